What follows belongs to an exercise in optimizing a design on an open flow for small area, a short achievable clock period and few clock cycles per item; a production flow would make more cautious choices. Function was checked by simulation only, so behaviour that the tests miss may differ from the original. The runs stand in the order in which they began. Some may have run side by side, so a run need not build on the results above it, and the first need not be the original design. Not every run is shown, and edits may drop behaviour that the tests do not exercise. Power and IR drop assume default switching activity.

--- flow/config.mk ---
export PLATFORM = sky130hd
export DESIGN_NAME = DIVIDER_wrapper
export DESIGN_NICKNAME = DIVIDER_wrapper
export VERILOG_FILES = /design/flow/design.v
export SDC_FILE = /design/flow/constraint.sdc
export NUM_CORES = 4
export LEC_CHECK = 0
export CAP_MARGIN = 20
export CORE_MARGIN = 2
export CORE_UTILIZATION = 40
export SLEW_MARGIN = 20
--- flow/constraint.sdc ---
create_clock -name core_clock -period 10.0 [get_ports {clk}]
set_input_delay 2.0000 -clock core_clock [delete_from_list [all_inputs] [get_ports {clk}]]
set_output_delay 2.0000 -clock core_clock [all_outputs]
set_load 0.01 [all_outputs]
--- flow/design.v ---
module DIVIDER (
    input logic [31:0] nume, den, 
    input en, clk, clr,
    output logic [31:0] quotient, remainder,
    output reg done, busy
);
logic [63:0] DEN, NEXT_DEN, NEXT_NUME, NUME;  
logic [31:0] NEXT_q, current_q ; 
logic [5:0]  NEXT_counter, counter; 
logic NEXT_done, current_done, check, running; 
assign busy = ~current_done; 
assign done = current_done; 
assign quotient = current_q; 
assign remainder = NUME[31:0]; 
always_ff @(posedge clk)begin 
    if(clr)begin 
        counter <= 0; 
        current_done <= 1; 
    end 
    else if(en && current_done)begin 
        current_done <= 0; 
        counter <= 0;  
        current_q <= NEXT_q; 
        NUME <= {32'b0, nume}; 
        DEN <= {den, 32'b0}; 
    end 
    else if(~current_done)begin 
        DEN <= NEXT_DEN; 
        NUME <= NEXT_NUME; 
        current_done <= NEXT_done; 
        current_q <= NEXT_q; 
        counter <= NEXT_counter; 
    end 
end 
always_comb begin 
    NEXT_done = 1; 
    NEXT_counter = 0; 
    NEXT_NUME = 0;  
    NEXT_DEN = 0; 
    NEXT_q = 0; 
    if(~current_done)begin 
        if(counter == 0)begin 
            case (den)
                0: begin 
                    NEXT_DEN = {32'b0,32'hffffffff};
                    NEXT_NUME ={32'b0, nume};
                    NEXT_q = 32'hffffffff;
                    NEXT_done = 1; 
                end
                1: begin 
                    NEXT_NUME =  64'b0;
                    NEXT_q = nume;
                    NEXT_done = 1;
                end
                2: begin 
                    NEXT_NUME = {63'b0,nume[0]};
                    NEXT_q = nume >> 1;
                    NEXT_done = 1;
                end
                4: begin 
                    NEXT_NUME = {62'b0,nume[1:0]};
                    NEXT_q = nume >> 2;
                    NEXT_done = 1;
                end
                8: begin 
                    NEXT_NUME = {61'b0,nume[2:0]};
                    NEXT_q = nume >> 3;
                    NEXT_done = 1;
                end
                default: begin 
                    NEXT_DEN = DEN >> 1;
                    NEXT_q = current_q << 1; 
                    if(NUME >= DEN)begin 
                        NEXT_NUME = NUME - DEN; 
                        NEXT_q[0] = 1; 
                    end 
                    else begin 
                        NEXT_NUME = NUME; 
                    end 
                    NEXT_counter = counter +1; 
                    NEXT_done = 0; 
                end 
            endcase
        end
        else begin 
            NEXT_DEN = DEN >> 1;
            NEXT_q = current_q << 1; 
            if(NUME >= DEN)begin 
                NEXT_NUME = NUME - DEN; 
                NEXT_q[0] = 1; 
            end 
            else begin 
                NEXT_NUME = NUME; 
            end 
            NEXT_counter = counter +1; 
            if(counter != 32)begin 
                NEXT_done = 0; 
            end 
        end 
    end 
end 
endmodule
module DIVIDER_wrapper(
    input clk, go, clr,
    input [1:0] func3,  
    input [31:0] rs1, rs2, 
    output done, 
    output logic [31:0] rd); 
    logic error, en, r_done, busy; 
    wire w_done; 
    wire [31:0] quotient, remainder; 
    logic [31:0] nume, den;
    DIVIDER divider(.nume(nume), 
                    .den(den),  
                    .en(en), 
                    .clk(clk), 
                    .clr(clr), 
                    .quotient(quotient), 
                    .remainder(remainder), 
                    .done(w_done),
                    .busy(busy)); 
    assign done = r_done; 
    logic neg_q, neg_r, is_rem; 
    always_ff@(posedge clk) begin 
        if(clr)begin 
            en <= 0; 
            r_done <= 1; 
        end 
        else begin 
            en <= 0; 
            if(go && r_done)begin 
                if(~func3[0])begin 
                    nume <= rs1[31] ? ~rs1 + 1: rs1; 
                    den <= rs2[31] ? ~rs2 + 1: rs2; 
                end 
                else begin 
                    nume <= rs1; 
                    den <= rs2; 
                end 
                neg_q <= ~func3[0] && (rs1[31]^rs2[31]) && (rs2 != 0); 
                neg_r <= ~func3[0] && rs1[31]; 
                is_rem <= func3[1]; 
                en <= 1; 
                r_done <= 0; 
            end 
            else if(~r_done && ~en && w_done)begin 
                if(is_rem)begin   
                    rd <= neg_r ? ~remainder + 1 : remainder; 
                end 
                else begin 
                    rd <= neg_q ? ~quotient + 1 : quotient; 
                end 
                r_done <= 1; 
            end 
        end 
    end 
endmodule 
--- flow/run.sh ---
#!/bin/bash
# synth_recipe.tcl (not shown) runs the flow's synth.tcl, then flattens the netlist and writes it again
# the make line also repeats each setting of config.mk as NAME=value (left out here)
make -C /OpenROAD-flow-scripts/flow DESIGN_CONFIG=/design/flow/config.mk WORK_HOME=/design/flow/orfs CLKGATE_MAP_FILE= SYNTH_SCRIPT=/design/flow/synth_recipe.tcl finish
==> flow_summary.rst, run 1 <==
.. list-table::
   :header-rows: 1

   * - Metric
     - Value
   * - Result of the run
     - no timing/DRC/antenna violations
   * - Cell Int Power
     - 2.402 mW
   * - Share of the synthesized area in the top cell type
     - 42.62%
   * - # DRC
     - 0
   * - Kind of path behind the tightest hold check
     - register to register
   * - Worst setup startpoint
     - divider.NUME[0]$_DFFE_PP_
   * - Number of library cell types mapped by synthesis
     - 88
   * - Hold slack final
     - 0.5064 ns
   * - Cell class contributing the biggest share of worst-path delay
     - simple AND/OR/NAND/NOR gates
   * - Worst Hold End
     - r_done$_SDFFE_PP1P_
   * - Cell with the biggest individual delay on the critical path
     - sky130_fd_sc_hd__or2_2
   * - Post-synthesis net count
     - 2075
   * - Sequential share of the synthesized area
     - 43.61%
   * - Number of optimization iterations in the first detailed-route pass
     - 10
   * - Tightest Pin Transition
     - 1.090 ns
   * - Initial cell density of the core
     - 40.38%
   * - Instance count after placement with tap cells included
     - 2544
   * - Mean post-synth cell area
     - 9.430 um2
   * - Final weighted congestion in routability-driven placement
     - 0.9263
   * - Total grt overflow
     - 0
   * - Top_reg_cell synth
     - sky130_fd_sc_hd__edfxtp_1
   * - Startpoint of the worst register-to-register path
     - divider.NUME[0]$_DFFE_PP_
   * - Combinational Power Share
     - 19.8%
   * - Area of the die
     - 0.04734 mm2
   * - Buffers plus inverters on the worst setup path
     - 2
   * - Relative slew slack
     - 27.30%
   * - Highest clock frequency the design can meet
     - 0.2111 GHz
   * - Post-synth EDFFs
     - 259
   * - RSZ-0062 raised after global routing
     - no
   * - Routed wirelength normalized by instance count
     - 19.62 um
   * - Clock tree root driver cell
     - sky130_fd_sc_hd__clkbuf_16
   * - Filler cells
     - 4255
   * - Number of input and output port buffers inserted
     - 101
   * - Number of global-route vias before repair
     - 14.26k
   * - Final instance count without filler cells
     - 2600
   * - Clk pin slew, worst setup/hold paths
     - 0.06 ns
   * - Synth-to-Final Area Change
     - 14.46%
   * - H-Tree Depth
     - 1
   * - MaxCap Viol Count
     - 0
   * - Net count reported at finish
     - 2116
   * - Flop2flop setup slack
     - 5.26 ns
   * - Via count
     - 15.36k
   * - Share of the clock period used by the worst path after layout
     - 47.37%
   * - Worst-path maximum fanout
     - 44
   * - Part of the total power dissipated in the clock network
     - 38.6%
   * - Clock period minus worst slack
     - 4.737 ns
   * - Core Rows
     - 78
   * - Switching power total
     - 930.9 uW
   * - Post-cts resize count
     - 0
   * - Peak supply drop
     - 0.1250 mV
   * - Type of the worst setup path
     - register to register
   * - Count of antenna diodes in the layout
     - 0
   * - Iter 0 DRT Violations
     - 1706
   * - Areal power density over the cells
     - 159.6 mW/mm2
   * - Sort of element at the end of the critical path
     - register
   * - Post CTS Setup Buffer Count
     - 0
   * - Storage element area
     - 0.007958 mm2
   * - Final Slew Violations
     - 0
   * - Aggregate negative setup slack
     - 0 ns
   * - Antenna violations before repair
     - 0
   * - Number of warning messages in the yosys log
     - 4
   * - Area used by multi-input combinational logic
     - 0.009464 mm2
   * - Clock tree sinks
     - 268
   * - Critical Path Max Stage Delay
     - 0.76 ns
   * - Clock Skews
     - 0.01327 ns
   * - Type of origin of the critical path
     - register
   * - Yosys reg bits
     - 268
   * - Total CTS buffers
     - 30
   * - Share of layout cells above drive strength 1
     - 5.350%
   * - Sequential power share
     - 41.5%
   * - Instance count along the most critical hold path
     - 2
   * - Cells after synthesis
     - 1935
   * - Worst path cell trace
     - inv_1, ha_1, fa_1, and2b_1, o2111ai_2, and4b_1, o31ai_4, a211oi_4, a31oi_4, or2_2, buf_4, mux2i_1, o21ai_1
   * - Pleak
     - 7.599 nW
   * - Proportion of synthesized flip-flops having asynchronous set or reset
     - 0%
   * - I/O Pins
     - 102
   * - Core region area
     - 0.04519 mm2
   * - Half-perimeter wire length of the detailed placement result
     - 37290 um
   * - Startpoint of the worst hold path
     - r_done$_SDFFE_PP1P_
   * - Maximum clock path buffer count
     - 3
   * - Total track usage
     - 21.21%
   * - Yosys top cell by area
     - sky130_fd_sc_hd__edfxtp_1
   * - Instance area after placement
     - 0.01974 mm2
   * - Chip width
     - 217.6 um
   * - Clock tree from TritonCTS
     - built
   * - Core Util, Final
     - 46.22%
   * - Worst flop-to-flop path endpoint
     - divider.NUME[18]$_DFFE_PP_
   * - Switching part of the total power
     - 27.93%
   * - FF-to-FF path depth
     - 13
   * - Number of buffers inserted by hold repair at cts
     - 0
   * - Post-route antenna net violation count
     - 0
   * - Setup violation total in the final timing report
     - 0
   * - Final routed wirelength across all metal layers
     - 51020 um
   * - Endpoints failing hold
     - 0
   * - Area of the mapped netlist
     - 0.01825 mm2
   * - Worst Path Required
     - 10.29 ns
   * - Global-route wire length before repair
     - 80250 um
   * - Later-pin clock latency in the skew report
     - 0.58 ns
   * - Synth top area cells
     - sky130_fd_sc_hd__edfxtp_1 43%, sky130_fd_sc_hd__ha_1 4.8%, sky130_fd_sc_hd__a21oi_1 4.6%
   * - Final standard cell area without fillers
     - 0.02089 mm2
   * - Number of vias per cell
     - 5.906
   * - Critical path arrival
     - 5.03 ns
   * - Vertical extent of the die
     - 217.6 um
   * - Largest net degree at the start of global routing
     - 88
==> flip-flops by register name (all words and copies together), names as in the netlist <==
signal	cells
is_rem	1
neg_q	1
divider.current_done	1
en	1
divider.current_q	32
divider.DEN	64
den	32
divider.counter	6
neg_r	1
divider.NUME	64
nume	32
rd	32
r_done	1
==> cells by family (layout without fill, tap and decap cells) <==
family | after synthesis | after routing | synth area share, %
AO/OA/AOI/OAI | 602 | 602 | 21.45
buffers and inverters | 221 | 286 | 4.854
adder cells (fa/ha/maj) | 71 | 71 | 4.909
flip-flops | 268 | 268 | 43.61
multiplexers | 35 | 35 | 1.920
AND/OR/NAND/NOR | 567 | 567 | 15.05
XOR/XNOR | 171 | 171 | 8.208
==> layout by cell type, fill, tap and decap left out, types with 29 or more instances in the layout <==
cell,count
sky130_fd_sc_hd__xnor2_1,85
sky130_fd_sc_hd__a222oi_1,29
sky130_fd_sc_hd__nand3_1,38
sky130_fd_sc_hd__nor2_1,126
sky130_fd_sc_hd__inv_1,111
sky130_fd_sc_hd__a21oi_1,165
sky130_fd_sc_hd__xor2_1,86
sky130_fd_sc_hd__edfxtp_1,259
sky130_fd_sc_hd__clkdlybuf4s50_1,101
sky130_fd_sc_hd__o21ai_0,116
sky130_fd_sc_hd__mux2i_1,35
sky130_fd_sc_hd__a211oi_1,32
sky130_fd_sc_hd__a21o_1,36
sky130_fd_sc_hd__o31ai_1,55
sky130_fd_sc_hd__nand2_1,203
sky130_fd_sc_hd__nor3_1,32
sky130_fd_sc_hd__ha_1,70
sky130_fd_sc_hd__clkbuf_16,31
sky130_fd_sc_hd__o21ai_1,49
==> final cells by class <==
cell class / count / area share [%]
Clock buffer: 33 / 3.750
Sequential cell: 268 / 38.10
Clock inverter: 23 / 1.761
Timing Repair Buffer: 119 / 5.487
Tap cell: 600 / 3.594
Multi-Input combinational cell: 1446 / 45.31
Inverter: 111 / 1.995
==> cells in the mapped netlist, types with 36 or more instances <==
cell type and count:
sky130_fd_sc_hd__o21ai_0 116, sky130_fd_sc_hd__o21ai_1 49, sky130_fd_sc_hd__nand3_1 38, sky130_fd_sc_hd__clkbuf_1 90, sky130_fd_sc_hd__nor2_1 128, sky130_fd_sc_hd__nand2_1 204
sky130_fd_sc_hd__a21o_1 36, sky130_fd_sc_hd__edfxtp_1 259, sky130_fd_sc_hd__inv_1 111, sky130_fd_sc_hd__a21oi_1 166, sky130_fd_sc_hd__o31ai_1 55, sky130_fd_sc_hd__xor2_1 86
sky130_fd_sc_hd__ha_1 70, sky130_fd_sc_hd__xnor2_1 85
==> power groups by stage <==
stage               Combinational, mW  Clock (mW)  Sequential, mW
floorplan                       0.465           0            1.39
global placement                0.643           0            1.40
detailed placement              0.649           0            1.41
CTS                             0.653        1.31            1.38
global route                    0.729        1.36            1.39
finish                          0.661        1.29            1.38
==> routing by layer <==
layer	up-vias	global-route usage, %	wire length (um)
met1	7325	32.59	24450
met4	0	7.055	1599
met5	-	0	0
li1	7307	-	-
met3	86	2.789	3738
met2	637	30.45	21230
==> tightest hold or removal path, cell delays in order, from the launching register on <==
cell,delay (ns)
sky130_fd_sc_hd__dfxtp_1,0.34
sky130_fd_sc_hd__inv_1,0.06
sky130_fd_sc_hd__a21oi_1,0.06
==> worst max-delay path by stage <==
stage	endpoint	depth (start not counted)	slack, ns
2_1_floorplan	divider.current_done$_SDFF_PP1_	2	3.13
3_3_place_gp	neg_q$_DFFE_PP_	10	4.96
3_5_place_dp	neg_q$_DFFE_PP_	10	4.90
4_1_cts	divider.NUME[4]$_DFFE_PP_	13	5.26
5_1_grt	divider.NUME[4]$_DFFE_PP_	13	5.03
6_report	divider.NUME[18]$_DFFE_PP_	13	5.26
==> metrics by stage <==
stage	power, mW	setup slack (ns)
2_1_floorplan	1.858	3.125
3_3_place_gp	2.047	4.962
3_5_place_dp	2.055	4.905
4_1_cts	3.344	5.258
5_1_grt	3.475	5.029
6_report	3.333	5.263
Testbench counts, summed over its fixed seeds: cycles 105,984, items 3,200.
==> inputs of run 2 (changes only) <==
==> flow/design.v (replaced) <==
module DIVIDER (
    input  logic        clk, clr, go,
    input  logic [1:0]  func3,
    input  logic [31:0] rs1, rs2,
    output logic        done,
    output logic [31:0] rd
);
localparam logic [1:0] S_PREP = 2'd0, S_ITER = 2'd1, S_FIN = 2'd2;
logic [1:0]  state;
logic        done_r;
logic [31:0] R, B, Q;
logic [4:0]  cnt;
logic        neg_q, neg_r, is_rem;
assign done = done_r;
assign rd   = is_rem ? R : Q;
function automatic [5:0] clz32(input [31:0] x);
    integer i;
    clz32 = 6'd32;
    for (i = 0; i < 32; i = i + 1)
        if (x[i]) clz32 = 6'd31 - i[5:0];
endfunction
logic        sgn;
logic [31:0] abs_a, abs_b;
assign sgn   = ~func3[0];
assign abs_a = (sgn & rs1[31]) ? -rs1 : rs1;
assign abs_b = (sgn & rs2[31]) ? -rs2 : rs2;
logic [5:0]  za, zb;
logic [5:0]  dd;
logic        b_zero, short_op;
assign za      = clz32(R);
assign zb      = clz32(B);
assign dd      = zb - za;
assign b_zero  = zb[5];
assign short_op = b_zero | (zb < za);
logic [32:0] diff;
logic        qbit;
assign diff = {1'b0, R} - {1'b0, B};
assign qbit = ~diff[32];
logic [31:0] negx;
assign negx = -(is_rem ? R : Q);
logic need_neg;
assign need_neg = is_rem ? neg_r : neg_q;
always_ff @(posedge clk) begin
    if (clr) begin
        done_r <= 1'b1;
        state  <= S_PREP;
    end else if (done_r) begin
        if (go) begin
            R      <= abs_a;
            B      <= abs_b;
            is_rem <= func3[1];
            neg_r  <= sgn & rs1[31];
            neg_q  <= sgn & (rs1[31] ^ rs2[31]) & (rs2 != 32'b0);
            state  <= S_PREP;
            done_r <= 1'b0;
        end
    end else begin
        case (state)
        S_PREP: begin
            if (short_op) begin
                Q <= {32{b_zero}};
                if (is_rem & neg_r) state <= S_FIN;
                else done_r <= 1'b1;
            end else begin
                B     <= B << dd[4:0];
                cnt   <= dd[4:0];
                Q     <= 32'b0;
                state <= S_ITER;
            end
        end
        S_ITER: begin
            if (qbit) R <= diff[31:0];
            Q   <= {Q[30:0], qbit};
            B   <= B >> 1;
            cnt <= cnt - 5'd1;
            if (cnt == 5'd0) begin
                if (need_neg) state <= S_FIN;
                else done_r <= 1'b1;
            end
        end
        default: begin
            if (is_rem) R <= negx;
            else        Q <= negx;
            done_r <= 1'b1;
        end
        endcase
    end
end
endmodule
module DIVIDER_wrapper(
    input clk, go, clr,
    input [1:0] func3,
    input [31:0] rs1, rs2,
    output done,
    output logic [31:0] rd);
    DIVIDER divider(.clk(clk), .clr(clr), .go(go), .func3(func3),
                    .rs1(rs1), .rs2(rs2), .done(done), .rd(rd));
endmodule
--- a/flow/config.mk
+++ b/flow/config.mk
@@ -7,2 +7,3 @@
 export LEC_CHECK = 0
+export ABC_CLOCK_PERIOD_IN_PS = 3000
 export CAP_MARGIN = 20
@@ -10,2 +11,3 @@
 export CORE_UTILIZATION = 40
+export SETUP_SLACK_MARGIN = 5
 export SLEW_MARGIN = 20
==> flow_summary.rst, run 2 <==
.. list-table::
   :header-rows: 1

   * - Metric
     - Value
   * - Most frequent standard cell in the layout excluding fill and tap cells
     - sky130_fd_sc_hd__a21oi_1
   * - FF-to-FF path depth
     - 15 (+2)
   * - Worst path setup slack after routing
     - 5.234 ns (-0.02984 ns)
   * - Total CTS buffers
     - 9 (-70%)
   * - Antenna violations before repair
     - 0 (unchanged)
   * - Net count reported at finish
     - 1537 (-27%)
   * - Core region area
     - 0.02855 mm2 (-37%)
   * - Highest clock frequency the design can meet
     - 0.2098 GHz (-0.63%)
   * - Iter 0 DRT Violations
     - 982 (-42%)
   * - Total grt overflow
     - 0 (unchanged)
   * - Synth top area cells
     - sky130_fd_sc_hd__edfxtp_1 27%, sky130_fd_sc_hd__a21oi_1 6.3%, sky130_fd_sc_hd__xor2_1 4.9%
   * - Clock tree sinks
     - 107 (-60%)
   * - I/O Pins
     - 102 (unchanged)
   * - Top cells by count, synth
     - 145 x sky130_fd_sc_hd__a21oi_1, 128 x sky130_fd_sc_hd__nor2_1, 117 x sky130_fd_sc_hd__nand2_1
   * - Kind of path behind the tightest hold check
     - register to register
   * - Sort of element at the end of the critical path
     - register
   * - Post-route antenna net violation count
     - 0 (unchanged)
   * - Yosys top cell by area
     - sky130_fd_sc_hd__edfxtp_1
   * - Area of the mapped netlist
     - 0.01150 mm2 (-37%)
   * - XOR/XNOR share of the synthesized area
     - 8.897% (+0.69 points)
   * - Clock tree root driver cell
     - sky130_fd_sc_hd__clkbuf_16
   * - Via count
     - 10.80k (-30%)
   * - MaxCap Viol Count
     - 0 (unchanged)
   * - Number of warning messages in the yosys log
     - 1 (-3)
   * - Routed wirelength normalized by instance count
     - 20.35 um (+3.7%)
   * - Setup violation total in the final timing report
     - 0 (unchanged)
   * - Endpoints failing hold
     - 0 (unchanged)
   * - Post-synthesis net count
     - 1477 (-29%)
   * - Type of the worst setup path
     - input pin to register
   * - Area of the die
     - 0.03013 mm2 (-36%)
   * - Share of the clock period used by the worst path after layout
     - 47.66% (+0.30 points)
   * - Result of the run
     - no timing/DRC/antenna violations
   * - Post-placement setup slack
     - 4.700 ns (-0.2047 ns)
   * - Mux contribution to synthesized area
     - 12.51% (+11 points)
   * - Clock tree from TritonCTS
     - built
   * - Global-route wire length before repair
     - 58510 um (-27%)
   * - Final routed wirelength across all metal layers
     - 36880 um (-28%)
   * - Critical Path Max Stage Delay
     - 0.70 ns (-0.06 ns)
   * - Critical path arrival
     - 4.90 ns (-0.13 ns)
   * - Number of global-route vias before repair
     - 10.45k (-27%)
   * - Later-pin clock latency in the skew report
     - 0.37 ns (-0.21 ns)
   * - Pleak
     - 4.854 nW (-36%)
   * - Vertical extent of the die
     - 173.6 um (-20%)
   * - Largest family of logic cells by synthesized area
     - compound AO/OA/AOI/OAI gates
   * - Peak supply drop
     - 0.09536 mV (-24%)
   * - Number of buffers inserted by hold repair at cts
     - 0 (unchanged)
   * - Clock period minus worst slack
     - 4.766 ns (+0.02984 ns)
   * - Tightest Pin Transition
     - 0.9600 ns (-0.1305 ns)
   * - Worst-path maximum fanout
     - 4 (-91%)
   * - Arithmetic-cell share of the synthesized area counting full adders, half adders and majority gates
     - 5.025% (+0.12 points)
   * - Total track usage
     - 24.17% (+3.0 points)
   * - Share of layout cells above drive strength 1
     - 9.734% (+4.4 points)
   * - Instance count along the most critical hold path
     - 2 (unchanged)
   * - Number of input and output port buffers inserted
     - 101 (unchanged)
   * - Maximum clock path buffer count
     - 2 (-1)
   * - Hold slack final
     - 0.5945 ns (+0.08808 ns)
   * - Number of optimization iterations in the first detailed-route pass
     - 5 (-5)
   * - Count of antenna diodes in the layout
     - 0 (unchanged)
   * - Initial cell density of the core
     - 40.30% (-0.087 points)
   * - Proportion of synthesized flip-flops having asynchronous set or reset
     - 0% (unchanged)
   * - Top-count cell post-synth
     - sky130_fd_sc_hd__a21oi_1
   * - Type of origin of the critical path
     - input pin
   * - Number of vias per cell
     - 5.962 (+0.95%)
   * - Commonest cells after routing, fill and taps aside
     - 141 x sky130_fd_sc_hd__a21oi_1, 125 x sky130_fd_sc_hd__nor2_1, 117 x sky130_fd_sc_hd__nand2_1
   * - Chip width
     - 173.6 um (-20%)
   * - Top_reg_cell synth
     - sky130_fd_sc_hd__edfxtp_1
   * - Worst path cell trace
     - clkdlybuf4s50_1, nor4_1, or4b_2, nor3_1, nand2_1, nor2_1, a21oi_1, xor2_1, mux2_2
   * - Share of the synthesized area in the top cell type
     - 27.15% (-15 points)
   * - Number of library cell types mapped by synthesis
     - 82 (-6.8%)
   * - RSZ-0062 raised after global routing
     - no
   * - Sequential share of the synthesized area
     - 27.67% (-16 points)
   * - Instance area after placement
     - 0.01284 mm2 (-35%)
   * - Mean post-synth cell area
     - 8.440 um2 (-11%)
   * - Synth Area in Compound Gates
     - 23.20% (+1.8 points)
   * - Largest net degree at the start of global routing
     - 65 (-26%)
   * - H-Tree Depth
     - 3 (+2)
   * - Yosys reg bits
     - 107 (-60%)
   * - Top flop regs
     - divider.B x32, divider.Q x32, divider.R x32
   * - Final instance count without filler cells
     - 1812 (-30%)
   * - Final standard cell area without fillers
     - 0.01330 mm2 (-36%)
   * - Instance count after placement with tap cells included
     - 1786 (-30%)
   * - Final weighted congestion in routability-driven placement
     - 0.9447 (+2.0%)
   * - Simple-Gate Fraction of Synth Area
     - 17.42% (+2.4 points)
   * - Worst Path Required
     - 10.13 ns (-0.16 ns)
   * - Clk pin slew, worst setup/hold paths
     - 0.09 ns (+0.03 ns)
   * - # DRC
     - 0 (unchanged)
   * - Cells after synthesis
     - 1363 (-30%)
   * - Cell with the biggest individual delay on the critical path
     - sky130_fd_sc_hd__or4b_2
   * - Synth-to-Final Area Change
     - 15.65%
   * - Half-perimeter wire length of the detailed placement result
     - 27330 um (-27%)
   * - Core Rows
     - 62 (-21%)
   * - Post-synth EDFFs
     - 104 (-60%)
   * - Relative slew slack
     - 35.86% (+8.6 points)
   * - Aggregate negative setup slack
     - 0 ns (unchanged)
   * - Clock Skews
     - 0.01492 ns (+0.001656 ns)
   * - Areal power density over the cells
     - 172.8 mW/mm2 (+8.3%)
   * - Final Slew Violations
     - 0 (unchanged)
-- run 2: changes by cell type after synthesis, sizes merged, moves of 27 or more --
cell    delta
inv       -40
a222oi    -27
o31ai     -37
xnor2     -34
clkbuf    -30
o21ai     -67
mux2      +30
ha        -27
edfxtp   -155
nand2     -86
-- run 2: cell type report --
cell class / instances / area [um2]
Multi-Input combinational cell: 1108 / 7838
Tap cell: 384 / 480.5
Fill cell: 2865 / 15240
Sequential cell: 107 / 3188
Clock inverter: 7 / 70.07
Timing Repair Buffer: 126 / 1236
Inverter: 71 / 266.5
Clock buffer: 9 / 225.2
-- run 2: final timing paths --
path                                 startpoint                         to  slack [ns]
hold / removal    divider.state[1]$_SDFFE_PP0P_  divider.done_r$_SDFF_PP1_        0.59
setup / recovery                         rs2[8]    divider.B[30]$_DFFE_PP_        5.23
setup reg to reg         divider.B[3]$_DFFE_PP_    divider.B[27]$_DFFE_PP_        5.26
hold reg to reg   divider.state[1]$_SDFFE_PP0P_  divider.done_r$_SDFF_PP1_        0.59
-- run 2: critical path, delay by kind of cell --
kind | cells | cell delay (ns)
xor+xnor | 1 | 0.19
buf+inv | 1 | 0.46
mux | 1 | 0.27
compound gates | 1 | 0.10
simple gates | 5 | 1.88
-- run 2: repair_timing --
action	CTS	global route
cloned	0	1
gates resized for setup	2	18
pin swaps	0	2
setup endpoints to repair	20	65
buffers inserted	0	9
-- run 2: kinds of logic after synthesis --
| logic type | Yosys count |
|---|---|
| xor+xnor | 116 |
| simple gates | 413 |
| mux | 110 |
| flops | 107 |
| buf+inv | 148 |
| fa+ha+maj | 45 |
| compound gates | 424 |
-- run 2: stage by stage --
stage	utilization, %	total power, mW
final	46.60	2.299
after detailed placement	44.98	1.870
after floorplan	-	1.521
after global placement	44.98	1.866
after CTS	46.03	2.252
after global routing	46.60	2.434
-- run 2: layer usage --
metal	wire [um]	global-route usage (%)
met4	535	5.147
met1	15830	32.12
met2	18300	42.00
met3	2206	3.355
met5	0	0
-- run 2: power breakdown --
group          total [mW]  internal, mW  switching, mW
sequential          0.654         0.570         0.0840
clock               0.378         0.177          0.201
combinational        1.27         0.551          0.717
Testbench counts for the RTL of run 2, summed over its fixed seeds: cycles 36,209, items 3,200.
==> inputs of run 3 (changes only) <==
--- a/flow/config.mk
+++ b/flow/config.mk
@@ -7,3 +7,2 @@
 export LEC_CHECK = 0
-export ABC_CLOCK_PERIOD_IN_PS = 3000
 export CAP_MARGIN = 20
@@ -11,3 +10,2 @@
 export CORE_UTILIZATION = 40
-export SETUP_SLACK_MARGIN = 5
 export SLEW_MARGIN = 20
==> flow_summary.rst, run 3 <==
.. list-table::
   :header-rows: 1

   * - Metric
     - Value
   * - Number of input and output port buffers inserted
     - 101 (unchanged)
   * - Number of buffers inserted by hold repair at cts
     - 0 (unchanged)
   * - Tightest Pin Transition
     - 1.115 ns (+0.1552 ns)
   * - Chip width
     - 173.6 um (unchanged)
   * - Aggregate negative setup slack
     - 0 ns (unchanged)
   * - Cell class contributing the biggest share of worst-path delay
     - compound AO/OA/AOI/OAI gates
   * - Relative slew slack
     - 25.38% (-10 points)
   * - Total grt overflow
     - 0 (unchanged)
   * - I/O Pins
     - 102 (unchanged)
   * - Type of origin of the critical path
     - register
   * - Share of the clock period used by the worst path after layout
     - 52.50% (+4.8 points)
   * - Clock tree from TritonCTS
     - built
   * - Buffers plus inverters on the worst setup path
     - 1 (unchanged)
   * - RSZ-0062 raised after global routing
     - no
   * - Mean post-synth cell area
     - 8.440 um2 (unchanged)
   * - MaxCap Viol Count
     - 0 (unchanged)
   * - Share of layout cells above drive strength 1
     - 8.316% (-1.4 points)
   * - Clock period minus worst slack
     - 5.250 ns (+0.4832 ns)
   * - Pleak
     - 4.799 nW (-1.1%)
   * - Core region area
     - 0.02855 mm2 (unchanged)
   * - Hold slack final
     - 0.5989 ns (+0.004344 ns)
   * - Commonest cells after routing, fill and taps aside
     - 144 x sky130_fd_sc_hd__a21oi_1, 127 x sky130_fd_sc_hd__nor2_1, 117 x sky130_fd_sc_hd__nand2_1
   * - Area of the mapped netlist
     - 0.01150 mm2 (unchanged)
   * - Critical path arrival
     - 5.37 ns (+0.47 ns)
   * - Maximum clock path buffer count
     - 2 (unchanged)
   * - Yosys top cell by area
     - sky130_fd_sc_hd__edfxtp_1
   * - Vertical extent of the die
     - 173.6 um (unchanged)
   * - Kind of path behind the tightest hold check
     - register to register
   * - Worst-path maximum fanout
     - 14 (+10)
   * - Global-route wire length before repair
     - 58120 um (-0.67%)
   * - Number of warning messages in the yosys log
     - 1 (unchanged)
   * - Half-perimeter wire length of the detailed placement result
     - 27480 um (+0.55%)
   * - Top cells by count, synth
     - 145 x sky130_fd_sc_hd__a21oi_1, 128 x sky130_fd_sc_hd__nor2_1, 117 x sky130_fd_sc_hd__nand2_1
   * - Via count
     - 10.83k (+0.28%)
   * - Area of the die
     - 0.03013 mm2 (unchanged)
   * - Worst flop-to-flop path endpoint
     - divider.B[31]$_DFFE_PP_
   * - Cell with the biggest individual delay on the critical path
     - sky130_fd_sc_hd__nor2_1
   * - Worst Path Required
     - 10.12 ns (about the same)
   * - Worst path cell trace
     - nor2_1, o311ai_0, a311oi_1, o31ai_1, a211oi_1, o311ai_0, a311o_1, a21oi_1, fa_1, nor2b_1, o21ai_0, nand3_1, nor2b_1, buf_4, nor2_1, nand2_1, o21a_1
   * - Synth top area cells
     - sky130_fd_sc_hd__edfxtp_1 27%, sky130_fd_sc_hd__a21oi_1 6.3%, sky130_fd_sc_hd__xor2_1 4.9%
   * - Post-synthesis net count
     - 1477 (unchanged)
   * - Number of library cell types mapped by synthesis
     - 82 (unchanged)
   * - Initial cell density of the core
     - 40.30% (unchanged)
   * - Number of vias per cell
     - 6.008 (+0.78%)
   * - Filler cells
     - 2838 (-0.94%)
   * - Routed wirelength normalized by instance count
     - 20.48 um (+0.63%)
   * - Post-route antenna net violation count
     - 0 (unchanged)
   * - Clock Skews
     - 0.01496 ns (+0.00003800 ns)
   * - Iter 0 DRT Violations
     - 973 (-0.92%)
   * - Critical Path Max Stage Delay
     - 0.72 ns (+0.02 ns)
   * - Antenna violations before repair
     - 0 (unchanged)
   * - Top_reg_cell synth
     - sky130_fd_sc_hd__edfxtp_1
   * - Clock tree root driver cell
     - sky130_fd_sc_hd__clkbuf_16
   * - Final Slew Violations
     - 0 (unchanged)
   * - Areal power density over the cells
     - 174.4 mW/mm2 (+0.93%)
   * - Count of antenna diodes in the layout
     - 0 (unchanged)
   * - Number of global-route vias before repair
     - 10.53k (+0.76%)
   * - Largest net degree at the start of global routing
     - 67 (+3.1%)
   * - Final routed wirelength across all metal layers
     - 36930 um (+0.13%)
   * - Post-cts resize count
     - 0 (-2)
   * - Clk pin slew, worst setup/hold paths
     - 0.08 ns (about the same)
   * - Post-synth EDFFs
     - 104 (unchanged)
   * - Top-count cell post-synth
     - sky130_fd_sc_hd__a21oi_1
   * - Total CTS buffers
     - 9 (unchanged)
   * - Endpoints failing hold
     - 0 (unchanged)
   * - H-Tree Depth
     - 3 (unchanged)
   * - Type of the worst setup path
     - register to register
   * - Highest clock frequency the design can meet
     - 0.1905 GHz (-9.2%)
   * - Later-pin clock latency in the skew report
     - 0.37 ns (about the same)
   * - Instance count on the critical path
     - 17 (+8)
   * - CP Capture Point
     - divider.B[31]$_DFFE_PP_
   * - Peak supply drop
     - 0.1222 mV (+28%)
   * - Top flop regs
     - divider.B x32, divider.Q x32, divider.R x32
   * - FF-to-FF path depth
     - 17 (+2)
   * - Result of the run
     - no timing/DRC/antenna violations
   * - Total track usage
     - 24.10% (-0.075 points)
   * - Synth-to-Final Area Change
     - 14.54%
   * - Final weighted congestion in routability-driven placement
     - 0.9171 (-2.9%)
   * - Worst setup startpoint
     - divider.B[1]$_DFFE_PP_
   * - # DRC
     - 0 (unchanged)
   * - Share of the synthesized area in the top cell type
     - 27.15% (unchanged)
   * - Most frequent standard cell in the layout excluding fill and tap cells
     - sky130_fd_sc_hd__a21oi_1
   * - Net count reported at finish
     - 1528 (-0.59%)
   * - Cells after synthesis
     - 1363 (unchanged)
   * - Flop2flop setup slack
     - 4.75 ns (-0.51 ns)
   * - Post CTS Setup Buffer Count
     - 0 (unchanged)
   * - Sequential share of the synthesized area
     - 27.67% (unchanged)
   * - Setup violation total in the final timing report
     - 0 (unchanged)
   * - Yosys reg bits
     - 107 (unchanged)
   * - Proportion of synthesized flip-flops having asynchronous set or reset
     - 0% (unchanged)
   * - Startpoint of the worst register-to-register path
     - divider.B[1]$_DFFE_PP_
   * - Core Rows
     - 62 (unchanged)
   * - Sort of element at the end of the critical path
     - register
   * - Number of optimization iterations in the first detailed-route pass
     - 5 (unchanged)
   * - Clock tree sinks
     - 107 (unchanged)
run 3: cell types whose count changed in the layout (fill, tap and decap cells not counted), sizes merged:
cell,delta
buf,-8
bufinv,+2
clkinv,-2
clkbuf,-1
clkinvlp,+1
inv,-1
run 3: power by group:
| part | total [mW] | internal, mW | switching (mW) |
|---|---|---|---|
| sequential | 0.655 | 0.570 | 0.0856 |
| combinational | 1.23 | 0.524 | 0.701 |
| clock | 0.418 | 0.225 | 0.193 |
| total | 2.30 | 1.32 | 0.980 |
run 3: stage by stage:
stage / cell area (um2) / instances / util (%) / power, mW / worst slack, ns
6_report: 13180 / 1803 / 46.16 / 2.299 / 4.750
5_1_grt: 13180 / 1803 / 46.16 / 2.436 / 4.350
4_1_cts: 13180 / 1803 / 46.16 / 2.289 / 4.936
3_5_place_dp: 12840 / 1787 / 44.99 / 1.869 / 4.757
3_3_place_gp: 12840 / 1787 / 44.99 / 1.865 / 4.839
2_1_floorplan: 11500 / 1363 / - / 1.521 / 4.791
run 3: layer usage:
layer | wire [um] | vias up | part of all wire, % | GRT usage [%]
li1 | - | 5207 | - | -
met1 | 16230 | 5213 | 44 | 31.90
met2 | 18050 | 362 | 49 | 41.52
met3 | 1991 | 51 | 5.4 | 3.443
met4 | 654 | 0 | 1.8 | 6.057
met5 | 0 | - | 0 | 0
run 3: final cells by class:
type	count	area, um2	area share [%]
Multi-Input combinational cell	1108	7779	59.04
Sequential cell	107	3188	24.20
Timing Repair Buffer	117	1131	8.584
Tap cell	384	480.5	3.646
Inverter	71	266.5	2.023
Clock buffer	9	225.2	1.709
Clock inverter	7	106.4	0.8071
run 3: worst min-delay path, cell delays in order (launching register included):
cell,delay (ns)
sky130_fd_sc_hd__dfxtp_2,0.39
sky130_fd_sc_hd__a22oi_1,0.10
sky130_fd_sc_hd__nor2_1,0.07
run 3: kinds of logic after synthesis:
group,Yosys count,share of synthesized area [%]
AOI/OAI and AO/OA,424,23.20
and+or+nand+nor,413,17.42
buffers and inverters,148,5.275
xor gates and xnor gates,116,8.897
muxes,110,12.51
DFF,107,27.67
adders and majority gates,45,5.025
run 3: worst min-delay path by stage:
stage,from,cells past startpoint,end
after floorplan,divider.cnt[0]$_DFFE_PP_,1,divider.cnt[0]$_DFFE_PP_
after global placement,divider.state[1]$_SDFFE_PP0P_,2,divider.state[1]$_SDFFE_PP0P_
after detailed placement,divider.state[1]$_SDFFE_PP0P_,2,divider.state[1]$_SDFFE_PP0P_
after CTS,divider.state[1]$_SDFFE_PP0P_,2,divider.state[1]$_SDFFE_PP0P_
after global routing,divider.cnt[0]$_DFFE_PP_,1,divider.cnt[0]$_DFFE_PP_
final,divider.state[1]$_SDFFE_PP0P_,2,divider.state[1]$_SDFFE_PP0P_
==> inputs of run 4 (changes only) <==
--- a/flow/design.v
+++ b/flow/design.v
@@ -11,3 +11,3 @@
 logic [31:0] R, B, Q;
-logic [4:0]  cnt;
+logic [3:0]  cnt;
 logic        neg_q, neg_r, is_rem;
@@ -15,8 +15,2 @@
 assign rd   = is_rem ? R : Q;
-function automatic [5:0] clz32(input [31:0] x);
-    integer i;
-    clz32 = 6'd32;
-    for (i = 0; i < 32; i = i + 1)
-        if (x[i]) clz32 = 6'd31 - i[5:0];
-endfunction
 logic        sgn;
@@ -27,13 +21,33 @@
 logic [5:0]  za, zb;
-logic [5:0]  dd;
+logic [6:0]  dd;
 logic        b_zero, short_op;
-assign za      = clz32(R);
-assign zb      = clz32(B);
-assign dd      = zb - za;
-assign b_zero  = zb[5];
-assign short_op = b_zero | (zb < za);
-logic [32:0] diff;
-logic        qbit;
-assign diff = {1'b0, R} - {1'b0, B};
-assign qbit = ~diff[32];
+lzc32 lz_a (.x(R), .n(za));
+lzc32 lz_b (.x(B), .n(zb));
+assign dd       = {1'b0, zb} - {1'b0, za};
+assign b_zero   = zb[5];
+assign short_op = b_zero | dd[6];
+logic [32:0] d1;
+logic [33:0] d2;
+logic [34:0] d3, csa_s, csa_c, x3, y3, z3;
+logic        ge1, ge2, ge3;
+assign d1 = {1'b0, R} - {1'b0, B};
+assign d2 = {2'b0, R} - {1'b0, B, 1'b0};
+assign x3 = {3'b0, R};
+assign y3 = {3'b0, B};
+assign z3 = ~{1'b0, B, 2'b0};
+assign csa_s = x3 ^ y3 ^ z3;
+assign csa_c = (x3 & y3) | (x3 & z3) | (y3 & z3);
+assign d3 = csa_s + {csa_c[33:0], 1'b1};
+assign ge1 = ~d1[32];
+assign ge2 = ~d2[33];
+assign ge3 = ~d3[34];
+logic [31:0] r_next;
+logic [1:0]  qd;
+always_comb begin
+    if (ge3)      r_next = d3[31:0];
+    else if (ge2) r_next = d2[31:0];
+    else if (ge1) r_next = d1[31:0];
+    else          r_next = R;
+end
+assign qd = {ge2, ge3 | (ge1 & ~ge2)};
 logic [31:0] negx;
@@ -64,4 +78,4 @@
             end else begin
-                B     <= B << dd[4:0];
-                cnt   <= dd[4:0];
+                B     <= B << {dd[4:1], 1'b0};
+                cnt   <= dd[4:1];
                 Q     <= 32'b0;
@@ -71,7 +85,7 @@
         S_ITER: begin
-            if (qbit) R <= diff[31:0];
-            Q   <= {Q[30:0], qbit};
-            B   <= B >> 1;
-            cnt <= cnt - 5'd1;
-            if (cnt == 5'd0) begin
+            R   <= r_next;
+            Q   <= {Q[29:0], qd};
+            B   <= {2'b0, B[31:2]};
+            cnt <= cnt - 4'd1;
+            if (cnt == 4'd0) begin
                 if (need_neg) state <= S_FIN;
@@ -89,2 +103,32 @@
 endmodule
+module lzc32 (
+    input  logic [31:0] x,
+    output logic [5:0]  n
+);
+    logic [15:0] z1; logic [15:0] c1;
+    logic [7:0]  z2; logic [1:0] c2 [8];
+    logic [3:0]  z3; logic [2:0] c3 [4];
+    logic [1:0]  z4; logic [3:0] c4 [2];
+    logic [4:0]  c5;
+    always_comb begin
+        for (int i = 0; i < 16; i++) begin
+            z1[i] = ~(x[2*i+1] | x[2*i]);
+            c1[i] = ~x[2*i+1];
+        end
+        for (int i = 0; i < 8; i++) begin
+            z2[i] = z1[2*i+1] & z1[2*i];
+            c2[i] = z1[2*i+1] ? {1'b1, c1[2*i]} : {1'b0, c1[2*i+1]};
+        end
+        for (int i = 0; i < 4; i++) begin
+            z3[i] = z2[2*i+1] & z2[2*i];
+            c3[i] = z2[2*i+1] ? {1'b1, c2[2*i]} : {1'b0, c2[2*i+1]};
+        end
+        for (int i = 0; i < 2; i++) begin
+            z4[i] = z3[2*i+1] & z3[2*i];
+            c4[i] = z3[2*i+1] ? {1'b1, c3[2*i]} : {1'b0, c3[2*i+1]};
+        end
+        c5 = z4[1] ? {1'b1, c4[0]} : {1'b0, c4[1]};
+        n  = (z4[1] & z4[0]) ? 6'd32 : {1'b0, c5};
+    end
+endmodule
 module DIVIDER_wrapper(
--- a/flow/config.mk
+++ b/flow/config.mk
@@ -7,2 +7,3 @@
 export LEC_CHECK = 0
+export ABC_CLOCK_PERIOD_IN_PS = 3000
 export CAP_MARGIN = 20
@@ -10,2 +11,3 @@
 export CORE_UTILIZATION = 40
+export SETUP_SLACK_MARGIN = 5
 export SLEW_MARGIN = 20
==> flow_summary.rst, run 4 <==
.. list-table::
   :header-rows: 1

   * - Metric
     - Value
   * - Result of the run
     - no timing/DRC/antenna violations
   * - Clock tree from TritonCTS
     - built
   * - Power consumption
     - 2.820 mW (+23%)
   * - Net count reported at finish
     - 2228 (+46%)
   * - Clock tree root driver cell
     - sky130_fd_sc_hd__clkbuf_16
   * - Total CTS buffers
     - 9 (unchanged)
   * - Number of global-route vias before repair
     - 15.26k (+45%)
   * - Later-pin clock latency in the skew report
     - 0.37 ns (about the same)
   * - Yosys top cell by area
     - sky130_fd_sc_hd__edfxtp_1
   * - # DRC
     - 0 (unchanged)
   * - Synth-to-Final Area Change
     - 14.39%
   * - Clock period minus worst slack
     - 4.911 ns (-0.3382 ns)
   * - Number of vias per cell
     - 6.216 (+3.5%)
   * - Clk pin slew, worst setup/hold paths
     - 0.07 ns (about the same)
   * - Share of the synthesized area in the top cell type
     - 20.19% (-7.0 points)
   * - Highest clock frequency the design can meet
     - 0.2036 GHz (+6.9%)
   * - Top_reg_cell synth
     - sky130_fd_sc_hd__edfxtp_1
   * - Sequential share of the synthesized area
     - 20.58% (-7.1 points)
   * - Type of the worst setup path
     - input pin to register
   * - Post-synthesis net count
     - 2155 (+46%)
   * - Most frequent standard cell in the layout excluding fill and tap cells
     - sky130_fd_sc_hd__a21oi_1
   * - Vertical extent of the die
     - 199.7 um (+15%)
   * - Via count
     - 15.76k (+45%)
   * - Worst Path Required
     - 10.12 ns (about the same)
   * - Total grt overflow
     - 0 (unchanged)
   * - Number of warning messages in the yosys log
     - 5 (+4)
   * - Cells after synthesis
     - 1946 (+43%)
   * - Clock tree sinks
     - 106 (-0.93%)
   * - Global-route wire length before repair
     - 88730 um (+53%)
   * - Mean post-synth cell area
     - 7.874 um2 (-6.7%)
   * - I/O Pins
     - 102 (unchanged)
   * - Share of layout cells above drive strength 1
     - 6.621% (-1.7 points)
   * - Antenna violations before repair
     - 0 (unchanged)
   * - H-Tree Depth
     - 3 (unchanged)
   * - Area of the die
     - 0.03989 mm2 (+32%)
   * - Peak supply drop
     - 0.08538 mV (-30%)
   * - Top cells by count, synth
     - 199 x sky130_fd_sc_hd__a21oi_1, 179 x sky130_fd_sc_hd__inv_1, 158 x sky130_fd_sc_hd__nand2_1
   * - Kind of path behind the tightest hold check
     - register to register
   * - Yosys reg bits
     - 106 (-0.93%)
   * - Clock Skews
     - 0.01131 ns (-0.003648 ns)
   * - Initial cell density of the core
     - 40.68% (+0.38 points)
   * - Final weighted congestion in routability-driven placement
     - 0.9727 (+6.1%)
   * - Post-synth EDFFs
     - 103 (-0.96%)
   * - Areal power density over the cells
     - 160.9 mW/mm2 (-7.8%)
   * - Top flop regs
     - divider.B x32, divider.Q x32, divider.R x32
   * - Number of library cell types mapped by synthesis
     - 87 (+6.1%)
   * - Share of the clock period used by the worst path after layout
     - 49.11% (-3.4 points)
   * - Synth top area cells
     - sky130_fd_sc_hd__edfxtp_1 20%, sky130_fd_sc_hd__ha_1 8.7%, sky130_fd_sc_hd__a21oi_1 6.5%
   * - Number of optimization iterations in the first detailed-route pass
     - 5 (unchanged)
   * - Core Rows
     - 71 (+15%)
   * - Final Slew Violations
     - 0 (unchanged)
   * - Chip width
     - 199.7 um (+15%)
   * - Iter 0 DRT Violations
     - 1602 (+65%)
   * - Pleak
     - 7.012 nW (+46%)
   * - Tightest Pin Transition
     - 1.123 ns (+0.007364 ns)
   * - Maximum clock path buffer count
     - 2 (unchanged)
   * - RSZ-0062 raised after global routing
     - yes
   * - Post-route antenna net violation count
     - 0 (unchanged)
   * - Core region area
     - 0.03767 mm2 (+32%)
   * - Endpoints failing hold
     - 0 (unchanged)
   * - Total track usage
     - 29.25% (+5.2 points)
   * - Largest net degree at the start of global routing
     - 73 (+9.0%)
   * - Half-perimeter wire length of the detailed placement result
     - 45690 um (+66%)
   * - Critical path arrival
     - 5.03 ns (-0.34 ns)
   * - Final routed wirelength across all metal layers
     - 58620 um (+59%)
   * - Aggregate negative setup slack
     - 0 ns (unchanged)
   * - MaxCap Viol Count
     - 0 (unchanged)
   * - Worst-path maximum fanout
     - 4 (-10)
   * - Routed wirelength normalized by instance count
     - 23.12 um (+13%)
   * - Sort of element at the end of the critical path
     - register
   * - Number of input and output port buffers inserted
     - 101 (unchanged)
   * - Top-count cell post-synth
     - sky130_fd_sc_hd__a21oi_1
   * - Setup violation total in the final timing report
     - 0 (unchanged)
   * - Area of the mapped netlist
     - 0.01532 mm2 (+33%)
   * - Count of antenna diodes in the layout
     - 0 (unchanged)
   * - Proportion of synthesized flip-flops having asynchronous set or reset
     - 0% (unchanged)
   * - Commonest cells after routing, fill and taps aside
     - 199 x sky130_fd_sc_hd__a21oi_1, 178 x sky130_fd_sc_hd__inv_1, 156 x sky130_fd_sc_hd__nand2_1
   * - Number of buffers inserted by hold repair at cts
     - 0 (unchanged)
   * - Type of origin of the critical path
     - input pin
   * - Relative slew slack
     - 25.08% (-0.30 points)
-- run 4: layer usage --
| layer | wire (um) | share of wire, % | vias to the layer above | GRT usage, % |
|---|---|---|---|---|
| met4 | 2672 | 4.6 | 0 | 12.65 |
| li1 | - | - | 7301 | - |
| met5 | 0 | 0 | - | 0 |
| met2 | 25350 | 43 | 757 | 44.86 |
| met3 | 4852 | 8.3 | 155 | 4.827 |
| met1 | 25740 | 44 | 7545 | 40.54 |
-- run 4: path summary, 6_finish.rpt --
path / start / to / slack, ns / cells after the start
min: divider.cnt[0]$_DFFE_PP_ / divider.cnt[0]$_DFFE_PP_ / 0.63 / 1
max: rs2[8] / divider.B[27]$_DFFE_PP_ / 5.09 / 10
min reg2reg: divider.cnt[0]$_DFFE_PP_ / divider.cnt[0]$_DFFE_PP_ / 0.63 / 1
max reg2reg: divider.R[27]$_DFFE_PP_ / divider.B[27]$_DFFE_PP_ / 5.21 / 12
-- run 4: per-stage QoR --
stage / std cells / worst slack [ns] / utilization [%] / hold WS (ns) / area [um2]
2_1_floorplan: 1946 / 5.093 / - / 0.5696 / 15330
3_3_place_gp: 2502 / 4.290 / 44.88 / 0.5980 / 16900
3_5_place_dp: 2502 / 4.155 / 44.88 / 0.6177 / 16900
4_1_cts: 2525 / 4.951 / 46.03 / 0.6306 / 17340
5_1_grt: 2535 / 4.973 / 46.53 / 0.6698 / 17530
6_report: 2535 / 5.089 / 46.53 / 0.6271 / 17530
-- run 4: timing repair --
action                     CTS  global route
pin swaps                    4             7
cloned                       1             1
resized for setup           16            25
setup endpoints to repair   89            86
setup buffers                6             9
-- run 4: power by group --
part | internal, mW | total (mW) | switching [mW]
combinational | 0.687 | 1.81 | 1.12
clock | 0.201 | 0.383 | 0.182
sequential | 0.551 | 0.627 | 0.0759
total | 1.44 | 2.82 | 1.38
-- run 4: layout make-up --
class | instances | area (um2)
Clock buffer | 11 | 242.7
Timing Repair inverter | 1 | 5.005
Timing Repair Buffer | 138 | 1297
Inverter | 180 | 679.4
Multi-Input combinational cell | 1583 | 11450
Tap cell | 511 | 639.4
Sequential cell | 106 | 3156
Clock inverter | 5 | 53.80
Fill cell | 3841 | 20140
-- run 4: kinds of logic (layout without fill, tap and decap cells) --
| family | count (synthesis) | after routing | synth area share [%] |
|---|---|---|---|
| AO/OA/AOI/OAI | 680 | 680 | 28.52 |
| XOR/XNOR | 169 | 169 | 9.660 |
| AND/OR/NAND/NOR | 520 | 521 | 16.71 |
| adder cells (fa/ha/maj) | 140 | 140 | 13.10 |
| multiplexers | 73 | 73 | 5.022 |
| flip-flops | 106 | 106 | 20.58 |
| buffers and inverters | 258 | 335 | 6.418 |
-- run 4: worst max-delay path: stages --
cell	delay (ns)
sky130_fd_sc_hd__clkdlybuf4s50_1	0.47
sky130_fd_sc_hd__or4_4	0.56
sky130_fd_sc_hd__nor3_2	0.15
sky130_fd_sc_hd__nand2_1	0.13
sky130_fd_sc_hd__or4_1	0.49
sky130_fd_sc_hd__nor4_4	0.40
sky130_fd_sc_hd__a21oi_1	0.14
sky130_fd_sc_hd__xnor2_1	0.25
sky130_fd_sc_hd__o22ai_1	0.12
sky130_fd_sc_hd__a211o_1	0.32
Testbench counts for the RTL of run 4, summed over its fixed seeds: cycles 22,314, items 3,200.
==> inputs of run 5 (changes only) <==
==> flow/flow/run.sh (new file) <==
#!/bin/bash
# Standard ORFS layout, with repair_timing aiming for extra setup slack.
set -euo pipefail
bash standard.sh SETUP_SLACK_MARGIN=6.6 finish > standard_flow.log 2>&1
==> flow/standard.sh (new file) <==
#!/bin/bash
# synth_recipe.tcl (not shown) runs the flow's synth.tcl, then flattens the netlist and writes it again
# the make line also repeats each setting of config.mk as NAME=value (left out here)
make -C /OpenROAD-flow-scripts/flow DESIGN_CONFIG=/design/flow/config.mk WORK_HOME=/design/flow/orfs CLKGATE_MAP_FILE= SYNTH_SCRIPT=/design/flow/synth_recipe.tcl "${@:-finish}"
removed: flow/run.sh
==> flow_summary.rst, run 5 <==
.. list-table::
   :header-rows: 1

   * - Metric
     - Value
   * - Synth top area cells
     - sky130_fd_sc_hd__edfxtp_1 20%, sky130_fd_sc_hd__ha_1 8.7%, sky130_fd_sc_hd__a21oi_1 6.5%
   * - Pleak
     - 9.350 nW (+33%)
   * - Switching power total
     - 1.837 mW (+33%)
   * - Total CTS buffers
     - 9 (unchanged)
   * - Clock tree root driver cell
     - sky130_fd_sc_hd__clkbuf_16
   * - Type of the worst setup path
     - input pin to register
   * - Top flop regs
     - divider.B x32, divider.Q x32, divider.R x32
   * - Post-synthesis net count
     - 2155 (unchanged)
   * - Combinational Power Share
     - 72.9% (+8.7 points)
   * - Final Slew Violations
     - 0 (unchanged)
   * - Half-perimeter wire length of the detailed placement result
     - 49180 um (+7.6%)
   * - Initial cell density of the core
     - 40.68% (unchanged)
   * - Clock Skews
     - 0.009845 ns (-0.001469 ns)
   * - Antenna violations before repair
     - 1 (+1)
   * - Iter 0 DRT Violations
     - 2700 (+69%)
   * - Sort of element at the end of the critical path
     - register
   * - Core Util, Final
     - 61.68% (+15 points)
   * - Endpoints failing hold
     - 0 (unchanged)
   * - Areal power density over the cells
     - 162.6 mW/mm2 (+1.1%)
   * - Clock period minus worst slack
     - 4.422 ns (-0.4894 ns)
   * - Yosys reg bits
     - 106 (unchanged)
   * - Clock tree sinks
     - 106 (unchanged)
   * - Commonest cells after routing, fill and taps aside
     - 248 x sky130_fd_sc_hd__buf_4, 156 x sky130_fd_sc_hd__a21oi_1, 146 x sky130_fd_sc_hd__inv_1
   * - Core Rows
     - 71 (unchanged)
   * - Proportion of synthesized flip-flops having asynchronous set or reset
     - 0% (unchanged)
   * - Cell with the biggest individual delay on the critical path
     - sky130_fd_sc_hd__or4_4
   * - Count of antenna diodes in the layout
     - 0 (unchanged)
   * - Number of optimization iterations in the first detailed-route pass
     - 6 (+1)
   * - Aggregate negative setup slack
     - 0 ns (unchanged)
   * - Peak supply drop
     - 0.1022 mV (+20%)
   * - Post-route antenna net violation count
     - 0 (unchanged)
   * - Clock tree from TritonCTS
     - built
   * - Largest net degree at the start of global routing
     - 72 (-1.4%)
   * - Chip width
     - 199.7 um (unchanged)
   * - Number of library cell types mapped by synthesis
     - 87 (unchanged)
   * - Maximum clock path buffer count
     - 2 (unchanged)
   * - Tightest Pin Transition
     - 1.050 ns (-0.07227 ns)
   * - Top cells by count, synth
     - 199 x sky130_fd_sc_hd__a21oi_1, 179 x sky130_fd_sc_hd__inv_1, 158 x sky130_fd_sc_hd__nand2_1
   * - Yosys top cell by area
     - sky130_fd_sc_hd__edfxtp_1
   * - Core region area
     - 0.03767 mm2 (unchanged)
   * - Mean post-synth cell area
     - 7.874 um2 (unchanged)
   * - Sequential power share
     - 16.4% (-5.8 points)
   * - RSZ-0062 raised after global routing
     - yes
   * - # DRC
     - 0 (unchanged)
   * - Post-placement setup slack
     - 4.539 ns (+0.3835 ns)
   * - Worst path setup slack after routing
     - 5.578 ns (+0.4894 ns)
   * - Worst-path maximum fanout
     - 4 (unchanged)
   * - Type of origin of the critical path
     - input pin
   * - Synth-to-Final Area Change
     - 51.63%
   * - Setup violation total in the final timing report
     - 0 (unchanged)
   * - Number of warning messages in the yosys log
     - 5 (unchanged)
   * - Final routed wirelength across all metal layers
     - 78030 um (+33%)
   * - Area of the die
     - 0.03989 mm2 (unchanged)
   * - Critical Path Max Stage Delay
     - 0.55 ns (about the same)
   * - Cell Int Power
     - 1.942 mW (+35%)
   * - Share of layout cells above drive strength 1
     - 34.36% (+28 points)
   * - Via count
     - 18.72k (+19%)
   * - Part of the total power dissipated in the clock network
     - 10.7% (-2.9 points)
   * - Later-pin clock latency in the skew report
     - 0.39 ns (+0.02 ns)
   * - Routed wirelength normalized by instance count
     - 27.12 um (+17%)
   * - Total grt overflow
     - 0 (unchanged)
   * - Highest clock frequency the design can meet
     - 0.2261 GHz (+11%)
   * - Final weighted congestion in routability-driven placement
     - 0.9694 (-0.34%)
   * - Net count reported at finish
     - 2570 (+15%)
   * - Share of the clock period used by the worst path after layout
     - 44.22% (-4.9 points)
   * - Post-synth EDFFs
     - 103 (unchanged)
   * - Area of the mapped netlist
     - 0.01532 mm2 (unchanged)
   * - Kind of path behind the tightest hold check
     - register to register
   * - Share of the synthesized area in the top cell type
     - 20.19% (unchanged)
   * - MaxCap Viol Count
     - 0 (unchanged)
   * - Result of the run
     - no timing/DRC/antenna violations
   * - Number of vias per cell
     - 6.508 (+4.7%)
   * - Clk pin slew, worst setup/hold paths
     - 0.08 ns (about the same)
   * - Number of input and output port buffers inserted
     - 101 (unchanged)
   * - Instance count after placement with tap cells included
     - 2504 (+0.080%)
   * - Global-route wire length before repair
     - 107500 um (+21%)
   * - Final instance count without filler cells
     - 2877 (+13%)
   * - H-Tree Depth
     - 3 (unchanged)
   * - Relative slew slack
     - 29.98% (+4.9 points)
   * - Cells after synthesis
     - 1946 (unchanged)
   * - Worst Path Required
     - 10.13 ns (about the same)
   * - Number of global-route vias before repair
     - 17.03k (+12%)
   * - Sequential share of the synthesized area
     - 20.58% (unchanged)
   * - Top-count cell post-synth
     - sky130_fd_sc_hd__a21oi_1
   * - Switching part of the total power
     - 48.61% (-0.37 points)
   * - Cell class contributing the biggest share of worst-path delay
     - simple AND/OR/NAND/NOR gates
   * - I/O Pins
     - 102 (unchanged)
   * - Critical path arrival
     - 4.55 ns (-0.48 ns)
   * - Vertical extent of the die
     - 199.7 um (unchanged)
   * - Total track usage
     - 36.34% (+7.1 points)
   * - Buffers plus inverters on the worst setup path
     - 2 (+1)
   * - Top_reg_cell synth
     - sky130_fd_sc_hd__edfxtp_1
   * - Worst path cell trace
     - buf_6, or4_4, nor2_4, buf_6, nand2_8, or4_4, nor3_4, nand2_2, o41ai_4, xnor2_1, a22oi_1, nand3_1
   * - Most frequent standard cell in the layout excluding fill and tap cells
     - sky130_fd_sc_hd__buf_4
run 5: cell counts after synthesis:
No cell type changed its count.
run 5: cell type report:
class	instances	area, um2
Fill cell	3125	14430
Multi-Input combinational cell	1587	13660
Timing Repair Buffer	475	4735
Sequential cell	106	3157
Inverter	180	724.4
Tap cell	511	639.4
Clock buffer	10	229.0
Clock inverter	6	71.32
Timing Repair inverter	2	15.01
run 5: final timing paths:
path,cells past startpoint,start,slack (ns),end
setup / recovery,12,rs1[5],5.58,divider.R[30]$_DFFE_PP_
hold / removal,1,divider.cnt[0]$_DFFE_PP_,0.62,divider.cnt[0]$_DFFE_PP_
setup reg to reg,22,divider.B[15]$_DFFE_PP_,5.63,divider.B[29]$_DFFE_PP_
hold reg to reg,1,divider.cnt[0]$_DFFE_PP_,0.62,divider.cnt[0]$_DFFE_PP_
run 5: power groups by stage:
stage | registers, mW | logic [mW] | clock network (mW)
3_5_place_dp | 0.644 | 1.76 | 0
2_1_floorplan | 0.602 | 1.29 | 0
6_report | 0.621 | 2.75 | 0.404
4_1_cts | 0.617 | 2.35 | 0.399
3_3_place_gp | 0.644 | 1.75 | 0
5_1_grt | 0.621 | 2.88 | 0.414
run 5: routing by layer:
| layer | up-vias | global-route usage [%] | routed length, um |
|---|---|---|---|
| li1 | 8005 | - | - |
| met1 | 8939 | 49.65 | 30540 |
| met2 | 1426 | 55.44 | 33100 |
| met3 | 354 | 7.072 | 9226 |
| met4 | 0 | 16.54 | 5172 |
| met5 | - | 0 | 0 |
run 5: stage by stage:
step	instance area (um2)	total power, mW	hold slack, ns
6_report	23230	3.779	0.6224
5_1_grt	23230	3.912	0.6410
3_5_place_dp	17190	2.400	0.6147
3_3_place_gp	17190	2.397	0.6058
2_1_floorplan	15780	1.895	0.5690
4_1_cts	21120	3.360	0.6245
run 5: what timing repair did:
| action | CTS | global route |
|---|---|---|
| pin swaps | 122 | 113 |
| hold buffers | 0 | 0 |
| gates resized for setup | 597 | 249 |
| hold endpoints to repair | 0 | 0 |
| buffers inserted | 214 | 121 |
| gates cloned | 17 | 5 |
| setup endpoints to repair | 204 | 195 |
run 5: worst register-to-register path: stages (launching register included):
cell	delay, ns
sky130_fd_sc_hd__edfxtp_1	0.55
sky130_fd_sc_hd__buf_6	0.20
sky130_fd_sc_hd__buf_6	0.11
sky130_fd_sc_hd__buf_6	0.11
sky130_fd_sc_hd__nor4_4	0.26
sky130_fd_sc_hd__nand2_2	0.17
sky130_fd_sc_hd__a21oi_4	0.16
sky130_fd_sc_hd__a211oi_4	0.09
sky130_fd_sc_hd__or3b_4	0.42
sky130_fd_sc_hd__nor2_4	0.12
sky130_fd_sc_hd__fa_2	0.25
sky130_fd_sc_hd__buf_6	0.13
sky130_fd_sc_hd__nor2b_4	0.04
sky130_fd_sc_hd__o21ai_1	0.12
sky130_fd_sc_hd__nand2b_1	0.11
sky130_fd_sc_hd__a21o_1	0.21
sky130_fd_sc_hd__a21oi_4	0.22
sky130_fd_sc_hd__nor2_2	0.08
sky130_fd_sc_hd__nor2_2	0.13
sky130_fd_sc_hd__nor4_4	0.04
sky130_fd_sc_hd__buf_4	0.18
sky130_fd_sc_hd__or2_4	0.29
sky130_fd_sc_hd__o21a_4	0.16
run 5: cell families after synthesis:
group	Yosys count	share of synthesized area [%]
mux	73	5.022
buf+inv	258	6.418
xor+xnor	169	9.660
simple gates	520	16.71
flops	106	20.58
fa+ha+maj	140	13.10
compound gates	680	28.52
==> inputs of run 6 (changes only) <==
==> flow/run.sh (new file) <==
#!/bin/bash
# synth_recipe.tcl (not shown) runs the flow's synth.tcl, then flattens the netlist and writes it again
# the make line also repeats each setting of config.mk as NAME=value (left out here)
make -C /OpenROAD-flow-scripts/flow DESIGN_CONFIG=/design/flow/config.mk WORK_HOME=/design/flow/orfs CLKGATE_MAP_FILE= SYNTH_SCRIPT=/design/flow/synth_recipe.tcl finish
--- a/flow/config.mk
+++ b/flow/config.mk
@@ -7,3 +7,3 @@
 export LEC_CHECK = 0
-export ABC_CLOCK_PERIOD_IN_PS = 3000
+export ABC_AREA = 1
 export CAP_MARGIN = 20
@@ -11,3 +11,2 @@
 export CORE_UTILIZATION = 40
-export SETUP_SLACK_MARGIN = 5
 export SLEW_MARGIN = 20
removed: flow/flow/run.sh
removed: flow/standard.sh
==> flow_summary.rst, run 6 <==
.. list-table::
   :header-rows: 1

   * - Metric
     - Value
   * - Net count reported at finish
     - 3038 (+18%)
   * - Post-synthesis net count
     - 2974 (+38%)
   * - Post-route antenna net violation count
     - 0 (unchanged)
   * - Peak supply drop
     - 0.08620 mV (-16%)
   * - Type of origin of the critical path
     - register
   * - Met1 global-route usage
     - 49.09% (-0.56 points)
   * - Clock Skews
     - 0.02216 ns (+0.01231 ns)
   * - Final weighted congestion in routability-driven placement
     - 1.060 (+9.3%)
   * - Half-perimeter wire length of the detailed placement result
     - 68030 um (+38%)
   * - Chip width
     - 210.1 um (+5.2%)
   * - XOR/XNOR share of the synthesized area
     - 4.272% (-5.4 points)
   * - Number of warning messages in the yosys log
     - 5 (unchanged)
   * - Power consumption
     - 3.708 mW (-1.9%)
   * - FF-to-FF path depth
     - 19 (-14%)
   * - Later-pin clock latency in the skew report
     - 0.40 ns (about the same)
   * - Worst-path maximum fanout
     - 29 (+25)
   * - Kind of path behind the tightest hold check
     - register to register
   * - Proportion of synthesized flip-flops having asynchronous set or reset
     - 0% (unchanged)
   * - Final routed wirelength across all metal layers
     - 81230 um (+4.1%)
   * - Routed wirelength normalized by instance count
     - 24.08 um (-11%)
   * - Endpoints failing hold
     - 0 (unchanged)
   * - Total track usage
     - 36.71% (+0.37 points)
   * - Area of the die
     - 0.04413 mm2 (+11%)
   * - Relative slew slack
     - 26.65% (-3.3 points)
   * - Clock tree sinks
     - 106 (unchanged)
   * - M2 GR Usage
     - 58.58% (+3.1 points)
   * - Share of the clock period used by the worst path after layout
     - 54.23% (+10 points)
   * - Core Rows
     - 75 (+5.6%)
   * - Worst Path Required
     - 10.10 ns (-0.03 ns)
   * - RSZ-0062 raised after global routing
     - no
   * - Maximum clock path buffer count
     - 2 (unchanged)
   * - Share of the synthesized area in the top cell type
     - 18.21% (-2.0 points)
   * - Areal power density over the cells
     - 197.1 mW/mm2 (+21%)
   * - Initial cell density of the core
     - 40.50% (-0.18 points)
   * - Instance count after placement with tap cells included
     - 3357 (+34%)
   * - Critical path arrival
     - 5.52 ns (+0.97 ns)
   * - Most frequent standard cell in the layout excluding fill and tap cells
     - sky130_fd_sc_hd__nand2_1
   * - MaxCap Viol Count
     - 0 (unchanged)
   * - Tightest Pin Transition
     - 1.089 ns (+0.03852 ns)
   * - Pleak
     - 8.685 nW (-7.1%)
   * - Sort of element at the end of the critical path
     - register
   * - Via count
     - 19.80k (+5.7%)
   * - Startpoint of the worst register-to-register path
     - divider.B[25]$_DFFE_PP_
   * - Yosys reg bits
     - 106 (unchanged)
   * - Commonest cells after routing, fill and taps aside
     - 677 x sky130_fd_sc_hd__nand2_1, 408 x sky130_fd_sc_hd__inv_1, 264 x sky130_fd_sc_hd__nor2_1
   * - CP Capture Point
     - divider.B[29]$_DFFE_PP_
   * - Core region area
     - 0.04195 mm2 (+11%)
   * - Filler cells
     - 4591 (+47%)
   * - Number of vias per cell
     - 5.870 (-9.8%)
   * - Post CTS Setup Buffer Count
     - 0 (-100%)
   * - Vertical extent of the die
     - 210.1 um (+5.2%)
   * - I/O Pins
     - 102 (unchanged)
   * - Mux contribution to synthesized area
     - 0.1178% (-4.9 points)
   * - Layer carrying the most global-route usage
     - met2
   * - Final standard cell area without fillers
     - 0.01882 mm2 (-19%)
   * - Hold slack final
     - 0.5153 ns (-0.1071 ns)
   * - Number of global-route vias before repair
     - 19.22k (+13%)
   * - Number of library cell types mapped by synthesis
     - 59 (-32%)
   * - Result of the run
     - no timing/DRC/antenna violations
   * - Area of the mapped netlist
     - 0.01699 mm2 (+11%)
   * - Top flop regs
     - divider.B x32, divider.Q x32, divider.R x32
   * - Simple-Gate Fraction of Synth Area
     - 33.00% (+16 points)
   * - Setup violation total in the final timing report
     - 0 (unchanged)
   * - Type of the worst setup path
     - register to register
   * - Worst flop-to-flop path endpoint
     - divider.B[29]$_DFFE_PP_
   * - Post-cts resize count
     - 0 (-100%)
   * - Aggregate negative setup slack
     - 0 ns (unchanged)
   * - # DRC
     - 0 (unchanged)
   * - Final instance count without filler cells
     - 3373 (+17%)
   * - Worst path setup slack after routing
     - 4.577 ns (-1.001 ns)
   * - Clock tree root driver cell
     - sky130_fd_sc_hd__clkbuf_16
   * - Highest clock frequency the design can meet
     - 0.1844 GHz (-18%)
   * - Top_reg_cell synth
     - sky130_fd_sc_hd__edfxtp_1
   * - Core Util, Final
     - 44.86% (-17 points)
   * - Cells after synthesis
     - 2765 (+42%)
   * - Total grt overflow
     - 0 (unchanged)
   * - Arithmetic-cell share of the synthesized area counting full adders, half adders and majority gates
     - 11.81% (-1.3 points)
   * - Number of input and output port buffers inserted
     - 101 (unchanged)
   * - Post-placement setup slack
     - 4.600 ns (+0.06142 ns)
   * - Clk pin slew, worst setup/hold paths
     - 0.10 ns (+0.02 ns)
   * - Count of antenna diodes in the layout
     - 0 (unchanged)
   * - Sequential share of the synthesized area
     - 18.56% (-2.0 points)
   * - Synth Area in Compound Gates
     - 21.00% (-7.5 points)
   * - Final Slew Violations
     - 0 (unchanged)
   * - Flop2flop setup slack
     - 4.58 ns (-1.05 ns)
   * - Clock period minus worst slack
     - 5.423 ns (+1.001 ns)
   * - Number of buffers inserted by hold repair at cts
     - 0 (unchanged)
   * - Top cells by count, synth
     - 677 x sky130_fd_sc_hd__nand2_1, 408 x sky130_fd_sc_hd__inv_1, 267 x sky130_fd_sc_hd__nor2_1
   * - Global-route met3 utilization
     - 7.703% (+0.63 points)
   * - Mean post-synth cell area
     - 6.144 um2 (-22%)
   * - Largest net degree at the start of global routing
     - 58 (-19%)
   * - Synth-to-Final Area Change
     - 10.77%
   * - Top-count cell post-synth
     - sky130_fd_sc_hd__nand2_1
   * - Yosys top cell by area
     - sky130_fd_sc_hd__edfxtp_1
   * - Antenna violations before repair
     - 2 (+1)
   * - Number of optimization iterations in the first detailed-route pass
     - 6 (unchanged)
   * - H-Tree Depth
     - 3 (unchanged)
   * - Worst setup startpoint
     - divider.B[25]$_DFFE_PP_
   * - Synth top area cells
     - sky130_fd_sc_hd__edfxtp_1 18%, sky130_fd_sc_hd__nand2_1 15%, sky130_fd_sc_hd__inv_1 9.0%
   * - Iter 0 DRT Violations
     - 2401 (-11%)
   * - Share of layout cells above drive strength 1
     - 3.599% (-31 points)
   * - Instance area after placement
     - 0.01851 mm2 (+7.7%)
   * - Total CTS buffers
     - 9 (unchanged)
   * - Clock tree from TritonCTS
     - built
   * - Global-route wire length before repair
     - 120400 um (+12%)
   * - Post-synth EDFFs
     - 103 (unchanged)
   * - Largest family of logic cells by synthesized area
     - simple AND/OR/NAND/NOR gates
==> run 6: cell types whose count changed after synthesis, sizes merged, moves of 31 or more <==
| cell | before | now |
|---|---|---|
| o21ai | 149 | 260 |
| nand3 | 30 | 235 |
| a21o | 50 | 19 |
| nor2 | 136 | 278 |
| mux2i | 51 | 2 |
| xnor2 | 97 | 18 |
| a21oi | 199 | 240 |
| nand2 | 158 | 685 |
| inv | 179 | 413 |
==> run 6: logic make-up after synthesis <==
| group | count (synthesis) |
|---|---|
| buf+inv | 487 |
| compound gates | 633 |
| mux | 2 |
| simple gates | 1315 |
| flops | 106 |
| xor+xnor | 82 |
| fa+ha+maj | 140 |
==> run 6: where the power goes <==
group	internal, mW	switching (mW)
Sequential	0.564	0.0754
Clock	0.181	0.220
Combinational	0.804	1.86
Total	1.55	2.16
==> run 6: final cells by class <==
cell class	instances	area [um2]	area share, %
timing repair buffer	123	1176	6.250
inverter	417	1565	8.318
clock buffer	9	225.2	1.197
tap	539	674.4	3.584
multi-input combinational	2172	11940	63.45
sequential	106	3153	16.76
clock inverter	7	83.83	0.4455
==> run 6: worst min path at each step <==
stage                                             start                             to  slack [ns]  depth (start not counted)
after floorplan           divider.state[0]$_SDFFE_PP0P_  divider.state[0]$_SDFFE_PP0P_        0.46                          2
after global placement    divider.state[0]$_SDFFE_PP0P_  divider.state[0]$_SDFFE_PP0P_        0.50                          2
after detailed placement  divider.state[0]$_SDFFE_PP0P_  divider.state[0]$_SDFFE_PP0P_        0.51                          2
after CTS                 divider.state[0]$_SDFFE_PP0P_  divider.state[0]$_SDFFE_PP0P_        0.52                          2
after global routing      divider.state[0]$_SDFFE_PP0P_  divider.state[0]$_SDFFE_PP0P_        0.55                          2
final                     divider.state[0]$_SDFFE_PP0P_  divider.state[0]$_SDFFE_PP0P_        0.52                          2
==> run 6: critical path: stages, from the launching register on <==
cell	delay [ns]
sky130_fd_sc_hd__edfxtp_1	0.58
sky130_fd_sc_hd__inv_1	0.32
sky130_fd_sc_hd__nand2_1	0.10
sky130_fd_sc_hd__nor2_1	0.10
sky130_fd_sc_hd__nand2_1	0.13
sky130_fd_sc_hd__nor2_2	0.23
sky130_fd_sc_hd__inv_1	0.08
sky130_fd_sc_hd__nor2_1	0.17
sky130_fd_sc_hd__a32oi_1	0.13
sky130_fd_sc_hd__fa_1	0.51
sky130_fd_sc_hd__o21ai_0	0.23
sky130_fd_sc_hd__nand2_1	0.10
sky130_fd_sc_hd__nand2_1	0.06
sky130_fd_sc_hd__a21oi_1	0.05
sky130_fd_sc_hd__nor2_1	0.44
sky130_fd_sc_hd__o21ai_0	0.14
sky130_fd_sc_hd__nor3_1	0.52
sky130_fd_sc_hd__or2_2	0.80
sky130_fd_sc_hd__o21ai_0	0.19
sky130_fd_sc_hd__inv_1	0.21
==> run 6: layer usage <==
layer,part of all wire (%),vias up
met5,0.011,-
met4,3.8,2
met3,10,155
met2,44,1046
met1,42,9255
li1,-,9340
==> inputs of run 7 (changes only) <==
==> flow/design.v (replaced) <==
module DIVIDER (
    input  logic        clk, clr, go,
    input  logic [1:0]  func3,
    input  logic [31:0] rs1, rs2,
    output logic        done,
    output logic [31:0] rd
);
logic        iter;       
logic        done_r;
logic [31:0] R, B, Q;
logic [3:0]  cnt;
logic        neg_q, neg_r, is_rem;
assign done = done_r;
assign rd   = is_rem ? R : Q;
logic        sgn, sa, sb;
logic [31:0] abs_a, abs_b;
assign sgn   = ~func3[0];
assign sa    = sgn & rs1[31];
assign sb    = sgn & rs2[31];
assign abs_a = sa ? -rs1 : rs1;
assign abs_b = sb ? -rs2 : rs2;
logic [5:0]  za, zb;
logic [6:0]  dd;
logic        b_zero, short_op;
lzc32 lz_a (.x(abs_a), .n(za));
lzc32 lz_b (.x(abs_b), .n(zb));
assign dd       = {1'b0, zb} - {1'b0, za};
assign b_zero   = (rs2 == 32'b0);
assign short_op = b_zero | dd[6];
logic [3:0] m;
logic [4:0] sh;
always_comb begin
    case (dd[4:0])
        5'd0,  5'd1,  5'd2:  m = 4'd0;
        5'd3,  5'd4,  5'd5:  m = 4'd1;
        5'd6,  5'd7,  5'd8:  m = 4'd2;
        5'd9,  5'd10, 5'd11: m = 4'd3;
        5'd12, 5'd13, 5'd14: m = 4'd4;
        5'd15, 5'd16, 5'd17: m = 4'd5;
        5'd18, 5'd19, 5'd20: m = 4'd6;
        5'd21, 5'd22, 5'd23: m = 4'd7;
        5'd24, 5'd25, 5'd26: m = 4'd8;
        5'd27, 5'd28, 5'd29: m = 4'd9;
        default:             m = 4'd10;
    endcase
end
logic [31:0] b_sh1, b_sh2, b_sh3, b_sh;
assign b_sh1 = m[0] ? {abs_b[28:0], 3'b0}  : abs_b;
assign b_sh2 = m[1] ? {b_sh1[25:0], 6'b0}  : b_sh1;
assign b_sh3 = m[2] ? {b_sh2[19:0], 12'b0} : b_sh2;
assign b_sh  = m[3] ? {b_sh3[7:0], 24'b0}  : b_sh3;
logic [34:0] t1;
logic [33:0] t2;
logic [32:0] t3;
logic [31:0] r1, r2, r3;
logic        q1, q2, q3;
assign t1 = {3'b0, R} - {1'b0, B, 2'b0};
assign q1 = ~t1[34];
assign r1 = q1 ? t1[31:0] : R;
assign t2 = {2'b0, r1} - {1'b0, B, 1'b0};
assign q2 = ~t2[33];
assign r2 = q2 ? t2[31:0] : r1;
assign t3 = {1'b0, r2} - {1'b0, B};
assign q3 = ~t3[32];
assign r3 = q3 ? t3[31:0] : r2;
logic [31:0] negx;
assign negx = -(is_rem ? R : Q);
logic need_neg;
assign need_neg = is_rem ? neg_r : neg_q;
always_ff @(posedge clk) begin
    if (clr) begin
        done_r <= 1'b1;
        iter   <= 1'b0;
    end else if (done_r) begin
        if (go) begin
            R      <= abs_a;
            B      <= b_sh;
            cnt    <= m;
            Q      <= {32{b_zero}};
            is_rem <= func3[1];
            neg_r  <= sa;
            neg_q  <= (sa ^ sb) & ~b_zero;
            iter   <= ~short_op;
            done_r <= 1'b0;
        end
    end else if (iter) begin
        R   <= r3;
        Q   <= {Q[28:0], q1, q2, q3};
        B   <= {3'b0, B[31:3]};
        cnt <= cnt - 4'd1;
        if (cnt == 4'd0) begin
            iter <= 1'b0;
            if (~need_neg) done_r <= 1'b1;
        end
    end else begin
        if (need_neg) begin
            if (is_rem) R <= negx;
            else        Q <= negx;
        end
        done_r <= 1'b1;
    end
end
endmodule
module lzc32 (
    input  logic [31:0] x,
    output logic [5:0]  n
);
    logic [15:0] z1; logic [15:0] c1;
    logic [7:0]  z2; logic [1:0] c2 [8];
    logic [3:0]  z3; logic [2:0] c3 [4];
    logic [1:0]  z4; logic [3:0] c4 [2];
    logic [4:0]  c5;
    always_comb begin
        for (int i = 0; i < 16; i++) begin
            z1[i] = ~(x[2*i+1] | x[2*i]);
            c1[i] = ~x[2*i+1];
        end
        for (int i = 0; i < 8; i++) begin
            z2[i] = z1[2*i+1] & z1[2*i];
            c2[i] = z1[2*i+1] ? {1'b1, c1[2*i]} : {1'b0, c1[2*i+1]};
        end
        for (int i = 0; i < 4; i++) begin
            z3[i] = z2[2*i+1] & z2[2*i];
            c3[i] = z2[2*i+1] ? {1'b1, c2[2*i]} : {1'b0, c2[2*i+1]};
        end
        for (int i = 0; i < 2; i++) begin
            z4[i] = z3[2*i+1] & z3[2*i];
            c4[i] = z3[2*i+1] ? {1'b1, c3[2*i]} : {1'b0, c3[2*i+1]};
        end
        c5 = z4[1] ? {1'b1, c4[0]} : {1'b0, c4[1]};
        n  = (z4[1] & z4[0]) ? 6'd32 : {1'b0, c5};
    end
endmodule
module DIVIDER_wrapper(
    input clk, go, clr,
    input [1:0] func3,
    input [31:0] rs1, rs2,
    output done,
    output logic [31:0] rd);
    DIVIDER divider(.clk(clk), .clr(clr), .go(go), .func3(func3),
                    .rs1(rs1), .rs2(rs2), .done(done), .rd(rd));
endmodule
--- a/flow/config.mk
+++ b/flow/config.mk
@@ -7,3 +7,3 @@
 export LEC_CHECK = 0
-export ABC_AREA = 1
+export ABC_CLOCK_PERIOD_IN_PS = 3000
 export CAP_MARGIN = 20
@@ -11,2 +11,3 @@
 export CORE_UTILIZATION = 40
+export SETUP_SLACK_MARGIN = 5
 export SLEW_MARGIN = 20
==> flow_summary.rst, run 7 <==
.. list-table::
   :header-rows: 1

   * - Metric
     - Value
   * - Result of the run
     - no timing/DRC/antenna violations
   * - FF-to-FF path depth
     - 35 (+16)
   * - Number of warning messages in the yosys log
     - 5 (unchanged)
   * - Worst-path maximum fanout
     - 8 (-72%)
   * - RSZ-0062 raised after global routing
     - yes
   * - Share of the synthesized area in the top cell type
     - 19.23% (+1.0 points)
   * - Critical Path Max Stage Delay
     - 0.46 ns (-0.34 ns)
   * - Later-pin clock latency in the skew report
     - 0.38 ns (-0.02 ns)
   * - Final weighted congestion in routability-driven placement
     - 1.033 (-2.5%)
   * - Worst Path Required
     - 10.12 ns (+0.02 ns)
   * - Sequential share of the synthesized area
     - 19.48% (+0.92 points)
   * - Type of the worst setup path
     - register to register
   * - Chip width
     - 204.5 um (-2.6%)
   * - Top_reg_cell synth
     - sky130_fd_sc_hd__edfxtp_1
   * - # DRC
     - 0 (unchanged)
   * - Aggregate negative setup slack
     - 0 ns (unchanged)
   * - CP Capture Point
     - divider.R[20]$_DFFE_PP_
   * - Via count
     - 18.41k (-7.0%)
   * - Yosys top cell by area
     - sky130_fd_sc_hd__edfxtp_1
   * - Post-placement setup slack
     - 0.7382 ns (-3.862 ns)
   * - Startpoint of the worst register-to-register path
     - divider.R[2]$_DFFE_PP_
   * - Core Rows
     - 73 (-2.7%)
   * - Top flop regs
     - divider.B x32, divider.Q x32, divider.R x32
   * - Total CTS buffers
     - 9 (unchanged)
   * - Post-synth EDFFs
     - 103 (unchanged)
   * - Peak supply drop
     - 0.1347 mV (+56%)
   * - Instance area after placement
     - 0.01790 mm2 (-3.3%)
   * - Sort of element at the end of the critical path
     - register
   * - Clk pin slew, worst setup/hold paths
     - 0.09 ns (about the same)
   * - Final standard cell area without fillers
     - 0.02194 mm2 (+17%)
   * - Post-route antenna net violation count
     - 0 (unchanged)
   * - Area of the mapped netlist
     - 0.01608 mm2 (-5.3%)
   * - Total grt overflow
     - 0 (unchanged)
   * - Worst setup startpoint
     - divider.R[2]$_DFFE_PP_
   * - Flop2flop setup slack
     - 2.14 ns (-2.43 ns)
   * - Hold slack final
     - 0.5635 ns (+0.04822 ns)
   * - Highest clock frequency the design can meet
     - 0.1273 GHz (-31%)
   * - Vertical extent of the die
     - 204.5 um (-2.6%)
   * - Core region area
     - 0.03973 mm2 (-5.3%)
   * - Endpoints failing hold
     - 0 (unchanged)
   * - Initial cell density of the core
     - 40.48% (about the same)
   * - Tightest Pin Transition
     - 1.128 ns (+0.03909 ns)
   * - Proportion of synthesized flip-flops having asynchronous set or reset
     - 0% (unchanged)
   * - Area of the die
     - 0.04183 mm2 (-5.2%)
   * - Worst path setup slack after routing
     - 2.145 ns (-2.432 ns)
   * - Pleak
     - 8.647 nW (-0.44%)
   * - Commonest cells after routing, fill and taps aside
     - 201 x sky130_fd_sc_hd__buf_4, 176 x sky130_fd_sc_hd__nand2_1, 146 x sky130_fd_sc_hd__nor2_1
   * - Clock Skews
     - 0.01654 ns (-0.005615 ns)
   * - Relative slew slack
     - 24.01% (-2.6 points)
   * - Most frequent cell on the critical path
     - sky130_fd_sc_hd__buf_6
   * - Areal power density over the cells
     - 222.3 mW/mm2 (+13%)
   * - Number of vias per cell
     - 6.447 (+9.8%)
   * - Top cells by count, synth
     - 186 x sky130_fd_sc_hd__nand2_1, 164 x sky130_fd_sc_hd__nor2_1, 160 x sky130_fd_sc_hd__a21oi_1
   * - Number of buffers inserted by hold repair at cts
     - 0 (unchanged)
   * - Clock period minus worst slack
     - 7.855 ns (+2.432 ns)
   * - Global-route wire length before repair
     - 101400 um (-16%)
   * - Cell with the biggest individual delay on the critical path
     - sky130_fd_sc_hd__a2111oi_4
   * - Number of global-route vias before repair
     - 17.61k (-8.4%)
   * - Maximum clock path buffer count
     - 2 (unchanged)
   * - Final Slew Violations
     - 0 (unchanged)
   * - Buffers plus inverters on the worst setup path
     - 8 (+5)
   * - Top-count cell post-synth
     - sky130_fd_sc_hd__nand2_1
   * - Number of optimization iterations in the first detailed-route pass
     - 7 (+1)
   * - Mean post-synth cell area
     - 7.834 um2 (+28%)
   * - H-Tree Depth
     - 3 (unchanged)
   * - Instance count after placement with tap cells included
     - 2613 (-22%)
   * - Share of the clock period used by the worst path after layout
     - 78.55% (+24 points)
   * - Startpoint of the worst hold path
     - divider.Q[0]$_DFFE_PP_
   * - Worst flop-to-flop path endpoint
     - divider.R[20]$_DFFE_PP_
   * - Cell class contributing the biggest share of worst-path delay
     - compound AO/OA/AOI/OAI gates
   * - Synth top area cells
     - sky130_fd_sc_hd__edfxtp_1 19%, sky130_fd_sc_hd__ha_1 8.2%, sky130_fd_sc_hd__xnor2_1 6.0%
   * - Iter 0 DRT Violations
     - 1627 (-32%)
   * - Yosys reg bits
     - 105 (-0.94%)
   * - Net count reported at finish
     - 2503 (-18%)
   * - Share of layout cells above drive strength 1
     - 28.97% (+25 points)
   * - Type of origin of the critical path
     - register
   * - Largest net degree at the start of global routing
     - 58 (unchanged)
   * - Antenna violations before repair
     - 0 (-2)
   * - Clock tree from TritonCTS
     - built
   * - Setup violation total in the final timing report
     - 0 (unchanged)
   * - Final instance count without filler cells
     - 2855 (-15%)
   * - Synth-to-Final Area Change
     - 36.44%
   * - Half-perimeter wire length of the detailed placement result
     - 48570 um (-29%)
   * - Total track usage
     - 31.46% (-5.3 points)
   * - Post-synthesis net count
     - 2231 (-25%)
   * - Number of library cell types mapped by synthesis
     - 98 (+66%)
   * - Routed wirelength normalized by instance count
     - 24.06 um (about the same)
   * - Count of antenna diodes in the layout
     - 0 (unchanged)
   * - I/O Pins
     - 102 (unchanged)
   * - Instance count on the critical path
     - 35 (+16)
   * - Cells after synthesis
     - 2053 (-26%)
   * - Critical path arrival
     - 7.98 ns (+2.46 ns)
   * - MaxCap Viol Count
     - 0 (unchanged)
   * - Kind of path behind the tightest hold check
     - register to register
   * - Clock tree sinks
     - 105 (-0.94%)
   * - Final routed wirelength across all metal layers
     - 68680 um (-15%)
   * - Most frequent standard cell in the layout excluding fill and tap cells
     - sky130_fd_sc_hd__buf_4
   * - Clock tree root driver cell
     - sky130_fd_sc_hd__clkbuf_16
   * - Number of input and output port buffers inserted
     - 101 (unchanged)
## run 7: layout make-up
cell class,count,area [um2]
repair inverters,1,5.005
repair buffers,346,3053
well taps,525,656.9
fillers,3662,17790
flip-flops and latches,105,3138
multi-input cells,1757,14380
inverters,105,404.1
clock inverters,7,83.83
clock buffers,9,225.2
## run 7: how the worst min path moves through the flow
stage / cells after the start / slack, ns / endpoint
after detailed placement: 2 / 0.54 / divider.Q[3]$_DFFE_PP_
after global routing: 2 / 0.59 / divider.Q[30]$_DFFE_PP_
after CTS: 2 / 0.56 / divider.Q[3]$_DFFE_PP_
final: 2 / 0.56 / divider.Q[3]$_DFFE_PP_
after floorplan: 2 / 0.52 / divider.Q[11]$_DFFE_PP_
after global placement: 2 / 0.53 / divider.Q[11]$_DFFE_PP_
## run 7: report_power, final
part,switching (mW),internal [mW],leakage [nW]
logic,2.17,1.71,7.50
registers,0.0477,0.561,0.995
clock network,0.194,0.200,0.154
## run 7: repair_timing
action / CTS / global route
cloned: 13 / 0
resized for setup: 385 / 167
pin swaps: 141 / 63
setup endpoints to repair: 90 / 72
buffers inserted: 163 / 50
## run 7: per-layer routing
metal	part of all wire (%)	vias up	GRT usage, %
met5	0	-	0
met4	7.8	0	21.14
met3	7.1	303	3.166
met2	46	973	51.60
met1	39	8794	39.13
li1	-	8335	-
## run 7: kinds of logic (layout without fill, tap and decap cells)
group	Yosys count	count (layout)	synth area share, %
and+or+nand+nor	677	681	21.32
AOI/OAI and AO/OA	672	679	28.41
muxes	126	126	8.145
DFF	105	105	19.48
adders and majority gates	110	110	8.728
xor gates and xnor gates	161	161	8.814
buffers and inverters	202	468	5.103
## run 7: per-stage QoR
stage	total power [mW]	utilization, %
after detailed placement	3.403	45.05
after floorplan	2.735	-
final	4.879	55.23
after global routing	5.114	55.23
after CTS	4.503	52.78
after global placement	3.384	45.05
## run 7: worst register-to-register path, delay by kind of cell (launching register included)
family	cells	cell delay (ns)
compound gates	17	3.80
fa+ha+maj	4	0.93
simple gates	3	0.89
flops	1	0.40
xor+xnor	1	0.09
mux	2	0.70
buf+inv	8	0.80
Testbench counts for the RTL of run 7, summed over its fixed seeds: cycles 15,354, items 3,200.
==> inputs of run 8 (changes only) <==
--- a/flow/config.mk
+++ b/flow/config.mk
@@ -7,3 +7,2 @@
 export LEC_CHECK = 0
-export ABC_CLOCK_PERIOD_IN_PS = 3000
 export CAP_MARGIN = 20
@@ -11,3 +10,2 @@
 export CORE_UTILIZATION = 40
-export SETUP_SLACK_MARGIN = 5
 export SLEW_MARGIN = 20
==> flow_summary.rst, run 8 <==
.. list-table::
   :header-rows: 1

   * - Metric
     - Value
   * - Result of the run
     - no timing/DRC/antenna violations
   * - Critical Path Max Stage Delay
     - 0.84 ns (+0.38 ns)
   * - Post-synth EDFFs
     - 103 (unchanged)
   * - Iter 0 DRT Violations
     - 1441 (-11%)
   * - Commonest cells after routing, fill and taps aside
     - 186 x sky130_fd_sc_hd__nand2_1, 162 x sky130_fd_sc_hd__nor2_1, 157 x sky130_fd_sc_hd__a21oi_1
   * - Global-route met3 utilization
     - 3.452% (+0.29 points)
   * - Relative slew slack
     - 34.15% (+10 points)
   * - Core Rows
     - 73 (unchanged)
   * - Yosys top cell by area
     - sky130_fd_sc_hd__edfxtp_1
   * - Global-route wire length before repair
     - 94300 um (-7.0%)
   * - Final Slew Violations
     - 0 (unchanged)
   * - Critical path arrival
     - 9.51 ns (+1.53 ns)
   * - Final routed wirelength across all metal layers
     - 62140 um (-9.5%)
   * - Power consumption
     - 3.945 mW (-19%)
   * - Cells after synthesis
     - 2053 (unchanged)
   * - Top_reg_cell synth
     - sky130_fd_sc_hd__edfxtp_1
   * - Via count
     - 16.90k (-8.2%)
   * - Routed wirelength normalized by instance count
     - 23.27 um (-3.3%)
   * - Clock tree sinks
     - 105 (unchanged)
   * - MaxCap Viol Count
     - 0 (unchanged)
   * - Kind of path behind the tightest hold check
     - register to register
   * - Highest clock frequency the design can meet
     - 0.1064 GHz (-16%)
   * - Post-placement setup slack
     - 0.4525 ns (-0.2857 ns)
   * - Yosys reg bits
     - 105 (unchanged)
   * - Half-perimeter wire length of the detailed placement result
     - 50050 um (+3.1%)
   * - Share of the clock period used by the worst path after layout
     - 93.98% (+15 points)
   * - Post CTS Setup Buffer Count
     - 0 (-100%)
   * - M2 GR Usage
     - 48.39% (-3.2 points)
   * - I/O Pins
     - 102 (unchanged)
   * - Synth top area cells
     - sky130_fd_sc_hd__edfxtp_1 19%, sky130_fd_sc_hd__ha_1 8.2%, sky130_fd_sc_hd__xnor2_1 6.0%
   * - Post-synthesis net count
     - 2231 (unchanged)
   * - Post-cts resize count
     - 0 (-100%)
   * - Sequential share of the synthesized area
     - 19.48% (unchanged)
   * - Total CTS buffers
     - 9 (unchanged)
   * - Clock Skews
     - 0.02010 ns (+0.003552 ns)
   * - Net count reported at finish
     - 2318 (-7.4%)
   * - Cell with the biggest individual delay on the critical path
     - sky130_fd_sc_hd__a2111oi_2
   * - # DRC
     - 0 (unchanged)
   * - Synth-to-Final Area Change
     - 13.36%
   * - Number of optimization iterations in the first detailed-route pass
     - 6 (-1)
   * - Chip width
     - 204.5 um (unchanged)
   * - Vertical extent of the die
     - 204.5 um (unchanged)
   * - Number of input and output port buffers inserted
     - 101 (unchanged)
   * - Type of origin of the critical path
     - register
   * - Final weighted congestion in routability-driven placement
     - 0.9727 (-5.8%)
   * - Top-count cell post-synth
     - sky130_fd_sc_hd__nand2_1
   * - Total track usage
     - 29.49% (-2.0 points)
   * - Clock period minus worst slack
     - 9.398 ns (+1.543 ns)
   * - Tightest Pin Transition
     - 0.9773 ns (-0.1505 ns)
   * - Maximum clock path buffer count
     - 2 (unchanged)
   * - Number of library cell types mapped by synthesis
     - 98 (unchanged)
   * - Largest net degree at the start of global routing
     - 62 (+6.9%)
   * - Worst-path maximum fanout
     - 38 (+30)
   * - Most frequent standard cell in the layout excluding fill and tap cells
     - sky130_fd_sc_hd__nand2_1
   * - Aggregate negative setup slack
     - 0 ns (unchanged)
   * - Number of global-route vias before repair
     - 16.06k (-8.8%)
   * - Areal power density over the cells
     - 216.4 mW/mm2 (-2.7%)
   * - Clk pin slew, worst setup/hold paths
     - 0.09 ns (about the same)
   * - Layer carrying the most global-route usage
     - met2
   * - Endpoints failing hold
     - 0 (unchanged)
   * - Post-route antenna net violation count
     - 0 (unchanged)
   * - Pleak
     - 7.185 nW (-17%)
   * - Area of the mapped netlist
     - 0.01608 mm2 (unchanged)
   * - Top flop regs
     - divider.B x32, divider.Q x32, divider.R x32
   * - Proportion of synthesized flip-flops having asynchronous set or reset
     - 0% (unchanged)
   * - Initial cell density of the core
     - 40.48% (unchanged)
   * - Met1 global-route usage
     - 38.56% (-0.58 points)
   * - Top cells by count, synth
     - 186 x sky130_fd_sc_hd__nand2_1, 164 x sky130_fd_sc_hd__nor2_1, 160 x sky130_fd_sc_hd__a21oi_1
   * - Number of warning messages in the yosys log
     - 5 (unchanged)
   * - Number of buffers inserted by hold repair at cts
     - 0 (unchanged)
   * - Clock tree root driver cell
     - sky130_fd_sc_hd__clkbuf_16
   * - Sort of element at the end of the critical path
     - register
   * - Total grt overflow
     - 0 (unchanged)
   * - Share of the synthesized area in the top cell type
     - 19.23% (unchanged)
   * - Mean post-synth cell area
     - 7.834 um2 (unchanged)
   * - Share of layout cells above drive strength 1
     - 8.531% (-20 points)
   * - Area of the die
     - 0.04183 mm2 (unchanged)
   * - Peak supply drop
     - 0.1468 mV (+8.9%)
   * - H-Tree Depth
     - 3 (unchanged)
   * - Later-pin clock latency in the skew report
     - 0.40 ns (+0.02 ns)
   * - Core region area
     - 0.03973 mm2 (unchanged)
   * - Worst Path Required
     - 10.11 ns (about the same)
   * - Type of the worst setup path
     - register to register
   * - Count of antenna diodes in the layout
     - 0 (unchanged)
   * - Worst path setup slack after routing
     - 0.6019 ns (-1.543 ns)
   * - Number of vias per cell
     - 6.331 (-1.8%)
   * - Clock tree from TritonCTS
     - built
   * - RSZ-0062 raised after global routing
     - no
   * - Antenna violations before repair
     - 2 (+2)
   * - Setup violation total in the final timing report
     - 0 (unchanged)
run 8: cell families after synthesis:
group,after synthesis,synth area share [%]
AND/OR/NAND/NOR,677,21.32
AO/OA/AOI/OAI,672,28.41
buffers and inverters,202,5.103
XOR/XNOR,161,8.814
multiplexers,126,8.145
adder cells (fa/ha/maj),110,8.728
flip-flops,105,19.48
run 8: layout make-up:
| cell class | count | area (um2) |
|---|---|---|
| flip-flops and latches | 105 | 3138 |
| clock inverters | 7 | 52.55 |
| multi-input cells | 1746 | 12180 |
| well taps | 525 | 656.9 |
| repair buffers | 173 | 1584 |
| clock buffers | 9 | 225.2 |
| inverters | 105 | 394.1 |
| fillers | 4032 | 21500 |
run 8: worst paths after layout:
check        cells after the start                      end               startpoint  slack [ns]
max                             33   divider.R[2]$_DFFE_PP_   divider.R[2]$_DFFE_PP_        0.60
min                              2  divider.Q[26]$_DFFE_PP_  divider.Q[23]$_DFFE_PP_        0.57
max reg2reg                     33   divider.R[2]$_DFFE_PP_   divider.R[2]$_DFFE_PP_        0.60
min reg2reg                      2  divider.Q[26]$_DFFE_PP_  divider.Q[23]$_DFFE_PP_        0.57
run 8: where the power goes:
part | total [mW] | internal (mW) | switching [mW]
logic | 2.97 | 1.16 | 1.81
clock network | 0.371 | 0.172 | 0.198
registers | 0.602 | 0.561 | 0.0411
total | 3.95 | 1.89 | 2.05
run 8: critical path: cells and delay by family, from the launching register on:
family / cells / cell delay (ns)
compound gates: 15 / 4.93
simple gates: 8 / 1.38
fa+ha+maj: 4 / 1.19
buf+inv: 5 / 0.74
flops: 1 / 0.49
mux: 1 / 0.37
run 8: per-stage QoR:
step           util [%]  std cells  hold slack (ns)  instance area (um2)
2_1_floorplan         -       2053           0.5212                16080
3_3_place_gp      45.12       2653           0.5319                17930
3_5_place_dp      45.19       2654           0.5380                17950
4_1_cts           45.89       2670           0.5650                18230
5_1_grt           45.89       2670           0.5942                18230
6_report          45.89       2670           0.5699                18230
run 8: per-layer routing:
metal	part of all wire, %	up-vias	routed length, um
li1	-	7956	-
met1	42	8099	26400
met2	47	706	28900
met3	6.2	142	3854
met4	4.8	0	2980
met5	0	-	0
==> inputs of run 9 (changes only) <==
--- a/flow/design.v
+++ b/flow/design.v
@@ -9,3 +9,4 @@
 logic        done_r;
-logic [31:0] R, B, Q;
+logic [31:0] R, Q;
+logic [33:0] B;
 logic [3:0]  cnt;
@@ -21,46 +22,36 @@
 assign abs_b = sb ? -rs2 : rs2;
-logic [5:0]  za, zb;
+logic [5:0]  la, lb, za, zb;
 logic [6:0]  dd;
 logic        b_zero, short_op;
-lzc32 lz_a (.x(abs_a), .n(za));
-lzc32 lz_b (.x(abs_b), .n(zb));
+lzc32 lz_a (.x(rs1 ^ {32{sa}}), .n(la));
+lzc32 lz_b (.x(rs2 ^ {32{sb}}), .n(lb));
+assign za       = la - {5'b0, sa};           
+assign zb       = lb[5] ? 6'd31 : lb;        
 assign dd       = {1'b0, zb} - {1'b0, za};
 assign b_zero   = (rs2 == 32'b0);
-assign short_op = b_zero | dd[6];
-logic [3:0] m;
-logic [4:0] sh;
+assign short_op = b_zero | dd[6];            
+logic [33:0] b_sh;
+assign b_sh = {2'b0, abs_b} << {dd[4:1], 1'b0};
+logic [34:0] d1;
+logic [35:0] d2;
+logic [36:0] d3, csa_s, csa_c, x3, y3, z3;
+logic        ge1, ge2, ge3;
+assign d1 = {3'b0, R} - {1'b0, B};
+assign d2 = {4'b0, R} - {1'b0, B, 1'b0};
+assign x3 = {5'b0, R};
+assign y3 = {3'b0, B};
+assign z3 = ~{1'b0, B, 2'b0};
+assign csa_s = x3 ^ y3 ^ z3;
+assign csa_c = (x3 & y3) | (x3 & z3) | (y3 & z3);
+assign d3 = csa_s + {csa_c[35:0], 1'b1};
+assign ge1 = ~d1[34];
+assign ge2 = ~d2[35];
+assign ge3 = ~d3[36];
+logic [31:0] r_next;
 always_comb begin
-    case (dd[4:0])
-        5'd0,  5'd1,  5'd2:  m = 4'd0;
-        5'd3,  5'd4,  5'd5:  m = 4'd1;
-        5'd6,  5'd7,  5'd8:  m = 4'd2;
-        5'd9,  5'd10, 5'd11: m = 4'd3;
-        5'd12, 5'd13, 5'd14: m = 4'd4;
-        5'd15, 5'd16, 5'd17: m = 4'd5;
-        5'd18, 5'd19, 5'd20: m = 4'd6;
-        5'd21, 5'd22, 5'd23: m = 4'd7;
-        5'd24, 5'd25, 5'd26: m = 4'd8;
-        5'd27, 5'd28, 5'd29: m = 4'd9;
-        default:             m = 4'd10;
-    endcase
+    if (ge3)      r_next = d3[31:0];
+    else if (ge2) r_next = d2[31:0];
+    else if (ge1) r_next = d1[31:0];
+    else          r_next = R;
 end
-logic [31:0] b_sh1, b_sh2, b_sh3, b_sh;
-assign b_sh1 = m[0] ? {abs_b[28:0], 3'b0}  : abs_b;
-assign b_sh2 = m[1] ? {b_sh1[25:0], 6'b0}  : b_sh1;
-assign b_sh3 = m[2] ? {b_sh2[19:0], 12'b0} : b_sh2;
-assign b_sh  = m[3] ? {b_sh3[7:0], 24'b0}  : b_sh3;
-logic [34:0] t1;
-logic [33:0] t2;
-logic [32:0] t3;
-logic [31:0] r1, r2, r3;
-logic        q1, q2, q3;
-assign t1 = {3'b0, R} - {1'b0, B, 2'b0};
-assign q1 = ~t1[34];
-assign r1 = q1 ? t1[31:0] : R;
-assign t2 = {2'b0, r1} - {1'b0, B, 1'b0};
-assign q2 = ~t2[33];
-assign r2 = q2 ? t2[31:0] : r1;
-assign t3 = {1'b0, r2} - {1'b0, B};
-assign q3 = ~t3[32];
-assign r3 = q3 ? t3[31:0] : r2;
 logic [31:0] negx;
@@ -77,3 +68,3 @@
             B      <= b_sh;
-            cnt    <= m;
+            cnt    <= dd[4:1];
             Q      <= {32{b_zero}};
@@ -86,5 +77,5 @@
     end else if (iter) begin
-        R   <= r3;
-        Q   <= {Q[28:0], q1, q2, q3};
-        B   <= {3'b0, B[31:3]};
+        R   <= r_next;
+        Q   <= {Q[29:0], ge2, ge3 | (ge1 & ~ge2)};
+        B   <= {2'b0, B[33:2]};
         cnt <= cnt - 4'd1;
--- a/flow/config.mk
+++ b/flow/config.mk
@@ -7,2 +7,3 @@
 export LEC_CHECK = 0
+export ABC_CLOCK_PERIOD_IN_PS = 3000
 export CAP_MARGIN = 20
@@ -10,2 +11,3 @@
 export CORE_UTILIZATION = 40
+export SETUP_SLACK_MARGIN = 5
 export SLEW_MARGIN = 20
==> flow_summary.rst, run 9 <==
.. list-table::
   :header-rows: 1

   * - Metric
     - Value
   * - Number of library cell types mapped by synthesis
     - 90 (-8.2%)
   * - Clock Skews
     - 0.01619 ns (-0.003907 ns)
   * - Kind of path behind the tightest hold check
     - register to register
   * - Total track usage
     - 30.44% (+0.95 points)
   * - Core region area
     - 0.04176 mm2 (+5.1%)
   * - Area of the mapped netlist
     - 0.01683 mm2 (+4.6%)
   * - Cells after synthesis
     - 2224 (+8.3%)
   * - Largest register FFs
     - 34
   * - Final routed wirelength across all metal layers
     - 68300 um (+9.9%)
   * - Startpoint of the worst register-to-register path
     - divider.B[7]$_DFFE_PP_
   * - Proportion of synthesized flip-flops having asynchronous set or reset
     - 0% (unchanged)
   * - Result of the run
     - no timing/DRC/antenna violations
   * - Sequential share of the synthesized area
     - 18.97% (-0.51 points)
   * - Endpoints failing hold
     - 0 (unchanged)
   * - MaxCap Viol Count
     - 0 (unchanged)
   * - Global-route wire length before repair
     - 103500 um (+9.8%)
   * - Via count
     - 18.56k (+9.8%)
   * - Type of the worst setup path
     - input pin to register
   * - Top-count cell post-synth
     - sky130_fd_sc_hd__nand2_1
   * - Total grt overflow
     - 0 (unchanged)
   * - I/O Pins
     - 102 (unchanged)
   * - # DRC
     - 0 (unchanged)
   * - Synth-to-Final Area Change
     - 24.30%
   * - Power consumption
     - 3.458 mW (-12%)
   * - Top flop regs
     - divider.B x34, divider.Q x32, divider.R x32
   * - Iter 0 DRT Violations
     - 1908 (+32%)
   * - Yosys top cell by area
     - sky130_fd_sc_hd__edfxtp_1
   * - Peak supply drop
     - 0.08916 mV (-39%)
   * - Clk pin slew, worst setup/hold paths
     - 0.09 ns (about the same)
   * - Vertical extent of the die
     - 209.1 um (+2.2%)
   * - Worst-path maximum fanout
     - 13 (-66%)
   * - Largest net degree at the start of global routing
     - 66 (+6.5%)
   * - Net count reported at finish
     - 2572 (+11%)
   * - Number of global-route vias before repair
     - 17.51k (+9.0%)
   * - Setup violation total in the final timing report
     - 0 (unchanged)
   * - Highest clock frequency the design can meet
     - 0.1565 GHz (+47%)
   * - Type of origin of the critical path
     - input pin
   * - Post-synthesis net count
     - 2438 (+9.3%)
   * - Number of warning messages in the yosys log
     - 5 (unchanged)
   * - Area of the die
     - 0.04373 mm2 (+4.5%)
   * - Final weighted congestion in routability-driven placement
     - 1.012 (+4.0%)
   * - Tightest Pin Transition
     - 1.174 ns (+0.1968 ns)
   * - Clock tree sinks
     - 107 (+1.9%)
   * - Synth top area cells
     - sky130_fd_sc_hd__edfxtp_1 19%, sky130_fd_sc_hd__ha_1 8.3%, sky130_fd_sc_hd__xnor2_1 5.6%
   * - Clock period minus worst slack
     - 6.391 ns (-3.008 ns)
   * - Number of buffers inserted by hold repair at cts
     - 0 (unchanged)
   * - Critical path arrival
     - 6.64 ns (-2.87 ns)
   * - Aggregate negative setup slack
     - 0 ns (unchanged)
   * - Worst Path Required
     - 10.25 ns (+0.14 ns)
   * - Top_reg_cell synth
     - sky130_fd_sc_hd__edfxtp_1
   * - FF-to-FF path depth
     - 15 (-55%)
   * - Chip width
     - 209.1 um (+2.2%)
   * - Clock tree from TritonCTS
     - built
   * - H-Tree Depth
     - 3 (unchanged)
   * - Sort of element at the end of the critical path
     - register
   * - Post-route antenna net violation count
     - 0 (unchanged)
   * - Worst flop-to-flop path endpoint
     - divider.R[3]$_DFFE_PP_
   * - Later-pin clock latency in the skew report
     - 0.39 ns (about the same)
   * - Total CTS buffers
     - 9 (unchanged)
   * - Areal power density over the cells
     - 165.3 mW/mm2 (-24%)
   * - Core Util, Final
     - 50.09% (+4.2 points)
   * - Commonest cells after routing, fill and taps aside
     - 195 x sky130_fd_sc_hd__nand2_1, 173 x sky130_fd_sc_hd__inv_1, 158 x sky130_fd_sc_hd__nor2_1
   * - Half-perimeter wire length of the detailed placement result
     - 50600 um (+1.1%)
   * - Core Rows
     - 75 (+2.7%)
   * - Mean post-synth cell area
     - 7.567 um2 (-3.4%)
   * - RSZ-0062 raised after global routing
     - yes
   * - Number of optimization iterations in the first detailed-route pass
     - 7 (+1)
   * - Clock tree root driver cell
     - sky130_fd_sc_hd__clkbuf_16
   * - Share of layout cells above drive strength 1
     - 17.35% (+8.8 points)
   * - Initial cell density of the core
     - 40.30% (-0.18 points)
   * - Relative slew slack
     - 21.00% (-13 points)
   * - Startpoint of the worst hold path
     - divider.iter$_SDFFE_PP0N_
   * - Top cells by count, synth
     - 211 x sky130_fd_sc_hd__nand2_1, 184 x sky130_fd_sc_hd__nor2_1, 178 x sky130_fd_sc_hd__inv_1
   * - Pleak
     - 8.488 nW (+18%)
   * - Register with the most flip-flops
     - divider.B
   * - Final Slew Violations
     - 0 (unchanged)
   * - Worst Hold End
     - divider.iter$_SDFFE_PP0N_
   * - Number of input and output port buffers inserted
     - 101 (unchanged)
   * - Antenna violations before repair
     - 1 (-1)
   * - Share of the synthesized area in the top cell type
     - 18.73% (-0.50 points)
   * - Maximum clock path buffer count
     - 2 (unchanged)
   * - Number of vias per cell
     - 6.393 (+0.98%)
   * - Flop2flop setup slack
     - 5.21 ns (+4.61 ns)
   * - Instance count along the most critical hold path
     - 2 (unchanged)
   * - Yosys reg bits
     - 107 (+1.9%)
   * - Most frequent standard cell in the layout excluding fill and tap cells
     - sky130_fd_sc_hd__nand2_1
   * - Post-synth EDFFs
     - 105 (+1.9%)
   * - Share of the clock period used by the worst path after layout
     - 63.91% (-30 points)
   * - Routed wirelength normalized by instance count
     - 23.53 um (+1.1%)
run 9: cell types whose count changed in the layout (fill, tap and decap cells not counted), sizes merged, moves of 25 or more:
cell           delta
buf              +78
fa               +30
mux2i            -46
inv              +77
nand2            +25
clkdlybuf4s50    -47
o21ai            +40
run 9: layout make-up:
type                       count  area, um2
timing repair inverter         4      33.78
tap                          539      674.4
multi-input combinational   1814      13670
timing repair buffer         243       2346
sequential                   107       3197
antenna                        1      2.502
clock buffer                   9      225.2
inverter                     179      701.9
clock inverter                 7      65.06
fill                        3972      20840
run 9: timing repair:
action                                  CTS  global route
gates cloned                             12             0
setup buffers                            80            35
pin swaps                                49            70
resized for setup                       195           167
endpoints found under the setup margin  119           118
run 9: power by group:
| part | total [mW] | leakage [nW] | switching [mW] | internal, mW |
|---|---|---|---|---|
| registers | 0.621 | 1.02 | 0.0566 | 0.565 |
| clock network | 0.381 | 0.146 | 0.204 | 0.177 |
| logic | 2.46 | 7.33 | 1.43 | 1.02 |
run 9: worst max-delay path by stage:
stage,from,endpoint,slack [ns],depth (start not counted)
2_1_floorplan,rs1[6],divider.B[32]$_SDFFCE_PN0P_,3.70,21
3_3_place_gp,rs1[31],divider.B[18]$_DFFE_PP_,2.11,20
3_5_place_dp,func3[0],divider.B[15]$_DFFE_PP_,1.96,24
4_1_cts,rs1[3],divider.B[15]$_DFFE_PP_,3.63,20
5_1_grt,func3[0],divider.B[26]$_DFFE_PP_,3.44,27
6_report,func3[0],divider.B[15]$_DFFE_PP_,3.61,22
run 9: per-layer routing:
layer | vias up | part of all wire, % | wire length (um) | GRT usage, %
li1 | 8442 | - | - | -
met1 | 8953 | 41 | 28280 | 40.63
met2 | 991 | 46 | 31500 | 50.02
met3 | 172 | 8.3 | 5646 | 3.697
met4 | 0 | 4.2 | 2863 | 12.36
met5 | - | 0 | 0 | 0
run 9: cells by family after synthesis:
family / share of synthesized area, %
adder cells (fa/ha/maj): 12.30
XOR/XNOR: 8.743
AND/OR/NAND/NOR: 20.39
multiplexers: 4.037
buffers and inverters: 7.144
flip-flops: 18.97
AO/OA/AOI/OAI: 28.42
run 9: stage by stage:
step	cells	worst slack, ns	hold WS [ns]	instance area [um2]
after global routing	2902	3.436	0.5481	20920
after global placement	2759	2.108	0.4964	18410
after detailed placement	2759	1.959	0.5097	18410
after CTS	2867	3.631	0.5217	20010
after floorplan	2224	3.697	0.5161	17190
final	2903	3.609	0.5245	20920
run 9: critical path, cell delays in order:
cell	delay [ns]
sky130_fd_sc_hd__buf_2	0.10
sky130_fd_sc_hd__buf_6	0.12
sky130_fd_sc_hd__buf_6	0.16
sky130_fd_sc_hd__nand3b_1	0.23
sky130_fd_sc_hd__o32a_1	0.31
sky130_fd_sc_hd__a2111oi_4	0.47
sky130_fd_sc_hd__nor2_4	0.08
sky130_fd_sc_hd__a31oi_4	0.20
sky130_fd_sc_hd__ha_4	0.25
sky130_fd_sc_hd__inv_4	0.06
sky130_fd_sc_hd__o21ai_4	0.05
sky130_fd_sc_hd__nand2b_4	0.16
sky130_fd_sc_hd__fa_2	0.50
sky130_fd_sc_hd__buf_6	0.16
sky130_fd_sc_hd__buf_12	0.12
sky130_fd_sc_hd__buf_16	0.12
sky130_fd_sc_hd__o2111a_2	0.27
sky130_fd_sc_hd__o31ai_4	0.37
sky130_fd_sc_hd__o221ai_1	0.15
sky130_fd_sc_hd__and2_1	0.19
sky130_fd_sc_hd__or4_1	0.46
sky130_fd_sc_hd__o21ai_1	0.08
Testbench counts for the RTL of run 9, summed over its fixed seeds: cycles 20,238, items 3,200.
==> inputs of run 10 (changes only) <==
--- a/flow/design.v
+++ b/flow/design.v
@@ -13,4 +13,8 @@
 logic        neg_q, neg_r, is_rem;
+logic        need_neg;
+assign need_neg = is_rem ? neg_r : neg_q;
 assign done = done_r;
-assign rd   = is_rem ? R : Q;
+logic [31:0] res;
+assign res = is_rem ? R : Q;
+assign rd  = need_neg ? -res : res;
 logic        sgn, sa, sb;
@@ -56,6 +60,2 @@
 end
-logic [31:0] negx;
-assign negx = -(is_rem ? R : Q);
-logic need_neg;
-assign need_neg = is_rem ? neg_r : neg_q;
 always_ff @(posedge clk) begin
@@ -82,10 +82,6 @@
         if (cnt == 4'd0) begin
-            iter <= 1'b0;
-            if (~need_neg) done_r <= 1'b1;
+            iter   <= 1'b0;
+            done_r <= 1'b1;
         end
     end else begin
-        if (need_neg) begin
-            if (is_rem) R <= negx;
-            else        Q <= negx;
-        end
         done_r <= 1'b1;
==> flow_summary.rst, run 10 <==
.. list-table::
   :header-rows: 1

   * - Metric
     - Value
   * - Result of the run
     - no timing/DRC/antenna violations
   * - Initial cell density of the core
     - 40.61% (+0.31 points)
   * - Final standard cell area without fillers
     - 0.02018 mm2 (-3.5%)
   * - H-Tree Depth
     - 3 (unchanged)
   * - Clock tree from TritonCTS
     - built
   * - Most frequent standard cell in the layout excluding fill and tap cells
     - sky130_fd_sc_hd__inv_1
   * - Share of the clock period used by the worst path after layout
     - 60.56% (-3.3 points)
   * - Highest clock frequency the design can meet
     - 0.1651 GHz (+5.5%)
   * - Later-pin clock latency in the skew report
     - 0.38 ns (about the same)
   * - Post-synth EDFFs
     - 105 (unchanged)
   * - # DRC
     - 0 (unchanged)
   * - Number of warning messages in the yosys log
     - 5 (unchanged)
   * - Largest register FFs
     - 34 (unchanged)
   * - Worst Path Required
     - 10.22 ns (-0.03 ns)
   * - Area of the die
     - 0.04196 mm2 (-4.1%)
   * - Via count
     - 16.95k (-8.7%)
   * - Tightest Pin Transition
     - 0.9840 ns (-0.1902 ns)
   * - Core region area
     - 0.03973 mm2 (-4.9%)
   * - Most frequent cell on the critical path
     - sky130_fd_sc_hd__buf_12
   * - Final instance count without filler cells
     - 2790 (-3.9%)
   * - Share of layout cells above drive strength 1
     - 17.98% (+0.63 points)
   * - Total track usage
     - 27.90% (-2.5 points)
   * - Register with the most flip-flops
     - divider.B
   * - Maximum clock path buffer count
     - 2 (unchanged)
   * - Number of vias per cell
     - 6.075 (-5.0%)
   * - Instance count after placement with tap cells included
     - 2643 (-4.2%)
   * - Worst-path maximum fanout
     - 7 (-6)
   * - Share of the synthesized area in the top cell type
     - 19.54% (+0.81 points)
   * - Worst path cell trace
     - buf_6, buf_6, nand2b_4, buf_12, clkinv_8, and3_4, nor2_4, a21o_1, nor2_2, nor3_2, a31oi_2, ha_1, a31oi_1, a22oi_2, fa_2, buf_12, buf_12, inv_16, a32o_2, a221oi_4, buf_4, a21oi_2, mux2_4, o221ai_2
   * - Commonest cells after routing, fill and taps aside
     - 185 x sky130_fd_sc_hd__inv_1, 173 x sky130_fd_sc_hd__nor2_1, 164 x sky130_fd_sc_hd__nand2_1
   * - Number of library cell types mapped by synthesis
     - 95 (+5.6%)
   * - Sequential share of the synthesized area
     - 19.79% (+0.82 points)
   * - Post-synthesis net count
     - 2341 (-4.0%)
   * - Synth-to-Final Area Change
     - 25.06%
   * - Yosys reg bits
     - 107 (unchanged)
   * - Critical Path Max Stage Delay
     - 0.61 ns (+0.11 ns)
   * - Number of input and output port buffers inserted
     - 101 (unchanged)
   * - Top cells by count, synth
     - 191 x sky130_fd_sc_hd__inv_1, 189 x sky130_fd_sc_hd__nor2_1, 181 x sky130_fd_sc_hd__a21oi_1
   * - Sort of element at the end of the critical path
     - register
   * - Antenna violations before repair
     - 3 (+2)
   * - Top flop regs
     - divider.B x34, divider.Q x32, divider.R x32
   * - Routed wirelength normalized by instance count
     - 21.19 um (-9.9%)
   * - Half-perimeter wire length of the detailed placement result
     - 43310 um (-14%)
   * - Number of buffers inserted by hold repair at cts
     - 0 (unchanged)
   * - Number of global-route vias before repair
     - 16.13k (-7.8%)
   * - Cell with the biggest individual delay on the critical path
     - sky130_fd_sc_hd__fa_2
   * - Mean post-synth cell area
     - 7.585 um2 (+0.24%)
   * - Cells after synthesis
     - 2127 (-4.4%)
   * - Core Rows
     - 73 (-2.7%)
   * - Critical path arrival
     - 6.27 ns (-0.37 ns)
   * - Largest net degree at the start of global routing
     - 85 (+29%)
   * - Endpoints failing hold
     - 0 (unchanged)
   * - Post-route antenna net violation count
     - 0 (unchanged)
   * - Final routed wirelength across all metal layers
     - 59120 um (-13%)
   * - Cell class contributing the biggest share of worst-path delay
     - compound AO/OA/AOI/OAI gates
   * - MaxCap Viol Count
     - 0 (unchanged)
   * - Kind of path behind the tightest hold check
     - register to register
   * - Total CTS buffers
     - 9 (unchanged)
   * - Chip width
     - 204.8 um (-2.0%)
   * - Core Util, Final
     - 50.79% (+0.69 points)
   * - Vertical extent of the die
     - 204.8 um (-2.0%)
   * - RSZ-0062 raised after global routing
     - yes
   * - Proportion of synthesized flip-flops having asynchronous set or reset
     - 0% (unchanged)
   * - Global-route wire length before repair
     - 91750 um (-11%)
   * - Top_reg_cell synth
     - sky130_fd_sc_hd__edfxtp_1
   * - Net count reported at finish
     - 2473 (-3.8%)
   * - Total grt overflow
     - 0 (unchanged)
   * - Synth top area cells
     - sky130_fd_sc_hd__edfxtp_1 20%, sky130_fd_sc_hd__ha_1 8.6%, sky130_fd_sc_hd__a21oi_1 5.6%
   * - Clock tree root driver cell
     - sky130_fd_sc_hd__clkbuf_16
   * - Buffers plus inverters on the worst setup path
     - 8 (+1)
   * - Pleak
     - 8.151 nW (-4.0%)
   * - Setup violation total in the final timing report
     - 0 (unchanged)
   * - Type of origin of the critical path
     - input pin
   * - Instance area after placement
     - 0.01766 mm2 (-4.1%)
   * - Relative slew slack
     - 33.71% (+13 points)
   * - Clock Skews
     - 0.01677 ns (+0.0005849 ns)
   * - Yosys top cell by area
     - sky130_fd_sc_hd__edfxtp_1
   * - Type of the worst setup path
     - input pin to register
   * - Peak supply drop
     - 0.1008 mV (+13%)
   * - Aggregate negative setup slack
     - 0 ns (unchanged)
   * - I/O Pins
     - 102 (unchanged)
   * - Final Slew Violations
     - 0 (unchanged)
   * - Final weighted congestion in routability-driven placement
     - 0.9543 (-5.7%)
   * - Area of the mapped netlist
     - 0.01613 mm2 (-4.1%)
   * - Areal power density over the cells
     - 159.2 mW/mm2 (-3.7%)
   * - Iter 0 DRT Violations
     - 1669 (-13%)
   * - Clk pin slew, worst setup/hold paths
     - 0.09 ns (about the same)
   * - Clock tree sinks
     - 107 (unchanged)
   * - Number of optimization iterations in the first detailed-route pass
     - 7 (unchanged)
   * - Clock period minus worst slack
     - 6.056 ns (-0.3348 ns)
   * - Top-count cell post-synth
     - sky130_fd_sc_hd__inv_1
-- run 10: changes by cell type in the layout (fill, tap and decap cells not counted), sizes merged, moves of 9 or more --
cell	previous run	this run
nand2	211	179
nand3	68	40
clkdlybuf4s50	54	37
inv	185	199
mux2	19	5
o21ai	166	179
or2	20	7
a21o	38	27
o22ai	18	29
clkdlybuf4s15	4	13
nand2b	30	39
-- run 10: stage by stage --
stage,setup WS [ns],hold slack (ns),power (mW)
4_1_cts,4.158,0.5383,3.092
3_5_place_dp,2.362,0.5253,2.455
5_1_grt,3.835,0.5691,3.423
3_3_place_gp,2.463,0.4923,2.443
2_1_floorplan,4.248,0.4746,2.022
6_report,3.944,0.5320,3.213
-- run 10: tightest hold or removal path, stage by stage, from the launching register on --
cell	delay (ns)
sky130_fd_sc_hd__dfxtp_1	0.33
sky130_fd_sc_hd__nand3_1	0.06
sky130_fd_sc_hd__o211ai_1	0.09
-- run 10: kinds of logic after synthesis --
kind of cell | after synthesis | synth area share, %
buffers and inverters | 316 | 7.763
multiplexers | 51 | 3.358
adder cells (fa/ha/maj) | 145 | 12.83
flip-flops | 107 | 19.79
XOR/XNOR | 167 | 9.066
AO/OA/AOI/OAI | 692 | 27.50
AND/OR/NAND/NOR | 649 | 19.70
-- run 10: timing repair --
| action | in CTS | in global routing |
|---|---|---|
| gates resized for setup | 318 | 95 |
| pin swaps | 92 | 60 |
| buffers inserted | 85 | 29 |
| cloned | 16 | 0 |
| endpoints found under the setup margin | 100 | 130 |
-- run 10: worst paths after layout --
| path | cells after the start | slack [ns] | startpoint | to |
|---|---|---|---|---|
| setup / recovery | 24 | 3.94 | func3[0] | divider.B[29]$_DFFE_PP_ |
| hold / removal | 2 | 0.53 | divider.iter$_SDFFE_PP0N_ | divider.iter$_SDFFE_PP0N_ |
| setup reg to reg | 14 | 5.27 | divider.R[2]$_DFFE_PP_ | divider.R[8]$_DFFE_PP_ |
| hold reg to reg | 2 | 0.53 | divider.iter$_SDFFE_PP0N_ | divider.iter$_SDFFE_PP0N_ |
-- run 10: layout make-up --
cell class | count | area [um2]
Fill cell | 3849 | 19550
Timing Repair inverter | 5 | 41.29
Clock buffer | 9 | 225.2
Timing Repair Buffer | 236 | 2325
Sequential cell | 107 | 3197
Multi-Input combinational cell | 1708 | 12910
Clock inverter | 7 | 73.82
Tap cell | 525 | 656.9
Inverter | 192 | 749.5
Antenna cell | 1 | 2.502
-- run 10: where the power goes --
group          internal, mW  total, mW  switching (mW)
sequential            0.562      0.617          0.0552
combinational         0.935       2.21            1.28
clock                 0.179      0.384           0.205
-- run 10: layer usage --
| layer | up-vias | track usage, % | wire length (um) |
|---|---|---|---|
| met2 | 719 | 44.47 | 26380 |
| li1 | 7997 | - | - |
| met5 | - | 0 | 21 |
| met3 | 151 | 3.245 | 4167 |
| met4 | 4 | 11.52 | 2562 |
| met1 | 8077 | 38.22 | 25990 |
Testbench counts for the RTL of run 10, summed over its fixed seeds: cycles 19,601, items 3,200.
==> inputs of run 11 (changes only) <==
--- a/flow/design.v
+++ b/flow/design.v
@@ -7,16 +7,14 @@
 );
-logic        iter;       
+localparam logic [1:0] S_PREP = 2'd0, S_ITER = 2'd1, S_FIN = 2'd2;
+logic [1:0]  state;
 logic        done_r;
-logic [31:0] R, Q;
-logic [33:0] B;
+logic [31:0] R, B, Q;
+logic [5:0]  za, zb;
 logic [3:0]  cnt;
 logic        neg_q, neg_r, is_rem;
-logic        need_neg;
-assign need_neg = is_rem ? neg_r : neg_q;
 assign done = done_r;
-logic [31:0] res;
-assign res = is_rem ? R : Q;
-assign rd  = need_neg ? -res : res;
+assign rd   = is_rem ? R : Q;
 logic        sgn, sa, sb;
 logic [31:0] abs_a, abs_b;
+logic [5:0]  la, lb;
 assign sgn   = ~func3[0];
@@ -26,21 +24,16 @@
 assign abs_b = sb ? -rs2 : rs2;
-logic [5:0]  la, lb, za, zb;
+lzc32 lz_a (.x(abs_a), .n(la));
+lzc32 lz_b (.x(abs_b), .n(lb));
 logic [6:0]  dd;
 logic        b_zero, short_op;
-lzc32 lz_a (.x(rs1 ^ {32{sa}}), .n(la));
-lzc32 lz_b (.x(rs2 ^ {32{sb}}), .n(lb));
-assign za       = la - {5'b0, sa};           
-assign zb       = lb[5] ? 6'd31 : lb;        
 assign dd       = {1'b0, zb} - {1'b0, za};
-assign b_zero   = (rs2 == 32'b0);
-assign short_op = b_zero | dd[6];            
-logic [33:0] b_sh;
-assign b_sh = {2'b0, abs_b} << {dd[4:1], 1'b0};
-logic [34:0] d1;
-logic [35:0] d2;
-logic [36:0] d3, csa_s, csa_c, x3, y3, z3;
+assign b_zero   = zb[5];
+assign short_op = b_zero | dd[6];        
+logic [32:0] d1;
+logic [33:0] d2;
+logic [34:0] d3, csa_s, csa_c, x3, y3, z3;
 logic        ge1, ge2, ge3;
-assign d1 = {3'b0, R} - {1'b0, B};
-assign d2 = {4'b0, R} - {1'b0, B, 1'b0};
-assign x3 = {5'b0, R};
+assign d1 = {1'b0, R} - {1'b0, B};
+assign d2 = {2'b0, R} - {1'b0, B, 1'b0};
+assign x3 = {3'b0, R};
 assign y3 = {3'b0, B};
@@ -49,6 +42,6 @@
 assign csa_c = (x3 & y3) | (x3 & z3) | (y3 & z3);
-assign d3 = csa_s + {csa_c[35:0], 1'b1};
-assign ge1 = ~d1[34];
-assign ge2 = ~d2[35];
-assign ge3 = ~d3[36];
+assign d3 = csa_s + {csa_c[33:0], 1'b1};
+assign ge1 = ~d1[32];
+assign ge2 = ~d2[33];
+assign ge3 = ~d3[34];
 logic [31:0] r_next;
@@ -60,2 +53,6 @@
 end
+logic [31:0] negx;
+assign negx = -(is_rem ? R : Q);
+logic need_neg;
+assign need_neg = is_rem ? neg_r : neg_q;
 always_ff @(posedge clk) begin
@@ -63,3 +60,3 @@
         done_r <= 1'b1;
-        iter   <= 1'b0;
+        state  <= S_PREP;
     end else if (done_r) begin
@@ -67,22 +64,40 @@
             R      <= abs_a;
-            B      <= b_sh;
-            cnt    <= dd[4:1];
-            Q      <= {32{b_zero}};
+            B      <= abs_b;
+            za     <= la;
+            zb     <= lb;
             is_rem <= func3[1];
             neg_r  <= sa;
-            neg_q  <= (sa ^ sb) & ~b_zero;
-            iter   <= ~short_op;
+            neg_q  <= (sa ^ sb) & (rs2 != 32'b0);
+            state  <= S_PREP;
             done_r <= 1'b0;
         end
-    end else if (iter) begin
-        R   <= r_next;
-        Q   <= {Q[29:0], ge2, ge3 | (ge1 & ~ge2)};
-        B   <= {2'b0, B[33:2]};
-        cnt <= cnt - 4'd1;
-        if (cnt == 4'd0) begin
-            iter   <= 1'b0;
+    end else begin
+        case (state)
+        S_PREP: begin
+            B     <= B << {dd[4:1], 1'b0};
+            cnt   <= dd[4:1];
+            Q     <= {32{b_zero}};
+            if (short_op) begin
+                if (is_rem & neg_r) state <= S_FIN;
+                else done_r <= 1'b1;
+            end else begin
+                state <= S_ITER;
+            end
+        end
+        S_ITER: begin
+            R   <= r_next;
+            Q   <= {Q[29:0], ge2, ge3 | (ge1 & ~ge2)};
+            B   <= {2'b0, B[31:2]};
+            cnt <= cnt - 4'd1;
+            if (cnt == 4'd0) begin
+                if (need_neg) state <= S_FIN;
+                else done_r <= 1'b1;
+            end
+        end
+        default: begin
+            if (is_rem) R <= negx;
+            else        Q <= negx;
             done_r <= 1'b1;
         end
-    end else begin
-        done_r <= 1'b1;
+        endcase
     end
==> flow_summary.rst, run 11 <==
.. list-table::
   :header-rows: 1

   * - Metric
     - Value
   * - Switching power total
     - 1.102 mW (-28%)
   * - Area of the die
     - 0.04442 mm2 (+5.9%)
   * - Result of the run
     - no timing/DRC/antenna violations
   * - Relative slew slack
     - 37.38% (+3.7 points)
   * - Top_reg_cell synth
     - sky130_fd_sc_hd__edfxtp_1
   * - Switching part of the total power
     - 41.94% (-5.9 points)
   * - Aggregate negative setup slack
     - 0 ns (unchanged)
   * - Later-pin clock latency in the skew report
     - 0.46 ns (+0.08 ns)
   * - Highest clock frequency the design can meet
     - 0.1993 GHz (+21%)
   * - Yosys reg bits
     - 118 (+10%)
   * - Worst Path Required
     - 10.33 ns (+0.11 ns)
   * - Number of warning messages in the yosys log
     - 5 (unchanged)
   * - Antenna violations before repair
     - 0 (-3)
   * - Post-synth EDFFs
     - 115 (+9.5%)
   * - Areal power density over the cells
     - 133.6 mW/mm2 (-16%)
   * - Clock Skews
     - 0.01296 ns (-0.003817 ns)
   * - Clock tree root driver cell
     - sky130_fd_sc_hd__clkbuf_16
   * - Buffers plus inverters on the worst setup path
     - 1 (-7)
   * - Cell class contributing the biggest share of worst-path delay
     - simple AND/OR/NAND/NOR gates
   * - Part of the total power dissipated in the clock network
     - 26.5% (+15 points)
   * - Top cells by count, synth
     - 226 x sky130_fd_sc_hd__a21oi_1, 187 x sky130_fd_sc_hd__nor2_1, 183 x sky130_fd_sc_hd__nand2_1
   * - Largest net degree at the start of global routing
     - 56 (-34%)
   * - I/O Pins
     - 102 (unchanged)
   * - Total CTS buffers
     - 17 (+8)
   * - Most frequent cell on the critical path
     - sky130_fd_sc_hd__or4_4
   * - Most frequent standard cell in the layout excluding fill and tap cells
     - sky130_fd_sc_hd__a21oi_1
   * - Post-synthesis net count
     - 2414 (+3.1%)
   * - Cells after synthesis
     - 2205 (+3.7%)
   * - Pleak
     - 7.754 nW (-4.9%)
   * - Critical path arrival
     - 5.34 ns (-0.93 ns)
   * - Worst path cell trace
     - clkdlybuf4s50_1, or4_4, or4_4, o31ai_4, xor2_2, nand2_1, a21boi_1, o21ai_1, a222oi_1, and3_1, o31a_1
   * - Top flop regs
     - divider.B x32, divider.Q x32, divider.R x32
   * - Maximum clock path buffer count
     - 2 (unchanged)
   * - Number of input and output port buffers inserted
     - 101 (unchanged)
   * - Commonest cells after routing, fill and taps aside
     - 222 x sky130_fd_sc_hd__a21oi_1, 184 x sky130_fd_sc_hd__nor2_1, 182 x sky130_fd_sc_hd__nand2_1
   * - Final instance count without filler cells
     - 2793 (+0.11%)
   * - Synth-to-Final Area Change
     - 15.04%
   * - Post-route antenna net violation count
     - 0 (unchanged)
   * - Total track usage
     - 30.16% (+2.3 points)
   * - Instance count after placement with tap cells included
     - 2751 (+4.1%)
   * - Number of vias per cell
     - 6.282 (+3.4%)
   * - Vertical extent of the die
     - 210.8 um (+2.9%)
   * - Initial cell density of the core
     - 40.67% (+0.065 points)
   * - Routed wirelength normalized by instance count
     - 24.20 um (+14%)
   * - Final routed wirelength across all metal layers
     - 67600 um (+14%)
   * - Sequential share of the synthesized area
     - 20.55% (+0.76 points)
   * - Sort of element at the end of the critical path
     - register
   * - Chip width
     - 210.8 um (+2.9%)
   * - Instance count on the critical path
     - 11 (-54%)
   * - Instance count along the most critical hold path
     - 2 (unchanged)
   * - Area of the mapped netlist
     - 0.01710 mm2 (+6.0%)
   * - Clk pin slew, worst setup/hold paths
     - 0.06 ns (-0.03 ns)
   * - Synth top area cells
     - sky130_fd_sc_hd__edfxtp_1 20%, sky130_fd_sc_hd__ha_1 7.8%, sky130_fd_sc_hd__a21oi_1 6.6%
   * - Type of origin of the critical path
     - input pin
   * - Setup violation total in the final timing report
     - 0 (unchanged)
   * - Top-count cell post-synth
     - sky130_fd_sc_hd__a21oi_1
   * - Worst-path maximum fanout
     - 6 (-1)
   * - Mean post-synth cell area
     - 7.755 um2 (+2.2%)
   * - Share of layout cells above drive strength 1
     - 9.184% (-8.8 points)
   * - Clock tree from TritonCTS
     - built
   * - Sequential power share
     - 24.0% (+4.8 points)
   * - Number of optimization iterations in the first detailed-route pass
     - 5 (-2)
   * - Global-route wire length before repair
     - 101800 um (+11%)
   * - Filler cells
     - 4244 (+10%)
   * - Iter 0 DRT Violations
     - 1487 (-11%)
   * - Half-perimeter wire length of the detailed placement result
     - 52690 um (+22%)
   * - Count of antenna diodes in the layout
     - 0 (-1)
   * - Number of global-route vias before repair
     - 16.78k (+4.0%)
   * - Critical Path Max Stage Delay
     - 0.55 ns (-0.06 ns)
   * - RSZ-0062 raised after global routing
     - yes
   * - Core Util, Final
     - 46.79% (-4.0 points)
   * - Kind of path behind the tightest hold check
     - register to register
   * - Peak supply drop
     - 0.1320 mV (+31%)
   * - Number of library cell types mapped by synthesis
     - 97 (+2.1%)
   * - Cell Int Power
     - 1.525 mW (-9.0%)
   * - Total grt overflow
     - 0 (unchanged)
   * - Core Rows
     - 75 (+2.7%)
   * - Clock tree sinks
     - 118 (+10%)
   * - Clock period minus worst slack
     - 5.017 ns (-1.039 ns)
   * - Final Slew Violations
     - 0 (unchanged)
   * - Net count reported at finish
     - 2450 (-0.93%)
   * - Yosys top cell by area
     - sky130_fd_sc_hd__edfxtp_1
   * - Endpoints failing hold
     - 0 (unchanged)
   * - Share of the clock period used by the worst path after layout
     - 50.17% (-10 points)
   * - Number of buffers inserted by hold repair at cts
     - 0 (unchanged)
   * - Cell with the biggest individual delay on the critical path
     - sky130_fd_sc_hd__or4_4
   * - Tightest Pin Transition
     - 0.9327 ns (-0.05132 ns)
   * - Type of the worst setup path
     - input pin to register
   * - Proportion of synthesized flip-flops having asynchronous set or reset
     - 0% (unchanged)
   * - Share of the synthesized area in the top cell type
     - 20.20% (+0.65 points)
   * - Core region area
     - 0.04204 mm2 (+5.8%)
   * - FF-to-FF path depth
     - 15 (+1)
   * - H-Tree Depth
     - 4 (+1)
   * - Combinational Power Share
     - 49.4% (-19 points)
   * - # DRC
     - 0 (unchanged)
   * - Final weighted congestion in routability-driven placement
     - 0.9334 (-2.2%)
   * - Via count
     - 17.55k (+3.5%)
   * - MaxCap Viol Count
     - 0 (unchanged)
-- run 11: cell types whose count changed in the layout (fill, tap and decap cells not counted), moves of 17 or more --
cell                              before  now
sky130_fd_sc_hd__clkdlybuf4s50_1      37   95
sky130_fd_sc_hd__a211oi_1             29   53
sky130_fd_sc_hd__mux2i_1              35   56
sky130_fd_sc_hd__dlygate4sd2_1        19    1
sky130_fd_sc_hd__nand2_1             164  182
sky130_fd_sc_hd__buf_4                85   38
sky130_fd_sc_hd__buf_2                17    0
sky130_fd_sc_hd__mux2_2                1   18
sky130_fd_sc_hd__buf_6                35    1
sky130_fd_sc_hd__a21oi_1             161  222
-- run 11: worst paths after layout --
path	from	to	slack, ns
worst max register to register	divider.B[1]$_DFFE_PP_	divider.R[11]$_DFFE_PP_	5.16
worst min-delay path	divider.Q[18]$_DFFE_PP_	divider.Q[20]$_DFFE_PP_	0.65
worst min register to register	divider.Q[18]$_DFFE_PP_	divider.Q[20]$_DFFE_PP_	0.65
worst max-delay path	rs1[2]	divider.za[0]$_SDFFCE_PP0P_	4.98
-- run 11: metrics by stage --
stage | total power, mW | instance area, um2 | worst slack [ns] | hold WS [ns]
3_3_place_gp | 1.880 | 18600 | 3.939 | 0.6288
4_1_cts | 2.592 | 19420 | 4.982 | 0.6438
6_report | 2.627 | 19670 | 4.983 | 0.6536
2_1_floorplan | 1.510 | 17100 | 5.149 | 0.5889
5_1_grt | 2.769 | 19670 | 4.846 | 0.6938
3_5_place_dp | 1.889 | 18600 | 3.926 | 0.6289
-- run 11: cell type report --
class,count,area (um2),area share (%)
inverter,181,681.9,3.467
multi-input combinational,1782,12820,65.19
clock inverter,14,206.4,1.050
tap,539,674.4,3.429
timing repair buffer,141,1339,6.806
clock buffer,18,429.2,2.182
sequential,118,3516,17.87
-- run 11: timing repair --
| item | in CTS | in global routing |
|---|---|---|
| setup buffers | 3 | 7 |
| resized for setup | 29 | 45 |
| endpoints found under the setup margin | 48 | 45 |
| pin swaps | 4 | 9 |
| endpoints found under the hold margin | 0 | 0 |
-- run 11: worst min-delay path, cell delays in order, from the launching register on --
cell                       delay, ns
sky130_fd_sc_hd__edfxtp_1       0.35
sky130_fd_sc_hd__a211oi_1       0.08
sky130_fd_sc_hd__a21oi_1        0.11
-- run 11: cells by family (layout without fill, tap and decap cells) --
group / count (synthesis) / count (layout) / synth area share [%]
AOI/OAI and AO/OA: 731 / 731 / 27.81
and+or+nand+nor: 661 / 661 / 19.56
buffers and inverters: 305 / 354 / 6.871
xor gates and xnor gates: 176 / 176 / 9.015
adders and majority gates: 140 / 140 / 11.74
DFF: 118 / 118 / 20.55
muxes: 74 / 74 / 4.464
-- run 11: routing by layer --
layer  vias to the layer above  wire length (um)  global-route usage, %
li1                       8123                 -                      -
met1                      8498             28670                  39.91
met2                       800             31570                  50.03
met3                       126              5184                  4.460
met4                         0              2183                  10.88
met5                         -                 0                      0
-- run 11: power groups by stage --
stage	registers [mW]	logic, mW	clock network, mW
floorplan	0.617	0.893	0
detailed placement	0.640	1.25	0
CTS	0.630	1.26	0.698
global route	0.634	1.41	0.721
finish	0.631	1.30	0.697
global placement	0.640	1.24	0
Testbench counts for the RTL of run 11, summed over its fixed seeds: cycles 22,314, items 3,200.
==> inputs of run 12 (changes only) <==
--- a/flow/config.mk
+++ b/flow/config.mk
@@ -7,3 +7,3 @@
 export LEC_CHECK = 0
-export ABC_CLOCK_PERIOD_IN_PS = 3000
+export ABC_CLOCK_PERIOD_IN_PS = 5000
 export CAP_MARGIN = 20
==> flow_summary.rst, run 12 <==
.. list-table::
   :header-rows: 1

   * - Metric
     - Value
   * - Type of origin of the critical path
     - input pin
   * - Core region area
     - 0.04204 mm2 (unchanged)
   * - Combinational Power Share
     - 49.4% (about the same)
   * - Post-route antenna net violation count
     - 0 (unchanged)
   * - Clock Skews
     - 0.01296 ns (unchanged)
   * - Total grt overflow
     - 0 (unchanged)
   * - Met1 global-route usage
     - 39.91% (unchanged)
   * - Vertical extent of the die
     - 210.8 um (unchanged)
   * - Global-route wire length before repair
     - 101800 um (unchanged)
   * - Part of the total power dissipated in the clock network
     - 26.5% (about the same)
   * - Routed wirelength normalized by instance count
     - 24.20 um (unchanged)
   * - Clock tree from TritonCTS
     - built
   * - Clock tree root driver cell
     - sky130_fd_sc_hd__clkbuf_16
   * - Top_reg_cell synth
     - sky130_fd_sc_hd__edfxtp_1
   * - Number of vias per cell
     - 6.282 (unchanged)
   * - Synth top area cells
     - sky130_fd_sc_hd__edfxtp_1 20%, sky130_fd_sc_hd__ha_1 7.8%, sky130_fd_sc_hd__a21oi_1 6.6%
   * - Core Rows
     - 75 (unchanged)
   * - Number of library cell types mapped by synthesis
     - 97 (unchanged)
   * - Worst-path maximum fanout
     - 6 (unchanged)
   * - Global-route met3 utilization
     - 4.460% (unchanged)
   * - Area of the die
     - 0.04442 mm2 (unchanged)
   * - Chip width
     - 210.8 um (unchanged)
   * - RSZ-0062 raised after global routing
     - yes
   * - Number of global-route vias before repair
     - 16.78k (unchanged)
   * - Post-placement setup slack
     - 3.926 ns (unchanged)
   * - Sort of element at the end of the critical path
     - register
   * - Clock tree sinks
     - 118 (unchanged)
   * - Synth-to-Final Area Change
     - 15.04% (unchanged)
   * - Total track usage
     - 30.16% (unchanged)
   * - Initial cell density of the core
     - 40.67% (unchanged)
   * - I/O Pins
     - 102 (unchanged)
   * - Pleak
     - 7.754 nW (unchanged)
   * - Sequential share of the synthesized area
     - 20.55% (unchanged)
   * - Area of the mapped netlist
     - 0.01710 mm2 (unchanged)
   * - Most frequent standard cell in the layout excluding fill and tap cells
     - sky130_fd_sc_hd__a21oi_1
   * - Yosys reg bits
     - 118 (unchanged)
   * - Iter 0 DRT Violations
     - 1487 (unchanged)
   * - Net count reported at finish
     - 2450 (unchanged)
   * - Yosys top cell by area
     - sky130_fd_sc_hd__edfxtp_1
   * - Switching power total
     - 1.102 mW (unchanged)
   * - Number of buffers inserted by hold repair at cts
     - 0 (unchanged)
   * - Maximum clock path buffer count
     - 2 (unchanged)
   * - Post-synth EDFFs
     - 115 (unchanged)
   * - Mean post-synth cell area
     - 7.755 um2 (unchanged)
   * - MaxCap Viol Count
     - 0 (unchanged)
   * - H-Tree Depth
     - 4 (unchanged)
   * - # DRC
     - 0 (unchanged)
   * - M2 GR Usage
     - 50.03% (unchanged)
   * - Most frequent cell on the critical path
     - sky130_fd_sc_hd__or4_4
   * - Tightest Pin Transition
     - 0.9327 ns (unchanged)
   * - Final Slew Violations
     - 0 (unchanged)
   * - Storage element area
     - 0.003516 mm2 (unchanged)
   * - Highest clock frequency the design can meet
     - 0.1993 GHz (unchanged)
   * - Proportion of synthesized flip-flops having asynchronous set or reset
     - 0% (unchanged)
   * - Number of input and output port buffers inserted
     - 101 (unchanged)
   * - Critical path arrival
     - 5.34 ns (about the same)
   * - Critical Path Max Stage Delay
     - 0.55 ns (about the same)
   * - Total CTS buffers
     - 17 (unchanged)
   * - Number of optimization iterations in the first detailed-route pass
     - 5 (unchanged)
   * - Layer carrying the most global-route usage
     - met2
   * - Post-synthesis net count
     - 2414 (unchanged)
   * - Cells after synthesis
     - 2205 (unchanged)
   * - Setup violation total in the final timing report
     - 0 (unchanged)
   * - Kind of path behind the tightest hold check
     - register to register
   * - Share of the synthesized area in the top cell type
     - 20.20% (unchanged)
   * - Later-pin clock latency in the skew report
     - 0.46 ns (about the same)
   * - Cell with the biggest individual delay on the critical path
     - sky130_fd_sc_hd__or4_4
   * - Endpoints failing hold
     - 0 (unchanged)
   * - Type of the worst setup path
     - input pin to register
   * - Areal power density over the cells
     - 133.6 mW/mm2 (unchanged)
   * - Worst Path Required
     - 10.33 ns (about the same)
   * - Top-count cell post-synth
     - sky130_fd_sc_hd__a21oi_1
   * - Via count
     - 17.55k (unchanged)
   * - Area used by multi-input combinational logic
     - 0.01282 mm2 (unchanged)
   * - Result of the run
     - no timing/DRC/antenna violations
   * - Largest net degree at the start of global routing
     - 56 (unchanged)
   * - Worst path setup slack after routing
     - 4.983 ns (unchanged)
   * - Top flop regs
     - divider.B x32, divider.Q x32, divider.R x32
   * - Number of warning messages in the yosys log
     - 5 (unchanged)
   * - Commonest cells after routing, fill and taps aside
     - 222 x sky130_fd_sc_hd__a21oi_1, 184 x sky130_fd_sc_hd__nor2_1, 182 x sky130_fd_sc_hd__nand2_1
   * - Relative slew slack
     - 37.38% (unchanged)
   * - Peak supply drop
     - 0.1320 mV (unchanged)
   * - Clk pin slew, worst setup/hold paths
     - 0.06 ns (about the same)
   * - Clock period minus worst slack
     - 5.017 ns (unchanged)
   * - Cell Int Power
     - 1.525 mW (unchanged)
   * - Count of antenna diodes in the layout
     - 0 (unchanged)
   * - Cell class contributing the biggest share of worst-path delay
     - simple AND/OR/NAND/NOR gates
   * - Buffers plus inverters on the worst setup path
     - 1 (unchanged)
   * - Final routed wirelength across all metal layers
     - 67600 um (unchanged)
   * - Worst path cell trace
     - clkdlybuf4s50_1, or4_4, or4_4, o31ai_4, xor2_2, nand2_1, a21boi_1, o21ai_1, a222oi_1, and3_1, o31a_1
   * - Filler cells
     - 4244 (unchanged)
   * - Half-perimeter wire length of the detailed placement result
     - 52690 um (unchanged)
   * - Switching part of the total power
     - 41.94% (unchanged)
   * - Share of the clock period used by the worst path after layout
     - 50.17% (unchanged)
   * - Sequential power share
     - 24.0% (about the same)
   * - Top cells by count, synth
     - 226 x sky130_fd_sc_hd__a21oi_1, 187 x sky130_fd_sc_hd__nor2_1, 183 x sky130_fd_sc_hd__nand2_1
   * - Share of layout cells above drive strength 1
     - 9.184% (unchanged)
   * - Aggregate negative setup slack
     - 0 ns (unchanged)
   * - Final weighted congestion in routability-driven placement
     - 0.9334 (unchanged)
   * - Antenna violations before repair
     - 0 (unchanged)
run 12: routing by layer:
layer / routed length, um / vias to the layer above
met2: 31570 / 800
met4: 2183 / 0
li1: - / 8123
met3: 5184 / 126
met1: 28670 / 8498
met5: 0 / -
run 12: per-stage QoR:
step                hold slack, ns  utilization (%)  cells  total power, mW  instance area, um2
floorplan                   0.5889                -   2205            1.510               17100
global placement            0.6288            44.24   2751            1.880               18600
detailed placement          0.6289            44.24   2751            1.889               18600
CTS                         0.6438            46.18   2786            2.592               19420
global route                0.6938            46.79   2793            2.769               19670
finish                      0.6536            46.79   2793            2.627               19670
run 12: worst register-to-register path, cell delays in order, from the launching register on:
cell	delay, ns
sky130_fd_sc_hd__edfxtp_1	0.62
sky130_fd_sc_hd__inv_1	0.18
sky130_fd_sc_hd__ha_1	0.34
sky130_fd_sc_hd__inv_1	0.07
sky130_fd_sc_hd__fa_1	0.47
sky130_fd_sc_hd__a211oi_1	0.31
sky130_fd_sc_hd__o21bai_1	0.18
sky130_fd_sc_hd__o22a_1	0.32
sky130_fd_sc_hd__a31o_2	0.31
sky130_fd_sc_hd__a31oi_2	0.29
sky130_fd_sc_hd__o21ai_2	0.17
sky130_fd_sc_hd__a31oi_4	0.31
sky130_fd_sc_hd__nor2_1	0.09
sky130_fd_sc_hd__buf_4	0.22
sky130_fd_sc_hd__a221oi_4	0.44
sky130_fd_sc_hd__a22oi_2	0.22
run 12: timing repair:
item / in CTS / in global routing
buffers inserted: 3 / 7
setup endpoints to repair: 48 / 45
resized for setup: 29 / 45
pin swaps: 4 / 9
run 12: cell type report:
class	count	area share, %
Inverter	181	3.467
Sequential cell	118	17.87
Tap cell	539	3.429
Clock inverter	14	1.050
Multi-Input combinational cell	1782	65.19
Timing Repair Buffer	141	6.806
Clock buffer	18	2.182
run 12: final timing paths:
kind	startpoint	cells past startpoint	slack, ns	end
worst min register to register	divider.Q[18]$_DFFE_PP_	2	0.65	divider.Q[20]$_DFFE_PP_
worst min-delay path	divider.Q[18]$_DFFE_PP_	2	0.65	divider.Q[20]$_DFFE_PP_
worst max-delay path	rs1[2]	11	4.98	divider.za[0]$_SDFFCE_PP0P_
worst max register to register	divider.B[1]$_DFFE_PP_	15	5.16	divider.R[11]$_DFFE_PP_
run 12: power groups by stage:
stage	clock network (mW)	logic, mW	registers (mW)
finish	0.697	1.30	0.631
global route	0.721	1.41	0.634
CTS	0.698	1.26	0.630
detailed placement	0	1.25	0.640
global placement	0	1.24	0.640
floorplan	0	0.893	0.617
run 12: cells by family after synthesis:
kind of cell             synth area share, %
adder cells (fa/ha/maj)                11.74
XOR/XNOR                               9.015
multiplexers                           4.464
buffers and inverters                  6.871
AND/OR/NAND/NOR                        19.56
flip-flops                             20.55
AO/OA/AOI/OAI                          27.81
==> inputs of run 13 (changes only) <==
--- a/flow/design.v
+++ b/flow/design.v
@@ -11,3 +11,2 @@
 logic [31:0] R, B, Q;
-logic [5:0]  za, zb;
 logic [3:0]  cnt;
@@ -16,17 +15,15 @@
 assign rd   = is_rem ? R : Q;
-logic        sgn, sa, sb;
+logic        sgn;
 logic [31:0] abs_a, abs_b;
-logic [5:0]  la, lb;
 assign sgn   = ~func3[0];
-assign sa    = sgn & rs1[31];
-assign sb    = sgn & rs2[31];
-assign abs_a = sa ? -rs1 : rs1;
-assign abs_b = sb ? -rs2 : rs2;
-lzc32 lz_a (.x(abs_a), .n(la));
-lzc32 lz_b (.x(abs_b), .n(lb));
+assign abs_a = (sgn & rs1[31]) ? -rs1 : rs1;
+assign abs_b = (sgn & rs2[31]) ? -rs2 : rs2;
+logic [5:0]  za, zb;
 logic [6:0]  dd;
 logic        b_zero, short_op;
+lzc32 lz_a (.x(R), .n(za));
+lzc32 lz_b (.x(B), .n(zb));
 assign dd       = {1'b0, zb} - {1'b0, za};
 assign b_zero   = zb[5];
-assign short_op = b_zero | dd[6];        
+assign short_op = b_zero | dd[6];
 logic [32:0] d1;
@@ -47,2 +44,3 @@
 logic [31:0] r_next;
+logic [1:0]  qd;
 always_comb begin
@@ -53,2 +51,3 @@
 end
+assign qd = {ge2, ge3 | (ge1 & ~ge2)};
 logic [31:0] negx;
@@ -65,7 +64,5 @@
             B      <= abs_b;
-            za     <= la;
-            zb     <= lb;
             is_rem <= func3[1];
-            neg_r  <= sa;
-            neg_q  <= (sa ^ sb) & (rs2 != 32'b0);
+            neg_r  <= sgn & rs1[31];
+            neg_q  <= sgn & (rs1[31] ^ rs2[31]) & (rs2 != 32'b0);
             state  <= S_PREP;
@@ -76,5 +73,5 @@
         S_PREP: begin
-            B     <= B << {dd[4:1], 1'b0};
-            cnt   <= dd[4:1];
-            Q     <= {32{b_zero}};
+            B   <= B << {dd[4:1], 1'b0};
+            cnt <= dd[4:1];
+            Q   <= {32{b_zero}};
             if (short_op) begin
@@ -88,3 +85,3 @@
             R   <= r_next;
-            Q   <= {Q[29:0], ge2, ge3 | (ge1 & ~ge2)};
+            Q   <= {Q[29:0], qd};
             B   <= {2'b0, B[31:2]};
--- a/flow/config.mk
+++ b/flow/config.mk
@@ -7,3 +7,3 @@
 export LEC_CHECK = 0
-export ABC_CLOCK_PERIOD_IN_PS = 5000
+export ABC_CLOCK_PERIOD_IN_PS = 3000
 export CAP_MARGIN = 20
==> flow_summary.rst, run 13 <==
.. list-table::
   :header-rows: 1

   * - Metric
     - Value
   * - Post-placement setup slack
     - 4.545 ns (+0.6183 ns)
   * - Clock period minus worst slack
     - 4.863 ns (-0.1534 ns)
   * - Filler cells
     - 3891 (-8.3%)
   * - Core region area
     - 0.03865 mm2 (-8.1%)
   * - Synth top area cells
     - sky130_fd_sc_hd__edfxtp_1 20%, sky130_fd_sc_hd__ha_1 8.5%, sky130_fd_sc_hd__a21oi_1 6.4%
   * - Most frequent standard cell in the layout excluding fill and tap cells
     - sky130_fd_sc_hd__a21oi_1
   * - Number of warning messages in the yosys log
     - 5 (unchanged)
   * - Largest net degree at the start of global routing
     - 71 (+27%)
   * - Worst-path maximum fanout
     - 23 (+17)
   * - Result of the run
     - no timing/DRC/antenna violations
   * - Type of the worst setup path
     - register to register
   * - Number of global-route vias before repair
     - 15.44k (-8.0%)
   * - Areal power density over the cells
     - 159.7 mW/mm2 (+20%)
   * - Number of vias per cell
     - 6.323 (+0.65%)
   * - Yosys reg bits
     - 106 (-10%)
   * - Top cells by count, synth
     - 200 x sky130_fd_sc_hd__a21oi_1, 190 x sky130_fd_sc_hd__inv_1, 144 x sky130_fd_sc_hd__nand2_1
   * - Via count
     - 16.40k (-6.5%)
   * - Core Rows
     - 72 (-4.0%)
   * - Number of optimization iterations in the first detailed-route pass
     - 6 (+1)
   * - Instance count along the most critical hold path
     - 2 (unchanged)
   * - H-Tree Depth
     - 3 (-1)
   * - Final standard cell area without fillers
     - 0.01786 mm2 (-9.2%)
   * - Iter 0 DRT Violations
     - 1798 (+21%)
   * - Aggregate negative setup slack
     - 0 ns (unchanged)
   * - Top flop regs
     - divider.B x32, divider.Q x32, divider.R x32
   * - Top-count cell post-synth
     - sky130_fd_sc_hd__a21oi_1
   * - Routed wirelength normalized by instance count
     - 23.91 um (-1.2%)
   * - Worst path setup slack after routing
     - 5.137 ns (+0.1534 ns)
   * - Pleak
     - 7.109 nW (-8.3%)
   * - Power consumption
     - 2.852 mW (+8.6%)
   * - Clk pin slew, worst setup/hold paths
     - 0.09 ns (+0.03 ns)
   * - Synth-to-Final Area Change
     - 13.95%
   * - Highest clock frequency the design can meet
     - 0.2056 GHz (+3.2%)
   * - # DRC
     - 0 (unchanged)
   * - Final routed wirelength across all metal layers
     - 62010 um (-8.3%)
   * - Clock tree from TritonCTS
     - built
   * - Share of the clock period used by the worst path after layout
     - 48.63% (-1.5 points)
   * - Type of origin of the critical path
     - register
   * - Share of the synthesized area in the top cell type
     - 19.73% (-0.47 points)
   * - FF-to-FF path depth
     - 12 (-3)
   * - Relative slew slack
     - 38.44% (+1.1 points)
   * - Half-perimeter wire length of the detailed placement result
     - 48420 um (-8.1%)
   * - Chip width
     - 202.0 um (-4.2%)
   * - Endpoints failing hold
     - 0 (unchanged)
   * - Tightest Pin Transition
     - 0.9137 ns (-0.01891 ns)
   * - Kind of path behind the tightest hold check
     - register to register
   * - Sequential share of the synthesized area
     - 20.11% (-0.44 points)
   * - Instance area after placement
     - 0.01723 mm2 (-7.3%)
   * - Critical path arrival
     - 5.10 ns (-0.24 ns)
   * - Hold slack final
     - 0.6486 ns (-0.004975 ns)
   * - Maximum clock path buffer count
     - 2 (unchanged)
   * - Number of buffers inserted by hold repair at cts
     - 0 (unchanged)
   * - Cells after synthesis
     - 2006 (-9.0%)
   * - Post-synthesis net count
     - 2215 (-8.2%)
   * - Clock tree root driver cell
     - sky130_fd_sc_hd__clkbuf_16
   * - Proportion of synthesized flip-flops having asynchronous set or reset
     - 0% (unchanged)
   * - Final weighted congestion in routability-driven placement
     - 0.9942 (+6.5%)
   * - Antenna violations before repair
     - 0 (unchanged)
   * - Number of input and output port buffers inserted
     - 101 (unchanged)
   * - Vertical extent of the die
     - 202.0 um (-4.2%)
   * - Post-route antenna net violation count
     - 0 (unchanged)
   * - Peak supply drop
     - 0.09267 mV (-30%)
   * - Mean post-synth cell area
     - 7.815 um2 (+0.78%)
   * - Instance count after placement with tap cells included
     - 2562 (-6.9%)
   * - Core Util, Final
     - 46.23% (-0.56 points)
   * - Setup violation total in the final timing report
     - 0 (unchanged)
   * - Area of the die
     - 0.04079 mm2 (-8.2%)
   * - Clock Skews
     - 0.01373 ns (+0.0007773 ns)
   * - Total CTS buffers
     - 9 (-8)
   * - Global-route wire length before repair
     - 93740 um (-7.9%)
   * - Area of the mapped netlist
     - 0.01568 mm2 (-8.3%)
   * - RSZ-0062 raised after global routing
     - yes
   * - Net count reported at finish
     - 2278 (-7.0%)
   * - Post-synth EDFFs
     - 103 (-10%)
   * - Commonest cells after routing, fill and taps aside
     - 198 x sky130_fd_sc_hd__a21oi_1, 190 x sky130_fd_sc_hd__inv_1, 143 x sky130_fd_sc_hd__nand2_1
   * - Total grt overflow
     - 0 (unchanged)
   * - Worst Path Required
     - 10.23 ns (-0.10 ns)
   * - Top_reg_cell synth
     - sky130_fd_sc_hd__edfxtp_1
   * - I/O Pins
     - 102 (unchanged)
   * - Clock tree sinks
     - 106 (-10%)
   * - Total track usage
     - 29.79% (-0.37 points)
   * - Later-pin clock latency in the skew report
     - 0.39 ns (-0.07 ns)
   * - Number of library cell types mapped by synthesis
     - 87 (-10%)
   * - Share of layout cells above drive strength 1
     - 6.365% (-2.8 points)
   * - Yosys top cell by area
     - sky130_fd_sc_hd__edfxtp_1
   * - Initial cell density of the core
     - 40.57% (-0.11 points)
   * - Final instance count without filler cells
     - 2594 (-7.1%)
   * - Final Slew Violations
     - 0 (unchanged)
   * - Sort of element at the end of the critical path
     - register
   * - MaxCap Viol Count
     - 0 (unchanged)
## run 13: worst max-delay path, cell delays in order, from the launching register on
cell and delay, ns:
sky130_fd_sc_hd__edfxtp_1 0.55, sky130_fd_sc_hd__nor4_4 0.44, sky130_fd_sc_hd__and2_1 0.29, sky130_fd_sc_hd__o2111ai_2 0.20, sky130_fd_sc_hd__a2111oi_2 0.48, sky130_fd_sc_hd__o211a_2 0.31
sky130_fd_sc_hd__clkinv_2 0.14, sky130_fd_sc_hd__fa_4 1.13, sky130_fd_sc_hd__mux2i_1 0.52, sky130_fd_sc_hd__nand3_1 0.13, sky130_fd_sc_hd__nor4_1 0.28, sky130_fd_sc_hd__a21oi_1 0.11
sky130_fd_sc_hd__o211ai_1 0.12
## run 13: cells by family after synthesis
| kind of cell | count (synthesis) | share of synthesized area, % |
|---|---|---|
| compound gates | 700 | 29.19 |
| simple gates | 559 | 18.00 |
| mux | 69 | 4.533 |
| flops | 106 | 20.11 |
| fa+ha+maj | 140 | 12.80 |
| buf+inv | 279 | 6.816 |
| xor+xnor | 153 | 8.547 |
## run 13: layer usage
layer	wire length [um]	vias up	part of all wire [%]	GRT usage, %
met5	0	-	0	0
met4	2489	0	4.0	11.61
met3	4200	108	6.8	3.644
met2	28810	716	46	48.67
met1	26510	7990	43	40.11
li1	-	7588	-	-
## run 13: what timing repair did
action,in CTS,in global routing
pin swaps,0,3
cloned,0,0
resized for setup,10,28
endpoints found under the hold margin,0,0
buffers inserted,0,14
setup endpoints to repair,40,87
## run 13: power breakdown
group,internal [mW],switching [mW]
combinational,0.690,1.14
sequential,0.546,0.0769
clock,0.179,0.217
total,1.42,1.44
## run 13: final timing paths
check	end	slack [ns]	startpoint
hold reg to reg	divider.Q[19]$_DFFE_PP_	0.65	divider.Q[17]$_DFFE_PP_
setup / recovery	divider.B[30]$_DFFE_PP_	5.14	divider.R[30]$_DFFE_PP_
setup reg to reg	divider.B[30]$_DFFE_PP_	5.14	divider.R[30]$_DFFE_PP_
hold / removal	divider.Q[19]$_DFFE_PP_	0.65	divider.Q[17]$_DFFE_PP_
## run 13: layout make-up
type	instances	area, um2	share of cell area (%)
antenna	2	5.005	0.02802
clock buffer	9	225.2	1.261
clock inverter	7	80.08	0.4482
inverter	191	718.2	4.020
multi-input combinational	1621	11690	65.46
sequential	106	3158	17.68
tap	518	648.1	3.628
timing repair buffer	140	1336	7.480
Testbench counts for the RTL of run 13, summed over its fixed seeds: cycles 22,314, items 3,200.
==> inputs of run 14 (changes only) <==
--- a/flow/design.v
+++ b/flow/design.v
@@ -14,3 +14,3 @@
 assign done = done_r;
-assign rd   = is_rem ? R : Q;
+assign rd   = R;     
 logic        sgn;
@@ -53,3 +53,3 @@
 logic [31:0] negx;
-assign negx = -(is_rem ? R : Q);
+assign negx = -R;
 logic need_neg;
@@ -75,3 +75,4 @@
             cnt <= dd[4:1];
-            Q   <= {32{b_zero}};
+            Q   <= 32'b0;
+            if (short_op & ~is_rem) R <= {32{b_zero}};
             if (short_op) begin
@@ -84,3 +85,4 @@
         S_ITER: begin
-            R   <= r_next;
+            if ((cnt == 4'd0) & ~is_rem) R <= {Q[29:0], qd};
+            else                         R <= r_next;
             Q   <= {Q[29:0], qd};
@@ -94,4 +96,3 @@
         default: begin
-            if (is_rem) R <= negx;
-            else        Q <= negx;
+            R <= negx;
             done_r <= 1'b1;
==> flow_summary.rst, run 14 <==
.. list-table::
   :header-rows: 1

   * - Metric
     - Value
   * - Number of optimization iterations in the first detailed-route pass
     - 5 (-1)
   * - Count of antenna diodes in the layout
     - 0 (-2)
   * - Cells after synthesis
     - 1922 (-4.2%)
   * - Clock tree sinks
     - 104 (-1.9%)
   * - Type of origin of the critical path
     - register
   * - Mean post-synth cell area
     - 7.826 um2 (+0.14%)
   * - Filler cells
     - 3732 (-4.1%)
   * - Post-route antenna net violation count
     - 0 (unchanged)
   * - Global-route wire length before repair
     - 86290 um (-7.9%)
   * - Total CTS buffers
     - 9 (unchanged)
   * - Share of the clock period used by the worst path after layout
     - 48.64% (about the same)
   * - Net count reported at finish
     - 2199 (-3.5%)
   * - Pleak
     - 6.820 nW (-4.1%)
   * - Part of the total power dissipated in the clock network
     - 11.6% (-2.3 points)
   * - Area of the die
     - 0.03917 mm2 (-4.0%)
   * - Share of layout cells above drive strength 1
     - 5.113% (-1.3 points)
   * - Setup violation total in the final timing report
     - 0 (unchanged)
   * - Areal power density over the cells
     - 199.1 mW/mm2 (+25%)
   * - Area of the mapped netlist
     - 0.01504 mm2 (-4.1%)
   * - MaxCap Viol Count
     - 0 (unchanged)
   * - Maximum clock path buffer count
     - 2 (unchanged)
   * - # DRC
     - 0 (unchanged)
   * - Clock Skews
     - 0.008706 ns (-0.005028 ns)
   * - Highest clock frequency the design can meet
     - 0.2056 GHz (about the same)
   * - Clock period minus worst slack
     - 4.864 ns (+0.001130 ns)
   * - Sort of element at the end of the critical path
     - register
   * - Synth-to-Final Area Change
     - 13.44%
   * - Switching power total
     - 1.770 mW (+23%)
   * - Number of vias per cell
     - 6.175 (-2.3%)
   * - Via count
     - 15.25k (-7.1%)
   * - Later-pin clock latency in the skew report
     - 0.39 ns (about the same)
   * - Proportion of synthesized flip-flops having asynchronous set or reset
     - 0% (unchanged)
   * - Cell class contributing the biggest share of worst-path delay
     - compound AO/OA/AOI/OAI gates
   * - Area used by multi-input combinational logic
     - 0.01115 mm2 (-4.6%)
   * - Final routed wirelength across all metal layers
     - 57330 um (-7.6%)
   * - Instance count after placement with tap cells included
     - 2440 (-4.8%)
   * - Clock tree root driver cell
     - sky130_fd_sc_hd__clkbuf_16
   * - Core region area
     - 0.03731 mm2 (-3.5%)
   * - Number of library cell types mapped by synthesis
     - 77 (-11%)
   * - Top flop regs
     - divider.B x32, divider.R x32, divider.Q x30
   * - Worst-path maximum fanout
     - 31 (+35%)
   * - Post-synthesis net count
     - 2131 (-3.8%)
   * - Clock tree from TritonCTS
     - built
   * - Iter 0 DRT Violations
     - 1405 (-22%)
   * - Sequential share of the synthesized area
     - 20.56% (+0.45 points)
   * - Number of input and output port buffers inserted
     - 101 (unchanged)
   * - Cell Int Power
     - 1.627 mW (+15%)
   * - Clk pin slew, worst setup/hold paths
     - 0.08 ns (about the same)
   * - Final weighted congestion in routability-driven placement
     - 0.9906 (-0.36%)
   * - Critical path arrival
     - 4.99 ns (-0.11 ns)
   * - Commonest cells after routing, fill and taps aside
     - 175 x sky130_fd_sc_hd__a21oi_1, 166 x sky130_fd_sc_hd__nor2_1, 161 x sky130_fd_sc_hd__inv_1
   * - Power consumption
     - 3.397 mW (+19%)
   * - Yosys reg bits
     - 104 (-1.9%)
   * - RSZ-0062 raised after global routing
     - no
   * - Yosys top cell by area
     - sky130_fd_sc_hd__edfxtp_1
   * - Post-synth EDFFs
     - 101 (-1.9%)
   * - Final Slew Violations
     - 0 (unchanged)
   * - Share of the synthesized area in the top cell type
     - 20.16% (+0.43 points)
   * - Instance area after placement
     - 0.01656 mm2 (-3.9%)
   * - H-Tree Depth
     - 3 (unchanged)
   * - Top_reg_cell synth
     - sky130_fd_sc_hd__edfxtp_1
   * - Number of warning messages in the yosys log
     - 5 (unchanged)
   * - Antenna violations before repair
     - 0 (unchanged)
   * - Tightest Pin Transition
     - 0.9166 ns (+0.002824 ns)
   * - Number of global-route vias before repair
     - 14.31k (-7.3%)
   * - Sequential power share
     - 19.2% (-2.6 points)
   * - Relative slew slack
     - 38.33% (-0.11 points)
   * - Chip width
     - 197.9 um (-2.0%)
   * - Endpoints failing hold
     - 0 (unchanged)
   * - Vertical extent of the die
     - 197.9 um (-2.0%)
   * - Kind of path behind the tightest hold check
     - register to register
   * - Worst Path Required
     - 10.13 ns (-0.10 ns)
   * - Buffers plus inverters on the worst setup path
     - 4 (+3)
   * - Final instance count without filler cells
     - 2469 (-4.8%)
   * - Total track usage
     - 29.16% (-0.63 points)
   * - Most frequent standard cell in the layout excluding fill and tap cells
     - sky130_fd_sc_hd__a21oi_1
   * - Switching part of the total power
     - 52.10% (+1.7 points)
   * - I/O Pins
     - 102 (unchanged)
   * - Peak supply drop
     - 0.1155 mV (+25%)
   * - Top cells by count, synth
     - 178 x sky130_fd_sc_hd__a21oi_1, 168 x sky130_fd_sc_hd__nor2_1, 161 x sky130_fd_sc_hd__inv_1
   * - Total grt overflow
     - 0 (unchanged)
   * - Initial cell density of the core
     - 40.32% (-0.25 points)
   * - Final standard cell area without fillers
     - 0.01706 mm2 (-4.5%)
   * - Half-perimeter wire length of the detailed placement result
     - 45600 um (-5.8%)
   * - Core Rows
     - 71 (-1.4%)
   * - Critical Path Max Stage Delay
     - 0.54 ns (-0.59 ns)
   * - Top-count cell post-synth
     - sky130_fd_sc_hd__a21oi_1
   * - Largest net degree at the start of global routing
     - 58 (-18%)
   * - Aggregate negative setup slack
     - 0 ns (unchanged)
   * - Worst path cell trace
     - inv_1, fa_1, inv_1, ha_1, o211ai_1, a21oi_1, o211ai_1, a31oi_1, a31oi_2, a21o_1, buf_4, nand2_1, o311a_1, buf_8
   * - Routed wirelength normalized by instance count
     - 23.22 um (-2.9%)
   * - Cell with the biggest individual delay on the critical path
     - sky130_fd_sc_hd__fa_1
   * - Storage element area
     - 0.003097 mm2 (-1.9%)
   * - Type of the worst setup path
     - register to register
   * - Core Util, Final
     - 45.73% (-0.49 points)
   * - Combinational Power Share
     - 69.2% (+4.9 points)
   * - Synth top area cells
     - sky130_fd_sc_hd__edfxtp_1 20%, sky130_fd_sc_hd__ha_1 8.8%, sky130_fd_sc_hd__a21oi_1 5.9%
   * - Result of the run
     - no timing/DRC/antenna violations
run 14: changes by cell type in the layout (fill, tap and decap cells not counted), sizes merged, moves of 12 or more:
| cell | change |
|---|---|
| and2 | +28 |
| a21oi | -22 |
| o21ai | +22 |
| mux2 | -13 |
| a31oi | -12 |
| a22oi | +12 |
| nor2 | +36 |
| nand2 | -13 |
| a22o | -17 |
| nor3 | -30 |
| inv | -30 |
run 14: what timing repair did:
item | in CTS | in global routing
setup buffers | 1 | 12
pin swaps | 1 | 5
resized for setup | 10 | 16
setup endpoints to repair | 61 | 82
hold buffers | 0 | 0
run 14: cells by family after synthesis:
family                   Yosys count  share of synthesized area [%]
flip-flops                       104                          20.56
AO/OA/AOI/OAI                    672                          28.76
adder cells (fa/ha/maj)          140                          13.34
AND/OR/NAND/NOR                  554                          18.37
XOR/XNOR                         158                          9.250
buffers and inverters            242                          6.222
multiplexers                      52                          3.485
run 14: final timing paths:
check,startpoint,to,slack [ns],depth (start not counted)
setup / recovery,divider.B[3]$_DFFE_PP_,divider.R[5]$_DFFE_PP_,5.14,14
hold / removal,divider.Q[8]$_SDFFCE_PN0P_,divider.Q[10]$_SDFFCE_PN0P_,0.55,1
setup reg to reg,divider.B[3]$_DFFE_PP_,divider.R[5]$_DFFE_PP_,5.14,14
hold reg to reg,divider.Q[8]$_SDFFCE_PN0P_,divider.Q[10]$_SDFFCE_PN0P_,0.55,1
run 14: through the flow:
step	setup slack (ns)	hold slack [ns]
final	5.136	0.5546
after global routing	4.998	0.5688
after CTS	5.010	0.5535
after detailed placement	4.570	0.5336
after global placement	4.584	0.5277
after floorplan	5.449	0.5184
run 14: layout make-up:
cell class	instances	area share, %
multi-input combinational	1576	65.36
sequential	104	18.15
timing repair buffer	138	7.677
inverter	161	3.542
tap	474	3.476
clock buffer	10	1.342
clock inverter	6	0.4546
run 14: power groups by stage:
stage	Sequential (mW)	Combinational, mW	Clock (mW)
4_1_cts	0.653	2.30	0.394
5_1_grt	0.661	2.54	0.410
3_5_place_dp	0.663	2.28	0
3_3_place_gp	0.661	2.26	0
6_report	0.653	2.35	0.394
2_1_floorplan	0.624	1.59	0
run 14: routing by layer:
layer  vias up  track usage (%)  routed length, um
met5         -                0                  0
met4         0            13.84               2639
met3       107            2.827               3445
met2       586            46.97              26300
met1      7320            39.32              24950
li1       7232                -                  -
run 14: worst reg2reg max path, delay by kind of cell (launching register included):
kind / cells / cell delay (ns)
AO/OA/AOI/OAI: 7 / 2.06
adder cells (fa/ha/maj): 2 / 0.86
buffers and inverters: 4 / 0.85
flip-flops: 1 / 0.53
AND/OR/NAND/NOR: 1 / 0.28
Testbench counts for the RTL of run 14, summed over its fixed seeds: cycles 22,314, items 3,200.
==> inputs of run 15 (changes only) <==
--- a/flow/design.v
+++ b/flow/design.v
@@ -14,16 +14,18 @@
 assign done = done_r;
-assign rd   = R;     
-logic        sgn;
-logic [31:0] abs_a, abs_b;
+assign rd   = R;
+logic        sgn, sa, sb;
+logic [31:0] abs_b;
 assign sgn   = ~func3[0];
-assign abs_a = (sgn & rs1[31]) ? -rs1 : rs1;
-assign abs_b = (sgn & rs2[31]) ? -rs2 : rs2;
-logic [5:0]  za, zb;
+assign sa    = sgn & rs1[31];
+assign sb    = sgn & rs2[31];
+assign abs_b = sb ? -rs2 : rs2;
+logic [5:0]  la, za, zb;
 logic [6:0]  dd;
 logic        b_zero, short_op;
-lzc32 lz_a (.x(R), .n(za));
+lzc32 lz_a (.x(R ^ {32{neg_r}}), .n(la));
 lzc32 lz_b (.x(B), .n(zb));
+assign za       = la - {5'b0, neg_r};
 assign dd       = {1'b0, zb} - {1'b0, za};
 assign b_zero   = zb[5];
-assign short_op = b_zero | dd[6];
+assign short_op = b_zero | dd[6];        
 logic [32:0] d1;
@@ -62,7 +64,7 @@
         if (go) begin
-            R      <= abs_a;
+            R      <= rs1;
             B      <= abs_b;
             is_rem <= func3[1];
-            neg_r  <= sgn & rs1[31];
-            neg_q  <= sgn & (rs1[31] ^ rs2[31]) & (rs2 != 32'b0);
+            neg_r  <= sa;
+            neg_q  <= sa ^ sb;
             state  <= S_PREP;
@@ -76,7 +78,7 @@
             Q   <= 32'b0;
-            if (short_op & ~is_rem) R <= {32{b_zero}};
             if (short_op) begin
-                if (is_rem & neg_r) state <= S_FIN;
-                else done_r <= 1'b1;
+                if (~is_rem) R <= {32{b_zero}};
+                done_r <= 1'b1;
             end else begin
+                if (neg_r) R <= negx;
                 state <= S_ITER;
@@ -96,3 +98,3 @@
         default: begin
-            R <= negx;
+            R      <= negx;
             done_r <= 1'b1;
==> flow_summary.rst, run 15 <==
.. list-table::
   :header-rows: 1

   * - Metric
     - Value
   * - Top cells by count, synth
     - 168 x sky130_fd_sc_hd__nand2_1, 166 x sky130_fd_sc_hd__a21oi_1, 165 x sky130_fd_sc_hd__inv_1
   * - Kind of path behind the tightest hold check
     - register to register
   * - Number of input and output port buffers inserted
     - 101 (unchanged)
   * - Worst Path Required
     - 10.10 ns (-0.03 ns)
   * - Top flop regs
     - divider.B x32, divider.R x32, divider.Q x30
   * - Areal power density over the cells
     - 240.1 mW/mm2 (+21%)
   * - Number of global-route vias before repair
     - 15.27k (+6.7%)
   * - Number of vias per cell
     - 6.322 (+2.4%)
   * - Total grt overflow
     - 0 (unchanged)
   * - Initial cell density of the core
     - 40.58% (+0.27 points)
   * - Tightest Pin Transition
     - 1.087 ns (+0.1707 ns)
   * - Setup violation total in the final timing report
     - 0 (unchanged)
   * - Final weighted congestion in routability-driven placement
     - 1.007 (+1.7%)
   * - Total track usage
     - 32.38% (+3.2 points)
   * - Synth top area cells
     - sky130_fd_sc_hd__edfxtp_1 20%, sky130_fd_sc_hd__ha_1 8.8%, sky130_fd_sc_hd__xnor2_1 5.5%
   * - Chip width
     - 199.3 um (+0.67%)
   * - Yosys reg bits
     - 104 (unchanged)
   * - # DRC
     - 0 (unchanged)
   * - Clock Skews
     - 0.01321 ns (+0.004509 ns)
   * - Startpoint of the worst hold path
     - divider.Q[6]$_SDFFCE_PN0P_
   * - Cells after synthesis
     - 1972 (+2.6%)
   * - Maximum clock path buffer count
     - 2 (unchanged)
   * - RSZ-0062 raised after global routing
     - yes
   * - Clock tree root driver cell
     - sky130_fd_sc_hd__clkbuf_16
   * - Antenna violations before repair
     - 0 (unchanged)
   * - Largest net degree at the start of global routing
     - 59 (+1.7%)
   * - Worst setup startpoint
     - divider.neg_r$_DFFE_PP_
   * - Area of the die
     - 0.03970 mm2 (+1.4%)
   * - Area of the mapped netlist
     - 0.01525 mm2 (+1.4%)
   * - Worst-path maximum fanout
     - 12 (-61%)
   * - Critical path arrival
     - 5.11 ns (+0.12 ns)
   * - Total CTS buffers
     - 9 (unchanged)
   * - Count of antenna diodes in the layout
     - 0 (unchanged)
   * - Top-count cell post-synth
     - sky130_fd_sc_hd__nand2_1
   * - Hold slack final
     - 0.5571 ns (+0.002422 ns)
   * - Final Slew Violations
     - 0 (unchanged)
   * - Cell with the biggest individual delay on the critical path
     - sky130_fd_sc_hd__fa_4
   * - Sequential share of the synthesized area
     - 20.28% (-0.28 points)
   * - Buffers plus inverters on the worst setup path
     - 3 (-1)
   * - Via count
     - 16.56k (+8.6%)
   * - Later-pin clock latency in the skew report
     - 0.38 ns (about the same)
   * - Net count reported at finish
     - 2313 (+5.2%)
   * - Post-synthesis net count
     - 2182 (+2.4%)
   * - Pleak
     - 7.281 nW (+6.8%)
   * - Post-synth EDFFs
     - 101 (unchanged)
   * - Share of the clock period used by the worst path after layout
     - 50.05% (+1.4 points)
   * - Vertical extent of the die
     - 199.3 um (+0.67%)
   * - Top_reg_cell synth
     - sky130_fd_sc_hd__edfxtp_1
   * - Critical Path Max Stage Delay
     - 0.49 ns (-0.05 ns)
   * - Number of warning messages in the yosys log
     - 5 (unchanged)
   * - Core region area
     - 0.03758 mm2 (+0.71%)
   * - Share of the synthesized area in the top cell type
     - 19.89% (-0.27 points)
   * - Commonest cells after routing, fill and taps aside
     - 165 x sky130_fd_sc_hd__inv_1, 163 x sky130_fd_sc_hd__nand2_1, 157 x sky130_fd_sc_hd__nor2_1
   * - Worst path cell trace
     - buf_6, bufbuf_16, nor3_4, o22ai_4, a311oi_2, o21ai_1, o211a_1, o31ai_2, ha_2, a221oi_2, nand2_1, fa_4, a21o_1, a21oi_4, buf_4, xnor2_2, a211oi_1, a21oi_1, mux2i_1, a22oi_1, o21ai_1
   * - Final routed wirelength across all metal layers
     - 66150 um (+15%)
   * - Relative slew slack
     - 27.25% (-11 points)
   * - Clock tree sinks
     - 104 (unchanged)
   * - Sort of element at the end of the critical path
     - register
   * - Half-perimeter wire length of the detailed placement result
     - 49470 um (+8.5%)
   * - I/O Pins
     - 102 (unchanged)
   * - Number of library cell types mapped by synthesis
     - 103 (+34%)
   * - Post-route antenna net violation count
     - 0 (unchanged)
   * - Most frequent standard cell in the layout excluding fill and tap cells
     - sky130_fd_sc_hd__inv_1
   * - H-Tree Depth
     - 3 (unchanged)
   * - Final instance count without filler cells
     - 2619 (+6.1%)
   * - Clock tree from TritonCTS
     - built
   * - Instance count after placement with tap cells included
     - 2515 (+3.1%)
   * - Number of optimization iterations in the first detailed-route pass
     - 6 (+1)
   * - Global-route wire length before repair
     - 95330 um (+10%)
   * - Core Rows
     - 71 (unchanged)
   * - Type of origin of the critical path
     - register
   * - Share of layout cells above drive strength 1
     - 12.48% (+7.4 points)
   * - Yosys top cell by area
     - sky130_fd_sc_hd__edfxtp_1
   * - Most frequent cell on the critical path
     - sky130_fd_sc_hd__o21ai_1
   * - Endpoints failing hold
     - 0 (unchanged)
   * - Startpoint of the worst register-to-register path
     - divider.neg_r$_DFFE_PP_
   * - Type of the worst setup path
     - register to register
   * - Highest clock frequency the design can meet
     - 0.1998 GHz (-2.8%)
   * - Proportion of synthesized flip-flops having asynchronous set or reset
     - 0% (unchanged)
   * - Aggregate negative setup slack
     - 0 ns (unchanged)
   * - Synth-to-Final Area Change
     - 20.50%
   * - Cell class contributing the biggest share of worst-path delay
     - compound AO/OA/AOI/OAI gates
   * - Clk pin slew, worst setup/hold paths
     - 0.07 ns (about the same)
   * - Clock period minus worst slack
     - 5.005 ns (+0.1410 ns)
   * - Result of the run
     - no timing/DRC/antenna violations
   * - MaxCap Viol Count
     - 0 (unchanged)
   * - Power consumption
     - 4.413 mW (+30%)
   * - Mean post-synth cell area
     - 7.733 um2 (-1.2%)
   * - Peak supply drop
     - 0.1161 mV (+0.45%)
   * - Number of buffers inserted by hold repair at cts
     - 0 (unchanged)
   * - Iter 0 DRT Violations
     - 2009 (+43%)
   * - Routed wirelength normalized by instance count
     - 25.26 um (+8.8%)
==> run 15: changes by cell type after synthesis, sizes merged, moves of 14 or more <==
| cell | before | now |
|---|---|---|
| a211oi | 47 | 26 |
| a21o | 47 | 31 |
| a31oi | 23 | 41 |
| buf | 8 | 23 |
| nand2 | 133 | 170 |
| nand3 | 31 | 54 |
| nor3 | 29 | 50 |
| o21ai | 154 | 184 |
| xor2 | 60 | 46 |
==> run 15: layout make-up <==
cell class | instances | area [um2]
Tap cell | 511 | 639.4
Fill cell | 3715 | 19200
Clock inverter | 6 | 50.05
Timing Repair Buffer | 207 | 2057
Clock buffer | 10 | 229.0
Inverter | 167 | 626.9
Sequential cell | 104 | 3097
Multi-Input combinational cell | 1614 | 11680
==> run 15: cells by family (layout without fill, tap and decap cells) <==
group / Yosys count / after routing / synth area share, %
DFF: 104 / 104 / 20.28
buffers and inverters: 258 / 390 / 6.687
xor gates and xnor gates: 142 / 142 / 8.156
AOI/OAI and AO/OA: 678 / 678 / 28.99
muxes: 41 / 41 / 2.806
adders and majority gates: 141 / 141 / 13.24
and+or+nand+nor: 608 / 612 / 19.84
==> run 15: per-stage QoR <==
step                worst slack, ns  cell area (um2)  util [%]
floorplan                     5.036            15260         -
global placement              4.168            16740     44.54
detailed placement            4.095            16740     44.56
CTS                           4.981            17600     46.85
global route                  4.788            18380     48.90
finish                        4.995            18380     48.90
==> run 15: worst register-to-register path, cell delays in order, from the launching register on <==
cell	delay, ns
sky130_fd_sc_hd__edfxtp_1	0.47
sky130_fd_sc_hd__buf_6	0.17
sky130_fd_sc_hd__bufbuf_16	0.27
sky130_fd_sc_hd__nor3_4	0.15
sky130_fd_sc_hd__o22ai_4	0.12
sky130_fd_sc_hd__a311oi_2	0.32
sky130_fd_sc_hd__o21ai_1	0.12
sky130_fd_sc_hd__o211a_1	0.14
sky130_fd_sc_hd__o31ai_2	0.21
sky130_fd_sc_hd__ha_2	0.32
sky130_fd_sc_hd__a221oi_2	0.21
sky130_fd_sc_hd__nand2_1	0.13
sky130_fd_sc_hd__fa_4	0.50
sky130_fd_sc_hd__a21o_1	0.21
sky130_fd_sc_hd__a21oi_4	0.21
sky130_fd_sc_hd__buf_4	0.15
sky130_fd_sc_hd__xnor2_2	0.26
sky130_fd_sc_hd__a211oi_1	0.14
sky130_fd_sc_hd__a21oi_1	0.21
sky130_fd_sc_hd__mux2i_1	0.14
sky130_fd_sc_hd__a22oi_1	0.19
sky130_fd_sc_hd__o21ai_1	0.10
==> run 15: final timing paths <==
path | to | slack, ns | cells past startpoint
max | divider.B[29]$_DFFE_PP_ | 4.99 | 21
min | divider.Q[8]$_SDFFCE_PN0P_ | 0.56 | 1
max reg2reg | divider.B[29]$_DFFE_PP_ | 4.99 | 21
min reg2reg | divider.Q[8]$_SDFFCE_PN0P_ | 0.56 | 1
==> run 15: metal layers <==
layer,global-route usage (%),vias to the layer above,part of all wire [%]
met1,45.07,7987,42
li1,-,7500,-
met4,11.44,0,3.9
met5,0,-,0
met3,3.983,132,9.1
met2,51.59,939,45
==> run 15: power breakdown <==
part | switching [mW] | total, mW | internal [mW]
clock network | 0.178 | 0.369 | 0.191
registers | 0.121 | 0.680 | 0.559
logic | 2.06 | 3.36 | 1.30
total | 2.36 | 4.41 | 2.05
==> run 15: what timing repair did <==
item / CTS / global route
pin swaps: 20 / 18
cloned: 6 / 7
setup buffers: 28 / 47
setup endpoints to repair: 101 / 100
resized for setup: 54 / 72
endpoints found under the hold margin: 0 / 0
Testbench counts for the RTL of run 15, summed over its fixed seeds: cycles 22,559, items 3,200.
==> inputs of run 16 (changes only) <==
--- a/flow/design.v
+++ b/flow/design.v
@@ -14,18 +14,16 @@
 assign done = done_r;
-assign rd   = R;
-logic        sgn, sa, sb;
-logic [31:0] abs_b;
+assign rd   = R;     
+logic        sgn;
+logic [31:0] abs_a, abs_b;
 assign sgn   = ~func3[0];
-assign sa    = sgn & rs1[31];
-assign sb    = sgn & rs2[31];
-assign abs_b = sb ? -rs2 : rs2;
-logic [5:0]  la, za, zb;
+assign abs_a = (sgn & rs1[31]) ? -rs1 : rs1;
+assign abs_b = (sgn & rs2[31]) ? -rs2 : rs2;
+logic [5:0]  za, zb;
 logic [6:0]  dd;
 logic        b_zero, short_op;
-lzc32 lz_a (.x(R ^ {32{neg_r}}), .n(la));
+lzc32 lz_a (.x(R), .n(za));
 lzc32 lz_b (.x(B), .n(zb));
-assign za       = la - {5'b0, neg_r};
 assign dd       = {1'b0, zb} - {1'b0, za};
 assign b_zero   = zb[5];
-assign short_op = b_zero | dd[6];        
+assign short_op = b_zero | dd[6];
 logic [32:0] d1;
@@ -64,7 +62,7 @@
         if (go) begin
-            R      <= rs1;
+            R      <= abs_a;
             B      <= abs_b;
             is_rem <= func3[1];
-            neg_r  <= sa;
-            neg_q  <= sa ^ sb;
+            neg_r  <= sgn & rs1[31];
+            neg_q  <= sgn & (rs1[31] ^ rs2[31]) & (rs2 != 32'b0);
             state  <= S_PREP;
@@ -78,7 +76,7 @@
             Q   <= 32'b0;
+            if (short_op & ~is_rem) R <= {32{b_zero}};
             if (short_op) begin
-                if (~is_rem) R <= {32{b_zero}};
-                done_r <= 1'b1;
+                if (is_rem & neg_r) state <= S_FIN;
+                else done_r <= 1'b1;
             end else begin
-                if (neg_r) R <= negx;
                 state <= S_ITER;
@@ -98,3 +96,3 @@
         default: begin
-            R      <= negx;
+            R <= negx;
             done_r <= 1'b1;
--- a/flow/config.mk
+++ b/flow/config.mk
@@ -10,3 +10,4 @@
 export CORE_MARGIN = 2
-export CORE_UTILIZATION = 40
+export CORE_UTILIZATION = 65
+export PLACE_DENSITY = 0.75
 export SETUP_SLACK_MARGIN = 5
==> flow_summary.rst, run 16 <==
.. list-table::
   :header-rows: 1

   * - Metric
     - Value
   * - Worst Path Required
     - 10.11 ns (about the same)
   * - Proportion of synthesized flip-flops having asynchronous set or reset
     - 0% (unchanged)
   * - Part of the total power dissipated in the clock network
     - 11.1% (+2.7 points)
   * - Critical Path Max Stage Delay
     - 0.56 ns (+0.07 ns)
   * - Synth top area cells
     - sky130_fd_sc_hd__edfxtp_1 20%, sky130_fd_sc_hd__ha_1 8.8%, sky130_fd_sc_hd__a21oi_1 5.9%
   * - Iter 0 DRT Violations
     - 2301 (+15%)
   * - Areal power density over the cells
     - 203.5 mW/mm2 (-15%)
   * - Number of input and output port buffers inserted
     - 101 (unchanged)
   * - Core Util, Final
     - 74.46% (+26 points)
   * - Sort of element at the end of the critical path
     - register
   * - Final routed wirelength across all metal layers
     - 56030 um (-15%)
   * - Yosys top cell by area
     - sky130_fd_sc_hd__edfxtp_1
   * - Number of warning messages in the yosys log
     - 5 (unchanged)
   * - Post-synth EDFFs
     - 101 (unchanged)
   * - Via count
     - 16.21k (-2.1%)
   * - Mean post-synth cell area
     - 7.826 um2 (+1.2%)
   * - Cell Int Power
     - 1.619 mW (-21%)
   * - Switching part of the total power
     - 52.95% (-0.51 points)
   * - Post-route antenna net violation count
     - 0 (unchanged)
   * - Initial cell density of the core
     - 66.24% (+26 points)
   * - Type of the worst setup path
     - input pin to register
   * - Critical path arrival
     - 5.11 ns (about the same)
   * - Clock Skews
     - 0.01199 ns (-0.001229 ns)
   * - Commonest cells after routing, fill and taps aside
     - 175 x sky130_fd_sc_hd__a21oi_1, 165 x sky130_fd_sc_hd__nor2_1, 161 x sky130_fd_sc_hd__inv_1
   * - # DRC
     - 0 (unchanged)
   * - Antenna violations before repair
     - 0 (unchanged)
   * - Later-pin clock latency in the skew report
     - 0.37 ns (about the same)
   * - Post-synthesis net count
     - 2131 (-2.3%)
   * - I/O Pins
     - 102 (unchanged)
   * - Worst-path maximum fanout
     - 5 (-7)
   * - Number of library cell types mapped by synthesis
     - 77 (-25%)
   * - Yosys reg bits
     - 104 (unchanged)
   * - Aggregate negative setup slack
     - 0 ns (unchanged)
   * - Switching power total
     - 1.822 mW (-23%)
   * - Vertical extent of the die
     - 156.1 um (-22%)
   * - Top cells by count, synth
     - 178 x sky130_fd_sc_hd__a21oi_1, 168 x sky130_fd_sc_hd__nor2_1, 161 x sky130_fd_sc_hd__inv_1
   * - Core Rows
     - 55 (-23%)
   * - Core region area
     - 0.02271 mm2 (-40%)
   * - Net count reported at finish
     - 2201 (-4.8%)
   * - Endpoints failing hold
     - 0 (unchanged)
   * - Clk pin slew, worst setup/hold paths
     - 0.09 ns (+0.02 ns)
   * - Top-count cell post-synth
     - sky130_fd_sc_hd__a21oi_1
   * - Count of antenna diodes in the layout
     - 0 (unchanged)
   * - Clock tree sinks
     - 104 (unchanged)
   * - Worst path cell trace
     - clkdlybuf4s50_1, or3_1, or3b_2, nor3_1, nand3_1, o21ai_0, xnor2_1, a22oi_1, o31a_1, o211ai_1
   * - Cells after synthesis
     - 1922 (-2.5%)
   * - Area of the mapped netlist
     - 0.01504 mm2 (-1.4%)
   * - MaxCap Viol Count
     - 0 (unchanged)
   * - Final weighted congestion in routability-driven placement
     - 1.004 (-0.34%)
   * - Tightest Pin Transition
     - 0.9759 ns (-0.1114 ns)
   * - Sequential share of the synthesized area
     - 20.56% (+0.28 points)
   * - Synth-to-Final Area Change
     - 12.41%
   * - Kind of path behind the tightest hold check
     - register to register
   * - Clock period minus worst slack
     - 5.002 ns (-0.003370 ns)
   * - Relative slew slack
     - 34.34% (+7.1 points)
   * - Chip width
     - 156.1 um (-22%)
   * - Number of vias per cell
     - 7.102 (+12%)
   * - Number of optimization iterations in the first detailed-route pass
     - 8 (+2)
   * - Setup violation total in the final timing report
     - 0 (unchanged)
   * - RSZ-0062 raised after global routing
     - no
   * - Clock tree root driver cell
     - sky130_fd_sc_hd__clkbuf_16
   * - Most frequent standard cell in the layout excluding fill and tap cells
     - sky130_fd_sc_hd__a21oi_1
   * - Peak supply drop
     - 0.1304 mV (+12%)
   * - Buffers plus inverters on the worst setup path
     - 1 (-2)
   * - Final Slew Violations
     - 0 (unchanged)
   * - Highest clock frequency the design can meet
     - 0.1999 GHz (about the same)
   * - Result of the run
     - no timing/DRC/antenna violations
   * - Total CTS buffers
     - 9 (unchanged)
   * - Top flop regs
     - divider.B x32, divider.R x32, divider.Q x30
   * - Share of layout cells above drive strength 1
     - 5.608% (-6.9 points)
   * - Type of origin of the critical path
     - input pin
   * - Cell class contributing the biggest share of worst-path delay
     - simple AND/OR/NAND/NOR gates
   * - Area of the die
     - 0.02438 mm2 (-39%)
   * - Maximum clock path buffer count
     - 2 (unchanged)
   * - Half-perimeter wire length of the detailed placement result
     - 43160 um (-13%)
   * - Largest net degree at the start of global routing
     - 70 (+19%)
   * - H-Tree Depth
     - 3 (unchanged)
   * - Global-route wire length before repair
     - 84220 um (-12%)
   * - Total track usage
     - 45.20% (+13 points)
   * - Number of global-route vias before repair
     - 14.89k (-2.5%)
   * - Routed wirelength normalized by instance count
     - 24.55 um (-2.8%)
   * - Share of the synthesized area in the top cell type
     - 20.16% (+0.27 points)
   * - Top_reg_cell synth
     - sky130_fd_sc_hd__edfxtp_1
   * - Cell with the biggest individual delay on the critical path
     - sky130_fd_sc_hd__or3b_2
   * - Clock tree from TritonCTS
     - built
   * - Combinational Power Share
     - 70.1% (-6.1 points)
   * - Total grt overflow
     - 0 (unchanged)
   * - Share of the clock period used by the worst path after layout
     - 50.02% (about the same)
   * - Pleak
     - 6.838 nW (-6.1%)
   * - Sequential power share
     - 18.8% (+3.4 points)
[run 16: path summary, 6_finish.rpt]
path / start / end / slack, ns / cells after the start
min: divider.Q[15]$_SDFFCE_PN0P_ / divider.Q[17]$_SDFFCE_PN0P_ / 0.55 / 1
max: rs2[2] / divider.B[28]$_DFFE_PP_ / 5.00 / 10
max reg2reg: divider.B[3]$_DFFE_PP_ / divider.R[13]$_DFFE_PP_ / 5.12 / 14
min reg2reg: divider.Q[15]$_SDFFCE_PN0P_ / divider.Q[17]$_SDFFCE_PN0P_ / 0.55 / 1
[run 16: metal layers]
layer | routed length, um | global-route usage (%)
met5 | 0 | 0
met4 | 4854 | 31.85
met3 | 6395 | 10.14
met2 | 24320 | 69.57
met1 | 20460 | 56.26
[run 16: power groups by stage]
stage	logic (mW)	registers, mW	clock network [mW]
floorplan	1.59	0.624	0
global placement	2.21	0.651	0
detailed placement	2.25	0.653	0
CTS	2.27	0.641	0.375
global route	2.56	0.651	0.387
finish	2.41	0.648	0.382
[run 16: area by class of cell]
class	count	area, um2
Clock buffer	9	225.2
Clock inverter	7	65.06
Fill cell	1733	5801
Inverter	161	604.3
Multi-Input combinational cell	1576	11220
Sequential cell	104	3097
Tap cell	285	356.6
Timing Repair Buffer	140	1339
[run 16: metrics by stage]
step | cell area (um2) | setup WS [ns] | cells | power (mW) | hold WS [ns]
after global placement | 16300 | 4.716 | 2249 | 2.863 | 0.5247
after detailed placement | 16300 | 4.532 | 2249 | 2.902 | 0.5369
final | 16910 | 4.998 | 2282 | 3.440 | 0.5511
after floorplan | 15040 | 5.449 | 1922 | 2.212 | 0.5184
after CTS | 16670 | 5.001 | 2268 | 3.292 | 0.5487
after global routing | 16910 | 5.006 | 2282 | 3.603 | 0.5648
[run 16: cell families after synthesis]
logic type	count (synthesis)	share of synthesized area (%)
multiplexers	52	3.485
AND/OR/NAND/NOR	554	18.37
buffers and inverters	242	6.222
flip-flops	104	20.56
XOR/XNOR	158	9.250
adder cells (fa/ha/maj)	140	13.34
AO/OA/AOI/OAI	672	28.76
[run 16: timing repair]
action	CTS	global route
hold buffers	0	0
hold endpoints to repair	0	0
gates resized for setup	10	23
setup endpoints to repair	67	76
pin swaps	0	3
setup buffers	3	14
Testbench counts for the RTL of run 16, summed over its fixed seeds: cycles 22,314, items 3,200.
==> inputs of run 17 (changes only) <==
--- a/flow/design.v
+++ b/flow/design.v
@@ -57,2 +57,21 @@
 always_ff @(posedge clk) begin
+    if (done_r) begin
+        B      <= abs_b;
+        is_rem <= func3[1];
+        neg_r  <= sgn & rs1[31];
+        neg_q  <= sgn & (rs1[31] ^ rs2[31]) & (rs2 != 32'b0);
+    end else if (state == S_PREP) begin
+        B      <= B << {dd[4:1], 1'b0};
+    end else begin
+        B      <= {2'b0, B[31:2]};
+    end
+    if (state == S_PREP) begin
+        Q   <= 32'b0;
+        cnt <= dd[4:1];
+    end else begin
+        Q   <= {Q[29:0], qd};
+        cnt <= cnt - 4'd1;
+    end
+end
+always_ff @(posedge clk) begin
     if (clr) begin
@@ -63,6 +82,2 @@
             R      <= abs_a;
-            B      <= abs_b;
-            is_rem <= func3[1];
-            neg_r  <= sgn & rs1[31];
-            neg_q  <= sgn & (rs1[31] ^ rs2[31]) & (rs2 != 32'b0);
             state  <= S_PREP;
@@ -73,5 +88,2 @@
         S_PREP: begin
-            B   <= B << {dd[4:1], 1'b0};
-            cnt <= dd[4:1];
-            Q   <= 32'b0;
             if (short_op & ~is_rem) R <= {32{b_zero}};
@@ -87,5 +99,2 @@
             else                         R <= r_next;
-            Q   <= {Q[29:0], qd};
-            B   <= {2'b0, B[31:2]};
-            cnt <= cnt - 4'd1;
             if (cnt == 4'd0) begin
--- a/flow/config.mk
+++ b/flow/config.mk
@@ -10,4 +10,3 @@
 export CORE_MARGIN = 2
-export CORE_UTILIZATION = 65
-export PLACE_DENSITY = 0.75
+export CORE_UTILIZATION = 40
 export SETUP_SLACK_MARGIN = 5
==> flow_summary.rst, run 17 <==
.. list-table::
   :header-rows: 1

   * - Metric
     - Value
   * - Cells after synthesis
     - 1874 (-2.5%)
   * - CP Capture Point
     - divider.R[29]$_DFFE_PP_
   * - Instance area after placement
     - 0.01568 mm2 (-3.8%)
   * - Number of library cell types mapped by synthesis
     - 85 (+10%)
   * - Share of layout cells above drive strength 1
     - 5.922% (+0.31 points)
   * - Sequential share of the synthesized area
     - 17.37% (-3.2 points)
   * - Most frequent standard cell in the layout excluding fill and tap cells
     - sky130_fd_sc_hd__a21oi_1
   * - Core region area
     - 0.03531 mm2 (+55%)
   * - Final Slew Violations
     - 0 (unchanged)
   * - Critical path arrival
     - 4.99 ns (-0.12 ns)
   * - Commonest cells after routing, fill and taps aside
     - 201 x sky130_fd_sc_hd__a21oi_1, 164 x sky130_fd_sc_hd__inv_1, 148 x sky130_fd_sc_hd__nor2_1
   * - H-Tree Depth
     - 3 (unchanged)
   * - Initial cell density of the core
     - 40.30% (-26 points)
   * - Highest clock frequency the design can meet
     - 0.2049 GHz (+2.5%)
   * - Largest net degree at the start of global routing
     - 72 (+2.9%)
   * - Endpoints failing hold
     - 0 (unchanged)
   * - Startpoint of the worst register-to-register path
     - divider.R[1]$_DFFE_PP_
   * - Yosys reg bits
     - 104 (unchanged)
   * - Iter 0 DRT Violations
     - 1373 (-40%)
   * - Instance count after placement with tap cells included
     - 2373 (+5.5%)
   * - Tightest Pin Transition
     - 0.8567 ns (-0.1192 ns)
   * - Final standard cell area without fillers
     - 0.01623 mm2 (-4.0%)
   * - Net count reported at finish
     - 2146 (-2.5%)
   * - Area of the mapped netlist
     - 0.01423 mm2 (-5.4%)
   * - Total grt overflow
     - 0 (unchanged)
   * - Clock period minus worst slack
     - 4.881 ns (-0.1208 ns)
   * - Clk pin slew, worst setup/hold paths
     - 0.08 ns (about the same)
   * - Worst-path maximum fanout
     - 4 (-1)
   * - Total CTS buffers
     - 9 (unchanged)
   * - RSZ-0062 raised after global routing
     - yes
   * - MaxCap Viol Count
     - 0 (unchanged)
   * - Clock tree from TritonCTS
     - built
   * - Number of global-route vias before repair
     - 13.99k (-6.0%)
   * - Chip width
     - 192.6 um (+23%)
   * - Share of the clock period used by the worst path after layout
     - 48.81% (-1.2 points)
   * - Via count
     - 14.92k (-7.9%)
   * - Top flop regs
     - divider.B x32, divider.R x32, divider.Q x30
   * - Worst flop-to-flop path endpoint
     - divider.B[29]$_DFFE_PP_
   * - Post-synthesis net count
     - 2083 (-2.3%)
   * - Antenna violations before repair
     - 0 (unchanged)
   * - Core Rows
     - 69 (+25%)
   * - Proportion of synthesized flip-flops having asynchronous set or reset
     - 0% (unchanged)
   * - Number of warning messages in the yosys log
     - 5 (unchanged)
   * - Global-route wire length before repair
     - 83600 um (-0.74%)
   * - Worst path cell trace
     - clkdlybuf4s50_1, or4_1, nor4_1, nor3b_1, a21oi_1, xnor2_1, nand2_1, a22oi_1, o41ai_1, a41oi_1, o21ai_1
   * - Critical Path Max Stage Delay
     - 0.67 ns (+0.11 ns)
   * - Vertical extent of the die
     - 192.6 um (+23%)
   * - Top-count cell post-synth
     - sky130_fd_sc_hd__a21oi_1
   * - Final weighted congestion in routability-driven placement
     - 0.9923 (-1.1%)
   * - Final routed wirelength across all metal layers
     - 56190 um (+0.29%)
   * - Top_reg_cell synth
     - sky130_fd_sc_hd__dfxtp_1
   * - Maximum clock path buffer count
     - 2 (unchanged)
   * - Yosys top cell by area
     - sky130_fd_sc_hd__ha_1
   * - Number of input and output port buffers inserted
     - 101 (unchanged)
   * - Type of origin of the critical path
     - input pin
   * - FF-to-FF path depth
     - 16 (+2)
   * - Routed wirelength normalized by instance count
     - 23.38 um (-4.8%)
   * - Post-synth EDFFs
     - 39 (-61%)
   * - Post-placement setup slack
     - 4.413 ns (-0.1194 ns)
   * - Clock tree root driver cell
     - sky130_fd_sc_hd__clkbuf_16
   * - Worst setup startpoint
     - rs1[22]
   * - Clock tree sinks
     - 104 (unchanged)
   * - Aggregate negative setup slack
     - 0 ns (unchanged)
   * - Worst Path Required
     - 10.11 ns (about the same)
   * - Setup violation total in the final timing report
     - 0 (unchanged)
   * - Cell with the biggest individual delay on the critical path
     - sky130_fd_sc_hd__or4_1
   * - Type of the worst setup path
     - input pin to register
   * - Area of the die
     - 0.03710 mm2 (+52%)
   * - Count of antenna diodes in the layout
     - 0 (unchanged)
   * - Top cells by count, synth
     - 203 x sky130_fd_sc_hd__a21oi_1, 164 x sky130_fd_sc_hd__inv_1, 149 x sky130_fd_sc_hd__nor2_1
   * - # DRC
     - 0 (unchanged)
   * - Share of the synthesized area in the top cell type
     - 9.320% (-11 points)
   * - Synth top area cells
     - sky130_fd_sc_hd__ha_1 9.3%, sky130_fd_sc_hd__dfxtp_1 9.1%, sky130_fd_sc_hd__edfxtp_1 8.2%
   * - Later-pin clock latency in the skew report
     - 0.37 ns (about the same)
   * - Number of vias per cell
     - 6.209 (-13%)
   * - Sort of element at the end of the critical path
     - register
   * - Synth-to-Final Area Change
     - 14.06%
   * - Post-route antenna net violation count
     - 0 (unchanged)
   * - Final instance count without filler cells
     - 2403 (+5.3%)
   * - Mean post-synth cell area
     - 7.594 um2 (-3.0%)
   * - Relative slew slack
     - 41.41% (+7.1 points)
   * - Number of optimization iterations in the first detailed-route pass
     - 6 (-2)
   * - Result of the run
     - no timing/DRC/antenna violations
   * - Total track usage
     - 29.96% (-15 points)
   * - Clock Skews
     - 0.01303 ns (+0.001044 ns)
   * - Kind of path behind the tightest hold check
     - register to register
   * - I/O Pins
     - 102 (unchanged)
   * - Worst path setup slack after routing
     - 5.119 ns (+0.1208 ns)
   * - Flop2flop setup slack
     - 5.13 ns (about the same)
   * - Half-perimeter wire length of the detailed placement result
     - 44170 um (+2.3%)
-- run 17: changes by cell type after synthesis, moves of 17 or more --
cell                       before  now
sky130_fd_sc_hd__dfxtp_1        3   65
sky130_fd_sc_hd__edfxtp_1     101   39
sky130_fd_sc_hd__o21ai_0      145  105
sky130_fd_sc_hd__a221oi_1       8   37
sky130_fd_sc_hd__a21oi_1      178  203
sky130_fd_sc_hd__o211ai_1      36   14
sky130_fd_sc_hd__a22oi_1       41   20
sky130_fd_sc_hd__nor2_1       168  149
sky130_fd_sc_hd__mux2i_1       49   32
-- run 17: through the flow --
| step | hold WS [ns] | utilization, % |
|---|---|---|
| 5_1_grt | 0.4673 | 45.97 |
| 6_report | 0.4583 | 45.97 |
| 2_1_floorplan | 0.4295 | - |
| 4_1_cts | 0.4582 | 45.32 |
| 3_5_place_dp | 0.4416 | 44.42 |
| 3_3_place_gp | 0.4366 | 44.42 |
-- run 17: kinds of logic after synthesis --
kind of cell | after synthesis | share of synthesized area, %
AOI/OAI and AO/OA | 633 | 29.19
and+or+nand+nor | 530 | 18.41
buffers and inverters | 249 | 6.735
xor gates and xnor gates | 167 | 10.28
adders and majority gates | 140 | 14.10
DFF | 104 | 17.37
muxes | 51 | 3.912
-- run 17: how the worst min path moves through the flow --
stage | cells after the start | start | end
global placement | 1 | divider.Q[10]$_SDFF_PP0_ | divider.Q[12]$_SDFF_PP0_
floorplan | 1 | divider.cnt[0]$_DFF_P_ | divider.cnt[0]$_DFF_P_
CTS | 1 | divider.Q[9]$_SDFF_PP0_ | divider.Q[11]$_SDFF_PP0_
detailed placement | 1 | divider.Q[9]$_SDFF_PP0_ | divider.Q[11]$_SDFF_PP0_
global route | 1 | divider.Q[9]$_SDFF_PP0_ | divider.Q[11]$_SDFF_PP0_
finish | 1 | divider.Q[9]$_SDFF_PP0_ | divider.Q[11]$_SDFF_PP0_
-- run 17: worst max-delay path, delay by kind of cell --
| family | cells | cell delay [ns] |
|---|---|---|
| simple gates | 4 | 1.51 |
| buf+inv | 1 | 0.52 |
| xor+xnor | 1 | 0.16 |
| compound gates | 5 | 0.79 |
-- run 17: repair_timing --
action,in CTS,in global routing
hold buffers,0,0
endpoints found under the setup margin,63,79
resized for setup,9,23
buffers inserted,2,10
cloned,0,2
pin swaps,0,5
-- run 17: per-layer routing --
metal | up-vias | global-route usage [%] | wire [um]
met3 | 83 | 3.510 | 4383
met1 | 7164 | 41.51 | 24740
li1 | 6983 | - | -
met4 | 0 | 10.31 | 1826
met2 | 691 | 48.04 | 25250
met5 | - | 0 | 0
-- run 17: layout make-up --
cell class	count	area [um2]
inverters	165	619.3
well taps	461	576.8
clock buffers	10	229.0
flip-flops and latches	104	2476
multi-input cells	1521	10920
fillers	3585	19080
repair buffers	136	1363
clock inverters	6	43.79
Testbench counts for the RTL of run 17, summed over its fixed seeds: cycles 22,314, items 3,200.
Power of run 17 is not shown: the default activity estimate is doubtful for this run.
==> inputs of run 18 (changes only) <==
--- a/flow/design.v
+++ b/flow/design.v
@@ -20,7 +20,9 @@
 assign abs_b = (sgn & rs2[31]) ? -rs2 : rs2;
-logic [5:0]  za, zb;
+logic        sa;
+logic [5:0]  la, lb, za, zb;
 logic [6:0]  dd;
 logic        b_zero, short_op;
-lzc32 lz_a (.x(R), .n(za));
-lzc32 lz_b (.x(B), .n(zb));
+assign sa = sgn & rs1[31];
+lzc32 lz_a (.x(rs1 ^ {32{sa}}), .n(la));
+lzc32 lz_b (.x(abs_b), .n(lb));
 assign dd       = {1'b0, zb} - {1'b0, za};
@@ -59,2 +61,4 @@
         B      <= abs_b;
+        za     <= la - {5'b0, sa};
+        zb     <= lb;
         is_rem <= func3[1];
==> flow_summary.rst, run 18 <==
.. list-table::
   :header-rows: 1

   * - Metric
     - Value
   * - Chip width
     - 205.2 um (+6.5%)
   * - Half-perimeter wire length of the detailed placement result
     - 49100 um (+11%)
   * - Result of the run
     - no timing/DRC/antenna violations
   * - Setup violation total in the final timing report
     - 0 (unchanged)
   * - Cell with the biggest individual delay on the critical path
     - sky130_fd_sc_hd__or4_4
   * - Routed wirelength normalized by instance count
     - 22.75 um (-2.7%)
   * - MaxCap Viol Count
     - 0 (unchanged)
   * - Share of layout cells above drive strength 1
     - 7.228% (+1.3 points)
   * - # DRC
     - 0 (unchanged)
   * - Most frequent standard cell in the layout excluding fill and tap cells
     - sky130_fd_sc_hd__nor2_1
   * - Core region area
     - 0.03982 mm2 (+13%)
   * - Clock period minus worst slack
     - 5.107 ns (+0.2257 ns)
   * - Clock tree root driver cell
     - sky130_fd_sc_hd__clkbuf_16
   * - Clock tree sinks
     - 116 (+12%)
   * - Core Rows
     - 73 (+5.8%)
   * - Areal power density over the cells
     - 262.4 mW/mm2
   * - Core Util, Final
     - 46.85% (+0.88 points)
   * - Initial cell density of the core
     - 40.67% (+0.36 points)
   * - Largest net degree at the start of global routing
     - 62 (-14%)
   * - Number of optimization iterations in the first detailed-route pass
     - 6 (unchanged)
   * - Worst-path maximum fanout
     - 7 (+3)
   * - Post-synth EDFFs
     - 51 (+31%)
   * - Number of warning messages in the yosys log
     - 5 (unchanged)
   * - Cells after synthesis
     - 2188 (+17%)
   * - Later-pin clock latency in the skew report
     - 0.44 ns (+0.07 ns)
   * - Critical Path Max Stage Delay
     - 0.59 ns (-0.08 ns)
   * - Filler cells
     - 4056 (+13%)
   * - Type of the worst setup path
     - input pin to register
   * - Number of vias per cell
     - 6.209 (about the same)
   * - Top flop regs
     - divider.B x32, divider.R x32, divider.Q x30
   * - Number of global-route vias before repair
     - 16.12k (+15%)
   * - Peak supply drop
     - 0.1573 mV
   * - Worst path setup slack after routing
     - 4.893 ns (-0.2257 ns)
   * - Total grt overflow
     - 0 (unchanged)
   * - Yosys reg bits
     - 116 (+12%)
   * - Number of library cell types mapped by synthesis
     - 84 (-1.2%)
   * - Antenna violations before repair
     - 0 (unchanged)
   * - Final weighted congestion in routability-driven placement
     - 0.9619 (-3.1%)
   * - Hold slack final
     - 0.4553 ns (-0.002960 ns)
   * - Total track usage
     - 29.50% (-0.46 points)
   * - Final Slew Violations
     - 0 (unchanged)
   * - Post-placement setup slack
     - 3.934 ns (-0.4787 ns)
   * - Storage element area
     - 0.002836 mm2 (+15%)
   * - Via count
     - 17.26k (+16%)
   * - Proportion of synthesized flip-flops having asynchronous set or reset
     - 0% (unchanged)
   * - Iter 0 DRT Violations
     - 1560 (+14%)
   * - Top cells by count, synth
     - 197 x sky130_fd_sc_hd__nor2_1, 190 x sky130_fd_sc_hd__a21oi_1, 184 x sky130_fd_sc_hd__inv_1
   * - Maximum clock path buffer count
     - 2 (unchanged)
   * - Critical path arrival
     - 5.29 ns (+0.30 ns)
   * - Startpoint of the worst register-to-register path
     - divider.R[24]$_DFFE_PP_
   * - Top_reg_cell synth
     - sky130_fd_sc_hd__dfxtp_1
   * - Worst Path Required
     - 10.18 ns (+0.07 ns)
   * - Pleak
     - 7.593 nW
   * - Post-route antenna net violation count
     - 0 (unchanged)
   * - RSZ-0062 raised after global routing
     - yes
   * - Area of the mapped netlist
     - 0.01619 mm2 (+14%)
   * - Tightest Pin Transition
     - 1.144 ns (+0.2870 ns)
   * - Top-count cell post-synth
     - sky130_fd_sc_hd__nor2_1
   * - Highest clock frequency the design can meet
     - 0.1958 GHz (-4.4%)
   * - Mean post-synth cell area
     - 7.401 um2 (-2.5%)
   * - Net count reported at finish
     - 2453 (+14%)
   * - Startpoint of the worst hold path
     - divider.Q[14]$_SDFF_PP0_
   * - Yosys top cell by area
     - sky130_fd_sc_hd__edfxtp_1
   * - Clock tree from TritonCTS
     - built
   * - Share of the clock period used by the worst path after layout
     - 51.07% (+2.3 points)
   * - Worst setup startpoint
     - rs2[10]
   * - Global-route wire length before repair
     - 94960 um (+14%)
   * - Worst path cell trace
     - dlygate4sd2_1, or4_4, or3_4, nor4_4, a21oi_1, o32a_1, nor4b_2, or3b_4, a41o_1, nor3b_1
   * - Number of input and output port buffers inserted
     - 101 (unchanged)
   * - Clk pin slew, worst setup/hold paths
     - 0.06 ns (-0.02 ns)
   * - Post-synthesis net count
     - 2399 (+15%)
   * - Count of antenna diodes in the layout
     - 0 (unchanged)
   * - Sequential share of the synthesized area
     - 17.49% (+0.12 points)
   * - Aggregate negative setup slack
     - 0 ns (unchanged)
   * - I/O Pins
     - 102 (unchanged)
   * - Synth top area cells
     - sky130_fd_sc_hd__edfxtp_1 9.5%, sky130_fd_sc_hd__ha_1 8.3%, sky130_fd_sc_hd__dfxtp_1 8.0%
   * - Sort of element at the end of the critical path
     - register
   * - Number of buffers inserted by hold repair at cts
     - 0 (unchanged)
   * - Share of the synthesized area in the top cell type
     - 9.457% (+0.14 points)
   * - Area used by multi-input combinational logic
     - 0.01250 mm2 (+14%)
   * - Endpoints failing hold
     - 0 (unchanged)
   * - Synth-to-Final Area Change
     - 15.20%
   * - Kind of path behind the tightest hold check
     - register to register
   * - Final routed wirelength across all metal layers
     - 63260 um (+13%)
   * - Area of the die
     - 0.04211 mm2 (+13%)
   * - Commonest cells after routing, fill and taps aside
     - 193 x sky130_fd_sc_hd__nor2_1, 189 x sky130_fd_sc_hd__a21oi_1, 184 x sky130_fd_sc_hd__inv_1
   * - H-Tree Depth
     - 4 (+1)
   * - Total CTS buffers
     - 17 (+8)
   * - Vertical extent of the die
     - 205.2 um (+6.5%)
   * - Clock Skews
     - 0.01057 ns (-0.002457 ns)
   * - Type of origin of the critical path
     - input pin
   * - Relative slew slack
     - 23.75% (-18 points)
==> run 18: power by group <==
part / total (mW) / switching [mW] / leakage [nW] / internal [mW]
clock network: 0.602 / 0.251 / 0.284 / 0.352
registers: 0.717 / 0.137 / 1.05 / 0.580
logic: 3.58 / 2.24 / 6.26 / 1.34
==> run 18: cell families after synthesis <==
kind of cell	count (synthesis)	share of synthesized area, %
AND/OR/NAND/NOR	705	21.87
XOR/XNOR	162	8.808
AO/OA/AOI/OAI	705	28.66
buffers and inverters	302	7.124
flip-flops	116	17.49
adder cells (fa/ha/maj)	142	12.55
multiplexers	56	3.500
==> run 18: metal layers <==
layer | vias to the layer above | track usage [%] | wire (um)
met5 | - | 0 | 0
met1 | 8243 | 40.34 | 27600
li1 | 8097 | - | -
met2 | 796 | 46.19 | 28120
met4 | 0 | 10.23 | 2028
met3 | 124 | 5.892 | 5512
==> run 18: worst paths after layout <==
kind | to | slack, ns | cells past startpoint
worst max-delay path | divider.zb[0]$_SDFFCE_PP0P_ | 4.89 | 10
worst min-delay path | divider.Q[16]$_SDFF_PP0_ | 0.46 | 1
worst max register to register | divider.R[0]$_DFFE_PP_ | 5.22 | 14
worst min register to register | divider.Q[16]$_SDFF_PP0_ | 0.46 | 1
==> run 18: timing repair <==
item                       4_1_cts  5_1_grt
resized for setup               24       38
buffers inserted                 5       18
pin swaps                        3       16
setup endpoints to repair       47       52
cloned                           0        2
==> run 18: worst max-delay path, delay by kind of cell <==
| family | cells | cell delay (ns) |
|---|---|---|
| buffers and inverters | 1 | 0.32 |
| AOI/OAI and AO/OA | 3 | 0.73 |
| and+or+nand+nor | 6 | 2.23 |
==> run 18: layout make-up <==
type | count | share of cell area, %
Tap cell | 525 | 3.521
Multi-Input combinational cell | 1772 | 66.98
Sequential cell | 116 | 15.20
Timing Repair Buffer | 151 | 7.572
Clock buffer | 22 | 2.656
Clock inverter | 10 | 0.3621
Inverter | 184 | 3.702
==> run 18: per-stage QoR <==
stage	cells	cell area, um2	power, mW
2_1_floorplan	2188	16210	3.153
3_3_place_gp	2723	17670	4.130
3_5_place_dp	2723	17670	4.141
4_1_cts	2760	18350	4.775
5_1_grt	2780	18660	5.256
6_report	2780	18660	4.896
Testbench counts for the RTL of run 18, summed over its fixed seeds: cycles 22,653, items 3,200.
==> inputs of run 19 (changes only) <==
--- a/flow/design.v
+++ b/flow/design.v
@@ -7,3 +7,3 @@
 );
-localparam logic [1:0] S_PREP = 2'd0, S_ITER = 2'd1, S_FIN = 2'd2;
+localparam logic [1:0] S_PREP = 2'd0, S_ITER = 2'd1, S_FIN = 2'd2, S_FIN0 = 2'd3;
 logic [1:0]  state;
@@ -20,9 +20,7 @@
 assign abs_b = (sgn & rs2[31]) ? -rs2 : rs2;
-logic        sa;
-logic [5:0]  la, lb, za, zb;
+logic [5:0]  za, zb;
 logic [6:0]  dd;
 logic        b_zero, short_op;
-assign sa = sgn & rs1[31];
-lzc32 lz_a (.x(rs1 ^ {32{sa}}), .n(la));
-lzc32 lz_b (.x(abs_b), .n(lb));
+lzc32 lz_a (.x(R), .n(za));
+lzc32 lz_b (.x(B), .n(zb));
 assign dd       = {1'b0, zb} - {1'b0, za};
@@ -55,3 +53,3 @@
 logic [31:0] negx;
-assign negx = -R;
+assign negx = ~d1[31:0];     
 logic need_neg;
@@ -61,4 +59,2 @@
         B      <= abs_b;
-        za     <= la - {5'b0, sa};
-        zb     <= lb;
         is_rem <= func3[1];
@@ -68,2 +64,4 @@
         B      <= B << {dd[4:1], 1'b0};
+    end else if ((cnt == 4'd0) | (state == S_FIN0)) begin
+        B      <= 32'd1;
     end else begin
@@ -94,3 +92,3 @@
             if (short_op) begin
-                if (is_rem & neg_r) state <= S_FIN;
+                if (is_rem & neg_r) state <= S_FIN0;
                 else done_r <= 1'b1;
@@ -107,2 +105,5 @@
             end
+        end
+        S_FIN0: begin
+            state <= S_FIN;
         end
==> flow_summary.rst, run 19 <==
.. list-table::
   :header-rows: 1

   * - Metric
     - Value
   * - Area of the mapped netlist
     - 0.01413 mm2 (-13%)
   * - Proportion of synthesized flip-flops having asynchronous set or reset
     - 0% (unchanged)
   * - Number of library cell types mapped by synthesis
     - 84 (unchanged)
   * - Buffers plus inverters on the worst setup path
     - 0 (-1)
   * - Worst Hold End
     - divider.cnt[0]$_DFF_P_
   * - Top flop regs
     - divider.B x32, divider.R x32, divider.Q x30
   * - Area of the die
     - 0.03684 mm2 (-13%)
   * - Share of the clock period used by the worst path after layout
     - 49.30% (-1.8 points)
   * - Cells after synthesis
     - 1878 (-14%)
   * - Final routed wirelength across all metal layers
     - 57480 um (-9.1%)
   * - Synth-to-Final Area Change
     - 14.89%
   * - Core Util, Final
     - 46.88% (about the same)
   * - Worst-path maximum fanout
     - 42 (+35)
   * - Cell class contributing the biggest share of worst-path delay
     - simple AND/OR/NAND/NOR gates
   * - Share of layout cells above drive strength 1
     - 6.019% (-1.2 points)
   * - Initial cell density of the core
     - 40.80% (+0.14 points)
   * - Instance count along the most critical hold path
     - 1 (unchanged)
   * - Via count
     - 15.05k (-13%)
   * - Mean post-synth cell area
     - 7.524 um2 (+1.7%)
   * - Number of input and output port buffers inserted
     - 101 (unchanged)
   * - Result of the run
     - no timing/DRC/antenna violations
   * - Synth top area cells
     - sky130_fd_sc_hd__ha_1 9.3%, sky130_fd_sc_hd__dfxtp_1 9.2%, sky130_fd_sc_hd__edfxtp_1 8.3%
   * - Share of the synthesized area in the top cell type
     - 9.298% (-0.16 points)
   * - FF-to-FF path depth
     - 12 (-2)
   * - Final standard cell area without fillers
     - 0.01623 mm2 (-13%)
   * - Number of optimization iterations in the first detailed-route pass
     - 6 (unchanged)
   * - Worst flop-to-flop path endpoint
     - divider.B[25]$_DFF_P_
   * - Later-pin clock latency in the skew report
     - 0.38 ns (-0.06 ns)
   * - Clock tree from TritonCTS
     - built
   * - H-Tree Depth
     - 3 (-1)
   * - Setup violation total in the final timing report
     - 0 (unchanged)
   * - Total CTS buffers
     - 9 (-8)
   * - Worst Path Required
     - 10.22 ns (+0.04 ns)
   * - Core region area
     - 0.03463 mm2 (-13%)
   * - Clk pin slew, worst setup/hold paths
     - 0.07 ns (about the same)
   * - Startpoint of the worst register-to-register path
     - divider.B[25]$_DFF_P_
   * - Critical Path Max Stage Delay
     - 1.26 ns (+0.67 ns)
   * - Worst path cell trace
     - or4_1, or2_4, nor3b_4, nor4b_1, o2111ai_1, o21ai_1, fa_4, nor2_1, nand2_1, a21oi_1, o21ai_0, a22oi_1
   * - Instance area after placement
     - 0.01561 mm2 (-12%)
   * - Cell with the biggest individual delay on the critical path
     - sky130_fd_sc_hd__fa_4
   * - Clock period minus worst slack
     - 4.930 ns (-0.1767 ns)
   * - RSZ-0062 raised after global routing
     - no
   * - I/O Pins
     - 102 (unchanged)
   * - Antenna violations before repair
     - 1 (+1)
   * - Yosys reg bits
     - 104 (-10%)
   * - Type of origin of the critical path
     - register
   * - Half-perimeter wire length of the detailed placement result
     - 44620 um (-9.1%)
   * - Final Slew Violations
     - 0 (unchanged)
   * - Largest net degree at the start of global routing
     - 65 (+4.8%)
   * - Most frequent standard cell in the layout excluding fill and tap cells
     - sky130_fd_sc_hd__a21oi_1
   * - Number of vias per cell
     - 6.271 (+1.0%)
   * - Vertical extent of the die
     - 192.0 um (-6.5%)
   * - Yosys top cell by area
     - sky130_fd_sc_hd__ha_1
   * - Chip width
     - 192.0 um (-6.5%)
   * - Number of global-route vias before repair
     - 14.21k (-12%)
   * - Startpoint of the worst hold path
     - divider.cnt[0]$_DFF_P_
   * - Clock tree sinks
     - 104 (-10%)
   * - Post-route antenna net violation count
     - 0 (unchanged)
   * - MaxCap Viol Count
     - 0 (unchanged)
   * - Aggregate negative setup slack
     - 0 ns (unchanged)
   * - Top_reg_cell synth
     - sky130_fd_sc_hd__dfxtp_1
   * - Worst path setup slack after routing
     - 5.070 ns (+0.1767 ns)
   * - Count of antenna diodes in the layout
     - 0 (unchanged)
   * - Commonest cells after routing, fill and taps aside
     - 210 x sky130_fd_sc_hd__a21oi_1, 169 x sky130_fd_sc_hd__inv_1, 133 x sky130_fd_sc_hd__nand2_1
   * - Number of buffers inserted by hold repair at cts
     - 0 (unchanged)
   * - Global-route wire length before repair
     - 85800 um (-9.6%)
   * - Post-placement setup slack
     - 4.424 ns (+0.4897 ns)
   * - Filler cells
     - 3508 (-14%)
   * - Final weighted congestion in routability-driven placement
     - 0.9642 (+0.24%)
   * - Post-synth EDFFs
     - 39 (-24%)
   * - Clock tree root driver cell
     - sky130_fd_sc_hd__clkbuf_16
   * - Endpoints failing hold
     - 0 (unchanged)
   * - Top-count cell post-synth
     - sky130_fd_sc_hd__a21oi_1
   * - Sequential share of the synthesized area
     - 17.50% (about the same)
   * - Tightest Pin Transition
     - 0.9778 ns (-0.1659 ns)
   * - Sort of element at the end of the critical path
     - register
   * - Maximum clock path buffer count
     - 2 (unchanged)
   * - Top cells by count, synth
     - 211 x sky130_fd_sc_hd__a21oi_1, 169 x sky130_fd_sc_hd__inv_1, 134 x sky130_fd_sc_hd__nand2_1
   * - Core Rows
     - 68 (-6.8%)
   * - Net count reported at finish
     - 2147 (-12%)
   * - Kind of path behind the tightest hold check
     - register to register
   * - # DRC
     - 0 (unchanged)
   * - Total grt overflow
     - 0 (unchanged)
   * - Post-synthesis net count
     - 2086 (-13%)
   * - Total track usage
     - 30.97% (+1.5 points)
   * - Clock Skews
     - 0.01371 ns (+0.003142 ns)
   * - Iter 0 DRT Violations
     - 1507 (-3.4%)
   * - Highest clock frequency the design can meet
     - 0.2028 GHz (+3.6%)
   * - Routed wirelength normalized by instance count
     - 23.96 um (+5.3%)
   * - Type of the worst setup path
     - register to register
   * - Relative slew slack
     - 33.98% (+10 points)
   * - Number of warning messages in the yosys log
     - 5 (unchanged)
   * - Critical path arrival
     - 5.15 ns (-0.14 ns)
   * - Flop2flop setup slack
     - 5.07 ns (-0.15 ns)
[run 19: changes by cell type in the layout (fill, tap and decap cells not counted), sizes merged, moves of 23 or more]
cell and delta:
nor2b +28, mux2i -23, nor3 -28, nor2 -65, and2 -33, xnor2 -27, a211oi -27
[run 19: routing by layer]
| layer | GRT usage [%] | wire length, um |
|---|---|---|
| met1 | 40.71 | 24430 |
| met2 | 49.68 | 26150 |
| met3 | 5.902 | 4600 |
| met4 | 12.78 | 2302 |
| met5 | 0 | 0 |
[run 19: logic make-up (layout without fill, tap and decap cells)]
kind of cell	Yosys count	after routing	share of synthesized area, %
buffers and inverters	255	320	6.907
DFF	104	104	17.50
AOI/OAI and AO/OA	677	677	31.52
and+or+nand+nor	527	528	18.60
xor gates and xnor gates	140	140	8.678
muxes	35	35	2.621
adders and majority gates	140	140	14.19
[run 19: area by class of cell]
cell class | instances | area [um2] | area share (%)
multi-input cells | 1520 | 10940 | 67.39
flip-flops and latches | 104 | 2479 | 15.27
repair buffers | 135 | 1282 | 7.900
inverters | 169 | 634.4 | 3.908
well taps | 455 | 569.3 | 3.507
clock buffers | 16 | 329.1 | 2.027
[run 19: through the flow]
stage / std cells / hold slack, ns
after floorplan: 1878 / 0.4297
after global placement: 2370 / 0.4541
after detailed placement: 2370 / 0.4607
after CTS: 2392 / 0.4728
after global routing: 2399 / 0.4787
final: 2399 / 0.4669
[run 19: worst max-delay path by stage]
stage / start / to / cells after the start
after detailed placement: divider.R[31]$_DFFE_PP_ / divider.R[22]$_DFFE_PP_ / 17
after global routing: divider.R[25]$_DFFE_PP_ / divider.R[12]$_DFFE_PP_ / 18
final: divider.B[25]$_DFF_P_ / divider.B[25]$_DFF_P_ / 12
after global placement: divider.R[31]$_DFFE_PP_ / divider.R[23]$_DFFE_PP_ / 17
after CTS: divider.B[31]$_DFFE_PP_ / divider.B[29]$_DFFE_PP_ / 13
after floorplan: divider.B[29]$_DFFE_PP_ / divider.R[10]$_DFFE_PP_ / 16
[run 19: repair_timing]
action	4_1_cts	5_1_grt
pin swaps	2	4
endpoints found under the setup margin	37	72
buffers inserted	5	7
cloned	1	0
gates resized for setup	13	27
[run 19: worst register-to-register path, cell delays in order (launching register included)]
cell	delay, ns
sky130_fd_sc_hd__dfxtp_1	0.40
sky130_fd_sc_hd__or4_1	0.63
sky130_fd_sc_hd__or2_4	0.32
sky130_fd_sc_hd__nor3b_4	0.29
sky130_fd_sc_hd__nor4b_1	0.09
sky130_fd_sc_hd__o2111ai_1	0.19
sky130_fd_sc_hd__o21ai_1	0.16
sky130_fd_sc_hd__fa_4	1.26
sky130_fd_sc_hd__nor2_1	0.30
sky130_fd_sc_hd__nand2_1	0.25
sky130_fd_sc_hd__a21oi_1	0.07
sky130_fd_sc_hd__o21ai_0	0.60
sky130_fd_sc_hd__a22oi_1	0.21
Testbench counts for the RTL of run 19, summed over its fixed seeds: cycles 22,443, items 3,200.
Power of run 19 is not shown: the default activity estimate is doubtful for this run.
==> inputs of run 20 (changes only) <==
--- a/flow/design.v
+++ b/flow/design.v
@@ -7,3 +7,3 @@
 );
-localparam logic [1:0] S_PREP = 2'd0, S_ITER = 2'd1, S_FIN = 2'd2, S_FIN0 = 2'd3;
+localparam logic [1:0] S_PREP = 2'd0, S_ITER = 2'd1, S_FIN = 2'd2;
 logic [1:0]  state;
@@ -32,4 +32,4 @@
 logic        ge1, ge2, ge3;
-assign d1 = {1'b0, R} - {1'b0, B};
-assign d2 = {2'b0, R} - {1'b0, B, 1'b0};
+addbk #(.W(33)) add1 (.a({1'b0, R}), .b(~{1'b0, B}), .cin(1'b1), .s(d1));
+addbk #(.W(34)) add2 (.a({2'b0, R}), .b(~{1'b0, B, 1'b0}), .cin(1'b1), .s(d2));
 assign x3 = {3'b0, R};
@@ -39,3 +39,3 @@
 assign csa_c = (x3 & y3) | (x3 & z3) | (y3 & z3);
-assign d3 = csa_s + {csa_c[33:0], 1'b1};
+addbk #(.W(35)) add3 (.a(csa_s), .b({csa_c[33:0], 1'b1}), .cin(1'b0), .s(d3));
 assign ge1 = ~d1[32];
@@ -53,3 +53,3 @@
 logic [31:0] negx;
-assign negx = ~d1[31:0];     
+assign negx = -R;
 logic need_neg;
@@ -64,4 +64,2 @@
         B      <= B << {dd[4:1], 1'b0};
-    end else if ((cnt == 4'd0) | (state == S_FIN0)) begin
-        B      <= 32'd1;
     end else begin
@@ -92,3 +90,3 @@
             if (short_op) begin
-                if (is_rem & neg_r) state <= S_FIN0;
+                if (is_rem & neg_r) state <= S_FIN;
                 else done_r <= 1'b1;
@@ -106,5 +104,2 @@
         end
-        S_FIN0: begin
-            state <= S_FIN;
-        end
         default: begin
@@ -116,2 +111,27 @@
 end
+endmodule
+module addbk #(parameter int W = 32, parameter int LG = 6) (
+    input  logic [W-1:0] a, b,
+    input  logic         cin,
+    output logic [W-1:0] s
+);
+    logic [W-1:0] p, g, pp, gg;
+    always_comb begin
+        p  = a ^ b;
+        g  = a & b;
+        pp = p;
+        gg = g;
+        gg[0] = g[0] | (p[0] & cin);
+        for (int i = 1; i <= LG; i++)
+            for (int j = 2**i - 1; j < W; j = j + 2**i) begin
+                gg[j] = gg[j] | (pp[j] & gg[j - 2**(i-1)]);
+                pp[j] = pp[j] & pp[j - 2**(i-1)];
+            end
+        for (int i = LG; i > 0; i--)
+            for (int j = 2**i + 2**(i-1) - 1; j < W; j = j + 2**i) begin
+                gg[j] = gg[j] | (pp[j] & gg[j - 2**(i-1)]);
+                pp[j] = pp[j] & pp[j - 2**(i-1)];
+            end
+        s = p ^ {gg[W-2:0], cin};
+    end
 endmodule
==> flow_summary.rst, run 20 <==
.. list-table::
   :header-rows: 1

   * - Metric
     - Value
   * - Mean post-synth cell area
     - 8.006 um2 (+6.4%)
   * - Top-count cell post-synth
     - sky130_fd_sc_hd__inv_1
   * - Worst-path maximum fanout
     - 22 (-48%)
   * - Setup violation total in the final timing report
     - 0 (unchanged)
   * - Worst path cell trace
     - inv_1, o311ai_2, a211oi_1, o311ai_1, a211oi_1, o31ai_1, a211oi_1, o311ai_2, inv_1, fa_4, nor2b_1, o21ai_0, a21boi_1, o21ai_0, a21oi_2, o21ai_0, nand2b_1, a221oi_4, buf_8
   * - Iter 0 DRT Violations
     - 1573 (+4.4%)
   * - Number of global-route vias before repair
     - 13.55k (-4.7%)
   * - Kind of path behind the tightest hold check
     - register to register
   * - Clock tree root driver cell
     - sky130_fd_sc_hd__clkbuf_16
   * - Top_reg_cell synth
     - sky130_fd_sc_hd__dfxtp_1
   * - Type of the worst setup path
     - register to register
   * - Later-pin clock latency in the skew report
     - 0.38 ns (about the same)
   * - Number of input and output port buffers inserted
     - 101 (unchanged)
   * - Sort of element at the end of the critical path
     - register
   * - # DRC
     - 0 (unchanged)
   * - Clock tree sinks
     - 104 (unchanged)
   * - Global-route wire length before repair
     - 79840 um (-6.9%)
   * - Yosys reg bits
     - 104 (unchanged)
   * - Area of the mapped netlist
     - 0.01380 mm2 (-2.3%)
   * - Number of library cell types mapped by synthesis
     - 76 (-9.5%)
   * - Total track usage
     - 28.90% (-2.1 points)
   * - Number of warning messages in the yosys log
     - 8 (+3)
   * - Share of layout cells above drive strength 1
     - 6.769% (+0.75 points)
   * - Half-perimeter wire length of the detailed placement result
     - 39970 um (-10%)
   * - MaxCap Viol Count
     - 0 (unchanged)
   * - Highest clock frequency the design can meet
     - 0.2077 GHz (+2.4%)
   * - Number of vias per cell
     - 6.131 (-2.2%)
   * - Post-placement setup slack
     - 4.264 ns (-0.1595 ns)
   * - Tightest Pin Transition
     - 1.136 ns (+0.1579 ns)
   * - Cell class contributing the biggest share of worst-path delay
     - compound AO/OA/AOI/OAI gates
   * - Aggregate negative setup slack
     - 0 ns (unchanged)
   * - Post-synth EDFFs
     - 39 (unchanged)
   * - Sequential share of the synthesized area
     - 17.91% (+0.42 points)
   * - Core Rows
     - 68 (unchanged)
   * - Critical Path Max Stage Delay
     - 0.50 ns (-0.76 ns)
   * - Global-route met3 utilization
     - 6.180% (+0.28 points)
   * - Critical path arrival
     - 4.88 ns (-0.27 ns)
   * - H-Tree Depth
     - 3 (unchanged)
   * - Clock Skews
     - 0.01547 ns (+0.001753 ns)
   * - Most frequent standard cell in the layout excluding fill and tap cells
     - sky130_fd_sc_hd__inv_1
   * - Vertical extent of the die
     - 189.8 um (-1.1%)
   * - Core region area
     - 0.03429 mm2 (-0.98%)
   * - Met1 global-route usage
     - 39.13% (-1.6 points)
   * - Clock tree from TritonCTS
     - built
   * - Type of origin of the critical path
     - register
   * - Share of the clock period used by the worst path after layout
     - 48.15% (-1.2 points)
   * - Endpoints failing hold
     - 0 (unchanged)
   * - Final routed wirelength across all metal layers
     - 52760 um (-8.2%)
   * - Antenna violations before repair
     - 0 (-1)
   * - Initial cell density of the core
     - 40.25% (-0.55 points)
   * - Final Slew Violations
     - 0 (unchanged)
   * - Top cells by count, synth
     - 165 x sky130_fd_sc_hd__inv_1, 153 x sky130_fd_sc_hd__a21oi_1, 145 x sky130_fd_sc_hd__nand2_1
   * - Cells after synthesis
     - 1724 (-8.2%)
   * - Count of antenna diodes in the layout
     - 0 (unchanged)
   * - Maximum clock path buffer count
     - 2 (unchanged)
   * - Area of the die
     - 0.03601 mm2 (-2.3%)
   * - Largest net degree at the start of global routing
     - 73 (+12%)
   * - Via count
     - 13.93k (-7.4%)
   * - Synth-to-Final Area Change
     - 16.28%
   * - Post-synthesis net count
     - 1975 (-5.3%)
   * - Cell with the biggest individual delay on the critical path
     - sky130_fd_sc_hd__edfxtp_1
   * - Commonest cells after routing, fill and taps aside
     - 165 x sky130_fd_sc_hd__inv_1, 150 x sky130_fd_sc_hd__a21oi_1, 145 x sky130_fd_sc_hd__nand2_1
   * - Proportion of synthesized flip-flops having asynchronous set or reset
     - 0% (unchanged)
   * - Total grt overflow
     - 0 (unchanged)
   * - Result of the run
     - no timing/DRC/antenna violations
   * - Routed wirelength normalized by instance count
     - 23.22 um (-3.1%)
   * - Post-route antenna net violation count
     - 0 (unchanged)
   * - Worst path setup slack after routing
     - 5.185 ns (+0.1152 ns)
   * - I/O Pins
     - 102 (unchanged)
   * - Synth top area cells
     - sky130_fd_sc_hd__fa_1 11%, sky130_fd_sc_hd__dfxtp_1 9.4%, sky130_fd_sc_hd__ha_1 9.4%
   * - Relative slew slack
     - 24.01% (-10 points)
   * - Chip width
     - 189.8 um (-1.1%)
   * - Number of optimization iterations in the first detailed-route pass
     - 6 (unchanged)
   * - Clk pin slew, worst setup/hold paths
     - 0.09 ns (+0.02 ns)
   * - Total CTS buffers
     - 9 (unchanged)
   * - Buffers plus inverters on the worst setup path
     - 3 (+3)
   * - Net count reported at finish
     - 2063 (-3.9%)
   * - Final weighted congestion in routability-driven placement
     - 0.9600 (-0.44%)
   * - M2 GR Usage
     - 45.55% (-4.1 points)
   * - Layer carrying the most global-route usage
     - met2
   * - Share of the synthesized area in the top cell type
     - 11.31% (+2.0 points)
   * - Worst Path Required
     - 10.07 ns (-0.15 ns)
   * - Top flop regs
     - divider.B x32, divider.R x32, divider.Q x30
   * - RSZ-0062 raised after global routing
     - no
   * - Clock period minus worst slack
     - 4.815 ns (-0.1152 ns)
   * - Yosys top cell by area
     - sky130_fd_sc_hd__fa_1
run 20: cell count changes after synthesis, sizes merged, moves of 12 or more:
cell	change
nand3	+13
fa	+44
o21ai	-35
a22oi	-19
nor2b	-30
clkbuf	-12
a21oi	-58
nor3	-14
nand2	+13
a32oi	+12
and2	+30
run 20: final cells by class:
type	instances	area [um2]
sequential	104	2477
inverter	165	619.3
multi-input combinational	1383	10680
clock inverter	7	72.57
timing repair buffer	149	1410
tap	455	569.3
clock buffer	9	225.2
fill	3407	18240
run 20: worst paths after layout:
kind	start	end	slack, ns	cells after the start
setup / recovery	divider.R[7]$_DFFE_PP_	divider.R[2]$_DFFE_PP_	5.18	19
hold / removal	divider.Q[11]$_SDFF_PP0_	divider.Q[13]$_SDFF_PP0_	0.47	1
setup reg to reg	divider.R[7]$_DFFE_PP_	divider.R[2]$_DFFE_PP_	5.18	19
hold reg to reg	divider.Q[11]$_SDFF_PP0_	divider.Q[13]$_SDFF_PP0_	0.47	1
run 20: through the flow:
step | utilization [%] | hold slack, ns | area, um2 | cells
floorplan | - | 0.4242 | 13810 | 1724
global placement | 44.59 | 0.4375 | 15290 | 2225
detailed placement | 44.59 | 0.4466 | 15290 | 2225
CTS | 45.84 | 0.4672 | 15720 | 2248
global route | 46.81 | 0.4927 | 16050 | 2272
finish | 46.81 | 0.4670 | 16050 | 2272
run 20: routing by layer:
metal	part of all wire (%)	up-vias	routed length, um
met1	43	6772	22650
li1	-	6363	-
met5	0	-	0
met3	8.9	111	4719
met4	3.4	0	1799
met2	45	684	23590
run 20: what timing repair did:
item	CTS	global route
cloned	2	1
pin swaps	1	3
hold buffers	0	0
resized for setup	13	25
setup endpoints to repair	75	80
buffers inserted	5	23
run 20: kinds of logic after synthesis:
group | count (synthesis) | synth area share (%)
AOI/OAI and AO/OA | 508 | 24.36
xor gates and xnor gates | 130 | 8.249
adders and majority gates | 182 | 20.74
buffers and inverters | 240 | 6.699
DFF | 104 | 17.91
muxes | 43 | 3.155
and+or+nand+nor | 517 | 18.88
Testbench counts for the RTL of run 20, summed over its fixed seeds: cycles 22,314, items 3,200.
Power of run 20 is not shown: the default activity estimate is doubtful for this run.
==> inputs of run 21 (changes only) <==
--- a/flow/design.v
+++ b/flow/design.v
@@ -18,4 +18,4 @@
 assign sgn   = ~func3[0];
-assign abs_a = (sgn & rs1[31]) ? -rs1 : rs1;
-assign abs_b = (sgn & rs2[31]) ? -rs2 : rs2;
+addbk #(.W(32)) absa (.a(rs1 ^ {32{sgn & rs1[31]}}), .b(32'b0), .cin(sgn & rs1[31]), .s(abs_a));
+addbk #(.W(32)) absb (.a(rs2 ^ {32{sgn & rs2[31]}}), .b(32'b0), .cin(sgn & rs2[31]), .s(abs_b));
 logic [5:0]  za, zb;
@@ -53,3 +53,3 @@
 logic [31:0] negx;
-assign negx = -R;
+addbk #(.W(32)) negr (.a(~R), .b(32'b0), .cin(1'b1), .s(negx));
 logic need_neg;
==> flow_summary.rst, run 21 <==
.. list-table::
   :header-rows: 1

   * - Metric
     - Value
   * - Result of the run
     - no timing/DRC/antenna violations
   * - Proportion of synthesized flip-flops having asynchronous set or reset
     - 0% (unchanged)
   * - Number of optimization iterations in the first detailed-route pass
     - 5 (-1)
   * - Number of library cell types mapped by synthesis
     - 95 (+25%)
   * - Aggregate negative setup slack
     - 0 ns (unchanged)
   * - Most frequent standard cell in the layout excluding fill and tap cells
     - sky130_fd_sc_hd__inv_1
   * - Routed wirelength normalized by instance count
     - 23.25 um (+0.13%)
   * - Clock tree sinks
     - 104 (unchanged)
   * - Total grt overflow
     - 0 (unchanged)
   * - Worst-path maximum fanout
     - 4 (-82%)
   * - Iter 0 DRT Violations
     - 1376 (-13%)
   * - RSZ-0062 raised after global routing
     - yes
   * - Post-route antenna net violation count
     - 0 (unchanged)
   * - Area of the mapped netlist
     - 0.01426 mm2 (+3.3%)
   * - Synth top area cells
     - sky130_fd_sc_hd__ha_1 13%, sky130_fd_sc_hd__fa_1 11%, sky130_fd_sc_hd__dfxtp_1 9.1%
   * - Chip width
     - 192.8 um (+1.6%)
   * - Later-pin clock latency in the skew report
     - 0.37 ns (about the same)
   * - Kind of path behind the tightest hold check
     - register to register
   * - # DRC
     - 0 (unchanged)
   * - I/O Pins
     - 102 (unchanged)
   * - Initial cell density of the core
     - 40.38% (+0.13 points)
   * - Top cells by count, synth
     - 176 x sky130_fd_sc_hd__inv_1, 149 x sky130_fd_sc_hd__ha_1, 130 x sky130_fd_sc_hd__a21oi_1
   * - Flop2flop setup slack
     - 5.13 ns (-0.05 ns)
   * - Clock period minus worst slack
     - 5.126 ns (+0.3112 ns)
   * - Number of buffers inserted by hold repair at cts
     - 0 (unchanged)
   * - MaxCap Viol Count
     - 0 (unchanged)
   * - Maximum clock path buffer count
     - 2 (unchanged)
   * - Commonest cells after routing, fill and taps aside
     - 174 x sky130_fd_sc_hd__inv_1, 145 x sky130_fd_sc_hd__ha_1, 126 x sky130_fd_sc_hd__a21oi_1
   * - Share of the synthesized area in the top cell type
     - 13.07% (+1.8 points)
   * - Final instance count without filler cells
     - 2301 (+1.3%)
   * - Highest clock frequency the design can meet
     - 0.1951 GHz (-6.1%)
   * - Via count
     - 13.86k (-0.51%)
   * - Tightest Pin Transition
     - 1.081 ns (-0.05478 ns)
   * - Number of warning messages in the yosys log
     - 9 (+1)
   * - Number of vias per cell
     - 6.023 (-1.8%)
   * - Top-count cell post-synth
     - sky130_fd_sc_hd__inv_1
   * - Cells after synthesis
     - 1710 (-0.81%)
   * - Yosys top cell by area
     - sky130_fd_sc_hd__ha_1
   * - Number of global-route vias before repair
     - 13.34k (-1.6%)
   * - Number of input and output port buffers inserted
     - 101 (unchanged)
   * - Antenna violations before repair
     - 0 (unchanged)
   * - Mean post-synth cell area
     - 8.339 um2 (+4.2%)
   * - Core region area
     - 0.03531 mm2 (+3.0%)
   * - Hold slack final
     - 0.4590 ns (-0.008038 ns)
   * - Largest net degree at the start of global routing
     - 72 (-1.4%)
   * - Clk pin slew, worst setup/hold paths
     - 0.08 ns (about the same)
   * - Clock tree root driver cell
     - sky130_fd_sc_hd__clkbuf_16
   * - Final routed wirelength across all metal layers
     - 53500 um (+1.4%)
   * - Relative slew slack
     - 27.86% (+3.9 points)
   * - Sequential share of the synthesized area
     - 17.34% (-0.58 points)
   * - Net count reported at finish
     - 2130 (+3.2%)
   * - Type of the worst setup path
     - input pin to register
   * - Yosys reg bits
     - 104 (unchanged)
   * - Total track usage
     - 28.90% (about the same)
   * - Sort of element at the end of the critical path
     - register
   * - Setup violation total in the final timing report
     - 0 (unchanged)
   * - Core Rows
     - 69 (+1.5%)
   * - Synth-to-Final Area Change
     - 18.39%
   * - Clock Skews
     - 0.01057 ns (-0.004895 ns)
   * - Endpoints failing hold
     - 0 (unchanged)
   * - Filler cells
     - 3376 (-0.91%)
   * - Final weighted congestion in routability-driven placement
     - 0.9541 (-0.61%)
   * - Type of origin of the critical path
     - input pin
   * - Post-synthesis net count
     - 2006 (+1.6%)
   * - Top flop regs
     - divider.B x32, divider.R x32, divider.Q x30
   * - Half-perimeter wire length of the detailed placement result
     - 41500 um (+3.8%)
   * - Area of the die
     - 0.03718 mm2 (+3.2%)
   * - Post-synth EDFFs
     - 39 (unchanged)
   * - Top_reg_cell synth
     - sky130_fd_sc_hd__dfxtp_1
   * - Share of layout cells above drive strength 1
     - 10.93% (+4.2 points)
   * - Worst Path Required
     - 10.09 ns (+0.02 ns)
   * - H-Tree Depth
     - 3 (unchanged)
   * - Global-route wire length before repair
     - 80190 um (+0.44%)
   * - Instance count after placement with tap cells included
     - 2222 (-0.13%)
   * - Vertical extent of the die
     - 192.8 um (+1.6%)
   * - Clock tree from TritonCTS
     - built
   * - Critical path arrival
     - 5.21 ns (+0.33 ns)
   * - Total CTS buffers
     - 9 (unchanged)
   * - Core Util, Final
     - 47.81% (+1.0 points)
   * - Final Slew Violations
     - 0 (unchanged)
   * - Share of the clock period used by the worst path after layout
     - 51.26% (+3.1 points)
run 21: final timing paths:
path                                   end                startpoint  cells past startpoint
setup / recovery   divider.R[29]$_DFFE_PP_                  func3[0]                     16
hold / removal    divider.Q[29]$_SDFF_PP0_  divider.Q[27]$_SDFF_PP0_                      1
setup reg to reg   divider.R[26]$_DFFE_PP_      divider.B[9]$_DFF_P_                     17
hold reg to reg   divider.Q[29]$_SDFF_PP0_  divider.Q[27]$_SDFF_PP0_                      1
run 21: layout make-up:
type / instances / area [um2] / area share, %
multi-input combinational: 1355 / 11110 / 65.81
sequential: 104 / 2490 / 14.75
timing repair buffer: 186 / 1727 / 10.23
inverter: 178 / 701.9 / 4.158
tap: 461 / 576.8 / 3.417
clock buffer: 11 / 232.7 / 1.378
clock inverter: 5 / 41.29 / 0.2446
antenna: 1 / 2.502 / 0.01482
run 21: logic make-up (layout without fill, tap and decap cells):
kind of cell | after synthesis | in the layout | share of synthesized area [%]
compound gates | 453 | 453 | 21.22
xor+xnor | 155 | 155 | 9.520
fa+ha+maj | 227 | 227 | 24.02
buf+inv | 252 | 380 | 7.133
flops | 104 | 104 | 17.34
mux | 50 | 50 | 3.545
other cells | 0 | 1 | 0
simple gates | 469 | 470 | 17.22
run 21: stage by stage:
step	area [um2]	setup slack (ns)
floorplan	14430	4.911
CTS	16330	4.904
finish	16880	4.874
detailed placement	15790	3.449
global route	16880	4.770
global placement	15790	3.465
run 21: worst max-delay path, stage by stage:
cell,delay [ns]
sky130_fd_sc_hd__buf_8,0.10
sky130_fd_sc_hd__nand2b_4,0.14
sky130_fd_sc_hd__buf_12,0.15
sky130_fd_sc_hd__clkinv_16,0.05
sky130_fd_sc_hd__nand2b_4,0.05
sky130_fd_sc_hd__or4_4,0.53
sky130_fd_sc_hd__a221oi_4,0.37
sky130_fd_sc_hd__o21ai_2,0.10
sky130_fd_sc_hd__or3b_4,0.42
sky130_fd_sc_hd__nand3b_1,0.20
sky130_fd_sc_hd__nand3b_1,0.25
sky130_fd_sc_hd__nor3b_2,0.23
sky130_fd_sc_hd__ha_2,0.21
sky130_fd_sc_hd__xor2_2,0.16
sky130_fd_sc_hd__xnor2_1,0.14
sky130_fd_sc_hd__a22oi_1,0.10
run 21: routing by layer:
metal	global-route usage [%]	vias to the layer above	wire, um
met5	0	-	0
met4	9.894	0	1699
met3	5.437	98	4719
met2	45.84	636	24030
met1	39.26	6738	23050
li1	-	6387	-
run 21: repair_timing:
| item | CTS | global route |
|---|---|---|
| hold endpoints to repair | 0 | 0 |
| pin swaps | 8 | 13 |
| cloned | 2 | 1 |
| setup endpoints to repair | 62 | 70 |
| resized for setup | 44 | 50 |
| buffers inserted | 10 | 49 |
Testbench counts for the RTL of run 21, summed over its fixed seeds: cycles 22,314, items 3,200.
Power of run 21 is not shown: the default activity estimate is doubtful for this run.
==> inputs of run 22 (changes only) <==
--- a/flow/design.v
+++ b/flow/design.v
@@ -18,4 +18,4 @@
 assign sgn   = ~func3[0];
-addbk #(.W(32)) absa (.a(rs1 ^ {32{sgn & rs1[31]}}), .b(32'b0), .cin(sgn & rs1[31]), .s(abs_a));
-addbk #(.W(32)) absb (.a(rs2 ^ {32{sgn & rs2[31]}}), .b(32'b0), .cin(sgn & rs2[31]), .s(abs_b));
+assign abs_a = (sgn & rs1[31]) ? -rs1 : rs1;
+assign abs_b = (sgn & rs2[31]) ? -rs2 : rs2;
 logic [5:0]  za, zb;
@@ -53,3 +53,3 @@
 logic [31:0] negx;
-addbk #(.W(32)) negr (.a(~R), .b(32'b0), .cin(1'b1), .s(negx));
+assign negx = -R;
 logic need_neg;
==> flow/flow/run.sh (new file) <==
#!/bin/bash
# Standard ORFS layout, with repair_timing aiming for extra setup slack.
set -euo pipefail
bash standard.sh SETUP_SLACK_MARGIN=5.6 finish > standard_flow.log 2>&1
==> flow/standard.sh (new file) <==
#!/bin/bash
# synth_recipe.tcl (not shown) runs the flow's synth.tcl, then flattens the netlist and writes it again
# the make line also repeats each setting of config.mk as NAME=value (left out here)
make -C /OpenROAD-flow-scripts/flow DESIGN_CONFIG=/design/flow/config.mk WORK_HOME=/design/flow/orfs CLKGATE_MAP_FILE= SYNTH_SCRIPT=/design/flow/synth_recipe.tcl "${@:-finish}"
removed: flow/run.sh
==> flow_summary.rst, run 22 <==
.. list-table::
   :header-rows: 1

   * - Metric
     - Value
   * - Area of the die
     - 0.03601 mm2 (-3.1%)
   * - Final weighted congestion in routability-driven placement
     - 0.9319 (-2.3%)
   * - Post-synthesis net count
     - 1975 (-1.5%)
   * - Area of the mapped netlist
     - 0.01380 mm2 (-3.2%)
   * - Aggregate negative setup slack
     - 0 ns (unchanged)
   * - Final Slew Violations
     - 0 (unchanged)
   * - FF-to-FF path depth
     - 17 (unchanged)
   * - # DRC
     - 0 (unchanged)
   * - Sequential share of the synthesized area
     - 17.91% (+0.58 points)
   * - Top_reg_cell synth
     - sky130_fd_sc_hd__dfxtp_1
   * - Endpoints failing hold
     - 0 (unchanged)
   * - Kind of path behind the tightest hold check
     - register to register
   * - Synth top area cells
     - sky130_fd_sc_hd__fa_1 11%, sky130_fd_sc_hd__dfxtp_1 9.4%, sky130_fd_sc_hd__ha_1 9.4%
   * - Relative slew slack
     - 23.31% (-4.5 points)
   * - Global-route met3 utilization
     - 4.261% (-1.2 points)
   * - Total track usage
     - 29.58% (+0.68 points)
   * - Storage element area
     - 0.002502 mm2 (+0.50%)
   * - Number of global-route vias before repair
     - 13.84k (+3.8%)
   * - Iter 0 DRT Violations
     - 1317 (-4.3%)
   * - Clock Skews
     - 0.01556 ns (+0.004992 ns)
   * - Number of buffers inserted by hold repair at cts
     - 0 (unchanged)
   * - I/O Pins
     - 102 (unchanged)
   * - Via count
     - 14.40k (+3.9%)
   * - Maximum clock path buffer count
     - 2 (unchanged)
   * - Proportion of synthesized flip-flops having asynchronous set or reset
     - 0% (unchanged)
   * - Critical path arrival
     - 4.68 ns (-0.53 ns)
   * - Most frequent standard cell in the layout excluding fill and tap cells
     - sky130_fd_sc_hd__inv_1
   * - Initial cell density of the core
     - 40.25% (-0.13 points)
   * - Layer carrying the most global-route usage
     - met2
   * - Worst-path maximum fanout
     - 6 (+2)
   * - Core Rows
     - 68 (-1.4%)
   * - Worst Path Required
     - 10.22 ns (+0.13 ns)
   * - Highest clock frequency the design can meet
     - 0.2242 GHz (+15%)
   * - Routed wirelength normalized by instance count
     - 23.36 um (+0.48%)
   * - M2 GR Usage
     - 46.87% (+1.0 points)
   * - Top cells by count, synth
     - 165 x sky130_fd_sc_hd__inv_1, 153 x sky130_fd_sc_hd__a21oi_1, 145 x sky130_fd_sc_hd__nand2_1
   * - Net count reported at finish
     - 2146 (+0.75%)
   * - Largest net degree at the start of global routing
     - 55 (-24%)
   * - Number of library cell types mapped by synthesis
     - 76 (-20%)
   * - Chip width
     - 189.8 um (-1.6%)
   * - Instance count along the most critical hold path
     - 1 (unchanged)
   * - RSZ-0062 raised after global routing
     - yes
   * - Final routed wirelength across all metal layers
     - 55040 um (+2.9%)
   * - Mean post-synth cell area
     - 8.006 um2 (-4.0%)
   * - Number of optimization iterations in the first detailed-route pass
     - 5 (unchanged)
   * - Total grt overflow
     - 0 (unchanged)
   * - Clock tree sinks
     - 104 (unchanged)
   * - Yosys top cell by area
     - sky130_fd_sc_hd__fa_1
   * - Number of input and output port buffers inserted
     - 101 (unchanged)
   * - Startpoint of the worst hold path
     - divider.Q[6]$_SDFF_PP0_
   * - Worst flop-to-flop path endpoint
     - divider.B[27]$_DFF_P_
   * - H-Tree Depth
     - 3 (unchanged)
   * - Area used by multi-input combinational logic
     - 0.01107 mm2 (-0.37%)
   * - Filler cells
     - 3274 (-3.0%)
   * - Clk pin slew, worst setup/hold paths
     - 0.10 ns (+0.02 ns)
   * - Global-route wire length before repair
     - 81810 um (+2.0%)
   * - Commonest cells after routing, fill and taps aside
     - 162 x sky130_fd_sc_hd__inv_1, 142 x sky130_fd_sc_hd__nand2_1, 137 x sky130_fd_sc_hd__a21oi_1
   * - Synth-to-Final Area Change
     - 25.86%
   * - Tightest Pin Transition
     - 1.146 ns (+0.06516 ns)
   * - Total CTS buffers
     - 9 (unchanged)
   * - Half-perimeter wire length of the detailed placement result
     - 40090 um (-3.4%)
   * - Number of warning messages in the yosys log
     - 8 (-1)
   * - Share of the synthesized area in the top cell type
     - 11.31% (-1.8 points)
   * - Number of vias per cell
     - 6.113 (+1.5%)
   * - Top-count cell post-synth
     - sky130_fd_sc_hd__inv_1
   * - Type of the worst setup path
     - register to register
   * - Top flop regs
     - divider.B x32, divider.R x32, divider.Q x30
   * - Clock tree from TritonCTS
     - built
   * - Post-synth EDFFs
     - 39 (unchanged)
   * - Result of the run
     - no timing/DRC/antenna violations
   * - Type of origin of the critical path
     - register
   * - Yosys reg bits
     - 104 (unchanged)
   * - Clock tree root driver cell
     - sky130_fd_sc_hd__clkbuf_16
   * - Sort of element at the end of the critical path
     - register
   * - Startpoint of the worst register-to-register path
     - divider.R[5]$_DFFE_PP_
   * - Met1 global-route usage
     - 40.51% (+1.2 points)
   * - Vertical extent of the die
     - 189.8 um (-1.6%)
   * - Setup violation total in the final timing report
     - 0 (unchanged)
   * - Antenna violations before repair
     - 0 (unchanged)
   * - Clock period minus worst slack
     - 4.459 ns (-0.6668 ns)
   * - Share of the clock period used by the worst path after layout
     - 44.59% (-6.7 points)
   * - Cells after synthesis
     - 1724 (+0.82%)
   * - Post-route antenna net violation count
     - 0 (unchanged)
   * - Flop2flop setup slack
     - 5.54 ns (+0.41 ns)
   * - MaxCap Viol Count
     - 0 (unchanged)
   * - Later-pin clock latency in the skew report
     - 0.39 ns (+0.02 ns)
   * - Worst Hold End
     - divider.Q[8]$_SDFF_PP0_
   * - Share of layout cells above drive strength 1
     - 16.47% (+5.5 points)
   * - Core region area
     - 0.03429 mm2 (-2.9%)
run 22: final cells by class:
cell class                      count  share of cell area [%]
Timing Repair inverter              1                 0.04322
Timing Repair Buffer              234                   13.12
Antenna cell                        1                 0.01441
Sequential cell                   104                   14.41
Clock inverter                      7                  0.5402
Inverter                          165                   3.587
Multi-Input combinational cell   1380                   63.72
Tap cell                          455                   3.277
Clock buffer                        9                   1.296
run 22: worst max-delay path by stage:
stage | start | to | slack, ns | cells past startpoint
6_report | divider.R[5]$_DFFE_PP_ | divider.B[27]$_DFF_P_ | 5.54 | 17
2_1_floorplan | divider.R[4]$_DFFE_PP_ | divider.R[10]$_DFFE_PP_ | 5.60 | 13
4_1_cts | divider.R[2]$_DFFE_PP_ | divider.B[29]$_DFFE_PP_ | 5.46 | 19
3_5_place_dp | divider.R[2]$_DFFE_PP_ | divider.B[27]$_DFF_P_ | 4.57 | 16
5_1_grt | divider.B[15]$_DFF_P_ | divider.B[24]$_DFF_P_ | 5.42 | 17
3_3_place_gp | divider.R[2]$_DFFE_PP_ | divider.B[31]$_DFFE_PP_ | 4.71 | 16
run 22: layer usage:
layer	vias to the layer above	part of all wire, %
met3	135	8.4
met4	0	4.3
met2	771	44
met1	6959	43
met5	-	0
li1	6537	-
run 22: metrics by stage:
step	utilization [%]	cell area (um2)	setup slack [ns]	std cells	hold slack, ns
5_1_grt	50.66	17370	5.425	2355	0.4765
3_3_place_gp	44.60	15290	4.713	2227	0.4441
3_5_place_dp	44.60	15290	4.568	2227	0.4412
2_1_floorplan	-	13840	5.603	1724	0.4242
4_1_cts	48.24	16540	5.460	2298	0.4628
6_report	50.66	17370	5.541	2356	0.4606
run 22: repair_timing:
action / 4_1_cts / 5_1_grt
pin swaps: 29 / 34
cloned: 3 / 4
setup buffers: 52 / 53
endpoints found under the setup margin: 97 / 91
gates resized for setup: 107 / 99
hold endpoints to repair: 0 / 0
run 22: critical path, stage by stage (launching register included):
cell and delay, ns:
sky130_fd_sc_hd__edfxtp_1 0.45, sky130_fd_sc_hd__o311ai_2 0.39, sky130_fd_sc_hd__a211oi_2 0.15, sky130_fd_sc_hd__o311ai_2 0.33
sky130_fd_sc_hd__a211oi_2 0.13, sky130_fd_sc_hd__o31ai_1 0.25, sky130_fd_sc_hd__a211oi_2 0.14, sky130_fd_sc_hd__o311ai_2 0.26
sky130_fd_sc_hd__inv_1 0.10, sky130_fd_sc_hd__fa_4 0.51, sky130_fd_sc_hd__xor2_4 0.19, sky130_fd_sc_hd__buf_6 0.17
sky130_fd_sc_hd__buf_16 0.15, sky130_fd_sc_hd__a21oi_1 0.25, sky130_fd_sc_hd__mux2i_2 0.18, sky130_fd_sc_hd__and3_1 0.22
sky130_fd_sc_hd__o31ai_1 0.30, sky130_fd_sc_hd__a22oi_1 0.12
run 22: kinds of logic (layout without fill, tap and decap cells):
group,after synthesis,count (layout),synth area share (%)
buf+inv,240,416,6.699
flops,104,104,17.91
compound gates,508,508,24.36
simple gates,517,517,18.88
mux,43,43,3.155
fa+ha+maj,182,182,20.74
xor+xnor,130,130,8.249
other cells,0,1,0
Testbench counts for the RTL of run 22, summed over its fixed seeds: cycles 22,314, items 3,200.
Power of run 22 is not shown: the default activity estimate is doubtful for this run.
==> inputs of run 23 (changes only) <==
--- a/flow/design.v
+++ b/flow/design.v
@@ -7,4 +7,4 @@
 );
-localparam logic [1:0] S_PREP = 2'd0, S_ITER = 2'd1, S_FIN = 2'd2;
-logic [1:0]  state;
+localparam logic S_PREP = 1'b0, S_ITER = 1'b1;
+logic        state;
 logic        done_r;
@@ -13,4 +13,5 @@
 logic        neg_q, neg_r, is_rem;
+logic        neg_out;    
 assign done = done_r;
-assign rd   = R;     
+addbk #(.W(32)) rdneg (.a(R ^ {32{neg_out}}), .b(32'b0), .cin(neg_out), .s(rd));
 logic        sgn;
@@ -52,4 +53,2 @@
 assign qd = {ge2, ge3 | (ge1 & ~ge2)};
-logic [31:0] negx;
-assign negx = -R;
 logic need_neg;
@@ -89,5 +88,5 @@
             if (short_op & ~is_rem) R <= {32{b_zero}};
+            neg_out <= is_rem & neg_r;
             if (short_op) begin
-                if (is_rem & neg_r) state <= S_FIN;
-                else done_r <= 1'b1;
+                done_r <= 1'b1;
             end else begin
@@ -100,9 +99,5 @@
             if (cnt == 4'd0) begin
-                if (need_neg) state <= S_FIN;
-                else done_r <= 1'b1;
+                neg_out <= need_neg;
+                done_r  <= 1'b1;
             end
-        end
-        default: begin
-            R <= negx;
-            done_r <= 1'b1;
         end
==> flow/run.sh (new file) <==
#!/bin/bash
# synth_recipe.tcl (not shown) runs the flow's synth.tcl, then flattens the netlist and writes it again
# the make line also repeats each setting of config.mk as NAME=value (left out here)
make -C /OpenROAD-flow-scripts/flow DESIGN_CONFIG=/design/flow/config.mk WORK_HOME=/design/flow/orfs CLKGATE_MAP_FILE= SYNTH_SCRIPT=/design/flow/synth_recipe.tcl finish
removed: flow/flow/run.sh
removed: flow/standard.sh
==> flow_summary.rst, run 23 <==
.. list-table::
   :header-rows: 1

   * - Metric
     - Value
   * - Share of the clock period used by the worst path after layout
     - 51.56% (+7.0 points)
   * - Tightest Pin Transition
     - 0.9056 ns (-0.2405 ns)
   * - Endpoints failing hold
     - 0 (unchanged)
   * - Number of warning messages in the yosys log
     - 9 (+1)
   * - Count of antenna diodes in the layout
     - 0 (-1)
   * - Chip width
     - 188.4 um (-0.70%)
   * - Number of vias per cell
     - 5.948 (-2.7%)
   * - Clock tree root driver cell
     - sky130_fd_sc_hd__clkbuf_16
   * - Commonest cells after routing, fill and taps aside
     - 158 x sky130_fd_sc_hd__inv_1, 157 x sky130_fd_sc_hd__a21oi_1, 118 x sky130_fd_sc_hd__nor2_1
   * - # DRC
     - 0 (unchanged)
   * - Antenna violations before repair
     - 0 (unchanged)
   * - Clock Skews
     - 0.02189 ns (+0.006325 ns)
   * - Core region area
     - 0.03353 mm2 (-2.2%)
   * - Net count reported at finish
     - 1999 (-6.8%)
   * - Share of the synthesized area in the top cell type
     - 11.48% (+0.16 points)
   * - Vertical extent of the die
     - 188.4 um (-0.70%)
   * - Post-route antenna net violation count
     - 0 (unchanged)
   * - I/O Pins
     - 102 (unchanged)
   * - Clock period minus worst slack
     - 5.156 ns (+0.6968 ns)
   * - Top-count cell post-synth
     - sky130_fd_sc_hd__a21oi_1
   * - Mean post-synth cell area
     - 8.306 um2 (+3.8%)
   * - Worst Path Required
     - 8.00 ns (-2.22 ns)
   * - Number of input and output port buffers inserted
     - 101 (unchanged)
   * - Number of library cell types mapped by synthesis
     - 81 (+6.6%)
   * - Top cells by count, synth
     - 165 x sky130_fd_sc_hd__a21oi_1, 159 x sky130_fd_sc_hd__inv_1, 122 x sky130_fd_sc_hd__nor2_1
   * - Yosys top cell by area
     - sky130_fd_sc_hd__fa_1
   * - Area of the mapped netlist
     - 0.01361 mm2 (-1.4%)
   * - Most frequent standard cell in the layout excluding fill and tap cells
     - sky130_fd_sc_hd__inv_1
   * - Area of the die
     - 0.03551 mm2 (-1.4%)
   * - Synth-to-Final Area Change
     - 17.45%
   * - Via count
     - 13.00k (-9.8%)
   * - MaxCap Viol Count
     - 0 (unchanged)
   * - Kind of path behind the tightest hold check
     - register to register
   * - Largest net degree at the start of global routing
     - 81 (+47%)
   * - RSZ-0062 raised after global routing
     - yes
   * - Number of optimization iterations in the first detailed-route pass
     - 5 (unchanged)
   * - Post-synth EDFFs
     - 40 (+2.6%)
   * - Filler cells
     - 3274 (unchanged)
   * - Proportion of synthesized flip-flops having asynchronous set or reset
     - 0% (unchanged)
   * - Post-synthesis net count
     - 1905 (-3.5%)
   * - Clk pin slew, worst setup/hold paths
     - 0.10 ns (about the same)
   * - Setup violation total in the final timing report
     - 0 (unchanged)
   * - Clock tree sinks
     - 104 (unchanged)
   * - Share of layout cells above drive strength 1
     - 9.902% (-6.6 points)
   * - Iter 0 DRT Violations
     - 1370 (+4.0%)
   * - Synth top area cells
     - sky130_fd_sc_hd__fa_1 11%, sky130_fd_sc_hd__ha_1 11%, sky130_fd_sc_hd__dfxtp_1 9.4%
   * - Type of the worst setup path
     - register to output port
   * - Yosys reg bits
     - 104 (unchanged)
   * - Result of the run
     - no timing/DRC/antenna violations
   * - Total CTS buffers
     - 9 (unchanged)
   * - Total grt overflow
     - 0 (unchanged)
   * - Critical path arrival
     - 3.16 ns (-1.52 ns)
   * - Highest clock frequency the design can meet
     - 0.1939 GHz (-14%)
   * - Final routed wirelength across all metal layers
     - 49210 um (-11%)
   * - Cells after synthesis
     - 1638 (-5.0%)
   * - Type of origin of the critical path
     - register
   * - Final weighted congestion in routability-driven placement
     - 0.9383 (+0.69%)
   * - Routed wirelength normalized by instance count
     - 22.52 um (-3.6%)
   * - Area used by multi-input combinational logic
     - 0.01057 mm2 (-4.5%)
   * - Sequential share of the synthesized area
     - 18.25% (+0.33 points)
   * - Final Slew Violations
     - 0 (unchanged)
   * - Number of global-route vias before repair
     - 12.39k (-11%)
   * - Global-route wire length before repair
     - 74510 um (-8.9%)
   * - Clock tree from TritonCTS
     - built
   * - Later-pin clock latency in the skew report
     - 0.38 ns (about the same)
   * - Top_reg_cell synth
     - sky130_fd_sc_hd__dfxtp_1
   * - Top flop regs
     - divider.B x32, divider.R x32, divider.Q x30
   * - Worst-path maximum fanout
     - 7 (+1)
   * - Flop2flop setup slack
     - 4.94 ns (-0.60 ns)
   * - Relative slew slack
     - 39.63% (+16 points)
   * - Half-perimeter wire length of the detailed placement result
     - 38960 um (-2.8%)
   * - Maximum clock path buffer count
     - 2 (unchanged)
   * - Sort of element at the end of the critical path
     - output port
   * - Aggregate negative setup slack
     - 0 ns (unchanged)
   * - Initial cell density of the core
     - 40.57% (+0.32 points)
   * - Storage element area
     - 0.002497 mm2 (-0.20%)
   * - Total track usage
     - 27.47% (-2.1 points)
   * - Core Rows
     - 67 (-1.5%)
   * - H-Tree Depth
     - 3 (unchanged)
-- run 23: changes by cell type after synthesis, sizes merged, moves of 18 or more --
cell   delta
a21o     -18
nand2    -56
mux2i    +31
nand3    -24
xor2     +18
a32oi    -24
-- run 23: logic make-up (layout without fill, tap and decap cells) --
| kind of cell | count (synthesis) | count (layout) | synth area share (%) |
|---|---|---|---|
| AO/OA/AOI/OAI | 455 | 455 | 21.17 |
| buffers and inverters | 229 | 328 | 6.584 |
| adder cells (fa/ha/maj) | 198 | 198 | 22.51 |
| multiplexers | 70 | 70 | 5.150 |
| XOR/XNOR | 157 | 157 | 10.11 |
| AND/OR/NAND/NOR | 425 | 425 | 16.23 |
| flip-flops | 104 | 104 | 18.25 |
-- run 23: worst paths after layout --
| check | cells past startpoint | start | endpoint |
|---|---|---|---|
| setup reg to reg | 15 | divider.R[19]$_DFFE_PP_ | divider.R[22]$_DFFE_PP_ |
| setup / recovery | 13 | divider.neg_out$_DFFE_PP_ | rd[31] |
| hold reg to reg | 1 | divider.Q[23]$_SDFF_PN0_ | divider.Q[25]$_SDFF_PN0_ |
| hold / removal | 1 | divider.Q[23]$_SDFF_PN0_ | divider.Q[25]$_SDFF_PN0_ |
-- run 23: per-layer routing --
layer / share of wire, % / up-vias / track usage, % / routed length (um)
li1: - / 6020 / - / -
met1: 45 / 6372 / 38.91 / 22160
met2: 44 / 543 / 42.93 / 21840
met3: 8.0 / 62 / 4.768 / 3939
met4: 2.6 / 0 / 7.873 / 1272
met5: 0 / - / 0 / 0
-- run 23: layout make-up --
cell class                 count  area share, %
clock buffer                   9          1.409
clock inverter                 7         0.6029
inverter                     160          3.782
multi-input combinational   1305          66.14
sequential                   104          15.63
tap                          448          3.508
timing repair buffer         152          8.926
-- run 23: critical path, stage by stage, from the launching register on --
cell                       delay (ns)
sky130_fd_sc_hd__edfxtp_1        0.57
sky130_fd_sc_hd__or3b_4          0.44
sky130_fd_sc_hd__nor3_2          0.14
sky130_fd_sc_hd__o211ai_1        0.14
sky130_fd_sc_hd__nand2b_4        0.18
sky130_fd_sc_hd__nor2_4          0.09
sky130_fd_sc_hd__and3_4          0.19
sky130_fd_sc_hd__and3_4          0.20
sky130_fd_sc_hd__nand2_4         0.05
sky130_fd_sc_hd__nor3b_2         0.17
sky130_fd_sc_hd__ha_2            0.20
sky130_fd_sc_hd__xnor2_1         0.12
sky130_fd_sc_hd__xnor2_1         0.13
sky130_fd_sc_hd__buf_2           0.14
-- run 23: per-stage QoR --
stage               cell area, um2  hold slack, ns  std cells  util [%]  setup slack (ns)
floorplan                    13620          0.4287       1638         -             4.898
global placement             15080          0.4376       2135     44.97             3.927
detailed placement           15080          0.4437       2135     44.97             3.837
CTS                          15680          0.4578       2169     46.75             4.846
global route                 15980          0.4759       2185     47.66             4.663
finish                       15980          0.4654       2185     47.66             4.844
-- run 23: timing repair --
item / 4_1_cts / 5_1_grt
gates cloned: 1 / 0
hold buffers: 0 / 0
buffers inserted: 17 / 16
pin swaps: 8 / 11
setup endpoints to repair: 74 / 83
gates resized for setup: 57 / 67
Testbench counts for the RTL of run 23, summed over its fixed seeds: cycles 21,603, items 3,200.
Power of run 23 is not shown: the default activity estimate is doubtful for this run.
==> inputs of run 24 (changes only) <==
--- a/flow/design.v
+++ b/flow/design.v
@@ -14,4 +14,8 @@
 logic        neg_out;    
+logic        const_out;  
+logic        ones_out;
 assign done = done_r;
-addbk #(.W(32)) rdneg (.a(R ^ {32{neg_out}}), .b(32'b0), .cin(neg_out), .s(rd));
+logic [31:0] rd_r;
+addbk #(.W(32)) rdneg (.a(R ^ {32{neg_out}}), .b(32'b0), .cin(neg_out), .s(rd_r));
+assign rd = const_out ? {32{ones_out}} : rd_r;
 logic        sgn;
@@ -87,4 +91,5 @@
         S_PREP: begin
-            if (short_op & ~is_rem) R <= {32{b_zero}};
-            neg_out <= is_rem & neg_r;
+            const_out <= short_op & ~is_rem;
+            ones_out  <= b_zero;
+            neg_out   <= is_rem & neg_r;
             if (short_op) begin
==> flow_summary.rst, run 24 <==
.. list-table::
   :header-rows: 1

   * - Metric
     - Value
   * - Worst-path maximum fanout
     - 3 (-4)
   * - Critical path arrival
     - 3.26 ns (+0.10 ns)
   * - Clock tree from TritonCTS
     - built
   * - Maximum clock path buffer count
     - 2 (unchanged)
   * - Relative slew slack
     - 43.53% (+3.9 points)
   * - Sort of element at the end of the critical path
     - output port
   * - Via count
     - 13.54k (+4.2%)
   * - Mux contribution to synthesized area
     - 2.736% (-2.4 points)
   * - Top cells by count, synth
     - 186 x sky130_fd_sc_hd__inv_1, 147 x sky130_fd_sc_hd__a21oi_1, 120 x sky130_fd_sc_hd__ha_1
   * - Number of library cell types mapped by synthesis
     - 88 (+8.6%)
   * - XOR/XNOR share of the synthesized area
     - 9.826% (-0.28 points)
   * - Net count reported at finish
     - 2070 (+3.6%)
   * - Share of the clock period used by the worst path after layout
     - 52.65% (+1.1 points)
   * - Core region area
     - 0.03437 mm2 (+2.5%)
   * - Simple-Gate Fraction of Synth Area
     - 17.06% (+0.83 points)
   * - Aggregate negative setup slack
     - 0 ns (unchanged)
   * - Post-synth EDFFs
     - 42 (+5.0%)
   * - Iter 0 DRT Violations
     - 1190 (-13%)
   * - Number of input and output port buffers inserted
     - 101 (unchanged)
   * - Worst Path Required
     - 8.00 ns (about the same)
   * - Instance area after placement
     - 0.01543 mm2 (+2.4%)
   * - Clock period minus worst slack
     - 5.265 ns (+0.1088 ns)
   * - Post-synthesis net count
     - 1977 (+3.8%)
   * - Startpoint of the worst register-to-register path
     - divider.R[21]$_DFFE_PP_
   * - Worst setup startpoint
     - divider.R[2]$_DFFE_PP_
   * - Post-route antenna net violation count
     - 0 (unchanged)
   * - Kind of path behind the tightest hold check
     - register to register
   * - Total CTS buffers
     - 9 (unchanged)
   * - Number of optimization iterations in the first detailed-route pass
     - 5 (unchanged)
   * - Top flop regs
     - divider.B x32, divider.R x32, divider.Q x30
   * - Share of the synthesized area in the top cell type
     - 11.23% (-0.25 points)
   * - Number of buffers inserted by hold repair at cts
     - 0 (unchanged)
   * - Clock tree sinks
     - 106 (+1.9%)
   * - Final routed wirelength across all metal layers
     - 51710 um (+5.1%)
   * - Number of warning messages in the yosys log
     - 9 (unchanged)
   * - Final weighted congestion in routability-driven placement
     - 0.9736 (+3.8%)
   * - Number of vias per cell
     - 5.985 (+0.61%)
   * - RSZ-0062 raised after global routing
     - yes
   * - Half-perimeter wire length of the detailed placement result
     - 40480 um (+3.9%)
   * - Final Slew Violations
     - 0 (unchanged)
   * - Count of antenna diodes in the layout
     - 0 (unchanged)
   * - Setup violation total in the final timing report
     - 0 (unchanged)
   * - Endpoints failing hold
     - 0 (unchanged)
   * - Share of layout cells above drive strength 1
     - 8.628% (-1.3 points)
   * - Area used by multi-input combinational logic
     - 0.01066 mm2 (+0.82%)
   * - Tightest Pin Transition
     - 0.8453 ns (-0.06025 ns)
   * - Largest family of logic cells by synthesized area
     - compound AO/OA/AOI/OAI gates
   * - Number of global-route vias before repair
     - 12.98k (+4.8%)
   * - Top-count cell post-synth
     - sky130_fd_sc_hd__inv_1
   * - I/O Pins
     - 102 (unchanged)
   * - Total track usage
     - 28.46% (+0.99 points)
   * - Most frequent standard cell in the layout excluding fill and tap cells
     - sky130_fd_sc_hd__inv_1
   * - MaxCap Viol Count
     - 0 (unchanged)
   * - Clk pin slew, worst setup/hold paths
     - 0.09 ns (about the same)
   * - Highest clock frequency the design can meet
     - 0.1899 GHz (-2.1%)
   * - Type of origin of the critical path
     - register
   * - Core Rows
     - 68 (+1.5%)
   * - Yosys top cell by area
     - sky130_fd_sc_hd__fa_1
   * - Synth Area in Compound Gates
     - 22.94% (+1.8 points)
   * - Result of the run
     - no timing/DRC/antenna violations
   * - Synth-to-Final Area Change
     - 16.65%
   * - Area of the die
     - 0.03627 mm2 (+2.2%)
   * - Startpoint of the worst hold path
     - divider.Q[17]$_SDFF_PN0_
   * - Arithmetic-cell share of the synthesized area counting full adders, half adders and majority gates
     - 22.03% (-0.48 points)
   * - Storage element area
     - 0.002546 mm2 (+2.0%)
   * - Largest net degree at the start of global routing
     - 78 (-3.7%)
   * - Later-pin clock latency in the skew report
     - 0.38 ns (about the same)
   * - Chip width
     - 190.4 um (+1.1%)
   * - Sequential share of the synthesized area
     - 18.28% (+0.040 points)
   * - # DRC
     - 0 (unchanged)
   * - Vertical extent of the die
     - 190.4 um (+1.1%)
   * - Commonest cells after routing, fill and taps aside
     - 184 x sky130_fd_sc_hd__inv_1, 147 x sky130_fd_sc_hd__a21oi_1, 116 x sky130_fd_sc_hd__ha_1
   * - Cells after synthesis
     - 1710 (+4.4%)
   * - Flop2flop setup slack
     - 5.15 ns (+0.21 ns)
   * - Final standard cell area without fillers
     - 0.01622 mm2 (+1.5%)
   * - Area of the mapped netlist
     - 0.01390 mm2 (+2.2%)
   * - Yosys reg bits
     - 106 (+1.9%)
   * - Filler cells
     - 3430 (+4.8%)
   * - Synth top area cells
     - sky130_fd_sc_hd__fa_1 11%, sky130_fd_sc_hd__ha_1 11%, sky130_fd_sc_hd__dfxtp_1 9.2%
   * - Global-route wire length before repair
     - 77830 um (+4.5%)
   * - Routed wirelength normalized by instance count
     - 22.85 um (+1.5%)
   * - Clock tree root driver cell
     - sky130_fd_sc_hd__clkbuf_16
   * - Proportion of synthesized flip-flops having asynchronous set or reset
     - 0% (unchanged)
   * - H-Tree Depth
     - 3 (unchanged)
   * - Initial cell density of the core
     - 40.45% (-0.12 points)
   * - Clock Skews
     - 0.01840 ns (-0.003488 ns)
   * - Total grt overflow
     - 0 (unchanged)
   * - Mean post-synth cell area
     - 8.131 um2 (-2.1%)
   * - Top_reg_cell synth
     - sky130_fd_sc_hd__dfxtp_1
   * - Type of the worst setup path
     - register to output port
   * - Antenna violations before repair
     - 0 (unchanged)
[run 24: kinds of logic (layout without fill, tap and decap cells)]
family / after synthesis / in the layout
AO/OA/AOI/OAI: 496 / 496
AND/OR/NAND/NOR: 457 / 457
multiplexers: 37 / 37
flip-flops: 106 / 106
adder cells (fa/ha/maj): 198 / 198
buffers and inverters: 260 / 357
XOR/XNOR: 156 / 157
[run 24: timing repair]
item | in CTS | in global routing
setup buffers | 13 | 9
gates cloned | 3 | 2
endpoints found under the setup margin | 50 | 103
resized for setup | 61 | 53
pin swaps | 6 | 10
[run 24: final timing paths]
check / end / cells past startpoint
worst min-delay path: divider.Q[19]$_SDFF_PN0_ / 1
worst max-delay path: rd[31] / 14
worst min register to register: divider.Q[19]$_SDFF_PN0_ / 1
worst max register to register: divider.B[24]$_DFF_P_ / 15
[run 24: area by class of cell]
type                            instances  area share, %
Clock buffer                            9          1.389
Timing Repair Buffer                  152          8.756
Sequential cell                       106          15.70
Timing Repair inverter                  2        0.09257
Inverter                              187          4.351
Multi-Input combinational cell       1345          65.70
Tap cell                              455          3.510
Clock inverter                          7         0.5014
[run 24: routing by layer]
layer  global-route usage, %  wire [um]  vias up
met3                   4.545       4618       94
met4                   11.18       2107        0
met1                   40.20      22880     6511
met5                       0          0        -
li1                        -          -     6301
met2                   43.34      22100      637
[run 24: worst max-delay path: stages, from the launching register on]
cell and delay [ns]:
sky130_fd_sc_hd__edfxtp_1 0.46, sky130_fd_sc_hd__or3b_4 0.43, sky130_fd_sc_hd__o22ai_2 0.18, sky130_fd_sc_hd__o211ai_1 0.20, sky130_fd_sc_hd__nand2b_4 0.21, sky130_fd_sc_hd__nor2_4 0.10
sky130_fd_sc_hd__and3_4 0.19, sky130_fd_sc_hd__and3_4 0.17, sky130_fd_sc_hd__and2_4 0.13, sky130_fd_sc_hd__and3b_1 0.15, sky130_fd_sc_hd__ha_1 0.15, sky130_fd_sc_hd__xnor2_1 0.13
sky130_fd_sc_hd__xnor2_1 0.14, sky130_fd_sc_hd__o21ai_1 0.07, sky130_fd_sc_hd__buf_2 0.17
[run 24: per-stage QoR]
step	hold slack, ns	std cells	setup WS [ns]	utilization (%)
finish	0.4675	2263	4.735	47.19
global placement	0.4399	2220	4.076	44.90
floorplan	0.4270	1710	4.932	-
CTS	0.4680	2252	4.694	46.45
global route	0.4924	2263	4.570	47.19
detailed placement	0.4394	2220	4.035	44.90
Testbench counts for the RTL of run 24, summed over its fixed seeds: cycles 21,603, items 3,200.
Power of run 24 is not shown: the default activity estimate is doubtful for this run.
==> inputs of run 25 (changes only) <==
--- a/flow/design.v
+++ b/flow/design.v
@@ -14,8 +14,11 @@
 logic        neg_out;    
-logic        const_out;  
-logic        ones_out;
 assign done = done_r;
-logic [31:0] rd_r;
-addbk #(.W(32)) rdneg (.a(R ^ {32{neg_out}}), .b(32'b0), .cin(neg_out), .s(rd_r));
-assign rd = const_out ? {32{ones_out}} : rd_r;
+logic [31:0] orp;
+always_comb begin
+    orp = R;
+    for (int l = 0; l < 5; l++)
+        for (int i = 0; i < 32; i++)
+            if (i[l]) orp[i] = orp[i] | orp[((i >> l) << l) - 1];
+end
+assign rd = R ^ ({orp[30:0], 1'b0} & {32{neg_out}});
 logic        sgn;
@@ -91,5 +94,4 @@
         S_PREP: begin
-            const_out <= short_op & ~is_rem;
-            ones_out  <= b_zero;
-            neg_out   <= is_rem & neg_r;
+            if (short_op & ~is_rem) R <= {32{b_zero}};
+            neg_out <= is_rem & neg_r;
             if (short_op) begin
==> flow_summary.rst, run 25 <==
.. list-table::
   :header-rows: 1

   * - Metric
     - Value
   * - Core region area
     - 0.03328 mm2 (-3.2%)
   * - Routed wirelength normalized by instance count
     - 22.57 um (-1.2%)
   * - Number of library cell types mapped by synthesis
     - 78 (-11%)
   * - Clock tree from TritonCTS
     - built
   * - Vertical extent of the die
     - 187.2 um (-1.7%)
   * - Final standard cell area without fillers
     - 0.01565 mm2 (-3.5%)
   * - Flop2flop setup slack
     - 5.13 ns (-0.02 ns)
   * - Global-route wire length before repair
     - 76050 um (-2.3%)
   * - Endpoints failing hold
     - 0 (unchanged)
   * - Top-count cell post-synth
     - sky130_fd_sc_hd__inv_1
   * - Highest clock frequency the design can meet
     - 0.2044 GHz (+7.6%)
   * - Post-route antenna net violation count
     - 0 (unchanged)
   * - Yosys reg bits
     - 104 (-1.9%)
   * - Top flop regs
     - divider.B x32, divider.R x32, divider.Q x30
   * - Worst-path maximum fanout
     - 5 (+2)
   * - Kind of path behind the tightest hold check
     - register to register
   * - Share of layout cells above drive strength 1
     - 8.146% (-0.48 points)
   * - Filler cells
     - 3318 (-3.3%)
   * - Instance area after placement
     - 0.01491 mm2 (-3.4%)
   * - Worst Path Required
     - 10.11 ns (+2.11 ns)
   * - Antenna violations before repair
     - 1 (+1)
   * - Proportion of synthesized flip-flops having asynchronous set or reset
     - 0% (unchanged)
   * - Chip width
     - 187.2 um (-1.7%)
   * - Synth-to-Final Area Change
     - 16.51%
   * - Share of the synthesized area in the top cell type
     - 11.63% (+0.40 points)
   * - RSZ-0062 raised after global routing
     - no
   * - Number of optimization iterations in the first detailed-route pass
     - 5 (unchanged)
   * - Mean post-synth cell area
     - 7.952 um2 (-2.2%)
   * - Count of antenna diodes in the layout
     - 0 (unchanged)
   * - Post-placement setup slack
     - 4.174 ns (+0.1390 ns)
   * - Clk pin slew, worst setup/hold paths
     - 0.09 ns (about the same)
   * - Half-perimeter wire length of the detailed placement result
     - 40310 um (-0.41%)
   * - Largest net degree at the start of global routing
     - 59 (-24%)
   * - Clock tree sinks
     - 104 (-1.9%)
   * - Final Slew Violations
     - 0 (unchanged)
   * - Maximum clock path buffer count
     - 2 (unchanged)
   * - FF-to-FF path depth
     - 19 (+4)
   * - Wire length the detailed router placed on met1
     - 22220 um (-2.9%)
   * - Final routed wirelength across all metal layers
     - 50280 um (-2.8%)
   * - Worst path setup slack after routing
     - 5.108 ns (+0.3725 ns)
   * - Storage element area
     - 0.002507 mm2 (-1.5%)
   * - Net count reported at finish
     - 2025 (-2.2%)
   * - Later-pin clock latency in the skew report
     - 0.37 ns (about the same)
   * - Most frequent standard cell in the layout excluding fill and tap cells
     - sky130_fd_sc_hd__inv_1
   * - Synth top area cells
     - sky130_fd_sc_hd__fa_1 12%, sky130_fd_sc_hd__ha_1 9.6%, sky130_fd_sc_hd__dfxtp_1 9.5%
   * - Routed wl met3
     - 4200 um (-9.1%)
   * - Met2 Routed Length
     - 22010 um (-0.41%)
   * - Number of warning messages in the yosys log
     - 8 (-1)
   * - Final weighted congestion in routability-driven placement
     - 1.030 (+5.8%)
   * - Worst Hold End
     - divider.Q[22]$_SDFF_PN0_
   * - Instance count along the most critical hold path
     - 1 (unchanged)
   * - Startpoint of the worst register-to-register path
     - divider.R[3]$_DFFE_PP_
   * - Result of the run
     - no timing/DRC/antenna violations
   * - Via count
     - 13.26k (-2.1%)
   * - Sort of element at the end of the critical path
     - register
   * - Area of the mapped netlist
     - 0.01343 mm2 (-3.4%)
   * - Number of input and output port buffers inserted
     - 101 (unchanged)
   * - I/O Pins
     - 102 (unchanged)
   * - Area used by multi-input combinational logic
     - 0.01025 mm2 (-3.9%)
   * - Commonest cells after routing, fill and taps aside
     - 174 x sky130_fd_sc_hd__inv_1, 160 x sky130_fd_sc_hd__a21oi_1, 154 x sky130_fd_sc_hd__nand2_1
   * - Startpoint of the worst hold path
     - divider.Q[20]$_SDFF_PN0_
   * - DR top layer
     - met5
   * - Aggregate negative setup slack
     - 0 ns (unchanged)
   * - Relative slew slack
     - 30.44% (-13 points)
   * - MaxCap Viol Count
     - 0 (unchanged)
   * - Area of the die
     - 0.03506 mm2 (-3.3%)
   * - Top cells by count, synth
     - 176 x sky130_fd_sc_hd__inv_1, 164 x sky130_fd_sc_hd__a21oi_1, 155 x sky130_fd_sc_hd__nand2_1
   * - Type of the worst setup path
     - input pin to register
   * - Cells after synthesis
     - 1689 (-1.2%)
   * - Total track usage
     - 28.28% (-0.18 points)
   * - H-Tree Depth
     - 3 (unchanged)
   * - Iter 0 DRT Violations
     - 1385 (+16%)
   * - # DRC
     - 0 (unchanged)
   * - Clock period minus worst slack
     - 4.892 ns (-0.3725 ns)
   * - Yosys top cell by area
     - sky130_fd_sc_hd__fa_1
   * - Clock tree root driver cell
     - sky130_fd_sc_hd__clkbuf_16
   * - Core Rows
     - 67 (-1.5%)
   * - Critical path arrival
     - 5.01 ns (+1.75 ns)
   * - Initial cell density of the core
     - 40.36% (-0.093 points)
   * - Share of the clock period used by the worst path after layout
     - 48.92% (-3.7 points)
   * - Top_reg_cell synth
     - sky130_fd_sc_hd__dfxtp_1
   * - Post-synthesis net count
     - 1939 (-1.9%)
   * - Type of origin of the critical path
     - input pin
   * - Total CTS buffers
     - 9 (unchanged)
   * - Worst flop-to-flop path endpoint
     - divider.R[19]$_DFFE_PP_
   * - Total grt overflow
     - 0 (unchanged)
   * - Post-synth EDFFs
     - 40 (-4.8%)
   * - Sequential share of the synthesized area
     - 18.48% (+0.20 points)
   * - Number of global-route vias before repair
     - 12.66k (-2.5%)
   * - Tightest Pin Transition
     - 1.036 ns (+0.1906 ns)
   * - Setup violation total in the final timing report
     - 0 (unchanged)
   * - Number of vias per cell
     - 5.952 (-0.55%)
   * - Core Util, Final
     - 47.02% (-0.17 points)
   * - Clock Skews
     - 0.01584 ns (-0.002566 ns)
==> run 25: routing by layer <==
layer / track usage, % / vias up
li1: - / 6151
met1: 40.07 / 6349
met2: 44.50 / 664
met3: 3.208 / 94
met4: 10.07 / 2
met5: 0 / -
==> run 25: worst max path at each step <==
stage | startpoint | to | slack [ns]
2_1_floorplan | divider.R[6]$_DFFE_PP_ | divider.R[10]$_DFFE_PP_ | 5.15
3_3_place_gp | divider.R[2]$_DFFE_PP_ | divider.R[25]$_DFFE_PP_ | 4.15
3_5_place_dp | divider.R[2]$_DFFE_PP_ | divider.R[25]$_DFFE_PP_ | 4.17
4_1_cts | rs1[0] | divider.R[30]$_DFFE_PP_ | 5.00
5_1_grt | divider.B[6]$_DFF_P_ | divider.R[22]$_DFFE_PP_ | 4.93
6_report | rs1[0] | divider.R[30]$_DFFE_PP_ | 5.11
==> run 25: kinds of logic after synthesis <==
kind of cell | synth area share, %
buf+inv | 7.126
fa+ha+maj | 21.22
simple gates | 17.09
mux | 3.987
xor+xnor | 9.064
compound gates | 23.03
flops | 18.48
==> run 25: area by class of cell <==
| cell class | instances | area share, % |
|---|---|---|
| inverter | 178 | 4.342 |
| timing repair buffer | 140 | 8.475 |
| clock buffer | 9 | 1.439 |
| clock inverter | 7 | 0.6636 |
| tap | 448 | 3.582 |
| multi-input combinational | 1342 | 65.48 |
| sequential | 104 | 16.02 |
==> run 25: timing repair <==
item,in CTS,in global routing
resized for setup,35,46
setup endpoints to repair,94,68
pin swaps,1,4
setup buffers,13,5
hold buffers,0,0
==> run 25: worst max-delay path: stages <==
cell	delay, ns
sky130_fd_sc_hd__clkdlybuf4s50_1	0.47
sky130_fd_sc_hd__inv_1	0.08
sky130_fd_sc_hd__ha_1	0.17
sky130_fd_sc_hd__or3b_2	0.48
sky130_fd_sc_hd__or4_4	0.46
sky130_fd_sc_hd__nor3_4	0.13
sky130_fd_sc_hd__and2_4	0.20
sky130_fd_sc_hd__nand3_1	0.11
sky130_fd_sc_hd__o41ai_2	0.40
sky130_fd_sc_hd__xor2_1	0.19
sky130_fd_sc_hd__a21o_1	0.21
sky130_fd_sc_hd__o21ai_1	0.09
==> run 25: per-stage QoR <==
step / cells / hold WS [ns]
2_1_floorplan: 1689 / 0.4269
4_1_cts: 2222 / 0.4647
6_report: 2228 / 0.4690
3_3_place_gp: 2193 / 0.4390
5_1_grt: 2228 / 0.4852
3_5_place_dp: 2193 / 0.4426
Testbench counts for the RTL of run 25, summed over its fixed seeds: cycles 21,603, items 3,200.
Power of run 25 is not shown: the default activity estimate is doubtful for this run.
==> inputs of run 26 (changes only) <==
--- a/flow/design.v
+++ b/flow/design.v
@@ -15,10 +15,3 @@
 assign done = done_r;
-logic [31:0] orp;
-always_comb begin
-    orp = R;
-    for (int l = 0; l < 5; l++)
-        for (int i = 0; i < 32; i++)
-            if (i[l]) orp[i] = orp[i] | orp[((i >> l) << l) - 1];
-end
-assign rd = R ^ ({orp[30:0], 1'b0} & {32{neg_out}});
+cneg32 rdneg (.x(R), .s(neg_out), .y(rd));
 logic        sgn;
@@ -26,4 +19,4 @@
 assign sgn   = ~func3[0];
-assign abs_a = (sgn & rs1[31]) ? -rs1 : rs1;
-assign abs_b = (sgn & rs2[31]) ? -rs2 : rs2;
+cneg32 absa (.x(rs1), .s(sgn & rs1[31]), .y(abs_a));
+cneg32 absb (.x(rs2), .s(sgn & rs2[31]), .y(abs_b));
 logic [5:0]  za, zb;
@@ -114,2 +107,16 @@
 endmodule
+module cneg32 (
+    input  logic [31:0] x,
+    input  logic        s,
+    output logic [31:0] y
+);
+    logic [31:0] orp;
+    always_comb begin
+        orp = x;
+        for (int l = 0; l < 5; l++)
+            for (int i = 0; i < 32; i++)
+                if (i[l]) orp[i] = orp[i] | orp[((i >> l) << l) - 1];
+    end
+    assign y = x ^ ({orp[30:0], 1'b0} & {32{s}});
+endmodule
 module addbk #(parameter int W = 32, parameter int LG = 6) (
==> flow_summary.rst, run 26 <==
.. list-table::
   :header-rows: 1

   * - Metric
     - Value
   * - Result of the run
     - no timing/DRC/antenna violations
   * - Antenna violations before repair
     - 0 (-1)
   * - Top flop regs
     - divider.B x32, divider.R x32, divider.Q x30
   * - Later-pin clock latency in the skew report
     - 0.36 ns (about the same)
   * - Aggregate negative setup slack
     - 0 ns (unchanged)
   * - Global-route wire length before repair
     - 71710 um (-5.7%)
   * - Number of vias per cell
     - 5.926 (-0.43%)
   * - Commonest cells after routing, fill and taps aside
     - 162 x sky130_fd_sc_hd__inv_1, 146 x sky130_fd_sc_hd__nand2_1, 139 x sky130_fd_sc_hd__a21oi_1
   * - Kind of path behind the tightest hold check
     - register to register
   * - Area of the mapped netlist
     - 0.01308 mm2 (-2.6%)
   * - Count of antenna diodes in the layout
     - 0 (unchanged)
   * - Instance count after placement with tap cells included
     - 2109 (-3.8%)
   * - Type of origin of the critical path
     - register
   * - Total CTS buffers
     - 9 (unchanged)
   * - Worst-path maximum fanout
     - 5 (unchanged)
   * - CP Capture Point
     - rd[29]
   * - Tightest Pin Transition
     - 1.006 ns (-0.02950 ns)
   * - # DRC
     - 0 (unchanged)
   * - Yosys reg bits
     - 104 (unchanged)
   * - Clock tree sinks
     - 104 (unchanged)
   * - Post-synthesis net count
     - 1868 (-3.7%)
   * - Filler cells
     - 3242 (-2.3%)
   * - Worst Path Required
     - 8.00 ns (-2.11 ns)
   * - Routed wirelength normalized by instance count
     - 21.82 um (-3.3%)
   * - Final weighted congestion in routability-driven placement
     - 0.9640 (-6.4%)
   * - Startpoint of the worst register-to-register path
     - divider.B[24]$_DFF_P_
   * - Core region area
     - 0.03237 mm2 (-2.7%)
   * - Endpoints failing hold
     - 0 (unchanged)
   * - Number of input and output port buffers inserted
     - 101 (unchanged)
   * - I/O Pins
     - 102 (unchanged)
   * - Top_reg_cell synth
     - sky130_fd_sc_hd__dfxtp_1
   * - Post-route antenna net violation count
     - 0 (unchanged)
   * - Instance count along the most critical hold path
     - 1 (unchanged)
   * - Yosys top cell by area
     - sky130_fd_sc_hd__fa_1
   * - Type of the worst setup path
     - register to output port
   * - Proportion of synthesized flip-flops having asynchronous set or reset
     - 0% (unchanged)
   * - Clock tree from TritonCTS
     - built
   * - Initial cell density of the core
     - 40.41% (+0.048 points)
   * - FF-to-FF path depth
     - 15 (-4)
   * - Number of global-route vias before repair
     - 12.26k (-3.2%)
   * - Synth top area cells
     - sky130_fd_sc_hd__fa_1 12%, sky130_fd_sc_hd__dfxtp_1 9.8%, sky130_fd_sc_hd__ha_1 9.7%
   * - Synth-to-Final Area Change
     - 17.60%
   * - Critical path arrival
     - 2.92 ns (-2.09 ns)
   * - H-Tree Depth
     - 3 (unchanged)
   * - Top-count cell post-synth
     - sky130_fd_sc_hd__inv_1
   * - Worst setup startpoint
     - divider.R[0]$_DFFE_PP_
   * - Number of buffers inserted by hold repair at cts
     - 0 (unchanged)
   * - Sequential share of the synthesized area
     - 18.98% (+0.50 points)
   * - Worst flop-to-flop path endpoint
     - divider.R[20]$_DFFE_PP_
   * - Area used by multi-input combinational logic
     - 0.01003 mm2 (-2.1%)
   * - Share of the synthesized area in the top cell type
     - 11.94% (+0.31 points)
   * - Chip width
     - 184.8 um (-1.3%)
   * - Clock tree root driver cell
     - sky130_fd_sc_hd__clkbuf_16
   * - Half-perimeter wire length of the detailed placement result
     - 36980 um (-8.3%)
   * - Vertical extent of the die
     - 184.8 um (-1.3%)
   * - Number of optimization iterations in the first detailed-route pass
     - 6 (+1)
   * - Post-synth EDFFs
     - 40 (unchanged)
   * - Highest clock frequency the design can meet
     - 0.2034 GHz (-0.51%)
   * - Sort of element at the end of the critical path
     - output port
   * - MaxCap Viol Count
     - 0 (unchanged)
   * - Mean post-synth cell area
     - 8.074 um2 (+1.5%)
   * - Maximum clock path buffer count
     - 2 (unchanged)
   * - Clock Skews
     - 0.01173 ns (-0.004101 ns)
   * - RSZ-0062 raised after global routing
     - no
   * - Number of warning messages in the yosys log
     - 9 (+1)
   * - Most frequent standard cell in the layout excluding fill and tap cells
     - sky130_fd_sc_hd__inv_1
   * - Number of library cell types mapped by synthesis
     - 69 (-12%)
   * - Storage element area
     - 0.002500 mm2 (-0.30%)
   * - Share of the clock period used by the worst path after layout
     - 49.17% (+0.25 points)
   * - Final Slew Violations
     - 0 (unchanged)
   * - Clk pin slew, worst setup/hold paths
     - 0.08 ns (about the same)
   * - Net count reported at finish
     - 1956 (-3.4%)
   * - Iter 0 DRT Violations
     - 1457 (+5.2%)
   * - Final routed wirelength across all metal layers
     - 47010 um (-6.5%)
   * - Area of the die
     - 0.03416 mm2 (-2.6%)
   * - Total grt overflow
     - 0 (unchanged)
   * - Relative slew slack
     - 32.60% (+2.2 points)
   * - Flop2flop setup slack
     - 5.10 ns (-0.03 ns)
   * - Setup violation total in the final timing report
     - 0 (unchanged)
   * - Via count
     - 12.77k (-3.7%)
   * - Core Rows
     - 66 (-1.5%)
   * - Clock period minus worst slack
     - 4.917 ns (+0.02499 ns)
   * - Top cells by count, synth
     - 163 x sky130_fd_sc_hd__inv_1, 149 x sky130_fd_sc_hd__nand2_1, 142 x sky130_fd_sc_hd__a21oi_1
   * - Cells after synthesis
     - 1620 (-4.1%)
   * - Startpoint of the worst hold path
     - divider.Q[11]$_SDFF_PN0_
   * - Share of layout cells above drive strength 1
     - 8.640% (+0.49 points)
   * - Total track usage
     - 27.52% (-0.77 points)
   * - Largest net degree at the start of global routing
     - 68 (+15%)
   * - Final instance count without filler cells
     - 2155 (-3.3%)
[run 26: changes by cell type in the layout (fill, tap and decap cells not counted), moves of 10 or more]
cell,previous run,this run
sky130_fd_sc_hd__a21o_1,42,18
sky130_fd_sc_hd__a21oi_1,160,139
sky130_fd_sc_hd__clkdlybuf4s50_1,100,85
sky130_fd_sc_hd__mux2i_1,33,48
sky130_fd_sc_hd__inv_1,174,162
sky130_fd_sc_hd__nor3_1,28,16
sky130_fd_sc_hd__o211ai_1,7,17
sky130_fd_sc_hd__o221ai_1,7,17
[run 26: cell type report]
| cell class | count | area share, % |
|---|---|---|
| clock buffers | 10 | 1.554 |
| clock inverters | 6 | 0.3172 |
| multi-input cells | 1282 | 65.22 |
| repair buffers | 148 | 9.086 |
| flip-flops and latches | 104 | 16.25 |
| inverters | 163 | 3.978 |
| well taps | 442 | 3.595 |
[run 26: cell families (layout without fill, tap and decap cells)]
logic type      after synthesis  after routing  synth area share, %
simple gates                442            442                16.31
xor+xnor                    142            142                9.508
mux                          52             52                4.190
compound gates              466            467                22.50
buf+inv                     235            327                6.916
flops                       104            104                18.98
fa+ha+maj                   179            179                21.60
[run 26: critical path, cell delays in order, from the launching register on]
cell,delay [ns]
sky130_fd_sc_hd__edfxtp_1,0.41
sky130_fd_sc_hd__or4_4,0.59
sky130_fd_sc_hd__nand4b_1,0.20
sky130_fd_sc_hd__buf_4,0.19
sky130_fd_sc_hd__nor3_4,0.19
sky130_fd_sc_hd__nand2_1,0.12
sky130_fd_sc_hd__o21ai_2,0.16
sky130_fd_sc_hd__xnor2_1,0.13
sky130_fd_sc_hd__clkdlybuf4s50_1,0.55
[run 26: worst min path at each step]
stage                                to  slack [ns]
2_1_floorplan  divider.Q[29]$_SDFF_PN0_        0.42
3_3_place_gp   divider.Q[29]$_SDFF_PN0_        0.43
3_5_place_dp   divider.Q[14]$_SDFF_PN0_        0.45
4_1_cts        divider.Q[13]$_SDFF_PN0_        0.46
5_1_grt        divider.Q[10]$_SDFF_PN0_        0.48
6_report       divider.Q[13]$_SDFF_PN0_        0.46
[run 26: per-layer routing]
| layer | global-route usage (%) | share of wire, % | up-vias |
|---|---|---|---|
| met5 | 0 | 0 | - |
| met2 | 43.21 | 44 | 607 |
| met3 | 2.654 | 8.9 | 75 |
| met1 | 40.17 | 44 | 6162 |
| met4 | 7.683 | 3.1 | 0 |
| li1 | - | - | 5927 |
[run 26: metrics by stage]
stage / hold WS, ns / instance area (um2) / worst slack (ns) / util (%)
2_1_floorplan: 0.4215 / 13090 / 4.954 / -
3_3_place_gp: 0.4342 / 14550 / 4.349 / 44.96
3_5_place_dp: 0.4477 / 14550 / 4.231 / 44.96
4_1_cts: 0.4620 / 15160 / 4.938 / 46.85
5_1_grt: 0.4822 / 15380 / 4.965 / 47.52
6_report: 0.4552 / 15380 / 5.083 / 47.52
[run 26: what timing repair did]
item	4_1_cts	5_1_grt
setup buffers	20	9
setup endpoints to repair	97	89
resized for setup	61	45
pin swaps	9	8
gates cloned	1	0
Testbench counts for the RTL of run 26, summed over its fixed seeds: cycles 21,603, items 3,200.
Power of run 26 is not shown: the default activity estimate is doubtful for this run.
==> inputs of run 27 (changes only) <==
--- a/flow/design.v
+++ b/flow/design.v
@@ -33,4 +33,4 @@
 logic        ge1, ge2, ge3;
-addbk #(.W(33)) add1 (.a({1'b0, R}), .b(~{1'b0, B}), .cin(1'b1), .s(d1));
-addbk #(.W(34)) add2 (.a({2'b0, R}), .b(~{1'b0, B, 1'b0}), .cin(1'b1), .s(d2));
+addsk #(.W(33)) add1 (.a({1'b0, R}), .b(~{1'b0, B}), .cin(1'b1), .s(d1));
+addsk #(.W(34)) add2 (.a({2'b0, R}), .b(~{1'b0, B, 1'b0}), .cin(1'b1), .s(d2));
 assign x3 = {3'b0, R};
@@ -40,3 +40,3 @@
 assign csa_c = (x3 & y3) | (x3 & z3) | (y3 & z3);
-addbk #(.W(35)) add3 (.a(csa_s), .b({csa_c[33:0], 1'b1}), .cin(1'b0), .s(d3));
+addsk #(.W(35)) add3 (.a(csa_s), .b({csa_c[33:0], 1'b1}), .cin(1'b0), .s(d3));
 assign ge1 = ~d1[32];
@@ -121,3 +121,3 @@
 endmodule
-module addbk #(parameter int W = 32, parameter int LG = 6) (
+module addsk #(parameter int W = 32, parameter int LG = 6) (
     input  logic [W-1:0] a, b,
@@ -133,12 +133,8 @@
         gg[0] = g[0] | (p[0] & cin);
-        for (int i = 1; i <= LG; i++)
-            for (int j = 2**i - 1; j < W; j = j + 2**i) begin
-                gg[j] = gg[j] | (pp[j] & gg[j - 2**(i-1)]);
-                pp[j] = pp[j] & pp[j - 2**(i-1)];
-            end
-        for (int i = LG; i > 0; i--)
-            for (int j = 2**i + 2**(i-1) - 1; j < W; j = j + 2**i) begin
-                gg[j] = gg[j] | (pp[j] & gg[j - 2**(i-1)]);
-                pp[j] = pp[j] & pp[j - 2**(i-1)];
-            end
+        for (int l = 0; l < LG; l++)
+            for (int i = 0; i < W; i++)
+                if (i[l]) begin
+                    gg[i] = gg[i] | (pp[i] & gg[((i >> l) << l) - 1]);
+                    pp[i] = pp[i] & pp[((i >> l) << l) - 1];
+                end
         s = p ^ {gg[W-2:0], cin};
==> flow_summary.rst, run 27 <==
.. list-table::
   :header-rows: 1

   * - Metric
     - Value
   * - Clock Skews
     - 0.01744 ns (+0.005705 ns)
   * - H-Tree Depth
     - 3 (unchanged)
   * - Maximum clock path buffer count
     - 2 (unchanged)
   * - Highest clock frequency the design can meet
     - 0.1977 GHz (-2.8%)
   * - Top_reg_cell synth
     - sky130_fd_sc_hd__dfxtp_1
   * - Mean post-synth cell area
     - 7.792 um2 (-3.5%)
   * - Area of the mapped netlist
     - 0.01332 mm2 (+1.9%)
   * - Final routed wirelength across all metal layers
     - 48750 um (+3.7%)
   * - Clock tree sinks
     - 104 (unchanged)
   * - Mux contribution to synthesized area
     - 3.606% (-0.58 points)
   * - Core Util, Final
     - 47.83% (+0.31 points)
   * - Aggregate negative setup slack
     - 0 ns (unchanged)
   * - DR top layer
     - met4
   * - Sort of element at the end of the critical path
     - output port
   * - Number of library cell types mapped by synthesis
     - 87 (+26%)
   * - Final Slew Violations
     - 0 (unchanged)
   * - Core region area
     - 0.03270 mm2 (+1.0%)
   * - Filler cells
     - 3303 (+1.9%)
   * - Yosys top cell by area
     - sky130_fd_sc_hd__dfxtp_1
   * - Core Rows
     - 66 (unchanged)
   * - Startpoint of the worst hold path
     - divider.Q[12]$_SDFF_PN0_
   * - # DRC
     - 0 (unchanged)
   * - Startpoint of the worst register-to-register path
     - divider.B[4]$_DFF_P_
   * - Type of the worst setup path
     - register to output port
   * - Routed wl met3
     - 3590 um (-15%)
   * - Critical path arrival
     - 3.06 ns (+0.14 ns)
   * - Clock tree root driver cell
     - sky130_fd_sc_hd__clkbuf_16
   * - MaxCap Viol Count
     - 0 (unchanged)
   * - Synth top area cells
     - sky130_fd_sc_hd__dfxtp_1 9.6%, sky130_fd_sc_hd__ha_1 9.5%, sky130_fd_sc_hd__edfxtp_1 9.0%
   * - Vertical extent of the die
     - 186.5 um (+0.91%)
   * - Routed wirelength normalized by instance count
     - 21.82 um (about the same)
   * - Number of global-route vias before repair
     - 12.55k (+2.4%)
   * - Cells after synthesis
     - 1710 (+5.6%)
   * - Initial cell density of the core
     - 40.74% (+0.34 points)
   * - Synth Area in Compound Gates
     - 26.23% (+3.7 points)
   * - Sequential share of the synthesized area
     - 18.63% (-0.35 points)
   * - Iter 0 DRT Violations
     - 1355 (-7.0%)
   * - Result of the run
     - no timing/DRC/antenna violations
   * - Worst setup startpoint
     - divider.R[2]$_DFFE_PP_
   * - Half-perimeter wire length of the detailed placement result
     - 38820 um (+5.0%)
   * - Commonest cells after routing, fill and taps aside
     - 155 x sky130_fd_sc_hd__nand2_1, 140 x sky130_fd_sc_hd__a21oi_1, 131 x sky130_fd_sc_hd__inv_1
   * - Instance count after placement with tap cells included
     - 2191 (+3.9%)
   * - Top cells by count, synth
     - 158 x sky130_fd_sc_hd__nand2_1, 142 x sky130_fd_sc_hd__a21oi_1, 133 x sky130_fd_sc_hd__inv_1
   * - Net count reported at finish
     - 2001 (+2.3%)
   * - Post-synth EDFFs
     - 40 (unchanged)
   * - Share of layout cells above drive strength 1
     - 8.599% (-0.041 points)
   * - Synth-to-Final Area Change
     - 17.39%
   * - Clk pin slew, worst setup/hold paths
     - 0.10 ns (+0.02 ns)
   * - Number of vias per cell
     - 5.994 (+1.1%)
   * - Antenna violations before repair
     - 0 (unchanged)
   * - Storage element area
     - 0.002491 mm2 (-0.35%)
   * - Total CTS buffers
     - 9 (unchanged)
   * - Top flop regs
     - divider.B x32, divider.R x32, divider.Q x30
   * - Type of origin of the critical path
     - register
   * - Tightest Pin Transition
     - 0.8955 ns (-0.1110 ns)
   * - Total track usage
     - 27.41% (-0.10 points)
   * - Number of optimization iterations in the first detailed-route pass
     - 5 (-1)
   * - Met2 Routed Length
     - 21710 um (+4.6%)
   * - Via count
     - 13.39k (+4.8%)
   * - Share of the clock period used by the worst path after layout
     - 50.58% (+1.4 points)
   * - Yosys reg bits
     - 104 (unchanged)
   * - I/O Pins
     - 102 (unchanged)
   * - Number of buffers inserted by hold repair at cts
     - 0 (unchanged)
   * - Wire length the detailed router placed on met1
     - 22250 um (+7.9%)
   * - FF-to-FF path depth
     - 13 (-2)
   * - Number of warning messages in the yosys log
     - 9 (unchanged)
   * - Area of the die
     - 0.03479 mm2 (+1.8%)
   * - Post-route antenna net violation count
     - 0 (unchanged)
   * - Most frequent standard cell in the layout excluding fill and tap cells
     - sky130_fd_sc_hd__nand2_1
   * - Setup violation total in the final timing report
     - 0 (unchanged)
   * - Instance count along the most critical hold path
     - 1 (unchanged)
   * - Kind of path behind the tightest hold check
     - register to register
   * - Endpoints failing hold
     - 0 (unchanged)
   * - Top-count cell post-synth
     - sky130_fd_sc_hd__nand2_1
   * - Post-synthesis net count
     - 1925 (+3.1%)
   * - Clock tree from TritonCTS
     - built
   * - Share of the synthesized area in the top cell type
     - 9.616% (-2.3 points)
   * - Worst-path maximum fanout
     - 4 (-1)
   * - Proportion of synthesized flip-flops having asynchronous set or reset
     - 0% (unchanged)
   * - Global-route wire length before repair
     - 74290 um (+3.6%)
   * - Later-pin clock latency in the skew report
     - 0.38 ns (+0.02 ns)
   * - Worst Path Required
     - 8.00 ns (about the same)
   * - Simple-Gate Fraction of Synth Area
     - 19.31% (+3.0 points)
   * - Total grt overflow
     - 0 (unchanged)
   * - Largest net degree at the start of global routing
     - 76 (+12%)
   * - Flop2flop setup slack
     - 5.10 ns (about the same)
   * - Area used by multi-input combinational logic
     - 0.01039 mm2 (+3.6%)
   * - Final weighted congestion in routability-driven placement
     - 0.9534 (-1.1%)
   * - Final instance count without filler cells
     - 2234 (+3.7%)
   * - RSZ-0062 raised after global routing
     - yes
   * - Number of input and output port buffers inserted
     - 101 (unchanged)
   * - Largest family of logic cells by synthesized area
     - compound AO/OA/AOI/OAI gates
   * - Clock period minus worst slack
     - 5.058 ns (+0.1405 ns)
   * - Chip width
     - 186.5 um (+0.91%)
   * - XOR/XNOR share of the synthesized area
     - 9.926% (+0.42 points)
   * - Relative slew slack
     - 39.84% (+7.2 points)
   * - Arithmetic-cell share of the synthesized area counting full adders, half adders and majority gates
     - 16.25% (-5.4 points)
## run 27: layout make-up
type | count | share of cell area, %
tap | 442 | 3.536
clock buffer | 9 | 1.440
multi-input combinational | 1394 | 66.44
antenna | 1 | 0.01600
clock inverter | 7 | 0.6479
timing repair buffer | 143 | 8.719
inverter | 134 | 3.272
sequential | 104 | 15.93
## run 27: final timing paths
| check | endpoint |
|---|---|
| worst max-delay path | rd[27] |
| worst max register to register | divider.R[13]$_DFFE_PP_ |
| worst min register to register | divider.Q[14]$_SDFF_PN0_ |
| worst min-delay path | divider.Q[14]$_SDFF_PN0_ |
## run 27: cells by family (layout without fill, tap and decap cells)
logic type               count (synthesis)  count (layout)
flip-flops                             104             104
other                                    0               1
XOR/XNOR                               151             151
buffers and inverters                  212             293
AND/OR/NAND/NOR                        516             516
adder cells (fa/ha/maj)                146             146
multiplexers                            48              48
AO/OA/AOI/OAI                          533             533
## run 27: worst max-delay path: stages, from the launching register on
cell	delay, ns
sky130_fd_sc_hd__edfxtp_1	0.42
sky130_fd_sc_hd__or4_4	0.56
sky130_fd_sc_hd__nand2b_4	0.16
sky130_fd_sc_hd__or3_4	0.40
sky130_fd_sc_hd__nor2_4	0.16
sky130_fd_sc_hd__nand2_4	0.08
sky130_fd_sc_hd__inv_4	0.12
sky130_fd_sc_hd__nand2_4	0.08
sky130_fd_sc_hd__o41ai_4	0.39
sky130_fd_sc_hd__xnor2_1	0.15
sky130_fd_sc_hd__buf_2	0.15
## run 27: through the flow
step | setup slack, ns | instance area (um2) | hold slack (ns)
2_1_floorplan | 5.184 | 13330 | 0.4296
3_3_place_gp | 4.423 | 14760 | 0.4398
3_5_place_dp | 4.393 | 14760 | 0.4446
4_1_cts | 4.878 | 15310 | 0.4569
5_1_grt | 4.861 | 15640 | 0.4798
6_report | 4.942 | 15640 | 0.4627
## run 27: what timing repair did
item,in CTS,in global routing
pin swaps,12,22
setup buffers,11,12
setup endpoints to repair,86,91
resized for setup,60,65
gates cloned,0,2
## run 27: per-layer routing
layer	vias to the layer above	global-route usage (%)
met5	-	0
met4	0	6.716
met3	66	3.442
met2	521	43.83
met1	6422	39.22
li1	6381	-
Testbench counts for the RTL of run 27, summed over its fixed seeds: cycles 21,603, items 3,200.
Power of run 27 is not shown: the default activity estimate is doubtful for this run.

-- what the ideal ports hide --
In the flow no input, the clock included, has a driving cell. The finished layouts below were timed again as built, in two steps. Step 1, drivers: a clkbuf_16 drives clk and a buf_2 each remaining input, both assumed. Step 2 moves the port delays by t, midway between the first and last clock arrival at a register: inputs arrive t later, outputs are due t later. That takes back most of the time a late clock gives input paths. a / b / c = ideal / step 1 / step 2; a / b = the first two.
run | shift t [ns] | setup WS [ns] | worst setup path at the end | slew at the worst register clock pin (ns) | cell pins on the clock port's net
run 1 | 0.628 | 5.263 / 5.263 / 4.874 | input to register | 0.07 / 0.07 | 1
run 2 | 0.416 | 5.234 / 5.257 / 4.842 | input to register | 0.09 / 0.09 | 1
run 3 | 0.412 | 4.750 / 4.750 / 4.676 | input to register | 0.09 / 0.09 | 1
run 4 | 0.420 | 5.089 / 5.118 / 4.698 | input to register | 0.08 / 0.08 | 1
run 5 | 0.434 | 5.578 / 5.595 / 5.162 | input to register | 0.09 / 0.09 | 1
run 6 | 0.441 | 4.577 / 4.577 / 4.490 | input to register | 0.10 / 0.10 | 1
run 7 | 0.419 | 2.145 / 2.145 / 2.145 | register to register | 0.09 / 0.09 | 1
run 8 | 0.440 | 0.602 / 0.602 / 0.280 | input to register | 0.09 / 0.09 | 1
run 9 | 0.430 | 3.609 / 3.635 / 3.205 | input to register | 0.09 / 0.09 | 1
run 10 | 0.422 | 3.944 / 3.957 / 3.535 | input to register | 0.09 / 0.09 | 1
run 11 | 0.504 | 4.983 / 5.009 / 4.505 | input to register | 0.07 / 0.07 | 1
run 12 | 0.504 | 4.983 / 5.009 / 4.505 | input to register | 0.07 / 0.07 | 1
run 13 | 0.438 | 5.137 / 5.137 / 4.787 | input to register | 0.09 / 0.09 | 1
run 14 | 0.445 | 5.136 / 5.136 / 4.788 | input to register | 0.08 / 0.08 | 1
run 15 | 0.420 | 4.995 / 4.995 / 4.920 | input to register | 0.08 / 0.08 | 1
run 16 | 0.417 | 4.998 / 5.018 / 4.601 | input to register | 0.09 / 0.09 | 1
run 17 | 0.419 | 5.119 / 5.126 / 4.727 | input to register | 0.08 / 0.08 | 1
run 18 | 0.491 | 4.893 / 4.931 / 4.439 | input to register | 0.06 / 0.06 | 1
run 19 | 0.428 | 5.070 / 5.070 / 4.862 | input to register | 0.08 / 0.08 | 1
run 20 | 0.422 | 5.185 / 5.185 / 4.837 | input to register | 0.09 / 0.09 | 1
run 21 | 0.416 | 4.874 / 4.885 / 4.469 | input to register | 0.08 / 0.08 | 1
run 22 | 0.425 | 5.541 / 5.541 / 5.266 | input to register | 0.10 / 0.10 | 1
run 23 | 0.419 | 4.844 / 4.794 / 4.676 | input to register | 0.10 / 0.10 | 1
run 24 | 0.420 | 4.735 / 4.686 / 4.714 | input to register | 0.09 / 0.09 | 1
run 25 | 0.418 | 5.108 / 5.133 / 4.719 | input to register | 0.09 / 0.09 | 1
run 26 | 0.394 | 5.083 / 5.043 / 4.737 | input to register | 0.08 / 0.08 | 1
run 27 | 0.423 | 4.942 / 4.888 / 4.744 | input to register | 0.10 / 0.10 | 1
After both steps setup and hold are still met in every run listed.
